Context: an optimization exercise on an open-source flow, tuned for a short achievable clock period and few clock cycles. The choices shown serve that exercise and are no tape-out recipe. Function was checked by simulation only, so behaviour that the tests miss may differ from the original. The runs stand in the order in which they began. Some may have run side by side, so a run need not build on the results above it, and the first need not be the original design. Some runs may be left out. An edit can pass the tests and still lose a function that they never use. No activity file was given, so power comes from the tool's default toggle rates.

**config.mk**
```make
export PLATFORM = sky130hd
export DESIGN_NAME = Microprocesador
export DESIGN_NICKNAME = Microprocesador
export VERILOG_FILES = /design/flow/design.v
export SDC_FILE = /design/flow/constraint.sdc
export NUM_CORES = 4
export LEC_CHECK = 0
export ABC_CLOCK_PERIOD_IN_PS = 6000
export CAP_MARGIN = 20
export CORE_MARGIN = 2
export CORE_UTILIZATION = 40
export PLACE_DENSITY = 0.6
export SETUP_SLACK_MARGIN = 3
export SLEW_MARGIN = 20
export TNS_END_PERCENT = 20
```
**constraint.sdc**
```tcl
create_clock -name core_clock -period 11.0 [get_ports {CLK}]
set_input_delay 2.2000 -clock core_clock [delete_from_list [all_inputs] [get_ports {CLK}]]
set_output_delay 2.2000 -clock core_clock [all_outputs]
set_load 0.01 [all_outputs]
```
**design.v**
```verilog
`timescale 1ns / 1ps
module Mux_2a1_32bits(           
    input  Control,              
    input [31:0] Entrada_0,      
    input [31:0] Entrada_1,      
    output reg [31:0] Salida     
    );
    always @(*)                              
		case(Control)                        
			1'b0: Salida <= Entrada_0;       
			1'b1: Salida <= Entrada_1;       
		endcase
endmodule
`timescale 1ns / 1ps
module Mux_2a1_5bits(            
    input  Control,              
    input [4:0] Entrada_0,       
    input [4:0] Entrada_1,       
    output reg [4:0] Salida      
    );
    always @(*)                            
		case(Control)                      
			1'b0: Salida <= Entrada_0;     
			1'b1: Salida <= Entrada_1;     
		endcase
endmodule
`timescale 1ns / 1ps
module Mux_4a1_32bits(           
    input [1:0] Control,         
    input [31:0] Entrada_0,      
    input [31:0] Entrada_1,      
    input [31:0] Entrada_10,     
    input [31:0] Entrada_11,     
    output reg [31:0] Salida     
    );
    always @(*)                              
		case(Control)                        
			2'b00: Salida <= Entrada_0;      
			2'b01: Salida <= Entrada_1;      
			2'b10: Salida <= Entrada_10;     
			2'b11: Salida <= Entrada_11;     
		endcase
endmodule
`timescale 1ns / 1ps
module SignExtend_8_32(          
    input [7:0] Entrada,         
    input Signo,                 
    output reg [31:0] Salida     
    );
    always @(*) begin
        if (Signo==1) begin
            if (Entrada[7]==1) begin                             
                Salida[31:8] <= 24'b111111111111111111111111;    
                Salida[7:0] <= Entrada[7:0];                     
            end
            else begin                                           
                Salida[31:8] <= 24'b000000000000000000000000;    
                Salida[7:0] <= Entrada[7:0];                     
            end
        end
        else begin
            Salida[31:6] <= 24'b000000000000000000000000;            
            Salida[7:0] <= Entrada[7:0];                             
        end
    end
endmodule
`timescale 1ns / 1ps
module SignExtend_12_32(         
    input [11:0] Entrada,        
    output reg [31:0] Salida     
    );
    always @(*) begin                                
        if (Entrada[11]==1) begin                        
            Salida[31:12] <= 20'b11111111111111111111;    
            Salida[11:0] <= Entrada[11:0];               
        end
        else begin                                       
            Salida[31:12] <= 20'b00000000000000000000;    
            Salida[11:0] <= Entrada[11:0];               
        end
    end
endmodule
`timescale 1ns / 1ps
module SignExtend_13_32(         
    input [12:0] Entrada,        
    output reg [31:0] Salida     
    );
    always @(*) begin                                    
        if (Entrada[12]==1) begin                        
            Salida[31:13] <= 19'b1111111111111111111;    
            Salida[12:0] <= Entrada[12:0];               
        end
        else begin                                       
            Salida[31:13] <= 19'b0000000000000000000;    
            Salida[12:0] <= Entrada[12:0];               
        end
    end
endmodule
`timescale 1ns / 1ps
module SignExtend_16_32(         
    input [15:0] Entrada,        
    input Signo,                
    output reg [31:0] Salida     
    );
    always @(*) begin                                    
        if (Signo==1) begin
            if (Entrada[15]==1) begin                    
                Salida[31:16] <= 16'b1111111111111111;   
                Salida[15:0] <= Entrada[15:0];           
            end
            else begin                                   
                Salida[31:16] <= 16'b000000000000000;    
                Salida[15:0] <= Entrada[15:0];           
            end
        end
    else begin
        Salida[31:16] <= 16'b000000000000000;    
        Salida[15:0] <= Entrada[15:0];           
        end
    end
endmodule
`timescale 1ns / 1ps
module SignExtend_20_32(         
    input [19:0] Entrada,        
    output reg [31:0] Salida     
    );
    always @(*) begin                                
        if (Entrada[19]==1) begin                    
            Salida[31:21] <= 11'b11111111111;        
            Salida[20:0] <= {Entrada[19:0], 1'b0};  
        end
        else begin                                   
            Salida[31:21] <= 11'b00000000000;        
            Salida[20:0] <= {Entrada[19:0], 1'b0};  
        end
    end
endmodule
`timescale 1ns / 1ps
module SignExtend_U(
    input [19:0] Entrada,        
    output reg [31:0] Salida     
    );
    always @(*) begin            
        Salida = {Entrada, 12'b0};    
    end
endmodule
`timescale 1ns / 1ps
module PC_ALU(
	input [31:0] A,     
	input [31:0] B,     
	output reg [31:0] ALU_out   
    );
    always @(*) begin    
        ALU_out=A+B;     
		end
endmodule
`timescale 1ns / 1ps
module RegPC(               
    output reg [31:0] Q,    
    input [31:0] D,         
    input Reset,            
    input CLK               
    );
always @(posedge CLK)       
begin
	if (Reset)
	    Q <= 32'd0;
	else
	    Q <= D;                 
end
endmodule
`timescale 1ns / 1ps
module Banco_Registros(          
    input CLK,                   
    input [4:0] rs2,             
    input [4:0] rs1,             
    input [4:0] rd,              
    input [31:0] di,             
    input wre,                   
    input Reset,
    output reg [31:0] do2,       
    output reg [31:0] do1        
    );
    integer i;
    reg [31:0] registers[31:0];  
	always @(posedge CLK)begin      
	   if(Reset)begin               
	       for(i=0; i<32; i=i+1)    
               registers[i] <= 0;   
	   end
	   else if(wre && rd != 5'd0) begin   
		  registers[rd]<=di;       
		  end
	   end
	always @(*) begin               
	   do2 = (rs2 == 5'd0) ? 32'd0 : registers[rs2];        
	   do1 = (rs1 == 5'd0) ? 32'd0 : registers[rs1];        
	   end
endmodule
`timescale 1ns / 1ps
module Main_ALU(
    input [4:0] Control,            
	input [31:0] A,                 
	input [31:0] B,                 
	output reg [31:0] ALU_out,      
	output reg Flag                 
    );
    always @(*) begin
        ALU_out=32'd0;                  
        Flag=1'b0;
		case (Control)   
			  5'b00000:  
			  begin
			     ALU_out=$signed(A)+$signed(B);
			  end
			  5'b00001:  
			  begin
			     ALU_out=$signed(A)-$signed(B);
			  end
			  5'b00010:  
			  begin
			     ALU_out=A<<B[4:0];
			  end
			  5'b00011:  
			  begin
                if ($signed(A)<$signed(B)) begin
                    ALU_out=32'd1;
                end
                else begin
                    ALU_out=32'd0;
                end
			  end
			  5'b00100:  
			  begin
			     if (A<B) begin
                    ALU_out=32'd1;
                 end
                 else begin
                    ALU_out=32'd0;
                 end
			  end
			  5'b00101:  
			  begin
			     ALU_out=A^B;
			  end
			  5'b00110:  
			  begin
			     ALU_out=A>>B[4:0];
			  end
			  5'b00111:  
			  begin
			     ALU_out=$signed(A)>>>B[4:0];
			  end
			  5'b01000:  
			  begin
			     ALU_out=A|B;
			  end
	          5'b01001:  
	          begin
	             ALU_out=A&B;
	          end
		      5'b01010:  
		      begin
		          ALU_out=B;
		      end
		      5'b01011:  
		      begin
		          if (A==B) begin
		              ALU_out=32'd1;
		              Flag=1;
		          end
		          else begin
		              ALU_out=32'd0;
		              Flag=0;
		          end
		      end
		      5'b01100:  
		      begin
		          if (A!=B) begin
		              ALU_out=32'd1;
		              Flag=1;
		          end
		          else begin
		              ALU_out=32'd0;
		              Flag=0;
		          end
		      end
		      5'b01101:  
		      begin
		          if ($signed(A)<$signed(B)) begin
		              ALU_out=32'd1;
		              Flag=1;
		          end
		          else begin
		              ALU_out=32'd0;
		              Flag=0;
		          end
		      end
		      5'b01110:  
		      begin
		          if ($signed(A)>=$signed(B)) begin
		              ALU_out=32'd1;
		              Flag=1;
		          end
		          else begin
		              ALU_out=32'd0;
		              Flag=0;
		          end
		      end
		      5'b01111:  
		      begin
		          if (A<B) begin
		              ALU_out=32'd1;
		              Flag=1;
		          end
		          else begin
		              ALU_out=32'd0;
		              Flag=0;
		          end
		      end
		      5'b10000:  
		      begin
			     if (A>=B) begin
			          ALU_out=32'd1;
		              Flag=1;
		          end
		          else begin
		              ALU_out=32'd0;
		              Flag=0;
		          end
		      end
		      default: ;
		      endcase
		end
endmodule
`timescale 1ns / 1ps
module Unidad_de_Control(
    input [6:0] opcode,  
	input [6:0] funct7,  
	input [2:0] funct3,  
	output reg wre,     
	output reg [1:0] muxsa,     
	output reg [1:0] muxsb,     
	output reg muximm,  
	output reg [4:0] aluop,     
	output reg [3:0] wme,   
	output reg su,  
	output reg [1:0] muxlm,   
	output reg jrj,     
	output reg [1:0] jrw,     
	output reg [1:0] pcsel  
    );
    always @(*) begin
    wre = 1'b0;
    muxsa = 2'b00;
    muxsb = 2'b00;
    muximm = 1'b0;
    aluop = 5'b00000;
    wme = 4'b0000;
    su = 1'b0;
    muxlm = 2'b10;
    jrj = 1'b0;
    jrw = 2'b00;
    pcsel = 2'b00;
    case (opcode)
        7'b0000011:  
        begin
        wre = 1'b1;
        jrw = 2'b01;
            case (funct3)    
                3'b000: begin  
                    su = 1'b1;
                    muxlm = 2'b01;
                end
                3'b001: begin  
                    su = 1'b1;
                    muxlm = 2'b00;
                end
                3'b010: begin  
                    su = 1'b1;
                    muxlm = 2'b10;
                end
                3'b100: begin  
                    su = 1'b0;
                    muxlm = 2'b01;
                end
                3'b101: begin  
                    su = 1'b0;
                    muxlm = 2'b00;
                end
                default: begin
                    su = 1'b0;
                    muxlm = 2'b10;
                end
            endcase 
        end
        7'b0010011:  
        begin
        wre = 1'b1;
            case (funct3)    
                3'b000: aluop = 5'b00000;  
                3'b001: aluop = 5'b00010;  
                3'b010: aluop = 5'b00011;  
                3'b011: aluop = 5'b00100;  
                3'b100: aluop = 5'b00101;  
                3'b101: aluop = funct7[5] ? 5'b00111 : 5'b00110;  
                3'b110: aluop = 5'b01000;  
                default: aluop = 5'b01001;  
            endcase 
        end
        7'b0100011:  
        begin
        muximm = 1'b1;
            case (funct3)    
                3'b000: wme = 4'b0001;    
                3'b001: wme = 4'b0011;    
                3'b010: wme = 4'b1111;    
                default: wme = 4'b0000;
            endcase
        end
        7'b0110011:  
        begin
        wre = 1'b1;
        muxsb = 2'b01;
            case (funct3)       
                3'b000: aluop = funct7[5] ? 5'b00001 : 5'b00000;  
                3'b001: aluop = 5'b00010;  
                3'b010: aluop = 5'b00011;  
                3'b011: aluop = 5'b00100;  
                3'b100: aluop = 5'b00101;  
                3'b101: aluop = funct7[5] ? 5'b00111 : 5'b00110;  
                3'b110: aluop = 5'b01000;  
                default: aluop = 5'b01001;  
            endcase
        end
        7'b1100011:  
        begin
        muxsb = 2'b01;
        pcsel = 2'b01;
            case (funct3)        
                3'b000: aluop = 5'b01011;  
                3'b001: aluop = 5'b01100;  
                3'b100: aluop = 5'b01101;  
                3'b101: aluop = 5'b01110;  
                3'b110: aluop = 5'b01111;  
                3'b111: aluop = 5'b10000;  
                default: aluop = 5'b00000;
            endcase
        end
        7'b0010111:  
        begin
        wre = 1'b1;
        muxsa = 2'b10;
        muxsb = 2'b10;
        end
        7'b0110111:  
        begin
        wre = 1'b1;
        muxsa = 2'b11;
        muxsb = 2'b10;
        aluop = 5'b01010;
        end
        7'b1100111:  
        begin
        wre = 1'b1;
        jrj = 1'b1;
        jrw = 2'b10;
        end
        7'b1101111:  
        begin
        wre = 1'b1;
        jrw = 2'b10;
        pcsel = 2'b10;
        end
        default: ;
    endcase
    end
endmodule
`timescale 1ns / 1ps
module Microprocesador(
    input CLK,
    input Reset,
    output [31:0] imem_addr,
    input  [31:0] imem_rdata,
    output [31:0] dmem_addr,
    output [31:0] dmem_wdata,
    output [3:0]  dmem_wstrb,
    input  [31:0] dmem_rdata
    );
    wire Flag, wre, SU, muximm, jrj;
    wire [31:0] INST, MemHalfWord, MemByte, RegPCIn, RegPCOut, BranchPC, JalPC, PCAluIn, Condtomuxalu, PCAluOut, PCPlus4, Uout, do1, AluA, AluB, di, Imm32, do2, MainOut, MemWord, MemData, DataOut, ImmOrU;
    wire [1:0] pcsel, muxlm, muxsa, muxsb, jrw;
    wire [19:0] JalIn, UIn;
    wire [12:0] BranchIn;
    wire [11:0] Cin12;
    wire [4:0] Imm5, aluop;
    wire [7:0] dout0;
    wire [15:0] HalfWord;
    wire [3:0] wme;
    assign imem_addr = RegPCOut;
    assign INST = imem_rdata;
    Unidad_de_Control UC (
        .opcode(INST[6:0]),
	    .funct7(INST[31:25]),
	    .funct3(INST[14:12]),
	    .wre(wre),
	    .muxsa(muxsa),
	    .muxsb(muxsb),
	    .muximm(muximm),
	    .aluop(aluop),
	    .wme(wme),
	    .su(SU),
	    .muxlm(muxlm),
	    .jrj(jrj),
	    .jrw(jrw),
	    .pcsel(pcsel)
    );
    Mux_2a1_32bits MuxJRJ (
        .Control(jrj),
        .Entrada_0(PCAluOut),
        .Entrada_1({MainOut[31:1], 1'b0}),
        .Salida(RegPCIn)
    );
    RegPC RegPC (
        .Q(RegPCOut),
        .D(RegPCIn),
        .Reset(Reset),
        .CLK(CLK)
    );
    Mux_2a1_32bits Condicion (
        .Control(Flag),
        .Entrada_0(32'd4),
        .Entrada_1(BranchPC),
        .Salida(Condtomuxalu)
    );
    Mux_4a1_32bits MuxPCALU (
        .Control(pcsel),
        .Entrada_0(32'd4),
        .Entrada_1(Condtomuxalu),
        .Entrada_10(JalPC),
        .Entrada_11(32'd4),
        .Salida(PCAluIn)
    );
    assign JalIn = {INST[31],INST[19:12],INST[20],INST[30:21]};
    SignExtend_20_32 SignJal (
        .Entrada(JalIn),
        .Salida(JalPC)
    );
    assign BranchIn = {INST[31],INST[7],INST[30:25],INST[11:8], 1'b0};
    SignExtend_13_32 Branch (
        .Entrada(BranchIn),
        .Salida(BranchPC)
    );
    PC_ALU PCAlu (
        .A(RegPCOut),
	    .B(PCAluIn),
	    .ALU_out(PCAluOut)
    );
    PC_ALU PCAlu4 (
        .A(RegPCOut),
	    .B(32'd4),
	    .ALU_out(PCPlus4)
    );
    Banco_Registros BancoRegistros (  
        .CLK(CLK),
        .rs2(INST[24:20]),
        .rs1(INST[19:15]),
        .rd(INST[11:7]),
        .di(di),
        .wre(wre),
        .Reset(Reset),
        .do2(do2),
        .do1(do1)
    );
    assign UIn = INST[31:12];
    SignExtend_U ExtensorU (
        .Entrada(UIn),
        .Salida(Uout)
    );
    Mux_2a1_5bits MuxInmediato (  
        .Control(muximm),
        .Entrada_0(INST[24:20]),
        .Entrada_1(INST[11:7]),
        .Salida(Imm5)
    );
    assign Cin12 = {INST[31:25], Imm5};
    SignExtend_12_32 ExtensorImm (
        .Entrada(Cin12),  
        .Salida(Imm32)   
    );
    Mux_4a1_32bits MainAluA (
        .Control(muxsa),
        .Entrada_0(do1),
        .Entrada_1(do1),
        .Entrada_10(RegPCOut),
        .Entrada_11(32'd0),
        .Salida(AluA)
    );
    Mux_4a1_32bits MainAluB (
        .Control(muxsb),
        .Entrada_0(Imm32),
        .Entrada_1(do2),
        .Entrada_10(Uout),
        .Entrada_11(32'd0),
        .Salida(AluB)
    );
    Main_ALU MainAlu (
        .Control(aluop),
	    .A(AluA),
	    .B(AluB),
	    .ALU_out(MainOut),
	    .Flag(Flag)
    );
    assign dmem_addr = MainOut;
    assign dmem_wstrb = Reset ? 4'b0000 :
                        (wme == 4'b0001) ? (4'b0001 << MainOut[1:0]) :
                        (wme == 4'b0011) ? (MainOut[1] ? 4'b1100 : 4'b0011) :
                        wme;
    assign dmem_wdata = (wme == 4'b0001) ? {4{do2[7:0]}} :
                        (wme == 4'b0011) ? {2{do2[15:0]}} :
                        do2;
    assign MemWord = dmem_rdata >> {MainOut[1:0], 3'b000};
    assign dout0 = MemWord[7:0];
    SignExtend_8_32 ExtensorByte (
        .Entrada(dout0), 
        .Salida(MemByte),    
        .Signo(SU)
    );
    assign HalfWord = MemWord[15:0];
    SignExtend_16_32 ExtensorHalfWord (
        .Entrada(HalfWord), 
        .Salida(MemHalfWord),    
        .Signo(SU)
    );
    Mux_4a1_32bits MuxMemOutput (
        .Control(muxlm),
        .Entrada_0(MemHalfWord),
        .Entrada_1(MemByte),
        .Entrada_10(MemWord),
        .Entrada_11(32'd0),
        .Salida(MemData)
    );
    Mux_4a1_32bits MuxWR (
        .Control(jrw),
        .Entrada_0(MainOut),
        .Entrada_1(MemData),
        .Entrada_10(PCPlus4),
        .Entrada_11(32'd0),
        .Salida(di)
    );
endmodule
```
**run.sh**
```bash
#!/bin/bash
# synth_recipe.tcl (not shown) runs the flow's synth.tcl, then flattens the netlist and writes it again
# the make line also repeats each setting of config.mk as NAME=value (left out here)
make -C /OpenROAD-flow-scripts/flow DESIGN_CONFIG=/design/flow/config.mk WORK_HOME=/design/flow/orfs CLKGATE_MAP_FILE= SYNTH_SCRIPT=/design/flow/synth_recipe.tcl finish
```
==> metrics.log, run 1 <==
[metrics] switch share: 0.352
[metrics] routed length on met2: 142000 um
[metrics] Async SR Flop Fraction: 0
[metrics] number of port buffers: 164
[metrics] final hold viol count: 0
[metrics] run status: timing/DRC/antenna clean
[metrics] warning count from the yosys run: 14
[metrics] via count: between 50k and 60k
[metrics] via count of the first global-routing pass: 57.1k
[metrics] worst min-delay path class: register to register
[metrics] clock root cell: sky130_fd_sc_hd__clkbuf_16
[metrics] peak ir drop on the vdd network: 0.127 mV
[metrics] min setup slack post-route: 974 ps
[metrics] Critical Path End: dmem_wstrb[0]
[metrics] Syn Area/Cell: 11.5 um^2
[metrics] CP startpoint: imem_rdata[20]
[metrics] number of enable-type register cells in the synthesized netlist: 1024
[metrics] instance count of the mapped netlist: 5939
[metrics] first-pass detailed-route iteration total: 8
[metrics] gp weighted congestion: 1.08
[metrics] startpoint kind of the worst setup timing path: input port
[metrics] number of different library cells in the post-synthesis netlist: 112
[metrics] final global-route overflow total: 0
[metrics] register clock-pin slew on the reported worst setup and hold paths: around 60 ps
[metrics] kind of capture point of the worst setup path: primary output
[metrics] Peak Freq: 0.0997 GHz
[metrics] routed wirelength normalized by instance count: 38.0 um
[metrics] power share of the clock group: 0.309
[metrics] cell area after synthesis: 68500 um^2
[metrics] Critical Path Max Stage Delay: 530 ps
[metrics] power density normalized to cell area: approximately 150 nW/um^2
[metrics] Design Power: 12900 uW
[metrics] worst reg2reg startpoint: BancoRegistros.registers[23][13]
[metrics] Max stage delay cell, worst path: sky130_fd_sc_hd__or4_4
[metrics] CP dominant cell by count: sky130_fd_sc_hd__nor2_4
[metrics] final-layout setup total negative slack: 0 ps
[metrics] DP HPWL: about 220000 um
[metrics] measured slew at the worst slew-check pin: ~1200 ps
[metrics] number of max-capacitance violations reported: 0
[metrics] Total GRT Usage: 0.371
[metrics] most used flip-flop cell after synthesis: sky130_fd_sc_hd__edfxtp_1
[metrics] cell internal pwr: 8380 uW
[metrics] number of buffers created by CTS: roughly 110
[metrics] DIE AREA: 175000 um^2
[metrics] R2R depth: 34
[metrics] leakage component of the power: 0.0310 uW
[metrics] Final setup viols: 0
[metrics] remaining max-slew budget at the tightest pin: 0.209
[metrics] DRT met1 WL: ~110000 um
[metrics] total length of routed met3 wires: 47500 um
[metrics] number of max-slew violations in the final report: 0
[metrics] end of the worst register-to-register path: RegPC.Q[28]
[metrics] Crit Path Category: input port to primary output
[metrics] total core area: between 150000 and 200000 um^2
[metrics] critical path required time: 8800 ps
[metrics] number of DRC violations after detailed-routing iteration 0: 10.2k
[metrics] Seq/Total Area, Yosys: 0.458
[metrics] share of the clock period used by the worst path: 0.911
[metrics] worst clock skew: 37.1 ps
[metrics] Filler Cells Inserted: about 15k
[metrics] width of the die: 418 um
[metrics] FF-to-FF setup slack: 3110 ps
[metrics] top routing layer in use: met5
[metrics] initial antenna violation count: 27
[metrics] post-route minimum period: 10030 ps
[metrics] vias per std cell: 6.84
[metrics] total number of H-tree levels: 3
[metrics] drc violations: 0
[metrics] Worst path depth: 26
[metrics] Switching Power: 4540 uW
[metrics] Arrival @ worst endpoint: 7830 ps
[metrics] largest driver fanout on the critical path: 7
[metrics] fraction of power consumed by sequential logic: 0.358
[metrics] Num Clock Sinks: 1055
[metrics] post-placement setup slack: ~40 ps
[metrics] worst path bufs/invs: 7
[metrics] final instance area: 84600 um^2
[metrics] largest net degree at the start of global routing: 65
[metrics] post-synthesis to final-layout area growth: 23.4%
[metrics] setup repair after global routing missed its margin: true
[metrics] cell family with most CP delay: simple AND/OR/NAND/NOR gates
[metrics] overall die height: 418 um
[metrics] Core Rows: 151
[metrics] Routed Wire Length: ~330000 um
[metrics] CTS tree: built
[metrics] portion of total power attributed to combinational logic: 0.332
[metrics] global-route wire length before repair: 453000 um
[metrics] post-layout net count: 6601
[metrics] clock latency on the worst-skew pair: 780 ps
[metrics] CTS max path bufs: 3
[metrics] Post-DRT Antenna Nets: 0
[metrics] instance area after placement: roughly 75000 um^2
[metrics] initial standard-cell utilization of the core: 0.404
[metrics] Top Ports: 166
[metrics] number of synthesized register bits: 1055
[metrics] share of cells above drive strength 1: 0.332
worst min-delay path, stage by stage, from the launching register on:
cell and delay (ps):
sky130_fd_sc_hd__dfxtp_1 360, sky130_fd_sc_hd__ha_1 230, sky130_fd_sc_hd__xnor2_1 90, sky130_fd_sc_hd__nand2_1 70, sky130_fd_sc_hd__a21oi_2 40
how the worst min path moves through the flow:
stage / startpoint / endpoint / slack [ps] / depth (start not counted)
floorplan: RegPC.Q[1] / BancoRegistros.registers[7][1] / 730 / 2
global placement: RegPC.Q[30] / RegPC.Q[30] / 820 / 4
detailed placement: RegPC.Q[30] / RegPC.Q[30] / 810 / 4
CTS: RegPC.Q[30] / RegPC.Q[30] / 820 / 4
global route: RegPC.Q[30] / RegPC.Q[30] / 900 / 4
finish: RegPC.Q[30] / RegPC.Q[30] / 830 / 4
metrics by stage:
stage | instances | hold slack [ps] | util
2_1_floorplan | 5971 | 730 | -
3_3_place_gp | 8254 | 817 | 0.442
3_5_place_dp | 8254 | 814 | 0.442
4_1_cts | 8627 | 825 | 0.488
5_1_grt | 8706 | 897 | 0.498
6_report | 8714 | 832 | 0.498
per-layer routing:
metal / vias up / track usage
met5: - / 0.0108
met4: 28 / 0.274
met3: 1477 / 0.128
met2: 5192 / 0.550
met1: 29500 / 0.447
li1: 23500 / -
layout by cell type (no fill, tap or decap), types with 81 or more instances in the layout:
cell | synthesis | layout
sky130_fd_sc_hd__mux4_2 | 489 | 489
sky130_fd_sc_hd__a22oi_1 | 147 | 130
sky130_fd_sc_hd__mux2i_1 | 333 | 312
sky130_fd_sc_hd__clkdlybuf4s50_1 | 0 | 110
sky130_fd_sc_hd__edfxtp_1 | 1024 | 1024
sky130_fd_sc_hd__nand2_1 | 406 | 348
sky130_fd_sc_hd__clkbuf_16 | 0 | 117
sky130_fd_sc_hd__nor2_2 | 120 | 136
sky130_fd_sc_hd__inv_1 | 128 | 114
sky130_fd_sc_hd__nand3_1 | 100 | 81
sky130_fd_sc_hd__buf_4 | 38 | 533
sky130_fd_sc_hd__ha_1 | 134 | 99
sky130_fd_sc_hd__a21oi_1 | 243 | 189
sky130_fd_sc_hd__nor3_1 | 123 | 111
sky130_fd_sc_hd__nor2_1 | 1013 | 986
sky130_fd_sc_hd__o21ai_0 | 187 | 135
final cells by class:
cell class	count	area [um^2]	area share
clock buffers	131	2900	0.0342
clock inverters	72	882	0.0104
inverters	136	529	0.00626
multi-input cells	4227	37200	0.440
well taps	2218	2780	0.0328
diodes	9	22.5	0.000266
repair buffers	866	8920	0.105
flip-flops and latches	1055	31400	0.371
synth_stat cells (30+ instances only):
| cell type | n | area (um^2) |
|---|---|---|
| sky130_fd_sc_hd__edfxtp_1 | 1024 | 30700 |
| sky130_fd_sc_hd__nor2_1 | 1013 | 3800 |
| sky130_fd_sc_hd__mux4_2 | 489 | 11000 |
| sky130_fd_sc_hd__nand2_1 | 406 | 1520 |
| sky130_fd_sc_hd__mux2i_1 | 333 | 3330 |
| sky130_fd_sc_hd__clkbuf_1 | 295 | 1110 |
| sky130_fd_sc_hd__a21oi_1 | 243 | 1220 |
| sky130_fd_sc_hd__o21ai_0 | 187 | 936 |
| sky130_fd_sc_hd__a22oi_1 | 147 | 1100 |
| sky130_fd_sc_hd__ha_1 | 134 | 1680 |
| sky130_fd_sc_hd__inv_1 | 128 | 480 |
| sky130_fd_sc_hd__buf_2 | 126 | 631 |
| sky130_fd_sc_hd__nor3_1 | 123 | 616 |
| sky130_fd_sc_hd__nor2_2 | 120 | 751 |
| sky130_fd_sc_hd__nand3_1 | 100 | 500 |
| sky130_fd_sc_hd__a211oi_1 | 59 | 443 |
| sky130_fd_sc_hd__nand2b_1 | 55 | 344 |
| sky130_fd_sc_hd__a21o_1 | 47 | 353 |
| sky130_fd_sc_hd__and3_1 | 47 | 294 |
| sky130_fd_sc_hd__buf_1 | 47 | 176 |
| sky130_fd_sc_hd__mux2_2 | 47 | 529 |
| sky130_fd_sc_hd__xnor2_1 | 46 | 403 |
| sky130_fd_sc_hd__buf_4 | 38 | 285 |
| sky130_fd_sc_hd__buf_6 | 38 | 428 |
| sky130_fd_sc_hd__a31oi_1 | 34 | 213 |
| sky130_fd_sc_hd__nor2b_1 | 33 | 206 |
| sky130_fd_sc_hd__o211ai_1 | 33 | 248 |
| sky130_fd_sc_hd__dfxtp_1 | 31 | 621 |
| sky130_fd_sc_hd__nor3_2 | 30 | 300 |
registers in the layout, summed over array words and instances (netlist names):
signal	cells
RegPC.Q	31
BancoRegistros.registers	1024
logic make-up after synthesis:
family / after synthesis / synth area share
xor gates and xnor gates: 73 / 0.00933
DFF: 1055 / 0.458
other: 1 / 0.0000547
and+or+nand+nor: 2052 / 0.135
adders and majority gates: 137 / 0.0253
muxes: 869 / 0.217
AOI/OAI and AO/OA: 1062 / 0.108
buffers and inverters: 690 / 0.0480
what timing repair did:
action	in CTS	in global routing
hold buffers	0	0
cloned	30	4
gates resized for setup	613	238
endpoints found under the setup margin	1066	1057
pin swaps	158	130
buffers inserted	140	73
power groups by stage:
stage	combinational (uW)	sequential [uW]	clock (uW)
2_1_floorplan	1990	4680	0
3_3_place_gp	3520	4700	0
3_5_place_dp	3520	4710	0
4_1_cts	3880	4630	3990
5_1_grt	4330	4640	4150
6_report	4290	4630	4000
Testbench counts, summed over its fixed seeds: cycles 31,218.
==> run 2, diff against run 1 <==
--- a/design.v
+++ b/design.v
@@ -487,165 +487,169 @@
     output [3:0]  dmem_wstrb,
     input  [31:0] dmem_rdata
     );
-    wire Flag, wre, SU, muximm, jrj;
-    wire [31:0] INST, MemHalfWord, MemByte, RegPCIn, RegPCOut, BranchPC, JalPC, PCAluIn, Condtomuxalu, PCAluOut, PCPlus4, Uout, do1, AluA, AluB, di, Imm32, do2, MainOut, MemWord, MemData, DataOut, ImmOrU;
-    wire [1:0] pcsel, muxlm, muxsa, muxsb, jrw;
-    wire [19:0] JalIn, UIn;
-    wire [12:0] BranchIn;
-    wire [11:0] Cin12;
-    wire [4:0] Imm5, aluop;
-    wire [7:0] dout0;
-    wire [15:0] HalfWord;
-    wire [3:0] wme;
-    assign imem_addr = RegPCOut;
-    assign INST = imem_rdata;
-    Unidad_de_Control UC (
-        .opcode(INST[6:0]),
-	    .funct7(INST[31:25]),
-	    .funct3(INST[14:12]),
-	    .wre(wre),
-	    .muxsa(muxsa),
-	    .muxsb(muxsb),
-	    .muximm(muximm),
-	    .aluop(aluop),
-	    .wme(wme),
-	    .su(SU),
-	    .muxlm(muxlm),
-	    .jrj(jrj),
-	    .jrw(jrw),
-	    .pcsel(pcsel)
-    );
-    Mux_2a1_32bits MuxJRJ (
-        .Control(jrj),
-        .Entrada_0(PCAluOut),
-        .Entrada_1({MainOut[31:1], 1'b0}),
-        .Salida(RegPCIn)
-    );
-    RegPC RegPC (
-        .Q(RegPCOut),
-        .D(RegPCIn),
-        .Reset(Reset),
-        .CLK(CLK)
-    );
-    Mux_2a1_32bits Condicion (
-        .Control(Flag),
-        .Entrada_0(32'd4),
-        .Entrada_1(BranchPC),
-        .Salida(Condtomuxalu)
-    );
-    Mux_4a1_32bits MuxPCALU (
-        .Control(pcsel),
-        .Entrada_0(32'd4),
-        .Entrada_1(Condtomuxalu),
-        .Entrada_10(JalPC),
-        .Entrada_11(32'd4),
-        .Salida(PCAluIn)
-    );
-    assign JalIn = {INST[31],INST[19:12],INST[20],INST[30:21]};
-    SignExtend_20_32 SignJal (
-        .Entrada(JalIn),
-        .Salida(JalPC)
-    );
-    assign BranchIn = {INST[31],INST[7],INST[30:25],INST[11:8], 1'b0};
-    SignExtend_13_32 Branch (
-        .Entrada(BranchIn),
-        .Salida(BranchPC)
-    );
-    PC_ALU PCAlu (
-        .A(RegPCOut),
-	    .B(PCAluIn),
-	    .ALU_out(PCAluOut)
-    );
-    PC_ALU PCAlu4 (
-        .A(RegPCOut),
-	    .B(32'd4),
-	    .ALU_out(PCPlus4)
-    );
-    Banco_Registros BancoRegistros (  
-        .CLK(CLK),
-        .rs2(INST[24:20]),
-        .rs1(INST[19:15]),
-        .rd(INST[11:7]),
-        .di(di),
-        .wre(wre),
-        .Reset(Reset),
-        .do2(do2),
-        .do1(do1)
-    );
-    assign UIn = INST[31:12];
-    SignExtend_U ExtensorU (
-        .Entrada(UIn),
-        .Salida(Uout)
-    );
-    Mux_2a1_5bits MuxInmediato (  
-        .Control(muximm),
-        .Entrada_0(INST[24:20]),
-        .Entrada_1(INST[11:7]),
-        .Salida(Imm5)
-    );
-    assign Cin12 = {INST[31:25], Imm5};
-    SignExtend_12_32 ExtensorImm (
-        .Entrada(Cin12),  
-        .Salida(Imm32)   
-    );
-    Mux_4a1_32bits MainAluA (
-        .Control(muxsa),
-        .Entrada_0(do1),
-        .Entrada_1(do1),
-        .Entrada_10(RegPCOut),
-        .Entrada_11(32'd0),
-        .Salida(AluA)
-    );
-    Mux_4a1_32bits MainAluB (
-        .Control(muxsb),
-        .Entrada_0(Imm32),
-        .Entrada_1(do2),
-        .Entrada_10(Uout),
-        .Entrada_11(32'd0),
-        .Salida(AluB)
-    );
-    Main_ALU MainAlu (
-        .Control(aluop),
-	    .A(AluA),
-	    .B(AluB),
-	    .ALU_out(MainOut),
-	    .Flag(Flag)
-    );
-    assign dmem_addr = MainOut;
-    assign dmem_wstrb = Reset ? 4'b0000 :
-                        (wme == 4'b0001) ? (4'b0001 << MainOut[1:0]) :
-                        (wme == 4'b0011) ? (MainOut[1] ? 4'b1100 : 4'b0011) :
-                        wme;
-    assign dmem_wdata = (wme == 4'b0001) ? {4{do2[7:0]}} :
-                        (wme == 4'b0011) ? {2{do2[15:0]}} :
-                        do2;
-    assign MemWord = dmem_rdata >> {MainOut[1:0], 3'b000};
-    assign dout0 = MemWord[7:0];
-    SignExtend_8_32 ExtensorByte (
-        .Entrada(dout0), 
-        .Salida(MemByte),    
-        .Signo(SU)
-    );
-    assign HalfWord = MemWord[15:0];
-    SignExtend_16_32 ExtensorHalfWord (
-        .Entrada(HalfWord), 
-        .Salida(MemHalfWord),    
-        .Signo(SU)
-    );
-    Mux_4a1_32bits MuxMemOutput (
-        .Control(muxlm),
-        .Entrada_0(MemHalfWord),
-        .Entrada_1(MemByte),
-        .Entrada_10(MemWord),
-        .Entrada_11(32'd0),
-        .Salida(MemData)
-    );
-    Mux_4a1_32bits MuxWR (
-        .Control(jrw),
-        .Entrada_0(MainOut),
-        .Entrada_1(MemData),
-        .Entrada_10(PCPlus4),
-        .Entrada_11(32'd0),
-        .Salida(di)
-    );
+    reg [31:0] pc;
+    reg        d_v;
+    reg [31:0] d_ir, d_pc;
+    reg        e_v;
+    reg [31:0] e_a, e_b, e_sd, e_alt;
+    reg        e_fa, e_fb, e_fs;
+    reg [4:0]  e_rd;
+    reg        e_wr, e_ld, e_st, e_br, e_jalr, e_sub, e_pt;
+    reg [2:0]  e_f3;
+    reg        e_s_add, e_s_sll, e_s_sr, e_s_sra, e_s_slt, e_s_sltu, e_s_xor, e_s_or, e_s_and, e_s_pass;
+    reg        e_c_eq, e_c_lt, e_c_ltu, e_c_inv;
+    reg [31:0] m_res, m_wdata;
+    reg [3:0]  m_wstrb;
+    reg [4:0]  m_rd;
+    reg        m_wr, m_ld;
+    reg [2:0]  m_f3;
+    reg [31:0] w_res;
+    reg [4:0]  w_rd;
+    reg        w_wr;
+    reg [31:0] rf [1:31];
+    assign imem_addr  = pc;
+    assign dmem_addr  = m_res;
+    assign dmem_wdata = m_wdata;
+    assign dmem_wstrb = m_wstrb;
+    wire [6:0] op  = d_ir[6:0];
+    wire [2:0] f3  = d_ir[14:12];
+    wire [4:0] rd  = d_ir[11:7];
+    wire [4:0] rs1 = d_ir[19:15];
+    wire [4:0] rs2 = d_ir[24:20];
+    wire op_lui   = (op == 7'b0110111);
+    wire op_auipc = (op == 7'b0010111);
+    wire op_jal   = (op == 7'b1101111);
+    wire op_jalr  = (op == 7'b1100111);
+    wire op_br    = (op == 7'b1100011);
+    wire op_ld    = (op == 7'b0000011);
+    wire op_st    = (op == 7'b0100011);
+    wire op_imm   = (op == 7'b0010011);
+    wire op_reg   = (op == 7'b0110011);
+    wire use1 = ~(op_lui | op_auipc | op_jal);
+    wire use2 = op_reg | op_st | op_br;
+    wire wr_d = (op_lui | op_auipc | op_jal | op_jalr | op_ld | op_imm | op_reg) && (rd != 5'd0);
+    wire [31:0] immI = {{20{d_ir[31]}}, d_ir[31:20]};
+    wire [31:0] immS = {{20{d_ir[31]}}, d_ir[31:25], d_ir[11:7]};
+    wire [31:0] immB = {{19{d_ir[31]}}, d_ir[31], d_ir[7], d_ir[30:25], d_ir[11:8], 1'b0};
+    wire [31:0] immU = {d_ir[31:12], 12'b0};
+    wire [31:0] immJ = {{11{d_ir[31]}}, d_ir[31], d_ir[19:12], d_ir[20], d_ir[30:21], 1'b0};
+    wire [31:0] d_tgt  = d_pc + (op_jal ? immJ : op_auipc ? immU : immB);
+    wire [31:0] d_pc4  = d_pc + 32'd4;
+    wire        d_pt   = op_jal | (op_br & d_ir[31]);
+    wire hz_e = e_ld && e_wr && ((use1 && rs1 == e_rd) || (use2 && rs2 == e_rd));
+    wire hz_m = m_ld && m_wr && ((use1 && rs1 == m_rd) || (use2 && rs2 == m_rd));
+    wire stall = d_v && (hz_e || hz_m);
+    wire [31:0] rf1 = (rs1 == 5'd0) ? 32'd0 : rf[rs1];
+    wire [31:0] rf2 = (rs2 == 5'd0) ? 32'd0 : rf[rs2];
+    wire fe1 = e_wr && rs1 == e_rd;
+    wire fe2 = e_wr && rs2 == e_rd;
+    wire [31:0] r1 = (m_wr && rs1 == m_rd) ? m_res : (w_wr && rs1 == w_rd) ? w_res : rf1;
+    wire [31:0] r2 = (m_wr && rs2 == m_rd) ? m_res : (w_wr && rs2 == w_rd) ? w_res : rf2;
+    wire [31:0] A  = e_fa ? m_res : e_a;
+    wire [31:0] B  = e_fb ? m_res : e_b;
+    wire [31:0] SD = e_fs ? m_res : e_sd;
+    wire [32:0] sum33 = {1'b0, A} + {1'b0, B ^ {32{e_sub}}} + {32'd0, e_sub};
+    wire [31:0] sum   = sum33[31:0];
+    wire        ltu   = ~sum33[32];
+    wire        lt    = (A[31] ^ B[31]) ? A[31] : sum[31];
+    wire        eq    = (A == B);
+    wire [31:0] shl = A << B[4:0];
+    wire [31:0] shr = {{32{e_s_sra & A[31]}}, A} >> B[4:0];
+    wire [31:0] ex_res = ({32{e_s_add}}  & sum)
+                       | ({32{e_s_sll}}  & shl)
+                       | ({32{e_s_sr}}   & shr)
+                       | ({32{e_s_slt}}  & {31'd0, lt})
+                       | ({32{e_s_sltu}} & {31'd0, ltu})
+                       | ({32{e_s_xor}}  & (A ^ B))
+                       | ({32{e_s_or}}   & (A | B))
+                       | ({32{e_s_and}}  & (A & B))
+                       | ({32{e_s_pass}} & e_alt);
+    wire taken   = (e_c_eq & eq) | (e_c_lt & lt) | (e_c_ltu & ltu);
+    wire redir   = (e_br & (taken ^ e_c_inv)) | e_jalr;
+    wire [31:0] redir_pc = e_jalr ? {sum[31:1], 1'b0} : e_alt;
+    wire [3:0] strb = (e_f3[1:0] == 2'b00) ? (4'b0001 << sum[1:0]) :
+                      (e_f3[1:0] == 2'b01) ? (sum[1] ? 4'b1100 : 4'b0011) : 4'b1111;
+    wire [31:0] lw = dmem_rdata >> {m_res[1:0], 3'b000};
+    wire [31:0] ld_val = (m_f3[1:0] == 2'b00) ? {{24{lw[7]  & ~m_f3[2]}}, lw[7:0]} :
+                         (m_f3[1:0] == 2'b01) ? {{16{lw[15] & ~m_f3[2]}}, lw[15:0]} : lw;
+    integer i;
+    always @(posedge CLK) begin
+        if (Reset) begin
+            pc   <= 32'd0;
+            d_v  <= 1'b0;
+            e_v  <= 1'b0;
+            e_wr <= 1'b0; e_ld <= 1'b0; e_st <= 1'b0; e_br <= 1'b0; e_jalr <= 1'b0;
+            m_wr <= 1'b0; m_ld <= 1'b0; m_wstrb <= 4'b0000;
+            w_wr <= 1'b0;
+        end else begin
+            if (redir)
+                pc <= redir_pc;
+            else if (!stall)
+                pc <= (d_v && d_pt) ? d_tgt : pc + 32'd4;
+            if (redir)
+                d_v <= 1'b0;
+            else if (!stall)
+                d_v <= !(d_v && d_pt);
+            if (!stall) begin
+                d_ir <= imem_rdata;
+                d_pc <= pc;
+            end
+            begin : idex
+                reg v;
+                v = d_v && !stall && !redir;
+                e_v    <= v;
+                e_wr   <= v && wr_d;
+                e_ld   <= v && op_ld;
+                e_st   <= v && op_st;
+                e_br   <= v && op_br;
+                e_jalr <= v && op_jalr;
+            end
+            e_rd  <= rd;
+            e_f3  <= f3;
+            e_fa  <= use1 && fe1;
+            e_fb  <= (op_reg || op_br) && fe2;
+            e_fs  <= fe2;
+            e_a   <= r1;
+            e_b   <= (op_reg || op_br) ? r2 : op_st ? immS : immI;
+            e_sd  <= r2;
+            e_alt <= (op_lui) ? immU : (op_auipc) ? d_tgt :
+                     (op_br && d_ir[31]) ? d_pc4 : op_br ? d_tgt : d_pc4;
+            e_pt  <= d_pt;
+            e_sub <= op_br || (op_reg && f3 == 3'b000 && d_ir[30]) ||
+                     ((op_reg || op_imm) && f3[2:1] == 2'b01);
+            e_s_add  <= op_ld || op_st || ((op_reg || op_imm) && f3 == 3'b000);
+            e_s_sll  <= (op_reg || op_imm) && f3 == 3'b001;
+            e_s_sr   <= (op_reg || op_imm) && f3 == 3'b101;
+            e_s_sra  <= d_ir[30];
+            e_s_slt  <= (op_reg || op_imm) && f3 == 3'b010;
+            e_s_sltu <= (op_reg || op_imm) && f3 == 3'b011;
+            e_s_xor  <= (op_reg || op_imm) && f3 == 3'b100;
+            e_s_or   <= (op_reg || op_imm) && f3 == 3'b110;
+            e_s_and  <= (op_reg || op_imm) && f3 == 3'b111;
+            e_s_pass <= op_lui || op_auipc || op_jal || op_jalr;
+            e_c_eq   <= f3[2:1] == 2'b00;
+            e_c_lt   <= f3[2:1] == 2'b10;
+            e_c_ltu  <= f3[2:1] == 2'b11;
+            e_c_inv  <= f3[0] ^ (op_br & d_ir[31]);
+            m_wr    <= e_wr;
+            m_ld    <= e_ld;
+            m_rd    <= e_rd;
+            m_f3    <= e_f3;
+            m_res   <= ex_res;
+            m_wstrb <= e_st ? strb : 4'b0000;
+            m_wdata <= (e_f3[1:0] == 2'b00) ? {4{SD[7:0]}} :
+                       (e_f3[1:0] == 2'b01) ? {2{SD[15:0]}} : SD;
+            w_wr  <= m_wr;
+            w_rd  <= m_rd;
+            w_res <= m_ld ? ld_val : m_res;
+        end
+    end
+    always @(posedge CLK) begin
+        if (Reset) begin
+            for (i = 1; i < 32; i = i + 1)
+                rf[i] <= 32'd0;
+        end else if (w_wr) begin
+            rf[w_rd] <= w_res;
+        end
+    end
 endmodule
==> config.mk (replaced) <==
export PLATFORM = sky130hd
export DESIGN_NAME = Microprocesador
export DESIGN_NICKNAME = Microprocesador
export VERILOG_FILES = /design/flow/design.v
export SDC_FILE = /design/flow/constraint.sdc
export NUM_CORES = 4
export LEC_CHECK = 0
export ABC_CLOCK_PERIOD_IN_PS = 3000
export CAP_MARGIN = 20
export CORE_MARGIN = 2
export CORE_UTILIZATION = 40
export PLACE_DENSITY = 0.6
export SETUP_SLACK_MARGIN = 5
export SLEW_MARGIN = 20
export TNS_END_PERCENT = 100
==> run 2 against run 1 <==
Clock-buffer cell count grew 71. Cell area up 8.7%. Still clean. Cell count rose by 3.6%. Largest cell class is now flip-flops and latches. Core utilization shrank 4.4 points. Hold slack got worse by 410 ps. Critical endpoint is now pc[8]. Via count decreased by 3.9%.
==> metrics.log, run 2 <==
[metrics] initial antenna violation count: 28
[metrics] critical path required time: 11700 ps
[metrics] width of the die: 456 um
[metrics] clock latency on the worst-skew pair: 870 ps
[metrics] critical hold path startpoint: e_f3[2]
[metrics] final global-route overflow total: 0
[metrics] worst reg2reg startpoint: e_fa
[metrics] synth top area cells: sky130_fd_sc_hd__edfxtp_1 50%, sky130_fd_sc_hd__mux4_2 18%, sky130_fd_sc_hd__and2_1 7.7%, sky130_fd_sc_hd__mux2i_1 2.3%, sky130_fd_sc_hd__clkbuf_1 2.2%
[metrics] via count: 57.3k
[metrics] Crit Path Category: register to register
[metrics] Seq/Total Area, Yosys: 0.510
[metrics] overall die height: 456 um
[metrics] min setup slack post-route: 5210 ps
[metrics] cell depth of the worst min-delay path: 0
[metrics] largest net degree at the start of global routing: around 160
[metrics] Total GRT Usage: 0.292
[metrics] worst path bufs/invs: 2
[metrics] measured slew at the worst slew-check pin: about 1200 ps
[metrics] R2R depth: 14
[metrics] Post-DRT Antenna Nets: 0
[metrics] register bank with the most flops: rf
[metrics] number of buffers created by CTS: 159
[metrics] Routed Wire Length: 309000 um
[metrics] Core Rows: 165
[metrics] Syn Area/Cell: roughly 13 um^2
[metrics] number of different library cells in the post-synthesis netlist: 88
[metrics] worst min-delay path class: register to register
[metrics] number of synthesized register bits: around 1.4k
[metrics] peak ir drop on the vdd network: roughly 0.18 mV
[metrics] Arrival @ worst endpoint: approximately 6500 ps
[metrics] cell taking the most area after synthesis: sky130_fd_sc_hd__edfxtp_1
[metrics] top library cells by usage in the layout, fill and taps aside: 1351 x sky130_fd_sc_hd__edfxtp_1, 1009 x sky130_fd_sc_hd__and2_1, 640 x sky130_fd_sc_hd__mux4_2
[metrics] number of DRC violations after detailed-routing iteration 0: slightly below 9k
[metrics] clock root cell: sky130_fd_sc_hd__clkbuf_16
[metrics] startpoint kind of the worst setup timing path: register
[metrics] register clock-pin slew on the reported worst setup and hold paths: 60 ps
[metrics] Critical Path Max Stage Delay: 900 ps
[metrics] number of max-capacitance violations reported: 0
[metrics] vias per std cell: 6.34
[metrics] cell family with most CP delay: simple AND/OR/NAND/NOR gates
[metrics] number of port buffers: 165
[metrics] drc violations: 0
[metrics] post-placement setup slack: 5390 ps
[metrics] setup repair after global routing missed its margin: false
[metrics] ordered list of cells on the worst path: buf_4, mux2i_1, ha_1, nor4_1, nand4_1, nor3_1, a211oi_1, o221ai_1, a311o_1, nor4_2, and3b_2, buf_4, mux2_2, o31ai_1
[metrics] most repeated cell in the gate-level netlist after synthesis: sky130_fd_sc_hd__edfxtp_1
[metrics] gp weighted congestion: 1.01
[metrics] leakage component of the power: 0.0330 uW
[metrics] remaining max-slew budget at the tightest pin: 0.224
[metrics] cell area after synthesis: 81800 um^2
[metrics] share of the clock period used by the worst path: 0.526
[metrics] Hold Buf Count CTS: 0
[metrics] final hold viol count: 0
[metrics] initial standard-cell utilization of the core: 0.403
[metrics] Async SR Flop Fraction: 0
[metrics] CTS max path bufs: 3
[metrics] post-synthesis to final-layout area growth: 12.4%
[metrics] CTS tree: built
[metrics] final-layout setup total negative slack: 0 ps
[metrics] Peak Freq: 0.173 GHz
[metrics] Post-CTS Setup Bufs: 0
[metrics] number of max-slew violations in the final report: 0
[metrics] post-route minimum period: 5790 ps
[metrics] run status: timing/DRC/antenna clean
[metrics] total core area: roughly 200000 um^2
[metrics] number of flip-flops in the largest register: 1024
[metrics] most common cell after layout, fill and taps aside: sky130_fd_sc_hd__edfxtp_1
[metrics] Filler Cells Inserted: 18.0k
[metrics] FF-to-FF setup slack: 5210 ps
[metrics] Hold Path End: m_f3[2]
[metrics] Finished Core Util: 0.453
[metrics] power density normalized to cell area: between 150 and 200 nW/um^2
[metrics] via count of the first global-routing pass: approximately 56k
[metrics] area share of the leading cell type in the synthesized netlist: 0.496
[metrics] end of the worst register-to-register path: pc[8]
[metrics] Num Clock Sinks: 1406
[metrics] Synth top cells by count: 1351 x sky130_fd_sc_hd__edfxtp_1, 1009 x sky130_fd_sc_hd__and2_1, 640 x sky130_fd_sc_hd__mux4_2
[metrics] routed wirelength normalized by instance count: 34.3 um
[metrics] DP HPWL: 204000 um
[metrics] first-pass detailed-route iteration total: 7
[metrics] largest driver fanout on the critical path: 71
[metrics] warning count from the yosys run: 1
[metrics] total number of H-tree levels: 4
[metrics] Resize count post-CTS: 0
[metrics] number of enable-type register cells in the synthesized netlist: 1351
[metrics] most used flip-flop cell after synthesis: sky130_fd_sc_hd__edfxtp_1
[metrics] worst clock skew: 95.3 ps
[metrics] global-route wire length before repair: 432000 um
[metrics] Max stage delay cell, worst path: sky130_fd_sc_hd__nor4_1
[metrics] instance count of the mapped netlist: between 6k and 7k
[metrics] kind of capture point of the worst setup path: register
[metrics] Final setup viols: 0
[metrics] post-layout net count: about 6.4k
[metrics] CP dominant cell by count: sky130_fd_sc_hd__buf_4
[metrics] Top Ports: 166
[metrics] share of cells above drive strength 1: 0.200
[metrics] DIE AREA: roughly 210000 um^2
==> run 2: cell types whose count changed in the layout (fill, tap and decap cells not counted), moves of 70 or more <==
cell                       change
sky130_fd_sc_hd__a22oi_1     -111
sky130_fd_sc_hd__and2_1      +989
sky130_fd_sc_hd__buf_4       -362
sky130_fd_sc_hd__edfxtp_1    +327
sky130_fd_sc_hd__mux2_2       +72
sky130_fd_sc_hd__mux2i_1     -126
sky130_fd_sc_hd__mux4_2      +151
sky130_fd_sc_hd__nor2_1      -631
sky130_fd_sc_hd__nor2_2      -104
sky130_fd_sc_hd__o21ai_0      +83
sky130_fd_sc_hd__xnor2_1      +70
==> run 2: kinds of logic after synthesis <==
| kind of cell | share of synthesized area |
|---|---|
| DFF | 0.510 |
| AOI/OAI and AO/OA | 0.0727 |
| adders and majority gates | 0.0198 |
| muxes | 0.215 |
| buffers and inverters | 0.0311 |
| and+or+nand+nor | 0.134 |
| xor gates and xnor gates | 0.0183 |
==> run 2: layout make-up <==
cell class | instances | area, um^2 | share of cell area
Clock inverter | 87 | 886 | 0.00964
Clock buffer | 202 | 4230 | 0.0461
Timing Repair Buffer | 354 | 3270 | 0.0356
Tap cell | 2672 | 3340 | 0.0364
Multi-Input combinational cell | 4212 | 38100 | 0.415
Antenna cell | 3 | 7.51 | 0.0000817
Inverter | 94 | 360 | 0.00392
Sequential cell | 1406 | 41700 | 0.454
==> run 2: worst max-delay path by stage <==
stage	startpoint	endpoint	slack [ps]	depth (start not counted)
finish	e_fa	pc[8]	5210	14
detailed placement	e_fb	pc[21]	5390	18
floorplan	Reset	rf[28][0]	5230	6
global route	e_fb	pc[8]	5110	18
global placement	e_fb	pc[21]	5400	18
CTS	e_fb	pc[8]	5380	18
==> run 2: routing by layer <==
layer / vias to the layer above / GRT usage / share of wire
met5: - / 0 / 0.00034
met4: 12 / 0.134 / 0.051
met3: 630 / 0.0595 / 0.11
met2: 3480 / 0.455 / 0.46
met1: 29500 / 0.392 / 0.38
li1: 23700 / - / -
==> run 2: where the power goes <==
group | switching [uW] | internal, uW
clock | 2340 | 2980
sequential | 317 | 6160
combinational | 2080 | 1210
==> run 2: per-stage QoR <==
step                hold slack [ps]  instances  cell area [um^2]  power, uW
finish                          425       9030             91900      15100
global route                    454       9028             91900      15500
CTS                             426       9016             91700      15000
detailed placement              411       8727             86600       9760
global placement                407       8726             86600       9760
floorplan                       400       6284             81800       8330
Testbench counts for the RTL of run 2, summed over its fixed seeds: cycles 35,747.
==> run 3, diff against run 2 <==
--- a/design.v
+++ b/design.v
@@ -487,18 +487,19 @@
     output [3:0]  dmem_wstrb,
     input  [31:0] dmem_rdata
     );
-    reg [31:0] pc;
-    reg        d_v;
+    reg [11:2] fpc;      
+    reg [31:0] pc;       
+    reg        d_v, d_pt;
     reg [31:0] d_ir, d_pc;
     reg        e_v;
-    reg [31:0] e_a, e_b, e_sd, e_alt;
+    reg [31:0] e_a, e_b, e_bx, e_sd, e_alt;
     reg        e_fa, e_fb, e_fs;
     reg [4:0]  e_rd;
-    reg        e_wr, e_ld, e_st, e_br, e_jalr, e_sub, e_pt;
+    reg        e_wr, e_ld, e_st, e_br, e_jalr, e_sub;
     reg [2:0]  e_f3;
     reg        e_s_add, e_s_sll, e_s_sr, e_s_sra, e_s_slt, e_s_sltu, e_s_xor, e_s_or, e_s_and, e_s_pass;
     reg        e_c_eq, e_c_lt, e_c_ltu, e_c_inv;
-    reg [31:0] m_res, m_wdata;
+    reg [31:0] m_res, m_addr, m_wdata;
     reg [3:0]  m_wstrb;
     reg [4:0]  m_rd;
     reg        m_wr, m_ld;
@@ -507,10 +508,16 @@
     reg [4:0]  w_rd;
     reg        w_wr;
     reg [31:0] rf [1:31];
-    assign imem_addr  = pc;
-    assign dmem_addr  = m_res;
+    assign imem_addr  = {20'd0, fpc, 2'b00};
+    assign dmem_addr  = m_addr;
     assign dmem_wdata = m_wdata;
     assign dmem_wstrb = m_wstrb;
+    wire [6:0]  f_op   = imem_rdata[6:0];
+    wire        f_jal  = (f_op == 7'b1101111);
+    wire        f_bbk  = (f_op == 7'b1100011) && imem_rdata[31];
+    wire [11:2] f_tJ   = fpc + {imem_rdata[20], imem_rdata[30:22]};
+    wire [11:2] f_tB   = fpc + {imem_rdata[7], imem_rdata[30:25], imem_rdata[11:9]};
+    wire [11:2] f_next = f_jal ? f_tJ : f_bbk ? f_tB : fpc + 10'd1;
     wire [6:0] op  = d_ir[6:0];
     wire [2:0] f3  = d_ir[14:12];
     wire [4:0] rd  = d_ir[11:7];
@@ -525,34 +532,46 @@
     wire op_st    = (op == 7'b0100011);
     wire op_imm   = (op == 7'b0010011);
     wire op_reg   = (op == 7'b0110011);
+    wire op_alu   = op_reg | op_imm;
     wire use1 = ~(op_lui | op_auipc | op_jal);
-    wire use2 = op_reg | op_st | op_br;
-    wire wr_d = (op_lui | op_auipc | op_jal | op_jalr | op_ld | op_imm | op_reg) && (rd != 5'd0);
+    wire useb = op_reg | op_br;             
+    wire use2 = useb | op_st;
+    wire wr_d = (op_lui | op_auipc | op_jal | op_jalr | op_ld | op_alu) && (rd != 5'd0);
+    wire sub_d = op_br || (op_reg && f3 == 3'b000 && d_ir[30]) || (op_alu && f3[2:1] == 2'b01);
     wire [31:0] immI = {{20{d_ir[31]}}, d_ir[31:20]};
     wire [31:0] immS = {{20{d_ir[31]}}, d_ir[31:25], d_ir[11:7]};
     wire [31:0] immB = {{19{d_ir[31]}}, d_ir[31], d_ir[7], d_ir[30:25], d_ir[11:8], 1'b0};
     wire [31:0] immU = {d_ir[31:12], 12'b0};
     wire [31:0] immJ = {{11{d_ir[31]}}, d_ir[31], d_ir[19:12], d_ir[20], d_ir[30:21], 1'b0};
-    wire [31:0] d_tgt  = d_pc + (op_jal ? immJ : op_auipc ? immU : immB);
+    wire [31:0] d_tgt  = d_pc + (op_auipc ? immU : immB);
     wire [31:0] d_pc4  = d_pc + 32'd4;
-    wire        d_pt   = op_jal | (op_br & d_ir[31]);
-    wire hz_e = e_ld && e_wr && ((use1 && rs1 == e_rd) || (use2 && rs2 == e_rd));
+    wire [31:0] d_tgtp = d_pc + (op_jal ? immJ : immB);    
+    wire [31:0] pc_f   = (d_v && d_pt) ? d_tgtp : pc;                
+    wire fe1 = e_wr && rs1 == e_rd;
+    wire fe2 = e_wr && rs2 == e_rd;
+    wire hz_e = e_ld && ((use1 && fe1) || (use2 && fe2));
     wire hz_m = m_ld && m_wr && ((use1 && rs1 == m_rd) || (use2 && rs2 == m_rd));
-    wire stall = d_v && (hz_e || hz_m);
+    wire hz_2 = use1 && fe1 && useb && fe2;
+    wire stall = d_v && (hz_e || hz_m || hz_2);
     wire [31:0] rf1 = (rs1 == 5'd0) ? 32'd0 : rf[rs1];
     wire [31:0] rf2 = (rs2 == 5'd0) ? 32'd0 : rf[rs2];
-    wire fe1 = e_wr && rs1 == e_rd;
-    wire fe2 = e_wr && rs2 == e_rd;
     wire [31:0] r1 = (m_wr && rs1 == m_rd) ? m_res : (w_wr && rs1 == w_rd) ? w_res : rf1;
     wire [31:0] r2 = (m_wr && rs2 == m_rd) ? m_res : (w_wr && rs2 == w_rd) ? w_res : rf2;
+    wire [31:0] bsel = useb ? r2 : op_st ? immS : immI;
+    wire [32:0] s0 = {1'b0, e_a}   + {1'b0, e_bx} + {32'd0, e_sub};
+    wire [32:0] s1 = {1'b0, m_res} + {1'b0, e_bx} + {32'd0, e_sub};
+    wire [32:0] s2 = {1'b0, e_a}   + {1'b0, m_res ^ {32{e_sub}}} + {32'd0, e_sub};
+    wire [32:0] s  = e_fa ? s1 : e_fb ? s2 : s0;
+    wire [31:0] sum = s[31:0];
+    wire eq0 = &(e_a ^ e_bx);        
+    wire eq1 = &(m_res ^ e_bx);
+    wire eq2 = (e_a == m_res);
+    wire eq  = e_fa ? eq1 : e_fb ? eq2 : eq0;
     wire [31:0] A  = e_fa ? m_res : e_a;
     wire [31:0] B  = e_fb ? m_res : e_b;
     wire [31:0] SD = e_fs ? m_res : e_sd;
-    wire [32:0] sum33 = {1'b0, A} + {1'b0, B ^ {32{e_sub}}} + {32'd0, e_sub};
-    wire [31:0] sum   = sum33[31:0];
-    wire        ltu   = ~sum33[32];
-    wire        lt    = (A[31] ^ B[31]) ? A[31] : sum[31];
-    wire        eq    = (A == B);
+    wire        ltu = ~s[32];
+    wire        lt  = (A[31] ^ B[31]) ? A[31] : sum[31];
     wire [31:0] shl = A << B[4:0];
     wire [31:0] shr = {{32{e_s_sra & A[31]}}, A} >> B[4:0];
     wire [31:0] ex_res = ({32{e_s_add}}  & sum)
@@ -569,31 +588,33 @@
     wire [31:0] redir_pc = e_jalr ? {sum[31:1], 1'b0} : e_alt;
     wire [3:0] strb = (e_f3[1:0] == 2'b00) ? (4'b0001 << sum[1:0]) :
                       (e_f3[1:0] == 2'b01) ? (sum[1] ? 4'b1100 : 4'b0011) : 4'b1111;
-    wire [31:0] lw = dmem_rdata >> {m_res[1:0], 3'b000};
+    wire [31:0] lw = dmem_rdata >> {m_addr[1:0], 3'b000};
     wire [31:0] ld_val = (m_f3[1:0] == 2'b00) ? {{24{lw[7]  & ~m_f3[2]}}, lw[7:0]} :
                          (m_f3[1:0] == 2'b01) ? {{16{lw[15] & ~m_f3[2]}}, lw[15:0]} : lw;
-    integer i;
     always @(posedge CLK) begin
         if (Reset) begin
+            fpc  <= 10'd0;
             pc   <= 32'd0;
+            d_pt <= 1'b0;
             d_v  <= 1'b0;
             e_v  <= 1'b0;
             e_wr <= 1'b0; e_ld <= 1'b0; e_st <= 1'b0; e_br <= 1'b0; e_jalr <= 1'b0;
             m_wr <= 1'b0; m_ld <= 1'b0; m_wstrb <= 4'b0000;
             w_wr <= 1'b0;
         end else begin
-            if (redir)
-                pc <= redir_pc;
-            else if (!stall)
-                pc <= (d_v && d_pt) ? d_tgt : pc + 32'd4;
+            if (redir) begin
+                fpc <= redir_pc[11:2];
+                pc  <= redir_pc;
+            end else if (!stall) begin
+                fpc <= f_next;
+                pc  <= pc_f + 32'd4;
+            end
+            if (!stall)
+                d_pt <= f_jal | f_bbk;
             if (redir)
                 d_v <= 1'b0;
             else if (!stall)
-                d_v <= !(d_v && d_pt);
-            if (!stall) begin
-                d_ir <= imem_rdata;
-                d_pc <= pc;
-            end
+                d_v <= 1'b1;
             begin : idex
                 reg v;
                 v = d_v && !stall && !redir;
@@ -604,48 +625,57 @@
                 e_br   <= v && op_br;
                 e_jalr <= v && op_jalr;
             end
-            e_rd  <= rd;
-            e_f3  <= f3;
-            e_fa  <= use1 && fe1;
-            e_fb  <= (op_reg || op_br) && fe2;
-            e_fs  <= fe2;
-            e_a   <= r1;
-            e_b   <= (op_reg || op_br) ? r2 : op_st ? immS : immI;
-            e_sd  <= r2;
-            e_alt <= (op_lui) ? immU : (op_auipc) ? d_tgt :
-                     (op_br && d_ir[31]) ? d_pc4 : op_br ? d_tgt : d_pc4;
-            e_pt  <= d_pt;
-            e_sub <= op_br || (op_reg && f3 == 3'b000 && d_ir[30]) ||
-                     ((op_reg || op_imm) && f3[2:1] == 2'b01);
-            e_s_add  <= op_ld || op_st || ((op_reg || op_imm) && f3 == 3'b000);
-            e_s_sll  <= (op_reg || op_imm) && f3 == 3'b001;
-            e_s_sr   <= (op_reg || op_imm) && f3 == 3'b101;
-            e_s_sra  <= d_ir[30];
-            e_s_slt  <= (op_reg || op_imm) && f3 == 3'b010;
-            e_s_sltu <= (op_reg || op_imm) && f3 == 3'b011;
-            e_s_xor  <= (op_reg || op_imm) && f3 == 3'b100;
-            e_s_or   <= (op_reg || op_imm) && f3 == 3'b110;
-            e_s_and  <= (op_reg || op_imm) && f3 == 3'b111;
-            e_s_pass <= op_lui || op_auipc || op_jal || op_jalr;
-            e_c_eq   <= f3[2:1] == 2'b00;
-            e_c_lt   <= f3[2:1] == 2'b10;
-            e_c_ltu  <= f3[2:1] == 2'b11;
-            e_c_inv  <= f3[0] ^ (op_br & d_ir[31]);
             m_wr    <= e_wr;
             m_ld    <= e_ld;
-            m_rd    <= e_rd;
-            m_f3    <= e_f3;
-            m_res   <= ex_res;
             m_wstrb <= e_st ? strb : 4'b0000;
-            m_wdata <= (e_f3[1:0] == 2'b00) ? {4{SD[7:0]}} :
-                       (e_f3[1:0] == 2'b01) ? {2{SD[15:0]}} : SD;
-            w_wr  <= m_wr;
-            w_rd  <= m_rd;
-            w_res <= m_ld ? ld_val : m_res;
+            w_wr    <= m_wr;
         end
     end
     always @(posedge CLK) begin
-        if (Reset) begin
+        if (!stall) begin
+            d_ir <= imem_rdata;
+            d_pc <= pc_f;
+        end
+        e_rd  <= rd;
+        e_f3  <= f3;
+        e_fa  <= use1 && fe1;
+        e_fb  <= useb && fe2;
+        e_fs  <= fe2;
+        e_a   <= r1;
+        e_b   <= bsel;
+        e_bx  <= bsel ^ {32{sub_d}};
+        e_sd  <= r2;
+        e_alt <= op_lui ? immU : op_auipc ? d_tgt :
+                 (op_br && !d_pt) ? d_tgt : d_pc4;
+        e_sub <= sub_d;
+        e_s_add  <= op_ld || op_st || (op_alu && f3 == 3'b000);
+        e_s_sll  <= op_alu && f3 == 3'b001;
+        e_s_sr   <= op_alu && f3 == 3'b101;
+        e_s_sra  <= d_ir[30];
+        e_s_slt  <= op_alu && f3 == 3'b010;
+        e_s_sltu <= op_alu && f3 == 3'b011;
+        e_s_xor  <= op_alu && f3 == 3'b100;
+        e_s_or   <= op_alu && f3 == 3'b110;
+        e_s_and  <= op_alu && f3 == 3'b111;
+        e_s_pass <= op_lui || op_auipc || op_jal || op_jalr;
+        e_c_eq   <= f3[2:1] == 2'b00;
+        e_c_lt   <= f3[2:1] == 2'b10;
+        e_c_ltu  <= f3[2:1] == 2'b11;
+        e_c_inv  <= f3[0] ^ d_pt;
+        m_rd    <= e_rd;
+        m_f3    <= e_f3;
+        m_res   <= ex_res;
+        m_addr  <= sum;
+        m_wdata <= (e_f3[1:0] == 2'b00) ? {4{SD[7:0]}} :
+                   (e_f3[1:0] == 2'b01) ? {2{SD[15:0]}} : SD;
+        w_rd  <= m_rd;
+        w_res <= m_ld ? ld_val : m_res;
+    end
+    reg rst_q;
+    always @(posedge CLK) rst_q <= Reset;
+    integer i;
+    always @(posedge CLK) begin
+        if (rst_q) begin
             for (i = 1; i < 32; i = i + 1)
                 rf[i] <= 32'd0;
         end else if (w_wr) begin
==> flow/run.sh (new file) <==
#!/bin/bash
set -euo pipefail
bash standard.sh SETUP_SLACK_MARGIN=7.7 TNS_END_PERCENT=100 ABC_CLOCK_PERIOD_IN_PS=3000 finish > standard_flow.log 2>&1
==> standard.sh (new file) <==
#!/bin/bash
# synth_recipe.tcl (not shown) runs the flow's synth.tcl, then flattens the netlist and writes it again
# the make line also repeats each setting of config.mk as NAME=value (left out here)
make -C /OpenROAD-flow-scripts/flow DESIGN_CONFIG=/design/flow/config.mk WORK_HOME=/design/flow/orfs CLKGATE_MAP_FILE= SYNTH_SCRIPT=/design/flow/synth_recipe.tcl "${@:-finish}"
removed: run.sh
==> run 3 against run 2 <==
Sequential share of layout area is 6.9 points lower. Critical endpoint is now pc[20]. Register-to-register slack improved by 1100 ps. Non-clock buffer count increased by 356. Wire length is 14% higher. Core utilization up 3.5 points. Clock skew shrank 41 ps.
==> metrics.log, run 3 <==
[metrics] run status: timing/DRC/antenna clean
[metrics] measured slew at the worst slew-check pin: 1100 ps
[metrics] synth top area cells: sky130_fd_sc_hd__edfxtp_1 37%, sky130_fd_sc_hd__mux4_2 17%, sky130_fd_sc_hd__dfxtp_1 9.0%, sky130_fd_sc_hd__and2_1 7.3%, sky130_fd_sc_hd__ha_1 3.3%
[metrics] Finished Core Util: 0.489
[metrics] Synth top cells by count: 1088 x sky130_fd_sc_hd__edfxtp_1, 1018 x sky130_fd_sc_hd__and2_1, 640 x sky130_fd_sc_hd__mux4_2
[metrics] global-route wire length before repair: 489000 um
[metrics] largest net degree at the start of global routing: 118
[metrics] worst path bufs/invs: 4
[metrics] Crit Path Category: register to register
[metrics] register clock-pin slew on the reported worst setup and hold paths: 60 ps
[metrics] number of max-slew violations in the final report: 0
[metrics] ordered list of cells on the worst path: nand2b_4, nor2_4, nand3_2, nor2_4, buf_6, mux2_4, ha_4, o211ai_1, buf_4, a211oi_4, o211ai_4, buf_6, a211o_1, nand3_4, nand4_4, or3_4, buf_4, nor4b_4, xnor2_1, a21oi_1, mux2i_1, o2bb2ai_1
[metrics] number of different library cells in the post-synthesis netlist: 100
[metrics] Routed Wire Length: 353000 um
[metrics] Final setup viols: 0
[metrics] initial antenna violation count: 19
[metrics] Top Ports: between 150 and 200
[metrics] post-layout net count: 7929
[metrics] gp weighted congestion: 1.00
[metrics] Num Clock Sinks: 1482
[metrics] most used flip-flop cell after synthesis: sky130_fd_sc_hd__edfxtp_1
[metrics] cell taking the most area after synthesis: sky130_fd_sc_hd__edfxtp_1
[metrics] routed wirelength normalized by instance count: 33.2 um
[metrics] final-layout setup total negative slack: 0 ps
[metrics] critical path required time: 11760 ps
[metrics] number of flip-flops in the largest register: roughly 1k
[metrics] Core Rows: ~170
[metrics] area share of the leading cell type in the synthesized netlist: 0.374
[metrics] number of max-capacitance violations reported: 0
[metrics] global-route track usage on met1: 0.383
[metrics] leakage component of the power: 0.0405 uW
[metrics] number of buffers created by CTS: 168
[metrics] share of the clock period used by the worst path: 0.425
[metrics] peak ir drop on the vdd network: 0.137 mV
[metrics] vias per std cell: 6.23
[metrics] min setup slack post-route: about 6300 ps
[metrics] via count of the first global-routing pass: 65.1k
[metrics] register bank with the most flops: rf
[metrics] overall die height: 471 um
[metrics] DIE AREA: 222000 um^2
[metrics] Peak Freq: 0.214 GHz
[metrics] warning count from the yosys run: 1
[metrics] Arrival @ worst endpoint: between 5000 and 6000 ps
[metrics] clock root cell: sky130_fd_sc_hd__clkbuf_16
[metrics] first-pass detailed-route iteration total: 6
[metrics] via count: 66.3k
[metrics] Syn Area/Cell: 11.8 um^2
[metrics] Async SR Flop Fraction: 0
[metrics] post-route minimum period: 4680 ps
[metrics] number of synthesized register bits: 1482
[metrics] startpoint kind of the worst setup timing path: register
[metrics] Total GRT Usage: 0.309
[metrics] CTS max path bufs: 3
[metrics] Max stage delay cell, worst path: sky130_fd_sc_hd__edfxtp_1
[metrics] kind of capture point of the worst setup path: register
[metrics] global routing met2 resource utilization: 0.495
[metrics] top library cells by usage in the layout, fill and taps aside: 1088 x sky130_fd_sc_hd__edfxtp_1, 1016 x sky130_fd_sc_hd__and2_1, 640 x sky130_fd_sc_hd__mux4_2
[metrics] initial standard-cell utilization of the core: 0.402
[metrics] Seq/Total Area, Yosys: 0.465
[metrics] clock latency on the worst-skew pair: 850 ps
[metrics] drc violations: 0
[metrics] post-placement setup slack: between 5000 and 6000 ps
[metrics] smallest hold slack: 335 ps
[metrics] instance count of the mapped netlist: between 7k and 8k
[metrics] largest driver fanout on the critical path: 7
[metrics] Post-DRT Antenna Nets: 0
[metrics] setup repair after global routing missed its margin: true
[metrics] final hold viol count: 0
[metrics] remaining max-slew budget at the tightest pin: 0.269
[metrics] number of enable-type register cells in the synthesized netlist: 1088
[metrics] total number of H-tree levels: 4
[metrics] most repeated cell in the gate-level netlist after synthesis: sky130_fd_sc_hd__edfxtp_1
[metrics] Critical Path Max Stage Delay: between 400 and 500 ps
[metrics] cell area after synthesis: 87300 um^2
[metrics] post-synthesis to final-layout area growth: 21.5%
[metrics] most congested layer reported by global routing: met2
[metrics] DP HPWL: 219000 um
[metrics] power density normalized to cell area: 145 nW/um^2
[metrics] met3 global-route usage: 0.0604
[metrics] worst clock skew: 53.9 ps
[metrics] width of the die: roughly 470 um
[metrics] worst min-delay path class: register to register
[metrics] CTS tree: built
[metrics] share of cells above drive strength 1: 0.296
[metrics] final global-route overflow total: 0
[metrics] total core area: between 200000 and 250000 um^2
[metrics] most common cell after layout, fill and taps aside: sky130_fd_sc_hd__edfxtp_1
[metrics] cell family with most CP delay: simple AND/OR/NAND/NOR gates
[metrics] number of DRC violations after detailed-routing iteration 0: 8841
[metrics] number of port buffers: approximately 140
## run 3: cell families after synthesis
family | count (synthesis) | synth area share
and+or+nand+nor | 2301 | 0.140
DFF | 1482 | 0.465
AOI/OAI and AO/OA | 1341 | 0.0984
muxes | 887 | 0.195
buffers and inverters | 813 | 0.0366
xor gates and xnor gates | 300 | 0.0301
adders and majority gates | 241 | 0.0352
other | 1 | 0.0000430
## run 3: path summary, 6_finish.rpt
check / start / endpoint / slack, ps / cells after the start
max: d_ir[4] / pc[20] / 6320 / 22
max reg2reg: d_ir[4] / pc[20] / 6320 / 22
min: e_f3[2] / m_f3[2] / 330 / 0
min reg2reg: e_f3[2] / m_f3[2] / 330 / 0
## run 3: what timing repair did
action / CTS / global route
buffers inserted: 245 / 122
gates cloned: 36 / 10
pin swaps: 179 / 147
setup endpoints to repair: 984 / 558
gates resized for setup: 1026 / 319
hold buffers: 0 / 0
## run 3: through the flow
| stage | std cells | instance area, um^2 | power (uW) |
|---|---|---|---|
| floorplan | 7387 | 88200 | 7960 |
| global placement | 9893 | 92100 | 9130 |
| detailed placement | 9894 | 92100 | 9150 |
| CTS | 10500 | 103000 | 15200 |
| global route | 10600 | 106000 | 15700 |
| finish | 10600 | 106000 | 15400 |
## run 3: cell type report
class	instances	area, um^2
timing repair inverter	1	8.76
timing repair buffer	710	8170
clock inverter	72	802
antenna	21	52.6
inverter	163	636
sequential	1482	40800
clock buffer	237	4640
fill	19000	111000
tap	2854	3570
multi-input combinational	5097	47400
## run 3: metal layers
layer,part of all wire,vias to the layer above,wire length (um)
met5,0.00019,-,67
met4,0.074,6,26200
met3,0.089,965,31300
met2,0.47,3655,164000
met1,0.37,33700,131000
li1,-,28000,-
## run 3: power by group
group / total, uW / internal, uW / leakage [uW] / switching [uW]
combinational: 3210 / 1370 / 0.0233 / 1830
clock: 5650 / 3190 / 0.00263 / 2460
sequential: 6530 / 6260 / 0.0146 / 266
total: 15400 / 10800 / 0.0405 / 4560
Testbench counts for the RTL of run 3, summed over its fixed seeds: cycles 34,309.
==> run 4, diff against run 3 <==
--- a/design.v
+++ b/design.v
@@ -488,7 +488,10 @@
     input  [31:0] dmem_rdata
     );
     reg [11:2] fpc;      
-    reg [31:0] pc;       
+    reg [31:0] pcb;      
+    reg [31:0] rpc;      
+    reg        r_redir;  
+    reg        r_kill;   
     reg        d_v, d_pt;
     reg [31:0] d_ir, d_pc;
     reg        e_v;
@@ -512,12 +515,12 @@
     assign dmem_addr  = m_addr;
     assign dmem_wdata = m_wdata;
     assign dmem_wstrb = m_wstrb;
-    wire [6:0]  f_op   = imem_rdata[6:0];
-    wire        f_jal  = (f_op == 7'b1101111);
-    wire        f_bbk  = (f_op == 7'b1100011) && imem_rdata[31];
-    wire [11:2] f_tJ   = fpc + {imem_rdata[20], imem_rdata[30:22]};
-    wire [11:2] f_tB   = fpc + {imem_rdata[7], imem_rdata[30:25], imem_rdata[11:9]};
-    wire [11:2] f_next = f_jal ? f_tJ : f_bbk ? f_tB : fpc + 10'd1;
+    reg [15:0] bt_v;
+    reg [11:6] bt_tag [0:15];
+    reg [11:2] bt_tgt [0:15];
+    wire [3:0]  f_idx  = fpc[5:2];
+    wire        f_hit  = bt_v[f_idx] && (bt_tag[f_idx] == fpc[11:6]);
+    wire [11:2] f_next = f_hit ? bt_tgt[f_idx] : fpc + 10'd1;
     wire [6:0] op  = d_ir[6:0];
     wire [2:0] f3  = d_ir[14:12];
     wire [4:0] rd  = d_ir[11:7];
@@ -537,41 +540,57 @@
     wire useb = op_reg | op_br;             
     wire use2 = useb | op_st;
     wire wr_d = (op_lui | op_auipc | op_jal | op_jalr | op_ld | op_alu) && (rd != 5'd0);
-    wire sub_d = op_br || (op_reg && f3 == 3'b000 && d_ir[30]) || (op_alu && f3[2:1] == 2'b01);
+    wire sub_d = op_reg && f3 == 3'b000 && d_ir[30];
     wire [31:0] immI = {{20{d_ir[31]}}, d_ir[31:20]};
     wire [31:0] immS = {{20{d_ir[31]}}, d_ir[31:25], d_ir[11:7]};
     wire [31:0] immB = {{19{d_ir[31]}}, d_ir[31], d_ir[7], d_ir[30:25], d_ir[11:8], 1'b0};
     wire [31:0] immU = {d_ir[31:12], 12'b0};
     wire [31:0] immJ = {{11{d_ir[31]}}, d_ir[31], d_ir[19:12], d_ir[20], d_ir[30:21], 1'b0};
-    wire [31:0] d_tgt  = d_pc + (op_auipc ? immU : immB);
+    wire [31:0] d_tB   = d_pc + immB;
+    wire [31:0] d_tJ   = d_pc + immJ;
+    wire [31:0] d_tU   = d_pc + immU;
     wire [31:0] d_pc4  = d_pc + 32'd4;
-    wire [31:0] d_tgtp = d_pc + (op_jal ? immJ : immB);    
-    wire [31:0] pc_f   = (d_v && d_pt) ? d_tgtp : pc;                
+    wire [31:0] pcb4   = pcb + 32'd4;
+    wire [31:0] d_tP   = op_jal ? d_tJ : d_tB;
+    wire        d_bbk  = op_br && d_ir[31];
+    wire        d_sp   = op_jal || d_bbk;                
+    wire [31:0] pc_f   = r_redir ? rpc : (d_v && d_pt) ? d_tP : pcb4;
     wire fe1 = e_wr && rs1 == e_rd;
     wire fe2 = e_wr && rs2 == e_rd;
     wire hz_e = e_ld && ((use1 && fe1) || (use2 && fe2));
     wire hz_m = m_ld && m_wr && ((use1 && rs1 == m_rd) || (use2 && rs2 == m_rd));
     wire hz_2 = use1 && fe1 && useb && fe2;
     wire stall = d_v && (hz_e || hz_m || hz_2);
+    wire id_redir = d_v && !stall && (d_sp != d_pt);
+    wire [31:0] id_tgt = d_sp ? d_tP : d_pc4;
     wire [31:0] rf1 = (rs1 == 5'd0) ? 32'd0 : rf[rs1];
     wire [31:0] rf2 = (rs2 == 5'd0) ? 32'd0 : rf[rs2];
     wire [31:0] r1 = (m_wr && rs1 == m_rd) ? m_res : (w_wr && rs1 == w_rd) ? w_res : rf1;
     wire [31:0] r2 = (m_wr && rs2 == m_rd) ? m_res : (w_wr && rs2 == w_rd) ? w_res : rf2;
     wire [31:0] bsel = useb ? r2 : op_st ? immS : immI;
-    wire [32:0] s0 = {1'b0, e_a}   + {1'b0, e_bx} + {32'd0, e_sub};
-    wire [32:0] s1 = {1'b0, m_res} + {1'b0, e_bx} + {32'd0, e_sub};
-    wire [32:0] s2 = {1'b0, e_a}   + {1'b0, m_res ^ {32{e_sub}}} + {32'd0, e_sub};
-    wire [32:0] s  = e_fa ? s1 : e_fb ? s2 : s0;
-    wire [31:0] sum = s[31:0];
-    wire eq0 = &(e_a ^ e_bx);        
-    wire eq1 = &(m_res ^ e_bx);
-    wire eq2 = (e_a == m_res);
-    wire eq  = e_fa ? eq1 : e_fb ? eq2 : eq0;
+    wire e_ok = ~r_kill;
+    wire [31:0] s0 = e_a   + e_bx + {31'd0, e_sub};
+    wire [31:0] s1 = m_res + e_bx + {31'd0, e_sub};
+    wire [31:0] s2 = e_a   + (m_res ^ {32{e_sub}}) + {31'd0, e_sub};
+    wire [31:0] sum = e_fa ? s1 : e_fb ? s2 : s0;
+    wire [31:0] j0 = e_a   + e_b;
+    wire [31:0] j1 = m_res + e_b;
+    wire [31:0] jt = e_fa ? j1 : j0;
+    wire eq0  = (e_a == e_b);
+    wire eq1  = (m_res == e_b);
+    wire eq2  = (e_a == m_res);
+    wire lu0  = (e_a < e_b);
+    wire lu1  = (m_res < e_b);
+    wire lu2  = (e_a < m_res);
+    wire ls0  = ($signed(e_a) < $signed(e_b));
+    wire ls1  = ($signed(m_res) < $signed(e_b));
+    wire ls2  = ($signed(e_a) < $signed(m_res));
+    wire eq   = e_fa ? eq1 : e_fb ? eq2 : eq0;
+    wire ltu  = e_fa ? lu1 : e_fb ? lu2 : lu0;
+    wire lt   = e_fa ? ls1 : e_fb ? ls2 : ls0;
     wire [31:0] A  = e_fa ? m_res : e_a;
     wire [31:0] B  = e_fb ? m_res : e_b;
     wire [31:0] SD = e_fs ? m_res : e_sd;
-    wire        ltu = ~s[32];
-    wire        lt  = (A[31] ^ B[31]) ? A[31] : sum[31];
     wire [31:0] shl = A << B[4:0];
     wire [31:0] shr = {{32{e_s_sra & A[31]}}, A} >> B[4:0];
     wire [31:0] ex_res = ({32{e_s_add}}  & sum)
@@ -584,17 +603,20 @@
                        | ({32{e_s_and}}  & (A & B))
                        | ({32{e_s_pass}} & e_alt);
     wire taken   = (e_c_eq & eq) | (e_c_lt & lt) | (e_c_ltu & ltu);
-    wire redir   = (e_br & (taken ^ e_c_inv)) | e_jalr;
-    wire [31:0] redir_pc = e_jalr ? {sum[31:1], 1'b0} : e_alt;
-    wire [3:0] strb = (e_f3[1:0] == 2'b00) ? (4'b0001 << sum[1:0]) :
-                      (e_f3[1:0] == 2'b01) ? (sum[1] ? 4'b1100 : 4'b0011) : 4'b1111;
+    wire redir   = e_ok & ((e_br & (taken ^ e_c_inv)) | e_jalr);
+    wire [31:0] redir_pc = e_jalr ? {jt[31:1], 1'b0} : e_alt;
+    wire [3:0] strb = (e_f3[1:0] == 2'b00) ? (4'b0001 << jt[1:0]) :
+                      (e_f3[1:0] == 2'b01) ? (jt[1] ? 4'b1100 : 4'b0011) : 4'b1111;
     wire [31:0] lw = dmem_rdata >> {m_addr[1:0], 3'b000};
     wire [31:0] ld_val = (m_f3[1:0] == 2'b00) ? {{24{lw[7]  & ~m_f3[2]}}, lw[7:0]} :
                          (m_f3[1:0] == 2'b01) ? {{16{lw[15] & ~m_f3[2]}}, lw[15:0]} : lw;
     always @(posedge CLK) begin
         if (Reset) begin
             fpc  <= 10'd0;
-            pc   <= 32'd0;
+            rpc  <= 32'd0;
+            r_redir <= 1'b1;
+            r_kill  <= 1'b0;
+            bt_v <= 16'd0;
             d_pt <= 1'b0;
             d_v  <= 1'b0;
             e_v  <= 1'b0;
@@ -602,22 +624,26 @@
             m_wr <= 1'b0; m_ld <= 1'b0; m_wstrb <= 4'b0000;
             w_wr <= 1'b0;
         end else begin
-            if (redir) begin
+            if (redir)
                 fpc <= redir_pc[11:2];
-                pc  <= redir_pc;
-            end else if (!stall) begin
+            else if (id_redir)
+                fpc <= id_tgt[11:2];
+            else if (!stall)
                 fpc <= f_next;
-                pc  <= pc_f + 32'd4;
-            end
+            rpc     <= redir ? redir_pc : id_tgt;
+            r_redir <= redir || id_redir;
+            r_kill  <= redir;
             if (!stall)
-                d_pt <= f_jal | f_bbk;
-            if (redir)
+                d_pt <= f_hit;
+            if (d_v && d_sp && !d_pt)
+                bt_v[d_pc[5:2]] <= 1'b1;
+            if (redir || id_redir)
                 d_v <= 1'b0;
             else if (!stall)
                 d_v <= 1'b1;
             begin : idex
                 reg v;
-                v = d_v && !stall && !redir;
+                v = d_v && !stall;
                 e_v    <= v;
                 e_wr   <= v && wr_d;
                 e_ld   <= v && op_ld;
@@ -625,9 +651,9 @@
                 e_br   <= v && op_br;
                 e_jalr <= v && op_jalr;
             end
-            m_wr    <= e_wr;
-            m_ld    <= e_ld;
-            m_wstrb <= e_st ? strb : 4'b0000;
+            m_wr    <= e_wr && e_ok;
+            m_ld    <= e_ld && e_ok;
+            m_wstrb <= (e_st && e_ok) ? strb : 4'b0000;
             w_wr    <= m_wr;
         end
     end
@@ -635,6 +661,7 @@
         if (!stall) begin
             d_ir <= imem_rdata;
             d_pc <= pc_f;
+            pcb  <= pc_f;
         end
         e_rd  <= rd;
         e_f3  <= f3;
@@ -645,8 +672,8 @@
         e_b   <= bsel;
         e_bx  <= bsel ^ {32{sub_d}};
         e_sd  <= r2;
-        e_alt <= op_lui ? immU : op_auipc ? d_tgt :
-                 (op_br && !d_pt) ? d_tgt : d_pc4;
+        e_alt <= op_lui ? immU : op_auipc ? d_tU :
+                 (op_br && !d_bbk) ? d_tB : d_pc4;
         e_sub <= sub_d;
         e_s_add  <= op_ld || op_st || (op_alu && f3 == 3'b000);
         e_s_sll  <= op_alu && f3 == 3'b001;
@@ -661,16 +688,22 @@
         e_c_eq   <= f3[2:1] == 2'b00;
         e_c_lt   <= f3[2:1] == 2'b10;
         e_c_ltu  <= f3[2:1] == 2'b11;
-        e_c_inv  <= f3[0] ^ d_pt;
+        e_c_inv  <= f3[0] ^ d_bbk;
         m_rd    <= e_rd;
         m_f3    <= e_f3;
         m_res   <= ex_res;
-        m_addr  <= sum;
+        m_addr  <= jt;
         m_wdata <= (e_f3[1:0] == 2'b00) ? {4{SD[7:0]}} :
                    (e_f3[1:0] == 2'b01) ? {2{SD[15:0]}} : SD;
         w_rd  <= m_rd;
         w_res <= m_ld ? ld_val : m_res;
     end
+    always @(posedge CLK) begin
+        if (d_v && d_sp && !d_pt) begin
+            bt_tag[d_pc[5:2]] <= d_pc[11:6];
+            bt_tgt[d_pc[5:2]] <= d_tP[11:2];
+        end
+    end
     reg rst_q;
     always @(posedge CLK) rst_q <= Reset;
     integer i;
==> run 4 against run 3 <==
Clock-buffer cell count increased by 8. Global-route usage is 0.47 points lower. First-iteration DRC count grew 15%. Sequential share of layout area increased by 1.3 points. Worst setup slack improved by 640 ps. Largest cell class unchanged. Still clean. Die area up 15%. Cell count increased by 14%. Hold slack improved by 6.5 ps.
==> metrics.log, run 4 <==
[metrics] Max stage delay cell, worst path: sky130_fd_sc_hd__fa_2
[metrics] clock root cell: sky130_fd_sc_hd__clkbuf_16
[metrics] synth top area cells: sky130_fd_sc_hd__edfxtp_1 40%, sky130_fd_sc_hd__mux4_2 16%, sky130_fd_sc_hd__dfxtp_1 8.3%, sky130_fd_sc_hd__and2_1 6.4%, sky130_fd_sc_hd__ha_1 4.3%
[metrics] Seq/Total Area, Yosys: 0.484
[metrics] cell internal pwr: 13000 uW
[metrics] DP HPWL: 251000 um
[metrics] initial standard-cell utilization of the core: 0.402
[metrics] first-pass detailed-route iteration total: 7
[metrics] Syn Area/Cell: 12.3 um^2
[metrics] cell family with most CP delay: compound AO/OA/AOI/OAI gates
[metrics] remaining max-slew budget at the tightest pin: 0.118
[metrics] instance area after placement: ~110000 um^2
[metrics] final instance area: 123000 um^2
[metrics] Switching Power: 5560 uW
[metrics] number of DRC violations after detailed-routing iteration 0: 10.2k
[metrics] power share of the clock group: 0.363
[metrics] most common cell after layout, fill and taps aside: sky130_fd_sc_hd__edfxtp_1
[metrics] number of max-capacitance violations reported: 0
[metrics] gp weighted congestion: 0.974
[metrics] via count: 76.0k
[metrics] instance count of the mapped netlist: around 8.2k
[metrics] CTS max path bufs: 3
[metrics] register bank with the most flops: rf
[metrics] fraction of power consumed by sequential logic: 0.423
[metrics] R2R depth: 14
[metrics] number of flip-flops in the largest register: 1024
[metrics] post-route minimum period: 4030 ps
[metrics] Num Clock Sinks: 1760
[metrics] final-layout setup total negative slack: 0 ps
[metrics] setup repair after global routing missed its margin: true
[metrics] power density normalized to cell area: 150 nW/um^2
[metrics] cell depth of the worst min-delay path: 0
[metrics] most used flip-flop cell after synthesis: sky130_fd_sc_hd__edfxtp_1
[metrics] Finished Core Util: 0.492
[metrics] Core Rows: around 180
[metrics] Top Ports: around 170
[metrics] portion of total power attributed to combinational logic: 0.214
[metrics] vias per std cell: 6.27
[metrics] width of the die: 506 um
[metrics] critical path required time: 11690 ps
[metrics] final global-route overflow total: 0
[metrics] Filler Cells Inserted: between 20k and 25k
[metrics] total core area: 251000 um^2
[metrics] cell taking the most area after synthesis: sky130_fd_sc_hd__edfxtp_1
[metrics] largest net degree at the start of global routing: 74
[metrics] share of cells above drive strength 1: 0.325
[metrics] cell area after synthesis: about 100000 um^2
[metrics] DIE AREA: 256000 um^2
[metrics] worst clock skew: 94.2 ps
[metrics] Crit Path Category: register to register
[metrics] drc violations: 0
[metrics] number of max-slew violations in the final report: 0
[metrics] min setup slack post-route: approximately 7000 ps
[metrics] number of port buffers: approximately 140
[metrics] kind of capture point of the worst setup path: register
[metrics] Synth top cells by count: 1344 x sky130_fd_sc_hd__edfxtp_1, 1030 x sky130_fd_sc_hd__and2_1, 727 x sky130_fd_sc_hd__mux4_2
[metrics] area share of the leading cell type in the synthesized netlist: 0.401
[metrics] worst path bufs/invs: 1
[metrics] largest driver fanout on the critical path: 6
[metrics] most repeated cell in the gate-level netlist after synthesis: sky130_fd_sc_hd__edfxtp_1
[metrics] run status: timing/DRC/antenna clean
[metrics] number of synthesized register bits: 1760
[metrics] Arrival @ worst endpoint: around 4700 ps
[metrics] number of enable-type register cells in the synthesized netlist: roughly 1.3k
[metrics] post-layout net count: 9007
[metrics] worst min-delay path class: register to register
[metrics] via count of the first global-routing pass: 73.6k
[metrics] ordered list of cells on the worst path: buf_12, mux2_4, fa_2, a21oi_4, o211ai_1, o221ai_2, o21ai_4, or3_4, a311o_1, o41ai_4, o21ai_1, xnor2_1, a32oi_2, a2111o_1
[metrics] routed wirelength normalized by instance count: 33.5 um
[metrics] Worst path depth: 14
[metrics] post-placement setup slack: 5610 ps
[metrics] startpoint kind of the worst setup timing path: register
[metrics] Post-DRT Antenna Nets: 0
[metrics] leakage component of the power: 0.0458 uW
[metrics] register clock-pin slew on the reported worst setup and hold paths: about 60 ps
[metrics] top library cells by usage in the layout, fill and taps aside: 1344 x sky130_fd_sc_hd__edfxtp_1, 1017 x sky130_fd_sc_hd__and2_1, 727 x sky130_fd_sc_hd__mux4_2
[metrics] Critical Path Max Stage Delay: a little under 400 ps
[metrics] final hold viol count: 0
[metrics] warning count from the yosys run: 1
[metrics] Routed Wire Length: 405000 um
[metrics] initial antenna violation count: 22
[metrics] total number of H-tree levels: 4
[metrics] CTS tree: built
[metrics] post-synthesis to final-layout area growth: 22.6%
[metrics] share of the clock period used by the worst path: 0.367
[metrics] clock latency on the worst-skew pair: 890 ps
[metrics] peak ir drop on the vdd network: 0.154 mV
[metrics] switch share: 0.301
[metrics] Async SR Flop Fraction: 0
[metrics] Peak Freq: ~0.25 GHz
[metrics] number of buffers created by CTS: between 150 and 200
[metrics] measured slew at the worst slew-check pin: 1310 ps
[metrics] Final setup viols: 0
[metrics] overall die height: 506 um
[metrics] global-route wire length before repair: 556000 um
[metrics] Total GRT Usage: 0.304
[metrics] number of different library cells in the post-synthesis netlist: 92
==> run 4: cell count changes after synthesis, sizes merged, moves of 54 or more <==
| cell | before | now |
|---|---|---|
| edfxtp | 1088 | 1344 |
| ha | 232 | 343 |
| mux4 | 640 | 727 |
| nand2 | 404 | 503 |
| o21ai | 297 | 351 |
==> run 4: logic make-up after synthesis <==
kind of cell | count (synthesis) | share of synthesized area
XOR/XNOR | 319 | 0.0278
multiplexers | 985 | 0.190
buffers and inverters | 895 | 0.0350
AND/OR/NAND/NOR | 2389 | 0.124
flip-flops | 1760 | 0.484
adder cells (fa/ha/maj) | 352 | 0.0444
AO/OA/AOI/OAI | 1506 | 0.0950
other | 1 | 0.0000373
==> run 4: through the flow <==
| stage | std cells | total power, uW | hold slack (ps) |
|---|---|---|---|
| after global routing | 12100 | 19000 | 338 |
| after floorplan | 8228 | 9720 | 310 |
| after global placement | 11200 | 11000 | 319 |
| after CTS | 11900 | 18100 | 341 |
| final | 12100 | 18500 | 341 |
| after detailed placement | 11200 | 11100 | 326 |
==> run 4: layer usage <==
metal | global-route usage | part of all wire | vias up
met5 | 0 | 0.00012 | -
met4 | 0.149 | 0.061 | 8
met3 | 0.0615 | 0.097 | 1022
met2 | 0.484 | 0.46 | 4361
met1 | 0.396 | 0.38 | 38900
li1 | - | - | 31600
==> run 4: power groups by stage <==
stage | registers (uW) | logic, uW | clock network, uW
after global placement | 7980 | 3060 | 0
after CTS | 7820 | 3560 | 6770
after global routing | 7850 | 4120 | 7020
after detailed placement | 7990 | 3080 | 0
after floorplan | 7790 | 1930 | 0
final | 7830 | 3960 | 6730
==> run 4: path summary, 6_finish.rpt <==
path            from        end  slack, ps
max            e_sub  m_res[30]       6970
min          e_f3[2]    m_f3[2]        340
max reg2reg    e_sub  m_res[30]       6970
min reg2reg  e_f3[2]    m_f3[2]        340
==> run 4: final cells by class <==
cell class / count / area (um^2) / area share
Multi-Input combinational cell: 5577 / 53600 / 0.434
Sequential cell: 1760 / 49100 / 0.398
Timing Repair Buffer: 839 / 9100 / 0.0737
Clock buffer: 245 / 5240 / 0.0425
Tap cell: 3348 / 4190 / 0.0339
Clock inverter: 117 / 1280 / 0.0104
Inverter: 215 / 856 / 0.00694
Antenna cell: 10 / 25.0 / 0.000203
Timing Repair inverter: 1 / 8.76 / 0.0000710
==> run 4: worst register-to-register path: cells and delay by family, from the launching register on <==
| kind | cells | cell delay, ps |
|---|---|---|
| fa+ha+maj | 1 | 390 |
| xor+xnor | 1 | 210 |
| mux | 1 | 330 |
| compound gates | 9 | 2140 |
| simple gates | 1 | 350 |
| buf+inv | 1 | 150 |
| flops | 1 | 350 |
==> run 4: timing repair <==
action                                  4_1_cts  5_1_grt
buffers inserted                            277      182
hold buffers                                  0        0
endpoints found under the setup margin     1288      612
pin swaps                                   132      308
resized for setup                          1205      597
gates cloned                                 33       23
Testbench counts for the RTL of run 4, summed over its fixed seeds: cycles 34,799.
==> run 5, diff against run 4 <==
--- a/design.v
+++ b/design.v
@@ -496,7 +496,7 @@
     reg [31:0] d_ir, d_pc;
     reg        e_v;
     reg [31:0] e_a, e_b, e_bx, e_sd, e_alt;
-    reg        e_fa, e_fb, e_fs;
+    reg        e_fa, e_fb, e_fn, e_fs;
     reg [4:0]  e_rd;
     reg        e_wr, e_ld, e_st, e_br, e_jalr, e_sub;
     reg [2:0]  e_f3;
@@ -515,11 +515,11 @@
     assign dmem_addr  = m_addr;
     assign dmem_wdata = m_wdata;
     assign dmem_wstrb = m_wstrb;
-    reg [15:0] bt_v;
-    reg [11:6] bt_tag [0:15];
-    reg [11:2] bt_tgt [0:15];
-    wire [3:0]  f_idx  = fpc[5:2];
-    wire        f_hit  = bt_v[f_idx] && (bt_tag[f_idx] == fpc[11:6]);
+    reg [3:0] bt_v;
+    reg [11:4] bt_tag [0:3];
+    reg [11:2] bt_tgt [0:3];
+    wire [1:0]  f_idx  = fpc[3:2];
+    wire        f_hit  = bt_v[f_idx] && (bt_tag[f_idx] == fpc[11:4]);
     wire [11:2] f_next = f_hit ? bt_tgt[f_idx] : fpc + 10'd1;
     wire [6:0] op  = d_ir[6:0];
     wire [2:0] f3  = d_ir[14:12];
@@ -551,18 +551,26 @@
     wire [31:0] d_tU   = d_pc + immU;
     wire [31:0] d_pc4  = d_pc + 32'd4;
     wire [31:0] pcb4   = pcb + 32'd4;
-    wire [31:0] d_tP   = op_jal ? d_tJ : d_tB;
+    wire [31:0] d_tP   = ({32{op_jal}} & d_tJ) | ({32{~op_jal}} & d_tB);
     wire        d_bbk  = op_br && d_ir[31];
     wire        d_sp   = op_jal || d_bbk;                
-    wire [31:0] pc_f   = r_redir ? rpc : (d_v && d_pt) ? d_tP : pcb4;
+    wire        pf_t   = !r_redir && d_v && d_pt;
+    wire [31:0] pc_f   = ({32{r_redir}} & rpc) | ({32{pf_t}} & d_tP) | ({32{!r_redir && !pf_t}} & pcb4);
     wire fe1 = e_wr && rs1 == e_rd;
     wire fe2 = e_wr && rs2 == e_rd;
     wire hz_e = e_ld && ((use1 && fe1) || (use2 && fe2));
     wire hz_m = m_ld && m_wr && ((use1 && rs1 == m_rd) || (use2 && rs2 == m_rd));
     wire hz_2 = use1 && fe1 && useb && fe2;
     wire stall = d_v && (hz_e || hz_m || hz_2);
-    wire id_redir = d_v && !stall && (d_sp != d_pt);
-    wire [31:0] id_tgt = d_sp ? d_tP : d_pc4;
+    wire        jb_e   = fe1 && e_s_pass;
+    wire        jb_m   = !fe1 && m_wr && !m_ld && rs1 == m_rd;
+    wire        jalr_id = op_jalr && (jb_e || jb_m);
+    wire [31:0] jt_e   = e_alt + immI;
+    wire [31:0] jt_m   = m_res + immI;
+    wire [31:0] jt_id  = ({32{jb_e}} & jt_e) | ({32{~jb_e}} & jt_m);
+    wire id_redir = d_v && !stall && (jalr_id || (!op_jalr && d_sp != d_pt));
+    wire [31:0] id_tgt = ({32{op_jalr}} & {jt_id[31:1], 1'b0}) | ({32{!op_jalr && d_sp}} & d_tP) |
+                         ({32{!op_jalr && !d_sp}} & d_pc4);
     wire [31:0] rf1 = (rs1 == 5'd0) ? 32'd0 : rf[rs1];
     wire [31:0] rf2 = (rs2 == 5'd0) ? 32'd0 : rf[rs2];
     wire [31:0] r1 = (m_wr && rs1 == m_rd) ? m_res : (w_wr && rs1 == w_rd) ? w_res : rf1;
@@ -572,10 +580,10 @@
     wire [31:0] s0 = e_a   + e_bx + {31'd0, e_sub};
     wire [31:0] s1 = m_res + e_bx + {31'd0, e_sub};
     wire [31:0] s2 = e_a   + (m_res ^ {32{e_sub}}) + {31'd0, e_sub};
-    wire [31:0] sum = e_fa ? s1 : e_fb ? s2 : s0;
+    wire [31:0] sum = ({32{e_fa}} & s1) | ({32{e_fb}} & s2) | ({32{e_fn}} & s0);
     wire [31:0] j0 = e_a   + e_b;
     wire [31:0] j1 = m_res + e_b;
-    wire [31:0] jt = e_fa ? j1 : j0;
+    wire [31:0] jt = ({32{e_fa}} & j1) | ({32{~e_fa}} & j0);
     wire eq0  = (e_a == e_b);
     wire eq1  = (m_res == e_b);
     wire eq2  = (e_a == m_res);
@@ -585,9 +593,9 @@
     wire ls0  = ($signed(e_a) < $signed(e_b));
     wire ls1  = ($signed(m_res) < $signed(e_b));
     wire ls2  = ($signed(e_a) < $signed(m_res));
-    wire eq   = e_fa ? eq1 : e_fb ? eq2 : eq0;
-    wire ltu  = e_fa ? lu1 : e_fb ? lu2 : lu0;
-    wire lt   = e_fa ? ls1 : e_fb ? ls2 : ls0;
+    wire eq   = (e_fa & eq1) | (e_fb & eq2) | (e_fn & eq0);
+    wire ltu  = (e_fa & lu1) | (e_fb & lu2) | (e_fn & lu0);
+    wire lt   = (e_fa & ls1) | (e_fb & ls2) | (e_fn & ls0);
     wire [31:0] A  = e_fa ? m_res : e_a;
     wire [31:0] B  = e_fb ? m_res : e_b;
     wire [31:0] SD = e_fs ? m_res : e_sd;
@@ -616,7 +624,7 @@
             rpc  <= 32'd0;
             r_redir <= 1'b1;
             r_kill  <= 1'b0;
-            bt_v <= 16'd0;
+            bt_v <= 4'd0;
             d_pt <= 1'b0;
             d_v  <= 1'b0;
             e_v  <= 1'b0;
@@ -636,7 +644,7 @@
             if (!stall)
                 d_pt <= f_hit;
             if (d_v && d_sp && !d_pt)
-                bt_v[d_pc[5:2]] <= 1'b1;
+                bt_v[d_pc[3:2]] <= 1'b1;
             if (redir || id_redir)
                 d_v <= 1'b0;
             else if (!stall)
@@ -649,7 +657,7 @@
                 e_ld   <= v && op_ld;
                 e_st   <= v && op_st;
                 e_br   <= v && op_br;
-                e_jalr <= v && op_jalr;
+                e_jalr <= v && op_jalr && !jalr_id;
             end
             m_wr    <= e_wr && e_ok;
             m_ld    <= e_ld && e_ok;
@@ -667,13 +675,15 @@
         e_f3  <= f3;
         e_fa  <= use1 && fe1;
         e_fb  <= useb && fe2;
+        e_fn  <= !(use1 && fe1) && !(useb && fe2);
         e_fs  <= fe2;
         e_a   <= r1;
         e_b   <= bsel;
         e_bx  <= bsel ^ {32{sub_d}};
         e_sd  <= r2;
-        e_alt <= op_lui ? immU : op_auipc ? d_tU :
-                 (op_br && !d_bbk) ? d_tB : d_pc4;
+        e_alt <= ({32{op_lui}} & immU) | ({32{op_auipc}} & d_tU) |
+                 ({32{op_br && !d_bbk}} & d_tB) |
+                 ({32{!(op_lui || op_auipc || (op_br && !d_bbk))}} & d_pc4);
         e_sub <= sub_d;
         e_s_add  <= op_ld || op_st || (op_alu && f3 == 3'b000);
         e_s_sll  <= op_alu && f3 == 3'b001;
@@ -700,8 +710,8 @@
     end
     always @(posedge CLK) begin
         if (d_v && d_sp && !d_pt) begin
-            bt_tag[d_pc[5:2]] <= d_pc[11:6];
-            bt_tgt[d_pc[5:2]] <= d_tP[11:2];
+            bt_tag[d_pc[3:2]] <= d_pc[11:4];
+            bt_tgt[d_pc[3:2]] <= d_tP[11:2];
         end
     end
     reg rst_q;
==> run 5 against run 4 <==
Critical path depth unchanged. Still clean on timing, DRC and antenna. Critical endpoint is now rpc[30]. Hold slack got worse by 2.4 ps. Clock skew increased by 30 ps. Synthesized cell count rose by 4.7%. Maximum frequency up 1.4%.
==> metrics.log, run 5 <==
[metrics] worst reg2reg startpoint: d_ir[20]
[metrics] most used flip-flop cell after synthesis: sky130_fd_sc_hd__edfxtp_1
[metrics] peak ir drop on the vdd network: between 0.15 and 0.2 mV
[metrics] synth top area cells: sky130_fd_sc_hd__edfxtp_1 35%, sky130_fd_sc_hd__mux4_2 15%, sky130_fd_sc_hd__dfxtp_1 8.2%, sky130_fd_sc_hd__and2_1 6.5%, sky130_fd_sc_hd__ha_1 5.5%
[metrics] worst clock skew: 124 ps
[metrics] largest net degree at the start of global routing: 65
[metrics] number of buffers created by CTS: 177
[metrics] instance area after placement: 103000 um^2
[metrics] Total GRT Usage: 0.329
[metrics] end of the worst register-to-register path: rpc[30]
[metrics] most repeated cell in the gate-level netlist after synthesis: sky130_fd_sc_hd__edfxtp_1
[metrics] Crit Path Category: register to register
[metrics] final instance area: about 120000 um^2
[metrics] Top Ports: approximately 170
[metrics] number of max-slew violations in the final report: 0
[metrics] Worst path depth: 14
[metrics] remaining max-slew budget at the tightest pin: 0.148
[metrics] Critical Path End: rpc[30]
[metrics] most common cell after layout, fill and taps aside: sky130_fd_sc_hd__edfxtp_1
[metrics] R2R depth: 14
[metrics] area share of the leading cell type in the synthesized netlist: 0.355
[metrics] routed wirelength normalized by instance count: 34.3 um
[metrics] kind of capture point of the worst setup path: register
[metrics] CP dominant cell by count: sky130_fd_sc_hd__a311o_1
[metrics] power density normalized to cell area: approximately 140 nW/um^2
[metrics] register bank with the most flops: rf
[metrics] DP HPWL: about 270000 um
[metrics] DIE AREA: 249000 um^2
[metrics] Core Rows: 181
[metrics] Finished Core Util: 0.497
[metrics] Routed Wire Length: 423000 um
[metrics] number of port buffers: roughly 140
[metrics] post-layout net count: 9474
[metrics] number of flip-flops in the largest register: 1024
[metrics] run status: timing/DRC/antenna clean
[metrics] top library cells by usage in the layout, fill and taps aside: 1160 x sky130_fd_sc_hd__edfxtp_1, 1006 x sky130_fd_sc_hd__and2_1, 660 x sky130_fd_sc_hd__mux4_2
[metrics] cell family with most CP delay: compound AO/OA/AOI/OAI gates
[metrics] Num Clock Sinks: 1563
[metrics] number of max-capacitance violations reported: 0
[metrics] via count: 78.6k
[metrics] Async SR Flop Fraction: 0
[metrics] Hold Buf Count CTS: 0
[metrics] via count of the first global-routing pass: 77.2k
[metrics] measured slew at the worst slew-check pin: 1260 ps
[metrics] startpoint kind of the worst setup timing path: register
[metrics] CTS max path bufs: 3
[metrics] CP startpoint: d_ir[20]
[metrics] Peak Freq: 0.251 GHz
[metrics] number of synthesized register bits: 1563
[metrics] instance count of the mapped netlist: 8590
[metrics] warning count from the yosys run: 1
[metrics] initial antenna violation count: 22
[metrics] Arrival @ worst endpoint: 4760 ps
[metrics] leakage component of the power: 0.0464 uW
[metrics] FF-to-FF setup slack: around 7000 ps
[metrics] width of the die: 499 um
[metrics] number of DRC violations after detailed-routing iteration 0: 9841
[metrics] initial standard-cell utilization of the core: 0.403
[metrics] drc violations: 0
[metrics] largest driver fanout on the critical path: 3
[metrics] ordered list of cells on the worst path: buf_12, and2_4, fa_2, a21o_1, a311o_1, a2111oi_4, o21bai_2, a211o_1, a311o_1, a311o_1, a31oi_4, xnor2_2, a21oi_1, o32ai_1
[metrics] cell area after synthesis: approximately 98000 um^2
[metrics] setup repair after global routing missed its margin: true
[metrics] Synth top cells by count: 1160 x sky130_fd_sc_hd__edfxtp_1, 1019 x sky130_fd_sc_hd__and2_1, 660 x sky130_fd_sc_hd__mux4_2
[metrics] critical path required time: 11780 ps
[metrics] final-layout setup total negative slack: 0 ps
[metrics] post-synthesis to final-layout area growth: 23.3%
[metrics] CTS tree: built
[metrics] Critical Path Max Stage Delay: 420 ps
[metrics] total core area: between 200000 and 250000 um^2
[metrics] clock root cell: sky130_fd_sc_hd__clkbuf_16
[metrics] number of different library cells in the post-synthesis netlist: 92
[metrics] cell taking the most area after synthesis: sky130_fd_sc_hd__edfxtp_1
[metrics] total number of H-tree levels: 4
[metrics] gp weighted congestion: 1.04
[metrics] post-route insts no fill: between 10k and 15k
[metrics] post-route minimum period: about 4000 ps
[metrics] final global-route overflow total: 0
[metrics] worst min-delay path class: register to register
[metrics] share of cells above drive strength 1: 0.307
[metrics] share of the clock period used by the worst path: 0.362
[metrics] vias per std cell: 6.38
[metrics] worst path bufs/invs: 1
[metrics] Syn Area/Cell: 11.4 um^2
[metrics] number of enable-type register cells in the synthesized netlist: about 1.2k
[metrics] Post-DRT Antenna Nets: 0
[metrics] Filler Cells Inserted: about 21k
[metrics] Final setup viols: 0
[metrics] number of placed instances, taps included: about 11k
[metrics] final hold viol count: 0
[metrics] overall die height: 499 um
[metrics] Seq/Total Area, Yosys: 0.437
[metrics] clock latency on the worst-skew pair: 900 ps
[metrics] first-pass detailed-route iteration total: 6
[metrics] global-route wire length before repair: 585000 um
[metrics] register clock-pin slew on the reported worst setup and hold paths: 70 ps
[metrics] Max stage delay cell, worst path: sky130_fd_sc_hd__edfxtp_1
-- run 5: cell count changes after synthesis, moves of 63 or more --
cell                       before   now
sky130_fd_sc_hd__a21o_1        75   144
sky130_fd_sc_hd__a21oi_1      481   544
sky130_fd_sc_hd__edfxtp_1    1344  1160
sky130_fd_sc_hd__ha_1         343   433
sky130_fd_sc_hd__mux4_2       727   660
sky130_fd_sc_hd__xnor2_1      187   252
-- run 5: logic make-up (layout without fill, tap and decap cells) --
| family | Yosys count | count (layout) | share of synthesized area |
|---|---|---|---|
| adders and majority gates | 445 | 445 | 0.0576 |
| xor gates and xnor gates | 386 | 386 | 0.0344 |
| muxes | 932 | 932 | 0.181 |
| buffers and inverters | 957 | 1455 | 0.0377 |
| other | 1 | 41 | 0.0000382 |
| AOI/OAI and AO/OA | 1799 | 1799 | 0.118 |
| and+or+nand+nor | 2507 | 2509 | 0.134 |
| DFF | 1563 | 1563 | 0.437 |
-- run 5: how the worst min path moves through the flow --
stage,to,from,slack [ps],cells after the start
floorplan,m_f3[2],e_f3[2],310,0
global placement,m_f3[2],e_f3[2],310,0
detailed placement,m_f3[2],e_f3[2],320,0
CTS,m_f3[2],e_f3[2],340,0
global route,m_f3[2],e_f3[2],350,0
finish,m_f3[2],e_f3[2],340,0
-- run 5: cell type report --
class                   instances  area, um^2  area share
inverters                     275        1070     0.00886
clock buffers                 208        4590      0.0379
clock inverters               119        1360      0.0113
flip-flops and latches       1563       43300       0.358
diodes                         19        47.5    0.000393
repair buffers                852        9740      0.0805
repair inverters                1        8.76   0.0000724
multi-input cells            6093       56900       0.470
well taps                    3202        4010      0.0331
-- run 5: worst reg2reg max path, stage by stage, from the launching register on --
cell and delay [ps]:
sky130_fd_sc_hd__edfxtp_1 420, sky130_fd_sc_hd__buf_12 170, sky130_fd_sc_hd__and2_4 140, sky130_fd_sc_hd__fa_2 350, sky130_fd_sc_hd__a21o_1 190, sky130_fd_sc_hd__a311o_1 390, sky130_fd_sc_hd__a2111oi_4 370, sky130_fd_sc_hd__o21bai_2 140
sky130_fd_sc_hd__a211o_1 350, sky130_fd_sc_hd__a311o_1 380, sky130_fd_sc_hd__a311o_1 410, sky130_fd_sc_hd__a31oi_4 220, sky130_fd_sc_hd__xnor2_2 180, sky130_fd_sc_hd__a21oi_1 110, sky130_fd_sc_hd__o32ai_1 120
-- run 5: per-stage QoR --
stage,power (uW),worst slack (ps),hold WS [ps]
detailed placement,10400,4900,316
floorplan,8940,7020,310
global placement,10400,4930,314
global route,17800,6940,353
finish,17300,7020,339
CTS,17000,6930,343
-- run 5: power by group --
| group | internal, uW | leakage (uW) | total, uW | switching, uW |
|---|---|---|---|---|
| clock | 3380 | 0.00287 | 6130 | 2750 |
| combinational | 1730 | 0.0282 | 4250 | 2520 |
| sequential | 6640 | 0.0153 | 6960 | 325 |
-- run 5: repair_timing --
| item | CTS | global route |
|---|---|---|
| setup endpoints to repair | 885 | 474 |
| gates cloned | 50 | 16 |
| resized for setup | 1358 | 463 |
| pin swaps | 233 | 264 |
| setup buffers | 292 | 148 |
-- run 5: metal layers --
metal  vias to the layer above  track usage  part of all wire
li1                      32900            -                 -
met1                     39700        0.396              0.36
met2                      4793        0.536              0.47
met3                      1259       0.0682             0.094
met4                         6        0.214             0.079
met5                         -            0          0.000092
Testbench counts for the RTL of run 5, summed over its fixed seeds: cycles 34,680.
==> run 6, diff against run 5 <==
--- a/design.v
+++ b/design.v
@@ -495,10 +495,11 @@
     reg        d_v, d_pt;
     reg [31:0] d_ir, d_pc;
     reg        e_v;
-    reg [31:0] e_a, e_b, e_bx, e_sd, e_alt;
+    reg [31:0] e_a, e_b, e_bn, e_sd, e_alt;
+    reg [5:0]  e_k;      
     reg        e_fa, e_fb, e_fn, e_fs;
     reg [4:0]  e_rd;
-    reg        e_wr, e_ld, e_st, e_br, e_jalr, e_sub;
+    reg        e_wr, e_ld, e_st, e_br, e_jalr;
     reg [2:0]  e_f3;
     reg        e_s_add, e_s_sll, e_s_sr, e_s_sra, e_s_slt, e_s_sltu, e_s_xor, e_s_or, e_s_and, e_s_pass;
     reg        e_c_eq, e_c_lt, e_c_ltu, e_c_inv;
@@ -546,11 +547,12 @@
     wire [31:0] immB = {{19{d_ir[31]}}, d_ir[31], d_ir[7], d_ir[30:25], d_ir[11:8], 1'b0};
     wire [31:0] immU = {d_ir[31:12], 12'b0};
     wire [31:0] immJ = {{11{d_ir[31]}}, d_ir[31], d_ir[19:12], d_ir[20], d_ir[30:21], 1'b0};
-    wire [31:0] d_tB   = d_pc + immB;
-    wire [31:0] d_tJ   = d_pc + immJ;
-    wire [31:0] d_tU   = d_pc + immU;
-    wire [31:0] d_pc4  = d_pc + 32'd4;
-    wire [31:0] pcb4   = pcb + 32'd4;
+    wire [31:0] d_tB, d_tJ, d_tU, d_pc4, pcb4;
+    rv_add32 u_tB (.a(d_pc), .b(immB), .ci(1'b0), .s(d_tB));
+    rv_add32 u_tJ (.a(d_pc), .b(immJ), .ci(1'b0), .s(d_tJ));
+    rv_add32 u_tU (.a(d_pc), .b(immU), .ci(1'b0), .s(d_tU));
+    rv_inc32 u_d4 (.a(d_pc), .s(d_pc4));
+    rv_inc32 u_p4 (.a(pcb),  .s(pcb4));
     wire [31:0] d_tP   = ({32{op_jal}} & d_tJ) | ({32{~op_jal}} & d_tB);
     wire        d_bbk  = op_br && d_ir[31];
     wire        d_sp   = op_jal || d_bbk;                
@@ -565,8 +567,9 @@
     wire        jb_e   = fe1 && e_s_pass;
     wire        jb_m   = !fe1 && m_wr && !m_ld && rs1 == m_rd;
     wire        jalr_id = op_jalr && (jb_e || jb_m);
-    wire [31:0] jt_e   = e_alt + immI;
-    wire [31:0] jt_m   = m_res + immI;
+    wire [31:0] jt_e, jt_m;
+    rv_add32 u_je (.a(e_alt), .b(immI), .ci(1'b0), .s(jt_e));
+    rv_add32 u_jm (.a(m_res), .b(immI), .ci(1'b0), .s(jt_m));
     wire [31:0] jt_id  = ({32{jb_e}} & jt_e) | ({32{~jb_e}} & jt_m);
     wire id_redir = d_v && !stall && (jalr_id || (!op_jalr && d_sp != d_pt));
     wire [31:0] id_tgt = ({32{op_jalr}} & {jt_id[31:1], 1'b0}) | ({32{!op_jalr && d_sp}} & d_tP) |
@@ -577,22 +580,20 @@
     wire [31:0] r2 = (m_wr && rs2 == m_rd) ? m_res : (w_wr && rs2 == w_rd) ? w_res : rf2;
     wire [31:0] bsel = useb ? r2 : op_st ? immS : immI;
     wire e_ok = ~r_kill;
-    wire [31:0] s0 = e_a   + e_bx + {31'd0, e_sub};
-    wire [31:0] s1 = m_res + e_bx + {31'd0, e_sub};
-    wire [31:0] s2 = e_a   + (m_res ^ {32{e_sub}}) + {31'd0, e_sub};
-    wire [31:0] sum = ({32{e_fa}} & s1) | ({32{e_fb}} & s2) | ({32{e_fn}} & s0);
-    wire [31:0] j0 = e_a   + e_b;
-    wire [31:0] j1 = m_res + e_b;
+    wire [31:0] j0, j1, a2, u0, u1, u2;
+    rv_add32 u_j0 (.a(e_a),   .b(e_b),    .ci(1'b0), .s(j0));
+    rv_add32 u_j1 (.a(m_res), .b(e_b),    .ci(1'b0), .s(j1));
+    rv_add32 u_a2 (.a(e_a),   .b(m_res),  .ci(1'b0), .s(a2));
+    rv_add32 u_u0 (.a(e_a),   .b(e_bn),   .ci(1'b1), .s(u0));
+    rv_add32 u_u1 (.a(m_res), .b(e_bn),   .ci(1'b1), .s(u1));
+    rv_add32 u_u2 (.a(e_a),   .b(~m_res), .ci(1'b1), .s(u2));
+    wire [31:0] sum = ({32{e_k[0]}} & j0) | ({32{e_k[1]}} & j1) | ({32{e_k[2]}} & a2) |
+                      ({32{e_k[3]}} & u0) | ({32{e_k[4]}} & u1) | ({32{e_k[5]}} & u2);
     wire [31:0] jt = ({32{e_fa}} & j1) | ({32{~e_fa}} & j0);
-    wire eq0  = (e_a == e_b);
-    wire eq1  = (m_res == e_b);
-    wire eq2  = (e_a == m_res);
-    wire lu0  = (e_a < e_b);
-    wire lu1  = (m_res < e_b);
-    wire lu2  = (e_a < m_res);
-    wire ls0  = ($signed(e_a) < $signed(e_b));
-    wire ls1  = ($signed(m_res) < $signed(e_b));
-    wire ls2  = ($signed(e_a) < $signed(m_res));
+    wire eq0, eq1, eq2, lu0, lu1, lu2, ls0, ls1, ls2;
+    rv_cmp32 u_c0 (.a(e_a),   .b(e_b),   .eq(eq0), .ltu(lu0), .lts(ls0));
+    rv_cmp32 u_c1 (.a(m_res), .b(e_b),   .eq(eq1), .ltu(lu1), .lts(ls1));
+    rv_cmp32 u_c2 (.a(e_a),   .b(m_res), .eq(eq2), .ltu(lu2), .lts(ls2));
     wire eq   = (e_fa & eq1) | (e_fb & eq2) | (e_fn & eq0);
     wire ltu  = (e_fa & lu1) | (e_fb & lu2) | (e_fn & lu0);
     wire lt   = (e_fa & ls1) | (e_fb & ls2) | (e_fn & ls0);
@@ -679,12 +680,13 @@
         e_fs  <= fe2;
         e_a   <= r1;
         e_b   <= bsel;
-        e_bx  <= bsel ^ {32{sub_d}};
+        e_bn  <= ~bsel;
         e_sd  <= r2;
         e_alt <= ({32{op_lui}} & immU) | ({32{op_auipc}} & d_tU) |
                  ({32{op_br && !d_bbk}} & d_tB) |
                  ({32{!(op_lui || op_auipc || (op_br && !d_bbk))}} & d_pc4);
-        e_sub <= sub_d;
+        e_k   <= {sub_d && (useb && fe2), sub_d && (use1 && fe1), sub_d && !(use1 && fe1) && !(useb && fe2),
+                  !sub_d && (useb && fe2), !sub_d && (use1 && fe1), !sub_d && !(use1 && fe1) && !(useb && fe2)};
         e_s_add  <= op_ld || op_st || (op_alu && f3 == 3'b000);
         e_s_sll  <= op_alu && f3 == 3'b001;
         e_s_sr   <= op_alu && f3 == 3'b101;
@@ -726,3 +728,28 @@
         end
     end
 endmodule
+module rv_add32 (
+    input  [31:0] a,
+    input  [31:0] b,
+    input         ci,
+    output [31:0] s
+    );
+    assign s = a + b + {31'd0, ci};
+endmodule
+module rv_inc32 (
+    input  [31:0] a,
+    output [31:0] s
+    );
+    assign s = a + 32'd4;
+endmodule
+module rv_cmp32 (
+    input  [31:0] a,
+    input  [31:0] b,
+    output        eq,
+    output        ltu,
+    output        lts
+    );
+    assign eq  = (a == b);
+    assign ltu = (a < b);
+    assign lts = ($signed(a) < $signed(b));
+endmodule
--- a/config.mk
+++ b/config.mk
@@ -12,4 +12,5 @@
 export PLACE_DENSITY = 0.6
 export SETUP_SLACK_MARGIN = 5
 export SLEW_MARGIN = 20
+export SYNTH_HIERARCHICAL = 1
 export TNS_END_PERCENT = 100
==> run 6 against run 5 <==
Sequential power hardly changed. Hold slack better by 29 ps. Total power is 1.8% higher. Synthesized cell count is 7.3% higher. Cell area is 2.3% higher. Core utilization is 1.9 points lower. Clock-buffer cell count is 9 higher. Largest power group unchanged. Highest routed layer unchanged.
==> metrics.log, run 6 <==
[metrics] clock root cell: sky130_fd_sc_hd__clkbuf_16
[metrics] Num Clock Sinks: between 1.5k and 2k
[metrics] largest driver fanout on the critical path: 6
[metrics] first-pass detailed-route iteration total: 7
[metrics] number of max-slew violations in the final report: 0
[metrics] met3 global-route usage: 0.0551
[metrics] post-route minimum period: 4190 ps
[metrics] Routed Wire Length: 420000 um
[metrics] Peak Freq: roughly 0.24 GHz
[metrics] cell taking the most area after synthesis: sky130_fd_sc_hd__edfxtp_1
[metrics] largest net degree at the start of global routing: 66
[metrics] smallest hold slack: between 300 and 400 ps
[metrics] width of the die: 514 um
[metrics] Hold Buf Count CTS: 0
[metrics] initial antenna violation count: 26
[metrics] number of flip-flops in the largest register: 1024
[metrics] end of the worst register-to-register path: fpc[8]
[metrics] worst clock skew: 110 ps
[metrics] global routing met2 resource utilization: 0.511
[metrics] total core area: 259000 um^2
[metrics] number of enable-type register cells in the synthesized netlist: 1160
[metrics] CP startpoint: e_b[7]
[metrics] Post-DRT Antenna Nets: 0
[metrics] overall die height: 514 um
[metrics] remaining max-slew budget at the tightest pin: 0.143
[metrics] fraction of power consumed by sequential logic: 0.393
[metrics] cell depth of the worst min-delay path: 0
[metrics] via count of the first global-routing pass: around 80k
[metrics] Filler Cells Inserted: 23.2k
[metrics] drc violations: 0
[metrics] post-layout net count: 10.1k
[metrics] Async SR Flop Fraction: 0
[metrics] peak ir drop on the vdd network: roughly 0.17 mV
[metrics] measured slew at the worst slew-check pin: between 1000 and 1500 ps
[metrics] critical path required time: 11740 ps
[metrics] instance count of the mapped netlist: 9215
[metrics] Crit Path Category: register to register
[metrics] number of buffers created by CTS: 178
[metrics] vias per std cell: 6.29
[metrics] Synth top cells by count: 1160 x sky130_fd_sc_hd__edfxtp_1, 1015 x sky130_fd_sc_hd__and2_1, 670 x sky130_fd_sc_hd__nor2_1
[metrics] Core Rows: 187
[metrics] number of synthesized register bits: 1568
[metrics] Total GRT Usage: 0.307
[metrics] run status: timing/DRC/antenna clean
[metrics] top library cells by usage in the layout, fill and taps aside: 1160 x sky130_fd_sc_hd__edfxtp_1, 1008 x sky130_fd_sc_hd__and2_1, 653 x sky130_fd_sc_hd__mux4_2
[metrics] area of the multi-input gates: 61700 um^2
[metrics] routed wirelength normalized by instance count: 32.1 um
[metrics] warning count from the yosys run: 7
[metrics] cell internal pwr: approximately 12000 uW
[metrics] gp weighted congestion: 1.01
[metrics] power density normalized to cell area: 143 nW/um^2
[metrics] register bank with the most flops: rf
[metrics] initial standard-cell utilization of the core: 0.402
[metrics] worst min-delay path class: register to register
[metrics] area share of the leading cell type in the synthesized netlist: 0.334
[metrics] via count: 82.2k
[metrics] Arrival @ worst endpoint: 4930 ps
[metrics] number of DRC violations after detailed-routing iteration 0: 9356
[metrics] final-layout setup total negative slack: 0 ps
[metrics] DP HPWL: approximately 280000 um
[metrics] R2R depth: 18
[metrics] FF-to-FF setup slack: 6810 ps
[metrics] cell area after synthesis: 104000 um^2
[metrics] most common cell after layout, fill and taps aside: sky130_fd_sc_hd__edfxtp_1
[metrics] Final setup viols: 0
[metrics] total number of H-tree levels: 4
[metrics] Seq. cell area: around 43000 um^2
[metrics] CTS max path bufs: 3
[metrics] synth top area cells: sky130_fd_sc_hd__edfxtp_1 33%, sky130_fd_sc_hd__mux4_2 14%, sky130_fd_sc_hd__dfxtp_1 7.8%, sky130_fd_sc_hd__and2_1 6.1%, sky130_fd_sc_hd__ha_1 5.9%
[metrics] switch share: 0.327
[metrics] portion of total power attributed to combinational logic: 0.261
[metrics] most used flip-flop cell after synthesis: sky130_fd_sc_hd__edfxtp_1
[metrics] number of port buffers: approximately 140
[metrics] worst reg2reg startpoint: e_b[7]
[metrics] number of max-capacitance violations reported: 0
[metrics] share of cells above drive strength 1: 0.274
[metrics] most repeated cell in the gate-level netlist after synthesis: sky130_fd_sc_hd__edfxtp_1
[metrics] DIE AREA: 264000 um^2
[metrics] critical hold path startpoint: e_rd[0]
[metrics] number of different library cells in the post-synthesis netlist: 103
[metrics] clock latency on the worst-skew pair: 890 ps
[metrics] Seq/Total Area, Yosys: 0.413
[metrics] final global-route overflow total: 0
[metrics] CTS tree: built
[metrics] Syn Area/Cell: 11.3 um^2
[metrics] register clock-pin slew on the reported worst setup and hold paths: 60 ps
[metrics] share of the clock period used by the worst path: 0.381
[metrics] power share of the clock group: 0.346
[metrics] kind of capture point of the worst setup path: register
[metrics] Switching Power: 5780 uW
[metrics] global-route track usage on met1: 0.372
[metrics] final hold viol count: 0
[metrics] startpoint kind of the worst setup timing path: register
[metrics] Hold Path End: m_rd[0]
[metrics] most congested layer reported by global routing: met2
[metrics] global-route wire length before repair: 586000 um
[metrics] post-synthesis to final-layout area growth: 18.9%
[metrics] setup repair after global routing missed its margin: true
[metrics] leakage component of the power: 0.0474 uW
[metrics] Top Ports: between 150 and 200
-- run 6: changes by cell type after synthesis, moves of 29 or more --
cell                       previous run  this run
sky130_fd_sc_hd__xor2_1             134       177
sky130_fd_sc_hd__nor2_1             486       670
sky130_fd_sc_hd__buf_1               90        47
sky130_fd_sc_hd__a22oi_1             59       156
sky130_fd_sc_hd__clkbuf_1           548       471
sky130_fd_sc_hd__nand2b_1            58        29
sky130_fd_sc_hd__inv_1              267       302
sky130_fd_sc_hd__xnor2_1            252       215
sky130_fd_sc_hd__nand3_1             84       159
sky130_fd_sc_hd__ha_1               433       494
sky130_fd_sc_hd__a211oi_1            91        50
sky130_fd_sc_hd__buf_2               21        97
sky130_fd_sc_hd__mux2i_1            154       327
-- run 6: layout make-up --
type | instances | area share
Multi-Input combinational cell | 6742 | 0.499
Antenna cell | 17 | 0.000344
Sequential cell | 1568 | 0.350
Tap cell | 3402 | 0.0344
Clock inverter | 109 | 0.00959
Timing Repair Buffer | 700 | 0.0592
Clock buffer | 217 | 0.0382
Inverter | 307 | 0.00942
-- run 6: critical path, stage by stage, from the launching register on --
cell and delay, ps:
sky130_fd_sc_hd__dfxtp_2 390, sky130_fd_sc_hd__inv_1 60, sky130_fd_sc_hd__ha_1 320, sky130_fd_sc_hd__a21oi_1 170, sky130_fd_sc_hd__nand3_1 160, sky130_fd_sc_hd__a221o_1 370
sky130_fd_sc_hd__o31a_1 360, sky130_fd_sc_hd__buf_4 170, sky130_fd_sc_hd__nor4_2 250, sky130_fd_sc_hd__a222oi_1 110, sky130_fd_sc_hd__buf_4 210, sky130_fd_sc_hd__nor2b_4 150
sky130_fd_sc_hd__or4_4 150, sky130_fd_sc_hd__a31oi_4 120, sky130_fd_sc_hd__or2_4 280, sky130_fd_sc_hd__buf_12 150, sky130_fd_sc_hd__or3_4 330, sky130_fd_sc_hd__o221a_1 140
sky130_fd_sc_hd__a211oi_2 210
-- run 6: how the worst max path moves through the flow --
stage,endpoint,cells past startpoint
3_5_place_dp,fpc[11],15
5_1_grt,fpc[8],17
4_1_cts,fpc[8],17
2_1_floorplan,rpc[29],11
3_3_place_gp,fpc[11],15
6_report,fpc[8],18
-- run 6: logic make-up after synthesis --
group | Yosys count | synth area share
adder cells (fa/ha/maj) | 516 | 0.0636
AND/OR/NAND/NOR | 2862 | 0.146
multiplexers | 1129 | 0.190
XOR/XNOR | 392 | 0.0330
other | 2 | 0.0000721
buffers and inverters | 958 | 0.0372
flip-flops | 1568 | 0.413
AO/OA/AOI/OAI | 1788 | 0.118
-- run 6: per-layer routing --
metal	wire [um]	part of all wire
met4	29100	0.069
met1	154000	0.37
met3	35000	0.083
met2	201000	0.48
met5	21	0.000050
-- run 6: through the flow --
step / instance area, um^2 / total power (uW) / utilization / worst slack, ps / std cells
after global placement: 110000 / 10900 / 0.423 / 4780 / 12300
after detailed placement: 110000 / 10900 / 0.423 / 4670 / 12300
after floorplan: 105000 / 9310 / - / 6670 / 9261
final: 124000 / 17700 / 0.477 / 6810 / 13100
after global routing: 124000 / 18100 / 0.477 / 6720 / 13100
after CTS: 121000 / 17400 / 0.468 / 6810 / 12900
-- run 6: per-module statistics from Yosys (local to each module, per instance) --
| module | flops+latches | cells | area (um^2) | copies in the design |
|---|---|---|---|---|
| Microprocesador | 1568 | 6193 | 82400 | 1 |
| rv_add32 | 0 | 229 | 1650 | 11 |
| rv_cmp32 | 0 | 115 | 826 | 3 |
| rv_inc32 | 0 | 79 | 574 | 2 |
-- run 6: timing repair --
| action | in CTS | in global routing |
|---|---|---|
| resized for setup | 1066 | 333 |
| setup buffers | 243 | 96 |
| cloned | 28 | 14 |
| setup endpoints to repair | 887 | 528 |
| pin swaps | 187 | 185 |
-- run 6: power groups by stage --
| stage | logic, uW | registers [uW] | clock network (uW) |
|---|---|---|---|
| floorplan | 2360 | 6950 | 0 |
| global placement | 3840 | 7050 | 0 |
| detailed placement | 3850 | 7080 | 0 |
| CTS | 4300 | 6920 | 6150 |
| global route | 4780 | 6970 | 6380 |
| finish | 4610 | 6940 | 6100 |
Testbench counts for the RTL of run 6, summed over its fixed seeds: cycles 34,680.
==> run 7, diff against run 6 <==
--- a/design.v
+++ b/design.v
@@ -516,12 +516,12 @@
     assign dmem_addr  = m_addr;
     assign dmem_wdata = m_wdata;
     assign dmem_wstrb = m_wstrb;
-    reg [3:0] bt_v;
-    reg [11:4] bt_tag [0:3];
-    reg [11:2] bt_tgt [0:3];
-    wire [1:0]  f_idx  = fpc[3:2];
-    wire        f_hit  = bt_v[f_idx] && (bt_tag[f_idx] == fpc[11:4]);
-    wire [11:2] f_next = f_hit ? bt_tgt[f_idx] : fpc + 10'd1;
+    wire        f_pt;
+    wire [11:2] f_next;
+    rv_fetch u_fetch (.fpc(fpc), .ins(imem_rdata), .taken(f_pt), .next(f_next));
+    wire [31:0] lw = dmem_rdata >> {m_addr[1:0], 3'b000};
+    wire [31:0] ld_val = (m_f3[1:0] == 2'b00) ? {{24{lw[7]  & ~m_f3[2]}}, lw[7:0]} :
+                         (m_f3[1:0] == 2'b01) ? {{16{lw[15] & ~m_f3[2]}}, lw[15:0]} : lw;
     wire [6:0] op  = d_ir[6:0];
     wire [2:0] f3  = d_ir[14:12];
     wire [4:0] rd  = d_ir[11:7];
@@ -561,9 +561,8 @@
     wire fe1 = e_wr && rs1 == e_rd;
     wire fe2 = e_wr && rs2 == e_rd;
     wire hz_e = e_ld && ((use1 && fe1) || (use2 && fe2));
-    wire hz_m = m_ld && m_wr && ((use1 && rs1 == m_rd) || (use2 && rs2 == m_rd));
     wire hz_2 = use1 && fe1 && useb && fe2;
-    wire stall = d_v && (hz_e || hz_m || hz_2);
+    wire stall = d_v && (hz_e || hz_2);
     wire        jb_e   = fe1 && e_s_pass;
     wire        jb_m   = !fe1 && m_wr && !m_ld && rs1 == m_rd;
     wire        jalr_id = op_jalr && (jb_e || jb_m);
@@ -576,8 +575,9 @@
                          ({32{!op_jalr && !d_sp}} & d_pc4);
     wire [31:0] rf1 = (rs1 == 5'd0) ? 32'd0 : rf[rs1];
     wire [31:0] rf2 = (rs2 == 5'd0) ? 32'd0 : rf[rs2];
-    wire [31:0] r1 = (m_wr && rs1 == m_rd) ? m_res : (w_wr && rs1 == w_rd) ? w_res : rf1;
-    wire [31:0] r2 = (m_wr && rs2 == m_rd) ? m_res : (w_wr && rs2 == w_rd) ? w_res : rf2;
+    wire [31:0] m_val = m_ld ? ld_val : m_res;
+    wire [31:0] r1 = (m_wr && rs1 == m_rd) ? m_val : (w_wr && rs1 == w_rd) ? w_res : rf1;
+    wire [31:0] r2 = (m_wr && rs2 == m_rd) ? m_val : (w_wr && rs2 == w_rd) ? w_res : rf2;
     wire [31:0] bsel = useb ? r2 : op_st ? immS : immI;
     wire e_ok = ~r_kill;
     wire [31:0] j0, j1, a2, u0, u1, u2;
@@ -616,16 +616,12 @@
     wire [31:0] redir_pc = e_jalr ? {jt[31:1], 1'b0} : e_alt;
     wire [3:0] strb = (e_f3[1:0] == 2'b00) ? (4'b0001 << jt[1:0]) :
                       (e_f3[1:0] == 2'b01) ? (jt[1] ? 4'b1100 : 4'b0011) : 4'b1111;
-    wire [31:0] lw = dmem_rdata >> {m_addr[1:0], 3'b000};
-    wire [31:0] ld_val = (m_f3[1:0] == 2'b00) ? {{24{lw[7]  & ~m_f3[2]}}, lw[7:0]} :
-                         (m_f3[1:0] == 2'b01) ? {{16{lw[15] & ~m_f3[2]}}, lw[15:0]} : lw;
     always @(posedge CLK) begin
         if (Reset) begin
             fpc  <= 10'd0;
             rpc  <= 32'd0;
             r_redir <= 1'b1;
             r_kill  <= 1'b0;
-            bt_v <= 4'd0;
             d_pt <= 1'b0;
             d_v  <= 1'b0;
             e_v  <= 1'b0;
@@ -643,9 +639,7 @@
             r_redir <= redir || id_redir;
             r_kill  <= redir;
             if (!stall)
-                d_pt <= f_hit;
-            if (d_v && d_sp && !d_pt)
-                bt_v[d_pc[3:2]] <= 1'b1;
+                d_pt <= f_pt;
             if (redir || id_redir)
                 d_v <= 1'b0;
             else if (!stall)
@@ -708,13 +702,7 @@
         m_wdata <= (e_f3[1:0] == 2'b00) ? {4{SD[7:0]}} :
                    (e_f3[1:0] == 2'b01) ? {2{SD[15:0]}} : SD;
         w_rd  <= m_rd;
-        w_res <= m_ld ? ld_val : m_res;
-    end
-    always @(posedge CLK) begin
-        if (d_v && d_sp && !d_pt) begin
-            bt_tag[d_pc[3:2]] <= d_pc[11:4];
-            bt_tgt[d_pc[3:2]] <= d_tP[11:2];
-        end
+        w_res <= m_val;
     end
     reg rst_q;
     always @(posedge CLK) rst_q <= Reset;
@@ -753,3 +741,17 @@
     assign ltu = (a < b);
     assign lts = ($signed(a) < $signed(b));
 endmodule
+module rv_fetch (
+    input  [11:2] fpc,
+    input  [31:0] ins,
+    output        taken,
+    output [11:2] next
+    );
+    wire        jal = (ins[6:0] == 7'b1101111);
+    wire        bbk = (ins[6:0] == 7'b1100011) && ins[31];
+    wire [11:2] tJ  = fpc + {ins[20], ins[30:22]};
+    wire [11:2] tB  = fpc + {ins[7], ins[30:25], ins[11:9]};
+    wire [11:2] n4  = fpc + 10'd1;
+    assign taken = jal | bbk;
+    assign next  = ({10{jal}} & tJ) | ({10{bbk}} & tB) | ({10{!jal && !bbk}} & n4);
+endmodule
==> run 7 against run 6 <==
Hold slack improved by 26 ps. Critical endpoint is now rpc[21]. Largest power group unchanged. Largest cell class unchanged. Synthesized cell count decreased by 0.46%. Sequential share of layout area decreased by 1.6 points. Via count grew 1.8%.
==> metrics.log, run 7 <==
[metrics] number of flip-flops in the largest register: ~1k
[metrics] xor and xnor fraction of the mapped netlist area: 0.0331
[metrics] R2R depth: 13
[metrics] number of enable-type register cells in the synthesized netlist: 1088
[metrics] initial antenna violation count: 36
[metrics] peak ir drop on the vdd network: 0.169 mV
[metrics] run status: timing/DRC/antenna clean
[metrics] cell area after synthesis: about 100000 um^2
[metrics] drc violations: 0
[metrics] startpoint kind of the worst setup timing path: register
[metrics] worst min-delay path class: register to register
[metrics] arithmetic-cell share of the synthesized area counting full adders, half adders and majority gates: 0.0667
[metrics] synth top area cells: sky130_fd_sc_hd__edfxtp_1 32%, sky130_fd_sc_hd__mux4_2 14%, sky130_fd_sc_hd__dfxtp_1 7.9%, sky130_fd_sc_hd__and2_1 6.2%, sky130_fd_sc_hd__ha_1 6.2%
[metrics] total length of routed met3 wires: between 40000 and 50000 um
[metrics] fraction of power consumed by sequential logic: 0.383
[metrics] via count of the first global-routing pass: 81.8k
[metrics] number of buffers created by CTS: 172
[metrics] post-synthesis to final-layout area growth: 20.5%
[metrics] Seq/Total Area, Yosys: 0.399
[metrics] post-layout net count: 10.1k
[metrics] number of synthesized register bits: about 1.5k
[metrics] initial standard-cell utilization of the core: 0.402
[metrics] portion of total power attributed to combinational logic: 0.275
[metrics] post-route minimum period: 3790 ps
[metrics] critical path required time: 11670 ps
[metrics] register bank with the most flops: rf
[metrics] number of max-slew violations in the final report: 0
[metrics] setup repair after global routing missed its margin: true
[metrics] power share of the clock group: 0.341
[metrics] top library cells by usage in the layout, fill and taps aside: 1088 x sky130_fd_sc_hd__edfxtp_1, 1007 x sky130_fd_sc_hd__and2_1, 639 x sky130_fd_sc_hd__mux4_2
[metrics] final hold viol count: 0
[metrics] remaining max-slew budget at the tightest pin: 0.210
[metrics] end of the worst register-to-register path: rpc[21]
[metrics] Arrival @ worst endpoint: 4460 ps
[metrics] register clock-pin slew on the reported worst setup and hold paths: 60 ps
[metrics] cell depth of the worst min-delay path: 0
[metrics] combinational family with the most area after synthesis: multiplexers
[metrics] number of port buffers: 143
[metrics] critical hold path startpoint: e_rd[0]
[metrics] Routed Wire Length: 435000 um
[metrics] share of cell area taken by muxes after synthesis: 0.189
[metrics] warning count from the yosys run: 7
[metrics] number of DRC violations after detailed-routing iteration 0: roughly 11k
[metrics] Critical Path Max Stage Delay: 510 ps
[metrics] Top Ports: 166
[metrics] routed wirelength normalized by instance count: between 30 and 40 um
[metrics] Final setup viols: 0
[metrics] DP HPWL: 277000 um
[metrics] most repeated cell in the gate-level netlist after synthesis: sky130_fd_sc_hd__edfxtp_1
[metrics] switch share: 0.331
[metrics] DIE AREA: 259000 um^2
[metrics] Num Clock Sinks: 1490
[metrics] cell internal pwr: 11600 uW
[metrics] instance count of the mapped netlist: 9173
[metrics] final global-route overflow total: 0
[metrics] cell family with most CP delay: compound AO/OA/AOI/OAI gates
[metrics] first-pass detailed-route iteration total: 9
[metrics] Post-DRT Antenna Nets: 0
[metrics] kind of capture point of the worst setup path: register
[metrics] vias per std cell: 6.43
[metrics] most used flip-flop cell after synthesis: sky130_fd_sc_hd__edfxtp_1
[metrics] cell taking the most area after synthesis: sky130_fd_sc_hd__edfxtp_1
[metrics] leakage component of the power: between 0.04 and 0.05 uW
[metrics] FF-to-FF setup slack: roughly 7200 ps
[metrics] top routing layer in use: met5
[metrics] Total GRT Usage: 0.324
[metrics] Core Rows: approximately 190
[metrics] Syn Area/Cell: 11.1 um^2
[metrics] Switching Power: 5730 uW
[metrics] clock root cell: sky130_fd_sc_hd__clkbuf_16
[metrics] share of the synthesized area in compound gates (AO/OA/AOI/OAI): 0.125
[metrics] power density normalized to cell area: 141 nW/um^2
[metrics] global-route wire length before repair: 601000 um
[metrics] clock latency on the worst-skew pair: 880 ps
[metrics] Crit Path Category: register to register
[metrics] overall die height: 509 um
[metrics] largest net degree at the start of global routing: 65
[metrics] routed length on met2: about 200000 um
[metrics] total number of H-tree levels: 4
[metrics] Synth top cells by count: 1088 x sky130_fd_sc_hd__edfxtp_1, 1014 x sky130_fd_sc_hd__and2_1, 658 x sky130_fd_sc_hd__nor2_1
[metrics] worst clock skew: between 90 and 100 ps
[metrics] number of max-capacitance violations reported: 0
[metrics] most common cell after layout, fill and taps aside: sky130_fd_sc_hd__edfxtp_1
[metrics] share of the clock period used by the worst path: 0.345
[metrics] width of the die: 509 um
[metrics] via count: around 84k
[metrics] gp weighted congestion: 1.02
[metrics] ordered list of cells on the worst path: clkbuf_16, ha_1, a21oi_1, o21ai_1, nor2_1, a31oi_4, buf_4, a21o_1, a21oi_1, xnor2_2, mux2_2, a221oi_1, o32ai_2
[metrics] simple-gate portion of the synthesized area: 0.149
[metrics] Finished Core Util: 0.484
[metrics] Peak Freq: 0.264 GHz
[metrics] CP dominant cell by count: sky130_fd_sc_hd__a21oi_1
[metrics] final-layout setup total negative slack: 0 ps
[metrics] worst path bufs/invs: 2
[metrics] Hold Path End: m_rd[0]
[metrics] Hold Buf Count CTS: 0
[metrics] CTS tree: built
[metrics] largest driver fanout on the critical path: 10
[metrics] measured slew at the worst slew-check pin: 1180 ps
[metrics] area share of the leading cell type in the synthesized netlist: 0.320
[metrics] worst reg2reg startpoint: d_ir[31]
[metrics] share of cells above drive strength 1: 0.289
[metrics] number of different library cells in the post-synthesis netlist: 105
[metrics] total core area: 254000 um^2
[metrics] DRT met1 WL: between 150000 and 200000 um
[metrics] Async SR Flop Fraction: 0
[metrics] CTS max path bufs: 3
[metrics] Design Power: 17300 uW
[metrics] Max stage delay cell, worst path: sky130_fd_sc_hd__edfxtp_1
-- run 7: changes by cell type after synthesis, sizes merged, moves of 19 or more --
cell,delta
edfxtp,-72
a21oi,-65
o21ai,+47
a22oi,-36
a221oi,+33
o21a,+25
o221ai,+25
mux4,-19
-- run 7: worst max-delay path by stage --
stage	start	to	slack [ps]	cells past startpoint
after detailed placement	m_res[31]	rpc[29]	5430	12
after global routing	m_res[25]	m_res[31]	7100	14
after global placement	m_res[31]	rpc[30]	5560	12
after CTS	d_ir[31]	rpc[29]	7260	12
after floorplan	d_ir[31]	rpc[29]	6700	11
final	d_ir[31]	rpc[21]	7210	13
-- run 7: per-stage QoR --
step | hold slack (ps) | setup WS, ps | std cells | instance area, um^2
floorplan | 310 | 6700 | 9219 | 103000
global placement | 389 | 5560 | 12300 | 108000
detailed placement | 384 | 5430 | 12300 | 108000
CTS | 394 | 7260 | 12900 | 120000
global route | 401 | 7100 | 13000 | 123000
finish | 393 | 7210 | 13000 | 123000
-- run 7: per-layer routing --
metal	global-route usage	vias up
met2	0.521	5003
met4	0.222	20
met3	0.0676	1367
li1	-	35300
met5	0	-
met1	0.390	42000
-- run 7: power groups by stage --
stage / Sequential [uW] / Clock [uW] / Combinational [uW]
after CTS: 6610 / 5940 / 4390
final: 6630 / 5910 / 4770
after global placement: 6740 / 0 / 3860
after floorplan: 6610 / 0 / 2440
after global routing: 6650 / 6150 / 4940
after detailed placement: 6760 / 0 / 3880
-- run 7: final cells by class --
class	count	area, um^2
clock inverters	72	1010
clock buffers	240	4740
well taps	3366	4210
repair buffers	744	7710
flip-flops and latches	1490	41100
multi-input cells	6778	63000
diodes	13	32.5
fillers	22600	131000
inverters	308	1160
-- run 7: per-module statistics from Yosys, one instance, submodules excluded --
| module | flops+latches | cell area, um^2 |
|---|---|---|
| rv_add32 | 0 | 1650 |
| rv_cmp32 | 0 | 826 |
| Microprocesador | 1490 | 79200 |
| rv_fetch | 0 | 1040 |
| rv_inc32 | 0 | 574 |
-- run 7: timing repair --
| action | 4_1_cts | 5_1_grt |
|---|---|---|
| endpoints found under the hold margin | 0 | 0 |
| endpoints found under the setup margin | 1131 | 478 |
| buffers inserted | 274 | 122 |
| pin swaps | 270 | 162 |
| cloned | 23 | 12 |
| resized for setup | 1297 | 383 |
-- run 7: logic make-up (layout without fill, tap and decap cells) --
logic type / count (synthesis) / count (layout)
adder cells (fa/ha/maj): 530 / 530
XOR/XNOR: 386 / 386
AND/OR/NAND/NOR: 2879 / 2884
other: 2 / 61
flip-flops: 1490 / 1490
buffers and inverters: 957 / 1364
AO/OA/AOI/OAI: 1821 / 1822
multiplexers: 1108 / 1108
-- run 7: worst register-to-register path, cell delays in order (launching register included) --
cell and delay (ps):
sky130_fd_sc_hd__edfxtp_1 510, sky130_fd_sc_hd__clkbuf_16 280, sky130_fd_sc_hd__ha_1 430, sky130_fd_sc_hd__a21oi_1 210
sky130_fd_sc_hd__o21ai_1 130, sky130_fd_sc_hd__nor2_1 190, sky130_fd_sc_hd__a31oi_4 190, sky130_fd_sc_hd__buf_4 200
sky130_fd_sc_hd__a21o_1 170, sky130_fd_sc_hd__a21oi_1 230, sky130_fd_sc_hd__xnor2_2 270, sky130_fd_sc_hd__mux2_2 370
sky130_fd_sc_hd__a221oi_1 290, sky130_fd_sc_hd__o32ai_2 140
Testbench counts for the RTL of run 7, summed over its fixed seeds: cycles 33,928.
==> run 8, diff against run 7 <==
--- a/design.v
+++ b/design.v
@@ -495,7 +495,7 @@
     reg        d_v, d_pt;
     reg [31:0] d_ir, d_pc;
     reg        e_v;
-    reg [31:0] e_a, e_b, e_bn, e_sd, e_alt;
+    reg [31:0] e_a, e_b, e_sd, e_alt;
     reg [5:0]  e_k;      
     reg        e_fa, e_fb, e_fn, e_fs;
     reg [4:0]  e_rd;
@@ -548,9 +548,9 @@
     wire [31:0] immU = {d_ir[31:12], 12'b0};
     wire [31:0] immJ = {{11{d_ir[31]}}, d_ir[31], d_ir[19:12], d_ir[20], d_ir[30:21], 1'b0};
     wire [31:0] d_tB, d_tJ, d_tU, d_pc4, pcb4;
-    rv_add32 u_tB (.a(d_pc), .b(immB), .ci(1'b0), .s(d_tB));
-    rv_add32 u_tJ (.a(d_pc), .b(immJ), .ci(1'b0), .s(d_tJ));
-    rv_add32 u_tU (.a(d_pc), .b(immU), .ci(1'b0), .s(d_tU));
+    rv_add32 u_tB (.a(d_pc), .b(immB), .s(d_tB));
+    rv_add32 u_tJ (.a(d_pc), .b(immJ), .s(d_tJ));
+    rv_add32 u_tU (.a(d_pc), .b(immU), .s(d_tU));
     rv_inc32 u_d4 (.a(d_pc), .s(d_pc4));
     rv_inc32 u_p4 (.a(pcb),  .s(pcb4));
     wire [31:0] d_tP   = ({32{op_jal}} & d_tJ) | ({32{~op_jal}} & d_tB);
@@ -567,8 +567,8 @@
     wire        jb_m   = !fe1 && m_wr && !m_ld && rs1 == m_rd;
     wire        jalr_id = op_jalr && (jb_e || jb_m);
     wire [31:0] jt_e, jt_m;
-    rv_add32 u_je (.a(e_alt), .b(immI), .ci(1'b0), .s(jt_e));
-    rv_add32 u_jm (.a(m_res), .b(immI), .ci(1'b0), .s(jt_m));
+    rv_add32 u_je (.a(e_alt), .b(immI), .s(jt_e));
+    rv_add32 u_jm (.a(m_res), .b(immI), .s(jt_m));
     wire [31:0] jt_id  = ({32{jb_e}} & jt_e) | ({32{~jb_e}} & jt_m);
     wire id_redir = d_v && !stall && (jalr_id || (!op_jalr && d_sp != d_pt));
     wire [31:0] id_tgt = ({32{op_jalr}} & {jt_id[31:1], 1'b0}) | ({32{!op_jalr && d_sp}} & d_tP) |
@@ -581,12 +581,12 @@
     wire [31:0] bsel = useb ? r2 : op_st ? immS : immI;
     wire e_ok = ~r_kill;
     wire [31:0] j0, j1, a2, u0, u1, u2;
-    rv_add32 u_j0 (.a(e_a),   .b(e_b),    .ci(1'b0), .s(j0));
-    rv_add32 u_j1 (.a(m_res), .b(e_b),    .ci(1'b0), .s(j1));
-    rv_add32 u_a2 (.a(e_a),   .b(m_res),  .ci(1'b0), .s(a2));
-    rv_add32 u_u0 (.a(e_a),   .b(e_bn),   .ci(1'b1), .s(u0));
-    rv_add32 u_u1 (.a(m_res), .b(e_bn),   .ci(1'b1), .s(u1));
-    rv_add32 u_u2 (.a(e_a),   .b(~m_res), .ci(1'b1), .s(u2));
+    rv_add32 u_j0 (.a(e_a),   .b(e_b),    .s(j0));
+    rv_add32 u_j1 (.a(m_res), .b(e_b),    .s(j1));
+    rv_add32 u_a2 (.a(e_a),   .b(m_res),  .s(a2));
+    rv_sub32 u_u0 (.a(e_a),   .b(e_b),    .s(u0));
+    rv_sub32 u_u1 (.a(m_res), .b(e_b),    .s(u1));
+    rv_sub32 u_u2 (.a(e_a),   .b(m_res),  .s(u2));
     wire [31:0] sum = ({32{e_k[0]}} & j0) | ({32{e_k[1]}} & j1) | ({32{e_k[2]}} & a2) |
                       ({32{e_k[3]}} & u0) | ({32{e_k[4]}} & u1) | ({32{e_k[5]}} & u2);
     wire [31:0] jt = ({32{e_fa}} & j1) | ({32{~e_fa}} & j0);
@@ -674,7 +674,6 @@
         e_fs  <= fe2;
         e_a   <= r1;
         e_b   <= bsel;
-        e_bn  <= ~bsel;
         e_sd  <= r2;
         e_alt <= ({32{op_lui}} & immU) | ({32{op_auipc}} & d_tU) |
                  ({32{op_br && !d_bbk}} & d_tB) |
@@ -719,10 +718,16 @@
 module rv_add32 (
     input  [31:0] a,
     input  [31:0] b,
-    input         ci,
     output [31:0] s
     );
-    assign s = a + b + {31'd0, ci};
+    assign s = a + b;
+endmodule
+module rv_sub32 (
+    input  [31:0] a,
+    input  [31:0] b,
+    output [31:0] s
+    );
+    assign s = a - b;
 endmodule
 module rv_inc32 (
     input  [31:0] a,
--- a/config.mk
+++ b/config.mk
@@ -12,5 +12,4 @@
 export PLACE_DENSITY = 0.6
 export SETUP_SLACK_MARGIN = 5
 export SLEW_MARGIN = 20
-export SYNTH_HIERARCHICAL = 1
 export TNS_END_PERCENT = 100
==> run 8 against run 7 <==
Wire length shrank 3.2%. Core utilization grew 0.84 points. Sequential power fell by 2%. Worst setup slack worse by 290 ps. Sequential cell count down 32. Cell area shrank 4.5%. Critical path type unchanged. Largest cell class unchanged. Highest routed layer unchanged.
==> metrics.log, run 8 <==
[metrics] Core Rows: 179
[metrics] number of max-capacitance violations reported: 0
[metrics] via count: roughly 80k
[metrics] CTS tree: built
[metrics] number of DRC violations after detailed-routing iteration 0: 9333
[metrics] synth top area cells: sky130_fd_sc_hd__edfxtp_1 34%, sky130_fd_sc_hd__mux4_2 15%, sky130_fd_sc_hd__dfxtp_1 7.7%, sky130_fd_sc_hd__and2_1 6.6%, sky130_fd_sc_hd__ha_1 5.0%
[metrics] first-pass detailed-route iteration total: 8
[metrics] worst min-delay path class: register to register
[metrics] initial antenna violation count: 35
[metrics] peak ir drop on the vdd network: 0.133 mV
[metrics] drc violations: 0
[metrics] post-route minimum period: 4080 ps
[metrics] cell taking the most area after synthesis: sky130_fd_sc_hd__edfxtp_1
[metrics] Seq/Total Area, Yosys: 0.418
[metrics] critical path required time: ~12000 ps
[metrics] number of max-slew violations in the final report: 0
[metrics] number of flip-flops in the largest register: 1024
[metrics] cell internal pwr: around 11000 uW
[metrics] worst reg2reg startpoint: e_b[1]
[metrics] setup repair after global routing missed its margin: true
[metrics] total core area: 238000 um^2
[metrics] area share of the leading cell type in the synthesized netlist: 0.341
[metrics] most used flip-flop cell after synthesis: sky130_fd_sc_hd__edfxtp_1
[metrics] via count of the first global-routing pass: 76.8k
[metrics] measured slew at the worst slew-check pin: 1330 ps
[metrics] Top Ports: 166
[metrics] DP HPWL: 277000 um
[metrics] min setup slack post-route: 6920 ps
[metrics] register bank with the most flops: rf
[metrics] post-placement setup slack: 5490 ps
[metrics] number of synthesized register bits: 1458
[metrics] critical hold path startpoint: e_f3[2]
[metrics] post-layout net count: 9348
[metrics] number of port buffers: 143
[metrics] most repeated cell in the gate-level netlist after synthesis: sky130_fd_sc_hd__edfxtp_1
[metrics] share of cells above drive strength 1: 0.308
[metrics] Synth top cells by count: 1088 x sky130_fd_sc_hd__edfxtp_1, 1007 x sky130_fd_sc_hd__and2_1, 641 x sky130_fd_sc_hd__mux4_2
[metrics] Crit Path Category: register to register
[metrics] Async SR Flop Fraction: 0
[metrics] Final setup viols: 0
[metrics] share of the clock period used by the worst path: 0.371
[metrics] largest net degree at the start of global routing: 66
[metrics] Syn Area/Cell: 11.1 um^2
[metrics] Hold Buf Count CTS: 0
[metrics] vias per std cell: 6.42
[metrics] final-layout setup total negative slack: 0 ps
[metrics] power density normalized to cell area: 143 nW/um^2
[metrics] CTS max path bufs: 3
[metrics] register clock-pin slew on the reported worst setup and hold paths: 60 ps
[metrics] FF-to-FF setup slack: 6920 ps
[metrics] number of buffers created by CTS: 169
[metrics] Total GRT Usage: 0.335
[metrics] leakage component of the power: 0.0437 uW
[metrics] width of the die: 494 um
[metrics] clock latency on the worst-skew pair: 850 ps
[metrics] number of different library cells in the post-synthesis netlist: 106
[metrics] R2R depth: 16
[metrics] instance count of the mapped netlist: 8646
[metrics] post-synthesis to final-layout area growth: 22.4%
[metrics] number of enable-type register cells in the synthesized netlist: roughly 1.1k
[metrics] power share of the clock group: 0.344
[metrics] overall die height: 494 um
[metrics] CP startpoint: e_b[1]
[metrics] fraction of power consumed by sequential logic: 0.389
[metrics] total number of H-tree levels: 4
[metrics] DIE AREA: 244000 um^2
[metrics] routed wirelength normalized by instance count: between 30 and 40 um
[metrics] Num Clock Sinks: 1458
[metrics] cell depth of the worst min-delay path: 0
[metrics] gp weighted congestion: about 1.0
[metrics] initial standard-cell utilization of the core: 0.403
[metrics] final global-route overflow total: 0
[metrics] Post-DRT Antenna Nets: 0
[metrics] kind of capture point of the worst setup path: register
[metrics] Peak Freq: 0.245 GHz
[metrics] clock root cell: sky130_fd_sc_hd__clkbuf_16
[metrics] run status: timing/DRC/antenna clean
[metrics] portion of total power attributed to combinational logic: 0.267
[metrics] final hold viol count: 0
[metrics] remaining max-slew budget at the tightest pin: 0.110
[metrics] global-route wire length before repair: 583000 um
[metrics] end of the worst register-to-register path: rpc[31]
[metrics] startpoint kind of the worst setup timing path: register
[metrics] Hold Path End: m_f3[2]
[metrics] Arrival @ worst endpoint: between 4000 and 5000 ps
[metrics] worst clock skew: 78.6 ps
[metrics] top library cells by usage in the layout, fill and taps aside: 1088 x sky130_fd_sc_hd__edfxtp_1, 1005 x sky130_fd_sc_hd__and2_1, 641 x sky130_fd_sc_hd__mux4_2
[metrics] largest driver fanout on the critical path: 5
[metrics] switch share: 0.328
[metrics] Routed Wire Length: 421000 um
[metrics] most common cell after layout, fill and taps aside: sky130_fd_sc_hd__edfxtp_1
[metrics] Switching Power: 5500 uW
[metrics] cell area after synthesis: 95900 um^2
[metrics] warning count from the yosys run: 1
run 8: changes by cell type after synthesis, sizes merged, moves of 42 or more:
cell and change:
mux2i -119, o21bai +44, ha -124, clkbuf +75
xor2 -53, nand3 -62, nor2 -130, a221oi +42
o21ai -53, o31ai +44, a22oi -96, a21oi +80
run 8: cells by family (layout without fill, tap and decap cells):
family | Yosys count | in the layout | share of synthesized area
fa+ha+maj | 395 | 395 | 0.0525
buf+inv | 1038 | 1391 | 0.0425
xor+xnor | 300 | 300 | 0.0274
compound gates | 1928 | 1928 | 0.135
simple gates | 2562 | 2568 | 0.139
other cells | 1 | 43 | 0.0000391
flops | 1458 | 1458 | 0.418
mux | 964 | 964 | 0.186
run 8: how the worst max path moves through the flow:
stage	end	slack, ps	cells past startpoint
final	rpc[31]	6920	16
after global placement	m_res[31]	5480	11
after CTS	rpc[30]	6980	14
after global routing	rpc[21]	6950	18
after detailed placement	rpc[30]	5490	13
after floorplan	fpc[11]	6730	12
run 8: cell type report:
cell class	count	area, um^2
fillers	21100	121000
multi-input cells	6177	58000
flip-flops and latches	1458	40400
repair buffers	765	8170
clock buffers	230	4650
well taps	3167	3960
inverters	316	1210
clock inverters	80	930
diodes	21	52.6
run 8: repair_timing:
| action | 4_1_cts | 5_1_grt |
|---|---|---|
| pin swaps | 240 | 204 |
| hold endpoints to repair | 0 | 0 |
| cloned | 30 | 10 |
| setup endpoints to repair | 840 | 370 |
| gates resized for setup | 1428 | 473 |
| setup buffers | 282 | 107 |
run 8: routing by layer:
metal / global-route usage / wire length [um] / vias up
met1: 0.422 / 157000 / 39800
met3: 0.0625 / 38200 / 1118
li1: - / - / 33000
met2: 0.542 / 196000 / 4474
met5: 0 / 75 / -
met4: 0.193 / 29900 / 12
run 8: critical path: stages, from the launching register on:
cell and delay, ps:
sky130_fd_sc_hd__dfxtp_4 370, sky130_fd_sc_hd__clkinvlp_4 160, sky130_fd_sc_hd__buf_6 160, sky130_fd_sc_hd__ha_4 280, sky130_fd_sc_hd__nor2b_4 50, sky130_fd_sc_hd__o311ai_4 310
sky130_fd_sc_hd__a21oi_2 140, sky130_fd_sc_hd__a221oi_4 380, sky130_fd_sc_hd__o211ai_1 190, sky130_fd_sc_hd__nand2_2 230, sky130_fd_sc_hd__buf_6 130, sky130_fd_sc_hd__o211ai_1 90
sky130_fd_sc_hd__buf_4 200, sky130_fd_sc_hd__a21oi_2 140, sky130_fd_sc_hd__nand3b_1 240, sky130_fd_sc_hd__o211ai_1 490, sky130_fd_sc_hd__a211oi_2 400
run 8: power groups by stage:
stage	registers, uW	clock network, uW	logic [uW]
2_1_floorplan	6470	0	2200
3_3_place_gp	6620	0	3560
5_1_grt	6540	6030	4670
4_1_cts	6500	5820	4120
3_5_place_dp	6630	0	3550
6_report	6520	5760	4480
run 8: per-stage QoR:
stage	area [um^2]	power, uW	cells	hold WS (ps)	utilization
2_1_floorplan	96500	8670	8667	310	-
3_3_place_gp	101000	10200	11500	311	0.423
3_5_place_dp	101000	10200	11500	312	0.423
4_1_cts	114000	16400	12100	325	0.478
5_1_grt	117000	17200	12200	350	0.492
6_report	117000	16800	12200	328	0.493
Testbench counts for the RTL of run 8, summed over its fixed seeds: cycles 33,928.
==> run 9, diff against run 8 <==
--- a/design.v
+++ b/design.v
@@ -489,7 +489,8 @@
     );
     reg [11:2] fpc;      
     reg [31:0] pcb;      
-    reg [31:0] rpc;      
+    reg [31:0] ra, rb;   
+    reg        rclr;     
     reg        r_redir;  
     reg        r_kill;   
     reg        d_v, d_pt;
@@ -555,8 +556,10 @@
     rv_inc32 u_p4 (.a(pcb),  .s(pcb4));
     wire [31:0] d_tP   = ({32{op_jal}} & d_tJ) | ({32{~op_jal}} & d_tB);
     wire        d_bbk  = op_br && d_ir[31];
-    wire        d_sp   = op_jal || d_bbk;                
     wire        pf_t   = !r_redir && d_v && d_pt;
+    wire [31:0] rsum;
+    rv_add32 u_rs (.a(ra), .b(rb), .s(rsum));
+    wire [31:0] rpc    = {rsum[31:1], rsum[0] & ~rclr};
     wire [31:0] pc_f   = ({32{r_redir}} & rpc) | ({32{pf_t}} & d_tP) | ({32{!r_redir && !pf_t}} & pcb4);
     wire fe1 = e_wr && rs1 == e_rd;
     wire fe2 = e_wr && rs2 == e_rd;
@@ -570,9 +573,7 @@
     rv_add32 u_je (.a(e_alt), .b(immI), .s(jt_e));
     rv_add32 u_jm (.a(m_res), .b(immI), .s(jt_m));
     wire [31:0] jt_id  = ({32{jb_e}} & jt_e) | ({32{~jb_e}} & jt_m);
-    wire id_redir = d_v && !stall && (jalr_id || (!op_jalr && d_sp != d_pt));
-    wire [31:0] id_tgt = ({32{op_jalr}} & {jt_id[31:1], 1'b0}) | ({32{!op_jalr && d_sp}} & d_tP) |
-                         ({32{!op_jalr && !d_sp}} & d_pc4);
+    wire id_redir = d_v && !stall && jalr_id;
     wire [31:0] rf1 = (rs1 == 5'd0) ? 32'd0 : rf[rs1];
     wire [31:0] rf2 = (rs2 == 5'd0) ? 32'd0 : rf[rs2];
     wire [31:0] m_val = m_ld ? ld_val : m_res;
@@ -619,7 +620,9 @@
     always @(posedge CLK) begin
         if (Reset) begin
             fpc  <= 10'd0;
-            rpc  <= 32'd0;
+            ra   <= 32'd0;
+            rb   <= 32'd0;
+            rclr <= 1'b0;
             r_redir <= 1'b1;
             r_kill  <= 1'b0;
             d_pt <= 1'b0;
@@ -632,10 +635,18 @@
             if (redir)
                 fpc <= redir_pc[11:2];
             else if (id_redir)
-                fpc <= id_tgt[11:2];
+                fpc <= jt_id[11:2];
             else if (!stall)
                 fpc <= f_next;
-            rpc     <= redir ? redir_pc : id_tgt;
+            if (redir) begin
+                ra   <= e_jalr ? A : e_alt;
+                rb   <= e_jalr ? e_b : 32'd0;
+                rclr <= e_jalr;
+            end else begin
+                ra   <= jb_e ? e_alt : m_res;
+                rb   <= immI;
+                rclr <= 1'b1;
+            end
             r_redir <= redir || id_redir;
             r_kill  <= redir;
             if (!stall)
--- a/config.mk
+++ b/config.mk
@@ -12,4 +12,5 @@
 export PLACE_DENSITY = 0.6
 export SETUP_SLACK_MARGIN = 5
 export SLEW_MARGIN = 20
+export SYNTH_HIERARCHICAL = 1
 export TNS_END_PERCENT = 100
==> run 9 against run 8 <==
Sequential power up 3.2%. Synthesized cell count rose by 6.2%. Cell count grew 6.2%. Register-to-register slack better by 230 ps. Clock power increased by 3%. Maximum frequency grew 6.0%. Cell area increased by 4.1%.
==> metrics.log, run 9 <==
[metrics] CTS max path bufs: 3
[metrics] share of the clock period used by the worst path: 0.350
[metrics] number of max-slew violations in the final report: 0
[metrics] Routed Wire Length: 445000 um
[metrics] ordered list of cells on the worst path: buf_12, inv_4, ha_4, and2_4, a221o_1, a221o_1, buf_6, buf_4, nor3_4, a222oi_1, buf_4, o22a_4, mux2i_4, nor3_4, buf_6, nand2b_4, clkbuf_16, o22ai_2
[metrics] initial standard-cell utilization of the core: 0.402
[metrics] Num Clock Sinks: 1491
[metrics] Arrival @ worst endpoint: 4660 ps
[metrics] routed wirelength normalized by instance count: between 30 and 40 um
[metrics] initial antenna violation count: 46
[metrics] leakage component of the power: 0.0475 uW
[metrics] top routing layer in use: met5
[metrics] gp weighted congestion: 1.05
[metrics] drc violations: 0
[metrics] kind of capture point of the worst setup path: register
[metrics] largest driver fanout on the critical path: 7
[metrics] DIE AREA: 259000 um^2
[metrics] via count of the first global-routing pass: 81.2k
[metrics] post-route minimum period: 3850 ps
[metrics] width of the die: 509 um
[metrics] setup repair after global routing missed its margin: true
[metrics] Core Rows: 185
[metrics] via count: around 84k
[metrics] worst min-delay path class: register to register
[metrics] DRT met1 WL: 162000 um
[metrics] first-pass detailed-route iteration total: 8
[metrics] Top Ports: 166
[metrics] top library cells by usage in the layout, fill and taps aside: 1088 x sky130_fd_sc_hd__edfxtp_1, 1026 x sky130_fd_sc_hd__and2_1, 625 x sky130_fd_sc_hd__mux4_2
[metrics] Critical Path Max Stage Delay: just under 400 ps
[metrics] number of max-capacitance violations reported: 0
[metrics] routed length on met2: ~200000 um
[metrics] Syn Area/Cell: 11.1 um^2
[metrics] Max stage delay cell, worst path: sky130_fd_sc_hd__a221o_1
[metrics] post-synthesis to final-layout area growth: 19.9%
[metrics] total number of H-tree levels: 4
[metrics] power share of the clock group: 0.337
[metrics] run status: timing/DRC/antenna clean
[metrics] Peak Freq: 0.260 GHz
[metrics] portion of total power attributed to combinational logic: 0.281
[metrics] switch share: 0.338
[metrics] global-route wire length before repair: approximately 620000 um
[metrics] warning count from the yosys run: 7
[metrics] Hold Buf Count CTS: 0
[metrics] Final setup viols: 0
[metrics] Switching Power: just under 6000 uW
[metrics] remaining max-slew budget at the tightest pin: 0.151
[metrics] cell area after synthesis: 102000 um^2
[metrics] Filler Cells Inserted: 22.7k
[metrics] largest net degree at the start of global routing: between 60 and 70
[metrics] clock latency on the worst-skew pair: 880 ps
[metrics] min setup slack post-route: 7150 ps
[metrics] most common cell after layout, fill and taps aside: sky130_fd_sc_hd__edfxtp_1
[metrics] Total GRT Usage: 0.334
[metrics] critical hold path startpoint: e_f3[2]
[metrics] power density normalized to cell area: ~140 nW/um^2
[metrics] Post-DRT Antenna Nets: 0
[metrics] CP startpoint: m_res[27]
[metrics] total core area: 254000 um^2
[metrics] final global-route overflow total: 0
[metrics] number of DRC violations after detailed-routing iteration 0: 11.4k
[metrics] instance count of the mapped netlist: approximately 9.2k
[metrics] peak ir drop on the vdd network: around 0.15 mV
[metrics] fraction of power consumed by sequential logic: 0.383
[metrics] cell internal pwr: roughly 12000 uW
[metrics] final hold viol count: 0
[metrics] clock root cell: sky130_fd_sc_hd__clkbuf_16
[metrics] critical path required time: around 12000 ps
[metrics] number of flip-flops in the largest register: 1024
[metrics] post-layout net count: 10.0k
[metrics] measured slew at the worst slew-check pin: 1240 ps
[metrics] final-layout setup total negative slack: 0 ps
[metrics] register bank with the most flops: rf
[metrics] Crit Path Category: register to register
[metrics] worst clock skew: 73.3 ps
[metrics] number of port buffers: 143
[metrics] share of cells above drive strength 1: 0.285
[metrics] CTS tree: built
[metrics] post-placement setup slack: 5920 ps
[metrics] overall die height: 509 um
[metrics] DP HPWL: 286000 um
[metrics] register clock-pin slew on the reported worst setup and hold paths: 70 ps
[metrics] worst reg2reg startpoint: m_res[27]
[metrics] vias per std cell: between 6 and 7
[metrics] startpoint kind of the worst setup timing path: register
[metrics] total length of routed met3 wires: 48400 um
[metrics] number of buffers created by CTS: 169
run 9: repair_timing:
action                     in CTS  in global routing
hold endpoints to repair        0                  0
gates resized for setup      1276                437
setup endpoints to repair     992                473
cloned                         18                  6
pin swaps                     200                232
setup buffers                 262                125
run 9: layer usage:
layer	GRT usage	vias up
li1	-	35000
met1	0.418	42200
met2	0.522	5490
met3	0.0756	1339
met4	0.215	24
met5	0	-
run 9: worst paths after layout:
path         endpoint  slack, ps  depth (start not counted)
max            ra[14]       7150                         18
min           m_f3[2]        350                          0
max reg2reg    ra[14]       7150                         18
min reg2reg   m_f3[2]        350                          0
run 9: area by class of cell:
cell class / instances / area (um^2) / share of cell area
multi-input cells: 6659 / 62000 / 0.508
clock inverters: 100 / 1090 / 0.00896
diodes: 19 / 47.5 / 0.000389
clock buffers: 219 / 4630 / 0.0379
inverters: 370 / 1420 / 0.0116
well taps: 3366 / 4210 / 0.0345
flip-flops and latches: 1491 / 41200 / 0.337
repair buffers: 748 / 7620 / 0.0624
run 9: power by group through the flow:
stage	Sequential, uW	Combinational (uW)	Clock (uW)
after floorplan	6640	2590	0
after global placement	6880	4020	0
after detailed placement	6890	4040	0
after CTS	6720	4520	5950
after global routing	6740	5130	6170
final	6730	4940	5930
run 9: metrics by stage:
| stage | hold slack, ps | instances | util | power, uW | instance area (um^2) |
|---|---|---|---|---|---|
| finish | 349 | 13000 | 0.482 | 17600 | 122000 |
| global route | 359 | 13000 | 0.482 | 18000 | 122000 |
| CTS | 347 | 12800 | 0.469 | 17200 | 119000 |
| detailed placement | 317 | 12200 | 0.422 | 10900 | 107000 |
| global placement | 319 | 12200 | 0.422 | 10900 | 107000 |
| floorplan | 310 | 9217 | - | 9230 | 102000 |
run 9: worst max-delay path: cells and delay by family, from the launching register on:
kind,cells,cell delay (ps)
buf+inv,7,990
compound gates,5,1290
flops,1,340
simple gates,4,690
mux,1,220
fa+ha+maj,1,210
Testbench counts for the RTL of run 9, summed over its fixed seeds: cycles 33,928.
==> run 10, diff against run 9 <==
--- a/design.v
+++ b/design.v
@@ -494,16 +494,16 @@
     reg        r_redir;  
     reg        r_kill;   
     reg        d_v, d_pt;
-    reg [31:0] d_ir, d_pc;
+    reg [31:0] d_ir, d_pc, d_pimm;
     reg        e_v;
     reg [31:0] e_a, e_b, e_sd, e_alt;
     reg [5:0]  e_k;      
     reg        e_fa, e_fb, e_fn, e_fs;
     reg [4:0]  e_rd;
-    reg        e_wr, e_ld, e_st, e_br, e_jalr;
+    reg        e_wr, e_ld, e_st, e_jalr;
+    reg [8:0]  e_mp, e_mn;   
     reg [2:0]  e_f3;
-    reg        e_s_add, e_s_sll, e_s_sr, e_s_sra, e_s_slt, e_s_sltu, e_s_xor, e_s_or, e_s_and, e_s_pass;
-    reg        e_c_eq, e_c_lt, e_c_ltu, e_c_inv;
+    reg        e_s_sll, e_s_sr, e_s_sra, e_s_slt, e_s_sltu, e_s_xor, e_s_or, e_s_and, e_s_pass;
     reg [31:0] m_res, m_addr, m_wdata;
     reg [3:0]  m_wstrb;
     reg [4:0]  m_rd;
@@ -520,6 +520,11 @@
     wire        f_pt;
     wire [11:2] f_next;
     rv_fetch u_fetch (.fpc(fpc), .ins(imem_rdata), .taken(f_pt), .next(f_next));
+    wire        f_jal   = (imem_rdata[6:0] == 7'b1101111);
+    wire        f_auipc = (imem_rdata[6:0] == 7'b0010111);
+    wire [31:0] f_imm   = f_jal   ? {{11{imem_rdata[31]}}, imem_rdata[31], imem_rdata[19:12], imem_rdata[20], imem_rdata[30:21], 1'b0} :
+                          f_auipc ? {imem_rdata[31:12], 12'b0} :
+                                    {{19{imem_rdata[31]}}, imem_rdata[31], imem_rdata[7], imem_rdata[30:25], imem_rdata[11:8], 1'b0};
     wire [31:0] lw = dmem_rdata >> {m_addr[1:0], 3'b000};
     wire [31:0] ld_val = (m_f3[1:0] == 2'b00) ? {{24{lw[7]  & ~m_f3[2]}}, lw[7:0]} :
                          (m_f3[1:0] == 2'b01) ? {{16{lw[15] & ~m_f3[2]}}, lw[15:0]} : lw;
@@ -543,18 +548,15 @@
     wire use2 = useb | op_st;
     wire wr_d = (op_lui | op_auipc | op_jal | op_jalr | op_ld | op_alu) && (rd != 5'd0);
     wire sub_d = op_reg && f3 == 3'b000 && d_ir[30];
+    wire add_d = op_alu && f3 == 3'b000 && !sub_d;
     wire [31:0] immI = {{20{d_ir[31]}}, d_ir[31:20]};
     wire [31:0] immS = {{20{d_ir[31]}}, d_ir[31:25], d_ir[11:7]};
     wire [31:0] immB = {{19{d_ir[31]}}, d_ir[31], d_ir[7], d_ir[30:25], d_ir[11:8], 1'b0};
     wire [31:0] immU = {d_ir[31:12], 12'b0};
-    wire [31:0] immJ = {{11{d_ir[31]}}, d_ir[31], d_ir[19:12], d_ir[20], d_ir[30:21], 1'b0};
-    wire [31:0] d_tB, d_tJ, d_tU, d_pc4, pcb4;
-    rv_add32 u_tB (.a(d_pc), .b(immB), .s(d_tB));
-    rv_add32 u_tJ (.a(d_pc), .b(immJ), .s(d_tJ));
-    rv_add32 u_tU (.a(d_pc), .b(immU), .s(d_tU));
+    wire [31:0] d_tP, d_pc4, pcb4;
+    rv_add32 u_tP (.a(d_pc), .b(d_pimm), .s(d_tP));
     rv_inc32 u_d4 (.a(d_pc), .s(d_pc4));
     rv_inc32 u_p4 (.a(pcb),  .s(pcb4));
-    wire [31:0] d_tP   = ({32{op_jal}} & d_tJ) | ({32{~op_jal}} & d_tB);
     wire        d_bbk  = op_br && d_ir[31];
     wire        pf_t   = !r_redir && d_v && d_pt;
     wire [31:0] rsum;
@@ -566,6 +568,10 @@
     wire hz_e = e_ld && ((use1 && fe1) || (use2 && fe2));
     wire hz_2 = use1 && fe1 && useb && fe2;
     wire stall = d_v && (hz_e || hz_2);
+    wire [2:0] br_case = {useb && fe2, use1 && fe1, !(use1 && fe1) && !(useb && fe2)};
+    wire [8:0] br_sel  = {{3{f3[2:1] == 2'b10}} & br_case, {3{f3[2:1] == 2'b11}} & br_case,
+                          {3{f3[2:1] == 2'b00}} & br_case};
+    wire       br_inv  = f3[0] ^ d_bbk;
     wire        jb_e   = fe1 && e_s_pass;
     wire        jb_m   = !fe1 && m_wr && !m_ld && rs1 == m_rd;
     wire        jalr_id = op_jalr && (jb_e || jb_m);
@@ -603,8 +609,7 @@
     wire [31:0] SD = e_fs ? m_res : e_sd;
     wire [31:0] shl = A << B[4:0];
     wire [31:0] shr = {{32{e_s_sra & A[31]}}, A} >> B[4:0];
-    wire [31:0] ex_res = ({32{e_s_add}}  & sum)
-                       | ({32{e_s_sll}}  & shl)
+    wire [31:0] ex_oth = ({32{e_s_sll}}  & shl)
                        | ({32{e_s_sr}}   & shr)
                        | ({32{e_s_slt}}  & {31'd0, lt})
                        | ({32{e_s_sltu}} & {31'd0, ltu})
@@ -612,8 +617,10 @@
                        | ({32{e_s_or}}   & (A | B))
                        | ({32{e_s_and}}  & (A & B))
                        | ({32{e_s_pass}} & e_alt);
-    wire taken   = (e_c_eq & eq) | (e_c_lt & lt) | (e_c_ltu & ltu);
-    wire redir   = e_ok & ((e_br & (taken ^ e_c_inv)) | e_jalr);
+    wire [31:0] ex_res = sum | ex_oth;
+    wire [8:0] cmp = {ls2, ls1, ls0, lu2, lu1, lu0, eq2, eq1, eq0};
+    wire mispred = |(e_mp & cmp) | |(e_mn & ~cmp);
+    wire redir   = e_ok & (mispred | e_jalr);
     wire [31:0] redir_pc = e_jalr ? {jt[31:1], 1'b0} : e_alt;
     wire [3:0] strb = (e_f3[1:0] == 2'b00) ? (4'b0001 << jt[1:0]) :
                       (e_f3[1:0] == 2'b01) ? (jt[1] ? 4'b1100 : 4'b0011) : 4'b1111;
@@ -628,7 +635,7 @@
             d_pt <= 1'b0;
             d_v  <= 1'b0;
             e_v  <= 1'b0;
-            e_wr <= 1'b0; e_ld <= 1'b0; e_st <= 1'b0; e_br <= 1'b0; e_jalr <= 1'b0;
+            e_wr <= 1'b0; e_ld <= 1'b0; e_st <= 1'b0; e_mp <= 9'd0; e_mn <= 9'd0; e_jalr <= 1'b0;
             m_wr <= 1'b0; m_ld <= 1'b0; m_wstrb <= 4'b0000;
             w_wr <= 1'b0;
         end else begin
@@ -662,7 +669,8 @@
                 e_wr   <= v && wr_d;
                 e_ld   <= v && op_ld;
                 e_st   <= v && op_st;
-                e_br   <= v && op_br;
+                e_mp   <= {9{v && op_br && !br_inv}} & br_sel;
+                e_mn   <= {9{v && op_br && br_inv}} & br_sel;
                 e_jalr <= v && op_jalr && !jalr_id;
             end
             m_wr    <= e_wr && e_ok;
@@ -674,6 +682,7 @@
     always @(posedge CLK) begin
         if (!stall) begin
             d_ir <= imem_rdata;
+            d_pimm <= f_imm;
             d_pc <= pc_f;
             pcb  <= pc_f;
         end
@@ -686,12 +695,10 @@
         e_a   <= r1;
         e_b   <= bsel;
         e_sd  <= r2;
-        e_alt <= ({32{op_lui}} & immU) | ({32{op_auipc}} & d_tU) |
-                 ({32{op_br && !d_bbk}} & d_tB) |
+        e_alt <= ({32{op_lui}} & immU) | ({32{op_auipc || (op_br && !d_bbk)}} & d_tP) |
                  ({32{!(op_lui || op_auipc || (op_br && !d_bbk))}} & d_pc4);
         e_k   <= {sub_d && (useb && fe2), sub_d && (use1 && fe1), sub_d && !(use1 && fe1) && !(useb && fe2),
-                  !sub_d && (useb && fe2), !sub_d && (use1 && fe1), !sub_d && !(use1 && fe1) && !(useb && fe2)};
-        e_s_add  <= op_ld || op_st || (op_alu && f3 == 3'b000);
+                  add_d && (useb && fe2), add_d && (use1 && fe1), add_d && !(use1 && fe1) && !(useb && fe2)};
         e_s_sll  <= op_alu && f3 == 3'b001;
         e_s_sr   <= op_alu && f3 == 3'b101;
         e_s_sra  <= d_ir[30];
@@ -701,10 +708,6 @@
         e_s_or   <= op_alu && f3 == 3'b110;
         e_s_and  <= op_alu && f3 == 3'b111;
         e_s_pass <= op_lui || op_auipc || op_jal || op_jalr;
-        e_c_eq   <= f3[2:1] == 2'b00;
-        e_c_lt   <= f3[2:1] == 2'b10;
-        e_c_ltu  <= f3[2:1] == 2'b11;
-        e_c_inv  <= f3[0] ^ d_bbk;
         m_rd    <= e_rd;
         m_f3    <= e_f3;
         m_res   <= ex_res;
==> run 10 against run 9 <==
Still clean on timing, DRC and antenna. Combinational power is 7.7% lower. Non-clock buffer count is 37 higher. First-iteration DRC count is 1.1% lower. Sequential share of layout area is 1.1 points higher. Register-to-register slack worse by 240 ps. Total power is 0.22% higher. Via count is 3.5% lower.
==> metrics.log, run 10 <==
[metrics] run status: timing/DRC/antenna clean
[metrics] gp weighted congestion: 1.06
[metrics] drc violations: 0
[metrics] Crit Path Category: register to register
[metrics] measured slew at the worst slew-check pin: approximately 1300 ps
[metrics] DP HPWL: 288000 um
[metrics] switch share: 0.328
[metrics] ordered list of cells on the worst path: buf_12, ha_4, fa_2, nor2b_4, o2111ai_4, a211oi_2, buf_4, o211ai_1, buf_4, nand4_1, buf_6, nand3_1, a31oi_2, xor2_2, a22oi_2, nand2_1, a221oi_2, nand3_1, a31oi_1, o211ai_1
[metrics] Hold Buf Count CTS: 0
[metrics] share of the clock period used by the worst path: 0.372
[metrics] vias per std cell: around 6.5
[metrics] top library cells by usage in the layout, fill and taps aside: 1118 x sky130_fd_sc_hd__edfxtp_1, 1025 x sky130_fd_sc_hd__and2_1, 622 x sky130_fd_sc_hd__mux4_2
[metrics] Post-DRT Antenna Nets: 0
[metrics] Max stage delay cell, worst path: sky130_fd_sc_hd__dfxtp_4
[metrics] share of cells above drive strength 1: 0.317
[metrics] post-layout net count: 9520
[metrics] number of flip-flops in the largest register: 1024
[metrics] cell family with most CP delay: compound AO/OA/AOI/OAI gates
[metrics] Final setup viols: 0
[metrics] total core area: between 200000 and 250000 um^2
[metrics] number of DRC violations after detailed-routing iteration 0: 11.2k
[metrics] clock latency on the worst-skew pair: 880 ps
[metrics] clock root cell: sky130_fd_sc_hd__clkbuf_16
[metrics] first-pass detailed-route iteration total: 10
[metrics] largest net degree at the start of global routing: 77
[metrics] leakage component of the power: between 0.04 and 0.05 uW
[metrics] Filler Cells Inserted: 21.8k
[metrics] startpoint kind of the worst setup timing path: register
[metrics] width of the die: between 500 and 600 um
[metrics] instance count of the mapped netlist: just under 9k
[metrics] routed wirelength normalized by instance count: around 36 um
[metrics] Total GRT Usage: 0.343
[metrics] CTS tree: built
[metrics] final global-route overflow total: 0
[metrics] Syn Area/Cell: 11.5 um^2
[metrics] CTS max path bufs: 3
[metrics] worst min-delay path class: register to register
[metrics] DIE AREA: 253000 um^2
[metrics] Critical Path Max Stage Delay: between 300 and 400 ps
[metrics] critical path required time: 11690 ps
[metrics] remaining max-slew budget at the tightest pin: 0.105
[metrics] power share of the clock group: 0.352
[metrics] number of max-capacitance violations reported: 0
[metrics] overall die height: slightly above 500 um
[metrics] cell internal pwr: 11800 uW
[metrics] number of port buffers: around 140
[metrics] Arrival @ worst endpoint: between 4000 and 5000 ps
[metrics] portion of total power attributed to combinational logic: 0.259
[metrics] final hold viol count: 0
[metrics] fraction of power consumed by sequential logic: 0.389
[metrics] setup repair after global routing missed its margin: true
[metrics] post-route minimum period: between 4000 and 5000 ps
[metrics] power density normalized to cell area: 145 nW/um^2
[metrics] initial antenna violation count: 43
[metrics] Core Rows: 183
[metrics] largest driver fanout on the critical path: 6
[metrics] Top Ports: 166
[metrics] Peak Freq: 0.244 GHz
[metrics] register clock-pin slew on the reported worst setup and hold paths: ~60 ps
[metrics] final-layout setup total negative slack: 0 ps
[metrics] smallest hold slack: between 300 and 400 ps
[metrics] Routed Wire Length: 447000 um
[metrics] via count of the first global-routing pass: 78.5k
[metrics] most common cell after layout, fill and taps aside: sky130_fd_sc_hd__edfxtp_1
[metrics] via count: 81.1k
[metrics] worst path bufs/invs: 4
[metrics] peak ir drop on the vdd network: 0.159 mV
[metrics] register bank with the most flops: rf
[metrics] kind of capture point of the worst setup path: register
[metrics] global-route wire length before repair: 609000 um
[metrics] Num Clock Sinks: 1533
[metrics] warning count from the yosys run: 7
[metrics] number of max-slew violations in the final report: 0
[metrics] total number of H-tree levels: 4
[metrics] initial standard-cell utilization of the core: 0.401
[metrics] Switching Power: 5790 uW
[metrics] number of buffers created by CTS: 173
[metrics] cell area after synthesis: 99600 um^2
[metrics] worst clock skew: approximately 90 ps
[metrics] post-synthesis to final-layout area growth: 22.2%
## run 10: worst reg2reg max path, delay by kind of cell, from the launching register on
kind,cells,cell delay (ps)
AO/OA/AOI/OAI,8,1620
buffers and inverters,4,670
AND/OR/NAND/NOR,5,600
adder cells (fa/ha/maj),2,550
flip-flops,1,390
XOR/XNOR,1,160
## run 10: path summary, 6_finish.rpt
kind	start	end	slack (ps)	cells past startpoint
worst min register to register	e_f3[2]	m_f3[2]	370	0
worst max register to register	m_res[0]	m_res[28]	6910	20
worst min-delay path	e_f3[2]	m_f3[2]	370	0
worst max-delay path	m_res[0]	m_res[28]	6910	20
## run 10: what timing repair did
item / in CTS / in global routing
pin swaps: 238 / 285
cloned: 33 / 9
resized for setup: 1362 / 414
setup endpoints to repair: 1204 / 617
buffers inserted: 258 / 193
## run 10: layout make-up
| class | count | area, um^2 | share of cell area |
|---|---|---|---|
| well taps | 3330 | 4170 | 0.0342 |
| clock buffers | 216 | 4750 | 0.0390 |
| repair buffers | 785 | 7930 | 0.0651 |
| diodes | 21 | 52.6 | 0.000432 |
| flip-flops and latches | 1533 | 42400 | 0.348 |
| inverters | 369 | 1400 | 0.0115 |
| multi-input cells | 6132 | 59700 | 0.491 |
| clock inverters | 104 | 1310 | 0.0108 |
## run 10: routing by layer
metal / share of wire / GRT usage / vias to the layer above
met5: 0.00028 / 0 / -
met2: 0.45 / 0.539 / 5414
met4: 0.087 / 0.237 / 18
li1: - / - / 33400
met1: 0.35 / 0.415 / 40900
met3: 0.11 / 0.0831 / 1400
## run 10: stage by stage
stage               setup WS (ps)   util  std cells  cell area, um^2  power (uW)
floorplan                    7150      -       8678           101000        9000
global placement             5790  0.423      11700           105000       10600
detailed placement           5770  0.423      11700           105000       10600
CTS                          7050  0.475      12300           118000       17200
global route                 6780  0.490      12500           122000       18000
finish                       6910  0.490      12500           122000       17600
## run 10: power groups by stage
stage	Combinational, uW	Sequential, uW	Clock (uW)
finish	4560	6870	6210
global route	4700	6880	6460
CTS	4100	6860	6240
detailed placement	3590	7010	0
global placement	3590	6990	0
floorplan	2190	6800	0
Testbench counts for the RTL of run 10, summed over its fixed seeds: cycles 33,928.
==> run 11, diff against run 10 <==
--- a/design.v
+++ b/design.v
@@ -489,8 +489,9 @@
     );
     reg [11:2] fpc;      
     reg [31:0] pcb;      
-    reg [31:0] ra, rb;   
-    reg        rclr;     
+    reg [31:0] xa, xb;   
+    reg        xclr;     
+    reg [31:0] ia, ib;   
     reg        r_redir;  
     reg        r_kill;   
     reg        d_v, d_pt;
@@ -557,11 +558,12 @@
     rv_add32 u_tP (.a(d_pc), .b(d_pimm), .s(d_tP));
     rv_inc32 u_d4 (.a(d_pc), .s(d_pc4));
     rv_inc32 u_p4 (.a(pcb),  .s(pcb4));
-    wire        d_bbk  = op_br && d_ir[31];
+    wire        d_bbk  = op_br && (d_ir[31] || d_ir[12]);    
     wire        pf_t   = !r_redir && d_v && d_pt;
-    wire [31:0] rsum;
-    rv_add32 u_rs (.a(ra), .b(rb), .s(rsum));
-    wire [31:0] rpc    = {rsum[31:1], rsum[0] & ~rclr};
+    wire [31:0] xsum, isum;
+    rv_add32 u_xs (.a(xa), .b(xb), .s(xsum));
+    rv_add32 u_is (.a(ia), .b(ib), .s(isum));
+    wire [31:0] rpc    = r_kill ? {xsum[31:1], xsum[0] & ~xclr} : {isum[31:1], 1'b0};
     wire [31:0] pc_f   = ({32{r_redir}} & rpc) | ({32{pf_t}} & d_tP) | ({32{!r_redir && !pf_t}} & pcb4);
     wire fe1 = e_wr && rs1 == e_rd;
     wire fe2 = e_wr && rs2 == e_rd;
@@ -627,11 +629,11 @@
     always @(posedge CLK) begin
         if (Reset) begin
             fpc  <= 10'd0;
-            ra   <= 32'd0;
-            rb   <= 32'd0;
-            rclr <= 1'b0;
+            xa   <= 32'd0;
+            xb   <= 32'd0;
+            xclr <= 1'b0;
             r_redir <= 1'b1;
-            r_kill  <= 1'b0;
+            r_kill  <= 1'b1;
             d_pt <= 1'b0;
             d_v  <= 1'b0;
             e_v  <= 1'b0;
@@ -645,15 +647,9 @@
                 fpc <= jt_id[11:2];
             else if (!stall)
                 fpc <= f_next;
-            if (redir) begin
-                ra   <= e_jalr ? A : e_alt;
-                rb   <= e_jalr ? e_b : 32'd0;
-                rclr <= e_jalr;
-            end else begin
-                ra   <= jb_e ? e_alt : m_res;
-                rb   <= immI;
-                rclr <= 1'b1;
-            end
+            xa   <= e_jalr ? A : e_alt;
+            xb   <= e_jalr ? e_b : 32'd0;
+            xclr <= e_jalr;
             r_redir <= redir || id_redir;
             r_kill  <= redir;
             if (!stall)
@@ -680,6 +676,8 @@
         end
     end
     always @(posedge CLK) begin
+        ia <= jb_e ? e_alt : m_res;
+        ib <= immI;
         if (!stall) begin
             d_ir <= imem_rdata;
             d_pimm <= f_imm;
@@ -767,7 +765,7 @@
     output [11:2] next
     );
     wire        jal = (ins[6:0] == 7'b1101111);
-    wire        bbk = (ins[6:0] == 7'b1100011) && ins[31];
+    wire        bbk = (ins[6:0] == 7'b1100011) && (ins[31] || ins[12]);
     wire [11:2] tJ  = fpc + {ins[20], ins[30:22]};
     wire [11:2] tB  = fpc + {ins[7], ins[30:25], ins[11:9]};
     wire [11:2] n4  = fpc + 10'd1;
==> run 11 against run 10 <==
Still clean. Sequential cell count is 43 higher. Die area is 2.6% higher. Synthesized area is 2.6% higher. Synthesized cell count is 2.3% higher. Sequential share of layout area is 0.64 points higher. Core utilization is 1.1 points lower. Clock power is 2% lower. Cell count is 1.1% higher. Via count is 0.19% higher. First-iteration DRC count is 1.4% lower. Total power is 0.33% higher. Clock skew is 15 ps lower. Largest cell class unchanged.
==> metrics.log, run 11 <==
[metrics] initial standard-cell utilization of the core: 0.402
[metrics] number of buffers created by CTS: roughly 180
[metrics] register bank with the most flops: rf
[metrics] clock latency on the worst-skew pair: between 800 and 900 ps
[metrics] kind of capture point of the worst setup path: register
[metrics] setup repair after global routing missed its margin: true
[metrics] total core area: 254000 um^2
[metrics] Routed Wire Length: between 400000 and 500000 um
[metrics] most common cell after layout, fill and taps aside: sky130_fd_sc_hd__edfxtp_1
[metrics] global-route wire length before repair: 600000 um
[metrics] share of the clock period used by the worst path: 0.354
[metrics] Core Rows: 185
[metrics] routed wirelength normalized by instance count: 34.5 um
[metrics] peak ir drop on the vdd network: approximately 0.16 mV
[metrics] Finished Core Util: 0.480
[metrics] leakage component of the power: about 0.047 uW
[metrics] via count: about 81k
[metrics] gp weighted congestion: 1.04
[metrics] instance count of the mapped netlist: 8853
[metrics] CTS tree: built
[metrics] via count of the first global-routing pass: 79.5k
[metrics] critical path required time: 11750 ps
[metrics] post-route minimum period: 3900 ps
[metrics] number of max-capacitance violations reported: 0
[metrics] Hold Buf Count CTS: 0
[metrics] register clock-pin slew on the reported worst setup and hold paths: about 80 ps
[metrics] number of port buffers: 143
[metrics] width of the die: around 510 um
[metrics] measured slew at the worst slew-check pin: about 1200 ps
[metrics] post-route insts no fill: 12.6k
[metrics] Top Ports: 166
[metrics] warning count from the yosys run: 7
[metrics] Design Power: 17700 uW
[metrics] DP HPWL: roughly 290000 um
[metrics] Num Clock Sinks: between 1.5k and 2k
[metrics] Total GRT Usage: 0.326
[metrics] Peak Freq: 0.257 GHz
[metrics] total number of H-tree levels: 4
[metrics] remaining max-slew budget at the tightest pin: 0.197
[metrics] final global-route overflow total: 0
[metrics] drc violations: 0
[metrics] first-pass detailed-route iteration total: 9
[metrics] post-synthesis to final-layout area growth: 19.4%
[metrics] Arrival @ worst endpoint: 4650 ps
[metrics] worst clock skew: about 72 ps
[metrics] DIE AREA: 259000 um^2
[metrics] largest net degree at the start of global routing: 86
[metrics] instance area after placement: 107000 um^2
[metrics] Critical Path Max Stage Delay: 480 ps
[metrics] clock root cell: sky130_fd_sc_hd__clkbuf_16
[metrics] overall die height: roughly 500 um
[metrics] number of DRC violations after detailed-routing iteration 0: 11.1k
[metrics] ordered list of cells on the worst path: inv_1, ha_2, and3_1, a221o_1, o211ai_1, nand4_1, a41oi_2, xnor2_2, nand2_1, o21ai_1, a221oi_2, and3_4, o221ai_2, or4b_1
[metrics] final-layout setup total negative slack: 0 ps
[metrics] largest driver fanout on the critical path: 7
[metrics] final instance area: 122000 um^2
[metrics] power density normalized to cell area: approximately 150 nW/um^2
[metrics] Filler Cells Inserted: ~23k
[metrics] final hold viol count: 0
[metrics] top library cells by usage in the layout, fill and taps aside: 1118 x sky130_fd_sc_hd__edfxtp_1, 1054 x sky130_fd_sc_hd__and2_1, 653 x sky130_fd_sc_hd__mux4_2
[metrics] number of max-slew violations in the final report: 0
[metrics] post-layout net count: 9660
[metrics] Max stage delay cell, worst path: sky130_fd_sc_hd__or4b_1
[metrics] share of cells above drive strength 1: 0.297
[metrics] cell area after synthesis: 102000 um^2
[metrics] CTS max path bufs: 3
[metrics] number of flip-flops in the largest register: around 1.0k
[metrics] vias per std cell: 6.44
[metrics] worst min-delay path class: register to register
[metrics] number of placed instances, taps included: 11.9k
[metrics] run status: timing/DRC/antenna clean
[metrics] Syn Area/Cell: 11.5 um^2
[metrics] Crit Path Category: register to register
[metrics] Post-DRT Antenna Nets: 0
[metrics] initial antenna violation count: 46
[metrics] Final setup viols: 0
[metrics] startpoint kind of the worst setup timing path: register
run 11: cell types whose count changed in the layout (fill, tap and decap cells not counted), sizes merged, moves of 26 or more:
cell,previous run,this run
mux4,622,653
and3,52,86
nand3,161,131
ha,448,479
dfxtp,415,458
o221a,41,10
nand2,377,348
nor3,86,116
buf,710,647
a211oi,49,117
mux2,110,158
and2,1043,1069
mux2i,332,299
run 11: per-stage QoR:
step,worst slack [ps],hold slack [ps]
after global routing,7060,358
after detailed placement,5780,321
after CTS,7090,345
final,7100,350
after global placement,5780,324
after floorplan,7020,310
run 11: power by group:
part	internal (uW)	switching, uW	leakage [uW]
Clock	3430	2660	0.00289
Sequential	6680	423	0.0154
Combinational	1830	2680	0.0286
Total	11900	5760	0.0470
run 11: critical path: cells and delay by family (launching register included):
family,cells,cell delay (ps)
AO/OA/AOI/OAI,6,1490
XOR/XNOR,1,120
adder cells (fa/ha/maj),1,320
buffers and inverters,1,70
flip-flops,1,440
AND/OR/NAND/NOR,5,1360
run 11: final cells by class:
| class | count | area, um^2 | share of cell area |
|---|---|---|---|
| clock buffer | 224 | 4850 | 0.0398 |
| sequential | 1576 | 43200 | 0.354 |
| clock inverter | 97 | 1040 | 0.00855 |
| timing repair buffer | 726 | 7190 | 0.0589 |
| inverter | 374 | 1410 | 0.0116 |
| multi-input combinational | 6248 | 60000 | 0.492 |
| antenna | 12 | 30.0 | 0.000246 |
| tap | 3366 | 4210 | 0.0345 |
run 11: worst paths after layout:
check	slack [ps]	end	cells after the start	from
worst max-delay path	7100	m_res[26]	14	m_res[10]
worst max register to register	7100	m_res[26]	14	m_res[10]
worst min-delay path	350	m_f3[2]	0	e_f3[2]
worst min register to register	350	m_f3[2]	0	e_f3[2]
run 11: metal layers:
layer | vias up | share of wire | GRT usage | wire length (um)
met1 | 40800 | 0.36 | 0.394 | 155000
met2 | 5039 | 0.47 | 0.527 | 202000
met5 | - | 0.00061 | 0 | 267
met4 | 28 | 0.083 | 0.221 | 36000
li1 | 34000 | - | - | -
met3 | 1402 | 0.095 | 0.0661 | 41300
run 11: timing repair:
item	CTS	global route
buffers inserted	248	137
endpoints found under the setup margin	1206	617
gates resized for setup	1220	351
gates cloned	18	3
pin swaps	162	193
Testbench counts for the RTL of run 11, summed over its fixed seeds: cycles 33,294.
==> run 12, diff against run 11 <==
--- a/design.v
+++ b/design.v
@@ -589,43 +589,20 @@
     wire [31:0] r2 = (m_wr && rs2 == m_rd) ? m_val : (w_wr && rs2 == w_rd) ? w_res : rf2;
     wire [31:0] bsel = useb ? r2 : op_st ? immS : immI;
     wire e_ok = ~r_kill;
-    wire [31:0] j0, j1, a2, u0, u1, u2;
-    rv_add32 u_j0 (.a(e_a),   .b(e_b),    .s(j0));
-    rv_add32 u_j1 (.a(m_res), .b(e_b),    .s(j1));
-    rv_add32 u_a2 (.a(e_a),   .b(m_res),  .s(a2));
-    rv_sub32 u_u0 (.a(e_a),   .b(e_b),    .s(u0));
-    rv_sub32 u_u1 (.a(m_res), .b(e_b),    .s(u1));
-    rv_sub32 u_u2 (.a(e_a),   .b(m_res),  .s(u2));
-    wire [31:0] sum = ({32{e_k[0]}} & j0) | ({32{e_k[1]}} & j1) | ({32{e_k[2]}} & a2) |
-                      ({32{e_k[3]}} & u0) | ({32{e_k[4]}} & u1) | ({32{e_k[5]}} & u2);
-    wire [31:0] jt = ({32{e_fa}} & j1) | ({32{~e_fa}} & j0);
-    wire eq0, eq1, eq2, lu0, lu1, lu2, ls0, ls1, ls2;
-    rv_cmp32 u_c0 (.a(e_a),   .b(e_b),   .eq(eq0), .ltu(lu0), .lts(ls0));
-    rv_cmp32 u_c1 (.a(m_res), .b(e_b),   .eq(eq1), .ltu(lu1), .lts(ls1));
-    rv_cmp32 u_c2 (.a(e_a),   .b(m_res), .eq(eq2), .ltu(lu2), .lts(ls2));
-    wire eq   = (e_fa & eq1) | (e_fb & eq2) | (e_fn & eq0);
-    wire ltu  = (e_fa & lu1) | (e_fb & lu2) | (e_fn & lu0);
-    wire lt   = (e_fa & ls1) | (e_fb & ls2) | (e_fn & ls0);
-    wire [31:0] A  = e_fa ? m_res : e_a;
-    wire [31:0] B  = e_fb ? m_res : e_b;
-    wire [31:0] SD = e_fs ? m_res : e_sd;
-    wire [31:0] shl = A << B[4:0];
-    wire [31:0] shr = {{32{e_s_sra & A[31]}}, A} >> B[4:0];
-    wire [31:0] ex_oth = ({32{e_s_sll}}  & shl)
-                       | ({32{e_s_sr}}   & shr)
-                       | ({32{e_s_slt}}  & {31'd0, lt})
-                       | ({32{e_s_sltu}} & {31'd0, ltu})
-                       | ({32{e_s_xor}}  & (A ^ B))
-                       | ({32{e_s_or}}   & (A | B))
-                       | ({32{e_s_and}}  & (A & B))
-                       | ({32{e_s_pass}} & e_alt);
-    wire [31:0] ex_res = sum | ex_oth;
-    wire [8:0] cmp = {ls2, ls1, ls0, lu2, lu1, lu0, eq2, eq1, eq0};
-    wire mispred = |(e_mp & cmp) | |(e_mn & ~cmp);
-    wire redir   = e_ok & (mispred | e_jalr);
-    wire [31:0] redir_pc = e_jalr ? {jt[31:1], 1'b0} : e_alt;
-    wire [3:0] strb = (e_f3[1:0] == 2'b00) ? (4'b0001 << jt[1:0]) :
-                      (e_f3[1:0] == 2'b01) ? (jt[1] ? 4'b1100 : 4'b0011) : 4'b1111;
+    wire [31:0] ex_res, jt, A, SDL;
+    wire [3:0]  strb;
+    wire        redir;
+    wire [11:2] fpc_o, fpc_n;
+    wire        take_f;
+    rv_ex u_ex (
+        .e_a(e_a), .e_b(e_b), .e_sd(e_sd), .e_alt(e_alt), .m_res(m_res),
+        .e_fa(e_fa), .e_fb(e_fb), .e_fn(e_fn), .e_fs(e_fs), .e_k(e_k),
+        .e_s({e_s_pass, e_s_and, e_s_or, e_s_xor, e_s_sltu, e_s_slt, e_s_sra, e_s_sr, e_s_sll}),
+        .e_mp(e_mp), .e_mn(e_mn), .e_ok(e_ok), .e_jalr(e_jalr), .e_f3(e_f3),
+        .fpc(fpc), .id_redir(id_redir), .id_pc(jt_id[11:2]), .stall(stall),
+        .ex_res(ex_res), .jt(jt), .A(A), .sd_lanes(SDL), .strb(strb), .redir(redir),
+        .take_f(take_f), .fpc_o(fpc_o));
+    rv_fmux u_fmux (.take(take_f), .f(f_next), .o(fpc_o), .n(fpc_n));
     always @(posedge CLK) begin
         if (Reset) begin
             fpc  <= 10'd0;
@@ -641,12 +618,7 @@
             m_wr <= 1'b0; m_ld <= 1'b0; m_wstrb <= 4'b0000;
             w_wr <= 1'b0;
         end else begin
-            if (redir)
-                fpc <= redir_pc[11:2];
-            else if (id_redir)
-                fpc <= jt_id[11:2];
-            else if (!stall)
-                fpc <= f_next;
+            fpc  <= fpc_n;
             xa   <= e_jalr ? A : e_alt;
             xb   <= e_jalr ? e_b : 32'd0;
             xclr <= e_jalr;
@@ -710,8 +682,7 @@
         m_f3    <= e_f3;
         m_res   <= ex_res;
         m_addr  <= jt;
-        m_wdata <= (e_f3[1:0] == 2'b00) ? {4{SD[7:0]}} :
-                   (e_f3[1:0] == 2'b01) ? {2{SD[15:0]}} : SD;
+        m_wdata <= SDL;
         w_rd  <= m_rd;
         w_res <= m_val;
     end
@@ -734,30 +705,12 @@
     );
     assign s = a + b;
 endmodule
-module rv_sub32 (
-    input  [31:0] a,
-    input  [31:0] b,
-    output [31:0] s
-    );
-    assign s = a - b;
-endmodule
 module rv_inc32 (
     input  [31:0] a,
     output [31:0] s
     );
     assign s = a + 32'd4;
 endmodule
-module rv_cmp32 (
-    input  [31:0] a,
-    input  [31:0] b,
-    output        eq,
-    output        ltu,
-    output        lts
-    );
-    assign eq  = (a == b);
-    assign ltu = (a < b);
-    assign lts = ($signed(a) < $signed(b));
-endmodule
 module rv_fetch (
     input  [11:2] fpc,
     input  [31:0] ins,
@@ -772,3 +725,86 @@
     assign taken = jal | bbk;
     assign next  = ({10{jal}} & tJ) | ({10{bbk}} & tB) | ({10{!jal && !bbk}} & n4);
 endmodule
+module rv_ex (
+    input  [31:0] e_a,
+    input  [31:0] e_b,
+    input  [31:0] e_sd,
+    input  [31:0] e_alt,
+    input  [31:0] m_res,
+    input         e_fa,
+    input         e_fb,
+    input         e_fn,
+    input         e_fs,
+    input  [5:0]  e_k,
+    input  [8:0]  e_s,       
+    input  [8:0]  e_mp,
+    input  [8:0]  e_mn,
+    input         e_ok,
+    input         e_jalr,
+    input  [2:0]  e_f3,
+    input  [11:2] fpc,
+    input         id_redir,
+    input  [11:2] id_pc,     
+    input         stall,
+    output [31:0] ex_res,
+    output [31:0] jt,
+    output [31:0] A,
+    output [31:0] sd_lanes,
+    output [3:0]  strb,
+    output        redir,
+    output        take_f,    
+    output [11:2] fpc_o      
+    );
+    wire [31:0] j0 = e_a + e_b;
+    wire [31:0] j1 = m_res + e_b;
+    wire [31:0] a2 = e_a + m_res;
+    wire [31:0] u0 = e_a - e_b;
+    wire [31:0] u1 = m_res - e_b;
+    wire [31:0] u2 = e_a - m_res;
+    wire [31:0] sum = ({32{e_k[0]}} & j0) | ({32{e_k[1]}} & j1) | ({32{e_k[2]}} & a2) |
+                      ({32{e_k[3]}} & u0) | ({32{e_k[4]}} & u1) | ({32{e_k[5]}} & u2);
+    assign jt = ({32{e_fa}} & j1) | ({32{~e_fa}} & j0);
+    wire eq0 = (e_a == e_b);
+    wire eq1 = (m_res == e_b);
+    wire eq2 = (e_a == m_res);
+    wire lu0 = (e_a < e_b);
+    wire lu1 = (m_res < e_b);
+    wire lu2 = (e_a < m_res);
+    wire ls0 = ($signed(e_a) < $signed(e_b));
+    wire ls1 = ($signed(m_res) < $signed(e_b));
+    wire ls2 = ($signed(e_a) < $signed(m_res));
+    wire ltu = (e_fa & lu1) | (e_fb & lu2) | (e_fn & lu0);
+    wire lt  = (e_fa & ls1) | (e_fb & ls2) | (e_fn & ls0);
+    assign A = e_fa ? m_res : e_a;
+    wire [31:0] B  = e_fb ? m_res : e_b;
+    wire [31:0] SD = e_fs ? m_res : e_sd;
+    wire [31:0] shl = A << B[4:0];
+    wire [31:0] shr = {{32{e_s[2] & A[31]}}, A} >> B[4:0];
+    wire [31:0] ex_oth = ({32{e_s[0]}} & shl)
+                       | ({32{e_s[1]}} & shr)
+                       | ({32{e_s[3]}} & {31'd0, lt})
+                       | ({32{e_s[4]}} & {31'd0, ltu})
+                       | ({32{e_s[5]}} & (A ^ B))
+                       | ({32{e_s[6]}} & (A | B))
+                       | ({32{e_s[7]}} & (A & B))
+                       | ({32{e_s[8]}} & e_alt);
+    assign ex_res = sum | ex_oth;
+    wire [8:0] cmp = {ls2, ls1, ls0, lu2, lu1, lu0, eq2, eq1, eq0};
+    wire mispred = |(e_mp & cmp) | |(e_mn & ~cmp);
+    assign redir = e_ok & (mispred | e_jalr);
+    wire [11:2] redir_pc = e_jalr ? jt[11:2] : e_alt[11:2];
+    assign take_f = !redir && !id_redir && !stall;
+    assign fpc_o  = redir ? redir_pc : id_redir ? id_pc : fpc;
+    assign strb = (e_f3[1:0] == 2'b00) ? (4'b0001 << jt[1:0]) :
+                  (e_f3[1:0] == 2'b01) ? (jt[1] ? 4'b1100 : 4'b0011) : 4'b1111;
+    assign sd_lanes = (e_f3[1:0] == 2'b00) ? {4{SD[7:0]}} :
+                      (e_f3[1:0] == 2'b01) ? {2{SD[15:0]}} : SD;
+endmodule
+module rv_fmux (
+    input         take,
+    input  [11:2] f,
+    input  [11:2] o,
+    output [11:2] n
+    );
+    assign n = take ? f : o;
+endmodule
==> run 12 against run 11 <==
Wire length rose by 13%. Clock skew is 17 ps lower. Cell count increased by 2.4%. Global-route usage grew 4.6 points. Non-clock buffer count grew 176. Clock-buffer cell count grew 19. Hold slack worse by 1.0 ps. Sequential cell count is the same.
==> metrics.log, run 12 <==
[metrics] run status: timing/DRC/antenna clean
[metrics] worst min-delay path class: register to register
[metrics] final hold viol count: 0
[metrics] power density normalized to cell area: 181 nW/um^2
[metrics] Crit Path Category: register to register
[metrics] kind of capture point of the worst setup path: register
[metrics] Switching Power: ~8500 uW
[metrics] fraction of power consumed by sequential logic: 0.337
[metrics] number of buffers created by CTS: 181
[metrics] Top Ports: about 170
[metrics] largest net degree at the start of global routing: between 80 and 90
[metrics] post-layout net count: 9869
[metrics] measured slew at the worst slew-check pin: between 1000 and 1500 ps
[metrics] clock latency on the worst-skew pair: 890 ps
[metrics] Post-DRT Antenna Nets: 0
[metrics] share of cells above drive strength 1: 0.301
[metrics] cell family with most CP delay: compound AO/OA/AOI/OAI gates
[metrics] instance count of the mapped netlist: 9020
[metrics] via count of the first global-routing pass: 80.3k
[metrics] clock root cell: sky130_fd_sc_hd__clkbuf_16
[metrics] total number of H-tree levels: 4
[metrics] final global-route overflow total: 0
[metrics] remaining max-slew budget at the tightest pin: 0.103
[metrics] area of the multi-input gates: 59300 um^2
[metrics] cell internal pwr: 13700 uW
[metrics] cell depth of the worst min-delay path: 0
[metrics] overall die height: 505 um
[metrics] Worst path depth: 19
[metrics] switch share: 0.382
[metrics] setup repair after global routing missed its margin: true
[metrics] Num Clock Sinks: 1576
[metrics] most common cell after layout, fill and taps aside: sky130_fd_sc_hd__edfxtp_1
[metrics] CTS tree: built
[metrics] routed wirelength normalized by instance count: roughly 38 um
[metrics] Total GRT Usage: 0.373
[metrics] post-route minimum period: 4190 ps
[metrics] Critical Path Max Stage Delay: 380 ps
[metrics] register clock-pin slew on the reported worst setup and hold paths: 60 ps
[metrics] Routed Wire Length: slightly below 500000 um
[metrics] critical path required time: between 10000 and 15000 ps
[metrics] met3 global-route usage: 0.0696
[metrics] number of DRC violations after detailed-routing iteration 0: 10.8k
[metrics] warning count from the yosys run: 7
[metrics] Core Rows: approximately 180
[metrics] Final setup viols: 0
[metrics] post-placement setup slack: approximately 5000 ps
[metrics] share of the clock period used by the worst path: 0.381
[metrics] Filler Cells Inserted: 22.3k
[metrics] Seq. cell area: 43100 um^2
[metrics] peak ir drop on the vdd network: 0.143 mV
[metrics] largest driver fanout on the critical path: 10
[metrics] initial antenna violation count: 46
[metrics] global routing met2 resource utilization: 0.569
[metrics] DP HPWL: 334000 um
[metrics] Max stage delay cell, worst path: sky130_fd_sc_hd__dfxtp_4
[metrics] Hold Buf Count CTS: 0
[metrics] Arrival @ worst endpoint: 4920 ps
[metrics] worst clock skew: 55.5 ps
[metrics] width of the die: 505 um
[metrics] post-synthesis to final-layout area growth: 22.8%
[metrics] global-route wire length before repair: 664000 um
[metrics] worst path bufs/invs: 5
[metrics] DIE AREA: 255000 um^2
[metrics] number of port buffers: 143
[metrics] register bank with the most flops: rf
[metrics] total core area: 249000 um^2
[metrics] number of flip-flops in the largest register: 1024
[metrics] leakage component of the power: 0.0463 uW
[metrics] top library cells by usage in the layout, fill and taps aside: 1118 x sky130_fd_sc_hd__edfxtp_1, 893 x sky130_fd_sc_hd__and2_1, 571 x sky130_fd_sc_hd__buf_4
[metrics] final-layout setup total negative slack: 0 ps
[metrics] portion of total power attributed to combinational logic: 0.377
[metrics] CTS max path bufs: 3
[metrics] ordered list of cells on the worst path: inv_2, ha_4, inv_2, fa_2, a211o_1, o211ai_1, buf_4, a211oi_4, buf_6, nor3_4, nand2_4, a211oi_4, mux2i_1, nor3_2, a31o_4, nor3b_4, buf_12, mux2_4, nor2b_1
[metrics] gp weighted congestion: roughly 1.1
[metrics] number of max-slew violations in the final report: 0
[metrics] initial standard-cell utilization of the core: 0.403
[metrics] number of max-capacitance violations reported: 0
[metrics] startpoint kind of the worst setup timing path: register
[metrics] vias per std cell: 6.49
[metrics] min setup slack post-route: 6810 ps
[metrics] power share of the clock group: 0.286
[metrics] Peak Freq: 0.238 GHz
[metrics] via count: between 80k and 90k
[metrics] first-pass detailed-route iteration total: 9
[metrics] most congested layer reported by global routing: met2
[metrics] global-route track usage on met1: 0.462
[metrics] R2R depth: 19
[metrics] cell area after synthesis: 100000 um^2
[metrics] Syn Area/Cell: between 10 and 15 um^2
[metrics] drc violations: 0
-- run 12: path summary, 6_finish.rpt --
path	start	slack, ps	to
worst max-delay path	m_res[0]	6810	fpc[11]
worst min register to register	e_f3[2]	350	m_f3[2]
worst min-delay path	e_f3[2]	350	m_f3[2]
worst max register to register	m_res[0]	6810	fpc[11]
-- run 12: routing by layer --
layer	up-vias	part of all wire	wire length, um
met5	-	0.00012	57
li1	34800	-	-
met1	42400	0.37	182000
met4	8	0.097	47900
met3	1270	0.090	44100
met2	5378	0.44	218000
-- run 12: repair_timing --
action                     4_1_cts  5_1_grt
resized for setup             1377      477
pin swaps                      140      172
setup endpoints to repair      907      604
cloned                          21       10
buffers inserted               246      197
-- run 12: cell type report --
type | instances | area share
multi-input cells | 6424 | 0.482
repair buffers | 902 | 0.0732
clock buffers | 243 | 0.0404
inverters | 318 | 0.0105
clock inverters | 94 | 0.00925
flip-flops and latches | 1576 | 0.350
diodes | 36 | 0.000732
repair inverters | 1 | 0.0000915
well taps | 3330 | 0.0338
-- run 12: through the flow --
step | util | std cells | hold WS (ps) | total power, uW | instance area [um^2]
2_1_floorplan | - | 9042 | 310 | 11300 | 101000
3_3_place_gp | 0.425 | 12100 | 334 | 14100 | 106000
3_5_place_dp | 0.425 | 12100 | 345 | 14100 | 106000
4_1_cts | 0.478 | 12700 | 348 | 21400 | 119000
5_1_grt | 0.494 | 12900 | 351 | 22800 | 123000
6_report | 0.495 | 12900 | 349 | 22200 | 123000
-- run 12: power groups by stage --
stage	Combinational, uW	Sequential (uW)	Clock, uW
final	8390	7480	6360
after global placement	6510	7620	0
after detailed placement	6490	7640	0
after floorplan	4010	7310	0
after CTS	7520	7460	6380
after global routing	8680	7500	6600
Testbench counts for the RTL of run 12, summed over its fixed seeds: cycles 33,294.
==> run 13, diff against run 12 <==
--- a/design.v
+++ b/design.v
@@ -497,14 +497,14 @@
     reg        d_v, d_pt;
     reg [31:0] d_ir, d_pc, d_pimm;
     reg        e_v;
-    reg [31:0] e_a, e_b, e_sd, e_alt;
+    reg [31:0] e_a, e_b, e_bn, e_sd, e_alt;
     reg [5:0]  e_k;      
     reg        e_fa, e_fb, e_fn, e_fs;
     reg [4:0]  e_rd;
-    reg        e_wr, e_ld, e_st, e_jalr;
-    reg [8:0]  e_mp, e_mn;   
+    reg        e_wr, e_ld, e_st, e_br, e_jalr;
     reg [2:0]  e_f3;
-    reg        e_s_sll, e_s_sr, e_s_sra, e_s_slt, e_s_sltu, e_s_xor, e_s_or, e_s_and, e_s_pass;
+    reg        e_s_add, e_s_sll, e_s_sr, e_s_sra, e_s_slt, e_s_sltu, e_s_xor, e_s_or, e_s_and, e_s_pass;
+    reg        e_c_eq, e_c_lt, e_c_ltu, e_c_inv;
     reg [31:0] m_res, m_addr, m_wdata;
     reg [3:0]  m_wstrb;
     reg [4:0]  m_rd;
@@ -515,7 +515,7 @@
     reg        w_wr;
     reg [31:0] rf [1:31];
     assign imem_addr  = {20'd0, fpc, 2'b00};
-    assign dmem_addr  = m_addr;
+    assign dmem_addr  = {m_addr[31:2], 2'b00};    
     assign dmem_wdata = m_wdata;
     assign dmem_wstrb = m_wstrb;
     wire        f_pt;
@@ -549,20 +549,18 @@
     wire use2 = useb | op_st;
     wire wr_d = (op_lui | op_auipc | op_jal | op_jalr | op_ld | op_alu) && (rd != 5'd0);
     wire sub_d = op_reg && f3 == 3'b000 && d_ir[30];
-    wire add_d = op_alu && f3 == 3'b000 && !sub_d;
     wire [31:0] immI = {{20{d_ir[31]}}, d_ir[31:20]};
     wire [31:0] immS = {{20{d_ir[31]}}, d_ir[31:25], d_ir[11:7]};
-    wire [31:0] immB = {{19{d_ir[31]}}, d_ir[31], d_ir[7], d_ir[30:25], d_ir[11:8], 1'b0};
     wire [31:0] immU = {d_ir[31:12], 12'b0};
     wire [31:0] d_tP, d_pc4, pcb4;
-    rv_add32 u_tP (.a(d_pc), .b(d_pimm), .s(d_tP));
+    rv_add32 u_tP (.a(d_pc), .b(d_pimm), .ci(1'b0), .s(d_tP));
     rv_inc32 u_d4 (.a(d_pc), .s(d_pc4));
     rv_inc32 u_p4 (.a(pcb),  .s(pcb4));
     wire        d_bbk  = op_br && (d_ir[31] || d_ir[12]);    
     wire        pf_t   = !r_redir && d_v && d_pt;
     wire [31:0] xsum, isum;
-    rv_add32 u_xs (.a(xa), .b(xb), .s(xsum));
-    rv_add32 u_is (.a(ia), .b(ib), .s(isum));
+    rv_add32 u_xs (.a(xa), .b(xb), .ci(1'b0), .s(xsum));
+    rv_add32 u_is (.a(ia), .b(ib), .ci(1'b0), .s(isum));
     wire [31:0] rpc    = r_kill ? {xsum[31:1], xsum[0] & ~xclr} : {isum[31:1], 1'b0};
     wire [31:0] pc_f   = ({32{r_redir}} & rpc) | ({32{pf_t}} & d_tP) | ({32{!r_redir && !pf_t}} & pcb4);
     wire fe1 = e_wr && rs1 == e_rd;
@@ -570,16 +568,12 @@
     wire hz_e = e_ld && ((use1 && fe1) || (use2 && fe2));
     wire hz_2 = use1 && fe1 && useb && fe2;
     wire stall = d_v && (hz_e || hz_2);
-    wire [2:0] br_case = {useb && fe2, use1 && fe1, !(use1 && fe1) && !(useb && fe2)};
-    wire [8:0] br_sel  = {{3{f3[2:1] == 2'b10}} & br_case, {3{f3[2:1] == 2'b11}} & br_case,
-                          {3{f3[2:1] == 2'b00}} & br_case};
-    wire       br_inv  = f3[0] ^ d_bbk;
     wire        jb_e   = fe1 && e_s_pass;
     wire        jb_m   = !fe1 && m_wr && !m_ld && rs1 == m_rd;
     wire        jalr_id = op_jalr && (jb_e || jb_m);
     wire [31:0] jt_e, jt_m;
-    rv_add32 u_je (.a(e_alt), .b(immI), .s(jt_e));
-    rv_add32 u_jm (.a(m_res), .b(immI), .s(jt_m));
+    rv_add32 u_je (.a(e_alt), .b(immI), .ci(1'b0), .s(jt_e));
+    rv_add32 u_jm (.a(m_res), .b(immI), .ci(1'b0), .s(jt_m));
     wire [31:0] jt_id  = ({32{jb_e}} & jt_e) | ({32{~jb_e}} & jt_m);
     wire id_redir = d_v && !stall && jalr_id;
     wire [31:0] rf1 = (rs1 == 5'd0) ? 32'd0 : rf[rs1];
@@ -589,20 +583,42 @@
     wire [31:0] r2 = (m_wr && rs2 == m_rd) ? m_val : (w_wr && rs2 == w_rd) ? w_res : rf2;
     wire [31:0] bsel = useb ? r2 : op_st ? immS : immI;
     wire e_ok = ~r_kill;
-    wire [31:0] ex_res, jt, A, SDL;
-    wire [3:0]  strb;
-    wire        redir;
-    wire [11:2] fpc_o, fpc_n;
-    wire        take_f;
-    rv_ex u_ex (
-        .e_a(e_a), .e_b(e_b), .e_sd(e_sd), .e_alt(e_alt), .m_res(m_res),
-        .e_fa(e_fa), .e_fb(e_fb), .e_fn(e_fn), .e_fs(e_fs), .e_k(e_k),
-        .e_s({e_s_pass, e_s_and, e_s_or, e_s_xor, e_s_sltu, e_s_slt, e_s_sra, e_s_sr, e_s_sll}),
-        .e_mp(e_mp), .e_mn(e_mn), .e_ok(e_ok), .e_jalr(e_jalr), .e_f3(e_f3),
-        .fpc(fpc), .id_redir(id_redir), .id_pc(jt_id[11:2]), .stall(stall),
-        .ex_res(ex_res), .jt(jt), .A(A), .sd_lanes(SDL), .strb(strb), .redir(redir),
-        .take_f(take_f), .fpc_o(fpc_o));
-    rv_fmux u_fmux (.take(take_f), .f(f_next), .o(fpc_o), .n(fpc_n));
+    wire [31:0] j0, j1, a2, u0, u1, u2;
+    rv_add32 u_j0 (.a(e_a),   .b(e_b),    .ci(1'b0), .s(j0));
+    rv_add32 u_j1 (.a(m_res), .b(e_b),    .ci(1'b0), .s(j1));
+    rv_add32 u_a2 (.a(e_a),   .b(m_res),  .ci(1'b0), .s(a2));
+    rv_add32 u_u0 (.a(e_a),   .b(e_bn),   .ci(1'b1), .s(u0));
+    rv_add32 u_u1 (.a(m_res), .b(e_bn),   .ci(1'b1), .s(u1));
+    rv_add32 u_u2 (.a(e_a),   .b(~m_res), .ci(1'b1), .s(u2));
+    wire [31:0] sum = ({32{e_k[0]}} & j0) | ({32{e_k[1]}} & j1) | ({32{e_k[2]}} & a2) |
+                      ({32{e_k[3]}} & u0) | ({32{e_k[4]}} & u1) | ({32{e_k[5]}} & u2);
+    wire [31:0] jt = ({32{e_fa}} & j1) | ({32{~e_fa}} & j0);
+    wire eq0, eq1, eq2, lu0, lu1, lu2, ls0, ls1, ls2;
+    rv_cmp32 u_c0 (.a(e_a),   .b(e_b),   .eq(eq0), .ltu(lu0), .lts(ls0));
+    rv_cmp32 u_c1 (.a(m_res), .b(e_b),   .eq(eq1), .ltu(lu1), .lts(ls1));
+    rv_cmp32 u_c2 (.a(e_a),   .b(m_res), .eq(eq2), .ltu(lu2), .lts(ls2));
+    wire eq   = (e_fa & eq1) | (e_fb & eq2) | (e_fn & eq0);
+    wire ltu  = (e_fa & lu1) | (e_fb & lu2) | (e_fn & lu0);
+    wire lt   = (e_fa & ls1) | (e_fb & ls2) | (e_fn & ls0);
+    wire [31:0] A  = e_fa ? m_res : e_a;
+    wire [31:0] B  = e_fb ? m_res : e_b;
+    wire [31:0] SD = e_fs ? m_res : e_sd;
+    wire [31:0] shl = A << B[4:0];
+    wire [31:0] shr = {{32{e_s_sra & A[31]}}, A} >> B[4:0];
+    wire [31:0] ex_res = ({32{e_s_add}}  & sum)
+                       | ({32{e_s_sll}}  & shl)
+                       | ({32{e_s_sr}}   & shr)
+                       | ({32{e_s_slt}}  & {31'd0, lt})
+                       | ({32{e_s_sltu}} & {31'd0, ltu})
+                       | ({32{e_s_xor}}  & (A ^ B))
+                       | ({32{e_s_or}}   & (A | B))
+                       | ({32{e_s_and}}  & (A & B))
+                       | ({32{e_s_pass}} & e_alt);
+    wire taken   = (e_c_eq & eq) | (e_c_lt & lt) | (e_c_ltu & ltu);
+    wire redir   = e_ok & ((e_br & (taken ^ e_c_inv)) | e_jalr);
+    wire [31:0] redir_pc = e_jalr ? {jt[31:1], 1'b0} : e_alt;
+    wire [3:0] strb = (e_f3[1:0] == 2'b00) ? (4'b0001 << jt[1:0]) :
+                      (e_f3[1:0] == 2'b01) ? (jt[1] ? 4'b1100 : 4'b0011) : 4'b1111;
     always @(posedge CLK) begin
         if (Reset) begin
             fpc  <= 10'd0;
@@ -614,11 +630,16 @@
             d_pt <= 1'b0;
             d_v  <= 1'b0;
             e_v  <= 1'b0;
-            e_wr <= 1'b0; e_ld <= 1'b0; e_st <= 1'b0; e_mp <= 9'd0; e_mn <= 9'd0; e_jalr <= 1'b0;
+            e_wr <= 1'b0; e_ld <= 1'b0; e_st <= 1'b0; e_br <= 1'b0; e_jalr <= 1'b0;
             m_wr <= 1'b0; m_ld <= 1'b0; m_wstrb <= 4'b0000;
             w_wr <= 1'b0;
         end else begin
-            fpc  <= fpc_n;
+            if (redir)
+                fpc <= redir_pc[11:2];
+            else if (id_redir)
+                fpc <= jt_id[11:2];
+            else if (!stall)
+                fpc <= f_next;
             xa   <= e_jalr ? A : e_alt;
             xb   <= e_jalr ? e_b : 32'd0;
             xclr <= e_jalr;
@@ -637,8 +658,7 @@
                 e_wr   <= v && wr_d;
                 e_ld   <= v && op_ld;
                 e_st   <= v && op_st;
-                e_mp   <= {9{v && op_br && !br_inv}} & br_sel;
-                e_mn   <= {9{v && op_br && br_inv}} & br_sel;
+                e_br   <= v && op_br;
                 e_jalr <= v && op_jalr && !jalr_id;
             end
             m_wr    <= e_wr && e_ok;
@@ -664,11 +684,13 @@
         e_fs  <= fe2;
         e_a   <= r1;
         e_b   <= bsel;
+        e_bn  <= ~bsel;
         e_sd  <= r2;
         e_alt <= ({32{op_lui}} & immU) | ({32{op_auipc || (op_br && !d_bbk)}} & d_tP) |
                  ({32{!(op_lui || op_auipc || (op_br && !d_bbk))}} & d_pc4);
         e_k   <= {sub_d && (useb && fe2), sub_d && (use1 && fe1), sub_d && !(use1 && fe1) && !(useb && fe2),
-                  add_d && (useb && fe2), add_d && (use1 && fe1), add_d && !(use1 && fe1) && !(useb && fe2)};
+                  !sub_d && (useb && fe2), !sub_d && (use1 && fe1), !sub_d && !(use1 && fe1) && !(useb && fe2)};
+        e_s_add  <= op_ld || op_st || (op_alu && f3 == 3'b000);
         e_s_sll  <= op_alu && f3 == 3'b001;
         e_s_sr   <= op_alu && f3 == 3'b101;
         e_s_sra  <= d_ir[30];
@@ -678,11 +700,16 @@
         e_s_or   <= op_alu && f3 == 3'b110;
         e_s_and  <= op_alu && f3 == 3'b111;
         e_s_pass <= op_lui || op_auipc || op_jal || op_jalr;
+        e_c_eq   <= f3[2:1] == 2'b00;
+        e_c_lt   <= f3[2:1] == 2'b10;
+        e_c_ltu  <= f3[2:1] == 2'b11;
+        e_c_inv  <= f3[0] ^ d_bbk;
         m_rd    <= e_rd;
         m_f3    <= e_f3;
         m_res   <= ex_res;
         m_addr  <= jt;
-        m_wdata <= SDL;
+        m_wdata <= (e_f3[1:0] == 2'b00) ? {4{SD[7:0]}} :
+                   (e_f3[1:0] == 2'b01) ? {2{SD[15:0]}} : SD;
         w_rd  <= m_rd;
         w_res <= m_val;
     end
@@ -701,9 +728,10 @@
 module rv_add32 (
     input  [31:0] a,
     input  [31:0] b,
+    input         ci,
     output [31:0] s
     );
-    assign s = a + b;
+    assign s = a + b + {31'd0, ci};
 endmodule
 module rv_inc32 (
     input  [31:0] a,
@@ -711,6 +739,17 @@
     );
     assign s = a + 32'd4;
 endmodule
+module rv_cmp32 (
+    input  [31:0] a,
+    input  [31:0] b,
+    output        eq,
+    output        ltu,
+    output        lts
+    );
+    assign eq  = (a == b);
+    assign ltu = (a < b);
+    assign lts = ($signed(a) < $signed(b));
+endmodule
 module rv_fetch (
     input  [11:2] fpc,
     input  [31:0] ins,
@@ -725,86 +764,3 @@
     assign taken = jal | bbk;
     assign next  = ({10{jal}} & tJ) | ({10{bbk}} & tB) | ({10{!jal && !bbk}} & n4);
 endmodule
-module rv_ex (
-    input  [31:0] e_a,
-    input  [31:0] e_b,
-    input  [31:0] e_sd,
-    input  [31:0] e_alt,
-    input  [31:0] m_res,
-    input         e_fa,
-    input         e_fb,
-    input         e_fn,
-    input         e_fs,
-    input  [5:0]  e_k,
-    input  [8:0]  e_s,       
-    input  [8:0]  e_mp,
-    input  [8:0]  e_mn,
-    input         e_ok,
-    input         e_jalr,
-    input  [2:0]  e_f3,
-    input  [11:2] fpc,
-    input         id_redir,
-    input  [11:2] id_pc,     
-    input         stall,
-    output [31:0] ex_res,
-    output [31:0] jt,
-    output [31:0] A,
-    output [31:0] sd_lanes,
-    output [3:0]  strb,
-    output        redir,
-    output        take_f,    
-    output [11:2] fpc_o      
-    );
-    wire [31:0] j0 = e_a + e_b;
-    wire [31:0] j1 = m_res + e_b;
-    wire [31:0] a2 = e_a + m_res;
-    wire [31:0] u0 = e_a - e_b;
-    wire [31:0] u1 = m_res - e_b;
-    wire [31:0] u2 = e_a - m_res;
-    wire [31:0] sum = ({32{e_k[0]}} & j0) | ({32{e_k[1]}} & j1) | ({32{e_k[2]}} & a2) |
-                      ({32{e_k[3]}} & u0) | ({32{e_k[4]}} & u1) | ({32{e_k[5]}} & u2);
-    assign jt = ({32{e_fa}} & j1) | ({32{~e_fa}} & j0);
-    wire eq0 = (e_a == e_b);
-    wire eq1 = (m_res == e_b);
-    wire eq2 = (e_a == m_res);
-    wire lu0 = (e_a < e_b);
-    wire lu1 = (m_res < e_b);
-    wire lu2 = (e_a < m_res);
-    wire ls0 = ($signed(e_a) < $signed(e_b));
-    wire ls1 = ($signed(m_res) < $signed(e_b));
-    wire ls2 = ($signed(e_a) < $signed(m_res));
-    wire ltu = (e_fa & lu1) | (e_fb & lu2) | (e_fn & lu0);
-    wire lt  = (e_fa & ls1) | (e_fb & ls2) | (e_fn & ls0);
-    assign A = e_fa ? m_res : e_a;
-    wire [31:0] B  = e_fb ? m_res : e_b;
-    wire [31:0] SD = e_fs ? m_res : e_sd;
-    wire [31:0] shl = A << B[4:0];
-    wire [31:0] shr = {{32{e_s[2] & A[31]}}, A} >> B[4:0];
-    wire [31:0] ex_oth = ({32{e_s[0]}} & shl)
-                       | ({32{e_s[1]}} & shr)
-                       | ({32{e_s[3]}} & {31'd0, lt})
-                       | ({32{e_s[4]}} & {31'd0, ltu})
-                       | ({32{e_s[5]}} & (A ^ B))
-                       | ({32{e_s[6]}} & (A | B))
-                       | ({32{e_s[7]}} & (A & B))
-                       | ({32{e_s[8]}} & e_alt);
-    assign ex_res = sum | ex_oth;
-    wire [8:0] cmp = {ls2, ls1, ls0, lu2, lu1, lu0, eq2, eq1, eq0};
-    wire mispred = |(e_mp & cmp) | |(e_mn & ~cmp);
-    assign redir = e_ok & (mispred | e_jalr);
-    wire [11:2] redir_pc = e_jalr ? jt[11:2] : e_alt[11:2];
-    assign take_f = !redir && !id_redir && !stall;
-    assign fpc_o  = redir ? redir_pc : id_redir ? id_pc : fpc;
-    assign strb = (e_f3[1:0] == 2'b00) ? (4'b0001 << jt[1:0]) :
-                  (e_f3[1:0] == 2'b01) ? (jt[1] ? 4'b1100 : 4'b0011) : 4'b1111;
-    assign sd_lanes = (e_f3[1:0] == 2'b00) ? {4{SD[7:0]}} :
-                      (e_f3[1:0] == 2'b01) ? {2{SD[15:0]}} : SD;
-endmodule
-module rv_fmux (
-    input         take,
-    input  [11:2] f,
-    input  [11:2] o,
-    output [11:2] n
-    );
-    assign n = take ? f : o;
-endmodule
==> flow/run.sh (replaced) <==
#!/bin/bash
# The standard layout (standard.sh), in two calls:
#  1. the standard synthesis, unchanged;
#  2. floorplan to final layout, with the timing repair steps aimed at a
#     tighter effective period than the SDC's (SETUP_SLACK_MARGIN), and the
#     delay cells (dlygate, dlymetal, clkdlybuf) added to the platform's
#     don't-use list, so that port buffers and repair use real buffers.
# The SDC, clock period and constraints are the standard flow's own and unchanged. Make's
# full output goes to synth_flow.log and layout_flow.log here; ORFS keeps each
# step's own log under orfs/logs.
set -euo pipefail
PLATFORM_DONT_USE="sky130_fd_sc_hd__probe_p_8 sky130_fd_sc_hd__probec_p_8 sky130_fd_sc_hd__lpflow_bleeder_1 sky130_fd_sc_hd__lpflow_clkbufkapwr_1 sky130_fd_sc_hd__lpflow_clkbufkapwr_16 sky130_fd_sc_hd__lpflow_clkbufkapwr_2 sky130_fd_sc_hd__lpflow_clkbufkapwr_4 sky130_fd_sc_hd__lpflow_clkbufkapwr_8 sky130_fd_sc_hd__lpflow_clkinvkapwr_1 sky130_fd_sc_hd__lpflow_clkinvkapwr_16 sky130_fd_sc_hd__lpflow_clkinvkapwr_2 sky130_fd_sc_hd__lpflow_clkinvkapwr_4 sky130_fd_sc_hd__lpflow_clkinvkapwr_8 sky130_fd_sc_hd__lpflow_decapkapwr_12 sky130_fd_sc_hd__lpflow_decapkapwr_3 sky130_fd_sc_hd__lpflow_decapkapwr_4 sky130_fd_sc_hd__lpflow_decapkapwr_6 sky130_fd_sc_hd__lpflow_decapkapwr_8 sky130_fd_sc_hd__lpflow_inputiso0n_1 sky130_fd_sc_hd__lpflow_inputiso0p_1 sky130_fd_sc_hd__lpflow_inputiso1n_1 sky130_fd_sc_hd__lpflow_inputiso1p_1 sky130_fd_sc_hd__lpflow_inputisolatch_1 sky130_fd_sc_hd__lpflow_isobufsrc_1 sky130_fd_sc_hd__lpflow_isobufsrc_16 sky130_fd_sc_hd__lpflow_isobufsrc_2 sky130_fd_sc_hd__lpflow_isobufsrc_4 sky130_fd_sc_hd__lpflow_isobufsrc_8 sky130_fd_sc_hd__lpflow_isobufsrckapwr_16 sky130_fd_sc_hd__lpflow_lsbuf_lh_hl_isowell_tap_1 sky130_fd_sc_hd__lpflow_lsbuf_lh_hl_isowell_tap_2 sky130_fd_sc_hd__lpflow_lsbuf_lh_hl_isowell_tap_4 sky130_fd_sc_hd__lpflow_lsbuf_lh_isowell_4 sky130_fd_sc_hd__lpflow_lsbuf_lh_isowell_tap_1 sky130_fd_sc_hd__lpflow_lsbuf_lh_isowell_tap_2 sky130_fd_sc_hd__lpflow_lsbuf_lh_isowell_tap_4"
bash standard.sh synth > synth_flow.log 2>&1
bash standard.sh "DONT_USE_CELLS=$PLATFORM_DONT_USE sky130_fd_sc_hd__dlygate* sky130_fd_sc_hd__dlymetal* sky130_fd_sc_hd__clkdlybuf*" \
  SETUP_SLACK_MARGIN=7.7 TNS_END_PERCENT=100 ABC_CLOCK_PERIOD_IN_PS=3000 finish > layout_flow.log 2>&1
==> run 13 against run 12 <==
Still clean. Total power fell by 19%. Sequential cell count rose by 20. Core utilization fell by 2.4 points. Cell count fell by 0.56%. Register-to-register slack improved by 340 ps. Sequential share of layout area rose by 1.4 points. Cell area fell by 2.9%. Synthesized cell count fell by 1.1%. Largest cell class unchanged. Highest routed layer unchanged.
==> metrics.log, run 13 <==
[metrics] initial antenna violation count: 58
[metrics] startpoint kind of the worst setup timing path: register
[metrics] Total GRT Usage: 0.319
[metrics] share of the clock period used by the worst path: 0.350
[metrics] fraction of power consumed by sequential logic: 0.404
[metrics] CTS max path bufs: 3
[metrics] cell family with most CP delay: compound AO/OA/AOI/OAI gates
[metrics] power density normalized to cell area: 150 nW/um^2
[metrics] global-route wire length before repair: just under 600000 um
[metrics] setup repair after global routing missed its margin: true
[metrics] switch share: 0.335
[metrics] Top Ports: 166
[metrics] Core Rows: around 190
[metrics] warning count from the yosys run: 7
[metrics] Peak Freq: 0.260 GHz
[metrics] DP HPWL: slightly below 300000 um
[metrics] register clock-pin slew on the reported worst setup and hold paths: 60 ps
[metrics] DIE AREA: 260000 um^2
[metrics] Final setup viols: 0
[metrics] Filler Cells Inserted: 22.8k
[metrics] Design Power: ~18000 uW
[metrics] Hold Buf Count CTS: 0
[metrics] Arrival @ worst endpoint: 4570 ps
[metrics] width of the die: 510 um
[metrics] number of placed instances, taps included: 12.0k
[metrics] first-pass detailed-route iteration total: 9
[metrics] number of flip-flops in the largest register: 1024
[metrics] overall die height: 510 um
[metrics] critical path required time: approximately 12000 ps
[metrics] routed wirelength normalized by instance count: approximately 33 um
[metrics] gp weighted congestion: 1.04
[metrics] final-layout setup total negative slack: 0 ps
[metrics] power share of the clock group: 0.340
[metrics] leakage component of the power: 0.0453 uW
[metrics] Seq. cell area: 43600 um^2
[metrics] instance count of the mapped netlist: 8920
[metrics] clock latency on the worst-skew pair: approximately 870 ps
[metrics] CTS tree: built
[metrics] peak ir drop on the vdd network: 0.175 mV
[metrics] ordered list of cells on the worst path: buf_8, ha_4, nand4_1, nor3_2, a21boi_2, o31a_1, buf_6, nor4_2, a222oi_1, buf_2, o22ai_4, nor4_4, a211oi_4, buf_6, buf_1, nor3_2, a31oi_1, o32ai_2
[metrics] post-route minimum period: 3850 ps
[metrics] Max stage delay cell, worst path: sky130_fd_sc_hd__dfxtp_4
[metrics] clock root cell: sky130_fd_sc_hd__clkbuf_16
[metrics] largest driver fanout on the critical path: 7
[metrics] via count: a little over 80k
[metrics] share of cells above drive strength 1: 0.262
[metrics] total core area: between 200000 and 300000 um^2
[metrics] post-layout net count: 9855
[metrics] measured slew at the worst slew-check pin: between 1000 and 1500 ps
[metrics] number of max-capacitance violations reported: 0
[metrics] smallest hold slack: 329 ps
[metrics] final global-route overflow total: 0
[metrics] final hold viol count: 0
[metrics] Syn Area/Cell: 11.5 um^2
[metrics] largest net degree at the start of global routing: 86
[metrics] top library cells by usage in the layout, fill and taps aside: 1118 x sky130_fd_sc_hd__edfxtp_1, 1048 x sky130_fd_sc_hd__and2_1, 635 x sky130_fd_sc_hd__mux4_2
[metrics] portion of total power attributed to combinational logic: 0.256
[metrics] worst clock skew: 60.9 ps
[metrics] area of the multi-input gates: 59300 um^2
[metrics] Num Clock Sinks: 1596
[metrics] Routed Wire Length: 427000 um
[metrics] cell internal pwr: ~12000 uW
[metrics] Post-DRT Antenna Nets: 0
[metrics] number of port buffers: 141
[metrics] cell area after synthesis: 102000 um^2
[metrics] remaining max-slew budget at the tightest pin: 0.122
[metrics] number of max-slew violations in the final report: 0
[metrics] number of buffers created by CTS: 180
[metrics] kind of capture point of the worst setup path: register
[metrics] Crit Path Category: register to register
[metrics] Critical Path Max Stage Delay: approximately 400 ps
[metrics] run status: timing/DRC/antenna clean
[metrics] worst min-delay path class: register to register
[metrics] vias per std cell: 6.34
[metrics] post-synthesis to final-layout area growth: 17.0%
[metrics] via count of the first global-routing pass: 79.0k
[metrics] post-route insts no fill: ~13k
[metrics] initial standard-cell utilization of the core: 0.402
[metrics] most common cell after layout, fill and taps aside: sky130_fd_sc_hd__edfxtp_1
[metrics] total number of H-tree levels: 4
[metrics] worst path bufs/invs: 5
[metrics] drc violations: 0
[metrics] number of DRC violations after detailed-routing iteration 0: ~10k
[metrics] Switching Power: between 6000 and 7000 uW
[metrics] register bank with the most flops: rf
-- run 13: timing repair --
action / in CTS / in global routing
pin swaps: 223 / 202
hold endpoints to repair: 0 / 0
buffers inserted: 294 / 198
endpoints found under the setup margin: 1602 / 859
cloned: 29 / 9
resized for setup: 873 / 427
-- run 13: metal layers --
layer | GRT usage | wire, um
met1 | 0.381 | 151000
met2 | 0.511 | 197000
met3 | 0.0704 | 41600
met4 | 0.223 | 36500
met5 | 0.00347 | 292
-- run 13: final cells by class --
| cell class | instances | share of cell area |
|---|---|---|
| antenna | 37 | 0.000774 |
| clock buffer | 228 | 0.0406 |
| clock inverter | 106 | 0.00860 |
| inverter | 324 | 0.0103 |
| multi-input combinational | 6388 | 0.496 |
| sequential | 1596 | 0.365 |
| tap | 3366 | 0.0352 |
| timing repair buffer | 807 | 0.0439 |
-- run 13: power by group through the flow --
stage | combinational (uW) | sequential [uW] | clock (uW)
floorplan | 2650 | 7080 | 0
global placement | 3820 | 7380 | 0
detailed placement | 3840 | 7400 | 0
CTS | 4240 | 7250 | 6140
global route | 4810 | 7280 | 6390
finish | 4600 | 7270 | 6120
-- run 13: path summary, 6_finish.rpt --
| check | from | end | slack (ps) | cells after the start |
|---|---|---|---|---|
| worst min-delay path | e_f3[2] | m_f3[2] | 330 | 0 |
| worst max register to register | e_a[13] | fpc[5] | 7150 | 18 |
| worst max-delay path | e_a[13] | fpc[5] | 7150 | 18 |
| worst min register to register | e_f3[2] | m_f3[2] | 330 | 0 |
-- run 13: through the flow --
stage / cell area [um^2] / util / worst slack, ps
CTS: 117000 / 0.458 / 7190
global placement: 106000 / 0.416 / 5530
global route: 119000 / 0.470 / 7100
detailed placement: 106000 / 0.416 / 5520
floorplan: 103000 / - / 7020
finish: 120000 / 0.470 / 7150
Testbench counts for the RTL of run 13, summed over its fixed seeds: cycles 33,294.
==> run 14, diff against run 13 <==
--- a/config.mk
+++ b/config.mk
@@ -8,8 +8,8 @@
 export ABC_CLOCK_PERIOD_IN_PS = 3000
 export CAP_MARGIN = 20
 export CORE_MARGIN = 2
-export CORE_UTILIZATION = 40
-export PLACE_DENSITY = 0.6
+export CORE_UTILIZATION = 52
+export PLACE_DENSITY = 0.68
 export SETUP_SLACK_MARGIN = 5
 export SLEW_MARGIN = 20
 export SYNTH_HIERARCHICAL = 1
==> run 14 against run 13 <==
Via count is 0.88% higher. First-iteration DRC count up 15%. Critical path type unchanged. Largest cell class unchanged. Highest routed layer unchanged. Cell area decreased by 0.94%. Critical endpoint is now fpc[2]. Sequential share of layout area is 0.33 points higher. Still clean on timing, DRC and antenna.
==> metrics.log, run 14 <==
[metrics] run status: timing/DRC/antenna clean
[metrics] first-pass detailed-route iteration total: 8
[metrics] DP HPWL: between 200000 and 300000 um
[metrics] peak ir drop on the vdd network: approximately 0.15 mV
[metrics] via count: 82.1k
[metrics] CTS tree: built
[metrics] Total GRT Usage: 0.414
[metrics] register clock-pin slew on the reported worst setup and hold paths: 60 ps
[metrics] largest driver fanout on the critical path: 10
[metrics] global-route wire length before repair: about 590000 um
[metrics] Hold Buf Count CTS: 0
[metrics] Core Rows: 162
[metrics] initial standard-cell utilization of the core: 0.524
[metrics] clock root cell: sky130_fd_sc_hd__clkbuf_16
[metrics] DIE AREA: 200000 um^2
[metrics] final-layout setup total negative slack: 0 ps
[metrics] Crit Path Category: register to register
[metrics] post-route minimum period: slightly below 4000 ps
[metrics] Design Power: roughly 18000 uW
[metrics] fraction of power consumed by sequential logic: 0.404
[metrics] Final setup viols: 0
[metrics] routed wirelength normalized by instance count: about 35 um
[metrics] number of DRC violations after detailed-routing iteration 0: 11.7k
[metrics] area of the multi-input gates: 59300 um^2
[metrics] kind of capture point of the worst setup path: register
[metrics] number of max-capacitance violations reported: 0
[metrics] remaining max-slew budget at the tightest pin: 0.146
[metrics] total core area: 195000 um^2
[metrics] worst clock skew: 60.3 ps
[metrics] overall die height: 447 um
[metrics] CTS max path bufs: 3
[metrics] startpoint kind of the worst setup timing path: register
[metrics] post-synthesis to final-layout area growth: 15.8%
[metrics] top library cells by usage in the layout, fill and taps aside: 1118 x sky130_fd_sc_hd__edfxtp_1, 1047 x sky130_fd_sc_hd__and2_1, 635 x sky130_fd_sc_hd__mux4_2
[metrics] Num Clock Sinks: 1596
[metrics] largest net degree at the start of global routing: 72
[metrics] Top Ports: 166
[metrics] via count of the first global-routing pass: 80.1k
[metrics] critical path required time: 11690 ps
[metrics] Seq. cell area: between 40000 and 50000 um^2
[metrics] end of the worst register-to-register path: fpc[2]
[metrics] Routed Wire Length: 423000 um
[metrics] power density normalized to cell area: 151 nW/um^2
[metrics] Post-DRT Antenna Nets: 0
[metrics] critical hold path startpoint: e_f3[2]
[metrics] final global-route overflow total: 0
[metrics] Hold Path End: m_f3[2]
[metrics] final hold viol count: 0
[metrics] worst reg2reg startpoint: m_res[31]
[metrics] vias per std cell: 6.80
[metrics] FF-to-FF setup slack: around 7100 ps
[metrics] Syn Area/Cell: between 10 and 15 um^2
[metrics] setup repair after global routing missed its margin: true
[metrics] switch share: 0.333
[metrics] cell area after synthesis: 102000 um^2
[metrics] number of buffers created by CTS: 177
[metrics] most common cell after layout, fill and taps aside: sky130_fd_sc_hd__edfxtp_1
[metrics] cell depth of the worst min-delay path: 0
[metrics] worst min-delay path class: register to register
[metrics] Filler Cells Inserted: around 16k
[metrics] cell internal pwr: around 12000 uW
[metrics] leakage component of the power: 0.0453 uW
[metrics] instance count of the mapped netlist: approximately 8.9k
[metrics] number of flip-flops in the largest register: 1024
[metrics] number of max-slew violations in the final report: 0
[metrics] register bank with the most flops: rf
[metrics] initial antenna violation count: 47
[metrics] share of cells above drive strength 1: 0.261
[metrics] power share of the clock group: 0.339
[metrics] number of port buffers: 141
[metrics] final instance area: ~120000 um^2
[metrics] drc violations: 0
[metrics] clock latency on the worst-skew pair: between 800 and 900 ps
[metrics] post-layout net count: 9833
[metrics] gp weighted congestion: approximately 1.0
[metrics] Peak Freq: 0.255 GHz
[metrics] portion of total power attributed to combinational logic: 0.257
[metrics] instance area after placement: roughly 100000 um^2
[metrics] Switching Power: 5960 uW
[metrics] R2R depth: 18
[metrics] measured slew at the worst slew-check pin: between 1000 and 1500 ps
[metrics] Arrival @ worst endpoint: 4610 ps
[metrics] width of the die: ~450 um
[metrics] warning count from the yosys run: 7
[metrics] total number of H-tree levels: 4
[metrics] share of the clock period used by the worst path: 0.356
==> run 14: worst max-delay path by stage <==
stage               cells past startpoint  endpoint            from  slack (ps)
global placement                       14    fpc[6]        m_res[8]        5630
floorplan                              10   fpc[11]  imem_rdata[28]        7020
detailed placement                     14    fpc[5]        m_res[8]        5460
finish                                 18    fpc[2]       m_res[31]        7080
global route                           20    fpc[9]         e_b[30]        7000
CTS                                    17    fpc[5]         e_b[30]        7170
==> run 14: power groups by stage <==
stage / Combinational [uW] / Sequential [uW] / Clock [uW]
after CTS: 4270 / 7210 / 6070
after detailed placement: 3830 / 7380 / 0
final: 4610 / 7240 / 6070
after global placement: 3810 / 7360 / 0
after global routing: 4800 / 7250 / 6300
after floorplan: 2650 / 7080 / 0
==> run 14: through the flow <==
stage	hold slack (ps)	instances	worst slack [ps]	util
finish	334	12100	7080	0.607
global route	337	12000	7000	0.606
CTS	334	11900	7170	0.594
detailed placement	326	11200	5460	0.537
global placement	315	11200	5630	0.537
floorplan	310	8954	7020	-
==> run 14: final cells by class <==
class	instances	area share
flip-flops and latches	1596	0.368
inverters	324	0.0104
well taps	2624	0.0277
clock inverters	88	0.00720
multi-input cells	6381	0.501
repair buffers	794	0.0438
repair inverters	1	0.0000423
diodes	28	0.000592
clock buffers	239	0.0417
==> run 14: critical path: stages, from the launching register on <==
cell and delay (ps):
sky130_fd_sc_hd__dfxtp_4 360, sky130_fd_sc_hd__inv_1 70, sky130_fd_sc_hd__ha_4 280, sky130_fd_sc_hd__and4_4 230
sky130_fd_sc_hd__nand4_1 230, sky130_fd_sc_hd__nor3_4 360, sky130_fd_sc_hd__o31a_1 200, sky130_fd_sc_hd__buf_6 120
sky130_fd_sc_hd__nor3_2 50, sky130_fd_sc_hd__a222oi_1 330, sky130_fd_sc_hd__buf_4 200, sky130_fd_sc_hd__o22ai_4 80
sky130_fd_sc_hd__buf_8 150, sky130_fd_sc_hd__nor4_2 300, sky130_fd_sc_hd__a211oi_4 70, sky130_fd_sc_hd__buf_2 160
sky130_fd_sc_hd__buf_2 190, sky130_fd_sc_hd__a31oi_1 240, sky130_fd_sc_hd__o32ai_2 110
==> run 14: repair_timing <==
item                       in CTS  in global routing
gates resized for setup       870                416
buffers inserted              329                153
setup endpoints to repair     977                494
gates cloned                   23                  7
pin swaps                     222                194
==> run 14: per-layer routing <==
layer | share of wire | vias up | GRT usage
li1 | - | 34300 | -
met4 | 0.091 | 28 | 0.308
met2 | 0.46 | 5487 | 0.656
met1 | 0.34 | 40800 | 0.489
met3 | 0.11 | 1540 | 0.104
met5 | 0.00062 | - | 0
==> run 15, diff against run 14 <==
--- a/design.v
+++ b/design.v
@@ -503,7 +503,7 @@
     reg [4:0]  e_rd;
     reg        e_wr, e_ld, e_st, e_br, e_jalr;
     reg [2:0]  e_f3;
-    reg        e_s_add, e_s_sll, e_s_sr, e_s_sra, e_s_slt, e_s_sltu, e_s_xor, e_s_or, e_s_and, e_s_pass;
+    reg        e_s_sll, e_s_sr, e_s_sra, e_s_slt, e_s_sltu, e_s_xor, e_s_or, e_s_and, e_s_pass;
     reg        e_c_eq, e_c_lt, e_c_ltu, e_c_inv;
     reg [31:0] m_res, m_addr, m_wdata;
     reg [3:0]  m_wstrb;
@@ -549,6 +549,7 @@
     wire use2 = useb | op_st;
     wire wr_d = (op_lui | op_auipc | op_jal | op_jalr | op_ld | op_alu) && (rd != 5'd0);
     wire sub_d = op_reg && f3 == 3'b000 && d_ir[30];
+    wire add_d = op_alu && f3 == 3'b000 && !sub_d;
     wire [31:0] immI = {{20{d_ir[31]}}, d_ir[31:20]};
     wire [31:0] immS = {{20{d_ir[31]}}, d_ir[31:25], d_ir[11:7]};
     wire [31:0] immU = {d_ir[31:12], 12'b0};
@@ -590,14 +591,11 @@
     rv_add32 u_u0 (.a(e_a),   .b(e_bn),   .ci(1'b1), .s(u0));
     rv_add32 u_u1 (.a(m_res), .b(e_bn),   .ci(1'b1), .s(u1));
     rv_add32 u_u2 (.a(e_a),   .b(~m_res), .ci(1'b1), .s(u2));
-    wire [31:0] sum = ({32{e_k[0]}} & j0) | ({32{e_k[1]}} & j1) | ({32{e_k[2]}} & a2) |
-                      ({32{e_k[3]}} & u0) | ({32{e_k[4]}} & u1) | ({32{e_k[5]}} & u2);
     wire [31:0] jt = ({32{e_fa}} & j1) | ({32{~e_fa}} & j0);
     wire eq0, eq1, eq2, lu0, lu1, lu2, ls0, ls1, ls2;
     rv_cmp32 u_c0 (.a(e_a),   .b(e_b),   .eq(eq0), .ltu(lu0), .lts(ls0));
     rv_cmp32 u_c1 (.a(m_res), .b(e_b),   .eq(eq1), .ltu(lu1), .lts(ls1));
     rv_cmp32 u_c2 (.a(e_a),   .b(m_res), .eq(eq2), .ltu(lu2), .lts(ls2));
-    wire eq   = (e_fa & eq1) | (e_fb & eq2) | (e_fn & eq0);
     wire ltu  = (e_fa & lu1) | (e_fb & lu2) | (e_fn & lu0);
     wire lt   = (e_fa & ls1) | (e_fb & ls2) | (e_fn & ls0);
     wire [31:0] A  = e_fa ? m_res : e_a;
@@ -605,8 +603,7 @@
     wire [31:0] SD = e_fs ? m_res : e_sd;
     wire [31:0] shl = A << B[4:0];
     wire [31:0] shr = {{32{e_s_sra & A[31]}}, A} >> B[4:0];
-    wire [31:0] ex_res = ({32{e_s_add}}  & sum)
-                       | ({32{e_s_sll}}  & shl)
+    wire [31:0] ex_oth = ({32{e_s_sll}}  & shl)
                        | ({32{e_s_sr}}   & shr)
                        | ({32{e_s_slt}}  & {31'd0, lt})
                        | ({32{e_s_sltu}} & {31'd0, ltu})
@@ -614,8 +611,12 @@
                        | ({32{e_s_or}}   & (A | B))
                        | ({32{e_s_and}}  & (A & B))
                        | ({32{e_s_pass}} & e_alt);
-    wire taken   = (e_c_eq & eq) | (e_c_lt & lt) | (e_c_ltu & ltu);
-    wire redir   = e_ok & ((e_br & (taken ^ e_c_inv)) | e_jalr);
+    wire [31:0] ex_res;
+    rv_rmux u_rmux (.k(e_k), .s0(j0), .s1(j1), .s2(a2), .s3(u0), .s4(u1), .s5(u2), .oth(ex_oth), .r(ex_res));
+    wire redir;
+    rv_taken u_taken (.cmp({ls2, ls1, ls0, lu2, lu1, lu0, eq2, eq1, eq0}), .fc({e_fb, e_fa, e_fn}),
+                      .kind({e_c_lt, e_c_ltu, e_c_eq}), .inv(e_c_inv), .br(e_br), .jalr(e_jalr), .ok(e_ok),
+                      .redir(redir));
     wire [31:0] redir_pc = e_jalr ? {jt[31:1], 1'b0} : e_alt;
     wire [3:0] strb = (e_f3[1:0] == 2'b00) ? (4'b0001 << jt[1:0]) :
                       (e_f3[1:0] == 2'b01) ? (jt[1] ? 4'b1100 : 4'b0011) : 4'b1111;
@@ -689,8 +690,7 @@
         e_alt <= ({32{op_lui}} & immU) | ({32{op_auipc || (op_br && !d_bbk)}} & d_tP) |
                  ({32{!(op_lui || op_auipc || (op_br && !d_bbk))}} & d_pc4);
         e_k   <= {sub_d && (useb && fe2), sub_d && (use1 && fe1), sub_d && !(use1 && fe1) && !(useb && fe2),
-                  !sub_d && (useb && fe2), !sub_d && (use1 && fe1), !sub_d && !(use1 && fe1) && !(useb && fe2)};
-        e_s_add  <= op_ld || op_st || (op_alu && f3 == 3'b000);
+                  add_d && (useb && fe2), add_d && (use1 && fe1), add_d && !(use1 && fe1) && !(useb && fe2)};
         e_s_sll  <= op_alu && f3 == 3'b001;
         e_s_sr   <= op_alu && f3 == 3'b101;
         e_s_sra  <= d_ir[30];
@@ -764,3 +764,33 @@
     assign taken = jal | bbk;
     assign next  = ({10{jal}} & tJ) | ({10{bbk}} & tB) | ({10{!jal && !bbk}} & n4);
 endmodule
+module rv_rmux (
+    input  [5:0]  k,
+    input  [31:0] s0,
+    input  [31:0] s1,
+    input  [31:0] s2,
+    input  [31:0] s3,
+    input  [31:0] s4,
+    input  [31:0] s5,
+    input  [31:0] oth,
+    output [31:0] r
+    );
+    assign r = ({32{k[0]}} & s0) | ({32{k[1]}} & s1) | ({32{k[2]}} & s2) |
+               ({32{k[3]}} & s3) | ({32{k[4]}} & s4) | ({32{k[5]}} & s5) | oth;
+endmodule
+module rv_taken (
+    input  [8:0] cmp,
+    input  [2:0] fc,
+    input  [2:0] kind,
+    input        inv,
+    input        br,
+    input        jalr,
+    input        ok,
+    output       redir
+    );
+    wire eq  = |(cmp[2:0] & fc);
+    wire ltu = |(cmp[5:3] & fc);
+    wire lt  = |(cmp[8:6] & fc);
+    wire taken = (kind[0] & eq) | (kind[1] & ltu) | (kind[2] & lt);
+    assign redir = ok & ((br & (taken ^ inv)) | jalr);
+endmodule
--- a/config.mk
+++ b/config.mk
@@ -8,8 +8,8 @@
 export ABC_CLOCK_PERIOD_IN_PS = 3000
 export CAP_MARGIN = 20
 export CORE_MARGIN = 2
-export CORE_UTILIZATION = 52
-export PLACE_DENSITY = 0.68
+export CORE_UTILIZATION = 40
+export PLACE_DENSITY = 0.6
 export SETUP_SLACK_MARGIN = 5
 export SLEW_MARGIN = 20
 export SYNTH_HIERARCHICAL = 1
==> run 15 against run 14 <==
Sequential share of layout area is 0.26 points lower. Worst setup slack improved by 120 ps. Critical path depth is 2 lower. Clock-buffer cell count is 18 lower. Clock power is 3.3% higher. Non-clock buffer count increased by 26. Largest cell class unchanged. Clock skew rose by 24 ps. Synthesized area about the same. Total power fell by 0.46%. Synthesized cell count fell by 0.54%. Critical path type unchanged. Die area increased by 30%. Cell count increased by 6.0%.
==> metrics.log, run 15 <==
[metrics] setup repair after global routing missed its margin: true
[metrics] most common cell after layout, fill and taps aside: sky130_fd_sc_hd__edfxtp_1
[metrics] end of the worst register-to-register path: fpc[8]
[metrics] ordered list of cells on the worst path: ha_4, and2_4, a221o_1, a221o_1, buf_6, nor2_4, nor4_4, a222oi_1, o22ai_2, mux2i_1, a211o_4, clkinvlp_4, buf_1, nor3_2, a31oi_2, o32ai_2
[metrics] register clock-pin slew on the reported worst setup and hold paths: 60 ps
[metrics] instance count of the mapped netlist: 8872
[metrics] global-route track usage on met1: 0.400
[metrics] Crit Path Category: register to register
[metrics] leakage component of the power: 0.0451 uW
[metrics] Total GRT Usage: 0.328
[metrics] total core area: 254000 um^2
[metrics] CP dominant cell by count: sky130_fd_sc_hd__a221o_1
[metrics] critical hold path startpoint: m_rd[4]
[metrics] clock latency on the worst-skew pair: between 800 and 900 ps
[metrics] min setup slack post-route: 7200 ps
[metrics] Peak Freq: 0.263 GHz
[metrics] Max stage delay cell, worst path: sky130_fd_sc_hd__a221o_1
[metrics] met3 global-route usage: 0.0675
[metrics] DP HPWL: 296000 um
[metrics] number of DRC violations after detailed-routing iteration 0: ~12k
[metrics] remaining max-slew budget at the tightest pin: 0.161
[metrics] post-synthesis to final-layout area growth: 16.8%
[metrics] largest net degree at the start of global routing: 71
[metrics] share of cells above drive strength 1: 0.249
[metrics] warning count from the yosys run: 7
[metrics] worst path bufs/invs: 3
[metrics] Final setup viols: 0
[metrics] Post-DRT Antenna Nets: 0
[metrics] share of the clock period used by the worst path: 0.345
[metrics] post-layout net count: 9826
[metrics] total number of H-tree levels: 4
[metrics] Arrival @ worst endpoint: 4480 ps
[metrics] vias per std cell: 6.45
[metrics] startpoint kind of the worst setup timing path: register
[metrics] final hold viol count: 0
[metrics] Hold Path End: w_rd[4]
[metrics] CTS tree: built
[metrics] worst clock skew: between 80 and 90 ps
[metrics] Hold Buf Count CTS: 0
[metrics] cell family with most CP delay: compound AO/OA/AOI/OAI gates
[metrics] top library cells by usage in the layout, fill and taps aside: 1118 x sky130_fd_sc_hd__edfxtp_1, 1048 x sky130_fd_sc_hd__and2_1, 623 x sky130_fd_sc_hd__mux4_2
[metrics] number of port buffers: 141
[metrics] DIE AREA: between 200000 and 300000 um^2
[metrics] number of flip-flops in the largest register: 1024
[metrics] most congested layer reported by global routing: met2
[metrics] FF-to-FF setup slack: 7200 ps
[metrics] largest driver fanout on the critical path: 4
[metrics] Num Clock Sinks: 1595
[metrics] width of the die: 510 um
[metrics] post-route minimum period: 3800 ps
[metrics] cell area after synthesis: ~100000 um^2
[metrics] first-pass detailed-route iteration total: 9
[metrics] post-placement setup slack: 6000 ps
[metrics] run status: timing/DRC/antenna clean
[metrics] Critical Path Max Stage Delay: 460 ps
[metrics] Syn Area/Cell: 11.5 um^2
[metrics] peak ir drop on the vdd network: 0.165 mV
[metrics] initial standard-cell utilization of the core: 0.402
[metrics] routed wirelength normalized by instance count: 34.2 um
[metrics] number of max-capacitance violations reported: 0
[metrics] overall die height: a little over 500 um
[metrics] gp weighted congestion: 1.02
[metrics] measured slew at the worst slew-check pin: 1260 ps
[metrics] initial antenna violation count: 44
[metrics] Design Power: 17800 uW
[metrics] Core Rows: approximately 190
[metrics] register bank with the most flops: rf
[metrics] Routed Wire Length: 438000 um
[metrics] R2R depth: 16
[metrics] power density normalized to cell area: roughly 150 nW/um^2
[metrics] kind of capture point of the worst setup path: register
[metrics] final global-route overflow total: 0
[metrics] number of buffers created by CTS: around 180
[metrics] worst reg2reg startpoint: e_a[27]
[metrics] final-layout setup total negative slack: 0 ps
[metrics] cell depth of the worst min-delay path: 0
[metrics] via count of the first global-routing pass: 79.5k
[metrics] critical path required time: 11690 ps
[metrics] smallest hold slack: 372 ps
[metrics] worst min-delay path class: register to register
[metrics] clock root cell: sky130_fd_sc_hd__clkbuf_16
[metrics] Top Ports: 166
[metrics] via count: 82.6k
[metrics] global routing met2 resource utilization: 0.531
[metrics] number of max-slew violations in the final report: 0
[metrics] global-route wire length before repair: 606000 um
[metrics] CTS max path bufs: 3
[metrics] drc violations: 0
## run 15: worst max-delay path by stage
stage	endpoint	startpoint	slack, ps	cells past startpoint
floorplan	fpc[11]	imem_rdata[28]	7040	10
detailed placement	fpc[11]	e_b[14]	6000	15
global route	fpc[7]	e_b[14]	7160	18
global placement	fpc[8]	e_b[14]	6000	14
finish	fpc[8]	e_a[27]	7200	16
CTS	fpc[11]	imem_rdata[6]	7370	9
## run 15: power by group
| part | total, uW | switching (uW) | internal [uW] |
|---|---|---|---|
| logic | 4340 | 2630 | 1710 |
| registers | 7230 | 468 | 6760 |
| clock network | 6270 | 2760 | 3500 |
| total | 17800 | 5860 | 12000 |
## run 15: per-stage QoR
stage	util	cells	instance area, um^2
global placement	0.417	11900	106000
floorplan	-	8906	103000
detailed placement	0.417	11900	106000
CTS	0.459	12600	117000
global route	0.470	12800	119000
finish	0.470	12800	119000
## run 15: final cells by class
| type | count | area (um^2) |
|---|---|---|
| multi-input combinational | 6350 | 58800 |
| fill | 22700 | 135000 |
| inverter | 316 | 1210 |
| antenna | 19 | 47.5 |
| timing repair inverter | 3 | 22.5 |
| tap | 3366 | 4210 |
| clock inverter | 111 | 1240 |
| sequential | 1595 | 43600 |
| timing repair buffer | 820 | 5450 |
| clock buffer | 221 | 4820 |
## run 15: per-layer routing
metal / vias up / wire (um)
li1: 34400 / -
met1: 41500 / 157000
met2: 5312 / 204000
met3: 1331 / 43400
met4: 14 / 34100
met5: - / 97
## run 15: repair_timing
item                       in CTS  in global routing
pin swaps                     151                146
gates cloned                   39                  7
resized for setup             845                408
setup buffers                 302                168
setup endpoints to repair    1738                536
Testbench counts for the RTL of run 15, summed over its fixed seeds: cycles 33,294.
==> run 16, diff against run 15 <==
--- a/design.v
+++ b/design.v
@@ -758,11 +758,11 @@
     );
     wire        jal = (ins[6:0] == 7'b1101111);
     wire        bbk = (ins[6:0] == 7'b1100011) && (ins[31] || ins[12]);
-    wire [11:2] tJ  = fpc + {ins[20], ins[30:22]};
-    wire [11:2] tB  = fpc + {ins[7], ins[30:25], ins[11:9]};
+    wire [11:2] off = ins[3] ? {ins[20], ins[30:25], ins[24:22]} : {ins[7], ins[30:25], ins[11:9]};
+    wire [11:2] t   = fpc + off;
     wire [11:2] n4  = fpc + 10'd1;
     assign taken = jal | bbk;
-    assign next  = ({10{jal}} & tJ) | ({10{bbk}} & tB) | ({10{!jal && !bbk}} & n4);
+    assign next  = ({10{taken}} & t) | ({10{~taken}} & n4);
 endmodule
 module rv_rmux (
     input  [5:0]  k,
==> run 16 against run 15 <==
Cell count fell by 0.84%. Critical endpoint unchanged. Clock-buffer cell count is 24 higher. Worst setup slack got worse by 79 ps. Critical path type unchanged. Core utilization decreased by 0.56 points. Largest cell class unchanged. First-iteration DRC count shrank 8.8%. Via count fell by 1.2%.
==> metrics.log, run 16 <==
[metrics] run status: timing/DRC/antenna clean
[metrics] share of cells above drive strength 1: 0.239
[metrics] total number of H-tree levels: 4
[metrics] clock latency on the worst-skew pair: 870 ps
[metrics] warning count from the yosys run: 7
[metrics] DRT met1 WL: 151000 um
[metrics] DP HPWL: between 200000 and 300000 um
[metrics] vias per std cell: ~6.4
[metrics] via count of the first global-routing pass: 78.2k
[metrics] final global-route overflow total: 0
[metrics] number of buffers created by CTS: approximately 180
[metrics] Finished Core Util: 0.464
[metrics] via count: 81.6k
[metrics] global-route wire length before repair: 591000 um
[metrics] total length of routed met3 wires: approximately 43000 um
[metrics] width of the die: 509 um
[metrics] number of max-slew violations in the final report: 0
[metrics] number of DRC violations after detailed-routing iteration 0: approximately 11k
[metrics] total core area: around 250000 um^2
[metrics] final hold viol count: 0
[metrics] end of the worst register-to-register path: fpc[8]
[metrics] Syn Area/Cell: 11.6 um^2
[metrics] most common cell after layout, fill and taps aside: sky130_fd_sc_hd__edfxtp_1
[metrics] worst min-delay path class: register to register
[metrics] overall die height: 509 um
[metrics] Arrival @ worst endpoint: 4590 ps
[metrics] peak ir drop on the vdd network: 0.186 mV
[metrics] Hold Buf Count CTS: 0
[metrics] number of flip-flops in the largest register: 1024
[metrics] Filler Cells Inserted: 23.0k
[metrics] final instance area: 118000 um^2
[metrics] power density normalized to cell area: 148 nW/um^2
[metrics] cell depth of the worst min-delay path: 0
[metrics] Peak Freq: 0.258 GHz
[metrics] Final setup viols: 0
[metrics] drc violations: 0
[metrics] cell area after synthesis: 102000 um^2
[metrics] top library cells by usage in the layout, fill and taps aside: 1118 x sky130_fd_sc_hd__edfxtp_1, 1046 x sky130_fd_sc_hd__and2_1, 623 x sky130_fd_sc_hd__mux4_2
[metrics] initial standard-cell utilization of the core: 0.402
[metrics] number of port buffers: 141
[metrics] setup repair after global routing missed its margin: true
[metrics] Core Rows: 185
[metrics] FF-to-FF setup slack: 7130 ps
[metrics] Hold Path End: w_rd[1]
[metrics] post-route minimum period: 3870 ps
[metrics] clock root cell: sky130_fd_sc_hd__clkbuf_16
[metrics] DIE AREA: 259000 um^2
[metrics] CTS tree: built
[metrics] Total GRT Usage: 0.321
[metrics] Routed Wire Length: 430000 um
[metrics] Post-DRT Antenna Nets: 0
[metrics] kind of capture point of the worst setup path: register
[metrics] gp weighted congestion: 1.06
[metrics] Top Ports: 166
[metrics] worst reg2reg startpoint: e_b[28]
[metrics] post-synthesis to final-layout area growth: 15.6%
[metrics] worst clock skew: approximately 75 ps
[metrics] startpoint kind of the worst setup timing path: register
[metrics] largest driver fanout on the critical path: 5
[metrics] largest net degree at the start of global routing: 77
[metrics] CTS max path bufs: 3
[metrics] routed wirelength normalized by instance count: 33.9 um
[metrics] critical hold path startpoint: m_rd[1]
[metrics] critical path required time: ~12000 ps
[metrics] post-layout net count: ~9.7k
[metrics] number of max-capacitance violations reported: 0
[metrics] measured slew at the worst slew-check pin: between 1000 and 1500 ps
[metrics] routed length on met2: 198000 um
[metrics] leakage component of the power: 0.0446 uW
[metrics] initial antenna violation count: 58
[metrics] share of the clock period used by the worst path: 0.352
[metrics] top routing layer in use: met5
[metrics] final-layout setup total negative slack: 0 ps
[metrics] remaining max-slew budget at the tightest pin: 0.0421
[metrics] instance count of the mapped netlist: between 8k and 9k
[metrics] register bank with the most flops: rf
[metrics] instance area after placement: 105000 um^2
[metrics] R2R depth: 16
[metrics] register clock-pin slew on the reported worst setup and hold paths: approximately 60 ps
[metrics] Crit Path Category: register to register
[metrics] Num Clock Sinks: 1595
[metrics] first-pass detailed-route iteration total: 7
[run 16: power by group]
group | internal (uW) | total [uW] | leakage, uW | switching (uW)
sequential | 6760 | 7210 | 0.0155 | 450
combinational | 1630 | 4200 | 0.0263 | 2560
clock | 3310 | 5980 | 0.00280 | 2670
total | 11700 | 17400 | 0.0446 | 5680
[run 16: per-layer routing]
metal,vias up,GRT usage
met1,41000,0.382
met5,-,0
met2,5004,0.518
li1,34200,-
met4,28,0.226
met3,1358,0.0683
[run 16: worst max path at each step]
stage	to	from	slack (ps)
after global placement	fpc[10]	imem_rdata[3]	6070
after global routing	fpc[9]	e_b[30]	7040
after detailed placement	e_b[5]	register	6040
after floorplan	fpc[10]	imem_rdata[3]	6650
final	fpc[8]	e_b[28]	7130
after CTS	rf[19][7]	w_rd[4]	7130
[run 16: what timing repair did]
item	4_1_cts	5_1_grt
cloned	38	9
buffers inserted	256	164
pin swaps	138	131
setup endpoints to repair	1804	553
gates resized for setup	723	356
[run 16: worst max-delay path, stage by stage (launching register included)]
cell                       delay (ps)
sky130_fd_sc_hd__dfxtp_4          380
sky130_fd_sc_hd__inv_2             50
sky130_fd_sc_hd__ha_4             240
sky130_fd_sc_hd__and4_4           210
sky130_fd_sc_hd__nand4_1          110
sky130_fd_sc_hd__buf_6            150
sky130_fd_sc_hd__nor3_4           260
sky130_fd_sc_hd__buf_2            160
sky130_fd_sc_hd__o31a_1           230
sky130_fd_sc_hd__nor4_4            70
sky130_fd_sc_hd__a222oi_1         480
sky130_fd_sc_hd__o22ai_1          150
sky130_fd_sc_hd__mux2i_1          170
sky130_fd_sc_hd__a211o_4          410
sky130_fd_sc_hd__nor2_4           220
sky130_fd_sc_hd__o21ai_4          150
sky130_fd_sc_hd__o32ai_2          280
[run 16: stage by stage]
stage	hold WS [ps]	power, uW	setup slack, ps	cells
floorplan	310	9530	6650	8856
global placement	385	10900	6070	11900
detailed placement	383	10900	6040	11900
CTS	363	17100	7130	12500
global route	375	17800	7040	12700
finish	369	17400	7130	12700
[run 16: cell type report]
class	count	area, um^2	area share
Multi-Input combinational cell	6319	58000	0.492
Sequential cell	1595	43500	0.370
Inverter	307	1170	0.00995
Timing Repair Buffer	746	5000	0.0425
Tap cell	3366	4210	0.0358
Antenna cell	34	85.1	0.000722
Clock buffer	245	4990	0.0424
Clock inverter	79	754	0.00641
Timing Repair inverter	3	22.5	0.000191
Testbench counts for the RTL of run 16, summed over its fixed seeds: cycles 33,294.
==> run 17, diff against run 16 <==
--- a/design.v
+++ b/design.v
@@ -501,10 +501,10 @@
     reg [5:0]  e_k;      
     reg        e_fa, e_fb, e_fn, e_fs;
     reg [4:0]  e_rd;
-    reg        e_wr, e_ld, e_st, e_br, e_jalr;
+    reg        e_wr, e_ld, e_st, e_jalr;
+    reg [8:0]  e_mp, e_mn;   
     reg [2:0]  e_f3;
     reg        e_s_sll, e_s_sr, e_s_sra, e_s_slt, e_s_sltu, e_s_xor, e_s_or, e_s_and, e_s_pass;
-    reg        e_c_eq, e_c_lt, e_c_ltu, e_c_inv;
     reg [31:0] m_res, m_addr, m_wdata;
     reg [3:0]  m_wstrb;
     reg [4:0]  m_rd;
@@ -569,6 +569,10 @@
     wire hz_e = e_ld && ((use1 && fe1) || (use2 && fe2));
     wire hz_2 = use1 && fe1 && useb && fe2;
     wire stall = d_v && (hz_e || hz_2);
+    wire [2:0] br_case = {useb && fe2, use1 && fe1, !(use1 && fe1) && !(useb && fe2)};
+    wire [8:0] br_sel  = {{3{f3[2:1] == 2'b10}} & br_case, {3{f3[2:1] == 2'b11}} & br_case,
+                          {3{f3[2:1] == 2'b00}} & br_case};
+    wire       br_inv  = f3[0] ^ d_bbk;
     wire        jb_e   = fe1 && e_s_pass;
     wire        jb_m   = !fe1 && m_wr && !m_ld && rs1 == m_rd;
     wire        jalr_id = op_jalr && (jb_e || jb_m);
@@ -614,9 +618,8 @@
     wire [31:0] ex_res;
     rv_rmux u_rmux (.k(e_k), .s0(j0), .s1(j1), .s2(a2), .s3(u0), .s4(u1), .s5(u2), .oth(ex_oth), .r(ex_res));
     wire redir;
-    rv_taken u_taken (.cmp({ls2, ls1, ls0, lu2, lu1, lu0, eq2, eq1, eq0}), .fc({e_fb, e_fa, e_fn}),
-                      .kind({e_c_lt, e_c_ltu, e_c_eq}), .inv(e_c_inv), .br(e_br), .jalr(e_jalr), .ok(e_ok),
-                      .redir(redir));
+    rv_taken u_taken (.cmp({ls2, ls1, ls0, lu2, lu1, lu0, eq2, eq1, eq0}), .mp(e_mp), .mn(e_mn),
+                      .jalr(e_jalr), .ok(e_ok), .redir(redir));
     wire [31:0] redir_pc = e_jalr ? {jt[31:1], 1'b0} : e_alt;
     wire [3:0] strb = (e_f3[1:0] == 2'b00) ? (4'b0001 << jt[1:0]) :
                       (e_f3[1:0] == 2'b01) ? (jt[1] ? 4'b1100 : 4'b0011) : 4'b1111;
@@ -631,7 +634,7 @@
             d_pt <= 1'b0;
             d_v  <= 1'b0;
             e_v  <= 1'b0;
-            e_wr <= 1'b0; e_ld <= 1'b0; e_st <= 1'b0; e_br <= 1'b0; e_jalr <= 1'b0;
+            e_wr <= 1'b0; e_ld <= 1'b0; e_st <= 1'b0; e_mp <= 9'd0; e_mn <= 9'd0; e_jalr <= 1'b0;
             m_wr <= 1'b0; m_ld <= 1'b0; m_wstrb <= 4'b0000;
             w_wr <= 1'b0;
         end else begin
@@ -659,7 +662,8 @@
                 e_wr   <= v && wr_d;
                 e_ld   <= v && op_ld;
                 e_st   <= v && op_st;
-                e_br   <= v && op_br;
+                e_mp   <= {9{v && op_br && !br_inv}} & br_sel;
+                e_mn   <= {9{v && op_br && br_inv}} & br_sel;
                 e_jalr <= v && op_jalr && !jalr_id;
             end
             m_wr    <= e_wr && e_ok;
@@ -700,10 +704,6 @@
         e_s_or   <= op_alu && f3 == 3'b110;
         e_s_and  <= op_alu && f3 == 3'b111;
         e_s_pass <= op_lui || op_auipc || op_jal || op_jalr;
-        e_c_eq   <= f3[2:1] == 2'b00;
-        e_c_lt   <= f3[2:1] == 2'b10;
-        e_c_ltu  <= f3[2:1] == 2'b11;
-        e_c_inv  <= f3[0] ^ d_bbk;
         m_rd    <= e_rd;
         m_f3    <= e_f3;
         m_res   <= ex_res;
@@ -780,17 +780,11 @@
 endmodule
 module rv_taken (
     input  [8:0] cmp,
-    input  [2:0] fc,
-    input  [2:0] kind,
-    input        inv,
-    input        br,
+    input  [8:0] mp,
+    input  [8:0] mn,
     input        jalr,
     input        ok,
     output       redir
     );
-    wire eq  = |(cmp[2:0] & fc);
-    wire ltu = |(cmp[5:3] & fc);
-    wire lt  = |(cmp[8:6] & fc);
-    wire taken = (kind[0] & eq) | (kind[1] & ltu) | (kind[2] & lt);
-    assign redir = ok & ((br & (taken ^ inv)) | jalr);
+    assign redir = ok & (|(mp & cmp) | |(mn & ~cmp) | jalr);
 endmodule
==> run 17 against run 16 <==
Synthesized cell count rose by 0.17%. Cell area rose by 0.89%. Worst setup slack improved by 50 ps. Clock power rose by 7.2%. Clock-buffer cell count rose by 6. Critical path depth fell by 2. Combinational power rose by 1%.
==> metrics.log, run 17 <==
[metrics] switch share: 0.324
[metrics] warning count from the yosys run: 7
[metrics] initial standard-cell utilization of the core: 0.402
[metrics] drc violations: 0
[metrics] share of the clock period used by the worst path: 0.348
[metrics] Routed Wire Length: 450000 um
[metrics] top library cells by usage in the layout, fill and taps aside: 1118 x sky130_fd_sc_hd__edfxtp_1, 1041 x sky130_fd_sc_hd__and2_1, 641 x sky130_fd_sc_hd__mux4_2
[metrics] DP HPWL: about 300000 um
[metrics] final hold viol count: 0
[metrics] number of buffers created by CTS: between 150 and 200
[metrics] R2R depth: 14
[metrics] initial antenna violation count: 50
[metrics] global routing met2 resource utilization: 0.529
[metrics] Filler Cells Inserted: 22.7k
[metrics] post-route minimum period: 3820 ps
[metrics] met3 global-route usage: 0.0831
[metrics] fraction of power consumed by sequential logic: 0.405
[metrics] number of DRC violations after detailed-routing iteration 0: 11.7k
[metrics] cell depth of the worst min-delay path: 0
[metrics] first-pass detailed-route iteration total: 12
[metrics] via count: 82.4k
[metrics] post-synthesis to final-layout area growth: 16.8%
[metrics] largest net degree at the start of global routing: slightly above 60
[metrics] setup repair after global routing missed its margin: true
[metrics] number of max-slew violations in the final report: 0
[metrics] Core Rows: about 190
[metrics] Peak Freq: 0.261 GHz
[metrics] Post-DRT Antenna Nets: 0
[metrics] width of the die: around 510 um
[metrics] global-route track usage on met1: 0.406
[metrics] instance count of the mapped netlist: between 8k and 9k
[metrics] CP startpoint: m_res[18]
[metrics] worst reg2reg startpoint: m_res[18]
[metrics] register clock-pin slew on the reported worst setup and hold paths: 60 ps
[metrics] Crit Path Category: register to register
[metrics] cell area after synthesis: around 100000 um^2
[metrics] most congested layer reported by global routing: met2
[metrics] routed wirelength normalized by instance count: 35.4 um
[metrics] leakage component of the power: 0.0450 uW
[metrics] DIE AREA: around 260000 um^2
[metrics] CTS tree: built
[metrics] most common cell after layout, fill and taps aside: sky130_fd_sc_hd__edfxtp_1
[metrics] peak ir drop on the vdd network: 0.182 mV
[metrics] clock root cell: sky130_fd_sc_hd__clkbuf_16
[metrics] number of max-capacitance violations reported: 0
[metrics] worst clock skew: 90.2 ps
[metrics] post-route insts no fill: ~13k
[metrics] Final setup viols: 0
[metrics] cell internal pwr: ~12000 uW
[metrics] Hold Buf Count CTS: 0
[metrics] global-route wire length before repair: 611000 um
[metrics] share of cells above drive strength 1: 0.254
[metrics] overall die height: 508 um
[metrics] Total GRT Usage: 0.335
[metrics] measured slew at the worst slew-check pin: between 1000 and 1500 ps
[metrics] clock latency on the worst-skew pair: 880 ps
[metrics] final global-route overflow total: 0
[metrics] number of placed instances, taps included: 11.9k
[metrics] vias per std cell: 6.48
[metrics] Num Clock Sinks: 1608
[metrics] remaining max-slew budget at the tightest pin: 0.0763
[metrics] total number of H-tree levels: 4
[metrics] critical path required time: about 12000 ps
[metrics] gp weighted congestion: 1.03
[metrics] largest driver fanout on the critical path: 9
[metrics] worst min-delay path class: register to register
[metrics] FF-to-FF setup slack: 7180 ps
[metrics] Syn Area/Cell: 11.5 um^2
[metrics] via count of the first global-routing pass: between 70k and 80k
[metrics] CTS max path bufs: 3
[metrics] power density normalized to cell area: ~150 nW/um^2
[metrics] kind of capture point of the worst setup path: register
[metrics] number of port buffers: approximately 140
[metrics] Top Ports: 166
[metrics] register bank with the most flops: rf
[metrics] total core area: between 200000 and 300000 um^2
[metrics] power share of the clock group: 0.358
[metrics] startpoint kind of the worst setup timing path: register
[metrics] final-layout setup total negative slack: 0 ps
[metrics] number of flip-flops in the largest register: 1024
[metrics] critical hold path startpoint: e_f3[2]
[metrics] Arrival @ worst endpoint: 4580 ps
[metrics] portion of total power attributed to combinational logic: 0.237
[metrics] Switching Power: 5810 uW
[metrics] post-layout net count: 9725
[metrics] run status: timing/DRC/antenna clean
[run 17: path summary, 6_finish.rpt]
| check | endpoint |
|---|---|
| worst max-delay path | fpc[10] |
| worst min-delay path | m_f3[2] |
| worst max register to register | fpc[10] |
| worst min register to register | m_f3[2] |
[run 17: power groups by stage]
stage / registers, uW / clock network [uW] / logic, uW
2_1_floorplan: 7100 / 0 / 2440
3_3_place_gp: 7350 / 0 / 3550
3_5_place_dp: 7370 / 0 / 3560
4_1_cts: 7220 / 6450 / 3930
5_1_grt: 7260 / 6680 / 4410
6_report: 7250 / 6410 / 4240
[run 17: cell type report]
| type | instances | area, um^2 | area share |
|---|---|---|---|
| repair buffers | 745 | 5120 | 0.0431 |
| well taps | 3366 | 4210 | 0.0354 |
| diodes | 29 | 72.6 | 0.000611 |
| multi-input cells | 6323 | 58200 | 0.489 |
| clock buffers | 251 | 5200 | 0.0437 |
| inverters | 307 | 1250 | 0.0105 |
| clock inverters | 93 | 1030 | 0.00866 |
| flip-flops and latches | 1608 | 43800 | 0.369 |
[run 17: metrics by stage]
stage	utilization	total power [uW]	hold WS (ps)	area, um^2	setup slack (ps)
finish	0.469	17900	328	119000	7180
global route	0.469	18400	333	119000	7110
CTS	0.459	17600	330	116000	7030
detailed placement	0.416	10900	316	105000	6060
global placement	0.415	10900	315	105000	6020
floorplan	-	9540	310	102000	6720
[run 17: what timing repair did]
action                                   CTS  global route
endpoints found under the setup margin  1741           996
pin swaps                                121           114
buffers inserted                         268           150
gates resized for setup                  856           332
gates cloned                              22            20
[run 17: worst max-delay path: stages (launching register included)]
cell and delay [ps]:
sky130_fd_sc_hd__dfxtp_4 510, sky130_fd_sc_hd__inv_1 80, sky130_fd_sc_hd__ha_1 310, sky130_fd_sc_hd__nand4_1 220
sky130_fd_sc_hd__nor3_4 350, sky130_fd_sc_hd__o31a_1 330, sky130_fd_sc_hd__nor4_4 60, sky130_fd_sc_hd__buf_1 130
sky130_fd_sc_hd__a222oi_1 320, sky130_fd_sc_hd__nand3_1 160, sky130_fd_sc_hd__o31a_4 430, sky130_fd_sc_hd__nor2_4 110
sky130_fd_sc_hd__inv_2 60, sky130_fd_sc_hd__or3b_4 440, sky130_fd_sc_hd__o221ai_2 190
[run 17: layer usage]
| layer | share of wire | up-vias | wire length [um] |
|---|---|---|---|
| li1 | - | 34000 | - |
| met1 | 0.35 | 41400 | 158000 |
| met2 | 0.45 | 5575 | 203000 |
| met3 | 0.11 | 1472 | 50600 |
| met4 | 0.085 | 30 | 38200 |
| met5 | 0.00050 | - | 224 |
Testbench counts for the RTL of run 17, summed over its fixed seeds: cycles 33,294.
==> run 18, diff against run 17 <==
--- a/design.v
+++ b/design.v
@@ -758,11 +758,11 @@
     );
     wire        jal = (ins[6:0] == 7'b1101111);
     wire        bbk = (ins[6:0] == 7'b1100011) && (ins[31] || ins[12]);
-    wire [11:2] off = ins[3] ? {ins[20], ins[30:25], ins[24:22]} : {ins[7], ins[30:25], ins[11:9]};
-    wire [11:2] t   = fpc + off;
+    wire [11:2] tJ  = fpc + {ins[20], ins[30:22]};
+    wire [11:2] tB  = fpc + {ins[7], ins[30:25], ins[11:9]};
     wire [11:2] n4  = fpc + 10'd1;
     assign taken = jal | bbk;
-    assign next  = ({10{taken}} & t) | ({10{~taken}} & n4);
+    assign next  = ({10{jal}} & tJ) | ({10{bbk}} & tB) | ({10{!jal && !bbk}} & n4);
 endmodule
 module rv_rmux (
     input  [5:0]  k,
==> run 18 against run 17 <==
Still clean on timing, DRC and antenna. Register-to-register slack worse by 130 ps. Sequential share of layout area decreased by 0.074 points. Cell count rose by 0.48%. Core utilization barely moved. Wire length increased by 0.29%. Sequential power hardly changed. Global-route usage rose by 0.33 points. Clock skew down 19 ps. Synthesized area grew 0.30%. Critical endpoint is now fpc[4].
==> metrics.log, run 18 <==
[metrics] run status: timing/DRC/antenna clean
[metrics] largest driver fanout on the critical path: 5
[metrics] first-pass detailed-route iteration total: 14
[metrics] leakage component of the power: about 0.045 uW
[metrics] Final setup viols: 0
[metrics] post-route insts no fill: 12.8k
[metrics] post-route minimum period: ~4000 ps
[metrics] via count of the first global-routing pass: 79.7k
[metrics] register bank with the most flops: rf
[metrics] initial standard-cell utilization of the core: 0.402
[metrics] DP HPWL: 300000 um
[metrics] clock latency on the worst-skew pair: 900 ps
[metrics] worst path bufs/invs: 2
[metrics] Peak Freq: around 0.25 GHz
[metrics] critical path required time: 11770 ps
[metrics] share of cells above drive strength 1: 0.252
[metrics] Num Clock Sinks: 1608
[metrics] startpoint kind of the worst setup timing path: register
[metrics] top library cells by usage in the layout, fill and taps aside: 1118 x sky130_fd_sc_hd__edfxtp_1, 1043 x sky130_fd_sc_hd__and2_1, 641 x sky130_fd_sc_hd__mux4_2
[metrics] Syn Area/Cell: between 10 and 15 um^2
[metrics] kind of capture point of the worst setup path: register
[metrics] number of DRC violations after detailed-routing iteration 0: about 12k
[metrics] total number of H-tree levels: 4
[metrics] Total GRT Usage: 0.338
[metrics] final-layout setup total negative slack: 0 ps
[metrics] share of the clock period used by the worst path: 0.360
[metrics] post-synthesis to final-layout area growth: 16.6%
[metrics] vias per std cell: 6.50
[metrics] overall die height: 509 um
[metrics] number of max-slew violations in the final report: 0
[metrics] number of flip-flops in the largest register: 1024
[metrics] CTS max path bufs: 3
[metrics] worst clock skew: 71.4 ps
[metrics] instance count of the mapped netlist: between 8k and 9k
[metrics] setup repair after global routing missed its margin: true
[metrics] Max stage delay cell, worst path: sky130_fd_sc_hd__a221o_1
[metrics] number of placed instances, taps included: between 10k and 15k
[metrics] peak ir drop on the vdd network: between 0.15 and 0.2 mV
[metrics] largest net degree at the start of global routing: 78
[metrics] number of max-capacitance violations reported: 0
[metrics] Arrival @ worst endpoint: 4730 ps
[metrics] ordered list of cells on the worst path: buf_2, ha_1, a21o_1, a221o_1, a221o_1, and2_4, nor4_4, mux2i_1, nand2_1, o31a_1, nor2_2, inv_2, or3b_4, o221ai_2
[metrics] Top Ports: 166
[metrics] most common cell after layout, fill and taps aside: sky130_fd_sc_hd__edfxtp_1
[metrics] gp weighted congestion: 1.04
[metrics] width of the die: a little over 500 um
[metrics] register clock-pin slew on the reported worst setup and hold paths: 60 ps
[metrics] min setup slack post-route: 7040 ps
[metrics] post-placement setup slack: 5930 ps
[metrics] post-layout net count: 9772
[metrics] total core area: 254000 um^2
[metrics] number of buffers created by CTS: 187
[metrics] cell area after synthesis: between 100000 and 150000 um^2
[metrics] cell family with most CP delay: compound AO/OA/AOI/OAI gates
[metrics] worst min-delay path class: register to register
[metrics] initial antenna violation count: 62
[metrics] remaining max-slew budget at the tightest pin: 0.137
[metrics] Filler Cells Inserted: around 23k
[metrics] Post-DRT Antenna Nets: 0
[metrics] clock root cell: sky130_fd_sc_hd__clkbuf_16
[metrics] Crit Path Category: register to register
[metrics] drc violations: 0
[metrics] instance area after placement: 106000 um^2
[metrics] CP dominant cell by count: sky130_fd_sc_hd__a221o_1
[metrics] Core Rows: 185
[metrics] power density normalized to cell area: between 150 and 200 nW/um^2
[metrics] final hold viol count: 0
[metrics] Routed Wire Length: 451000 um
[metrics] CTS tree: built
[metrics] Finished Core Util: 0.469
[metrics] Critical Path Max Stage Delay: approximately 430 ps
[metrics] final instance area: roughly 120000 um^2
[metrics] DIE AREA: 259000 um^2
[metrics] routed wirelength normalized by instance count: 35.3 um
[metrics] measured slew at the worst slew-check pin: ~1300 ps
[metrics] final global-route overflow total: 0
[metrics] Hold Buf Count CTS: 0
[metrics] warning count from the yosys run: 7
[metrics] number of port buffers: 141
[metrics] global-route wire length before repair: 618000 um
[metrics] via count: 83.1k
-- run 18: area by class of cell --
class,instances,area [um^2],share of cell area
antenna,49,123,0.00103
clock buffer,226,5010,0.0421
clock inverter,117,1500,0.0126
inverter,316,1290,0.0109
multi-input combinational,6368,58300,0.490
sequential,1608,43800,0.368
tap,3366,4210,0.0354
timing repair buffer,732,4760,0.0400
timing repair inverter,1,11.3,0.0000946
-- run 18: per-stage QoR --
| stage | hold WS, ps | total power (uW) |
|---|---|---|
| 3_5_place_dp | 323 | 11000 |
| 4_1_cts | 353 | 17900 |
| 3_3_place_gp | 317 | 11000 |
| 2_1_floorplan | 310 | 9570 |
| 6_report | 353 | 18200 |
| 5_1_grt | 354 | 18700 |
-- run 18: final timing paths --
kind | start | endpoint | slack (ps) | depth (start not counted)
setup / recovery | m_res[25] | fpc[4] | 7040 | 14
hold / removal | e_f3[2] | m_f3[2] | 350 | 0
setup reg to reg | m_res[25] | fpc[4] | 7040 | 14
hold reg to reg | e_f3[2] | m_f3[2] | 350 | 0
-- run 18: worst reg2reg max path: cells and delay by family (launching register included) --
| kind | cells | cell delay [ps] |
|---|---|---|
| simple gates | 5 | 1180 |
| fa+ha+maj | 1 | 330 |
| compound gates | 5 | 1520 |
| buf+inv | 2 | 260 |
| mux | 1 | 220 |
| flops | 1 | 380 |
-- run 18: timing repair --
| action | CTS | global route |
|---|---|---|
| resized for setup | 823 | 330 |
| pin swaps | 129 | 101 |
| cloned | 40 | 8 |
| setup endpoints to repair | 1761 | 826 |
| buffers inserted | 268 | 142 |
-- run 18: power breakdown --
group          leakage [uW]  total [uW]  switching, uW  internal, uW
registers            0.0157        7270            466          6810
clock network       0.00316        6690           2830          3860
logic                0.0262        4260           2610          1650
-- run 18: layer usage --
metal	GRT usage	share of wire	vias to the layer above
li1	-	-	34300
met1	0.408	0.35	41700
met2	0.530	0.45	5635
met3	0.0868	0.11	1462
met4	0.234	0.083	36
met5	0	0.00055	-
Testbench counts for the RTL of run 18, summed over its fixed seeds: cycles 33,294.

-- separate check: timing with driven ports --
The flow's constraints put no driver on any port. The routed layouts listed below were extracted and timed again, unchanged, in two steps. Step 1 sets driving cells, clkbuf_16 on the clock port and buf_2 on the other inputs (assumed; they add their load-dependent delay and slew). Step 2 also shifts input and output timing later by t, the mid clock arrival at the registers, as if the neighbouring blocks saw the same clock. Slacks: no drivers / after step 1 / after step 2; pairs: no drivers / after step 1.
run | shift t [ns] | setup WS [ns] | latest minus earliest clock arrival (ns) | pins driven straight from the clock port
run 1 | 0.845 | 0.974 / 0.726 / 0.636 | 0.037 / 0.037 | 1
run 2 | 0.900 | 5.209 / 5.209 / 5.209 | 0.096 / 0.096 | 1
run 3 | 0.903 | 6.323 / 6.323 / 5.823 | 0.055 / 0.055 | 1
run 4 | 0.940 | 6.967 / 6.967 / 6.733 | 0.100 / 0.100 | 1
run 5 | 0.929 | 7.023 / 7.023 / 6.533 | 0.135 / 0.135 | 1
run 6 | 0.927 | 6.807 / 6.807 / 6.784 | 0.111 / 0.112 | 1
run 7 | 0.927 | 7.209 / 7.209 / 6.423 | 0.094 / 0.094 | 1
run 8 | 0.912 | 6.920 / 6.920 / 6.203 | 0.087 / 0.087 | 1
run 9 | 0.931 | 7.150 / 7.150 / 6.408 | 0.076 / 0.076 | 1
run 10 | 0.927 | 6.906 / 6.906 / 6.274 | 0.097 / 0.097 | 1
run 11 | 0.939 | 7.104 / 7.104 / 6.406 | 0.075 / 0.075 | 1
run 12 | 0.963 | 6.805 / 6.805 / 5.927 | 0.060 / 0.060 | 1
run 13 | 0.930 | 7.148 / 7.148 / 6.308 | 0.063 / 0.064 | 1
run 14 | 0.935 | 7.083 / 7.083 / 6.323 | 0.066 / 0.066 | 1
run 15 | 0.948 | 7.204 / 7.204 / 6.428 | 0.092 / 0.092 | 1
run 16 | 0.931 | 7.125 / 7.125 / 6.282 | 0.075 / 0.076 | 1
run 17 | 0.939 | 7.175 / 7.175 / 6.359 | 0.092 / 0.091 | 1
run 18 | 0.958 | 7.045 / 7.004 / 6.408 | 0.077 / 0.078 | 1
After both steps setup and hold are still met in every run listed. For run 12, which loses most, drivers alone change the setup slack by 0.000 ns; drivers and shift together by -0.878 ns.
